Background: an optimization exercise with open tools, aiming at small area and a short achievable clock period. Do not read the settings as production practice.
In this exercise RTL edits were held to simulation tests only and were not proved equivalent to the original.
The runs stand in the order in which they began. Some may have run side by side, so a run need not build on the results above it, and the first need not be the original design.
Some runs may be left out. An edit can pass the tests and still lose a function that they never use.
Power figures rest on the tool's default switching activity, not on a simulated workload.

==> design/flow/config.mk <==
export PLATFORM = sky130hd
export DESIGN_NAME = output_conversion
export DESIGN_NICKNAME = output_conversion
export VERILOG_FILES = /design/flow/design.v
export SDC_FILE = /design/flow/constraint.sdc
export NUM_CORES = 4
export LEC_CHECK = 0
export CAP_MARGIN = 20
export CORE_MARGIN = 2
export CORE_UTILIZATION = 40
export SLEW_MARGIN = 20
==> design/flow/run.sh <==
#!/bin/bash
# synth_recipe.tcl (not shown) runs the flow's synth.tcl, then flattens the netlist and writes it again
# the make line also repeats each setting of config.mk as NAME=value (left out here)
make -C /OpenROAD-flow-scripts/flow DESIGN_CONFIG=/design/flow/config.mk WORK_HOME=/design/flow/orfs CLKGATE_MAP_FILE= SYNTH_SCRIPT=/design/flow/synth_recipe.tcl finish
==> design/flow/design.v <==
module coeff_rom (
    input wire [3:0] phase,       
    input wire [2:0] tap_index,   
    output reg signed [15:0] coeff
);
    always @(*) begin
        case (phase)
            4'd0: case (tap_index)
                0: coeff = 16'sd218;   1: coeff = -379;   2: coeff = -2418;  3: coeff = 9643;
                4: coeff = 20288;      5: coeff = 6490;   6: coeff = -953;   7: coeff = -120;
            endcase
            4'd1: case (tap_index)
                0: coeff = 216;    1: coeff = -483;   2: coeff = -2134;  3: coeff = 10584;
                4: coeff = 19996;  5: coeff = 5695;   6: coeff = -1022;  7: coeff = -84;
            endcase
            4'd2: case (tap_index)
                0: coeff = 211;    1: coeff = -582;   2: coeff = -1810;  3: coeff = 11502;
                4: coeff = 19642;  5: coeff = 4927;   6: coeff = -1072;  7: coeff = -49;
            endcase
            4'd3: case (tap_index)
                0: coeff = 203;    1: coeff = -676;   2: coeff = -1447;  3: coeff = 12394;
                4: coeff = 19229;  5: coeff = 4185;   6: coeff = -1104;  7: coeff = -16;
            endcase
            4'd4: case (tap_index)
                0: coeff = 193;    1: coeff = -764;   2: coeff = -1045;  3: coeff = 13257;
                4: coeff = 18758;  5: coeff = 3472;   6: coeff = -1119;  7: coeff = 16;
            endcase
            4'd5: case (tap_index)
                0: coeff = 179;    1: coeff = -844;   2: coeff = -605;   3: coeff = 14088;
                4: coeff = 18233;  5: coeff = 2790;   6: coeff = -1119;  7: coeff = 46;
            endcase
            4'd6: case (tap_index)
                0: coeff = 163;    1: coeff = -917;   2: coeff = -128;   3: coeff = 14884;
                4: coeff = 17656;  5: coeff = 2139;   6: coeff = -1103;  7: coeff = 74;
            endcase
            4'd7: case (tap_index)
                0: coeff = 145;    1: coeff = -980;   2: coeff = 386;    3: coeff = 15641;
                4: coeff = 17030;  5: coeff = 1520;   6: coeff = -1074;  7: coeff = 100;
            endcase
            4'd8: case (tap_index)
                0: coeff = 124;    1: coeff = -1033;  2: coeff = 936;    3: coeff = 16357;
                4: coeff = 16357;  5: coeff = 936;    6: coeff = -1033;  7: coeff = 124;
            endcase
            4'd9: case (tap_index)
                0: coeff = 100;    1: coeff = -1074;  2: coeff = 1520;   3: coeff = 17030;
                4: coeff = 15641;  5: coeff = 386;    6: coeff = -980;   7: coeff = 145;
            endcase
            4'd10: case (tap_index)
                0: coeff = 74;     1: coeff = -1103;  2: coeff = 2139;   3: coeff = 17656;
                4: coeff = 14884;  5: coeff = -128;   6: coeff = -917;   7: coeff = 163;
            endcase
            4'd11: case (tap_index)
                0: coeff = 46;     1: coeff = -1119;  2: coeff = 2790;   3: coeff = 18233;
                4: coeff = 14088;  5: coeff = -605;   6: coeff = -844;   7: coeff = 179;
            endcase
            4'd12: case (tap_index)
                0: coeff = 16;     1: coeff = -1119;  2: coeff = 3472;   3: coeff = 18758;
                4: coeff = 13257;  5: coeff = -1045;  6: coeff = -764;   7: coeff = 193;
            endcase
            4'd13: case (tap_index)
                0: coeff = -16;    1: coeff = -1104;  2: coeff = 4185;   3: coeff = 19229;
                4: coeff = 12394;  5: coeff = -1447;  6: coeff = -676;   7: coeff = 203;
            endcase
            4'd14: case (tap_index)
                0: coeff = -49;    1: coeff = -1072;  2: coeff = 4927;   3: coeff = 19642;
                4: coeff = 11502;  5: coeff = -1810;  6: coeff = -582;   7: coeff = 211;
            endcase
            4'd15: case (tap_index)
                0: coeff = -84;    1: coeff = -1022;  2: coeff = 5695;   3: coeff = 19996;
                4: coeff = 10584;  5: coeff = -2134;  6: coeff = -483;   7: coeff = 216;
            endcase
            default: coeff = 16'sd0;
        endcase
    end
endmodule
module polyphase_upsampler (
    input wire clk,
    input wire reset_n,
    input wire signed [15:0] in_sample,
    input wire               valid_in,      
    output reg signed [15:0] out_sample,
	 output reg valid_out
);
    parameter UPSAMPLE_NUM = 274;
    parameter UPSAMPLE_DEN = 170;  
    reg [15:0] phase_accum;
    wire [3:0] phase_index = phase_accum[15:12];  
    reg signed [15:0] sample_buf [0:7];
    reg [2:0] wr_ptr;
    wire signed [15:0] coeff;
    reg [2:0] tap_index;
    coeff_rom coeffs (
        .phase(phase_index),
        .tap_index(tap_index),
        .coeff(coeff)
    );
    reg signed [31:0] acc;
    reg [2:0] mac_ptr;
    reg [2:0] rd_index;
    reg signed [15:0] sample_val;
    reg mac_active;
    always @(posedge clk) begin
			valid_out <= 0;
        if (!reset_n) begin
            wr_ptr <= 0;
            mac_ptr <= 0;
            phase_accum <= 0;
            mac_active <= 0;
            acc <= 0;
            out_sample <= 0;
            tap_index <= 0;
            rd_index <= 0;
            sample_val <= 0;
            sample_buf[0] <= 0; sample_buf[1] <= 0; sample_buf[2] <= 0; sample_buf[3] <= 0;
            sample_buf[4] <= 0; sample_buf[5] <= 0; sample_buf[6] <= 0; sample_buf[7] <= 0;
        end else begin
            if (valid_in) begin
                sample_buf[wr_ptr] <= in_sample;
                wr_ptr <= wr_ptr + 1;
                phase_accum <= phase_accum + UPSAMPLE_NUM;
            end
            if (!mac_active && (phase_accum >= UPSAMPLE_DEN)) begin
                mac_active <= 1;
                mac_ptr <= 0;
                acc <= 0;
            end
            if (mac_active) begin
                tap_index <= mac_ptr;
                rd_index <= wr_ptr - mac_ptr - 1;
                sample_val <= sample_buf[rd_index & 3'b111];
                acc <= acc + sample_val * coeff;
                mac_ptr <= mac_ptr + 1;
                if (mac_ptr == 7) begin
							valid_out <= 1;
							mac_active <= 0;
							out_sample <= acc[30:15];   
							phase_accum <= phase_accum - UPSAMPLE_DEN;
                end
            end
        end
    end
endmodule
module output_conversion (
    input  wire        clk,
    input  wire        reset_n,
    input  wire signed [15:0] sample_L,
    input  wire               valid_L,
    input  wire signed [15:0] sample_R,
    input  wire               valid_R,
    input  wire [7:0]  volume,
    input  wire        mute,
    output reg signed [15:0] out_L,
    output reg signed [15:0] out_R,
    output reg               valid_out
);
    wire signed [15:0] up_L, up_R;
    wire valid_up_L, valid_up_R;
    polyphase_upsampler up_left (
        .clk(clk),
        .reset_n(reset_n),
        .in_sample(sample_L),
        .valid_in(valid_L),
        .out_sample(up_L),
        .valid_out(valid_up_L)
    );
    polyphase_upsampler up_right (
        .clk(clk),
        .reset_n(reset_n),
        .in_sample(sample_R),
        .valid_in(valid_R),
        .out_sample(up_R),
        .valid_out(valid_up_R)
    );
    wire signed [23:0] scaled_L = (mute) ? 24'sd0 : (up_L * volume);
    wire signed [23:0] scaled_R = (mute) ? 24'sd0 : (up_R * volume);
    always @(posedge clk) begin
        if (!reset_n) begin
            out_L <= 0;
            out_R <= 0;
            valid_out <= 0;
        end else if (valid_up_L && valid_up_R) begin
            out_L <= scaled_L >>> 8;
            out_R <= scaled_R >>> 8;
            valid_out <= 1;
        end else begin
            valid_out <= 0;
        end
    end
endmodule
==> design/flow/constraint.sdc <==
create_clock -name core_clock -period 8.0 [get_ports {clk}]
set_input_delay 1.6000 -clock core_clock [delete_from_list [all_inputs] [get_ports {clk}]]
set_output_delay 1.6000 -clock core_clock [all_outputs]
set_load 0.01 [all_outputs]
==> results of run 1 <==
## path summary, 6_finish.rpt
| path | to | from |
|---|---|---|
| min | out_L[12] | out_L[12] |
| max reg2reg | up_left.acc[30] | up_left.phase_accum[15] |
| min reg2reg | out_L[12] | out_L[12] |
| max | up_left.acc[30] | up_left.phase_accum[15] |
## cell usage after synthesis, types with 18 or more instances
| cell type | count |
|---|---|
| a21o_1 | 21 |
| o21ai_0 | 140 |
| ha_1 | 306 |
| mux2i_1 | 76 |
| nand2_1 | 684 |
| and2_1 | 594 |
| a21boi_0 | 37 |
| clkbuf_1 | 242 |
| a22o_1 | 18 |
| o211a_1 | 36 |
| and3_1 | 29 |
| inv_1 | 901 |
| xnor2_1 | 90 |
| a22oi_1 | 83 |
| a31oi_1 | 24 |
| a32oi_1 | 18 |
| xor2_1 | 45 |
| nand2b_1 | 39 |
| o21a_1 | 24 |
| buf_1 | 36 |
| dfxtp_1 | 497 |
| nor3_1 | 68 |
| nand3_1 | 48 |
| a21oi_1 | 137 |
| a221oi_1 | 23 |
| edfxtp_1 | 256 |
| mux4_2 | 66 |
| fa_1 | 738 |
| nor2b_1 | 103 |
| nor2_1 | 325 |
## cell families after synthesis
family / after synthesis / synth area share, %
compound gates: 698 / 8.20
xor+xnor: 135 / 2.00
fa+ha+maj: 1044 / 31.5
buf+inv: 1203 / 7.71
flops: 753 / 29.9
mux: 159 / 4.13
simple gates: 1975 / 16.6
## metal layers
| layer | GRT usage, % | wire length [um] |
|---|---|---|
| met1 | 31.4 | 75800 |
| met2 | 35.9 | 76500 |
| met3 | 3.81 | 10000 |
| met5 | 0 | 13 |
| met4 | 7.05 | 5210 |
## layout make-up
type / count / area share [%]
Antenna cell: 3 / 0.0113
Clock buffer: 116 / 3.68
Clock inverter: 49 / 1.01
Inverter: 906 / 5.12
Multi-Input combinational cell: 4011 / 55.7
Sequential cell: 753 / 26.6
Tap cell: 1930 / 3.63
Timing Repair Buffer: 332 / 4.27
## per-stage QoR
step	instance area, um^2	setup slack, ps
CTS	66300	27.4
global placement	63200	77.7
detailed placement	63200	6.00
finish	66500	336
global route	66400	3.98
floorplan	59100	234
## worst max-delay path, stage by stage (launching register included)
cell and delay [ps]:
dfxtp_4 410, or2_2 390, nor2_1 580, a221oi_2 210
a31oi_2 340, buf_4 200, nand2_1 90, fa_1 610
inv_1 130, fa_1 500, inv_1 50, fa_1 490
inv_1 50, fa_1 490, fa_1 490, inv_1 50
fa_1 470, inv_1 40, ha_1 280, a21o_1 200
a21oi_1 180, o21ai_0 110, a221o_1 380, a311o_1 280
o211ai_1 140, o21ai_0 150, xnor2_1 160, o21ai_1 70
## power by group through the flow
stage	Clock (mW)	Combinational, mW	Sequential, mW
2_1_floorplan	0	5.53	4.39
3_3_place_gp	0	7.45	4.57
3_5_place_dp	0	7.58	4.57
4_1_cts	4.40	7.61	4.49
5_1_grt	4.53	8.76	4.51
6_report	4.30	7.59	4.49
## what timing repair did
item | 4_1_cts | 5_1_grt
buffers inserted | 0 | 4
endpoints found under the setup margin | 0 | 18
gates resized for setup | 0 | 27
==> results.py, run 1 <==
metrics = {
    "outcome": {
        "outcome": "complete, no violations",
    },
    "floorplan": {
        "start_util_pct": 40.1,
        "die_area_um2": 151000,
        "fp.dieW_um": 388,
        "fp.coreArea_um2": 147000,
        "die_y_um": 388,
        "std_cell_rows": 141,
        "ios": 78,
    },
    "sta": {
        "relSlewSlack_pct": 22.6,
        "slew_viol_final": 0,
        "holdWs_ps": 453,
        "rsz0062_at_grt": "no",
        "skew_ps": 57.3,
        "timing.final.crit_share_pct": 95.8,
        "tns_ps": 0,
        "max_freq_mhz": 130,
        "finalHoldViolations": 0,
        "fin_crit_ps": 7660,
        "setup_viol": 0,
        "worst_pin_slew_ps": 1160,
    },
    "final_layout": {
        "post-route-util_pct": 45.2,
        "multi_input_area_um2": 37000,
        "mostFrequentLayoutCell": "inv_1",
        "synthToLayoutAreaGrowth_pct": 12.5,
        "drive_gt1_share_pct": 8.71,
        "ff_latch_area_um2": 17700,
        "mostFrequentLayoutCells": "901 x inv_1, 738 x fa_1, 683 x nand2_1",
        "fin_nets": 7182,
        "fin_cells": 8100,
        "fillCellCount": 13900,
    },
    "power": {
        "p_seq_share_pct": 27.4,
        "p_int_mw": 10.1,
        "power_frac_comb_pct": 46.3,
        "pwr_density_cell_nw_per_um2": 246,
        "p_clk_share_pct": 26.3,
        "sw_frac_of_total_pct": 38.1,
        "vdd_drop_max_uv": 222,
        "p_sw_mw": 6.23,
        "power_mw": 16.4,
        "total_leakage_power_nw": 29.9,
    },
    "place": {
        "dp_hpwl_um": 127000,
        "dp_cells": 7926,
        "portBuffers": 77,
        "gp_congestion": 0.976,
    },
    "worst_hold_path": {
        "hold_class": "flip-flop to flip-flop",
        "whs_path_depth": 2,
    },
    "logic_synthesis": {
        "syn_inst": 5967,
        "synth_area_leaders": "fa_1 25%, dfxtp_1 17%, edfxtp_1 13%",
        "synth_warnings": 3,
        "synthArstFlopShare_pct": 0,
        "ys_types": 91,
        "synth_top_area_share_pct": 25.0,
        "synth_area_per_cell_um2": 9.90,
        "synth_area_leader_cell": "fa_1",
        "synth-seq-cells": 753,
        "synthFlopType": "dfxtp_1",
        "synth-edff-count": 256,
        "ys_seq_area_share_pct": 29.9,
        "netlist_area_um2": 59100,
    },
    "detailed_routing": {
        "antenna_left": 0,
        "routed_wl_um": 168000,
        "vias": 42100,
        "drt-initial-drc-count": 2898,
        "drt-wirelength-per-cell_um": 20.7,
        "dr.pass1.iters": 6,
        "drcViolationCount": 0,
        "via_per_inst": 5.20,
    },
    "run": {
        "cap_violations": 0,
    },
    "critical_path": {
        "setup.worst_path.end_class": "flip-flop",
        "path_class": "flip-flop to flip-flop",
        "path_max_fanout": 15,
        "worstSetupStartpointType": "flip-flop",
        "reg2reg_slack_ps": 340,
        "cp_data_required_time_ps": 8560,
        "cp.arrival_ps": 8220,
        "r2r_cells": 27,
    },
    "global_route": {
        "grt_pass1_vias": 44300,
        "antenna_found_initial": 3,
        "grt_usage_pct": 22.6,
        "overflow": 0,
        "grt_max_degree": 57,
        "grt_pass1_wl_um": 265000,
    },
    "clock_tree": {
        "cts_root_buf": "clkbuf_16",
        "cts_buffer_depth": 3,
        "tritoncts": "yes",
        "numCtsBuffers": 89,
        "clock_latency_ps": 730,
        "cts.clk_slew.worst_paths_ps": 60,
        "cts_sinks": 753,
        "cts_hold_buf": 0,
        "htree_levels": 3,
    },
}
==> run 2: changes to the inputs <==
==> design/flow/design.v (replaced) <==
module coeff_rom (
    input wire [3:0] phase,
    input wire [2:0] tap_index,
    output reg [23:0] booth
);
    always @(*) begin
        case ({phase, tap_index})
            7'd0: booth = 24'h001aae;  
            7'd1: booth = 24'h005c09;  
            7'd2: booth = 24'h155c46;  
            7'd3: booth = 24'h38ab6d;  
            7'd4: booth = 24'h245200;  
            7'd5: booth = 24'h0b12ae;  
            7'd6: booth = 24'h028215;  
            7'd7: booth = 24'h000c70;  
            7'd8: booth = 24'h001ab0;  
            7'd9: booth = 24'h0060a9;  
            7'd10: booth = 24'h150b6e;  
            7'd11: booth = 24'h3712b0;  
            7'd12: booth = 24'h2460a8;  
            7'd13: booth = 24'h056205;  
            7'd14: booth = 24'h02800e;  
            7'd15: booth = 24'h000b68;  
            7'd16: booth = 24'h001a4d;  
            7'd17: booth = 24'h02aa2e;  
            7'd18: booth = 24'h031146;  
            7'd19: booth = 24'h369146;  
            7'd20: booth = 24'h269a2e;  
            7'd21: booth = 24'h04d205;  
            7'd22: booth = 24'h028a40;  
            7'd23: booth = 24'h000a45;  
            7'd24: booth = 24'h001a6d;  
            7'd25: booth = 24'h0292a8;  
            7'd26: booth = 24'h02e2b1;  
            7'd27: booth = 24'h34056e;  
            7'd28: booth = 24'h26d0a9;  
            7'd29: booth = 24'h0402b1;  
            7'd30: booth = 24'h028b40;  
            7'd31: booth = 24'h000140;  
            7'd32: booth = 24'h001a01;  
            7'd33: booth = 24'h029008;  
            7'd34: booth = 24'h02816d;  
            7'd35: booth = 24'h348a71;  
            7'd36: booth = 24'h271216;  
            7'd37: booth = 24'h06ac40;  
            7'd38: booth = 24'h028b81;  
            7'd39: booth = 24'h000040;  
            7'd40: booth = 24'h001b4d;  
            7'd41: booth = 24'h029b48;  
            7'd42: booth = 24'h02ab8d;  
            7'd43: booth = 24'h355070;  
            7'd44: booth = 24'h215231;  
            7'd45: booth = 24'h06d196;  
            7'd46: booth = 24'h028b81;  
            7'd47: booth = 24'h000346;  
            7'd48: booth = 24'h001b8d;  
            7'd49: booth = 24'h02856d;  
            7'd50: booth = 24'h000c00;  
            7'd51: booth = 24'h22e388;  
            7'd52: booth = 24'h209030;  
            7'd53: booth = 24'h0702ad;  
            7'd54: booth = 24'h028b41;  
            7'd55: booth = 24'h00026e;  
            7'd56: booth = 24'h001c41;  
            7'd57: booth = 24'h028368;  
            7'd58: booth = 24'h002c0e;  
            7'd59: booth = 24'h2290b1;  
            7'd60: booth = 24'h20dc16;  
            7'd61: booth = 24'h00a140;  
            7'd62: booth = 24'h028a46;  
            7'd63: booth = 24'h000588;  
            7'd64: booth = 24'h000428;  
            7'd65: booth = 24'h028155;  
            7'd66: booth = 24'h008b70;  
            7'd67: booth = 24'h200189;  
            7'd68: booth = 24'h200189;  
            7'd69: booth = 24'h008b70;  
            7'd70: booth = 24'h028155;  
            7'd71: booth = 24'h000428;  
            7'd72: booth = 24'h000588;  
            7'd73: booth = 24'h028a46;  
            7'd74: booth = 24'h00a140;  
            7'd75: booth = 24'h20dc16;  
            7'd76: booth = 24'h2290b1;  
            7'd77: booth = 24'h002c0e;  
            7'd78: booth = 24'h028368;  
            7'd79: booth = 24'h001c41;  
            7'd80: booth = 24'h00026e;  
            7'd81: booth = 24'h028b41;  
            7'd82: booth = 24'h0702ad;  
            7'd83: booth = 24'h209030;  
            7'd84: booth = 24'h22e388;  
            7'd85: booth = 24'h000c00;  
            7'd86: booth = 24'h02856d;  
            7'd87: booth = 24'h001b8d;  
            7'd88: booth = 24'h000346;  
            7'd89: booth = 24'h028b81;  
            7'd90: booth = 24'h06d196;  
            7'd91: booth = 24'h215231;  
            7'd92: booth = 24'h355070;  
            7'd93: booth = 24'h02ab8d;  
            7'd94: booth = 24'h029b48;  
            7'd95: booth = 24'h001b4d;  
            7'd96: booth = 24'h000040;  
            7'd97: booth = 24'h028b81;  
            7'd98: booth = 24'h06ac40;  
            7'd99: booth = 24'h271216;  
            7'd100: booth = 24'h348a71;  
            7'd101: booth = 24'h02816d;  
            7'd102: booth = 24'h029008;  
            7'd103: booth = 24'h001a01;  
            7'd104: booth = 24'h000140;  
            7'd105: booth = 24'h028b40;  
            7'd106: booth = 24'h0402b1;  
            7'd107: booth = 24'h26d0a9;  
            7'd108: booth = 24'h34056e;  
            7'd109: booth = 24'h02e2b1;  
            7'd110: booth = 24'h0292a8;  
            7'd111: booth = 24'h001a6d;  
            7'd112: booth = 24'h000a45;  
            7'd113: booth = 24'h028a40;  
            7'd114: booth = 24'h04d205;  
            7'd115: booth = 24'h269a2e;  
            7'd116: booth = 24'h369146;  
            7'd117: booth = 24'h031146;  
            7'd118: booth = 24'h02aa2e;  
            7'd119: booth = 24'h001a4d;  
            7'd120: booth = 24'h000b68;  
            7'd121: booth = 24'h02800e;  
            7'd122: booth = 24'h056205;  
            7'd123: booth = 24'h2460a8;  
            7'd124: booth = 24'h3712b0;  
            7'd125: booth = 24'h150b6e;  
            7'd126: booth = 24'h0060a9;  
            7'd127: booth = 24'h001ab0;  
            default: booth = 24'h000000;
        endcase
    end
endmodule
module booth_mult (
    input wire [15:0] x,
    input wire [23:0] b,
    output wire [30:0] s,
    output wire [30:0] c
);
    wire m1, m2, m3, m4, m5, m6, m7, m8, m9, m10, m11, m12, m13, m14, m15, m16, m17, m18, m19, m20, m21, m22, m23, m24, m25, m26, m27, m28, m29, m30, m31, m32, m33, m34, m35, m36, m37, m38, m39, m40, m41, m42, m43, m44, m45, m46, m47, m48, m49, m50, m51, m52, m53, m54, m55, m56, m57, m58, m59, m60, m61, m62, m63, m64, m65, m66, m67, m68, m69, m70, m71, m72, m73, m74, m75, m76, m77, m78, m79, m80, m81, m82, m83, m84, m85, m86, m87, m88, m89, m90, m91, m92, m93, m94, m95, m96, m97, m98, m99, m100, m101, m102, m103, m104, m105, m106, m107, m108, m109, m110, m111, m112, m113, m114, m115, m116, m117, m118, m119, m120, m121, m122, m123, m124, m125, m126, m127, m128, m129, m130, m131, m132, m133, m134, m135, m136, m137, m138, m139, m140, m141, m142, m143, m144, m145, m146, m147, m148, m149, m150, m151, m152, m153, m154, m155, m156, m157, m158, m159, m160, m161, m162, m163, m164, m165, m166, m167, m168, m169, m170, m171, m172, m173, m174, m175, m176, m177, m178, m179, m180, m181, m182, m183, m184, m185, m186, m187, m188, m189, m190, m191, m192, m193, m194, m195, m196, m197, m198, m199, m200, m201, m202, m203, m204, m205, m206, m207, m208, m209, m210, m211, m212, m213, m214, m215, m216, m217, m218, m219, m220, m221, m222, m223, m224, m225, m226, m227, m228, m229, m230, m231, m232, m233, m234, m235, m236, m237, m238, m239, m240, m241, m242, m243, m244, m245, m246, m247, m248, m249, m250, m251, m252, m253, m254, m255, m256, m257, m258, m259, m260, m261, m262, m263, m264, m265, m266, m267, m268, m269, m270, m271, m272, m273, m274, m275, m276, m277, m278, m279, m280, m281, m282, m283, m284, m285, m286, m287, m288, m289, m290, m291, m292, m293, m294, m295, m296, m297, m298, m299, m300, m301, m302, m303, m304, m305, m306, m307, m308, m309, m310, m311, m312, m313, m314, m315, m316, m317, m318, m319, m320, m321, m322, m323, m324, m325, m326, m327, m328, m329, m330, m331, m332, m333, m334, m335, m336, m337, m338, m339, m340, m341, m342, m343, m344, m345, m346, m347, m348, m349, m350, m351, m352, m353, m354, m355, m356, m357;
    assign m1 = (b[0] & x[0]) ^ b[2];
    assign m2 = ((b[0] & x[1]) | (b[1] & x[0])) ^ b[2];
    assign m3 = ((b[0] & x[2]) | (b[1] & x[1])) ^ b[2];
    assign m4 = ((b[0] & x[3]) | (b[1] & x[2])) ^ b[2];
    assign m5 = ((b[0] & x[4]) | (b[1] & x[3])) ^ b[2];
    assign m6 = ((b[0] & x[5]) | (b[1] & x[4])) ^ b[2];
    assign m7 = ((b[0] & x[6]) | (b[1] & x[5])) ^ b[2];
    assign m8 = ((b[0] & x[7]) | (b[1] & x[6])) ^ b[2];
    assign m9 = ((b[0] & x[8]) | (b[1] & x[7])) ^ b[2];
    assign m10 = ((b[0] & x[9]) | (b[1] & x[8])) ^ b[2];
    assign m11 = ((b[0] & x[10]) | (b[1] & x[9])) ^ b[2];
    assign m12 = ((b[0] & x[11]) | (b[1] & x[10])) ^ b[2];
    assign m13 = ((b[0] & x[12]) | (b[1] & x[11])) ^ b[2];
    assign m14 = ((b[0] & x[13]) | (b[1] & x[12])) ^ b[2];
    assign m15 = ((b[0] & x[14]) | (b[1] & x[13])) ^ b[2];
    assign m16 = ((b[0] & x[15]) | (b[1] & x[14])) ^ b[2];
    assign m17 = ~(((b[0] & x[15]) | (b[1] & x[15])) ^ b[2]);
    assign m18 = (b[3] & x[0]) ^ b[5];
    assign m19 = ((b[3] & x[1]) | (b[4] & x[0])) ^ b[5];
    assign m20 = ((b[3] & x[2]) | (b[4] & x[1])) ^ b[5];
    assign m21 = ((b[3] & x[3]) | (b[4] & x[2])) ^ b[5];
    assign m22 = ((b[3] & x[4]) | (b[4] & x[3])) ^ b[5];
    assign m23 = ((b[3] & x[5]) | (b[4] & x[4])) ^ b[5];
    assign m24 = ((b[3] & x[6]) | (b[4] & x[5])) ^ b[5];
    assign m25 = ((b[3] & x[7]) | (b[4] & x[6])) ^ b[5];
    assign m26 = ((b[3] & x[8]) | (b[4] & x[7])) ^ b[5];
    assign m27 = ((b[3] & x[9]) | (b[4] & x[8])) ^ b[5];
    assign m28 = ((b[3] & x[10]) | (b[4] & x[9])) ^ b[5];
    assign m29 = ((b[3] & x[11]) | (b[4] & x[10])) ^ b[5];
    assign m30 = ((b[3] & x[12]) | (b[4] & x[11])) ^ b[5];
    assign m31 = ((b[3] & x[13]) | (b[4] & x[12])) ^ b[5];
    assign m32 = ((b[3] & x[14]) | (b[4] & x[13])) ^ b[5];
    assign m33 = ((b[3] & x[15]) | (b[4] & x[14])) ^ b[5];
    assign m34 = ~(((b[3] & x[15]) | (b[4] & x[15])) ^ b[5]);
    assign m35 = (b[6] & x[0]) ^ b[8];
    assign m36 = ((b[6] & x[1]) | (b[7] & x[0])) ^ b[8];
    assign m37 = ((b[6] & x[2]) | (b[7] & x[1])) ^ b[8];
    assign m38 = ((b[6] & x[3]) | (b[7] & x[2])) ^ b[8];
    assign m39 = ((b[6] & x[4]) | (b[7] & x[3])) ^ b[8];
    assign m40 = ((b[6] & x[5]) | (b[7] & x[4])) ^ b[8];
    assign m41 = ((b[6] & x[6]) | (b[7] & x[5])) ^ b[8];
    assign m42 = ((b[6] & x[7]) | (b[7] & x[6])) ^ b[8];
    assign m43 = ((b[6] & x[8]) | (b[7] & x[7])) ^ b[8];
    assign m44 = ((b[6] & x[9]) | (b[7] & x[8])) ^ b[8];
    assign m45 = ((b[6] & x[10]) | (b[7] & x[9])) ^ b[8];
    assign m46 = ((b[6] & x[11]) | (b[7] & x[10])) ^ b[8];
    assign m47 = ((b[6] & x[12]) | (b[7] & x[11])) ^ b[8];
    assign m48 = ((b[6] & x[13]) | (b[7] & x[12])) ^ b[8];
    assign m49 = ((b[6] & x[14]) | (b[7] & x[13])) ^ b[8];
    assign m50 = ((b[6] & x[15]) | (b[7] & x[14])) ^ b[8];
    assign m51 = ~(((b[6] & x[15]) | (b[7] & x[15])) ^ b[8]);
    assign m52 = (b[9] & x[0]) ^ b[11];
    assign m53 = ((b[9] & x[1]) | (b[10] & x[0])) ^ b[11];
    assign m54 = ((b[9] & x[2]) | (b[10] & x[1])) ^ b[11];
    assign m55 = ((b[9] & x[3]) | (b[10] & x[2])) ^ b[11];
    assign m56 = ((b[9] & x[4]) | (b[10] & x[3])) ^ b[11];
    assign m57 = ((b[9] & x[5]) | (b[10] & x[4])) ^ b[11];
    assign m58 = ((b[9] & x[6]) | (b[10] & x[5])) ^ b[11];
    assign m59 = ((b[9] & x[7]) | (b[10] & x[6])) ^ b[11];
    assign m60 = ((b[9] & x[8]) | (b[10] & x[7])) ^ b[11];
    assign m61 = ((b[9] & x[9]) | (b[10] & x[8])) ^ b[11];
    assign m62 = ((b[9] & x[10]) | (b[10] & x[9])) ^ b[11];
    assign m63 = ((b[9] & x[11]) | (b[10] & x[10])) ^ b[11];
    assign m64 = ((b[9] & x[12]) | (b[10] & x[11])) ^ b[11];
    assign m65 = ((b[9] & x[13]) | (b[10] & x[12])) ^ b[11];
    assign m66 = ((b[9] & x[14]) | (b[10] & x[13])) ^ b[11];
    assign m67 = ((b[9] & x[15]) | (b[10] & x[14])) ^ b[11];
    assign m68 = ~(((b[9] & x[15]) | (b[10] & x[15])) ^ b[11]);
    assign m69 = (b[12] & x[0]) ^ b[14];
    assign m70 = ((b[12] & x[1]) | (b[13] & x[0])) ^ b[14];
    assign m71 = ((b[12] & x[2]) | (b[13] & x[1])) ^ b[14];
    assign m72 = ((b[12] & x[3]) | (b[13] & x[2])) ^ b[14];
    assign m73 = ((b[12] & x[4]) | (b[13] & x[3])) ^ b[14];
    assign m74 = ((b[12] & x[5]) | (b[13] & x[4])) ^ b[14];
    assign m75 = ((b[12] & x[6]) | (b[13] & x[5])) ^ b[14];
    assign m76 = ((b[12] & x[7]) | (b[13] & x[6])) ^ b[14];
    assign m77 = ((b[12] & x[8]) | (b[13] & x[7])) ^ b[14];
    assign m78 = ((b[12] & x[9]) | (b[13] & x[8])) ^ b[14];
    assign m79 = ((b[12] & x[10]) | (b[13] & x[9])) ^ b[14];
    assign m80 = ((b[12] & x[11]) | (b[13] & x[10])) ^ b[14];
    assign m81 = ((b[12] & x[12]) | (b[13] & x[11])) ^ b[14];
    assign m82 = ((b[12] & x[13]) | (b[13] & x[12])) ^ b[14];
    assign m83 = ((b[12] & x[14]) | (b[13] & x[13])) ^ b[14];
    assign m84 = ((b[12] & x[15]) | (b[13] & x[14])) ^ b[14];
    assign m85 = ~(((b[12] & x[15]) | (b[13] & x[15])) ^ b[14]);
    assign m86 = (b[15] & x[0]) ^ b[17];
    assign m87 = ((b[15] & x[1]) | (b[16] & x[0])) ^ b[17];
    assign m88 = ((b[15] & x[2]) | (b[16] & x[1])) ^ b[17];
    assign m89 = ((b[15] & x[3]) | (b[16] & x[2])) ^ b[17];
    assign m90 = ((b[15] & x[4]) | (b[16] & x[3])) ^ b[17];
    assign m91 = ((b[15] & x[5]) | (b[16] & x[4])) ^ b[17];
    assign m92 = ((b[15] & x[6]) | (b[16] & x[5])) ^ b[17];
    assign m93 = ((b[15] & x[7]) | (b[16] & x[6])) ^ b[17];
    assign m94 = ((b[15] & x[8]) | (b[16] & x[7])) ^ b[17];
    assign m95 = ((b[15] & x[9]) | (b[16] & x[8])) ^ b[17];
    assign m96 = ((b[15] & x[10]) | (b[16] & x[9])) ^ b[17];
    assign m97 = ((b[15] & x[11]) | (b[16] & x[10])) ^ b[17];
    assign m98 = ((b[15] & x[12]) | (b[16] & x[11])) ^ b[17];
    assign m99 = ((b[15] & x[13]) | (b[16] & x[12])) ^ b[17];
    assign m100 = ((b[15] & x[14]) | (b[16] & x[13])) ^ b[17];
    assign m101 = ((b[15] & x[15]) | (b[16] & x[14])) ^ b[17];
    assign m102 = ~(((b[15] & x[15]) | (b[16] & x[15])) ^ b[17]);
    assign m103 = (b[18] & x[0]) ^ b[20];
    assign m104 = ((b[18] & x[1]) | (b[19] & x[0])) ^ b[20];
    assign m105 = ((b[18] & x[2]) | (b[19] & x[1])) ^ b[20];
    assign m106 = ((b[18] & x[3]) | (b[19] & x[2])) ^ b[20];
    assign m107 = ((b[18] & x[4]) | (b[19] & x[3])) ^ b[20];
    assign m108 = ((b[18] & x[5]) | (b[19] & x[4])) ^ b[20];
    assign m109 = ((b[18] & x[6]) | (b[19] & x[5])) ^ b[20];
    assign m110 = ((b[18] & x[7]) | (b[19] & x[6])) ^ b[20];
    assign m111 = ((b[18] & x[8]) | (b[19] & x[7])) ^ b[20];
    assign m112 = ((b[18] & x[9]) | (b[19] & x[8])) ^ b[20];
    assign m113 = ((b[18] & x[10]) | (b[19] & x[9])) ^ b[20];
    assign m114 = ((b[18] & x[11]) | (b[19] & x[10])) ^ b[20];
    assign m115 = ((b[18] & x[12]) | (b[19] & x[11])) ^ b[20];
    assign m116 = ((b[18] & x[13]) | (b[19] & x[12])) ^ b[20];
    assign m117 = ((b[18] & x[14]) | (b[19] & x[13])) ^ b[20];
    assign m118 = ((b[18] & x[15]) | (b[19] & x[14])) ^ b[20];
    assign m119 = ~(((b[18] & x[15]) | (b[19] & x[15])) ^ b[20]);
    assign m120 = (b[21] & x[0]) ^ b[23];
    assign m121 = ((b[21] & x[1]) | (b[22] & x[0])) ^ b[23];
    assign m122 = ((b[21] & x[2]) | (b[22] & x[1])) ^ b[23];
    assign m123 = ((b[21] & x[3]) | (b[22] & x[2])) ^ b[23];
    assign m124 = ((b[21] & x[4]) | (b[22] & x[3])) ^ b[23];
    assign m125 = ((b[21] & x[5]) | (b[22] & x[4])) ^ b[23];
    assign m126 = ((b[21] & x[6]) | (b[22] & x[5])) ^ b[23];
    assign m127 = ((b[21] & x[7]) | (b[22] & x[6])) ^ b[23];
    assign m128 = ((b[21] & x[8]) | (b[22] & x[7])) ^ b[23];
    assign m129 = ((b[21] & x[9]) | (b[22] & x[8])) ^ b[23];
    assign m130 = ((b[21] & x[10]) | (b[22] & x[9])) ^ b[23];
    assign m131 = ((b[21] & x[11]) | (b[22] & x[10])) ^ b[23];
    assign m132 = ((b[21] & x[12]) | (b[22] & x[11])) ^ b[23];
    assign m133 = ((b[21] & x[13]) | (b[22] & x[12])) ^ b[23];
    assign m134 = ((b[21] & x[14]) | (b[22] & x[13])) ^ b[23];
    assign m135 = ((b[21] & x[15]) | (b[22] & x[14])) ^ b[23];
    assign m136 = ~(((b[21] & x[15]) | (b[22] & x[15])) ^ b[23]);
    assign m137 = m11 ^ m26;
    assign m138 = m11 & m26;
    assign m139 = m12 ^ m27;
    assign m140 = m12 & m27;
    assign m141 = m13 ^ m28 ^ m43;
    assign m142 = (m13 & m28) | (m13 & m43) | (m28 & m43);
    assign m143 = m58 ^ m73;
    assign m144 = m58 & m73;
    assign m145 = m14 ^ m29 ^ m44;
    assign m146 = (m14 & m29) | (m14 & m44) | (m29 & m44);
    assign m147 = m59 ^ m74;
    assign m148 = m59 & m74;
    assign m149 = m15 ^ m30 ^ m45;
    assign m150 = (m15 & m30) | (m15 & m45) | (m30 & m45);
    assign m151 = m60 ^ m75 ^ m90;
    assign m152 = (m60 & m75) | (m60 & m90) | (m75 & m90);
    assign m153 = m105 ^ m120;
    assign m154 = m105 & m120;
    assign m155 = m16 ^ m31 ^ m46;
    assign m156 = (m16 & m31) | (m16 & m46) | (m31 & m46);
    assign m157 = m61 ^ m76 ^ m91;
    assign m158 = (m61 & m76) | (m61 & m91) | (m76 & m91);
    assign m159 = m106 ^ m121;
    assign m160 = m106 & m121;
    assign m161 = m17 ^ m32 ^ m47;
    assign m162 = (m17 & m32) | (m17 & m47) | (m32 & m47);
    assign m163 = m62 ^ m77 ^ m92;
    assign m164 = (m62 & m77) | (m62 & m92) | (m77 & m92);
    assign m165 = ~(m107 ^ m122);
    assign m166 = m107 | m122;
    assign m167 = m33 ^ m48 ^ m63;
    assign m168 = (m33 & m48) | (m33 & m63) | (m48 & m63);
    assign m169 = m78 ^ m93 ^ m108;
    assign m170 = (m78 & m93) | (m78 & m108) | (m93 & m108);
    assign m171 = ~m123;
    assign m172 = m34 ^ m49 ^ m64;
    assign m173 = (m34 & m49) | (m34 & m64) | (m49 & m64);
    assign m174 = m79 ^ m94 ^ m109;
    assign m175 = (m79 & m94) | (m79 & m109) | (m94 & m109);
    assign m176 = m50 ^ m65 ^ m80;
    assign m177 = (m50 & m65) | (m50 & m80) | (m65 & m80);
    assign m178 = m95 ^ m110;
    assign m179 = m95 & m110;
    assign m180 = m51 ^ m66 ^ m81;
    assign m181 = (m51 & m66) | (m51 & m81) | (m66 & m81);
    assign m182 = m67 ^ m82;
    assign m183 = m67 & m82;
    assign m184 = m7 ^ m22;
    assign m185 = m7 & m22;
    assign m186 = m8 ^ m23;
    assign m187 = m8 & m23;
    assign m188 = m9 ^ m24 ^ m39;
    assign m189 = (m9 & m24) | (m9 & m39) | (m24 & m39);
    assign m190 = m54 ^ m69;
    assign m191 = m54 & m69;
    assign m192 = m10 ^ m25 ^ m40;
    assign m193 = (m10 & m25) | (m10 & m40) | (m25 & m40);
    assign m194 = m55 ^ m70;
    assign m195 = m55 & m70;
    assign m196 = m137 ^ m41 ^ m56;
    assign m197 = (m137 & m41) | (m137 & m56) | (m41 & m56);
    assign m198 = m71 ^ m86 ^ b[17];
    assign m199 = (m71 & m86) | (m71 & b[17]) | (m86 & b[17]);
    assign m200 = m138 ^ m139 ^ m42;
    assign m201 = (m138 & m139) | (m138 & m42) | (m139 & m42);
    assign m202 = m57 ^ m72 ^ m87;
    assign m203 = (m57 & m72) | (m57 & m87) | (m72 & m87);
    assign m204 = m140 ^ m141 ^ m143;
    assign m205 = (m140 & m141) | (m140 & m143) | (m141 & m143);
    assign m206 = m88 ^ m103 ^ b[20];
    assign m207 = (m88 & m103) | (m88 & b[20]) | (m103 & b[20]);
    assign m208 = m142 ^ m144 ^ m145;
    assign m209 = (m142 & m144) | (m142 & m145) | (m144 & m145);
    assign m210 = m147 ^ m89 ^ m104;
    assign m211 = (m147 & m89) | (m147 & m104) | (m89 & m104);
    assign m212 = m146 ^ m148 ^ m149;
    assign m213 = (m146 & m148) | (m146 & m149) | (m148 & m149);
    assign m214 = m151 ^ m153 ^ b[23];
    assign m215 = (m151 & m153) | (m151 & b[23]) | (m153 & b[23]);
    assign m216 = m150 ^ m152 ^ m154;
    assign m217 = (m150 & m152) | (m150 & m154) | (m152 & m154);
    assign m218 = m155 ^ m157 ^ m159;
    assign m219 = (m155 & m157) | (m155 & m159) | (m157 & m159);
    assign m220 = m156 ^ m158 ^ m160;
    assign m221 = (m156 & m158) | (m156 & m160) | (m158 & m160);
    assign m222 = m161 ^ m163 ^ m165;
    assign m223 = (m161 & m163) | (m161 & m165) | (m163 & m165);
    assign m224 = m162 ^ m164 ^ m166;
    assign m225 = (m162 & m164) | (m162 & m166) | (m164 & m166);
    assign m226 = m167 ^ m169 ^ m171;
    assign m227 = (m167 & m169) | (m167 & m171) | (m169 & m171);
    assign m228 = m168 ^ m170 ^ m123;
    assign m229 = (m168 & m170) | (m168 & m123) | (m170 & m123);
    assign m230 = m172 ^ m174 ^ m124;
    assign m231 = (m172 & m174) | (m172 & m124) | (m174 & m124);
    assign m232 = m173 ^ m175 ^ m176;
    assign m233 = (m173 & m175) | (m173 & m176) | (m175 & m176);
    assign m234 = ~(m178 ^ m125);
    assign m235 = m178 | m125;
    assign m236 = m177 ^ m179 ^ m180;
    assign m237 = (m177 & m179) | (m177 & m180) | (m179 & m180);
    assign m238 = m96 ^ m111 ^ m126;
    assign m239 = (m96 & m111) | (m96 & m126) | (m111 & m126);
    assign m240 = m181 ^ m182 ^ m97;
    assign m241 = (m181 & m182) | (m181 & m97) | (m182 & m97);
    assign m242 = ~(m112 ^ m127);
    assign m243 = m112 | m127;
    assign m244 = m183 ^ m68 ^ m83;
    assign m245 = (m183 & m68) | (m183 & m83) | (m68 & m83);
    assign m246 = m98 ^ m113 ^ m128;
    assign m247 = (m98 & m113) | (m98 & m128) | (m113 & m128);
    assign m248 = m84 ^ m99 ^ m114;
    assign m249 = (m84 & m99) | (m84 & m114) | (m99 & m114);
    assign m250 = ~m129;
    assign m251 = m85 ^ m100 ^ m115;
    assign m252 = (m85 & m100) | (m85 & m115) | (m100 & m115);
    assign m253 = m101 ^ m116;
    assign m254 = m101 & m116;
    assign m255 = m5 ^ m20;
    assign m256 = m5 & m20;
    assign m257 = m6 ^ m21;
    assign m258 = m6 & m21;
    assign m259 = m184 ^ m37 ^ m52;
    assign m260 = (m184 & m37) | (m184 & m52) | (m37 & m52);
    assign m261 = m185 ^ m186 ^ m38;
    assign m262 = (m185 & m186) | (m185 & m38) | (m186 & m38);
    assign m263 = m187 ^ m188 ^ m190;
    assign m264 = (m187 & m188) | (m187 & m190) | (m188 & m190);
    assign m265 = m189 ^ m191 ^ m192;
    assign m266 = (m189 & m191) | (m189 & m192) | (m191 & m192);
    assign m267 = m193 ^ m195 ^ m196;
    assign m268 = (m193 & m195) | (m193 & m196) | (m195 & m196);
    assign m269 = m197 ^ m199 ^ m200;
    assign m270 = (m197 & m199) | (m197 & m200) | (m199 & m200);
    assign m271 = m201 ^ m203 ^ m204;
    assign m272 = (m201 & m203) | (m201 & m204) | (m203 & m204);
    assign m273 = m205 ^ m207 ^ m208;
    assign m274 = (m205 & m207) | (m205 & m208) | (m207 & m208);
    assign m275 = m209 ^ m211 ^ m212;
    assign m276 = (m209 & m211) | (m209 & m212) | (m211 & m212);
    assign m277 = m213 ^ m215 ^ m216;
    assign m278 = (m213 & m215) | (m213 & m216) | (m215 & m216);
    assign m279 = m217 ^ m219 ^ m220;
    assign m280 = (m217 & m219) | (m217 & m220) | (m219 & m220);
    assign m281 = m221 ^ m223 ^ m224;
    assign m282 = (m221 & m223) | (m221 & m224) | (m223 & m224);
    assign m283 = m225 ^ m227 ^ m228;
    assign m284 = (m225 & m227) | (m225 & m228) | (m227 & m228);
    assign m285 = m229 ^ m231 ^ m232;
    assign m286 = (m229 & m231) | (m229 & m232) | (m231 & m232);
    assign m287 = m233 ^ m235 ^ m236;
    assign m288 = (m233 & m235) | (m233 & m236) | (m235 & m236);
    assign m289 = m237 ^ m239 ^ m240;
    assign m290 = (m237 & m239) | (m237 & m240) | (m239 & m240);
    assign m291 = m241 ^ m243 ^ m244;
    assign m292 = (m241 & m243) | (m241 & m244) | (m243 & m244);
    assign m293 = m245 ^ m247 ^ m248;
    assign m294 = (m245 & m247) | (m245 & m248) | (m247 & m248);
    assign m295 = m249 ^ m129 ^ m251;
    assign m296 = (m249 & m129) | (m249 & m251) | (m129 & m251);
    assign m297 = m252 ^ m253 ^ m131;
    assign m298 = (m252 & m253) | (m252 & m131) | (m253 & m131);
    assign m299 = m254 ^ m102 ^ m117;
    assign m300 = (m254 & m102) | (m254 & m117) | (m102 & m117);
    assign m301 = m118 ^ m133;
    assign m302 = m118 & m133;
    assign m303 = m3 ^ m18;
    assign m304 = m3 & m18;
    assign m305 = m4 ^ m19;
    assign m306 = m4 & m19;
    assign m307 = m255 ^ m35 ^ b[8];
    assign m308 = (m255 & m35) | (m255 & b[8]) | (m35 & b[8]);
    assign m309 = m256 ^ m257 ^ m36;
    assign m310 = (m256 & m257) | (m256 & m36) | (m257 & m36);
    assign m311 = m258 ^ m259 ^ b[11];
    assign m312 = (m258 & m259) | (m258 & b[11]) | (m259 & b[11]);
    assign m313 = m260 ^ m261 ^ m53;
    assign m314 = (m260 & m261) | (m260 & m53) | (m261 & m53);
    assign m315 = m262 ^ m263 ^ b[14];
    assign m316 = (m262 & m263) | (m262 & b[14]) | (m263 & b[14]);
    assign m317 = m264 ^ m265 ^ m194;
    assign m318 = (m264 & m265) | (m264 & m194) | (m265 & m194);
    assign m319 = m266 ^ m267 ^ m198;
    assign m320 = (m266 & m267) | (m266 & m198) | (m267 & m198);
    assign m321 = m268 ^ m269 ^ m202;
    assign m322 = (m268 & m269) | (m268 & m202) | (m269 & m202);
    assign m323 = m270 ^ m271 ^ m206;
    assign m324 = (m270 & m271) | (m270 & m206) | (m271 & m206);
    assign m325 = m272 ^ m273 ^ m210;
    assign m326 = (m272 & m273) | (m272 & m210) | (m273 & m210);
    assign m327 = m274 ^ m275 ^ m214;
    assign m328 = (m274 & m275) | (m274 & m214) | (m275 & m214);
    assign m329 = m276 ^ m277 ^ m218;
    assign m330 = (m276 & m277) | (m276 & m218) | (m277 & m218);
    assign m331 = m278 ^ m279 ^ m222;
    assign m332 = (m278 & m279) | (m278 & m222) | (m279 & m222);
    assign m333 = m280 ^ m281 ^ m226;
    assign m334 = (m280 & m281) | (m280 & m226) | (m281 & m226);
    assign m335 = m282 ^ m283 ^ m230;
    assign m336 = (m282 & m283) | (m282 & m230) | (m283 & m230);
    assign m337 = m284 ^ m285 ^ m234;
    assign m338 = (m284 & m285) | (m284 & m234) | (m285 & m234);
    assign m339 = m286 ^ m287 ^ m238;
    assign m340 = (m286 & m287) | (m286 & m238) | (m287 & m238);
    assign m341 = m288 ^ m289 ^ m242;
    assign m342 = (m288 & m289) | (m288 & m242) | (m289 & m242);
    assign m343 = m290 ^ m291 ^ m246;
    assign m344 = (m290 & m291) | (m290 & m246) | (m291 & m246);
    assign m345 = m292 ^ m293 ^ m250;
    assign m346 = (m292 & m293) | (m292 & m250) | (m293 & m250);
    assign m347 = m294 ^ m295 ^ m130;
    assign m348 = (m294 & m295) | (m294 & m130) | (m295 & m130);
    assign m349 = ~(m296 ^ m297);
    assign m350 = m296 | m297;
    assign m351 = m298 ^ m299 ^ m132;
    assign m352 = (m298 & m299) | (m298 & m132) | (m299 & m132);
    assign m353 = ~(m300 ^ m301);
    assign m354 = m300 | m301;
    assign m355 = m302 ^ m119 ^ m134;
    assign m356 = (m302 & m119) | (m302 & m134) | (m119 & m134);
    assign m357 = ~m135;
    assign s = {m135, m356, m354, m352, m350, m348, m346, m344, m342, m340, m338, m336, m334, m332, m330, m328, m326, m324, m322, m320, m318, m316, m314, m312, m310, m308, m306, m304, m303, m2, m1};
    assign c = {m136, m357, m355, m353, m351, m349, m347, m345, m343, m341, m339, m337, m335, m333, m331, m329, m327, m325, m323, m321, m319, m317, m315, m313, m311, m309, m307, m305, b[5], 1'b0, b[2]};
endmodule
module polyphase_upsampler (
    input wire clk,
    input wire reset_n,
    input wire signed [15:0] in_sample,
    input wire               valid_in,
    output reg signed [15:0] out_sample,
    output reg valid_out
);
    parameter UPSAMPLE_NUM = 274;
    parameter UPSAMPLE_DEN = 170;
    reg [15:0] phase_accum;
    reg signed [15:0] sample_buf [0:7];
    reg [2:0] wr_ptr;
    reg [2:0] tap_index;
    reg [2:0] mac_ptr;
    reg [2:0] rd_index;
    reg signed [15:0] sample_val;
    reg mac_active;
    reg [23:0] coeff_b;
    reg [30:0] prod_s, prod_c;
    reg [30:0] acc;
    wire last = mac_active && (mac_ptr == 3'd7);
    reg [15:0] phase_next;
    reg [2:0] tap_next;
    always @(*) begin
        if (!reset_n) phase_next = 16'd0;
        else if (last) phase_next = phase_accum - UPSAMPLE_DEN;
        else if (valid_in) phase_next = phase_accum + UPSAMPLE_NUM;
        else phase_next = phase_accum;
        if (!reset_n) tap_next = 3'd0;
        else if (mac_active) tap_next = mac_ptr;
        else tap_next = tap_index;
    end
    wire [23:0] coeff_b_next;
    coeff_rom coeffs (
        .phase(phase_next[15:12]),
        .tap_index(tap_next),
        .booth(coeff_b_next)
    );
    wire [30:0] ps, pc;
    booth_mult mult (
        .x(sample_val),
        .b(coeff_b),
        .s(ps),
        .c(pc)
    );
    wire [30:0] acc_in = (mac_ptr == 3'd1) ? 31'd0 : acc;
    wire [30:0] csa_s = acc_in ^ prod_s ^ prod_c;
    wire [30:0] csa_c = (acc_in & prod_s) | (acc_in & prod_c) | (prod_s & prod_c);
    wire [30:0] sum = csa_s + {csa_c[29:0], 1'b0};
    always @(posedge clk) begin
        phase_accum <= phase_next;
        tap_index <= tap_next;
        coeff_b <= coeff_b_next;
        prod_s <= ps;
        prod_c <= pc;
        acc <= sum;
        valid_out <= 0;
        if (!reset_n) begin
            wr_ptr <= 0;
            mac_ptr <= 0;
            mac_active <= 0;
            out_sample <= 0;
            rd_index <= 0;
            sample_val <= 0;
            sample_buf[0] <= 0; sample_buf[1] <= 0; sample_buf[2] <= 0; sample_buf[3] <= 0;
            sample_buf[4] <= 0; sample_buf[5] <= 0; sample_buf[6] <= 0; sample_buf[7] <= 0;
        end else begin
            if (valid_in) begin
                sample_buf[wr_ptr] <= in_sample;
                wr_ptr <= wr_ptr + 1;
            end
            if (!mac_active && (phase_accum >= UPSAMPLE_DEN)) begin
                mac_active <= 1;
                mac_ptr <= 0;
            end
            if (mac_active) begin
                rd_index <= wr_ptr - mac_ptr - 1;
                sample_val <= sample_buf[rd_index];
                mac_ptr <= mac_ptr + 1;
                if (mac_ptr == 7) begin
                    valid_out <= 1;
                    mac_active <= 0;
                    out_sample <= sum[30:15];
                end
            end
        end
    end
endmodule
module output_conversion (
    input  wire        clk,
    input  wire        reset_n,
    input  wire signed [15:0] sample_L,
    input  wire               valid_L,
    input  wire signed [15:0] sample_R,
    input  wire               valid_R,
    input  wire [7:0]  volume,
    input  wire        mute,
    output reg signed [15:0] out_L,
    output reg signed [15:0] out_R,
    output reg               valid_out
);
    wire signed [15:0] up_L, up_R;
    wire valid_up_L, valid_up_R;
    polyphase_upsampler up_left (
        .clk(clk), .reset_n(reset_n),
        .in_sample(sample_L), .valid_in(valid_L),
        .out_sample(up_L), .valid_out(valid_up_L)
    );
    polyphase_upsampler up_right (
        .clk(clk), .reset_n(reset_n),
        .in_sample(sample_R), .valid_in(valid_R),
        .out_sample(up_R), .valid_out(valid_up_R)
    );
    wire [23:0] vs_L, vc_L, vs_R, vc_R;
    vol_mult mul_L (.a(up_L), .b(volume), .s(vs_L), .c(vc_L));
    vol_mult mul_R (.a(up_R), .b(volume), .s(vs_R), .c(vc_R));
    wire [23:0] scaled_L = vs_L + vc_L;
    wire [23:0] scaled_R = vs_R + vc_R;
    always @(posedge clk) begin
        if (!reset_n) begin
            out_L <= 0;
            out_R <= 0;
            valid_out <= 0;
        end else if (valid_up_L && valid_up_R) begin
            out_L <= mute ? 16'd0 : scaled_L[23:8];
            out_R <= mute ? 16'd0 : scaled_R[23:8];
            valid_out <= 1;
        end else begin
            valid_out <= 0;
        end
    end
endmodule
module vol_mult (
    input wire [15:0] a,
    input wire [7:0] b,
    output wire [23:0] s,
    output wire [23:0] c
);
    wire v1, v2, v3, v4, v5, v6, v7, v8, v9, v10, v11, v12, v13, v14, v15, v16, v17, v18, v19, v20, v21, v22, v23, v24, v25, v26, v27, v28, v29, v30, v31, v32, v33, v34, v35, v36, v37, v38, v39, v40, v41, v42, v43, v44, v45, v46, v47, v48, v49, v50, v51, v52, v53, v54, v55, v56, v57, v58, v59, v60, v61, v62, v63, v64, v65, v66, v67, v68, v69, v70, v71, v72, v73, v74, v75, v76, v77, v78, v79, v80, v81, v82, v83, v84, v85, v86, v87, v88, v89, v90, v91, v92, v93, v94, v95, v96, v97, v98, v99, v100, v101, v102, v103, v104, v105, v106, v107, v108, v109, v110, v111, v112, v113, v114, v115, v116, v117, v118, v119, v120, v121, v122, v123, v124, v125, v126, v127, v128, v129, v130, v131, v132, v133, v134, v135, v136, v137, v138, v139, v140, v141, v142, v143, v144, v145, v146, v147, v148, v149, v150, v151, v152, v153, v154, v155, v156, v157, v158, v159, v160, v161, v162, v163, v164, v165, v166, v167, v168, v169, v170, v171, v172, v173, v174, v175, v176, v177, v178, v179, v180, v181, v182, v183, v184, v185, v186, v187, v188, v189, v190, v191, v192, v193, v194, v195, v196, v197, v198, v199, v200, v201, v202, v203, v204, v205, v206, v207, v208, v209, v210, v211, v212, v213, v214, v215, v216, v217, v218, v219, v220, v221, v222, v223, v224, v225, v226, v227, v228, v229, v230, v231, v232, v233, v234, v235, v236, v237, v238, v239, v240, v241, v242, v243, v244, v245, v246, v247, v248, v249, v250, v251, v252, v253, v254, v255, v256, v257, v258, v259, v260, v261, v262, v263, v264, v265, v266, v267, v268, v269, v270, v271, v272, v273, v274, v275, v276, v277, v278, v279, v280, v281, v282, v283, v284, v285, v286, v287, v288, v289, v290, v291, v292, v293, v294, v295, v296, v297, v298, v299, v300, v301, v302, v303, v304, v305, v306, v307, v308;
    assign v1 = a[0] & b[0];
    assign v2 = a[1] & b[0];
    assign v3 = a[2] & b[0];
    assign v4 = a[3] & b[0];
    assign v5 = a[4] & b[0];
    assign v6 = a[5] & b[0];
    assign v7 = a[6] & b[0];
    assign v8 = a[7] & b[0];
    assign v9 = a[8] & b[0];
    assign v10 = a[9] & b[0];
    assign v11 = a[10] & b[0];
    assign v12 = a[11] & b[0];
    assign v13 = a[12] & b[0];
    assign v14 = a[13] & b[0];
    assign v15 = a[14] & b[0];
    assign v16 = a[15] & b[0];
    assign v17 = a[0] & b[1];
    assign v18 = a[1] & b[1];
    assign v19 = a[2] & b[1];
    assign v20 = a[3] & b[1];
    assign v21 = a[4] & b[1];
    assign v22 = a[5] & b[1];
    assign v23 = a[6] & b[1];
    assign v24 = a[7] & b[1];
    assign v25 = a[8] & b[1];
    assign v26 = a[9] & b[1];
    assign v27 = a[10] & b[1];
    assign v28 = a[11] & b[1];
    assign v29 = a[12] & b[1];
    assign v30 = a[13] & b[1];
    assign v31 = a[14] & b[1];
    assign v32 = a[15] & b[1];
    assign v33 = a[0] & b[2];
    assign v34 = a[1] & b[2];
    assign v35 = a[2] & b[2];
    assign v36 = a[3] & b[2];
    assign v37 = a[4] & b[2];
    assign v38 = a[5] & b[2];
    assign v39 = a[6] & b[2];
    assign v40 = a[7] & b[2];
    assign v41 = a[8] & b[2];
    assign v42 = a[9] & b[2];
    assign v43 = a[10] & b[2];
    assign v44 = a[11] & b[2];
    assign v45 = a[12] & b[2];
    assign v46 = a[13] & b[2];
    assign v47 = a[14] & b[2];
    assign v48 = a[15] & b[2];
    assign v49 = a[0] & b[3];
    assign v50 = a[1] & b[3];
    assign v51 = a[2] & b[3];
    assign v52 = a[3] & b[3];
    assign v53 = a[4] & b[3];
    assign v54 = a[5] & b[3];
    assign v55 = a[6] & b[3];
    assign v56 = a[7] & b[3];
    assign v57 = a[8] & b[3];
    assign v58 = a[9] & b[3];
    assign v59 = a[10] & b[3];
    assign v60 = a[11] & b[3];
    assign v61 = a[12] & b[3];
    assign v62 = a[13] & b[3];
    assign v63 = a[14] & b[3];
    assign v64 = a[15] & b[3];
    assign v65 = a[0] & b[4];
    assign v66 = a[1] & b[4];
    assign v67 = a[2] & b[4];
    assign v68 = a[3] & b[4];
    assign v69 = a[4] & b[4];
    assign v70 = a[5] & b[4];
    assign v71 = a[6] & b[4];
    assign v72 = a[7] & b[4];
    assign v73 = a[8] & b[4];
    assign v74 = a[9] & b[4];
    assign v75 = a[10] & b[4];
    assign v76 = a[11] & b[4];
    assign v77 = a[12] & b[4];
    assign v78 = a[13] & b[4];
    assign v79 = a[14] & b[4];
    assign v80 = a[15] & b[4];
    assign v81 = a[0] & b[5];
    assign v82 = a[1] & b[5];
    assign v83 = a[2] & b[5];
    assign v84 = a[3] & b[5];
    assign v85 = a[4] & b[5];
    assign v86 = a[5] & b[5];
    assign v87 = a[6] & b[5];
    assign v88 = a[7] & b[5];
    assign v89 = a[8] & b[5];
    assign v90 = a[9] & b[5];
    assign v91 = a[10] & b[5];
    assign v92 = a[11] & b[5];
    assign v93 = a[12] & b[5];
    assign v94 = a[13] & b[5];
    assign v95 = a[14] & b[5];
    assign v96 = a[15] & b[5];
    assign v97 = a[0] & b[6];
    assign v98 = a[1] & b[6];
    assign v99 = a[2] & b[6];
    assign v100 = a[3] & b[6];
    assign v101 = a[4] & b[6];
    assign v102 = a[5] & b[6];
    assign v103 = a[6] & b[6];
    assign v104 = a[7] & b[6];
    assign v105 = a[8] & b[6];
    assign v106 = a[9] & b[6];
    assign v107 = a[10] & b[6];
    assign v108 = a[11] & b[6];
    assign v109 = a[12] & b[6];
    assign v110 = a[13] & b[6];
    assign v111 = a[14] & b[6];
    assign v112 = a[15] & b[6];
    assign v113 = a[0] & b[7];
    assign v114 = a[1] & b[7];
    assign v115 = a[2] & b[7];
    assign v116 = a[3] & b[7];
    assign v117 = a[4] & b[7];
    assign v118 = a[5] & b[7];
    assign v119 = a[6] & b[7];
    assign v120 = a[7] & b[7];
    assign v121 = a[8] & b[7];
    assign v122 = a[9] & b[7];
    assign v123 = a[10] & b[7];
    assign v124 = a[11] & b[7];
    assign v125 = a[12] & b[7];
    assign v126 = a[13] & b[7];
    assign v127 = a[14] & b[7];
    assign v128 = a[15] & b[7];
    assign v129 = v7 ^ v22;
    assign v130 = v7 & v22;
    assign v131 = v8 ^ v23 ^ v38;
    assign v132 = (v8 & v23) | (v8 & v38) | (v23 & v38);
    assign v133 = v53 ^ v68;
    assign v134 = v53 & v68;
    assign v135 = v9 ^ v24 ^ v39;
    assign v136 = (v9 & v24) | (v9 & v39) | (v24 & v39);
    assign v137 = v54 ^ v69 ^ v84;
    assign v138 = (v54 & v69) | (v54 & v84) | (v69 & v84);
    assign v139 = v10 ^ v25 ^ v40;
    assign v140 = (v10 & v25) | (v10 & v40) | (v25 & v40);
    assign v141 = v55 ^ v70 ^ v85;
    assign v142 = (v55 & v70) | (v55 & v85) | (v70 & v85);
    assign v143 = v11 ^ v26 ^ v41;
    assign v144 = (v11 & v26) | (v11 & v41) | (v26 & v41);
    assign v145 = v56 ^ v71 ^ v86;
    assign v146 = (v56 & v71) | (v56 & v86) | (v71 & v86);
    assign v147 = v12 ^ v27 ^ v42;
    assign v148 = (v12 & v27) | (v12 & v42) | (v27 & v42);
    assign v149 = v57 ^ v72 ^ v87;
    assign v150 = (v57 & v72) | (v57 & v87) | (v72 & v87);
    assign v151 = v13 ^ v28 ^ v43;
    assign v152 = (v13 & v28) | (v13 & v43) | (v28 & v43);
    assign v153 = v58 ^ v73 ^ v88;
    assign v154 = (v58 & v73) | (v58 & v88) | (v73 & v88);
    assign v155 = v14 ^ v29 ^ v44;
    assign v156 = (v14 & v29) | (v14 & v44) | (v29 & v44);
    assign v157 = v59 ^ v74 ^ v89;
    assign v158 = (v59 & v74) | (v59 & v89) | (v74 & v89);
    assign v159 = v15 ^ v30 ^ v45;
    assign v160 = (v15 & v30) | (v15 & v45) | (v30 & v45);
    assign v161 = v60 ^ v75 ^ v90;
    assign v162 = (v60 & v75) | (v60 & v90) | (v75 & v90);
    assign v163 = v16 ^ v31 ^ v46;
    assign v164 = (v16 & v31) | (v16 & v46) | (v31 & v46);
    assign v165 = v61 ^ v76 ^ v91;
    assign v166 = (v61 & v76) | (v61 & v91) | (v76 & v91);
    assign v167 = v32 ^ v47 ^ v62;
    assign v168 = (v32 & v47) | (v32 & v62) | (v47 & v62);
    assign v169 = v77 ^ v92;
    assign v170 = v77 & v92;
    assign v171 = v48 ^ v63 ^ v78;
    assign v172 = (v48 & v63) | (v48 & v78) | (v63 & v78);
    assign v173 = v5 ^ v20;
    assign v174 = v5 & v20;
    assign v175 = v6 ^ v21 ^ v36;
    assign v176 = (v6 & v21) | (v6 & v36) | (v21 & v36);
    assign v177 = v51 ^ v66;
    assign v178 = v51 & v66;
    assign v179 = v129 ^ v37 ^ v52;
    assign v180 = (v129 & v37) | (v129 & v52) | (v37 & v52);
    assign v181 = v67 ^ v82 ^ v97;
    assign v182 = (v67 & v82) | (v67 & v97) | (v82 & v97);
    assign v183 = v130 ^ v131 ^ v133;
    assign v184 = (v130 & v131) | (v130 & v133) | (v131 & v133);
    assign v185 = v83 ^ v98 ^ v113;
    assign v186 = (v83 & v98) | (v83 & v113) | (v98 & v113);
    assign v187 = v132 ^ v134 ^ v135;
    assign v188 = (v132 & v134) | (v132 & v135) | (v134 & v135);
    assign v189 = v137 ^ v99 ^ v114;
    assign v190 = (v137 & v99) | (v137 & v114) | (v99 & v114);
    assign v191 = v136 ^ v138 ^ v139;
    assign v192 = (v136 & v138) | (v136 & v139) | (v138 & v139);
    assign v193 = v141 ^ v100 ^ v115;
    assign v194 = (v141 & v100) | (v141 & v115) | (v100 & v115);
    assign v195 = v140 ^ v142 ^ v143;
    assign v196 = (v140 & v142) | (v140 & v143) | (v142 & v143);
    assign v197 = v145 ^ v101 ^ v116;
    assign v198 = (v145 & v101) | (v145 & v116) | (v101 & v116);
    assign v199 = v144 ^ v146 ^ v147;
    assign v200 = (v144 & v146) | (v144 & v147) | (v146 & v147);
    assign v201 = v149 ^ v102 ^ v117;
    assign v202 = (v149 & v102) | (v149 & v117) | (v102 & v117);
    assign v203 = v148 ^ v150 ^ v151;
    assign v204 = (v148 & v150) | (v148 & v151) | (v150 & v151);
    assign v205 = v153 ^ v103 ^ v118;
    assign v206 = (v153 & v103) | (v153 & v118) | (v103 & v118);
    assign v207 = v152 ^ v154 ^ v155;
    assign v208 = (v152 & v154) | (v152 & v155) | (v154 & v155);
    assign v209 = v157 ^ v104 ^ v119;
    assign v210 = (v157 & v104) | (v157 & v119) | (v104 & v119);
    assign v211 = v156 ^ v158 ^ v159;
    assign v212 = (v156 & v158) | (v156 & v159) | (v158 & v159);
    assign v213 = v161 ^ v105 ^ v120;
    assign v214 = (v161 & v105) | (v161 & v120) | (v105 & v120);
    assign v215 = v160 ^ v162 ^ v163;
    assign v216 = (v160 & v162) | (v160 & v163) | (v162 & v163);
    assign v217 = v165 ^ v106 ^ v121;
    assign v218 = (v165 & v106) | (v165 & v121) | (v106 & v121);
    assign v219 = v164 ^ v166 ^ v167;
    assign v220 = (v164 & v166) | (v164 & v167) | (v166 & v167);
    assign v221 = v169 ^ v107 ^ v122;
    assign v222 = (v169 & v107) | (v169 & v122) | (v107 & v122);
    assign v223 = v168 ^ v170 ^ v171;
    assign v224 = (v168 & v170) | (v168 & v171) | (v170 & v171);
    assign v225 = v93 ^ v108 ^ v123;
    assign v226 = (v93 & v108) | (v93 & v123) | (v108 & v123);
    assign v227 = v172 ^ v64 ^ v79;
    assign v228 = (v172 & v64) | (v172 & v79) | (v64 & v79);
    assign v229 = v94 ^ v109 ^ v124;
    assign v230 = (v94 & v109) | (v94 & v124) | (v109 & v124);
    assign v231 = v80 ^ v95 ^ v110;
    assign v232 = (v80 & v95) | (v80 & v110) | (v95 & v110);
    assign v233 = v4 ^ v19;
    assign v234 = v4 & v19;
    assign v235 = v173 ^ v35 ^ v50;
    assign v236 = (v173 & v35) | (v173 & v50) | (v35 & v50);
    assign v237 = v174 ^ v175 ^ v177;
    assign v238 = (v174 & v175) | (v174 & v177) | (v175 & v177);
    assign v239 = v176 ^ v178 ^ v179;
    assign v240 = (v176 & v178) | (v176 & v179) | (v178 & v179);
    assign v241 = v180 ^ v182 ^ v183;
    assign v242 = (v180 & v182) | (v180 & v183) | (v182 & v183);
    assign v243 = v184 ^ v186 ^ v187;
    assign v244 = (v184 & v186) | (v184 & v187) | (v186 & v187);
    assign v245 = v188 ^ v190 ^ v191;
    assign v246 = (v188 & v190) | (v188 & v191) | (v190 & v191);
    assign v247 = v192 ^ v194 ^ v195;
    assign v248 = (v192 & v194) | (v192 & v195) | (v194 & v195);
    assign v249 = v196 ^ v198 ^ v199;
    assign v250 = (v196 & v198) | (v196 & v199) | (v198 & v199);
    assign v251 = v200 ^ v202 ^ v203;
    assign v252 = (v200 & v202) | (v200 & v203) | (v202 & v203);
    assign v253 = v204 ^ v206 ^ v207;
    assign v254 = (v204 & v206) | (v204 & v207) | (v206 & v207);
    assign v255 = v208 ^ v210 ^ v211;
    assign v256 = (v208 & v210) | (v208 & v211) | (v210 & v211);
    assign v257 = v212 ^ v214 ^ v215;
    assign v258 = (v212 & v214) | (v212 & v215) | (v214 & v215);
    assign v259 = v216 ^ v218 ^ v219;
    assign v260 = (v216 & v218) | (v216 & v219) | (v218 & v219);
    assign v261 = v220 ^ v222 ^ v223;
    assign v262 = (v220 & v222) | (v220 & v223) | (v222 & v223);
    assign v263 = v224 ^ v226 ^ v227;
    assign v264 = (v224 & v226) | (v224 & v227) | (v226 & v227);
    assign v265 = v228 ^ v230 ^ v231;
    assign v266 = (v228 & v230) | (v228 & v231) | (v230 & v231);
    assign v267 = v232 ^ v96 ^ v111;
    assign v268 = (v232 & v96) | (v232 & v111) | (v96 & v111);
    assign v269 = v3 ^ v18;
    assign v270 = v3 & v18;
    assign v271 = v233 ^ v34 ^ v49;
    assign v272 = (v233 & v34) | (v233 & v49) | (v34 & v49);
    assign v273 = v234 ^ v235 ^ v65;
    assign v274 = (v234 & v235) | (v234 & v65) | (v235 & v65);
    assign v275 = v236 ^ v237 ^ v81;
    assign v276 = (v236 & v237) | (v236 & v81) | (v237 & v81);
    assign v277 = v238 ^ v239 ^ v181;
    assign v278 = (v238 & v239) | (v238 & v181) | (v239 & v181);
    assign v279 = v240 ^ v241 ^ v185;
    assign v280 = (v240 & v241) | (v240 & v185) | (v241 & v185);
    assign v281 = v242 ^ v243 ^ v189;
    assign v282 = (v242 & v243) | (v242 & v189) | (v243 & v189);
    assign v283 = v244 ^ v245 ^ v193;
    assign v284 = (v244 & v245) | (v244 & v193) | (v245 & v193);
    assign v285 = v246 ^ v247 ^ v197;
    assign v286 = (v246 & v247) | (v246 & v197) | (v247 & v197);
    assign v287 = v248 ^ v249 ^ v201;
    assign v288 = (v248 & v249) | (v248 & v201) | (v249 & v201);
    assign v289 = v250 ^ v251 ^ v205;
    assign v290 = (v250 & v251) | (v250 & v205) | (v251 & v205);
    assign v291 = v252 ^ v253 ^ v209;
    assign v292 = (v252 & v253) | (v252 & v209) | (v253 & v209);
    assign v293 = v254 ^ v255 ^ v213;
    assign v294 = (v254 & v255) | (v254 & v213) | (v255 & v213);
    assign v295 = v256 ^ v257 ^ v217;
    assign v296 = (v256 & v257) | (v256 & v217) | (v257 & v217);
    assign v297 = v258 ^ v259 ^ v221;
    assign v298 = (v258 & v259) | (v258 & v221) | (v259 & v221);
    assign v299 = v260 ^ v261 ^ v225;
    assign v300 = (v260 & v261) | (v260 & v225) | (v261 & v225);
    assign v301 = v262 ^ v263 ^ v229;
    assign v302 = (v262 & v263) | (v262 & v229) | (v263 & v229);
    assign v303 = v264 ^ v265 ^ v125;
    assign v304 = (v264 & v265) | (v264 & v125) | (v265 & v125);
    assign v305 = v266 ^ v267 ^ v126;
    assign v306 = (v266 & v267) | (v266 & v126) | (v267 & v126);
    assign v307 = v268 ^ v112 ^ v127;
    assign v308 = (v268 & v112) | (v268 & v127) | (v112 & v127);
    assign s = {1'b0, v308, v306, v304, v302, v300, v298, v296, v294, v292, v290, v288, v286, v284, v282, v280, v278, v276, v274, v272, v270, v269, v2, v1};
    assign c = {1'b0, v128, v307, v305, v303, v301, v299, v297, v295, v293, v291, v289, v287, v285, v283, v281, v279, v277, v275, v273, v271, v33, v17, 1'b0};
endmodule
==> run 2 against run 1 <==
  * Total power is 6.9% lower
  * Clock skew is 19 ps lower
  * Non-clock buffer count is 146 lower
  * Critical path depth is 11 lower
  * Still clean on timing, DRC and antenna
  * Sequential power is 2% lower
  * Critical endpoint is now out_R[12]
  * Combinational power is 4.3% lower
  * Clock-buffer cell count is 16 lower
==> results.py, run 2 <==
metrics = {
    "run": {
        "cap_violations": 0,
    },
    "floorplan": {
        "die_y_um": 360,
        "fp.coreArea_um2": 126000,
        "fp.dieW_um": 360,
        "ios": 78,
        "die_area_um2": 130000,
        "std_cell_rows": 130,
        "start_util_pct": 40.3,
    },
    "sta": {
        "fin_crit_ps": 6450,
        "timing.final.crit_share_pct": 80.6,
        "skew_ps": 38.7,
        "slew_viol_final": 0,
        "setup_viol": 0,
        "rsz0062_at_grt": "no",
        "finalHoldViolations": 0,
        "tns_ps": 0,
        "max_freq_mhz": 155,
        "worst_pin_slew_ps": 1110,
        "holdWs_ps": 454,
        "relSlewSlack_pct": 25.7,
    },
    "power": {
        "p_int_mw": 9.35,
        "vdd_drop_max_uv": 222,
        "power_mw": 15.2,
        "p_seq_share_pct": 28.7,
        "total_leakage_power_nw": 22.3,
        "p_clk_share_pct": 23.6,
        "power_frac_comb_pct": 47.6,
        "pwr_density_cell_nw_per_um2": 275,
        "p_sw_mw": 5.90,
        "sw_frac_of_total_pct": 38.7,
    },
    "logic_synthesis": {
        "yosysMostFrequentCell": "and2_1",
        "synth-edff-count": 256,
        "synth_warnings": 3,
        "ys_types": 95,
        "synth_top_area_share_pct": 15.5,
        "ys_seq_area_share_pct": 30.3,
        "synthArstFlopShare_pct": 0,
        "synth-seq-cells": 639,
        "synth_area_per_cell_um2": 9.51,
        "synthFlopType": "dfxtp_1",
        "synth_commonest_cells": "550 x and2_1, 500 x inv_1, 392 x fa_1",
        "synth_area_leaders": "fa_1 15%, edfxtp_1 15%, dfxtp_1 15%",
        "syn_inst": 5328,
        "netlist_area_um2": 50700,
        "synth_area_leader_cell": "fa_1",
    },
    "final_layout": {
        "fin_cells": 6888,
        "fillCellCount": 12000,
        "mostFrequentLayoutCells": "550 x and2_1, 499 x inv_1, 392 x fa_1",
        "drive_gt1_share_pct": 6.70,
        "reg_top3": "up_left.sample_buf (128), up_right.sample_buf (128)",
        "fin_nets": 5827,
        "mostFrequentLayoutCell": "and2_1",
        "synthToLayoutAreaGrowth_pct": 9.28,
    },
    "detailed_routing": {
        "drcViolationCount": 0,
        "drt-initial-drc-count": 3946,
        "antenna_left": 0,
        "via_per_inst": 5.65,
        "drt-wirelength-per-cell_um": 20.0,
        "vias": 38900,
        "routed_wl_um": 138000,
        "dr.pass1.iters": 6,
    },
    "critical_path": {
        "setup.worst_path.end_class": "flip-flop",
        "cp_num_buf_inv": 3,
        "crit_top_cell": "fa_1",
        "critical_path.top_delay_family": "adder cells",
        "path_max_fanout": 22,
        "crit_chain": "clkdlybuf4s50_1 > and2_1 > fa_1 > inv_1 > fa_1 > inv_1 > fa_1 > fa_1 > ha_1 > a211o_1 > a211oi_1 > o311a_1 > o311ai_0 > a21oi_1 > xor2_1 > o21ai_0",
        "max_stage_delay_ps": 850,
        "path_class": "input port to flip-flop",
        "slowest_stage": "clkdlybuf4s50_1",
        "cp.arrival_ps": 6970,
        "worstSetupStartpointType": "input port",
        "cp_data_required_time_ps": 8530,
    },
    "clock_tree": {
        "cts_setup_buffers": 0,
        "cts_root_buf": "clkbuf_16",
        "numCtsBuffers": 75,
        "cts_buffer_depth": 3,
        "clock_latency_ps": 690,
        "cts.clk_slew.worst_paths_ps": 60,
        "htree_levels": 3,
        "cts_hold_buf": 0,
        "cts_resized": 0,
        "tritoncts": "yes",
        "cts_sinks": 639,
    },
    "global_route": {
        "overflow": 0,
        "grt_pass1_wl_um": 221000,
        "grt_pass1_vias": 38500,
        "grt_usage_pct": 21.1,
        "antenna_found_initial": 5,
        "grt_max_degree": 83,
    },
    "place": {
        "gp_congestion": 0.968,
        "dp_cells": 6751,
        "dp_hpwl_um": 94400,
        "portBuffers": 77,
    },
    "outcome": {
        "outcome": "complete, no violations",
    },
    "worst_hold_path": {
        "hold_class": "flip-flop to flip-flop",
    },
}
==> run 2: cell types whose count changed in the layout (fill, tap and decap cells not counted), moves of 113 or more <==
cell     previous run  this run
a22oi_1            83       234
buf_4             240       110
xnor2_1            90       256
fa_1              738       392
inv_1             901       499
dfxtp_1           489       376
nand2_1           683       345
==> run 2: final cells by class <==
| type | count | area, um^2 | share of cell area (%) |
|---|---|---|---|
| Sequential cell | 639 | 15400 | 27.7 |
| Clock buffer | 100 | 2080 | 3.76 |
| Tap cell | 1650 | 2060 | 3.73 |
| Multi-Input combinational cell | 3764 | 31800 | 57.5 |
| Timing Repair Buffer | 186 | 1590 | 2.86 |
| Inverter | 512 | 1920 | 3.47 |
| Clock inverter | 34 | 528 | 0.953 |
| Antenna cell | 3 | 7.51 | 0.0136 |
==> run 2: path summary, 6_finish.rpt <==
check / end / cells past startpoint / slack (ps) / from
max: out_R[12] / 16 / 1550 / volume[2]
min: out_R[12] / 2 / 450 / out_R[12]
max reg2reg: up_left.coeff_b[9] / 11 / 2900 / up_left.mac_active
min reg2reg: out_R[12] / 2 / 450 / out_R[12]
==> run 2: power by group through the flow <==
stage	combinational, mW	sequential [mW]	clock (mW)
floorplan	5.77	4.23	0
global placement	7.13	4.44	0
detailed placement	7.23	4.45	0
CTS	7.29	4.39	3.70
global route	8.26	4.44	3.82
finish	7.26	4.38	3.60
==> run 2: routing by layer <==
layer / share of wire [%] / wire length [um] / GRT usage [%]
met5: 0.012 / 17 / 0
met4: 2.6 / 3610 / 6.48
met3: 7.7 / 10600 / 3.69
met2: 44 / 61400 / 32.6
met1: 45 / 62400 / 30.1
==> run 2: worst min-delay path, stage by stage, from the launching register on <==
cell and delay (ps):
dfxtp_1 320, nand2_1 40, o21ai_0 50
==> run 2: logic make-up after synthesis <==
family	synth area share, %
DFF	30.3
adders and majority gates	20.7
xor gates and xnor gates	6.22
muxes	4.84
and+or+nand+nor	15.2
AOI/OAI and AO/OA	15.8
buffers and inverters	6.98
==> run 2: per-stage QoR <==
step	instance area (um^2)	setup WS (ps)	util [%]
3_5_place_dp	52800	879	42.0
2_1_floorplan	50700	2010	-
3_3_place_gp	52800	935	42.0
6_report	55400	1550	44.1
5_1_grt	55400	1280	44.1
4_1_cts	55400	1610	44.0
==> run 3: changes to the inputs <==
--- a/design/flow/config.mk
+++ b/design/flow/config.mk
@@ -5,7 +5,9 @@
 export SDC_FILE = /design/flow/constraint.sdc
 export NUM_CORES = 4
 export LEC_CHECK = 0
+export ABC_CLOCK_PERIOD_IN_PS = 4000
 export CAP_MARGIN = 20
 export CORE_MARGIN = 2
 export CORE_UTILIZATION = 40
+export SETUP_SLACK_MARGIN = 3.5
 export SLEW_MARGIN = 20
==> run 3 against run 2 <==
  * Still clean on timing, DRC and antenna
  * Wire length rose by 1.2%
  * Sequential cell count unchanged
  * Via count rose by 0.91%
==> results.py, run 3 <==
metrics = {
    "clock_tree": {
        "clock_latency_ps": 690,
        "tritoncts": "yes",
        "cts.clk_slew.worst_paths_ps": 50,
        "cts_root_buf": "clkbuf_16",
        "htree_levels": 3,
        "cts_sinks": 639,
        "cts_buffer_depth": 3,
        "numCtsBuffers": 75,
    },
    "logic_synthesis": {
        "synthArstFlopShare_pct": 0,
        "synth_top_area_share_pct": 15.5,
        "synth_commonest_cells": "550 x and2_1, 500 x inv_1, 392 x fa_1",
        "synth_area_leader_cell": "fa_1",
        "synth-seq-cells": 639,
        "ys_seq_area_share_pct": 30.3,
        "yosysMostFrequentCell": "and2_1",
        "synth-edff-count": 256,
        "synth_area_leaders": "fa_1 15%, edfxtp_1 15%, dfxtp_1 15%",
        "synth_warnings": 3,
        "synth_area_per_cell_um2": 9.51,
        "synthFlopType": "dfxtp_1",
        "syn_inst": 5328,
        "netlist_area_um2": 50700,
        "ys_types": 95,
    },
    "worst_hold_path": {
        "hold_class": "flip-flop to flip-flop",
        "hold_start": "out_L[11]",
    },
    "detailed_routing": {
        "dr.pass1.iters": 7,
        "top_layer": "met5",
        "drt-initial-drc-count": 3865,
        "wl_met2_um": 62800,
        "wl_met3_um": 10900,
        "antenna_left": 0,
        "vias": 39300,
        "wl_met1_um": 61700,
        "routed_wl_um": 140000,
        "drcViolationCount": 0,
        "via_per_inst": 5.66,
        "drt-wirelength-per-cell_um": 20.1,
    },
    "run": {
        "cap_violations": 0,
    },
    "critical_path": {
        "path_class": "input port to flip-flop",
        "cp.arrival_ps": 5630,
        "setup.worst_path.end_class": "flip-flop",
        "cp_data_required_time_ps": 8510,
        "crit_top_cell": "fa_1",
        "path_max_fanout": 7,
        "slowest_stage": "fa_1",
        "crit_chain": "buf_16 > and2_4 > fa_1 > inv_1 > fa_1 > inv_1 > fa_1 > fa_1 > ha_4 > a211o_1 > a211oi_4 > o311a_4 > o31a_1 > o31ai_2 > xnor2_1 > o21ai_1",
        "startpoint": "volume[2]",
        "worstSetupStartpointType": "input port",
        "max_stage_delay_ps": 540,
        "reg2reg_from": "up_left.out_sample[13]",
    },
    "power": {
        "vdd_drop_max_uv": 185,
        "pwr_density_cell_nw_per_um2": 270,
        "total_leakage_power_nw": 22.7,
    },
    "floorplan": {
        "die_y_um": 360,
        "ios": 78,
        "std_cell_rows": 130,
        "fp.dieW_um": 360,
        "die_area_um2": 130000,
        "start_util_pct": 40.3,
        "fp.coreArea_um2": 126000,
    },
    "sta": {
        "slew_viol_final": 0,
        "tns_ps": 0,
        "timing.final.crit_share_pct": 64.0,
        "max_freq_mhz": 195,
        "relSlewSlack_pct": 25.6,
        "skew_ps": 44.8,
        "finalHoldViolations": 0,
        "holdWs_ps": 438,
        "setup_viol": 0,
        "rsz0062_at_grt": "yes",
        "fin_crit_ps": 5120,
        "worst_pin_slew_ps": 1110,
    },
    "final_layout": {
        "fin_nets": 5873,
        "final_cell_area_um2": 57100,
        "reg_top3": "up_left.sample_buf (128), up_right.sample_buf (128)",
        "synthToLayoutAreaGrowth_pct": 12.6,
        "mostFrequentLayoutCell": "and2_1",
        "post-route-util_pct": 45.4,
        "drive_gt1_share_pct": 10.8,
        "mostFrequentLayoutCells": "518 x and2_1, 477 x inv_1, 388 x fa_1",
    },
    "global_route": {
        "antenna_found_initial": 10,
        "overflow": 0,
        "grt_max_degree": 125,
        "grt_pass1_vias": 39000,
        "grt_pass1_wl_um": 223000,
        "grt_usage_pct": 21.2,
    },
    "place": {
        "gp_congestion": 0.963,
        "dp_hpwl_um": 93500,
        "place_area_um2": 53000,
        "portBuffers": 77,
    },
    "outcome": {
        "outcome": "complete, no violations",
    },
}
## run 3: cell types whose count changed in the layout (fill, tap and decap cells not counted), moves of 13 or more
cell / delta
and2_4: +32
ha_4: +23
a21oi_1: -15
buf_6: +13
ha_1: -26
buf_4: +13
inv_1: -22
o21ai_0: -15
and2_1: -32
inv_2: +18
buf_12: +13
## run 3: worst max-delay path, delay by kind of cell
family / cells / cell delay [ps]
compound gates: 6 / 1250
buf+inv: 3 / 230
simple gates: 1 / 160
fa+ha+maj: 5 / 2240
xor+xnor: 1 / 150
## run 3: final timing paths
| path | endpoint | slack, ps | depth (start not counted) |
|---|---|---|---|
| worst max-delay path | out_R[14] | 2880 | 16 |
| worst min-delay path | out_L[11] | 440 | 2 |
| worst max register to register | out_L[14] | 3420 | 15 |
| worst min register to register | out_L[11] | 440 | 2 |
## run 3: cell type report
| cell class | instances | area (um^2) |
|---|---|---|
| Clock inverter | 38 | 503 |
| Antenna cell | 5 | 12.5 |
| Inverter | 512 | 1970 |
| Multi-Input combinational cell | 3764 | 32700 |
| Fill cell | 11700 | 68700 |
| Timing Repair Buffer | 232 | 2360 |
| Tap cell | 1650 | 2060 |
| Clock buffer | 100 | 2080 |
| Sequential cell | 639 | 15400 |
## run 3: per-layer routing
layer / vias up / track usage, %
li1: 18200 / -
met1: 19200 / 29.1
met4: 8 / 7.01
met5: - / 0
met2: 1613 / 33.7
met3: 310 / 4.02
## run 3: stage by stage
step                power [mW]  instances  worst slack (ps)
floorplan                 10.0       5328              2330
global placement          11.5       6739               958
detailed placement        11.6       6739               984
CTS                       15.4       6910              2910
global route              16.7       6938              2730
finish                    15.4       6940              2880
## run 3: what timing repair did
action | in CTS | in global routing
setup endpoints to repair | 87 | 90
hold buffers | 0 | 0
pin swaps | 82 | 63
gates resized for setup | 164 | 92
setup buffers | 26 | 25
gates cloned | 7 | 0
## run 3: where the power goes
part           internal (mW)  switching, mW  leakage, nW  total (mW)
Combinational           3.31           4.17         15.7        7.48
Sequential              4.02          0.372         5.81        4.39
Clock                   2.03           1.49         1.22        3.52
## run 3: cell families (layout without fill, tap and decap cells)
family	Yosys count	count (layout)	synth area share [%]
compound gates	1147	1147	15.8
buf+inv	925	882	6.98
simple gates	1495	1495	15.2
xor+xnor	356	356	6.22
mux	162	162	4.84
other cells	0	5	0
flops	639	639	30.3
fa+ha+maj	604	604	20.7
==> run 4: changes to the inputs <==
==> design/flow/design.v (replaced) <==
module coeff_rom (
    input wire [3:0] phase,
    input wire [2:0] tap_index,
    output reg [23:0] booth
);
    always @(*) begin
        case ({phase, tap_index})
            7'd0: booth = 24'h001aae;  
            7'd1: booth = 24'h005c09;  
            7'd2: booth = 24'h155c46;  
            7'd3: booth = 24'h38ab6d;  
            7'd4: booth = 24'h245200;  
            7'd5: booth = 24'h0b12ae;  
            7'd6: booth = 24'h028215;  
            7'd7: booth = 24'h000c70;  
            7'd8: booth = 24'h001ab0;  
            7'd9: booth = 24'h0060a9;  
            7'd10: booth = 24'h150b6e;  
            7'd11: booth = 24'h3712b0;  
            7'd12: booth = 24'h2460a8;  
            7'd13: booth = 24'h056205;  
            7'd14: booth = 24'h02800e;  
            7'd15: booth = 24'h000b68;  
            7'd16: booth = 24'h001a4d;  
            7'd17: booth = 24'h02aa2e;  
            7'd18: booth = 24'h031146;  
            7'd19: booth = 24'h369146;  
            7'd20: booth = 24'h269a2e;  
            7'd21: booth = 24'h04d205;  
            7'd22: booth = 24'h028a40;  
            7'd23: booth = 24'h000a45;  
            7'd24: booth = 24'h001a6d;  
            7'd25: booth = 24'h0292a8;  
            7'd26: booth = 24'h02e2b1;  
            7'd27: booth = 24'h34056e;  
            7'd28: booth = 24'h26d0a9;  
            7'd29: booth = 24'h0402b1;  
            7'd30: booth = 24'h028b40;  
            7'd31: booth = 24'h000140;  
            7'd32: booth = 24'h001a01;  
            7'd33: booth = 24'h029008;  
            7'd34: booth = 24'h02816d;  
            7'd35: booth = 24'h348a71;  
            7'd36: booth = 24'h271216;  
            7'd37: booth = 24'h06ac40;  
            7'd38: booth = 24'h028b81;  
            7'd39: booth = 24'h000040;  
            7'd40: booth = 24'h001b4d;  
            7'd41: booth = 24'h029b48;  
            7'd42: booth = 24'h02ab8d;  
            7'd43: booth = 24'h355070;  
            7'd44: booth = 24'h215231;  
            7'd45: booth = 24'h06d196;  
            7'd46: booth = 24'h028b81;  
            7'd47: booth = 24'h000346;  
            7'd48: booth = 24'h001b8d;  
            7'd49: booth = 24'h02856d;  
            7'd50: booth = 24'h000c00;  
            7'd51: booth = 24'h22e388;  
            7'd52: booth = 24'h209030;  
            7'd53: booth = 24'h0702ad;  
            7'd54: booth = 24'h028b41;  
            7'd55: booth = 24'h00026e;  
            7'd56: booth = 24'h001c41;  
            7'd57: booth = 24'h028368;  
            7'd58: booth = 24'h002c0e;  
            7'd59: booth = 24'h2290b1;  
            7'd60: booth = 24'h20dc16;  
            7'd61: booth = 24'h00a140;  
            7'd62: booth = 24'h028a46;  
            7'd63: booth = 24'h000588;  
            7'd64: booth = 24'h000428;  
            7'd65: booth = 24'h028155;  
            7'd66: booth = 24'h008b70;  
            7'd67: booth = 24'h200189;  
            7'd68: booth = 24'h200189;  
            7'd69: booth = 24'h008b70;  
            7'd70: booth = 24'h028155;  
            7'd71: booth = 24'h000428;  
            7'd72: booth = 24'h000588;  
            7'd73: booth = 24'h028a46;  
            7'd74: booth = 24'h00a140;  
            7'd75: booth = 24'h20dc16;  
            7'd76: booth = 24'h2290b1;  
            7'd77: booth = 24'h002c0e;  
            7'd78: booth = 24'h028368;  
            7'd79: booth = 24'h001c41;  
            7'd80: booth = 24'h00026e;  
            7'd81: booth = 24'h028b41;  
            7'd82: booth = 24'h0702ad;  
            7'd83: booth = 24'h209030;  
            7'd84: booth = 24'h22e388;  
            7'd85: booth = 24'h000c00;  
            7'd86: booth = 24'h02856d;  
            7'd87: booth = 24'h001b8d;  
            7'd88: booth = 24'h000346;  
            7'd89: booth = 24'h028b81;  
            7'd90: booth = 24'h06d196;  
            7'd91: booth = 24'h215231;  
            7'd92: booth = 24'h355070;  
            7'd93: booth = 24'h02ab8d;  
            7'd94: booth = 24'h029b48;  
            7'd95: booth = 24'h001b4d;  
            7'd96: booth = 24'h000040;  
            7'd97: booth = 24'h028b81;  
            7'd98: booth = 24'h06ac40;  
            7'd99: booth = 24'h271216;  
            7'd100: booth = 24'h348a71;  
            7'd101: booth = 24'h02816d;  
            7'd102: booth = 24'h029008;  
            7'd103: booth = 24'h001a01;  
            7'd104: booth = 24'h000140;  
            7'd105: booth = 24'h028b40;  
            7'd106: booth = 24'h0402b1;  
            7'd107: booth = 24'h26d0a9;  
            7'd108: booth = 24'h34056e;  
            7'd109: booth = 24'h02e2b1;  
            7'd110: booth = 24'h0292a8;  
            7'd111: booth = 24'h001a6d;  
            7'd112: booth = 24'h000a45;  
            7'd113: booth = 24'h028a40;  
            7'd114: booth = 24'h04d205;  
            7'd115: booth = 24'h269a2e;  
            7'd116: booth = 24'h369146;  
            7'd117: booth = 24'h031146;  
            7'd118: booth = 24'h02aa2e;  
            7'd119: booth = 24'h001a4d;  
            7'd120: booth = 24'h000b68;  
            7'd121: booth = 24'h02800e;  
            7'd122: booth = 24'h056205;  
            7'd123: booth = 24'h2460a8;  
            7'd124: booth = 24'h3712b0;  
            7'd125: booth = 24'h150b6e;  
            7'd126: booth = 24'h0060a9;  
            7'd127: booth = 24'h001ab0;  
            default: booth = 24'h000000;
        endcase
    end
endmodule
module mac_tree (
    input wire [15:0] x,
    input wire [23:0] b,
    input wire [30:0] as,
    input wire [30:0] ac,
    output wire [30:0] s,
    output wire [30:0] c
);
    wire m1, m2, m3, m4, m5, m6, m7, m8, m9, m10, m11, m12, m13, m14, m15, m16, m17, m18, m19, m20, m21, m22, m23, m24, m25, m26, m27, m28, m29, m30, m31, m32, m33, m34, m35, m36, m37, m38, m39, m40, m41, m42, m43, m44, m45, m46, m47, m48, m49, m50, m51, m52, m53, m54, m55, m56, m57, m58, m59, m60, m61, m62, m63, m64, m65, m66, m67, m68, m69, m70, m71, m72, m73, m74, m75, m76, m77, m78, m79, m80, m81, m82, m83, m84, m85, m86, m87, m88, m89, m90, m91, m92, m93, m94, m95, m96, m97, m98, m99, m100, m101, m102, m103, m104, m105, m106, m107, m108, m109, m110, m111, m112, m113, m114, m115, m116, m117, m118, m119, m120, m121, m122, m123, m124, m125, m126, m127, m128, m129, m130, m131, m132, m133, m134, m135, m136, m137, m138, m139, m140, m141, m142, m143, m144, m145, m146, m147, m148, m149, m150, m151, m152, m153, m154, m155, m156, m157, m158, m159, m160, m161, m162, m163, m164, m165, m166, m167, m168, m169, m170, m171, m172, m173, m174, m175, m176, m177, m178, m179, m180, m181, m182, m183, m184, m185, m186, m187, m188, m189, m190, m191, m192, m193, m194, m195, m196, m197, m198, m199, m200, m201, m202, m203, m204, m205, m206, m207, m208, m209, m210, m211, m212, m213, m214, m215, m216, m217, m218, m219, m220, m221, m222, m223, m224, m225, m226, m227, m228, m229, m230, m231, m232, m233, m234, m235, m236, m237, m238, m239, m240, m241, m242, m243, m244, m245, m246, m247, m248, m249, m250, m251, m252, m253, m254, m255, m256, m257, m258, m259, m260, m261, m262, m263, m264, m265, m266, m267, m268, m269, m270, m271, m272, m273, m274, m275, m276, m277, m278, m279, m280, m281, m282, m283, m284, m285, m286, m287, m288, m289, m290, m291, m292, m293, m294, m295, m296, m297, m298, m299, m300, m301, m302, m303, m304, m305, m306, m307, m308, m309, m310, m311, m312, m313, m314, m315, m316, m317, m318, m319, m320, m321, m322, m323, m324, m325, m326, m327, m328, m329, m330, m331, m332, m333, m334, m335, m336, m337, m338, m339, m340, m341, m342, m343, m344, m345, m346, m347, m348, m349, m350, m351, m352, m353, m354, m355, m356, m357, m358, m359, m360, m361, m362, m363, m364, m365, m366, m367, m368, m369, m370, m371, m372, m373, m374, m375, m376, m377, m378, m379, m380, m381, m382, m383, m384, m385, m386, m387, m388, m389, m390, m391, m392, m393, m394, m395, m396, m397, m398, m399, m400, m401, m402, m403, m404, m405, m406, m407, m408, m409, m410, m411, m412, m413, m414, m415, m416, m417, m418, m419, m420, m421, m422, m423, m424, m425, m426, m427, m428, m429, m430, m431, m432, m433, m434, m435, m436, m437, m438, m439, m440, m441, m442, m443, m444, m445, m446, m447, m448, m449, m450, m451, m452, m453, m454, m455, m456, m457, m458, m459, m460, m461, m462, m463, m464, m465, m466, m467, m468, m469, m470, m471, m472, m473, m474, m475, m476, m477, m478, m479, m480, m481, m482;
    assign m1 = (b[0] & x[0]) ^ b[2];
    assign m2 = ((b[0] & x[1]) | (b[1] & x[0])) ^ b[2];
    assign m3 = ((b[0] & x[2]) | (b[1] & x[1])) ^ b[2];
    assign m4 = ((b[0] & x[3]) | (b[1] & x[2])) ^ b[2];
    assign m5 = ((b[0] & x[4]) | (b[1] & x[3])) ^ b[2];
    assign m6 = ((b[0] & x[5]) | (b[1] & x[4])) ^ b[2];
    assign m7 = ((b[0] & x[6]) | (b[1] & x[5])) ^ b[2];
    assign m8 = ((b[0] & x[7]) | (b[1] & x[6])) ^ b[2];
    assign m9 = ((b[0] & x[8]) | (b[1] & x[7])) ^ b[2];
    assign m10 = ((b[0] & x[9]) | (b[1] & x[8])) ^ b[2];
    assign m11 = ((b[0] & x[10]) | (b[1] & x[9])) ^ b[2];
    assign m12 = ((b[0] & x[11]) | (b[1] & x[10])) ^ b[2];
    assign m13 = ((b[0] & x[12]) | (b[1] & x[11])) ^ b[2];
    assign m14 = ((b[0] & x[13]) | (b[1] & x[12])) ^ b[2];
    assign m15 = ((b[0] & x[14]) | (b[1] & x[13])) ^ b[2];
    assign m16 = ((b[0] & x[15]) | (b[1] & x[14])) ^ b[2];
    assign m17 = ~(((b[0] & x[15]) | (b[1] & x[15])) ^ b[2]);
    assign m18 = (b[3] & x[0]) ^ b[5];
    assign m19 = ((b[3] & x[1]) | (b[4] & x[0])) ^ b[5];
    assign m20 = ((b[3] & x[2]) | (b[4] & x[1])) ^ b[5];
    assign m21 = ((b[3] & x[3]) | (b[4] & x[2])) ^ b[5];
    assign m22 = ((b[3] & x[4]) | (b[4] & x[3])) ^ b[5];
    assign m23 = ((b[3] & x[5]) | (b[4] & x[4])) ^ b[5];
    assign m24 = ((b[3] & x[6]) | (b[4] & x[5])) ^ b[5];
    assign m25 = ((b[3] & x[7]) | (b[4] & x[6])) ^ b[5];
    assign m26 = ((b[3] & x[8]) | (b[4] & x[7])) ^ b[5];
    assign m27 = ((b[3] & x[9]) | (b[4] & x[8])) ^ b[5];
    assign m28 = ((b[3] & x[10]) | (b[4] & x[9])) ^ b[5];
    assign m29 = ((b[3] & x[11]) | (b[4] & x[10])) ^ b[5];
    assign m30 = ((b[3] & x[12]) | (b[4] & x[11])) ^ b[5];
    assign m31 = ((b[3] & x[13]) | (b[4] & x[12])) ^ b[5];
    assign m32 = ((b[3] & x[14]) | (b[4] & x[13])) ^ b[5];
    assign m33 = ((b[3] & x[15]) | (b[4] & x[14])) ^ b[5];
    assign m34 = ~(((b[3] & x[15]) | (b[4] & x[15])) ^ b[5]);
    assign m35 = (b[6] & x[0]) ^ b[8];
    assign m36 = ((b[6] & x[1]) | (b[7] & x[0])) ^ b[8];
    assign m37 = ((b[6] & x[2]) | (b[7] & x[1])) ^ b[8];
    assign m38 = ((b[6] & x[3]) | (b[7] & x[2])) ^ b[8];
    assign m39 = ((b[6] & x[4]) | (b[7] & x[3])) ^ b[8];
    assign m40 = ((b[6] & x[5]) | (b[7] & x[4])) ^ b[8];
    assign m41 = ((b[6] & x[6]) | (b[7] & x[5])) ^ b[8];
    assign m42 = ((b[6] & x[7]) | (b[7] & x[6])) ^ b[8];
    assign m43 = ((b[6] & x[8]) | (b[7] & x[7])) ^ b[8];
    assign m44 = ((b[6] & x[9]) | (b[7] & x[8])) ^ b[8];
    assign m45 = ((b[6] & x[10]) | (b[7] & x[9])) ^ b[8];
    assign m46 = ((b[6] & x[11]) | (b[7] & x[10])) ^ b[8];
    assign m47 = ((b[6] & x[12]) | (b[7] & x[11])) ^ b[8];
    assign m48 = ((b[6] & x[13]) | (b[7] & x[12])) ^ b[8];
    assign m49 = ((b[6] & x[14]) | (b[7] & x[13])) ^ b[8];
    assign m50 = ((b[6] & x[15]) | (b[7] & x[14])) ^ b[8];
    assign m51 = ~(((b[6] & x[15]) | (b[7] & x[15])) ^ b[8]);
    assign m52 = (b[9] & x[0]) ^ b[11];
    assign m53 = ((b[9] & x[1]) | (b[10] & x[0])) ^ b[11];
    assign m54 = ((b[9] & x[2]) | (b[10] & x[1])) ^ b[11];
    assign m55 = ((b[9] & x[3]) | (b[10] & x[2])) ^ b[11];
    assign m56 = ((b[9] & x[4]) | (b[10] & x[3])) ^ b[11];
    assign m57 = ((b[9] & x[5]) | (b[10] & x[4])) ^ b[11];
    assign m58 = ((b[9] & x[6]) | (b[10] & x[5])) ^ b[11];
    assign m59 = ((b[9] & x[7]) | (b[10] & x[6])) ^ b[11];
    assign m60 = ((b[9] & x[8]) | (b[10] & x[7])) ^ b[11];
    assign m61 = ((b[9] & x[9]) | (b[10] & x[8])) ^ b[11];
    assign m62 = ((b[9] & x[10]) | (b[10] & x[9])) ^ b[11];
    assign m63 = ((b[9] & x[11]) | (b[10] & x[10])) ^ b[11];
    assign m64 = ((b[9] & x[12]) | (b[10] & x[11])) ^ b[11];
    assign m65 = ((b[9] & x[13]) | (b[10] & x[12])) ^ b[11];
    assign m66 = ((b[9] & x[14]) | (b[10] & x[13])) ^ b[11];
    assign m67 = ((b[9] & x[15]) | (b[10] & x[14])) ^ b[11];
    assign m68 = ~(((b[9] & x[15]) | (b[10] & x[15])) ^ b[11]);
    assign m69 = (b[12] & x[0]) ^ b[14];
    assign m70 = ((b[12] & x[1]) | (b[13] & x[0])) ^ b[14];
    assign m71 = ((b[12] & x[2]) | (b[13] & x[1])) ^ b[14];
    assign m72 = ((b[12] & x[3]) | (b[13] & x[2])) ^ b[14];
    assign m73 = ((b[12] & x[4]) | (b[13] & x[3])) ^ b[14];
    assign m74 = ((b[12] & x[5]) | (b[13] & x[4])) ^ b[14];
    assign m75 = ((b[12] & x[6]) | (b[13] & x[5])) ^ b[14];
    assign m76 = ((b[12] & x[7]) | (b[13] & x[6])) ^ b[14];
    assign m77 = ((b[12] & x[8]) | (b[13] & x[7])) ^ b[14];
    assign m78 = ((b[12] & x[9]) | (b[13] & x[8])) ^ b[14];
    assign m79 = ((b[12] & x[10]) | (b[13] & x[9])) ^ b[14];
    assign m80 = ((b[12] & x[11]) | (b[13] & x[10])) ^ b[14];
    assign m81 = ((b[12] & x[12]) | (b[13] & x[11])) ^ b[14];
    assign m82 = ((b[12] & x[13]) | (b[13] & x[12])) ^ b[14];
    assign m83 = ((b[12] & x[14]) | (b[13] & x[13])) ^ b[14];
    assign m84 = ((b[12] & x[15]) | (b[13] & x[14])) ^ b[14];
    assign m85 = ~(((b[12] & x[15]) | (b[13] & x[15])) ^ b[14]);
    assign m86 = (b[15] & x[0]) ^ b[17];
    assign m87 = ((b[15] & x[1]) | (b[16] & x[0])) ^ b[17];
    assign m88 = ((b[15] & x[2]) | (b[16] & x[1])) ^ b[17];
    assign m89 = ((b[15] & x[3]) | (b[16] & x[2])) ^ b[17];
    assign m90 = ((b[15] & x[4]) | (b[16] & x[3])) ^ b[17];
    assign m91 = ((b[15] & x[5]) | (b[16] & x[4])) ^ b[17];
    assign m92 = ((b[15] & x[6]) | (b[16] & x[5])) ^ b[17];
    assign m93 = ((b[15] & x[7]) | (b[16] & x[6])) ^ b[17];
    assign m94 = ((b[15] & x[8]) | (b[16] & x[7])) ^ b[17];
    assign m95 = ((b[15] & x[9]) | (b[16] & x[8])) ^ b[17];
    assign m96 = ((b[15] & x[10]) | (b[16] & x[9])) ^ b[17];
    assign m97 = ((b[15] & x[11]) | (b[16] & x[10])) ^ b[17];
    assign m98 = ((b[15] & x[12]) | (b[16] & x[11])) ^ b[17];
    assign m99 = ((b[15] & x[13]) | (b[16] & x[12])) ^ b[17];
    assign m100 = ((b[15] & x[14]) | (b[16] & x[13])) ^ b[17];
    assign m101 = ((b[15] & x[15]) | (b[16] & x[14])) ^ b[17];
    assign m102 = ~(((b[15] & x[15]) | (b[16] & x[15])) ^ b[17]);
    assign m103 = (b[18] & x[0]) ^ b[20];
    assign m104 = ((b[18] & x[1]) | (b[19] & x[0])) ^ b[20];
    assign m105 = ((b[18] & x[2]) | (b[19] & x[1])) ^ b[20];
    assign m106 = ((b[18] & x[3]) | (b[19] & x[2])) ^ b[20];
    assign m107 = ((b[18] & x[4]) | (b[19] & x[3])) ^ b[20];
    assign m108 = ((b[18] & x[5]) | (b[19] & x[4])) ^ b[20];
    assign m109 = ((b[18] & x[6]) | (b[19] & x[5])) ^ b[20];
    assign m110 = ((b[18] & x[7]) | (b[19] & x[6])) ^ b[20];
    assign m111 = ((b[18] & x[8]) | (b[19] & x[7])) ^ b[20];
    assign m112 = ((b[18] & x[9]) | (b[19] & x[8])) ^ b[20];
    assign m113 = ((b[18] & x[10]) | (b[19] & x[9])) ^ b[20];
    assign m114 = ((b[18] & x[11]) | (b[19] & x[10])) ^ b[20];
    assign m115 = ((b[18] & x[12]) | (b[19] & x[11])) ^ b[20];
    assign m116 = ((b[18] & x[13]) | (b[19] & x[12])) ^ b[20];
    assign m117 = ((b[18] & x[14]) | (b[19] & x[13])) ^ b[20];
    assign m118 = ((b[18] & x[15]) | (b[19] & x[14])) ^ b[20];
    assign m119 = ~(((b[18] & x[15]) | (b[19] & x[15])) ^ b[20]);
    assign m120 = (b[21] & x[0]) ^ b[23];
    assign m121 = ((b[21] & x[1]) | (b[22] & x[0])) ^ b[23];
    assign m122 = ((b[21] & x[2]) | (b[22] & x[1])) ^ b[23];
    assign m123 = ((b[21] & x[3]) | (b[22] & x[2])) ^ b[23];
    assign m124 = ((b[21] & x[4]) | (b[22] & x[3])) ^ b[23];
    assign m125 = ((b[21] & x[5]) | (b[22] & x[4])) ^ b[23];
    assign m126 = ((b[21] & x[6]) | (b[22] & x[5])) ^ b[23];
    assign m127 = ((b[21] & x[7]) | (b[22] & x[6])) ^ b[23];
    assign m128 = ((b[21] & x[8]) | (b[22] & x[7])) ^ b[23];
    assign m129 = ((b[21] & x[9]) | (b[22] & x[8])) ^ b[23];
    assign m130 = ((b[21] & x[10]) | (b[22] & x[9])) ^ b[23];
    assign m131 = ((b[21] & x[11]) | (b[22] & x[10])) ^ b[23];
    assign m132 = ((b[21] & x[12]) | (b[22] & x[11])) ^ b[23];
    assign m133 = ((b[21] & x[13]) | (b[22] & x[12])) ^ b[23];
    assign m134 = ((b[21] & x[14]) | (b[22] & x[13])) ^ b[23];
    assign m135 = ((b[21] & x[15]) | (b[22] & x[14])) ^ b[23];
    assign m136 = ~(((b[21] & x[15]) | (b[22] & x[15])) ^ b[23]);
    assign m137 = m13 ^ m28;
    assign m138 = m13 & m28;
    assign m139 = m14 ^ m29;
    assign m140 = m14 & m29;
    assign m141 = m15 ^ m30 ^ m45;
    assign m142 = (m15 & m30) | (m15 & m45) | (m30 & m45);
    assign m143 = m60 ^ m75;
    assign m144 = m60 & m75;
    assign m145 = m16 ^ m31 ^ m46;
    assign m146 = (m16 & m31) | (m16 & m46) | (m31 & m46);
    assign m147 = m61 ^ m76;
    assign m148 = m61 & m76;
    assign m149 = m17 ^ m32 ^ m47;
    assign m150 = (m17 & m32) | (m17 & m47) | (m32 & m47);
    assign m151 = m62 ^ m77 ^ m92;
    assign m152 = (m62 & m77) | (m62 & m92) | (m77 & m92);
    assign m153 = m33 ^ m48 ^ m63;
    assign m154 = (m33 & m48) | (m33 & m63) | (m48 & m63);
    assign m155 = m78 ^ m93;
    assign m156 = m78 & m93;
    assign m157 = m34 ^ m49 ^ m64;
    assign m158 = (m34 & m49) | (m34 & m64) | (m49 & m64);
    assign m159 = m50 ^ m65;
    assign m160 = m50 & m65;
    assign m161 = m7 ^ m22;
    assign m162 = m7 & m22;
    assign m163 = m8 ^ m23;
    assign m164 = m8 & m23;
    assign m165 = m9 ^ m24 ^ m39;
    assign m166 = (m9 & m24) | (m9 & m39) | (m24 & m39);
    assign m167 = m54 ^ m69;
    assign m168 = m54 & m69;
    assign m169 = m10 ^ m25 ^ m40;
    assign m170 = (m10 & m25) | (m10 & m40) | (m25 & m40);
    assign m171 = m55 ^ m70;
    assign m172 = m55 & m70;
    assign m173 = m11 ^ m26 ^ m41;
    assign m174 = (m11 & m26) | (m11 & m41) | (m26 & m41);
    assign m175 = m56 ^ m71 ^ m86;
    assign m176 = (m56 & m71) | (m56 & m86) | (m71 & m86);
    assign m177 = b[17] ^ as[10];
    assign m178 = b[17] & as[10];
    assign m179 = m12 ^ m27 ^ m42;
    assign m180 = (m12 & m27) | (m12 & m42) | (m27 & m42);
    assign m181 = m57 ^ m72 ^ m87;
    assign m182 = (m57 & m72) | (m57 & m87) | (m72 & m87);
    assign m183 = as[11] ^ ac[11];
    assign m184 = as[11] & ac[11];
    assign m185 = m137 ^ m43 ^ m58;
    assign m186 = (m137 & m43) | (m137 & m58) | (m43 & m58);
    assign m187 = m73 ^ m88 ^ m103;
    assign m188 = (m73 & m88) | (m73 & m103) | (m88 & m103);
    assign m189 = b[20] ^ as[12] ^ ac[12];
    assign m190 = (b[20] & as[12]) | (b[20] & ac[12]) | (as[12] & ac[12]);
    assign m191 = m138 ^ m139 ^ m44;
    assign m192 = (m138 & m139) | (m138 & m44) | (m139 & m44);
    assign m193 = m59 ^ m74 ^ m89;
    assign m194 = (m59 & m74) | (m59 & m89) | (m74 & m89);
    assign m195 = m104 ^ as[13] ^ ac[13];
    assign m196 = (m104 & as[13]) | (m104 & ac[13]) | (as[13] & ac[13]);
    assign m197 = m140 ^ m141 ^ m143;
    assign m198 = (m140 & m141) | (m140 & m143) | (m141 & m143);
    assign m199 = m90 ^ m105 ^ m120;
    assign m200 = (m90 & m105) | (m90 & m120) | (m105 & m120);
    assign m201 = b[23] ^ as[14] ^ ac[14];
    assign m202 = (b[23] & as[14]) | (b[23] & ac[14]) | (as[14] & ac[14]);
    assign m203 = m142 ^ m144 ^ m145;
    assign m204 = (m142 & m144) | (m142 & m145) | (m144 & m145);
    assign m205 = m147 ^ m91 ^ m106;
    assign m206 = (m147 & m91) | (m147 & m106) | (m91 & m106);
    assign m207 = m121 ^ as[15] ^ ac[15];
    assign m208 = (m121 & as[15]) | (m121 & ac[15]) | (as[15] & ac[15]);
    assign m209 = m146 ^ m148 ^ m149;
    assign m210 = (m146 & m148) | (m146 & m149) | (m148 & m149);
    assign m211 = m151 ^ m107 ^ m122;
    assign m212 = (m151 & m107) | (m151 & m122) | (m107 & m122);
    assign m213 = ~(as[16] ^ ac[16]);
    assign m214 = as[16] | ac[16];
    assign m215 = m150 ^ m152 ^ m153;
    assign m216 = (m150 & m152) | (m150 & m153) | (m152 & m153);
    assign m217 = m155 ^ m108 ^ m123;
    assign m218 = (m155 & m108) | (m155 & m123) | (m108 & m123);
    assign m219 = ~(as[17] ^ ac[17]);
    assign m220 = as[17] | ac[17];
    assign m221 = m154 ^ m156 ^ m157;
    assign m222 = (m154 & m156) | (m154 & m157) | (m156 & m157);
    assign m223 = m79 ^ m94 ^ m109;
    assign m224 = (m79 & m94) | (m79 & m109) | (m94 & m109);
    assign m225 = m124 ^ as[18] ^ ac[18];
    assign m226 = (m124 & as[18]) | (m124 & ac[18]) | (as[18] & ac[18]);
    assign m227 = m158 ^ m159 ^ m80;
    assign m228 = (m158 & m159) | (m158 & m80) | (m159 & m80);
    assign m229 = m95 ^ m110 ^ m125;
    assign m230 = (m95 & m110) | (m95 & m125) | (m110 & m125);
    assign m231 = ~(as[19] ^ ac[19]);
    assign m232 = as[19] | ac[19];
    assign m233 = m160 ^ m51 ^ m66;
    assign m234 = (m160 & m51) | (m160 & m66) | (m51 & m66);
    assign m235 = m81 ^ m96 ^ m111;
    assign m236 = (m81 & m96) | (m81 & m111) | (m96 & m111);
    assign m237 = m126 ^ as[20] ^ ac[20];
    assign m238 = (m126 & as[20]) | (m126 & ac[20]) | (as[20] & ac[20]);
    assign m239 = m67 ^ m82 ^ m97;
    assign m240 = (m67 & m82) | (m67 & m97) | (m82 & m97);
    assign m241 = m112 ^ m127 ^ as[21];
    assign m242 = (m112 & m127) | (m112 & as[21]) | (m127 & as[21]);
    assign m243 = ~ac[21];
    assign m244 = m68 ^ m83 ^ m98;
    assign m245 = (m68 & m83) | (m68 & m98) | (m83 & m98);
    assign m246 = m113 ^ m128 ^ as[22];
    assign m247 = (m113 & m128) | (m113 & as[22]) | (m128 & as[22]);
    assign m248 = m84 ^ m99 ^ m114;
    assign m249 = (m84 & m99) | (m84 & m114) | (m99 & m114);
    assign m250 = m129 ^ as[23];
    assign m251 = m129 & as[23];
    assign m252 = m85 ^ m100 ^ m115;
    assign m253 = (m85 & m100) | (m85 & m115) | (m100 & m115);
    assign m254 = m101 ^ m116;
    assign m255 = m101 & m116;
    assign m256 = m3 ^ m18;
    assign m257 = m3 & m18;
    assign m258 = m4 ^ m19;
    assign m259 = m4 & m19;
    assign m260 = m5 ^ m20 ^ m35;
    assign m261 = (m5 & m20) | (m5 & m35) | (m20 & m35);
    assign m262 = b[8] ^ as[4];
    assign m263 = b[8] & as[4];
    assign m264 = m6 ^ m21 ^ m36;
    assign m265 = (m6 & m21) | (m6 & m36) | (m21 & m36);
    assign m266 = as[5] ^ ac[5];
    assign m267 = as[5] & ac[5];
    assign m268 = m161 ^ m37 ^ m52;
    assign m269 = (m161 & m37) | (m161 & m52) | (m37 & m52);
    assign m270 = b[11] ^ as[6] ^ ac[6];
    assign m271 = (b[11] & as[6]) | (b[11] & ac[6]) | (as[6] & ac[6]);
    assign m272 = m162 ^ m163 ^ m38;
    assign m273 = (m162 & m163) | (m162 & m38) | (m163 & m38);
    assign m274 = m53 ^ as[7] ^ ac[7];
    assign m275 = (m53 & as[7]) | (m53 & ac[7]) | (as[7] & ac[7]);
    assign m276 = m164 ^ m165 ^ m167;
    assign m277 = (m164 & m165) | (m164 & m167) | (m165 & m167);
    assign m278 = b[14] ^ as[8] ^ ac[8];
    assign m279 = (b[14] & as[8]) | (b[14] & ac[8]) | (as[8] & ac[8]);
    assign m280 = m166 ^ m168 ^ m169;
    assign m281 = (m166 & m168) | (m166 & m169) | (m168 & m169);
    assign m282 = m171 ^ as[9] ^ ac[9];
    assign m283 = (m171 & as[9]) | (m171 & ac[9]) | (as[9] & ac[9]);
    assign m284 = m170 ^ m172 ^ m173;
    assign m285 = (m170 & m172) | (m170 & m173) | (m172 & m173);
    assign m286 = m175 ^ m177 ^ ac[10];
    assign m287 = (m175 & m177) | (m175 & ac[10]) | (m177 & ac[10]);
    assign m288 = m174 ^ m176 ^ m178;
    assign m289 = (m174 & m176) | (m174 & m178) | (m176 & m178);
    assign m290 = m179 ^ m181 ^ m183;
    assign m291 = (m179 & m181) | (m179 & m183) | (m181 & m183);
    assign m292 = m180 ^ m182 ^ m184;
    assign m293 = (m180 & m182) | (m180 & m184) | (m182 & m184);
    assign m294 = m185 ^ m187 ^ m189;
    assign m295 = (m185 & m187) | (m185 & m189) | (m187 & m189);
    assign m296 = m186 ^ m188 ^ m190;
    assign m297 = (m186 & m188) | (m186 & m190) | (m188 & m190);
    assign m298 = m191 ^ m193 ^ m195;
    assign m299 = (m191 & m193) | (m191 & m195) | (m193 & m195);
    assign m300 = m192 ^ m194 ^ m196;
    assign m301 = (m192 & m194) | (m192 & m196) | (m194 & m196);
    assign m302 = m197 ^ m199 ^ m201;
    assign m303 = (m197 & m199) | (m197 & m201) | (m199 & m201);
    assign m304 = m198 ^ m200 ^ m202;
    assign m305 = (m198 & m200) | (m198 & m202) | (m200 & m202);
    assign m306 = m203 ^ m205 ^ m207;
    assign m307 = (m203 & m205) | (m203 & m207) | (m205 & m207);
    assign m308 = m204 ^ m206 ^ m208;
    assign m309 = (m204 & m206) | (m204 & m208) | (m206 & m208);
    assign m310 = m209 ^ m211 ^ m213;
    assign m311 = (m209 & m211) | (m209 & m213) | (m211 & m213);
    assign m312 = m210 ^ m212 ^ m214;
    assign m313 = (m210 & m212) | (m210 & m214) | (m212 & m214);
    assign m314 = m215 ^ m217 ^ m219;
    assign m315 = (m215 & m217) | (m215 & m219) | (m217 & m219);
    assign m316 = m216 ^ m218 ^ m220;
    assign m317 = (m216 & m218) | (m216 & m220) | (m218 & m220);
    assign m318 = m221 ^ m223 ^ m225;
    assign m319 = (m221 & m223) | (m221 & m225) | (m223 & m225);
    assign m320 = m222 ^ m224 ^ m226;
    assign m321 = (m222 & m224) | (m222 & m226) | (m224 & m226);
    assign m322 = m227 ^ m229 ^ m231;
    assign m323 = (m227 & m229) | (m227 & m231) | (m229 & m231);
    assign m324 = m228 ^ m230 ^ m232;
    assign m325 = (m228 & m230) | (m228 & m232) | (m230 & m232);
    assign m326 = m233 ^ m235 ^ m237;
    assign m327 = (m233 & m235) | (m233 & m237) | (m235 & m237);
    assign m328 = m234 ^ m236 ^ m238;
    assign m329 = (m234 & m236) | (m234 & m238) | (m236 & m238);
    assign m330 = m239 ^ m241 ^ m243;
    assign m331 = (m239 & m241) | (m239 & m243) | (m241 & m243);
    assign m332 = m240 ^ m242 ^ ac[21];
    assign m333 = (m240 & m242) | (m240 & ac[21]) | (m242 & ac[21]);
    assign m334 = m244 ^ m246 ^ ac[22];
    assign m335 = (m244 & m246) | (m244 & ac[22]) | (m246 & ac[22]);
    assign m336 = m245 ^ m247 ^ m248;
    assign m337 = (m245 & m247) | (m245 & m248) | (m247 & m248);
    assign m338 = ~(m250 ^ ac[23]);
    assign m339 = m250 | ac[23];
    assign m340 = m249 ^ m251 ^ m252;
    assign m341 = (m249 & m251) | (m249 & m252) | (m251 & m252);
    assign m342 = m130 ^ as[24] ^ ac[24];
    assign m343 = (m130 & as[24]) | (m130 & ac[24]) | (as[24] & ac[24]);
    assign m344 = m253 ^ m254 ^ m131;
    assign m345 = (m253 & m254) | (m253 & m131) | (m254 & m131);
    assign m346 = ~(as[25] ^ ac[25]);
    assign m347 = as[25] | ac[25];
    assign m348 = m255 ^ m102 ^ m117;
    assign m349 = (m255 & m102) | (m255 & m117) | (m102 & m117);
    assign m350 = m132 ^ as[26] ^ ac[26];
    assign m351 = (m132 & as[26]) | (m132 & ac[26]) | (as[26] & ac[26]);
    assign m352 = m118 ^ m133 ^ as[27];
    assign m353 = (m118 & m133) | (m118 & as[27]) | (m133 & as[27]);
    assign m354 = ~ac[27];
    assign m355 = m119 ^ m134 ^ as[28];
    assign m356 = (m119 & m134) | (m119 & as[28]) | (m134 & as[28]);
    assign m357 = m135 ^ as[29];
    assign m358 = m135 & as[29];
    assign m359 = m1 ^ b[2];
    assign m360 = m1 & b[2];
    assign m361 = m2 ^ as[1];
    assign m362 = m2 & as[1];
    assign m363 = m256 ^ b[5] ^ as[2];
    assign m364 = (m256 & b[5]) | (m256 & as[2]) | (b[5] & as[2]);
    assign m365 = m257 ^ m258 ^ as[3];
    assign m366 = (m257 & m258) | (m257 & as[3]) | (m258 & as[3]);
    assign m367 = m259 ^ m260 ^ m262;
    assign m368 = (m259 & m260) | (m259 & m262) | (m260 & m262);
    assign m369 = m261 ^ m263 ^ m264;
    assign m370 = (m261 & m263) | (m261 & m264) | (m263 & m264);
    assign m371 = m265 ^ m267 ^ m268;
    assign m372 = (m265 & m267) | (m265 & m268) | (m267 & m268);
    assign m373 = m269 ^ m271 ^ m272;
    assign m374 = (m269 & m271) | (m269 & m272) | (m271 & m272);
    assign m375 = m273 ^ m275 ^ m276;
    assign m376 = (m273 & m275) | (m273 & m276) | (m275 & m276);
    assign m377 = m277 ^ m279 ^ m280;
    assign m378 = (m277 & m279) | (m277 & m280) | (m279 & m280);
    assign m379 = m281 ^ m283 ^ m284;
    assign m380 = (m281 & m283) | (m281 & m284) | (m283 & m284);
    assign m381 = m285 ^ m287 ^ m288;
    assign m382 = (m285 & m287) | (m285 & m288) | (m287 & m288);
    assign m383 = m289 ^ m291 ^ m292;
    assign m384 = (m289 & m291) | (m289 & m292) | (m291 & m292);
    assign m385 = m293 ^ m295 ^ m296;
    assign m386 = (m293 & m295) | (m293 & m296) | (m295 & m296);
    assign m387 = m297 ^ m299 ^ m300;
    assign m388 = (m297 & m299) | (m297 & m300) | (m299 & m300);
    assign m389 = m301 ^ m303 ^ m304;
    assign m390 = (m301 & m303) | (m301 & m304) | (m303 & m304);
    assign m391 = m305 ^ m307 ^ m308;
    assign m392 = (m305 & m307) | (m305 & m308) | (m307 & m308);
    assign m393 = m309 ^ m311 ^ m312;
    assign m394 = (m309 & m311) | (m309 & m312) | (m311 & m312);
    assign m395 = m313 ^ m315 ^ m316;
    assign m396 = (m313 & m315) | (m313 & m316) | (m315 & m316);
    assign m397 = m317 ^ m319 ^ m320;
    assign m398 = (m317 & m319) | (m317 & m320) | (m319 & m320);
    assign m399 = m321 ^ m323 ^ m324;
    assign m400 = (m321 & m323) | (m321 & m324) | (m323 & m324);
    assign m401 = m325 ^ m327 ^ m328;
    assign m402 = (m325 & m327) | (m325 & m328) | (m327 & m328);
    assign m403 = m329 ^ m331 ^ m332;
    assign m404 = (m329 & m331) | (m329 & m332) | (m331 & m332);
    assign m405 = m333 ^ m335 ^ m336;
    assign m406 = (m333 & m335) | (m333 & m336) | (m335 & m336);
    assign m407 = m337 ^ m339 ^ m340;
    assign m408 = (m337 & m339) | (m337 & m340) | (m339 & m340);
    assign m409 = m341 ^ m343 ^ m344;
    assign m410 = (m341 & m343) | (m341 & m344) | (m343 & m344);
    assign m411 = m345 ^ m347 ^ m348;
    assign m412 = (m345 & m347) | (m345 & m348) | (m347 & m348);
    assign m413 = m349 ^ m351 ^ m352;
    assign m414 = (m349 & m351) | (m349 & m352) | (m351 & m352);
    assign m415 = m353 ^ ac[27] ^ m355;
    assign m416 = (m353 & ac[27]) | (m353 & m355) | (ac[27] & m355);
    assign m417 = m356 ^ m357 ^ ac[29];
    assign m418 = (m356 & m357) | (m356 & ac[29]) | (m357 & ac[29]);
    assign m419 = m358 ^ m136 ^ as[30];
    assign m420 = (m358 & m136) | (m358 & as[30]) | (m136 & as[30]);
    assign m421 = m359 ^ as[0];
    assign m422 = m359 & as[0];
    assign m423 = m360 ^ m361 ^ ac[1];
    assign m424 = (m360 & m361) | (m360 & ac[1]) | (m361 & ac[1]);
    assign m425 = m362 ^ m363 ^ ac[2];
    assign m426 = (m362 & m363) | (m362 & ac[2]) | (m363 & ac[2]);
    assign m427 = m364 ^ m365 ^ ac[3];
    assign m428 = (m364 & m365) | (m364 & ac[3]) | (m365 & ac[3]);
    assign m429 = m366 ^ m367 ^ ac[4];
    assign m430 = (m366 & m367) | (m366 & ac[4]) | (m367 & ac[4]);
    assign m431 = m368 ^ m369 ^ m266;
    assign m432 = (m368 & m369) | (m368 & m266) | (m369 & m266);
    assign m433 = m370 ^ m371 ^ m270;
    assign m434 = (m370 & m371) | (m370 & m270) | (m371 & m270);
    assign m435 = m372 ^ m373 ^ m274;
    assign m436 = (m372 & m373) | (m372 & m274) | (m373 & m274);
    assign m437 = m374 ^ m375 ^ m278;
    assign m438 = (m374 & m375) | (m374 & m278) | (m375 & m278);
    assign m439 = m376 ^ m377 ^ m282;
    assign m440 = (m376 & m377) | (m376 & m282) | (m377 & m282);
    assign m441 = m378 ^ m379 ^ m286;
    assign m442 = (m378 & m379) | (m378 & m286) | (m379 & m286);
    assign m443 = m380 ^ m381 ^ m290;
    assign m444 = (m380 & m381) | (m380 & m290) | (m381 & m290);
    assign m445 = m382 ^ m383 ^ m294;
    assign m446 = (m382 & m383) | (m382 & m294) | (m383 & m294);
    assign m447 = m384 ^ m385 ^ m298;
    assign m448 = (m384 & m385) | (m384 & m298) | (m385 & m298);
    assign m449 = m386 ^ m387 ^ m302;
    assign m450 = (m386 & m387) | (m386 & m302) | (m387 & m302);
    assign m451 = m388 ^ m389 ^ m306;
    assign m452 = (m388 & m389) | (m388 & m306) | (m389 & m306);
    assign m453 = m390 ^ m391 ^ m310;
    assign m454 = (m390 & m391) | (m390 & m310) | (m391 & m310);
    assign m455 = m392 ^ m393 ^ m314;
    assign m456 = (m392 & m393) | (m392 & m314) | (m393 & m314);
    assign m457 = m394 ^ m395 ^ m318;
    assign m458 = (m394 & m395) | (m394 & m318) | (m395 & m318);
    assign m459 = m396 ^ m397 ^ m322;
    assign m460 = (m396 & m397) | (m396 & m322) | (m397 & m322);
    assign m461 = m398 ^ m399 ^ m326;
    assign m462 = (m398 & m399) | (m398 & m326) | (m399 & m326);
    assign m463 = m400 ^ m401 ^ m330;
    assign m464 = (m400 & m401) | (m400 & m330) | (m401 & m330);
    assign m465 = m402 ^ m403 ^ m334;
    assign m466 = (m402 & m403) | (m402 & m334) | (m403 & m334);
    assign m467 = m404 ^ m405 ^ m338;
    assign m468 = (m404 & m405) | (m404 & m338) | (m405 & m338);
    assign m469 = m406 ^ m407 ^ m342;
    assign m470 = (m406 & m407) | (m406 & m342) | (m407 & m342);
    assign m471 = m408 ^ m409 ^ m346;
    assign m472 = (m408 & m409) | (m408 & m346) | (m409 & m346);
    assign m473 = m410 ^ m411 ^ m350;
    assign m474 = (m410 & m411) | (m410 & m350) | (m411 & m350);
    assign m475 = m412 ^ m413 ^ m354;
    assign m476 = (m412 & m413) | (m412 & m354) | (m413 & m354);
    assign m477 = m414 ^ m415 ^ ac[28];
    assign m478 = (m414 & m415) | (m414 & ac[28]) | (m415 & ac[28]);
    assign m479 = ~(m416 ^ m417);
    assign m480 = m416 | m417;
    assign m481 = m418 ^ m419 ^ ac[30];
    assign m482 = (m418 & m419) | (m418 & ac[30]) | (m419 & ac[30]);
    assign s = {m480, m478, m476, m474, m472, m470, m468, m466, m464, m462, m460, m458, m456, m454, m452, m450, m448, m446, m444, m442, m440, m438, m436, m434, m432, m430, m428, m426, m424, m422, m421};
    assign c = {m481, m479, m477, m475, m473, m471, m469, m467, m465, m463, m461, m459, m457, m455, m453, m451, m449, m447, m445, m443, m441, m439, m437, m435, m433, m431, m429, m427, m425, m423, ac[0]};
endmodule
module polyphase_upsampler (
    input wire clk,
    input wire reset_n,
    input wire signed [15:0] in_sample,
    input wire               valid_in,
    output reg signed [15:0] out_sample,
    output reg [17:0]        out_sample_x3,    
    output reg valid_out
);
    parameter UPSAMPLE_NUM = 274;
    parameter UPSAMPLE_DEN = 170;
    reg [15:0] phase_accum;
    reg [127:0] sample_buf;           
    reg [2:0] wr_ptr;
    reg [2:0] tap_index;
    reg [2:0] mac_ptr;
    reg [2:0] rd_index;
    reg signed [15:0] sample_val;
    reg mac_active;
    reg [23:0] coeff_b;
    reg [30:0] acc_s;
    reg [30:0] acc_c;
    reg acc_clr;
    wire last = mac_active && (mac_ptr == 3'd7);
    wire start = !mac_active && (phase_accum >= UPSAMPLE_DEN);
    reg [15:0] phase_next;
    reg [2:0] tap_next;
    reg [2:0] mac_ptr_next;
    always @(*) begin
        if (!reset_n) phase_next = 16'd0;
        else if (last) phase_next = phase_accum - UPSAMPLE_DEN;
        else if (valid_in) phase_next = phase_accum + UPSAMPLE_NUM;
        else phase_next = phase_accum;
        if (!reset_n) tap_next = 3'd0;
        else if (mac_active) tap_next = mac_ptr;
        else tap_next = tap_index;
        if (!reset_n || start) mac_ptr_next = 3'd0;
        else if (mac_active) mac_ptr_next = mac_ptr + 3'd1;
        else mac_ptr_next = mac_ptr;
    end
    wire [23:0] coeff_b_next;
    coeff_rom coeffs (
        .phase(phase_next[15:12]),
        .tap_index(tap_next),
        .booth(coeff_b_next)
    );
    wire [30:0] ts;
    wire [30:0] tc;
    mac_tree mac (
        .x(sample_val),
        .b(coeff_b),
        .as(acc_s & {31{~acc_clr}}),
        .ac(acc_c & {31{~acc_clr}}),
        .s(ts),
        .c(tc)
    );
    wire [30:0] sum = acc_s + acc_c;
    wire [15:0] up = sum[30:15];
    wire [15:0] din = in_sample & {16{reset_n}};
    integer i;
    always @(posedge clk) begin
        for (i = 0; i < 8; i = i + 1)
            if (!reset_n || (valid_in && wr_ptr == i))
                sample_buf[16*i +: 16] <= din;
    end
    always @(posedge clk) begin
        phase_accum <= phase_next;
        tap_index <= tap_next;
        mac_ptr <= mac_ptr_next;
        coeff_b <= coeff_b_next;
        acc_clr <= (mac_ptr_next == 3'd0);
        acc_s <= ts;
        acc_c <= tc;
        if (last) begin
            out_sample <= up;
            out_sample_x3 <= {2'b00, up} + {1'b0, up, 1'b0};
        end
        valid_out <= 0;
        if (!reset_n) begin
            wr_ptr <= 0;
            mac_active <= 0;
            rd_index <= 0;
            sample_val <= 0;
        end else begin
            if (valid_in)
                wr_ptr <= wr_ptr + 1;
            if (start)
                mac_active <= 1;
            if (mac_active) begin
                rd_index <= wr_ptr - mac_ptr - 1;
                sample_val <= sample_buf[16*rd_index +: 16];
                if (mac_ptr == 7) begin
                    valid_out <= 1;
                    mac_active <= 0;
                end
            end
        end
    end
endmodule
module output_conversion (
    input  wire        clk,
    input  wire        reset_n,
    input  wire signed [15:0] sample_L,
    input  wire               valid_L,
    input  wire signed [15:0] sample_R,
    input  wire               valid_R,
    input  wire [7:0]  volume,
    input  wire        mute,
    output reg signed [15:0] out_L,
    output reg signed [15:0] out_R,
    output reg               valid_out
);
    wire signed [15:0] up_L, up_R;
    wire [17:0] up3_L, up3_R;
    wire valid_up_L, valid_up_R;
    polyphase_upsampler up_left (
        .clk(clk), .reset_n(reset_n),
        .in_sample(sample_L), .valid_in(valid_L),
        .out_sample(up_L), .out_sample_x3(up3_L), .valid_out(valid_up_L)
    );
    polyphase_upsampler up_right (
        .clk(clk), .reset_n(reset_n),
        .in_sample(sample_R), .valid_in(valid_R),
        .out_sample(up_R), .out_sample_x3(up3_R), .valid_out(valid_up_R)
    );
    wire [23:0] vs_L, vc_L, vs_R, vc_R;
    vol_mult mul_L (.u1(up_L), .u3(up3_L), .v(volume), .s(vs_L), .c(vc_L));
    vol_mult mul_R (.u1(up_R), .u3(up3_R), .v(volume), .s(vs_R), .c(vc_R));
    wire [23:0] scaled_L = vs_L + vc_L;
    wire [23:0] scaled_R = vs_R + vc_R;
    always @(posedge clk) begin
        if (!reset_n) begin
            out_L <= 0;
            out_R <= 0;
            valid_out <= 0;
        end else if (valid_up_L && valid_up_R) begin
            out_L <= mute ? 16'd0 : scaled_L[23:8];
            out_R <= mute ? 16'd0 : scaled_R[23:8];
            valid_out <= 1;
        end else begin
            valid_out <= 0;
        end
    end
endmodule
module vol_mult (
    input wire [15:0] u1,
    input wire [17:0] u3,
    input wire [7:0] v,
    output wire [23:0] s,
    output wire [23:0] c
);
    wire v1, v2, v3, v4, v5, v6, v7, v8, v9, v10, v11, v12, v13, v14, v15, v16, v17, v18, v19, v20, v21, v22, v23, v24, v25, v26, v27, v28, v29, v30, v31, v32, v33, v34, v35, v36, v37, v38, v39, v40, v41, v42, v43, v44, v45, v46, v47, v48, v49, v50, v51, v52, v53, v54, v55, v56, v57, v58, v59, v60, v61, v62, v63, v64, v65, v66, v67, v68, v69, v70, v71, v72, v73, v74, v75, v76, v77, v78, v79, v80, v81, v82, v83, v84, v85, v86, v87, v88, v89, v90, v91, v92, v93, v94, v95, v96, v97, v98, v99, v100, v101, v102, v103, v104, v105, v106, v107, v108, v109, v110, v111, v112, v113, v114, v115, v116, v117, v118, v119, v120, v121, v122, v123, v124, v125, v126, v127, v128, v129, v130, v131, v132, v133, v134, v135, v136, v137, v138, v139, v140, v141, v142, v143, v144, v145, v146, v147, v148;
    assign v1 = ~v[1] & v[0];
    assign v2 = v[1] & ~v[0];
    assign v3 = v[1] & v[0];
    assign v4 = (v1 & u1[0]) | (v3 & u3[0]);
    assign v5 = (v1 & u1[1]) | (v2 & u1[0]) | (v3 & u3[1]);
    assign v6 = (v1 & u1[2]) | (v2 & u1[1]) | (v3 & u3[2]);
    assign v7 = (v1 & u1[3]) | (v2 & u1[2]) | (v3 & u3[3]);
    assign v8 = (v1 & u1[4]) | (v2 & u1[3]) | (v3 & u3[4]);
    assign v9 = (v1 & u1[5]) | (v2 & u1[4]) | (v3 & u3[5]);
    assign v10 = (v1 & u1[6]) | (v2 & u1[5]) | (v3 & u3[6]);
    assign v11 = (v1 & u1[7]) | (v2 & u1[6]) | (v3 & u3[7]);
    assign v12 = (v1 & u1[8]) | (v2 & u1[7]) | (v3 & u3[8]);
    assign v13 = (v1 & u1[9]) | (v2 & u1[8]) | (v3 & u3[9]);
    assign v14 = (v1 & u1[10]) | (v2 & u1[9]) | (v3 & u3[10]);
    assign v15 = (v1 & u1[11]) | (v2 & u1[10]) | (v3 & u3[11]);
    assign v16 = (v1 & u1[12]) | (v2 & u1[11]) | (v3 & u3[12]);
    assign v17 = (v1 & u1[13]) | (v2 & u1[12]) | (v3 & u3[13]);
    assign v18 = (v1 & u1[14]) | (v2 & u1[13]) | (v3 & u3[14]);
    assign v19 = (v1 & u1[15]) | (v2 & u1[14]) | (v3 & u3[15]);
    assign v20 = (v2 & u1[15]) | (v3 & u3[16]);
    assign v21 = (v3 & u3[17]);
    assign v22 = ~v[3] & v[2];
    assign v23 = v[3] & ~v[2];
    assign v24 = v[3] & v[2];
    assign v25 = (v22 & u1[0]) | (v24 & u3[0]);
    assign v26 = (v22 & u1[1]) | (v23 & u1[0]) | (v24 & u3[1]);
    assign v27 = (v22 & u1[2]) | (v23 & u1[1]) | (v24 & u3[2]);
    assign v28 = (v22 & u1[3]) | (v23 & u1[2]) | (v24 & u3[3]);
    assign v29 = (v22 & u1[4]) | (v23 & u1[3]) | (v24 & u3[4]);
    assign v30 = (v22 & u1[5]) | (v23 & u1[4]) | (v24 & u3[5]);
    assign v31 = (v22 & u1[6]) | (v23 & u1[5]) | (v24 & u3[6]);
    assign v32 = (v22 & u1[7]) | (v23 & u1[6]) | (v24 & u3[7]);
    assign v33 = (v22 & u1[8]) | (v23 & u1[7]) | (v24 & u3[8]);
    assign v34 = (v22 & u1[9]) | (v23 & u1[8]) | (v24 & u3[9]);
    assign v35 = (v22 & u1[10]) | (v23 & u1[9]) | (v24 & u3[10]);
    assign v36 = (v22 & u1[11]) | (v23 & u1[10]) | (v24 & u3[11]);
    assign v37 = (v22 & u1[12]) | (v23 & u1[11]) | (v24 & u3[12]);
    assign v38 = (v22 & u1[13]) | (v23 & u1[12]) | (v24 & u3[13]);
    assign v39 = (v22 & u1[14]) | (v23 & u1[13]) | (v24 & u3[14]);
    assign v40 = (v22 & u1[15]) | (v23 & u1[14]) | (v24 & u3[15]);
    assign v41 = (v23 & u1[15]) | (v24 & u3[16]);
    assign v42 = (v24 & u3[17]);
    assign v43 = ~v[5] & v[4];
    assign v44 = v[5] & ~v[4];
    assign v45 = v[5] & v[4];
    assign v46 = (v43 & u1[0]) | (v45 & u3[0]);
    assign v47 = (v43 & u1[1]) | (v44 & u1[0]) | (v45 & u3[1]);
    assign v48 = (v43 & u1[2]) | (v44 & u1[1]) | (v45 & u3[2]);
    assign v49 = (v43 & u1[3]) | (v44 & u1[2]) | (v45 & u3[3]);
    assign v50 = (v43 & u1[4]) | (v44 & u1[3]) | (v45 & u3[4]);
    assign v51 = (v43 & u1[5]) | (v44 & u1[4]) | (v45 & u3[5]);
    assign v52 = (v43 & u1[6]) | (v44 & u1[5]) | (v45 & u3[6]);
    assign v53 = (v43 & u1[7]) | (v44 & u1[6]) | (v45 & u3[7]);
    assign v54 = (v43 & u1[8]) | (v44 & u1[7]) | (v45 & u3[8]);
    assign v55 = (v43 & u1[9]) | (v44 & u1[8]) | (v45 & u3[9]);
    assign v56 = (v43 & u1[10]) | (v44 & u1[9]) | (v45 & u3[10]);
    assign v57 = (v43 & u1[11]) | (v44 & u1[10]) | (v45 & u3[11]);
    assign v58 = (v43 & u1[12]) | (v44 & u1[11]) | (v45 & u3[12]);
    assign v59 = (v43 & u1[13]) | (v44 & u1[12]) | (v45 & u3[13]);
    assign v60 = (v43 & u1[14]) | (v44 & u1[13]) | (v45 & u3[14]);
    assign v61 = (v43 & u1[15]) | (v44 & u1[14]) | (v45 & u3[15]);
    assign v62 = (v44 & u1[15]) | (v45 & u3[16]);
    assign v63 = (v45 & u3[17]);
    assign v64 = ~v[7] & v[6];
    assign v65 = v[7] & ~v[6];
    assign v66 = v[7] & v[6];
    assign v67 = (v64 & u1[0]) | (v66 & u3[0]);
    assign v68 = (v64 & u1[1]) | (v65 & u1[0]) | (v66 & u3[1]);
    assign v69 = (v64 & u1[2]) | (v65 & u1[1]) | (v66 & u3[2]);
    assign v70 = (v64 & u1[3]) | (v65 & u1[2]) | (v66 & u3[3]);
    assign v71 = (v64 & u1[4]) | (v65 & u1[3]) | (v66 & u3[4]);
    assign v72 = (v64 & u1[5]) | (v65 & u1[4]) | (v66 & u3[5]);
    assign v73 = (v64 & u1[6]) | (v65 & u1[5]) | (v66 & u3[6]);
    assign v74 = (v64 & u1[7]) | (v65 & u1[6]) | (v66 & u3[7]);
    assign v75 = (v64 & u1[8]) | (v65 & u1[7]) | (v66 & u3[8]);
    assign v76 = (v64 & u1[9]) | (v65 & u1[8]) | (v66 & u3[9]);
    assign v77 = (v64 & u1[10]) | (v65 & u1[9]) | (v66 & u3[10]);
    assign v78 = (v64 & u1[11]) | (v65 & u1[10]) | (v66 & u3[11]);
    assign v79 = (v64 & u1[12]) | (v65 & u1[11]) | (v66 & u3[12]);
    assign v80 = (v64 & u1[13]) | (v65 & u1[12]) | (v66 & u3[13]);
    assign v81 = (v64 & u1[14]) | (v65 & u1[13]) | (v66 & u3[14]);
    assign v82 = (v64 & u1[15]) | (v65 & u1[14]) | (v66 & u3[15]);
    assign v83 = (v65 & u1[15]) | (v66 & u3[16]);
    assign v84 = (v66 & u3[17]);
    assign v85 = v10 ^ v29;
    assign v86 = v10 & v29;
    assign v87 = v11 ^ v30 ^ v49;
    assign v88 = (v11 & v30) | (v11 & v49) | (v30 & v49);
    assign v89 = v12 ^ v31 ^ v50;
    assign v90 = (v12 & v31) | (v12 & v50) | (v31 & v50);
    assign v91 = v13 ^ v32 ^ v51;
    assign v92 = (v13 & v32) | (v13 & v51) | (v32 & v51);
    assign v93 = v14 ^ v33 ^ v52;
    assign v94 = (v14 & v33) | (v14 & v52) | (v33 & v52);
    assign v95 = v15 ^ v34 ^ v53;
    assign v96 = (v15 & v34) | (v15 & v53) | (v34 & v53);
    assign v97 = v16 ^ v35 ^ v54;
    assign v98 = (v16 & v35) | (v16 & v54) | (v35 & v54);
    assign v99 = v17 ^ v36 ^ v55;
    assign v100 = (v17 & v36) | (v17 & v55) | (v36 & v55);
    assign v101 = v18 ^ v37 ^ v56;
    assign v102 = (v18 & v37) | (v18 & v56) | (v37 & v56);
    assign v103 = v19 ^ v38 ^ v57;
    assign v104 = (v19 & v38) | (v19 & v57) | (v38 & v57);
    assign v105 = v20 ^ v39 ^ v58;
    assign v106 = (v20 & v39) | (v20 & v58) | (v39 & v58);
    assign v107 = v21 ^ v40 ^ v59;
    assign v108 = (v21 & v40) | (v21 & v59) | (v40 & v59);
    assign v109 = v41 ^ v60;
    assign v110 = v41 & v60;
    assign v111 = v42 ^ v61;
    assign v112 = v42 & v61;
    assign v113 = v8 ^ v27;
    assign v114 = v8 & v27;
    assign v115 = v9 ^ v28 ^ v47;
    assign v116 = (v9 & v28) | (v9 & v47) | (v28 & v47);
    assign v117 = v85 ^ v48 ^ v67;
    assign v118 = (v85 & v48) | (v85 & v67) | (v48 & v67);
    assign v119 = v86 ^ v87 ^ v68;
    assign v120 = (v86 & v87) | (v86 & v68) | (v87 & v68);
    assign v121 = v88 ^ v89 ^ v69;
    assign v122 = (v88 & v89) | (v88 & v69) | (v89 & v69);
    assign v123 = v90 ^ v91 ^ v70;
    assign v124 = (v90 & v91) | (v90 & v70) | (v91 & v70);
    assign v125 = v92 ^ v93 ^ v71;
    assign v126 = (v92 & v93) | (v92 & v71) | (v93 & v71);
    assign v127 = v94 ^ v95 ^ v72;
    assign v128 = (v94 & v95) | (v94 & v72) | (v95 & v72);
    assign v129 = v96 ^ v97 ^ v73;
    assign v130 = (v96 & v97) | (v96 & v73) | (v97 & v73);
    assign v131 = v98 ^ v99 ^ v74;
    assign v132 = (v98 & v99) | (v98 & v74) | (v99 & v74);
    assign v133 = v100 ^ v101 ^ v75;
    assign v134 = (v100 & v101) | (v100 & v75) | (v101 & v75);
    assign v135 = v102 ^ v103 ^ v76;
    assign v136 = (v102 & v103) | (v102 & v76) | (v103 & v76);
    assign v137 = v104 ^ v105 ^ v77;
    assign v138 = (v104 & v105) | (v104 & v77) | (v105 & v77);
    assign v139 = v106 ^ v107 ^ v78;
    assign v140 = (v106 & v107) | (v106 & v78) | (v107 & v78);
    assign v141 = v108 ^ v109 ^ v79;
    assign v142 = (v108 & v109) | (v108 & v79) | (v109 & v79);
    assign v143 = v110 ^ v111 ^ v80;
    assign v144 = (v110 & v111) | (v110 & v80) | (v111 & v80);
    assign v145 = v112 ^ v62 ^ v81;
    assign v146 = (v112 & v62) | (v112 & v81) | (v62 & v81);
    assign v147 = v63 ^ v82;
    assign v148 = v63 & v82;
    assign s = {v84, v148, v146, v144, v142, v140, v138, v136, v134, v132, v130, v128, v126, v124, v122, v120, v118, v116, v114, v113, v7, v6, v5, v4};
    assign c = {1'b0, v83, v147, v145, v143, v141, v139, v137, v135, v133, v131, v129, v127, v125, v123, v121, v119, v117, v115, v46, v26, v25, 1'b0, 1'b0};
endmodule
--- a/design/flow/config.mk
+++ b/design/flow/config.mk
@@ -5,9 +5,8 @@
 export SDC_FILE = /design/flow/constraint.sdc
 export NUM_CORES = 4
 export LEC_CHECK = 0
-export ABC_CLOCK_PERIOD_IN_PS = 4000
 export CAP_MARGIN = 20
 export CORE_MARGIN = 2
 export CORE_UTILIZATION = 40
-export SETUP_SLACK_MARGIN = 3.5
+export SETUP_SLACK_MARGIN = 4.5
 export SLEW_MARGIN = 20
==> run 4 against run 3 <==
  * Via count decreased by 0.37%
  * Worst hold slack improved by 9.1 ps
  * Combinational power grew about 70%
  * Worst setup slack improved by 73 ps
  * Sequential power rose by 6.4%
  * Sequential share of layout area down 0.64 points
  * Sequential cell count down 22
  * Synthesized cell count shrank 7.2%
  * Core utilization up 4.0 points
  * Clock power shrank 5%
  * Critical endpoint is now out_R[15]
  * Largest power group unchanged
==> results.py, run 4 <==
metrics = {
    "sta": {
        "finalHoldViolations": 0,
        "rsz0062_at_grt": "yes",
        "slew_viol_final": 0,
        "worst_pin_slew_ps": 969,
        "max_freq_mhz": 198,
        "timing.final.crit_share_pct": 63.1,
        "relSlewSlack_pct": 35.3,
        "tns_ps": 0,
        "setup_viol": 0,
        "fin_ws_ps": 2950,
        "fin_crit_ps": 5050,
        "holdWs_ps": 448,
        "skew_ps": 30.1,
    },
    "floorplan": {
        "ios": 78,
        "fp.dieW_um": 354,
        "die_area_um2": 125000,
        "die_y_um": 354,
        "fp.coreArea_um2": 122000,
        "std_cell_rows": 128,
        "start_util_pct": 40.3,
    },
    "detailed_routing": {
        "vias": 39100,
        "via_per_inst": 5.74,
        "drt-wirelength-per-cell_um": 21.1,
        "drt-initial-drc-count": 3856,
        "dr.pass1.iters": 6,
        "routed_wl_um": 144000,
        "drcViolationCount": 0,
        "antenna_left": 0,
    },
    "logic_synthesis": {
        "synth_top_area_share_pct": 19.7,
        "synthFlopType": "edfxtp_1",
        "syn_inst": 4947,
        "netlist_area_um2": 49000,
        "synth-edff-count": 322,
        "synthArstFlopShare_pct": 0,
        "synth-seq-cells": 617,
        "synth_commonest_cells": "474 x inv_1, 340 x fa_1, 322 x edfxtp_1",
        "yosysMostFrequentCell": "inv_1",
        "synth_area_leaders": "edfxtp_1 20%, fa_1 14%, dfxtp_1 12%",
        "ys_seq_area_share_pct": 31.8,
        "synth_warnings": 3,
        "synth_area_per_cell_um2": 9.91,
        "ys_types": 104,
        "synth_area_leader_cell": "edfxtp_1",
    },
    "clock_tree": {
        "htree_levels": 3,
        "numCtsBuffers": 72,
        "cts_root_buf": "clkbuf_16",
        "cts_buffer_depth": 3,
        "tritoncts": "yes",
        "cts.clk_slew.worst_paths_ps": 60,
        "cts_hold_buf": 0,
        "clock_latency_ps": 690,
        "cts_sinks": 617,
    },
    "critical_path": {
        "setup.worst_path.end_class": "flip-flop",
        "reg2reg_from": "up_left.acc_c[1]",
        "worstSetupStartpointType": "input port",
        "reg2reg_slack_ps": 3070,
        "rr_endpoint": "up_left.out_sample_x3[9]",
        "path_class": "input port to flip-flop",
        "path_max_fanout": 5,
        "cp_data_required_time_ps": 8550,
        "r2r_cells": 29,
        "cp.arrival_ps": 5600,
    },
    "final_layout": {
        "fin_nets": 5768,
        "synthToLayoutAreaGrowth_pct": 22.7,
        "fin_cells": 6813,
        "mostFrequentLayoutCell": "inv_1",
        "post-route-util_pct": 49.4,
        "mostFrequentLayoutCells": "458 x inv_1, 324 x fa_1, 322 x edfxtp_1",
        "final_cell_area_um2": 60100,
        "reg_top3": "up_left.sample_buf (128), up_right.sample_buf (128)",
        "drive_gt1_share_pct": 24.4,
        "fillCellCount": 11000,
        "num_antenna_cells": 0,
    },
    "outcome": {
        "outcome": "complete, no violations",
    },
    "power": {
        "p_sw_mw": 8.07,
        "vdd_drop_max_uv": 399,
        "p_clk_share_pct": 16.2,
        "total_leakage_power_nw": 23.5,
        "power_frac_comb_pct": 61.3,
        "sw_frac_of_total_pct": 38.9,
        "p_seq_share_pct": 22.5,
        "p_int_mw": 12.7,
        "pwr_density_cell_nw_per_um2": 345,
        "power_mw": 20.7,
    },
    "place": {
        "gp_congestion": 0.957,
        "dp_cells": 6338,
        "place_area_um2": 51500,
        "dp_slack_ps": 1310,
        "portBuffers": 77,
        "dp_hpwl_um": 92200,
    },
    "global_route": {
        "grt_pass1_vias": 38300,
        "grt_max_degree": 69,
        "antenna_found_initial": 2,
        "grt_usage_pct": 21.9,
        "grt_pass1_wl_um": 221000,
        "overflow": 0,
    },
    "worst_hold_path": {
        "whs_path_depth": 2,
        "hold_class": "flip-flop to flip-flop",
        "min_to": "out_R[14]",
        "hold_start": "out_R[14]",
    },
    "run": {
        "cap_violations": 0,
    },
}
==> run 4: cell count changes after synthesis, moves of 30 or more <==
cell,change
nand3_1,-39
mux2_2,+110
nor2b_1,+100
nand2b_1,+30
fa_1,-52
a21oi_1,+45
nand2_1,-73
clkbuf_1,-42
and2_1,-472
a22o_1,+92
dfxtp_1,-88
ha_1,+41
edfxtp_1,+66
==> run 4: worst max-delay path by stage <==
stage,start,endpoint,slack [ps],cells after the start
after global placement,volume[4],out_R[15],1340,18
after CTS,volume[0],out_R[15],3040,18
final,volume[2],out_R[15],2950,18
after detailed placement,volume[4],out_R[15],1310,18
after global routing,up_left.acc_c[1],up_left.out_sample_x3[17],2850,26
after floorplan,volume[0],out_R[15],2450,18
==> run 4: metal layers <==
| metal | vias to the layer above | track usage, % | wire, um |
|---|---|---|---|
| met5 | - | 0 | 0 |
| met1 | 19100 | 31.4 | 63500 |
| met2 | 1824 | 33.0 | 63200 |
| li1 | 17800 | - | - |
| met4 | 0 | 7.92 | 5030 |
| met3 | 413 | 4.07 | 11900 |
==> run 4: power groups by stage <==
stage	Clock (mW)	Combinational, mW	Sequential, mW
after floorplan	0	7.39	4.51
after global placement	0	8.79	4.74
after detailed placement	0	9.04	4.75
after CTS	3.45	10.8	4.68
after global routing	3.58	14.2	4.72
final	3.36	12.7	4.67
==> run 4: repair_timing <==
item,in CTS,in global routing
gates cloned,21,8
buffers inserted,157,157
resized for setup,433,373
pin swaps,98,196
setup endpoints to repair,165,143
==> run 4: cell families (layout without fill, tap and decap cells) <==
logic type	count (synthesis)	after routing	share of synthesized area (%)
AOI/OAI and AO/OA	1234	1234	17.5
xor gates and xnor gates	354	354	6.34
adders and majority gates	595	595	20.4
buffers and inverters	881	1118	6.98
DFF	617	617	31.8
muxes	246	246	7.05
and+or+nand+nor	1020	1024	9.96
==> run 4: layout make-up <==
cell class              instances  area [um^2]  share of cell area (%)
clock buffers                  89         1940                    3.23
clock inverters                43          510                   0.849
inverters                     486         1950                    3.24
multi-input cells            3453        32700                    54.4
flip-flops and latches        617        15800                    26.3
well taps                    1625         2030                    3.38
repair buffers                494         5150                    8.57
repair inverters                6         56.3                  0.0936
==> run 4: critical path, cell delays in order <==
cell and delay, ps:
buf_16 120, buf_12 140, mux2_4 290, a22o_1 220
fa_1 470, fa_1 540, ha_4 210, a21o_1 210
a21oi_4 160, nor3b_4 220, o31ai_4 110, o2111ai_2 260
o211ai_2 130, o41a_1 340, a21o_1 220, a21oi_2 130
xnor2_1 130, o21ai_1 80
==> run 5: changes to the inputs <==
--- a/design/flow/config.mk
+++ b/design/flow/config.mk
@@ -7,6 +7,6 @@
 export LEC_CHECK = 0
 export CAP_MARGIN = 20
 export CORE_MARGIN = 2
-export CORE_UTILIZATION = 40
+export CORE_UTILIZATION = 60
 export SETUP_SLACK_MARGIN = 4.5
 export SLEW_MARGIN = 20
==> run 5 against run 4 <==
  * Combinational power shrank 6%
  * Via count grew 2.3%
  * First-iteration DRC count grew 35%
  * Global-route usage increased by 12 points
  * Sequential share of layout area rose by 0.51 points
  * Non-clock buffer count is 37 lower
  * Critical endpoint unchanged
  * Highest routed layer is now met5
==> results.py, run 5 <==
metrics = {
    "final_layout": {
        "fin_nets": 5725,
        "fillCellCount": 5831,
        "drive_gt1_share_pct": 23.1,
        "synthToLayoutAreaGrowth_pct": 20.1,
        "reg_top3": "up_left.sample_buf (128), up_right.sample_buf (128)",
        "ff_latch_area_um2": 15800,
        "multi_input_area_um2": 32600,
        "mostFrequentLayoutCells": "455 x inv_1, 322 x edfxtp_1, 321 x fa_1",
        "mostFrequentLayoutCell": "inv_1",
    },
    "logic_synthesis": {
        "synth_area_leaders": "edfxtp_1 20%, fa_1 14%, dfxtp_1 12%",
        "synth_warnings": 3,
        "synthFlopType": "edfxtp_1",
        "synth-edff-count": 322,
        "synth-seq-cells": 617,
        "synth_top_area_share_pct": 19.7,
        "synth_area_per_cell_um2": 9.91,
        "synth_adder_area_share_pct": 20.4,
        "synth_compound_area_share_pct": 17.5,
        "synthArstFlopShare_pct": 0,
        "netlist_area_um2": 49000,
        "synth_commonest_cells": "474 x inv_1, 340 x fa_1, 322 x edfxtp_1",
        "ys_types": 104,
        "synth-simple-area-share_pct": 9.96,
        "muxShareOfSynthArea_pct": 7.05,
        "synth_top_family_by_area": "adder cells",
        "ys_seq_area_share_pct": 31.8,
        "yosysMostFrequentCell": "inv_1",
        "synth_xor_area_share_pct": 6.34,
        "syn_inst": 4947,
        "synth_area_leader_cell": "edfxtp_1",
    },
    "detailed_routing": {
        "antenna_left": 0,
        "dr.pass1.iters": 10,
        "vias": 40000,
        "routed_wl_um": 147000,
        "drt-initial-drc-count": 5221,
        "via_per_inst": 6.46,
        "drt-wirelength-per-cell_um": 23.7,
        "drcViolationCount": 0,
    },
    "clock_tree": {
        "clock_latency_ps": 650,
        "tritoncts": "yes",
        "cts_hold_buf": 0,
        "htree_levels": 3,
        "cts_buffer_depth": 3,
        "cts_root_buf": "clkbuf_16",
        "cts.clk_slew.worst_paths_ps": 50,
        "numCtsBuffers": 69,
        "cts_sinks": 617,
    },
    "critical_path": {
        "slowest_stage": "fa_1",
        "max_stage_delay_ps": 560,
        "crit_chain": "buf_16 > mux2_4 > a22o_1 > fa_1 > fa_1 > ha_4 > a21o_1 > a21oi_4 > nor3b_4 > o31ai_4 > o2111ai_4 > o211ai_2 > o41a_1 > a21o_1 > a21oi_2 > xnor2_1 > o21ai_1",
        "cp.arrival_ps": 5550,
        "path_max_fanout": 5,
        "cp_data_required_time_ps": 8480,
        "path_class": "input port to flip-flop",
        "setup.worst_path.end_class": "flip-flop",
        "worstSetupStartpointType": "input port",
    },
    "sta": {
        "relSlewSlack_pct": 32.7,
        "tns_ps": 0,
        "fin_crit_ps": 5060,
        "skew_ps": 47.7,
        "holdWs_ps": 444,
        "max_freq_mhz": 197,
        "slew_viol_final": 0,
        "finalHoldViolations": 0,
        "worst_pin_slew_ps": 1010,
        "setup_viol": 0,
        "rsz0062_at_grt": "yes",
        "timing.final.crit_share_pct": 63.3,
    },
    "floorplan": {
        "fp.dieW_um": 290,
        "die_y_um": 290,
        "die_area_um2": 84000,
        "start_util_pct": 60.8,
        "fp.coreArea_um2": 80700,
        "std_cell_rows": 104,
        "ios": 78,
    },
    "global_route": {
        "grt_usage_pct": 34.0,
        "grt_pass1_wl_um": 227000,
        "overflow": 0,
        "grt_max_degree": 70,
        "antenna_found_initial": 2,
        "grt_pass1_vias": 39400,
    },
    "power": {
        "total_leakage_power_nw": 23.3,
        "pwr_density_cell_nw_per_um2": 337,
        "vdd_drop_max_uv": 622,
    },
    "place": {
        "gp_congestion": 1.02,
        "portBuffers": 77,
        "dp_hpwl_um": 91700,
    },
    "run": {
        "cap_violations": 0,
    },
    "outcome": {
        "outcome": "complete, no violations",
    },
    "worst_hold_path": {
        "hold_class": "flip-flop to flip-flop",
    },
}
[run 5: cell counts after synthesis]
Identical to the previous run, type by type.
[run 5: layout make-up]
type                       count  share of cell area (%)
sequential                   617                    26.8
clock buffer                  85                    3.05
timing repair inverter         5                  0.0680
inverter                     486                    3.36
multi-input combinational   3451                    55.4
antenna                        1                 0.00425
timing repair buffer         457                    8.17
clock inverter                40                   0.886
tap                         1060                    2.25
[run 5: logic make-up after synthesis]
kind of cell             after synthesis
multiplexers                         246
buffers and inverters                881
AND/OR/NAND/NOR                     1020
AO/OA/AOI/OAI                       1234
adder cells (fa/ha/maj)              595
XOR/XNOR                             354
flip-flops                           617
[run 5: routing by layer]
| layer | global-route usage, % | wire (um) |
|---|---|---|
| met2 | 52.7 | 65300 |
| met1 | 46.7 | 60200 |
| met5 | 0 | 9 |
| met4 | 13.8 | 7060 |
| met3 | 7.04 | 14400 |
[run 5: critical path: cells and delay by family]
family                     cells  cell delay [ps]
AOI/OAI and AO/OA             10             1900
adders and majority gates      3             1260
muxes                          1              290
and+or+nand+nor                1              240
buffers and inverters          1              120
xor gates and xnor gates       1              120
[run 5: where the power goes]
part / internal [mW] / switching, mW
combinational: 5.69 / 6.27
clock: 1.86 / 1.39
sequential: 4.32 / 0.340
total: 11.9 / 8.01
[run 5: final timing paths]
| check | start | to | slack, ps | cells past startpoint |
|---|---|---|---|---|
| hold reg to reg | out_R[15] | out_R[15] | 440 | 2 |
| setup / recovery | volume[4] | out_R[15] | 2940 | 17 |
| setup reg to reg | up_left.acc_c[1] | up_left.out_sample_x3[15] | 3150 | 25 |
| hold / removal | out_R[15] | out_R[15] | 440 | 2 |
[run 5: timing repair]
item / 4_1_cts / 5_1_grt
pin swaps: 102 / 180
cloned: 23 / 4
buffers inserted: 124 / 158
gates resized for setup: 474 / 262
endpoints found under the setup margin: 167 / 146
[run 5: stage by stage]
step	util, %	setup WS (ps)	power [mW]	area (um^2)	cells
6_report	73.0	2940	19.9	58900	6202
5_1_grt	73.0	2800	21.4	58900	6201
4_1_cts	69.9	2990	18.2	56400	6039
3_5_place_dp	62.8	1230	13.9	50700	5767
3_3_place_gp	62.8	1330	13.6	50700	5767
2_1_floorplan	-	2450	11.9	50200	4947
==> run 6: changes to the inputs <==
--- a/design/flow/design.v
+++ b/design/flow/design.v
@@ -739,8 +739,8 @@
     input  wire               valid_R,
     input  wire [7:0]  volume,
     input  wire        mute,
-    output reg signed [15:0] out_L,
-    output reg signed [15:0] out_R,
+    output wire signed [15:0] out_L,
+    output wire signed [15:0] out_R,
     output reg               valid_out
 );
     wire signed [15:0] up_L, up_R;
@@ -759,16 +759,24 @@
     wire [23:0] vs_L, vc_L, vs_R, vc_R;
     vol_mult mul_L (.u1(up_L), .u3(up3_L), .v(volume), .s(vs_L), .c(vc_L));
     vol_mult mul_R (.u1(up_R), .u3(up3_R), .v(volume), .s(vs_R), .c(vc_R));
-    wire [23:0] scaled_L = vs_L + vc_L;
-    wire [23:0] scaled_R = vs_R + vc_R;
+    wire [8:0] low_L = vs_L[7:0] + vc_L[7:0];
+    wire [8:0] low_R = vs_R[7:0] + vc_R[7:0];
+    reg [15:0] hs_L, hc_L, hs_R, hc_R;
+    reg ci_L, ci_R;
+    assign out_L = hs_L + hc_L + {15'd0, ci_L};
+    assign out_R = hs_R + hc_R + {15'd0, ci_R};
     always @(posedge clk) begin
         if (!reset_n) begin
-            out_L <= 0;
-            out_R <= 0;
+            hs_L <= 0; hc_L <= 0; ci_L <= 0;
+            hs_R <= 0; hc_R <= 0; ci_R <= 0;
             valid_out <= 0;
         end else if (valid_up_L && valid_up_R) begin
-            out_L <= mute ? 16'd0 : scaled_L[23:8];
-            out_R <= mute ? 16'd0 : scaled_R[23:8];
+            hs_L <= mute ? 16'd0 : vs_L[23:8];
+            hc_L <= mute ? 16'd0 : vc_L[23:8];
+            ci_L <= mute ? 1'b0 : low_L[8];
+            hs_R <= mute ? 16'd0 : vs_R[23:8];
+            hc_R <= mute ? 16'd0 : vc_R[23:8];
+            ci_R <= mute ? 1'b0 : low_R[8];
             valid_out <= 1;
         end else begin
             valid_out <= 0;
--- a/design/flow/config.mk
+++ b/design/flow/config.mk
@@ -7,6 +7,6 @@
 export LEC_CHECK = 0
 export CAP_MARGIN = 20
 export CORE_MARGIN = 2
-export CORE_UTILIZATION = 60
-export SETUP_SLACK_MARGIN = 4.5
+export CORE_UTILIZATION = 40
+export SETUP_SLACK_MARGIN = 4.0
 export SLEW_MARGIN = 20
==> run 6 against run 5 <==
  * Worst setup slack improved by 54 ps
  * Cell area shrank 1.8%
  * Wire length down 5.2%
  * Synthesized cell count rose by 3.3%
  * Highest routed layer unchanged
  * Core utilization is 27 points lower
  * Combinational power up 11%
  * Critical endpoint is now out_R[14]
  * Non-clock buffer count fell by 145
  * Die area grew 53%
  * First-iteration DRC count down 39%
==> results.py, run 6 <==
metrics = {
    "outcome": {
        "outcome": "complete, no violations",
    },
    "run": {
        "cap_violations": 0,
    },
    "critical_path": {
        "reg2reg_from": "up_right.acc_c[7]",
        "cp_num_buf_inv": 3,
        "path_class": "flip-flop to primary output",
        "rr_endpoint": "up_right.out_sample_x3[13]",
        "cp_data_required_time_ps": 6400,
        "slowest_stage": "fa_2",
        "worstSetupStartpointType": "flip-flop",
        "setup.worst_path.end_class": "primary output",
        "path_max_fanout": 3,
        "cp.arrival_ps": 3410,
        "crit_top_cell": "a21oi_2",
        "max_stage_delay_ps": 340,
        "reg2reg_slack_ps": 3300,
        "r2r_cells": 25,
        "critical_path.top_delay_family": "compound AO/OA/AOI/OAI gates",
        "crit_chain": "inv_2 > fa_2 > inv_2 > fa_2 > a21o_1 > a21oi_2 > o21ai_1 > a21oi_2 > o21ai_2 > a21oi_2 > o21ai_2 > a21oi_2 > o21bai_1 > a21oi_2 > nor4bb_1 > or3_1 > buf_2",
    },
    "logic_synthesis": {
        "muxShareOfSynthArea_pct": 7.07,
        "synthFlopType": "dfxtp_1",
        "synth_top_area_share_pct": 19.3,
        "netlist_area_um2": 50200,
        "synth_compound_area_share_pct": 17.1,
        "syn_inst": 5109,
        "synthArstFlopShare_pct": 0,
        "synth_xor_area_share_pct": 6.09,
        "synth_area_per_cell_um2": 9.83,
        "synth_adder_area_share_pct": 19.9,
        "synth_commonest_cells": "424 x inv_1, 350 x nor2_1, 343 x fa_1",
        "synth-seq-cells": 649,
        "synth_top_family_by_area": "adder cells",
        "yosysMostFrequentCell": "inv_1",
        "synth_warnings": 3,
        "synth-simple-area-share_pct": 11.1,
        "synth_area_leader_cell": "edfxtp_1",
        "synth-edff-count": 322,
        "ys_seq_area_share_pct": 32.3,
        "synth_area_leaders": "edfxtp_1 19%, fa_1 14%, dfxtp_1 13%",
        "ys_types": 93,
    },
    "floorplan": {
        "fp.dieW_um": 358,
        "ios": 78,
        "fp.coreArea_um2": 125000,
        "std_cell_rows": 130,
        "start_util_pct": 40.1,
        "die_y_um": 358,
        "die_area_um2": 128000,
    },
    "clock_tree": {
        "htree_levels": 3,
        "cts.clk_slew.worst_paths_ps": 60,
        "tritoncts": "yes",
        "cts_buffer_depth": 3,
        "cts_root_buf": "clkbuf_16",
        "cts_hold_buf": 0,
        "numCtsBuffers": 78,
        "cts_sinks": 649,
        "clock_latency_ps": 700,
    },
    "sta": {
        "skew_ps": 38.6,
        "timing.final.crit_share_pct": 62.6,
        "relSlewSlack_pct": 26.3,
        "rsz0062_at_grt": "yes",
        "finalHoldViolations": 0,
        "setup_viol": 0,
        "max_freq_mhz": 200,
        "fin_crit_ps": 5010,
        "tns_ps": 0,
        "slew_viol_final": 0,
        "worst_pin_slew_ps": 1080,
    },
    "power": {
        "vdd_drop_max_uv": 371,
        "pwr_density_cell_nw_per_um2": 378,
        "total_leakage_power_nw": 22.3,
    },
    "place": {
        "portBuffers": 77,
        "dp_hpwl_um": 91900,
        "gp_congestion": 0.962,
        "place_area_um2": 52300,
    },
    "worst_hold_path": {
        "whs_path_depth": 1,
        "hold_class": "flip-flop to flip-flop",
    },
    "detailed_routing": {
        "drt-wirelength-per-cell_um": 20.5,
        "vias": 38700,
        "antenna_left": 0,
        "wl_met3_um": 8650,
        "via_per_inst": 5.69,
        "top_layer": "met5",
        "drt-initial-drc-count": 3193,
        "routed_wl_um": 139000,
        "dr.pass1.iters": 8,
        "drcViolationCount": 0,
        "wl_met2_um": 64100,
        "wl_met1_um": 62400,
    },
    "final_layout": {
        "drive_gt1_share_pct": 17.6,
        "fin_nets": 5715,
        "mostFrequentLayoutCells": "405 x inv_1, 338 x fa_1, 325 x nor2_1",
        "mostFrequentLayoutCell": "inv_1",
        "synthToLayoutAreaGrowth_pct": 15.2,
        "num_antenna_cells": 0,
        "reg_top3": "up_left.sample_buf (128), up_right.sample_buf (128)",
        "fillCellCount": 11700,
        "final_cell_area_um2": 57800,
    },
    "global_route": {
        "grt_pass1_vias": 38500,
        "grt_usage_pct": 21.3,
        "antenna_found_initial": 1,
        "overflow": 0,
        "grt_max_degree": 86,
        "grt_pass1_wl_um": 220000,
    },
}
[run 6: changes by cell type after synthesis, sizes merged, moves of 12 or more]
cell,previous run,this run
nor3b,6,22
o311ai,16,30
a21oi,233,270
dfxtp,295,327
o21ai,213,201
inv,483,430
nor3,65,123
a21boi,3,16
clkbuf,299,338
nor2,287,353
[run 6: cells by family (layout without fill, tap and decap cells)]
logic type                 after synthesis  count (layout)
muxes                                  253             253
AOI/OAI and AO/OA                     1249            1250
xor gates and xnor gates               345             345
buffers and inverters                  857             889
adders and majority gates              591             591
DFF                                    649             649
and+or+nand+nor                       1165            1166
[run 6: how the worst max path moves through the flow]
| stage | startpoint | end | depth (start not counted) |
|---|---|---|---|
| after detailed placement | reset_n | up_right.coeff_b[7] | 9 |
| after global placement | valid_R | up_right.coeff_b[7] | 13 |
| after global routing | hs_R[0] | out_R[14] | 17 |
| after floorplan | up_right.acc_c[1] | up_right.out_sample_x3[15] | 25 |
| final | hs_R[0] | out_R[14] | 17 |
| after CTS | hs_L[0] | out_L[14] | 17 |
[run 6: metal layers]
layer / vias to the layer above / GRT usage (%)
met5: - / 0
met4: 2 / 6.85
met3: 256 / 3.32
met2: 1359 / 33.9
met1: 19100 / 29.6
li1: 18000 / -
[run 6: cell type report]
cell class,instances,area (um^2),share of cell area [%]
Inverter,432,1670,2.88
Multi-Input combinational cell,3605,32200,55.7
Timing Repair Buffer,312,2950,5.09
Sequential cell,649,16300,28.2
Tap cell,1650,2060,3.57
Timing Repair inverter,1,8.76,0.0151
Clock buffer,94,2030,3.51
Clock inverter,50,629,1.09
[run 6: where the power goes]
| part | total (mW) | switching (mW) | internal (mW) |
|---|---|---|---|
| logic | 13.3 | 6.64 | 6.67 |
| registers | 4.87 | 0.384 | 4.49 |
| clock network | 3.67 | 1.56 | 2.11 |
[run 6: metrics by stage]
step	std cells	utilization [%]	setup WS, ps	power, mW	hold WS [ps]
2_1_floorplan	5109	-	3750	12.1	420
3_5_place_dp	6490	41.8	2210	14.1	446
3_3_place_gp	6490	41.8	2140	13.9	446
6_report	6793	46.2	2990	21.9	468
4_1_cts	6748	45.3	2860	20.0	467
5_1_grt	6793	46.2	2690	23.6	492
[run 6: worst register-to-register path, delay by kind of cell (launching register included)]
kind	cells	cell delay (ps)
DFF	1	320
adders and majority gates	2	680
xor gates and xnor gates	2	230
buffers and inverters	3	460
AOI/OAI and AO/OA	12	2090
and+or+nand+nor	6	650
[run 6: repair_timing]
item,CTS,global route
resized for setup,309,203
setup buffers,106,43
pin swaps,108,91
endpoints found under the setup margin,130,100
gates cloned,8,2
==> run 7: changes to the inputs <==
--- a/design/flow/design.v
+++ b/design/flow/design.v
@@ -637,7 +637,6 @@
     input wire signed [15:0] in_sample,
     input wire               valid_in,
     output reg signed [15:0] out_sample,
-    output reg [17:0]        out_sample_x3,    
     output reg valid_out
 );
     parameter UPSAMPLE_NUM = 274;
@@ -651,12 +650,14 @@
     reg signed [15:0] sample_val;
     reg mac_active;
     reg [23:0] coeff_b;
+    reg ph_inc, ph_dec;
     reg [30:0] acc_s;
     reg [30:0] acc_c;
     reg acc_clr;
     wire last = mac_active && (mac_ptr == 3'd7);
     wire start = !mac_active && (phase_accum >= UPSAMPLE_DEN);
     reg [15:0] phase_next;
+    reg [3:0] phase_hi_next;
     reg [2:0] tap_next;
     reg [2:0] mac_ptr_next;
     always @(*) begin
@@ -664,6 +665,10 @@
         else if (last) phase_next = phase_accum - UPSAMPLE_DEN;
         else if (valid_in) phase_next = phase_accum + UPSAMPLE_NUM;
         else phase_next = phase_accum;
+        if (!reset_n) phase_hi_next = 4'd0;
+        else if (last) phase_hi_next = phase_accum[15:12] - {3'd0, ph_dec};
+        else if (valid_in) phase_hi_next = phase_accum[15:12] + {3'd0, ph_inc};
+        else phase_hi_next = phase_accum[15:12];
         if (!reset_n) tap_next = 3'd0;
         else if (mac_active) tap_next = mac_ptr;
         else tap_next = tap_index;
@@ -673,7 +678,7 @@
     end
     wire [23:0] coeff_b_next;
     coeff_rom coeffs (
-        .phase(phase_next[15:12]),
+        .phase(phase_hi_next),
         .tap_index(tap_next),
         .booth(coeff_b_next)
     );
@@ -688,7 +693,6 @@
         .c(tc)
     );
     wire [30:0] sum = acc_s + acc_c;
-    wire [15:0] up = sum[30:15];
     wire [15:0] din = in_sample & {16{reset_n}};
     integer i;
     always @(posedge clk) begin
@@ -698,16 +702,15 @@
     end
     always @(posedge clk) begin
         phase_accum <= phase_next;
+        ph_inc <= (phase_next[11:0] >= 12'd3822);
+        ph_dec <= (phase_next[11:0] < 12'd170);
         tap_index <= tap_next;
         mac_ptr <= mac_ptr_next;
         coeff_b <= coeff_b_next;
         acc_clr <= (mac_ptr_next == 3'd0);
         acc_s <= ts;
         acc_c <= tc;
-        if (last) begin
-            out_sample <= up;
-            out_sample_x3 <= {2'b00, up} + {1'b0, up, 1'b0};
-        end
+        out_sample <= sum[30:15];
         valid_out <= 0;
         if (!reset_n) begin
             wr_ptr <= 0;
@@ -744,201 +747,285 @@
     output reg               valid_out
 );
     wire signed [15:0] up_L, up_R;
-    wire [17:0] up3_L, up3_R;
     wire valid_up_L, valid_up_R;
     polyphase_upsampler up_left (
         .clk(clk), .reset_n(reset_n),
         .in_sample(sample_L), .valid_in(valid_L),
-        .out_sample(up_L), .out_sample_x3(up3_L), .valid_out(valid_up_L)
+        .out_sample(up_L), .valid_out(valid_up_L)
     );
     polyphase_upsampler up_right (
         .clk(clk), .reset_n(reset_n),
         .in_sample(sample_R), .valid_in(valid_R),
-        .out_sample(up_R), .out_sample_x3(up3_R), .valid_out(valid_up_R)
+        .out_sample(up_R), .valid_out(valid_up_R)
     );
-    wire [23:0] vs_L, vc_L, vs_R, vc_R;
-    vol_mult mul_L (.u1(up_L), .u3(up3_L), .v(volume), .s(vs_L), .c(vc_L));
-    vol_mult mul_R (.u1(up_R), .u3(up3_R), .v(volume), .s(vs_R), .c(vc_R));
-    wire [8:0] low_L = vs_L[7:0] + vc_L[7:0];
-    wire [8:0] low_R = vs_R[7:0] + vc_R[7:0];
-    reg [15:0] hs_L, hc_L, hs_R, hc_R;
-    reg ci_L, ci_R;
-    assign out_L = hs_L + hc_L + {15'd0, ci_L};
-    assign out_R = hs_R + hc_R + {15'd0, ci_R};
+    wire load = valid_up_L && valid_up_R;
+    out_stage st_L (.clk(clk), .reset_n(reset_n), .load(load), .mute(mute),
+                    .up(up_L), .volume(volume), .out(out_L));
+    out_stage st_R (.clk(clk), .reset_n(reset_n), .load(load), .mute(mute),
+                    .up(up_R), .volume(volume), .out(out_R));
     always @(posedge clk) begin
-        if (!reset_n) begin
-            hs_L <= 0; hc_L <= 0; ci_L <= 0;
-            hs_R <= 0; hc_R <= 0; ci_R <= 0;
-            valid_out <= 0;
-        end else if (valid_up_L && valid_up_R) begin
-            hs_L <= mute ? 16'd0 : vs_L[23:8];
-            hc_L <= mute ? 16'd0 : vc_L[23:8];
-            ci_L <= mute ? 1'b0 : low_L[8];
-            hs_R <= mute ? 16'd0 : vs_R[23:8];
-            hc_R <= mute ? 16'd0 : vc_R[23:8];
-            ci_R <= mute ? 1'b0 : low_R[8];
-            valid_out <= 1;
-        end else begin
-            valid_out <= 0;
+        if (!reset_n) valid_out <= 0;
+        else valid_out <= load;
+    end
+endmodule
+module out_stage (
+    input  wire        clk,
+    input  wire        reset_n,
+    input  wire        load,
+    input  wire        mute,
+    input  wire [15:0] up,
+    input  wire [7:0]  volume,
+    output wire [15:0] out
+);
+    wire [23:0] vs, vc;
+    vol_mult mul (.u(up), .v(volume), .s(vs), .c(vc));
+    wire [8:0] low = {1'b0, vs[7:0]} + {1'b0, vc[7:0]};
+    wire [4:0] b0 = {1'b0, vs[11:8]}  + {1'b0, vc[11:8]};
+    wire [4:0] b1 = {1'b0, vs[15:12]} + {1'b0, vc[15:12]};
+    wire [4:0] b2 = {1'b0, vs[19:16]} + {1'b0, vc[19:16]};
+    wire [3:0] b3 = vs[23:20] + vc[23:20];
+    reg [15:0] bsum;
+    reg [2:0] bgen;
+    reg cin;
+    always @(posedge clk) begin
+        if (!reset_n || (load && mute)) begin
+            bsum <= 0;
+            bgen <= 0;
+            cin <= 0;
+        end else if (load) begin
+            bsum <= {b3, b2[3:0], b1[3:0], b0[3:0]};
+            bgen <= {b2[4], b1[4], b0[4]};
+            cin <= low[8];
         end
     end
+    wire p0 = &bsum[3:0];
+    wire p1 = &bsum[7:4];
+    wire p2 = &bsum[11:8];
+    wire c0 = cin;
+    wire c1 = bgen[0] | (p0 & cin);
+    wire c2 = bgen[1] | (p1 & bgen[0]) | (p1 & p0 & cin);
+    wire c3 = bgen[2] | (p2 & bgen[1]) | (p2 & p1 & bgen[0]) | (p2 & p1 & p0 & cin);
+    assign out = {bsum[15:12] + {3'd0, c3}, bsum[11:8] + {3'd0, c2},
+                  bsum[7:4] + {3'd0, c1}, bsum[3:0] + {3'd0, c0}};
 endmodule
 module vol_mult (
-    input wire [15:0] u1,
-    input wire [17:0] u3,
+    input wire [15:0] u,
     input wire [7:0] v,
     output wire [23:0] s,
     output wire [23:0] c
 );
-    wire v1, v2, v3, v4, v5, v6, v7, v8, v9, v10, v11, v12, v13, v14, v15, v16, v17, v18, v19, v20, v21, v22, v23, v24, v25, v26, v27, v28, v29, v30, v31, v32, v33, v34, v35, v36, v37, v38, v39, v40, v41, v42, v43, v44, v45, v46, v47, v48, v49, v50, v51, v52, v53, v54, v55, v56, v57, v58, v59, v60, v61, v62, v63, v64, v65, v66, v67, v68, v69, v70, v71, v72, v73, v74, v75, v76, v77, v78, v79, v80, v81, v82, v83, v84, v85, v86, v87, v88, v89, v90, v91, v92, v93, v94, v95, v96, v97, v98, v99, v100, v101, v102, v103, v104, v105, v106, v107, v108, v109, v110, v111, v112, v113, v114, v115, v116, v117, v118, v119, v120, v121, v122, v123, v124, v125, v126, v127, v128, v129, v130, v131, v132, v133, v134, v135, v136, v137, v138, v139, v140, v141, v142, v143, v144, v145, v146, v147, v148;
-    assign v1 = ~v[1] & v[0];
+    wire v1, v2, v3, v4, v5, v6, v7, v8, v9, v10, v11, v12, v13, v14, v15, v16, v17, v18, v19, v20, v21, v22, v23, v24, v25, v26, v27, v28, v29, v30, v31, v32, v33, v34, v35, v36, v37, v38, v39, v40, v41, v42, v43, v44, v45, v46, v47, v48, v49, v50, v51, v52, v53, v54, v55, v56, v57, v58, v59, v60, v61, v62, v63, v64, v65, v66, v67, v68, v69, v70, v71, v72, v73, v74, v75, v76, v77, v78, v79, v80, v81, v82, v83, v84, v85, v86, v87, v88, v89, v90, v91, v92, v93, v94, v95, v96, v97, v98, v99, v100, v101, v102, v103, v104, v105, v106, v107, v108, v109, v110, v111, v112, v113, v114, v115, v116, v117, v118, v119, v120, v121, v122, v123, v124, v125, v126, v127, v128, v129, v130, v131, v132, v133, v134, v135, v136, v137, v138, v139, v140, v141, v142, v143, v144, v145, v146, v147, v148, v149, v150, v151, v152, v153, v154, v155, v156, v157, v158, v159, v160, v161, v162, v163, v164, v165, v166, v167, v168, v169, v170, v171, v172, v173, v174, v175, v176, v177, v178, v179, v180, v181, v182, v183, v184, v185, v186, v187, v188, v189, v190, v191, v192, v193, v194, v195, v196, v197, v198, v199, v200, v201, v202, v203, v204, v205, v206, v207, v208, v209, v210, v211;
+    assign v1 = v[0];
     assign v2 = v[1] & ~v[0];
-    assign v3 = v[1] & v[0];
-    assign v4 = (v1 & u1[0]) | (v3 & u3[0]);
-    assign v5 = (v1 & u1[1]) | (v2 & u1[0]) | (v3 & u3[1]);
-    assign v6 = (v1 & u1[2]) | (v2 & u1[1]) | (v3 & u3[2]);
-    assign v7 = (v1 & u1[3]) | (v2 & u1[2]) | (v3 & u3[3]);
-    assign v8 = (v1 & u1[4]) | (v2 & u1[3]) | (v3 & u3[4]);
-    assign v9 = (v1 & u1[5]) | (v2 & u1[4]) | (v3 & u3[5]);
-    assign v10 = (v1 & u1[6]) | (v2 & u1[5]) | (v3 & u3[6]);
-    assign v11 = (v1 & u1[7]) | (v2 & u1[6]) | (v3 & u3[7]);
-    assign v12 = (v1 & u1[8]) | (v2 & u1[7]) | (v3 & u3[8]);
-    assign v13 = (v1 & u1[9]) | (v2 & u1[8]) | (v3 & u3[9]);
-    assign v14 = (v1 & u1[10]) | (v2 & u1[9]) | (v3 & u3[10]);
-    assign v15 = (v1 & u1[11]) | (v2 & u1[10]) | (v3 & u3[11]);
-    assign v16 = (v1 & u1[12]) | (v2 & u1[11]) | (v3 & u3[12]);
-    assign v17 = (v1 & u1[13]) | (v2 & u1[12]) | (v3 & u3[13]);
-    assign v18 = (v1 & u1[14]) | (v2 & u1[13]) | (v3 & u3[14]);
-    assign v19 = (v1 & u1[15]) | (v2 & u1[14]) | (v3 & u3[15]);
-    assign v20 = (v2 & u1[15]) | (v3 & u3[16]);
-    assign v21 = (v3 & u3[17]);
-    assign v22 = ~v[3] & v[2];
-    assign v23 = v[3] & ~v[2];
-    assign v24 = v[3] & v[2];
-    assign v25 = (v22 & u1[0]) | (v24 & u3[0]);
-    assign v26 = (v22 & u1[1]) | (v23 & u1[0]) | (v24 & u3[1]);
-    assign v27 = (v22 & u1[2]) | (v23 & u1[1]) | (v24 & u3[2]);
-    assign v28 = (v22 & u1[3]) | (v23 & u1[2]) | (v24 & u3[3]);
-    assign v29 = (v22 & u1[4]) | (v23 & u1[3]) | (v24 & u3[4]);
-    assign v30 = (v22 & u1[5]) | (v23 & u1[4]) | (v24 & u3[5]);
-    assign v31 = (v22 & u1[6]) | (v23 & u1[5]) | (v24 & u3[6]);
-    assign v32 = (v22 & u1[7]) | (v23 & u1[6]) | (v24 & u3[7]);
-    assign v33 = (v22 & u1[8]) | (v23 & u1[7]) | (v24 & u3[8]);
-    assign v34 = (v22 & u1[9]) | (v23 & u1[8]) | (v24 & u3[9]);
-    assign v35 = (v22 & u1[10]) | (v23 & u1[9]) | (v24 & u3[10]);
-    assign v36 = (v22 & u1[11]) | (v23 & u1[10]) | (v24 & u3[11]);
-    assign v37 = (v22 & u1[12]) | (v23 & u1[11]) | (v24 & u3[12]);
-    assign v38 = (v22 & u1[13]) | (v23 & u1[12]) | (v24 & u3[13]);
-    assign v39 = (v22 & u1[14]) | (v23 & u1[13]) | (v24 & u3[14]);
-    assign v40 = (v22 & u1[15]) | (v23 & u1[14]) | (v24 & u3[15]);
-    assign v41 = (v23 & u1[15]) | (v24 & u3[16]);
-    assign v42 = (v24 & u3[17]);
-    assign v43 = ~v[5] & v[4];
-    assign v44 = v[5] & ~v[4];
-    assign v45 = v[5] & v[4];
-    assign v46 = (v43 & u1[0]) | (v45 & u3[0]);
-    assign v47 = (v43 & u1[1]) | (v44 & u1[0]) | (v45 & u3[1]);
-    assign v48 = (v43 & u1[2]) | (v44 & u1[1]) | (v45 & u3[2]);
-    assign v49 = (v43 & u1[3]) | (v44 & u1[2]) | (v45 & u3[3]);
-    assign v50 = (v43 & u1[4]) | (v44 & u1[3]) | (v45 & u3[4]);
-    assign v51 = (v43 & u1[5]) | (v44 & u1[4]) | (v45 & u3[5]);
-    assign v52 = (v43 & u1[6]) | (v44 & u1[5]) | (v45 & u3[6]);
-    assign v53 = (v43 & u1[7]) | (v44 & u1[6]) | (v45 & u3[7]);
-    assign v54 = (v43 & u1[8]) | (v44 & u1[7]) | (v45 & u3[8]);
-    assign v55 = (v43 & u1[9]) | (v44 & u1[8]) | (v45 & u3[9]);
-    assign v56 = (v43 & u1[10]) | (v44 & u1[9]) | (v45 & u3[10]);
-    assign v57 = (v43 & u1[11]) | (v44 & u1[10]) | (v45 & u3[11]);
-    assign v58 = (v43 & u1[12]) | (v44 & u1[11]) | (v45 & u3[12]);
-    assign v59 = (v43 & u1[13]) | (v44 & u1[12]) | (v45 & u3[13]);
-    assign v60 = (v43 & u1[14]) | (v44 & u1[13]) | (v45 & u3[14]);
-    assign v61 = (v43 & u1[15]) | (v44 & u1[14]) | (v45 & u3[15]);
-    assign v62 = (v44 & u1[15]) | (v45 & u3[16]);
-    assign v63 = (v45 & u3[17]);
-    assign v64 = ~v[7] & v[6];
-    assign v65 = v[7] & ~v[6];
-    assign v66 = v[7] & v[6];
-    assign v67 = (v64 & u1[0]) | (v66 & u3[0]);
-    assign v68 = (v64 & u1[1]) | (v65 & u1[0]) | (v66 & u3[1]);
-    assign v69 = (v64 & u1[2]) | (v65 & u1[1]) | (v66 & u3[2]);
-    assign v70 = (v64 & u1[3]) | (v65 & u1[2]) | (v66 & u3[3]);
-    assign v71 = (v64 & u1[4]) | (v65 & u1[3]) | (v66 & u3[4]);
-    assign v72 = (v64 & u1[5]) | (v65 & u1[4]) | (v66 & u3[5]);
-    assign v73 = (v64 & u1[6]) | (v65 & u1[5]) | (v66 & u3[6]);
-    assign v74 = (v64 & u1[7]) | (v65 & u1[6]) | (v66 & u3[7]);
-    assign v75 = (v64 & u1[8]) | (v65 & u1[7]) | (v66 & u3[8]);
-    assign v76 = (v64 & u1[9]) | (v65 & u1[8]) | (v66 & u3[9]);
-    assign v77 = (v64 & u1[10]) | (v65 & u1[9]) | (v66 & u3[10]);
-    assign v78 = (v64 & u1[11]) | (v65 & u1[10]) | (v66 & u3[11]);
-    assign v79 = (v64 & u1[12]) | (v65 & u1[11]) | (v66 & u3[12]);
-    assign v80 = (v64 & u1[13]) | (v65 & u1[12]) | (v66 & u3[13]);
-    assign v81 = (v64 & u1[14]) | (v65 & u1[13]) | (v66 & u3[14]);
-    assign v82 = (v64 & u1[15]) | (v65 & u1[14]) | (v66 & u3[15]);
-    assign v83 = (v65 & u1[15]) | (v66 & u3[16]);
-    assign v84 = (v66 & u3[17]);
-    assign v85 = v10 ^ v29;
-    assign v86 = v10 & v29;
-    assign v87 = v11 ^ v30 ^ v49;
-    assign v88 = (v11 & v30) | (v11 & v49) | (v30 & v49);
-    assign v89 = v12 ^ v31 ^ v50;
-    assign v90 = (v12 & v31) | (v12 & v50) | (v31 & v50);
-    assign v91 = v13 ^ v32 ^ v51;
-    assign v92 = (v13 & v32) | (v13 & v51) | (v32 & v51);
-    assign v93 = v14 ^ v33 ^ v52;
-    assign v94 = (v14 & v33) | (v14 & v52) | (v33 & v52);
-    assign v95 = v15 ^ v34 ^ v53;
-    assign v96 = (v15 & v34) | (v15 & v53) | (v34 & v53);
-    assign v97 = v16 ^ v35 ^ v54;
-    assign v98 = (v16 & v35) | (v16 & v54) | (v35 & v54);
-    assign v99 = v17 ^ v36 ^ v55;
-    assign v100 = (v17 & v36) | (v17 & v55) | (v36 & v55);
-    assign v101 = v18 ^ v37 ^ v56;
-    assign v102 = (v18 & v37) | (v18 & v56) | (v37 & v56);
-    assign v103 = v19 ^ v38 ^ v57;
-    assign v104 = (v19 & v38) | (v19 & v57) | (v38 & v57);
-    assign v105 = v20 ^ v39 ^ v58;
-    assign v106 = (v20 & v39) | (v20 & v58) | (v39 & v58);
-    assign v107 = v21 ^ v40 ^ v59;
-    assign v108 = (v21 & v40) | (v21 & v59) | (v40 & v59);
-    assign v109 = v41 ^ v60;
-    assign v110 = v41 & v60;
-    assign v111 = v42 ^ v61;
-    assign v112 = v42 & v61;
-    assign v113 = v8 ^ v27;
-    assign v114 = v8 & v27;
-    assign v115 = v9 ^ v28 ^ v47;
-    assign v116 = (v9 & v28) | (v9 & v47) | (v28 & v47);
-    assign v117 = v85 ^ v48 ^ v67;
-    assign v118 = (v85 & v48) | (v85 & v67) | (v48 & v67);
-    assign v119 = v86 ^ v87 ^ v68;
-    assign v120 = (v86 & v87) | (v86 & v68) | (v87 & v68);
-    assign v121 = v88 ^ v89 ^ v69;
-    assign v122 = (v88 & v89) | (v88 & v69) | (v89 & v69);
-    assign v123 = v90 ^ v91 ^ v70;
-    assign v124 = (v90 & v91) | (v90 & v70) | (v91 & v70);
-    assign v125 = v92 ^ v93 ^ v71;
-    assign v126 = (v92 & v93) | (v92 & v71) | (v93 & v71);
-    assign v127 = v94 ^ v95 ^ v72;
-    assign v128 = (v94 & v95) | (v94 & v72) | (v95 & v72);
-    assign v129 = v96 ^ v97 ^ v73;
-    assign v130 = (v96 & v97) | (v96 & v73) | (v97 & v73);
-    assign v131 = v98 ^ v99 ^ v74;
-    assign v132 = (v98 & v99) | (v98 & v74) | (v99 & v74);
-    assign v133 = v100 ^ v101 ^ v75;
-    assign v134 = (v100 & v101) | (v100 & v75) | (v101 & v75);
-    assign v135 = v102 ^ v103 ^ v76;
-    assign v136 = (v102 & v103) | (v102 & v76) | (v103 & v76);
-    assign v137 = v104 ^ v105 ^ v77;
-    assign v138 = (v104 & v105) | (v104 & v77) | (v105 & v77);
-    assign v139 = v106 ^ v107 ^ v78;
-    assign v140 = (v106 & v107) | (v106 & v78) | (v107 & v78);
-    assign v141 = v108 ^ v109 ^ v79;
-    assign v142 = (v108 & v109) | (v108 & v79) | (v109 & v79);
-    assign v143 = v110 ^ v111 ^ v80;
-    assign v144 = (v110 & v111) | (v110 & v80) | (v111 & v80);
-    assign v145 = v112 ^ v62 ^ v81;
-    assign v146 = (v112 & v62) | (v112 & v81) | (v62 & v81);
-    assign v147 = v63 ^ v82;
-    assign v148 = v63 & v82;
-    assign s = {v84, v148, v146, v144, v142, v140, v138, v136, v134, v132, v130, v128, v126, v124, v122, v120, v118, v116, v114, v113, v7, v6, v5, v4};
-    assign c = {1'b0, v83, v147, v145, v143, v141, v139, v137, v135, v133, v131, v129, v127, v125, v123, v121, v119, v117, v115, v46, v26, v25, 1'b0, 1'b0};
+    assign v3 = (v1 & u[0]) ^ v[1];
+    assign v4 = ((v1 & u[1]) | (v2 & u[0])) ^ v[1];
+    assign v5 = ((v1 & u[2]) | (v2 & u[1])) ^ v[1];
+    assign v6 = ((v1 & u[3]) | (v2 & u[2])) ^ v[1];
+    assign v7 = ((v1 & u[4]) | (v2 & u[3])) ^ v[1];
+    assign v8 = ((v1 & u[5]) | (v2 & u[4])) ^ v[1];
+    assign v9 = ((v1 & u[6]) | (v2 & u[5])) ^ v[1];
+    assign v10 = ((v1 & u[7]) | (v2 & u[6])) ^ v[1];
+    assign v11 = ((v1 & u[8]) | (v2 & u[7])) ^ v[1];
+    assign v12 = ((v1 & u[9]) | (v2 & u[8])) ^ v[1];
+    assign v13 = ((v1 & u[10]) | (v2 & u[9])) ^ v[1];
+    assign v14 = ((v1 & u[11]) | (v2 & u[10])) ^ v[1];
+    assign v15 = ((v1 & u[12]) | (v2 & u[11])) ^ v[1];
+    assign v16 = ((v1 & u[13]) | (v2 & u[12])) ^ v[1];
+    assign v17 = ((v1 & u[14]) | (v2 & u[13])) ^ v[1];
+    assign v18 = ((v1 & u[15]) | (v2 & u[14])) ^ v[1];
+    assign v19 = ((v1 & 1'b0) | (v2 & u[15])) ^ v[1];
+    assign v20 = ~(((v1 & 1'b0) | (v2 & 1'b0)) ^ v[1]);
+    assign v21 = v[2] ^ v[1];
+    assign v22 = (v[3] & ~v[2] & ~v[1]) | (~v[3] & v[2] & v[1]);
+    assign v23 = (v21 & u[0]) ^ v[3];
+    assign v24 = ((v21 & u[1]) | (v22 & u[0])) ^ v[3];
+    assign v25 = ((v21 & u[2]) | (v22 & u[1])) ^ v[3];
+    assign v26 = ((v21 & u[3]) | (v22 & u[2])) ^ v[3];
+    assign v27 = ((v21 & u[4]) | (v22 & u[3])) ^ v[3];
+    assign v28 = ((v21 & u[5]) | (v22 & u[4])) ^ v[3];
+    assign v29 = ((v21 & u[6]) | (v22 & u[5])) ^ v[3];
+    assign v30 = ((v21 & u[7]) | (v22 & u[6])) ^ v[3];
+    assign v31 = ((v21 & u[8]) | (v22 & u[7])) ^ v[3];
+    assign v32 = ((v21 & u[9]) | (v22 & u[8])) ^ v[3];
+    assign v33 = ((v21 & u[10]) | (v22 & u[9])) ^ v[3];
+    assign v34 = ((v21 & u[11]) | (v22 & u[10])) ^ v[3];
+    assign v35 = ((v21 & u[12]) | (v22 & u[11])) ^ v[3];
+    assign v36 = ((v21 & u[13]) | (v22 & u[12])) ^ v[3];
+    assign v37 = ((v21 & u[14]) | (v22 & u[13])) ^ v[3];
+    assign v38 = ((v21 & u[15]) | (v22 & u[14])) ^ v[3];
+    assign v39 = ((v21 & 1'b0) | (v22 & u[15])) ^ v[3];
+    assign v40 = ~(((v21 & 1'b0) | (v22 & 1'b0)) ^ v[3]);
+    assign v41 = v[4] ^ v[3];
+    assign v42 = (v[5] & ~v[4] & ~v[3]) | (~v[5] & v[4] & v[3]);
+    assign v43 = (v41 & u[0]) ^ v[5];
+    assign v44 = ((v41 & u[1]) | (v42 & u[0])) ^ v[5];
+    assign v45 = ((v41 & u[2]) | (v42 & u[1])) ^ v[5];
+    assign v46 = ((v41 & u[3]) | (v42 & u[2])) ^ v[5];
+    assign v47 = ((v41 & u[4]) | (v42 & u[3])) ^ v[5];
+    assign v48 = ((v41 & u[5]) | (v42 & u[4])) ^ v[5];
+    assign v49 = ((v41 & u[6]) | (v42 & u[5])) ^ v[5];
+    assign v50 = ((v41 & u[7]) | (v42 & u[6])) ^ v[5];
+    assign v51 = ((v41 & u[8]) | (v42 & u[7])) ^ v[5];
+    assign v52 = ((v41 & u[9]) | (v42 & u[8])) ^ v[5];
+    assign v53 = ((v41 & u[10]) | (v42 & u[9])) ^ v[5];
+    assign v54 = ((v41 & u[11]) | (v42 & u[10])) ^ v[5];
+    assign v55 = ((v41 & u[12]) | (v42 & u[11])) ^ v[5];
+    assign v56 = ((v41 & u[13]) | (v42 & u[12])) ^ v[5];
+    assign v57 = ((v41 & u[14]) | (v42 & u[13])) ^ v[5];
+    assign v58 = ((v41 & u[15]) | (v42 & u[14])) ^ v[5];
+    assign v59 = ((v41 & 1'b0) | (v42 & u[15])) ^ v[5];
+    assign v60 = ~(((v41 & 1'b0) | (v42 & 1'b0)) ^ v[5]);
+    assign v61 = v[6] ^ v[5];
+    assign v62 = (v[7] & ~v[6] & ~v[5]) | (~v[7] & v[6] & v[5]);
+    assign v63 = (v61 & u[0]) ^ v[7];
+    assign v64 = ((v61 & u[1]) | (v62 & u[0])) ^ v[7];
+    assign v65 = ((v61 & u[2]) | (v62 & u[1])) ^ v[7];
+    assign v66 = ((v61 & u[3]) | (v62 & u[2])) ^ v[7];
+    assign v67 = ((v61 & u[4]) | (v62 & u[3])) ^ v[7];
+    assign v68 = ((v61 & u[5]) | (v62 & u[4])) ^ v[7];
+    assign v69 = ((v61 & u[6]) | (v62 & u[5])) ^ v[7];
+    assign v70 = ((v61 & u[7]) | (v62 & u[6])) ^ v[7];
+    assign v71 = ((v61 & u[8]) | (v62 & u[7])) ^ v[7];
+    assign v72 = ((v61 & u[9]) | (v62 & u[8])) ^ v[7];
+    assign v73 = ((v61 & u[10]) | (v62 & u[9])) ^ v[7];
+    assign v74 = ((v61 & u[11]) | (v62 & u[10])) ^ v[7];
+    assign v75 = ((v61 & u[12]) | (v62 & u[11])) ^ v[7];
+    assign v76 = ((v61 & u[13]) | (v62 & u[12])) ^ v[7];
+    assign v77 = ((v61 & u[14]) | (v62 & u[13])) ^ v[7];
+    assign v78 = ((v61 & u[15]) | (v62 & u[14])) ^ v[7];
+    assign v79 = ((v61 & 1'b0) | (v62 & u[15])) ^ v[7];
+    assign v80 = ~(((v61 & 1'b0) | (v62 & 1'b0)) ^ v[7]);
+    assign v81 = v[7] & u[0];
+    assign v82 = v[7] & u[1];
+    assign v83 = v[7] & u[2];
+    assign v84 = v[7] & u[3];
+    assign v85 = v[7] & u[4];
+    assign v86 = v[7] & u[5];
+    assign v87 = v[7] & u[6];
+    assign v88 = v[7] & u[7];
+    assign v89 = v[7] & u[8];
+    assign v90 = v[7] & u[9];
+    assign v91 = v[7] & u[10];
+    assign v92 = v[7] & u[11];
+    assign v93 = v[7] & u[12];
+    assign v94 = v[7] & u[13];
+    assign v95 = v[7] & u[14];
+    assign v96 = v[7] & u[15];
+    assign v97 = v9 ^ v27;
+    assign v98 = v9 & v27;
+    assign v99 = v10 ^ v28;
+    assign v100 = v10 & v28;
+    assign v101 = v11 ^ v29 ^ v47;
+    assign v102 = (v11 & v29) | (v11 & v47) | (v29 & v47);
+    assign v103 = v12 ^ v30 ^ v48;
+    assign v104 = (v12 & v30) | (v12 & v48) | (v30 & v48);
+    assign v105 = v13 ^ v31 ^ v49;
+    assign v106 = (v13 & v31) | (v13 & v49) | (v31 & v49);
+    assign v107 = v14 ^ v32 ^ v50;
+    assign v108 = (v14 & v32) | (v14 & v50) | (v32 & v50);
+    assign v109 = v15 ^ v33 ^ v51;
+    assign v110 = (v15 & v33) | (v15 & v51) | (v33 & v51);
+    assign v111 = v16 ^ v34 ^ v52;
+    assign v112 = (v16 & v34) | (v16 & v52) | (v34 & v52);
+    assign v113 = v17 ^ v35 ^ v53;
+    assign v114 = (v17 & v35) | (v17 & v53) | (v35 & v53);
+    assign v115 = v18 ^ v36 ^ v54;
+    assign v116 = (v18 & v36) | (v18 & v54) | (v36 & v54);
+    assign v117 = v19 ^ v37 ^ v55;
+    assign v118 = (v19 & v37) | (v19 & v55) | (v37 & v55);
+    assign v119 = v20 ^ v38 ^ v56;
+    assign v120 = (v20 & v38) | (v20 & v56) | (v38 & v56);
+    assign v121 = v74 ^ v90;
+    assign v122 = v74 & v90;
+    assign v123 = v39 ^ v57 ^ v75;
+    assign v124 = (v39 & v57) | (v39 & v75) | (v57 & v75);
+    assign v125 = ~v91;
+    assign v126 = v40 ^ v58 ^ v76;
+    assign v127 = (v40 & v58) | (v40 & v76) | (v58 & v76);
+    assign v128 = v59 ^ v77;
+    assign v129 = v59 & v77;
+    assign v130 = v7 ^ v25;
+    assign v131 = v7 & v25;
+    assign v132 = v8 ^ v26;
+    assign v133 = v8 & v26;
+    assign v134 = v97 ^ v45 ^ v63;
+    assign v135 = (v97 & v45) | (v97 & v63) | (v45 & v63);
+    assign v136 = v98 ^ v99 ^ v46;
+    assign v137 = (v98 & v99) | (v98 & v46) | (v99 & v46);
+    assign v138 = v100 ^ v101 ^ v65;
+    assign v139 = (v100 & v101) | (v100 & v65) | (v101 & v65);
+    assign v140 = v102 ^ v103 ^ v66;
+    assign v141 = (v102 & v103) | (v102 & v66) | (v103 & v66);
+    assign v142 = v104 ^ v105 ^ v67;
+    assign v143 = (v104 & v105) | (v104 & v67) | (v105 & v67);
+    assign v144 = v106 ^ v107 ^ v68;
+    assign v145 = (v106 & v107) | (v106 & v68) | (v107 & v68);
+    assign v146 = v108 ^ v109 ^ v69;
+    assign v147 = (v108 & v109) | (v108 & v69) | (v109 & v69);
+    assign v148 = v110 ^ v111 ^ v70;
+    assign v149 = (v110 & v111) | (v110 & v70) | (v111 & v70);
+    assign v150 = v112 ^ v113 ^ v71;
+    assign v151 = (v112 & v113) | (v112 & v71) | (v113 & v71);
+    assign v152 = v114 ^ v115 ^ v72;
+    assign v153 = (v114 & v115) | (v114 & v72) | (v115 & v72);
+    assign v154 = v116 ^ v117 ^ v73;
+    assign v155 = (v116 & v117) | (v116 & v73) | (v117 & v73);
+    assign v156 = v118 ^ v119 ^ v121;
+    assign v157 = (v118 & v119) | (v118 & v121) | (v119 & v121);
+    assign v158 = v120 ^ v122 ^ v123;
+    assign v159 = (v120 & v122) | (v120 & v123) | (v122 & v123);
+    assign v160 = v124 ^ v91 ^ v126;
+    assign v161 = (v124 & v91) | (v124 & v126) | (v91 & v126);
+    assign v162 = v127 ^ v128 ^ v93;
+    assign v163 = (v127 & v128) | (v127 & v93) | (v128 & v93);
+    assign v164 = v129 ^ v60 ^ v78;
+    assign v165 = (v129 & v60) | (v129 & v78) | (v60 & v78);
+    assign v166 = v79 ^ v95;
+    assign v167 = v79 & v95;
+    assign v168 = v5 ^ v23;
+    assign v169 = v5 & v23;
+    assign v170 = v6 ^ v24;
+    assign v171 = v6 & v24;
+    assign v172 = v130 ^ v43 ^ v[5];
+    assign v173 = (v130 & v43) | (v130 & v[5]) | (v43 & v[5]);
+    assign v174 = v131 ^ v132 ^ v44;
+    assign v175 = (v131 & v132) | (v131 & v44) | (v132 & v44);
+    assign v176 = v133 ^ v134 ^ v[7];
+    assign v177 = (v133 & v134) | (v133 & v[7]) | (v134 & v[7]);
+    assign v178 = v135 ^ v136 ^ v64;
+    assign v179 = (v135 & v136) | (v135 & v64) | (v136 & v64);
+    assign v180 = v137 ^ v138 ^ v81;
+    assign v181 = (v137 & v138) | (v137 & v81) | (v138 & v81);
+    assign v182 = v139 ^ v140 ^ v82;
+    assign v183 = (v139 & v140) | (v139 & v82) | (v140 & v82);
+    assign v184 = v141 ^ v142 ^ v83;
+    assign v185 = (v141 & v142) | (v141 & v83) | (v142 & v83);
+    assign v186 = v143 ^ v144 ^ v84;
+    assign v187 = (v143 & v144) | (v143 & v84) | (v144 & v84);
+    assign v188 = v145 ^ v146 ^ v85;
+    assign v189 = (v145 & v146) | (v145 & v85) | (v146 & v85);
+    assign v190 = v147 ^ v148 ^ v86;
+    assign v191 = (v147 & v148) | (v147 & v86) | (v148 & v86);
+    assign v192 = v149 ^ v150 ^ v87;
+    assign v193 = (v149 & v150) | (v149 & v87) | (v150 & v87);
+    assign v194 = v151 ^ v152 ^ v88;
+    assign v195 = (v151 & v152) | (v151 & v88) | (v152 & v88);
+    assign v196 = v153 ^ v154 ^ v89;
+    assign v197 = (v153 & v154) | (v153 & v89) | (v154 & v89);
+    assign v198 = ~(v155 ^ v156);
+    assign v199 = v155 | v156;
+    assign v200 = v157 ^ v158 ^ v125;
+    assign v201 = (v157 & v158) | (v157 & v125) | (v158 & v125);
+    assign v202 = v159 ^ v160 ^ v92;
+    assign v203 = (v159 & v160) | (v159 & v92) | (v160 & v92);
+    assign v204 = ~(v161 ^ v162);
+    assign v205 = v161 | v162;
+    assign v206 = v163 ^ v164 ^ v94;
+    assign v207 = (v163 & v164) | (v163 & v94) | (v164 & v94);
+    assign v208 = ~(v165 ^ v166);
+    assign v209 = v165 | v166;
+    assign v210 = v167 ^ v80 ^ v96;
+    assign v211 = (v167 & v80) | (v167 & v96) | (v80 & v96);
+    assign s = {v209, v207, v205, v203, v201, v199, v197, v195, v193, v191, v189, v187, v185, v183, v181, v179, v177, v175, v173, v171, v169, v168, v4, v3};
+    assign c = {v210, v208, v206, v204, v202, v200, v198, v196, v194, v192, v190, v188, v186, v184, v182, v180, v178, v176, v174, v172, v170, v[3], 1'b0, v[1]};
 endmodule
--- a/design/flow/config.mk
+++ b/design/flow/config.mk
@@ -8,5 +8,5 @@
 export CAP_MARGIN = 20
 export CORE_MARGIN = 2
 export CORE_UTILIZATION = 40
-export SETUP_SLACK_MARGIN = 4.0
+export SETUP_SLACK_MARGIN = 4.2
 export SLEW_MARGIN = 20
==> run 7 against run 6 <==
  * First-iteration DRC count rose by 47%
  * Fmax rose by 6.9%
  * Sequential share of layout area is 3.5 points lower
  * Via count up 11%
  * Sequential power decreased by 4.3%
  * Worst setup slack better by 330 ps
  * Worst hold slack lost 9.3 ps
  * Register-to-register slack better by 410 ps
  * Cell area rose by 2.1%
  * Clock skew is 24 ps higher
  * Critical path type is now input port to flip-flop
  * Still clean
  * Critical path depth increased by 1
==> results.py, run 7 <==
metrics = {
    "final_layout": {
        "num_antenna_cells": 0,
        "fillCellCount": 12000,
        "fin_cells": 7185,
        "synthToLayoutAreaGrowth_pct": 15.0,
        "mostFrequentLayoutCells": "464 x inv_1, 409 x nand2_1, 358 x nor2_1",
        "mostFrequentLayoutCell": "inv_1",
        "multi_input_area_um2": 34700,
        "reg_top3": "up_left.sample_buf (128), up_right.sample_buf (128)",
        "ff_latch_area_um2": 14600,
        "drive_gt1_share_pct": 15.4,
        "fin_nets": 6152,
        "final_cell_area_um2": 59100,
    },
    "logic_synthesis": {
        "ys_types": 99,
        "syn_inst": 5609,
        "synthArstFlopShare_pct": 0,
        "ys_seq_area_share_pct": 28.2,
        "synth_commonest_cells": "496 x inv_1, 423 x nand2_1, 378 x nor2_1",
        "synth_warnings": 4,
        "synth_area_leaders": "edfxtp_1 15%, fa_1 15%, dfxtp_1 13%",
        "synthFlopType": "dfxtp_1",
        "synth_area_leader_cell": "edfxtp_1",
        "synth_area_per_cell_um2": 9.16,
        "yosysMostFrequentCell": "inv_1",
        "netlist_area_um2": 51400,
        "synth-edff-count": 256,
        "synth_top_area_share_pct": 15.0,
        "synth-seq-cells": 595,
    },
    "clock_tree": {
        "cts_buffer_depth": 3,
        "numCtsBuffers": 73,
        "cts.clk_slew.worst_paths_ps": 60,
        "clock_latency_ps": 720,
        "htree_levels": 3,
        "tritoncts": "yes",
        "cts_sinks": 595,
        "cts_root_buf": "clkbuf_16",
    },
    "floorplan": {
        "start_util_pct": 40.3,
        "ios": 78,
        "die_y_um": 362,
        "std_cell_rows": 131,
        "fp.dieW_um": 362,
        "fp.coreArea_um2": 128000,
        "die_area_um2": 131000,
    },
    "place": {
        "place_area_um2": 53400,
        "dp_hpwl_um": 102000,
        "gp_congestion": 0.986,
        "dp_slack_ps": 1460,
        "dp_cells": 6916,
        "portBuffers": 77,
    },
    "critical_path": {
        "worstSetupStartpointType": "input port",
        "cp_data_required_time_ps": 8530,
        "setup.worst_path.end_class": "flip-flop",
        "path_class": "input port to flip-flop",
        "cp.arrival_ps": 5220,
        "path_max_fanout": 8,
    },
    "detailed_routing": {
        "dr.pass1.iters": 7,
        "vias": 43000,
        "drcViolationCount": 0,
        "via_per_inst": 5.98,
        "drt-initial-drc-count": 4701,
        "antenna_left": 0,
        "drt-wirelength-per-cell_um": 21.9,
        "routed_wl_um": 157000,
    },
    "sta": {
        "setup_viol": 0,
        "slew_viol_final": 0,
        "fin_ws_ps": 3310,
        "max_freq_mhz": 213,
        "fin_crit_ps": 4690,
        "skew_ps": 62.6,
        "finalHoldViolations": 0,
        "relSlewSlack_pct": 24.4,
        "rsz0062_at_grt": "yes",
        "tns_ps": 0,
        "timing.final.crit_share_pct": 58.6,
        "worst_pin_slew_ps": 1130,
    },
    "global_route": {
        "met3_usage_pct": 4.21,
        "busiest_layer": "met2",
        "antenna_found_initial": 3,
        "grt_pass1_wl_um": 246000,
        "grt_max_degree": 70,
        "overflow": 0,
        "met2_usage_pct": 36.7,
        "use_met1_pct": 31.8,
        "grt_usage_pct": 23.4,
        "grt_pass1_vias": 42300,
    },
    "power": {
        "vdd_drop_max_uv": 239,
        "pwr_density_cell_nw_per_um2": 305,
        "total_leakage_power_nw": 22.7,
    },
    "outcome": {
        "outcome": "complete, no violations",
    },
    "run": {
        "cap_violations": 0,
    },
    "worst_hold_path": {
        "hold_class": "flip-flop to flip-flop",
    },
}
[run 7: changes by cell type in the layout (fill, tap and decap cells not counted), moves of 66 or more]
| cell | change |
|---|---|
| o22ai_1 | +68 |
| a22o_1 | -86 |
| edfxtp_1 | -66 |
| mux2_2 | -112 |
| a21oi_1 | +67 |
| nand2_1 | +150 |
[run 7: cell families (layout without fill, tap and decap cells)]
logic type / Yosys count / in the layout / share of synthesized area, %
buffers and inverters: 1025 / 931 / 7.87
multiplexers: 146 / 146 / 4.54
AO/OA/AOI/OAI: 1486 / 1486 / 19.6
AND/OR/NAND/NOR: 1323 / 1331 / 12.0
flip-flops: 595 / 595 / 28.2
adder cells (fa/ha/maj): 658 / 658 / 21.4
XOR/XNOR: 376 / 376 / 6.41
[run 7: timing repair]
action | in CTS | in global routing
gates cloned | 18 | 5
setup buffers | 98 | 23
endpoints found under the hold margin | 0 | 0
endpoints found under the setup margin | 133 | 115
hold buffers | 0 | 0
pin swaps | 72 | 83
resized for setup | 381 | 198
[run 7: area by class of cell]
type	count	area share (%)
clock buffers	93	3.30
clock inverters	32	0.712
inverters	502	3.29
multi-input cells	3997	58.8
flip-flops and latches	595	24.7
well taps	1662	3.52
repair buffers	303	5.65
repair inverters	1	0.0127
[run 7: worst max-delay path: stages]
cell       delay, ps
buf_16           120
buf_16           130
buf_12           140
nor2_4           210
clkbuf_16        210
a211oi_2          50
nor2_1           130
a221oi_2          60
fa_1             590
inv_2             50
fa_1             550
fa_1             440
buf_4            160
fa_2             370
nor2b_2          140
nor3_1            70
a21oi_1          150
nor2_1            50
[run 7: stage by stage]
step,util (%),power (mW),hold slack [ps]
global placement,41.9,13.8,442
global route,46.3,19.9,480
floorplan,-,11.9,428
finish,46.3,18.0,459
CTS,45.5,17.7,459
detailed placement,41.9,14.0,443
[run 7: power by group]
| group | internal (mW) | switching, mW | total [mW] |
|---|---|---|---|
| Clock | 1.86 | 1.42 | 3.28 |
| Combinational | 4.76 | 5.35 | 10.1 |
| Sequential | 3.79 | 0.866 | 4.66 |
| Total | 10.4 | 7.63 | 18.0 |
[run 7: final timing paths]
check                                            start                endpoint  slack (ps)  cells past startpoint
worst max-delay path                         volume[1]            st_R.bsum[6]        3310                     18
worst min-delay path            up_left.phase_accum[0]  up_left.phase_accum[0]         460                      1
worst max register to register   up_left.out_sample[6]            st_L.bsum[3]        3710                     15
worst min register to register  up_left.phase_accum[0]  up_left.phase_accum[0]         460                      1
[run 7: routing by layer]
layer	part of all wire, %	routed length, um	vias to the layer above
met5	0.015	24	-
met4	4.5	7020	4
met3	8.5	13400	528
met2	45	70100	2128
met1	42	66700	20900
li1	-	-	19400
==> run 8: changes to the inputs <==
--- a/design/flow/design.v
+++ b/design/flow/design.v
@@ -777,8 +777,9 @@
     input  wire [7:0]  volume,
     output wire [15:0] out
 );
+    wire [17:0] up3 = {2'b00, up} + {1'b0, up, 1'b0};
     wire [23:0] vs, vc;
-    vol_mult mul (.u(up), .v(volume), .s(vs), .c(vc));
+    vol_mult mul (.u1(up), .u3(up3), .v(volume), .s(vs), .c(vc));
     wire [8:0] low = {1'b0, vs[7:0]} + {1'b0, vc[7:0]};
     wire [4:0] b0 = {1'b0, vs[11:8]}  + {1'b0, vc[11:8]};
     wire [4:0] b1 = {1'b0, vs[15:12]} + {1'b0, vc[15:12]};
@@ -809,223 +810,161 @@
                   bsum[7:4] + {3'd0, c1}, bsum[3:0] + {3'd0, c0}};
 endmodule
 module vol_mult (
-    input wire [15:0] u,
+    input wire [15:0] u1,
+    input wire [17:0] u3,
     input wire [7:0] v,
     output wire [23:0] s,
     output wire [23:0] c
 );
-    wire v1, v2, v3, v4, v5, v6, v7, v8, v9, v10, v11, v12, v13, v14, v15, v16, v17, v18, v19, v20, v21, v22, v23, v24, v25, v26, v27, v28, v29, v30, v31, v32, v33, v34, v35, v36, v37, v38, v39, v40, v41, v42, v43, v44, v45, v46, v47, v48, v49, v50, v51, v52, v53, v54, v55, v56, v57, v58, v59, v60, v61, v62, v63, v64, v65, v66, v67, v68, v69, v70, v71, v72, v73, v74, v75, v76, v77, v78, v79, v80, v81, v82, v83, v84, v85, v86, v87, v88, v89, v90, v91, v92, v93, v94, v95, v96, v97, v98, v99, v100, v101, v102, v103, v104, v105, v106, v107, v108, v109, v110, v111, v112, v113, v114, v115, v116, v117, v118, v119, v120, v121, v122, v123, v124, v125, v126, v127, v128, v129, v130, v131, v132, v133, v134, v135, v136, v137, v138, v139, v140, v141, v142, v143, v144, v145, v146, v147, v148, v149, v150, v151, v152, v153, v154, v155, v156, v157, v158, v159, v160, v161, v162, v163, v164, v165, v166, v167, v168, v169, v170, v171, v172, v173, v174, v175, v176, v177, v178, v179, v180, v181, v182, v183, v184, v185, v186, v187, v188, v189, v190, v191, v192, v193, v194, v195, v196, v197, v198, v199, v200, v201, v202, v203, v204, v205, v206, v207, v208, v209, v210, v211;
-    assign v1 = v[0];
+    wire v1, v2, v3, v4, v5, v6, v7, v8, v9, v10, v11, v12, v13, v14, v15, v16, v17, v18, v19, v20, v21, v22, v23, v24, v25, v26, v27, v28, v29, v30, v31, v32, v33, v34, v35, v36, v37, v38, v39, v40, v41, v42, v43, v44, v45, v46, v47, v48, v49, v50, v51, v52, v53, v54, v55, v56, v57, v58, v59, v60, v61, v62, v63, v64, v65, v66, v67, v68, v69, v70, v71, v72, v73, v74, v75, v76, v77, v78, v79, v80, v81, v82, v83, v84, v85, v86, v87, v88, v89, v90, v91, v92, v93, v94, v95, v96, v97, v98, v99, v100, v101, v102, v103, v104, v105, v106, v107, v108, v109, v110, v111, v112, v113, v114, v115, v116, v117, v118, v119, v120, v121, v122, v123, v124, v125, v126, v127, v128, v129, v130, v131, v132, v133, v134, v135, v136, v137, v138, v139, v140, v141, v142, v143, v144, v145, v146, v147, v148;
+    assign v1 = ~v[1] & v[0];
     assign v2 = v[1] & ~v[0];
-    assign v3 = (v1 & u[0]) ^ v[1];
-    assign v4 = ((v1 & u[1]) | (v2 & u[0])) ^ v[1];
-    assign v5 = ((v1 & u[2]) | (v2 & u[1])) ^ v[1];
-    assign v6 = ((v1 & u[3]) | (v2 & u[2])) ^ v[1];
-    assign v7 = ((v1 & u[4]) | (v2 & u[3])) ^ v[1];
-    assign v8 = ((v1 & u[5]) | (v2 & u[4])) ^ v[1];
-    assign v9 = ((v1 & u[6]) | (v2 & u[5])) ^ v[1];
-    assign v10 = ((v1 & u[7]) | (v2 & u[6])) ^ v[1];
-    assign v11 = ((v1 & u[8]) | (v2 & u[7])) ^ v[1];
-    assign v12 = ((v1 & u[9]) | (v2 & u[8])) ^ v[1];
-    assign v13 = ((v1 & u[10]) | (v2 & u[9])) ^ v[1];
-    assign v14 = ((v1 & u[11]) | (v2 & u[10])) ^ v[1];
-    assign v15 = ((v1 & u[12]) | (v2 & u[11])) ^ v[1];
-    assign v16 = ((v1 & u[13]) | (v2 & u[12])) ^ v[1];
-    assign v17 = ((v1 & u[14]) | (v2 & u[13])) ^ v[1];
-    assign v18 = ((v1 & u[15]) | (v2 & u[14])) ^ v[1];
-    assign v19 = ((v1 & 1'b0) | (v2 & u[15])) ^ v[1];
-    assign v20 = ~(((v1 & 1'b0) | (v2 & 1'b0)) ^ v[1]);
-    assign v21 = v[2] ^ v[1];
-    assign v22 = (v[3] & ~v[2] & ~v[1]) | (~v[3] & v[2] & v[1]);
-    assign v23 = (v21 & u[0]) ^ v[3];
-    assign v24 = ((v21 & u[1]) | (v22 & u[0])) ^ v[3];
-    assign v25 = ((v21 & u[2]) | (v22 & u[1])) ^ v[3];
-    assign v26 = ((v21 & u[3]) | (v22 & u[2])) ^ v[3];
-    assign v27 = ((v21 & u[4]) | (v22 & u[3])) ^ v[3];
-    assign v28 = ((v21 & u[5]) | (v22 & u[4])) ^ v[3];
-    assign v29 = ((v21 & u[6]) | (v22 & u[5])) ^ v[3];
-    assign v30 = ((v21 & u[7]) | (v22 & u[6])) ^ v[3];
-    assign v31 = ((v21 & u[8]) | (v22 & u[7])) ^ v[3];
-    assign v32 = ((v21 & u[9]) | (v22 & u[8])) ^ v[3];
-    assign v33 = ((v21 & u[10]) | (v22 & u[9])) ^ v[3];
-    assign v34 = ((v21 & u[11]) | (v22 & u[10])) ^ v[3];
-    assign v35 = ((v21 & u[12]) | (v22 & u[11])) ^ v[3];
-    assign v36 = ((v21 & u[13]) | (v22 & u[12])) ^ v[3];
-    assign v37 = ((v21 & u[14]) | (v22 & u[13])) ^ v[3];
-    assign v38 = ((v21 & u[15]) | (v22 & u[14])) ^ v[3];
-    assign v39 = ((v21 & 1'b0) | (v22 & u[15])) ^ v[3];
-    assign v40 = ~(((v21 & 1'b0) | (v22 & 1'b0)) ^ v[3]);
-    assign v41 = v[4] ^ v[3];
-    assign v42 = (v[5] & ~v[4] & ~v[3]) | (~v[5] & v[4] & v[3]);
-    assign v43 = (v41 & u[0]) ^ v[5];
-    assign v44 = ((v41 & u[1]) | (v42 & u[0])) ^ v[5];
-    assign v45 = ((v41 & u[2]) | (v42 & u[1])) ^ v[5];
-    assign v46 = ((v41 & u[3]) | (v42 & u[2])) ^ v[5];
-    assign v47 = ((v41 & u[4]) | (v42 & u[3])) ^ v[5];
-    assign v48 = ((v41 & u[5]) | (v42 & u[4])) ^ v[5];
-    assign v49 = ((v41 & u[6]) | (v42 & u[5])) ^ v[5];
-    assign v50 = ((v41 & u[7]) | (v42 & u[6])) ^ v[5];
-    assign v51 = ((v41 & u[8]) | (v42 & u[7])) ^ v[5];
-    assign v52 = ((v41 & u[9]) | (v42 & u[8])) ^ v[5];
-    assign v53 = ((v41 & u[10]) | (v42 & u[9])) ^ v[5];
-    assign v54 = ((v41 & u[11]) | (v42 & u[10])) ^ v[5];
-    assign v55 = ((v41 & u[12]) | (v42 & u[11])) ^ v[5];
-    assign v56 = ((v41 & u[13]) | (v42 & u[12])) ^ v[5];
-    assign v57 = ((v41 & u[14]) | (v42 & u[13])) ^ v[5];
-    assign v58 = ((v41 & u[15]) | (v42 & u[14])) ^ v[5];
-    assign v59 = ((v41 & 1'b0) | (v42 & u[15])) ^ v[5];
-    assign v60 = ~(((v41 & 1'b0) | (v42 & 1'b0)) ^ v[5]);
-    assign v61 = v[6] ^ v[5];
-    assign v62 = (v[7] & ~v[6] & ~v[5]) | (~v[7] & v[6] & v[5]);
-    assign v63 = (v61 & u[0]) ^ v[7];
-    assign v64 = ((v61 & u[1]) | (v62 & u[0])) ^ v[7];
-    assign v65 = ((v61 & u[2]) | (v62 & u[1])) ^ v[7];
-    assign v66 = ((v61 & u[3]) | (v62 & u[2])) ^ v[7];
-    assign v67 = ((v61 & u[4]) | (v62 & u[3])) ^ v[7];
-    assign v68 = ((v61 & u[5]) | (v62 & u[4])) ^ v[7];
-    assign v69 = ((v61 & u[6]) | (v62 & u[5])) ^ v[7];
-    assign v70 = ((v61 & u[7]) | (v62 & u[6])) ^ v[7];
-    assign v71 = ((v61 & u[8]) | (v62 & u[7])) ^ v[7];
-    assign v72 = ((v61 & u[9]) | (v62 & u[8])) ^ v[7];
-    assign v73 = ((v61 & u[10]) | (v62 & u[9])) ^ v[7];
-    assign v74 = ((v61 & u[11]) | (v62 & u[10])) ^ v[7];
-    assign v75 = ((v61 & u[12]) | (v62 & u[11])) ^ v[7];
-    assign v76 = ((v61 & u[13]) | (v62 & u[12])) ^ v[7];
-    assign v77 = ((v61 & u[14]) | (v62 & u[13])) ^ v[7];
-    assign v78 = ((v61 & u[15]) | (v62 & u[14])) ^ v[7];
-    assign v79 = ((v61 & 1'b0) | (v62 & u[15])) ^ v[7];
-    assign v80 = ~(((v61 & 1'b0) | (v62 & 1'b0)) ^ v[7]);
-    assign v81 = v[7] & u[0];
-    assign v82 = v[7] & u[1];
-    assign v83 = v[7] & u[2];
-    assign v84 = v[7] & u[3];
-    assign v85 = v[7] & u[4];
-    assign v86 = v[7] & u[5];
-    assign v87 = v[7] & u[6];
-    assign v88 = v[7] & u[7];
-    assign v89 = v[7] & u[8];
-    assign v90 = v[7] & u[9];
-    assign v91 = v[7] & u[10];
-    assign v92 = v[7] & u[11];
-    assign v93 = v[7] & u[12];
-    assign v94 = v[7] & u[13];
-    assign v95 = v[7] & u[14];
-    assign v96 = v[7] & u[15];
-    assign v97 = v9 ^ v27;
-    assign v98 = v9 & v27;
-    assign v99 = v10 ^ v28;
-    assign v100 = v10 & v28;
-    assign v101 = v11 ^ v29 ^ v47;
-    assign v102 = (v11 & v29) | (v11 & v47) | (v29 & v47);
-    assign v103 = v12 ^ v30 ^ v48;
-    assign v104 = (v12 & v30) | (v12 & v48) | (v30 & v48);
-    assign v105 = v13 ^ v31 ^ v49;
-    assign v106 = (v13 & v31) | (v13 & v49) | (v31 & v49);
-    assign v107 = v14 ^ v32 ^ v50;
-    assign v108 = (v14 & v32) | (v14 & v50) | (v32 & v50);
-    assign v109 = v15 ^ v33 ^ v51;
-    assign v110 = (v15 & v33) | (v15 & v51) | (v33 & v51);
-    assign v111 = v16 ^ v34 ^ v52;
-    assign v112 = (v16 & v34) | (v16 & v52) | (v34 & v52);
-    assign v113 = v17 ^ v35 ^ v53;
-    assign v114 = (v17 & v35) | (v17 & v53) | (v35 & v53);
-    assign v115 = v18 ^ v36 ^ v54;
-    assign v116 = (v18 & v36) | (v18 & v54) | (v36 & v54);
-    assign v117 = v19 ^ v37 ^ v55;
-    assign v118 = (v19 & v37) | (v19 & v55) | (v37 & v55);
-    assign v119 = v20 ^ v38 ^ v56;
-    assign v120 = (v20 & v38) | (v20 & v56) | (v38 & v56);
-    assign v121 = v74 ^ v90;
-    assign v122 = v74 & v90;
-    assign v123 = v39 ^ v57 ^ v75;
-    assign v124 = (v39 & v57) | (v39 & v75) | (v57 & v75);
-    assign v125 = ~v91;
-    assign v126 = v40 ^ v58 ^ v76;
-    assign v127 = (v40 & v58) | (v40 & v76) | (v58 & v76);
-    assign v128 = v59 ^ v77;
-    assign v129 = v59 & v77;
-    assign v130 = v7 ^ v25;
-    assign v131 = v7 & v25;
-    assign v132 = v8 ^ v26;
-    assign v133 = v8 & v26;
-    assign v134 = v97 ^ v45 ^ v63;
-    assign v135 = (v97 & v45) | (v97 & v63) | (v45 & v63);
-    assign v136 = v98 ^ v99 ^ v46;
-    assign v137 = (v98 & v99) | (v98 & v46) | (v99 & v46);
-    assign v138 = v100 ^ v101 ^ v65;
-    assign v139 = (v100 & v101) | (v100 & v65) | (v101 & v65);
-    assign v140 = v102 ^ v103 ^ v66;
-    assign v141 = (v102 & v103) | (v102 & v66) | (v103 & v66);
-    assign v142 = v104 ^ v105 ^ v67;
-    assign v143 = (v104 & v105) | (v104 & v67) | (v105 & v67);
-    assign v144 = v106 ^ v107 ^ v68;
-    assign v145 = (v106 & v107) | (v106 & v68) | (v107 & v68);
-    assign v146 = v108 ^ v109 ^ v69;
-    assign v147 = (v108 & v109) | (v108 & v69) | (v109 & v69);
-    assign v148 = v110 ^ v111 ^ v70;
-    assign v149 = (v110 & v111) | (v110 & v70) | (v111 & v70);
-    assign v150 = v112 ^ v113 ^ v71;
-    assign v151 = (v112 & v113) | (v112 & v71) | (v113 & v71);
-    assign v152 = v114 ^ v115 ^ v72;
-    assign v153 = (v114 & v115) | (v114 & v72) | (v115 & v72);
-    assign v154 = v116 ^ v117 ^ v73;
-    assign v155 = (v116 & v117) | (v116 & v73) | (v117 & v73);
-    assign v156 = v118 ^ v119 ^ v121;
-    assign v157 = (v118 & v119) | (v118 & v121) | (v119 & v121);
-    assign v158 = v120 ^ v122 ^ v123;
-    assign v159 = (v120 & v122) | (v120 & v123) | (v122 & v123);
-    assign v160 = v124 ^ v91 ^ v126;
-    assign v161 = (v124 & v91) | (v124 & v126) | (v91 & v126);
-    assign v162 = v127 ^ v128 ^ v93;
-    assign v163 = (v127 & v128) | (v127 & v93) | (v128 & v93);
-    assign v164 = v129 ^ v60 ^ v78;
-    assign v165 = (v129 & v60) | (v129 & v78) | (v60 & v78);
-    assign v166 = v79 ^ v95;
-    assign v167 = v79 & v95;
-    assign v168 = v5 ^ v23;
-    assign v169 = v5 & v23;
-    assign v170 = v6 ^ v24;
-    assign v171 = v6 & v24;
-    assign v172 = v130 ^ v43 ^ v[5];
-    assign v173 = (v130 & v43) | (v130 & v[5]) | (v43 & v[5]);
-    assign v174 = v131 ^ v132 ^ v44;
-    assign v175 = (v131 & v132) | (v131 & v44) | (v132 & v44);
-    assign v176 = v133 ^ v134 ^ v[7];
-    assign v177 = (v133 & v134) | (v133 & v[7]) | (v134 & v[7]);
-    assign v178 = v135 ^ v136 ^ v64;
-    assign v179 = (v135 & v136) | (v135 & v64) | (v136 & v64);
-    assign v180 = v137 ^ v138 ^ v81;
-    assign v181 = (v137 & v138) | (v137 & v81) | (v138 & v81);
-    assign v182 = v139 ^ v140 ^ v82;
-    assign v183 = (v139 & v140) | (v139 & v82) | (v140 & v82);
-    assign v184 = v141 ^ v142 ^ v83;
-    assign v185 = (v141 & v142) | (v141 & v83) | (v142 & v83);
-    assign v186 = v143 ^ v144 ^ v84;
-    assign v187 = (v143 & v144) | (v143 & v84) | (v144 & v84);
-    assign v188 = v145 ^ v146 ^ v85;
-    assign v189 = (v145 & v146) | (v145 & v85) | (v146 & v85);
-    assign v190 = v147 ^ v148 ^ v86;
-    assign v191 = (v147 & v148) | (v147 & v86) | (v148 & v86);
-    assign v192 = v149 ^ v150 ^ v87;
-    assign v193 = (v149 & v150) | (v149 & v87) | (v150 & v87);
-    assign v194 = v151 ^ v152 ^ v88;
-    assign v195 = (v151 & v152) | (v151 & v88) | (v152 & v88);
-    assign v196 = v153 ^ v154 ^ v89;
-    assign v197 = (v153 & v154) | (v153 & v89) | (v154 & v89);
-    assign v198 = ~(v155 ^ v156);
-    assign v199 = v155 | v156;
-    assign v200 = v157 ^ v158 ^ v125;
-    assign v201 = (v157 & v158) | (v157 & v125) | (v158 & v125);
-    assign v202 = v159 ^ v160 ^ v92;
-    assign v203 = (v159 & v160) | (v159 & v92) | (v160 & v92);
-    assign v204 = ~(v161 ^ v162);
-    assign v205 = v161 | v162;
-    assign v206 = v163 ^ v164 ^ v94;
-    assign v207 = (v163 & v164) | (v163 & v94) | (v164 & v94);
-    assign v208 = ~(v165 ^ v166);
-    assign v209 = v165 | v166;
-    assign v210 = v167 ^ v80 ^ v96;
-    assign v211 = (v167 & v80) | (v167 & v96) | (v80 & v96);
-    assign s = {v209, v207, v205, v203, v201, v199, v197, v195, v193, v191, v189, v187, v185, v183, v181, v179, v177, v175, v173, v171, v169, v168, v4, v3};
-    assign c = {v210, v208, v206, v204, v202, v200, v198, v196, v194, v192, v190, v188, v186, v184, v182, v180, v178, v176, v174, v172, v170, v[3], 1'b0, v[1]};
+    assign v3 = v[1] & v[0];
+    assign v4 = (v1 & u1[0]) | (v3 & u3[0]);
+    assign v5 = (v1 & u1[1]) | (v2 & u1[0]) | (v3 & u3[1]);
+    assign v6 = (v1 & u1[2]) | (v2 & u1[1]) | (v3 & u3[2]);
+    assign v7 = (v1 & u1[3]) | (v2 & u1[2]) | (v3 & u3[3]);
+    assign v8 = (v1 & u1[4]) | (v2 & u1[3]) | (v3 & u3[4]);
+    assign v9 = (v1 & u1[5]) | (v2 & u1[4]) | (v3 & u3[5]);
+    assign v10 = (v1 & u1[6]) | (v2 & u1[5]) | (v3 & u3[6]);
+    assign v11 = (v1 & u1[7]) | (v2 & u1[6]) | (v3 & u3[7]);
+    assign v12 = (v1 & u1[8]) | (v2 & u1[7]) | (v3 & u3[8]);
+    assign v13 = (v1 & u1[9]) | (v2 & u1[8]) | (v3 & u3[9]);
+    assign v14 = (v1 & u1[10]) | (v2 & u1[9]) | (v3 & u3[10]);
+    assign v15 = (v1 & u1[11]) | (v2 & u1[10]) | (v3 & u3[11]);
+    assign v16 = (v1 & u1[12]) | (v2 & u1[11]) | (v3 & u3[12]);
+    assign v17 = (v1 & u1[13]) | (v2 & u1[12]) | (v3 & u3[13]);
+    assign v18 = (v1 & u1[14]) | (v2 & u1[13]) | (v3 & u3[14]);
+    assign v19 = (v1 & u1[15]) | (v2 & u1[14]) | (v3 & u3[15]);
+    assign v20 = (v2 & u1[15]) | (v3 & u3[16]);
+    assign v21 = (v3 & u3[17]);
+    assign v22 = ~v[3] & v[2];
+    assign v23 = v[3] & ~v[2];
+    assign v24 = v[3] & v[2];
+    assign v25 = (v22 & u1[0]) | (v24 & u3[0]);
+    assign v26 = (v22 & u1[1]) | (v23 & u1[0]) | (v24 & u3[1]);
+    assign v27 = (v22 & u1[2]) | (v23 & u1[1]) | (v24 & u3[2]);
+    assign v28 = (v22 & u1[3]) | (v23 & u1[2]) | (v24 & u3[3]);
+    assign v29 = (v22 & u1[4]) | (v23 & u1[3]) | (v24 & u3[4]);
+    assign v30 = (v22 & u1[5]) | (v23 & u1[4]) | (v24 & u3[5]);
+    assign v31 = (v22 & u1[6]) | (v23 & u1[5]) | (v24 & u3[6]);
+    assign v32 = (v22 & u1[7]) | (v23 & u1[6]) | (v24 & u3[7]);
+    assign v33 = (v22 & u1[8]) | (v23 & u1[7]) | (v24 & u3[8]);
+    assign v34 = (v22 & u1[9]) | (v23 & u1[8]) | (v24 & u3[9]);
+    assign v35 = (v22 & u1[10]) | (v23 & u1[9]) | (v24 & u3[10]);
+    assign v36 = (v22 & u1[11]) | (v23 & u1[10]) | (v24 & u3[11]);
+    assign v37 = (v22 & u1[12]) | (v23 & u1[11]) | (v24 & u3[12]);
+    assign v38 = (v22 & u1[13]) | (v23 & u1[12]) | (v24 & u3[13]);
+    assign v39 = (v22 & u1[14]) | (v23 & u1[13]) | (v24 & u3[14]);
+    assign v40 = (v22 & u1[15]) | (v23 & u1[14]) | (v24 & u3[15]);
+    assign v41 = (v23 & u1[15]) | (v24 & u3[16]);
+    assign v42 = (v24 & u3[17]);
+    assign v43 = ~v[5] & v[4];
+    assign v44 = v[5] & ~v[4];
+    assign v45 = v[5] & v[4];
+    assign v46 = (v43 & u1[0]) | (v45 & u3[0]);
+    assign v47 = (v43 & u1[1]) | (v44 & u1[0]) | (v45 & u3[1]);
+    assign v48 = (v43 & u1[2]) | (v44 & u1[1]) | (v45 & u3[2]);
+    assign v49 = (v43 & u1[3]) | (v44 & u1[2]) | (v45 & u3[3]);
+    assign v50 = (v43 & u1[4]) | (v44 & u1[3]) | (v45 & u3[4]);
+    assign v51 = (v43 & u1[5]) | (v44 & u1[4]) | (v45 & u3[5]);
+    assign v52 = (v43 & u1[6]) | (v44 & u1[5]) | (v45 & u3[6]);
+    assign v53 = (v43 & u1[7]) | (v44 & u1[6]) | (v45 & u3[7]);
+    assign v54 = (v43 & u1[8]) | (v44 & u1[7]) | (v45 & u3[8]);
+    assign v55 = (v43 & u1[9]) | (v44 & u1[8]) | (v45 & u3[9]);
+    assign v56 = (v43 & u1[10]) | (v44 & u1[9]) | (v45 & u3[10]);
+    assign v57 = (v43 & u1[11]) | (v44 & u1[10]) | (v45 & u3[11]);
+    assign v58 = (v43 & u1[12]) | (v44 & u1[11]) | (v45 & u3[12]);
+    assign v59 = (v43 & u1[13]) | (v44 & u1[12]) | (v45 & u3[13]);
+    assign v60 = (v43 & u1[14]) | (v44 & u1[13]) | (v45 & u3[14]);
+    assign v61 = (v43 & u1[15]) | (v44 & u1[14]) | (v45 & u3[15]);
+    assign v62 = (v44 & u1[15]) | (v45 & u3[16]);
+    assign v63 = (v45 & u3[17]);
+    assign v64 = ~v[7] & v[6];
+    assign v65 = v[7] & ~v[6];
+    assign v66 = v[7] & v[6];
+    assign v67 = (v64 & u1[0]) | (v66 & u3[0]);
+    assign v68 = (v64 & u1[1]) | (v65 & u1[0]) | (v66 & u3[1]);
+    assign v69 = (v64 & u1[2]) | (v65 & u1[1]) | (v66 & u3[2]);
+    assign v70 = (v64 & u1[3]) | (v65 & u1[2]) | (v66 & u3[3]);
+    assign v71 = (v64 & u1[4]) | (v65 & u1[3]) | (v66 & u3[4]);
+    assign v72 = (v64 & u1[5]) | (v65 & u1[4]) | (v66 & u3[5]);
+    assign v73 = (v64 & u1[6]) | (v65 & u1[5]) | (v66 & u3[6]);
+    assign v74 = (v64 & u1[7]) | (v65 & u1[6]) | (v66 & u3[7]);
+    assign v75 = (v64 & u1[8]) | (v65 & u1[7]) | (v66 & u3[8]);
+    assign v76 = (v64 & u1[9]) | (v65 & u1[8]) | (v66 & u3[9]);
+    assign v77 = (v64 & u1[10]) | (v65 & u1[9]) | (v66 & u3[10]);
+    assign v78 = (v64 & u1[11]) | (v65 & u1[10]) | (v66 & u3[11]);
+    assign v79 = (v64 & u1[12]) | (v65 & u1[11]) | (v66 & u3[12]);
+    assign v80 = (v64 & u1[13]) | (v65 & u1[12]) | (v66 & u3[13]);
+    assign v81 = (v64 & u1[14]) | (v65 & u1[13]) | (v66 & u3[14]);
+    assign v82 = (v64 & u1[15]) | (v65 & u1[14]) | (v66 & u3[15]);
+    assign v83 = (v65 & u1[15]) | (v66 & u3[16]);
+    assign v84 = (v66 & u3[17]);
+    assign v85 = v10 ^ v29;
+    assign v86 = v10 & v29;
+    assign v87 = v11 ^ v30 ^ v49;
+    assign v88 = (v11 & v30) | (v11 & v49) | (v30 & v49);
+    assign v89 = v12 ^ v31 ^ v50;
+    assign v90 = (v12 & v31) | (v12 & v50) | (v31 & v50);
+    assign v91 = v13 ^ v32 ^ v51;
+    assign v92 = (v13 & v32) | (v13 & v51) | (v32 & v51);
+    assign v93 = v14 ^ v33 ^ v52;
+    assign v94 = (v14 & v33) | (v14 & v52) | (v33 & v52);
+    assign v95 = v15 ^ v34 ^ v53;
+    assign v96 = (v15 & v34) | (v15 & v53) | (v34 & v53);
+    assign v97 = v16 ^ v35 ^ v54;
+    assign v98 = (v16 & v35) | (v16 & v54) | (v35 & v54);
+    assign v99 = v17 ^ v36 ^ v55;
+    assign v100 = (v17 & v36) | (v17 & v55) | (v36 & v55);
+    assign v101 = v18 ^ v37 ^ v56;
+    assign v102 = (v18 & v37) | (v18 & v56) | (v37 & v56);
+    assign v103 = v19 ^ v38 ^ v57;
+    assign v104 = (v19 & v38) | (v19 & v57) | (v38 & v57);
+    assign v105 = v20 ^ v39 ^ v58;
+    assign v106 = (v20 & v39) | (v20 & v58) | (v39 & v58);
+    assign v107 = v21 ^ v40 ^ v59;
+    assign v108 = (v21 & v40) | (v21 & v59) | (v40 & v59);
+    assign v109 = v41 ^ v60;
+    assign v110 = v41 & v60;
+    assign v111 = v42 ^ v61;
+    assign v112 = v42 & v61;
+    assign v113 = v8 ^ v27;
+    assign v114 = v8 & v27;
+    assign v115 = v9 ^ v28 ^ v47;
+    assign v116 = (v9 & v28) | (v9 & v47) | (v28 & v47);
+    assign v117 = v85 ^ v48 ^ v67;
+    assign v118 = (v85 & v48) | (v85 & v67) | (v48 & v67);
+    assign v119 = v86 ^ v87 ^ v68;
+    assign v120 = (v86 & v87) | (v86 & v68) | (v87 & v68);
+    assign v121 = v88 ^ v89 ^ v69;
+    assign v122 = (v88 & v89) | (v88 & v69) | (v89 & v69);
+    assign v123 = v90 ^ v91 ^ v70;
+    assign v124 = (v90 & v91) | (v90 & v70) | (v91 & v70);
+    assign v125 = v92 ^ v93 ^ v71;
+    assign v126 = (v92 & v93) | (v92 & v71) | (v93 & v71);
+    assign v127 = v94 ^ v95 ^ v72;
+    assign v128 = (v94 & v95) | (v94 & v72) | (v95 & v72);
+    assign v129 = v96 ^ v97 ^ v73;
+    assign v130 = (v96 & v97) | (v96 & v73) | (v97 & v73);
+    assign v131 = v98 ^ v99 ^ v74;
+    assign v132 = (v98 & v99) | (v98 & v74) | (v99 & v74);
+    assign v133 = v100 ^ v101 ^ v75;
+    assign v134 = (v100 & v101) | (v100 & v75) | (v101 & v75);
+    assign v135 = v102 ^ v103 ^ v76;
+    assign v136 = (v102 & v103) | (v102 & v76) | (v103 & v76);
+    assign v137 = v104 ^ v105 ^ v77;
+    assign v138 = (v104 & v105) | (v104 & v77) | (v105 & v77);
+    assign v139 = v106 ^ v107 ^ v78;
+    assign v140 = (v106 & v107) | (v106 & v78) | (v107 & v78);
+    assign v141 = v108 ^ v109 ^ v79;
+    assign v142 = (v108 & v109) | (v108 & v79) | (v109 & v79);
+    assign v143 = v110 ^ v111 ^ v80;
+    assign v144 = (v110 & v111) | (v110 & v80) | (v111 & v80);
+    assign v145 = v112 ^ v62 ^ v81;
+    assign v146 = (v112 & v62) | (v112 & v81) | (v62 & v81);
+    assign v147 = v63 ^ v82;
+    assign v148 = v63 & v82;
+    assign s = {v84, v148, v146, v144, v142, v140, v138, v136, v134, v132, v130, v128, v126, v124, v122, v120, v118, v116, v114, v113, v7, v6, v5, v4};
+    assign c = {1'b0, v83, v147, v145, v143, v141, v139, v137, v135, v133, v131, v129, v127, v125, v123, v121, v119, v117, v115, v46, v26, v25, 1'b0, 1'b0};
 endmodule
--- a/design/flow/config.mk
+++ b/design/flow/config.mk
@@ -8,5 +8,5 @@
 export CAP_MARGIN = 20
 export CORE_MARGIN = 2
 export CORE_UTILIZATION = 40
-export SETUP_SLACK_MARGIN = 4.2
+export SETUP_SLACK_MARGIN = 4.3
 export SLEW_MARGIN = 20
==> run 8 against run 7 <==
  * Sequential share of layout area grew 1.7 points
  * Non-clock buffer count shrank 37
  * Sequential power shrank 4%
  * Synthesized cell count shrank 7.9%
  * Largest power group unchanged
  * Register-to-register slack lost 390 ps
  * Clock-buffer cell count shrank 5
  * Cell area shrank 5.7%
  * Sequential cell count is the same
  * Combinational power grew 24%
  * Global-route usage shrank 1.5 points
==> results.py, run 8 <==
metrics = {
    "outcome": {
        "outcome": "complete, no violations",
    },
    "clock_tree": {
        "htree_levels": 3,
        "cts_buffer_depth": 3,
        "cts_sinks": 595,
        "cts.clk_slew.worst_paths_ps": 50,
        "tritoncts": "yes",
        "clock_latency_ps": 690,
        "cts_root_buf": "clkbuf_16",
        "numCtsBuffers": 74,
    },
    "logic_synthesis": {
        "synth-edff-count": 256,
        "ys_seq_area_share_pct": 30.0,
        "synthArstFlopShare_pct": 0,
        "synth_commonest_cells": "476 x inv_1, 434 x nand2_1, 371 x clkbuf_1",
        "synthFlopType": "dfxtp_1",
        "synth-seq-cells": 595,
        "netlist_area_um2": 48300,
        "synth_area_per_cell_um2": 9.34,
        "ys_types": 80,
        "yosysMostFrequentCell": "inv_1",
        "synth_warnings": 4,
        "synth_top_area_share_pct": 15.9,
        "syn_inst": 5168,
        "synth_area_leaders": "edfxtp_1 16%, fa_1 14%, dfxtp_1 14%",
        "synth_area_leader_cell": "edfxtp_1",
    },
    "detailed_routing": {
        "dr.pass1.iters": 10,
        "antenna_left": 0,
        "vias": 38800,
        "drt-wirelength-per-cell_um": 20.3,
        "drt-initial-drc-count": 4303,
        "via_per_inst": 5.75,
        "routed_wl_um": 137000,
        "drcViolationCount": 0,
    },
    "floorplan": {
        "start_util_pct": 40.3,
        "fp.coreArea_um2": 120000,
        "ios": 78,
        "fp.dieW_um": 351,
        "die_area_um2": 124000,
        "die_y_um": 351,
        "std_cell_rows": 127,
    },
    "place": {
        "dp_cells": 6493,
        "dp_hpwl_um": 90500,
        "portBuffers": 77,
        "place_area_um2": 50300,
        "gp_congestion": 0.931,
        "dp_slack_ps": 1980,
    },
    "final_layout": {
        "fin_nets": 5754,
        "post-route-util_pct": 46.5,
        "final_cell_area_um2": 55700,
        "num_antenna_cells": 0,
        "fin_cells": 6758,
        "mostFrequentLayoutCells": "437 x inv_1, 406 x nand2_1, 323 x fa_1",
        "mostFrequentLayoutCell": "inv_1",
        "fillCellCount": 11300,
        "drive_gt1_share_pct": 16.6,
        "multi_input_area_um2": 32100,
        "synthToLayoutAreaGrowth_pct": 15.3,
        "ff_latch_area_um2": 14700,
        "reg_top3": "up_left.sample_buf (128), up_right.sample_buf (128)",
    },
    "sta": {
        "max_freq_mhz": 214,
        "tns_ps": 0,
        "skew_ps": 39.3,
        "fin_ws_ps": 3320,
        "relSlewSlack_pct": 25.1,
        "slew_viol_final": 0,
        "fin_crit_ps": 4680,
        "finalHoldViolations": 0,
        "setup_viol": 0,
        "rsz0062_at_grt": "yes",
        "holdWs_ps": 459,
        "worst_pin_slew_ps": 1120,
        "timing.final.crit_share_pct": 58.4,
    },
    "global_route": {
        "grt_usage_pct": 21.9,
        "grt_pass1_wl_um": 218000,
        "overflow": 0,
        "grt_pass1_vias": 38400,
        "antenna_found_initial": 0,
        "grt_max_degree": 77,
    },
    "power": {
        "pwr_density_cell_nw_per_um2": 369,
        "power_mw": 20.5,
        "total_leakage_power_nw": 22.0,
        "vdd_drop_max_uv": 348,
    },
    "critical_path": {
        "worstSetupStartpointType": "flip-flop",
        "cp.arrival_ps": 5200,
        "path_class": "flip-flop to flip-flop",
        "setup.worst_path.end_class": "flip-flop",
        "path_max_fanout": 4,
        "cp_data_required_time_ps": 8520,
    },
    "worst_hold_path": {
        "hold_class": "flip-flop to flip-flop",
    },
    "run": {
        "cap_violations": 0,
    },
}
==> run 8: cell count changes after synthesis, sizes merged, moves of 39 or more <==
cell    delta
o22ai     -67
a211oi    -47
a21oi    -100
nor2      -62
o21ai     +39
buf       -89
==> run 8: final cells by class <==
cell class	instances	area share [%]
Timing Repair inverter	1	0.0135
Timing Repair Buffer	266	4.36
Multi-Input combinational cell	3669	57.7
Tap cell	1612	3.62
Clock inverter	49	1.22
Sequential cell	595	26.4
Inverter	478	3.27
Clock buffer	88	3.51
==> run 8: kinds of logic (layout without fill, tap and decap cells) <==
kind of cell / count (synthesis) / count (layout) / synth area share [%]
buf+inv: 908 / 882 / 7.10
flops: 595 / 595 / 30.0
mux: 204 / 204 / 6.04
compound gates: 1216 / 1216 / 16.7
simple gates: 1266 / 1270 / 12.1
fa+ha+maj: 625 / 625 / 21.6
xor+xnor: 354 / 354 / 6.42
==> run 8: per-layer routing <==
| layer | global-route usage, % | routed length [um] | up-vias |
|---|---|---|---|
| li1 | - | - | 17800 |
| met1 | 30.5 | 60700 | 18900 |
| met2 | 34.2 | 61500 | 1768 |
| met3 | 3.83 | 10800 | 335 |
| met4 | 7.68 | 4470 | 0 |
| met5 | 0 | 0 | - |
==> run 8: report_power, final <==
part / leakage (nW) / internal (mW) / switching [mW]
Clock: 1.26 / 2.11 / 1.47
Sequential: 5.45 / 3.81 / 0.663
Combinational: 15.3 / 6.04 / 6.44
Total: 22.0 / 12.0 / 8.57
==> run 8: worst paths after layout <==
path                             end                     from  slack (ps)  cells past startpoint
min reg2reg  up_right.phase_accum[0]  up_right.phase_accum[0]         460                      1
min          up_right.phase_accum[0]  up_right.phase_accum[0]         460                      1
max                    st_L.bsum[14]    up_left.out_sample[1]        3320                     26
max reg2reg            st_L.bsum[14]    up_left.out_sample[1]        3320                     26
==> run 8: critical path, cell delays in order (launching register included) <==
cell,delay (ps)
dfxtp_4,370
ha_4,130
inv_2,30
fa_2,340
nor2b_2,130
o21ai_2,80
a21boi_2,160
o21ai_2,80
a21oi_2,190
a41oi_2,160
a211oi_2,370
a21o_2,290
buf_4,140
buf_6,100
xor2_4,170
o221ai_2,150
ha_4,300
inv_2,30
fa_2,360
inv_2,80
ha_4,130
inv_2,30
fa_2,320
xor2_1,130
nor2_1,50
a21oi_1,140
nor2_1,50
==> run 8: timing repair <==
| item | 4_1_cts | 5_1_grt |
|---|---|---|
| hold endpoints to repair | 0 | 0 |
| endpoints found under the setup margin | 147 | 112 |
| hold buffers | 0 | 0 |
| buffers inserted | 86 | 36 |
| gates resized for setup | 405 | 166 |
| gates cloned | 5 | 1 |
| pin swaps | 132 | 97 |
==> run 9: changes to the inputs <==
--- a/design/flow/design.v
+++ b/design/flow/design.v
@@ -636,7 +636,7 @@
     input wire reset_n,
     input wire signed [15:0] in_sample,
     input wire               valid_in,
-    output reg signed [15:0] out_sample,
+    output reg [15:0]        out_sample,
     output reg valid_out
 );
     parameter UPSAMPLE_NUM = 274;
@@ -658,40 +658,647 @@
     wire start = !mac_active && (phase_accum >= UPSAMPLE_DEN);
     reg [15:0] phase_next;
     reg [3:0] phase_hi_next;
-    reg [2:0] tap_next;
+    reg [2:0] tap_next, tap_rom;
     reg [2:0] mac_ptr_next;
     always @(*) begin
         if (!reset_n) phase_next = 16'd0;
         else if (last) phase_next = phase_accum - UPSAMPLE_DEN;
         else if (valid_in) phase_next = phase_accum + UPSAMPLE_NUM;
         else phase_next = phase_accum;
-        if (!reset_n) phase_hi_next = 4'd0;
-        else if (last) phase_hi_next = phase_accum[15:12] - {3'd0, ph_dec};
+        if (last) phase_hi_next = phase_accum[15:12] - {3'd0, ph_dec};
         else if (valid_in) phase_hi_next = phase_accum[15:12] + {3'd0, ph_inc};
         else phase_hi_next = phase_accum[15:12];
-        if (!reset_n) tap_next = 3'd0;
-        else if (mac_active) tap_next = mac_ptr;
-        else tap_next = tap_index;
+        if (mac_active) tap_rom = mac_ptr;
+        else tap_rom = tap_index;
+        tap_next = reset_n ? tap_rom : 3'd0;
         if (!reset_n || start) mac_ptr_next = 3'd0;
         else if (mac_active) mac_ptr_next = mac_ptr + 3'd1;
         else mac_ptr_next = mac_ptr;
     end
-    wire [23:0] coeff_b_next;
-    coeff_rom coeffs (
-        .phase(phase_hi_next),
-        .tap_index(tap_next),
-        .booth(coeff_b_next)
-    );
+    reg [23:0] coeff_b_rom;
+    wire [23:0] coeff_b_next = reset_n ? coeff_b_rom : 24'h001aae;
+    always @(*) begin
+        case ({phase_hi_next, tap_rom})
+            7'd0: coeff_b_rom = 24'h001aae;  
+            7'd1: coeff_b_rom = 24'h005c09;  
+            7'd2: coeff_b_rom = 24'h155c46;  
+            7'd3: coeff_b_rom = 24'h38ab6d;  
+            7'd4: coeff_b_rom = 24'h245200;  
+            7'd5: coeff_b_rom = 24'h0b12ae;  
+            7'd6: coeff_b_rom = 24'h028215;  
+            7'd7: coeff_b_rom = 24'h000c70;  
+            7'd8: coeff_b_rom = 24'h001ab0;  
+            7'd9: coeff_b_rom = 24'h0060a9;  
+            7'd10: coeff_b_rom = 24'h150b6e;  
+            7'd11: coeff_b_rom = 24'h3712b0;  
+            7'd12: coeff_b_rom = 24'h2460a8;  
+            7'd13: coeff_b_rom = 24'h056205;  
+            7'd14: coeff_b_rom = 24'h02800e;  
+            7'd15: coeff_b_rom = 24'h000b68;  
+            7'd16: coeff_b_rom = 24'h001a4d;  
+            7'd17: coeff_b_rom = 24'h02aa2e;  
+            7'd18: coeff_b_rom = 24'h031146;  
+            7'd19: coeff_b_rom = 24'h369146;  
+            7'd20: coeff_b_rom = 24'h269a2e;  
+            7'd21: coeff_b_rom = 24'h04d205;  
+            7'd22: coeff_b_rom = 24'h028a40;  
+            7'd23: coeff_b_rom = 24'h000a45;  
+            7'd24: coeff_b_rom = 24'h001a6d;  
+            7'd25: coeff_b_rom = 24'h0292a8;  
+            7'd26: coeff_b_rom = 24'h02e2b1;  
+            7'd27: coeff_b_rom = 24'h34056e;  
+            7'd28: coeff_b_rom = 24'h26d0a9;  
+            7'd29: coeff_b_rom = 24'h0402b1;  
+            7'd30: coeff_b_rom = 24'h028b40;  
+            7'd31: coeff_b_rom = 24'h000140;  
+            7'd32: coeff_b_rom = 24'h001a01;  
+            7'd33: coeff_b_rom = 24'h029008;  
+            7'd34: coeff_b_rom = 24'h02816d;  
+            7'd35: coeff_b_rom = 24'h348a71;  
+            7'd36: coeff_b_rom = 24'h271216;  
+            7'd37: coeff_b_rom = 24'h06ac40;  
+            7'd38: coeff_b_rom = 24'h028b81;  
+            7'd39: coeff_b_rom = 24'h000040;  
+            7'd40: coeff_b_rom = 24'h001b4d;  
+            7'd41: coeff_b_rom = 24'h029b48;  
+            7'd42: coeff_b_rom = 24'h02ab8d;  
+            7'd43: coeff_b_rom = 24'h355070;  
+            7'd44: coeff_b_rom = 24'h215231;  
+            7'd45: coeff_b_rom = 24'h06d196;  
+            7'd46: coeff_b_rom = 24'h028b81;  
+            7'd47: coeff_b_rom = 24'h000346;  
+            7'd48: coeff_b_rom = 24'h001b8d;  
+            7'd49: coeff_b_rom = 24'h02856d;  
+            7'd50: coeff_b_rom = 24'h000c00;  
+            7'd51: coeff_b_rom = 24'h22e388;  
+            7'd52: coeff_b_rom = 24'h209030;  
+            7'd53: coeff_b_rom = 24'h0702ad;  
+            7'd54: coeff_b_rom = 24'h028b41;  
+            7'd55: coeff_b_rom = 24'h00026e;  
+            7'd56: coeff_b_rom = 24'h001c41;  
+            7'd57: coeff_b_rom = 24'h028368;  
+            7'd58: coeff_b_rom = 24'h002c0e;  
+            7'd59: coeff_b_rom = 24'h2290b1;  
+            7'd60: coeff_b_rom = 24'h20dc16;  
+            7'd61: coeff_b_rom = 24'h00a140;  
+            7'd62: coeff_b_rom = 24'h028a46;  
+            7'd63: coeff_b_rom = 24'h000588;  
+            7'd64: coeff_b_rom = 24'h000428;  
+            7'd65: coeff_b_rom = 24'h028155;  
+            7'd66: coeff_b_rom = 24'h008b70;  
+            7'd67: coeff_b_rom = 24'h200189;  
+            7'd68: coeff_b_rom = 24'h200189;  
+            7'd69: coeff_b_rom = 24'h008b70;  
+            7'd70: coeff_b_rom = 24'h028155;  
+            7'd71: coeff_b_rom = 24'h000428;  
+            7'd72: coeff_b_rom = 24'h000588;  
+            7'd73: coeff_b_rom = 24'h028a46;  
+            7'd74: coeff_b_rom = 24'h00a140;  
+            7'd75: coeff_b_rom = 24'h20dc16;  
+            7'd76: coeff_b_rom = 24'h2290b1;  
+            7'd77: coeff_b_rom = 24'h002c0e;  
+            7'd78: coeff_b_rom = 24'h028368;  
+            7'd79: coeff_b_rom = 24'h001c41;  
+            7'd80: coeff_b_rom = 24'h00026e;  
+            7'd81: coeff_b_rom = 24'h028b41;  
+            7'd82: coeff_b_rom = 24'h0702ad;  
+            7'd83: coeff_b_rom = 24'h209030;  
+            7'd84: coeff_b_rom = 24'h22e388;  
+            7'd85: coeff_b_rom = 24'h000c00;  
+            7'd86: coeff_b_rom = 24'h02856d;  
+            7'd87: coeff_b_rom = 24'h001b8d;  
+            7'd88: coeff_b_rom = 24'h000346;  
+            7'd89: coeff_b_rom = 24'h028b81;  
+            7'd90: coeff_b_rom = 24'h06d196;  
+            7'd91: coeff_b_rom = 24'h215231;  
+            7'd92: coeff_b_rom = 24'h355070;  
+            7'd93: coeff_b_rom = 24'h02ab8d;  
+            7'd94: coeff_b_rom = 24'h029b48;  
+            7'd95: coeff_b_rom = 24'h001b4d;  
+            7'd96: coeff_b_rom = 24'h000040;  
+            7'd97: coeff_b_rom = 24'h028b81;  
+            7'd98: coeff_b_rom = 24'h06ac40;  
+            7'd99: coeff_b_rom = 24'h271216;  
+            7'd100: coeff_b_rom = 24'h348a71;  
+            7'd101: coeff_b_rom = 24'h02816d;  
+            7'd102: coeff_b_rom = 24'h029008;  
+            7'd103: coeff_b_rom = 24'h001a01;  
+            7'd104: coeff_b_rom = 24'h000140;  
+            7'd105: coeff_b_rom = 24'h028b40;  
+            7'd106: coeff_b_rom = 24'h0402b1;  
+            7'd107: coeff_b_rom = 24'h26d0a9;  
+            7'd108: coeff_b_rom = 24'h34056e;  
+            7'd109: coeff_b_rom = 24'h02e2b1;  
+            7'd110: coeff_b_rom = 24'h0292a8;  
+            7'd111: coeff_b_rom = 24'h001a6d;  
+            7'd112: coeff_b_rom = 24'h000a45;  
+            7'd113: coeff_b_rom = 24'h028a40;  
+            7'd114: coeff_b_rom = 24'h04d205;  
+            7'd115: coeff_b_rom = 24'h269a2e;  
+            7'd116: coeff_b_rom = 24'h369146;  
+            7'd117: coeff_b_rom = 24'h031146;  
+            7'd118: coeff_b_rom = 24'h02aa2e;  
+            7'd119: coeff_b_rom = 24'h001a4d;  
+            7'd120: coeff_b_rom = 24'h000b68;  
+            7'd121: coeff_b_rom = 24'h02800e;  
+            7'd122: coeff_b_rom = 24'h056205;  
+            7'd123: coeff_b_rom = 24'h2460a8;  
+            7'd124: coeff_b_rom = 24'h3712b0;  
+            7'd125: coeff_b_rom = 24'h150b6e;  
+            7'd126: coeff_b_rom = 24'h0060a9;  
+            7'd127: coeff_b_rom = 24'h001ab0;  
+            default: coeff_b_rom = 24'h000000;
+        endcase
+    end
     wire [30:0] ts;
     wire [30:0] tc;
-    mac_tree mac (
-        .x(sample_val),
-        .b(coeff_b),
-        .as(acc_s & {31{~acc_clr}}),
-        .ac(acc_c & {31{~acc_clr}}),
-        .s(ts),
-        .c(tc)
-    );
+    wire [30:0] acc_in_s = acc_s & {31{~acc_clr}};
+    wire [30:0] acc_in_c = acc_c & {31{~acc_clr}};
+    wire m1, m2, m3, m4, m5, m6, m7, m8, m9, m10, m11, m12, m13, m14, m15, m16, m17, m18, m19, m20, m21, m22, m23, m24, m25, m26, m27, m28, m29, m30, m31, m32, m33, m34, m35, m36, m37, m38, m39, m40, m41, m42, m43, m44, m45, m46, m47, m48, m49, m50, m51, m52, m53, m54, m55, m56, m57, m58, m59, m60, m61, m62, m63, m64, m65, m66, m67, m68, m69, m70, m71, m72, m73, m74, m75, m76, m77, m78, m79, m80, m81, m82, m83, m84, m85, m86, m87, m88, m89, m90, m91, m92, m93, m94, m95, m96, m97, m98, m99, m100, m101, m102, m103, m104, m105, m106, m107, m108, m109, m110, m111, m112, m113, m114, m115, m116, m117, m118, m119, m120, m121, m122, m123, m124, m125, m126, m127, m128, m129, m130, m131, m132, m133, m134, m135, m136, m137, m138, m139, m140, m141, m142, m143, m144, m145, m146, m147, m148, m149, m150, m151, m152, m153, m154, m155, m156, m157, m158, m159, m160, m161, m162, m163, m164, m165, m166, m167, m168, m169, m170, m171, m172, m173, m174, m175, m176, m177, m178, m179, m180, m181, m182, m183, m184, m185, m186, m187, m188, m189, m190, m191, m192, m193, m194, m195, m196, m197, m198, m199, m200, m201, m202, m203, m204, m205, m206, m207, m208, m209, m210, m211, m212, m213, m214, m215, m216, m217, m218, m219, m220, m221, m222, m223, m224, m225, m226, m227, m228, m229, m230, m231, m232, m233, m234, m235, m236, m237, m238, m239, m240, m241, m242, m243, m244, m245, m246, m247, m248, m249, m250, m251, m252, m253, m254, m255, m256, m257, m258, m259, m260, m261, m262, m263, m264, m265, m266, m267, m268, m269, m270, m271, m272, m273, m274, m275, m276, m277, m278, m279, m280, m281, m282, m283, m284, m285, m286, m287, m288, m289, m290, m291, m292, m293, m294, m295, m296, m297, m298, m299, m300, m301, m302, m303, m304, m305, m306, m307, m308, m309, m310, m311, m312, m313, m314, m315, m316, m317, m318, m319, m320, m321, m322, m323, m324, m325, m326, m327, m328, m329, m330, m331, m332, m333, m334, m335, m336, m337, m338, m339, m340, m341, m342, m343, m344, m345, m346, m347, m348, m349, m350, m351, m352, m353, m354, m355, m356, m357, m358, m359, m360, m361, m362, m363, m364, m365, m366, m367, m368, m369, m370, m371, m372, m373, m374, m375, m376, m377, m378, m379, m380, m381, m382, m383, m384, m385, m386, m387, m388, m389, m390, m391, m392, m393, m394, m395, m396, m397, m398, m399, m400, m401, m402, m403, m404, m405, m406, m407, m408, m409, m410, m411, m412, m413, m414, m415, m416, m417, m418, m419, m420, m421, m422, m423, m424, m425, m426, m427, m428, m429, m430, m431, m432, m433, m434, m435, m436, m437, m438, m439, m440, m441, m442, m443, m444, m445, m446, m447, m448, m449, m450, m451, m452, m453, m454, m455, m456, m457, m458, m459, m460, m461, m462, m463, m464, m465, m466, m467, m468, m469, m470, m471, m472, m473, m474, m475, m476, m477, m478, m479, m480, m481, m482;
+    assign m1 = (coeff_b[0] & sample_val[0]) ^ coeff_b[2];
+    assign m2 = ((coeff_b[0] & sample_val[1]) | (coeff_b[1] & sample_val[0])) ^ coeff_b[2];
+    assign m3 = ((coeff_b[0] & sample_val[2]) | (coeff_b[1] & sample_val[1])) ^ coeff_b[2];
+    assign m4 = ((coeff_b[0] & sample_val[3]) | (coeff_b[1] & sample_val[2])) ^ coeff_b[2];
+    assign m5 = ((coeff_b[0] & sample_val[4]) | (coeff_b[1] & sample_val[3])) ^ coeff_b[2];
+    assign m6 = ((coeff_b[0] & sample_val[5]) | (coeff_b[1] & sample_val[4])) ^ coeff_b[2];
+    assign m7 = ((coeff_b[0] & sample_val[6]) | (coeff_b[1] & sample_val[5])) ^ coeff_b[2];
+    assign m8 = ((coeff_b[0] & sample_val[7]) | (coeff_b[1] & sample_val[6])) ^ coeff_b[2];
+    assign m9 = ((coeff_b[0] & sample_val[8]) | (coeff_b[1] & sample_val[7])) ^ coeff_b[2];
+    assign m10 = ((coeff_b[0] & sample_val[9]) | (coeff_b[1] & sample_val[8])) ^ coeff_b[2];
+    assign m11 = ((coeff_b[0] & sample_val[10]) | (coeff_b[1] & sample_val[9])) ^ coeff_b[2];
+    assign m12 = ((coeff_b[0] & sample_val[11]) | (coeff_b[1] & sample_val[10])) ^ coeff_b[2];
+    assign m13 = ((coeff_b[0] & sample_val[12]) | (coeff_b[1] & sample_val[11])) ^ coeff_b[2];
+    assign m14 = ((coeff_b[0] & sample_val[13]) | (coeff_b[1] & sample_val[12])) ^ coeff_b[2];
+    assign m15 = ((coeff_b[0] & sample_val[14]) | (coeff_b[1] & sample_val[13])) ^ coeff_b[2];
+    assign m16 = ((coeff_b[0] & sample_val[15]) | (coeff_b[1] & sample_val[14])) ^ coeff_b[2];
+    assign m17 = ~(((coeff_b[0] & sample_val[15]) | (coeff_b[1] & sample_val[15])) ^ coeff_b[2]);
+    assign m18 = (coeff_b[3] & sample_val[0]) ^ coeff_b[5];
+    assign m19 = ((coeff_b[3] & sample_val[1]) | (coeff_b[4] & sample_val[0])) ^ coeff_b[5];
+    assign m20 = ((coeff_b[3] & sample_val[2]) | (coeff_b[4] & sample_val[1])) ^ coeff_b[5];
+    assign m21 = ((coeff_b[3] & sample_val[3]) | (coeff_b[4] & sample_val[2])) ^ coeff_b[5];
+    assign m22 = ((coeff_b[3] & sample_val[4]) | (coeff_b[4] & sample_val[3])) ^ coeff_b[5];
+    assign m23 = ((coeff_b[3] & sample_val[5]) | (coeff_b[4] & sample_val[4])) ^ coeff_b[5];
+    assign m24 = ((coeff_b[3] & sample_val[6]) | (coeff_b[4] & sample_val[5])) ^ coeff_b[5];
+    assign m25 = ((coeff_b[3] & sample_val[7]) | (coeff_b[4] & sample_val[6])) ^ coeff_b[5];
+    assign m26 = ((coeff_b[3] & sample_val[8]) | (coeff_b[4] & sample_val[7])) ^ coeff_b[5];
+    assign m27 = ((coeff_b[3] & sample_val[9]) | (coeff_b[4] & sample_val[8])) ^ coeff_b[5];
+    assign m28 = ((coeff_b[3] & sample_val[10]) | (coeff_b[4] & sample_val[9])) ^ coeff_b[5];
+    assign m29 = ((coeff_b[3] & sample_val[11]) | (coeff_b[4] & sample_val[10])) ^ coeff_b[5];
+    assign m30 = ((coeff_b[3] & sample_val[12]) | (coeff_b[4] & sample_val[11])) ^ coeff_b[5];
+    assign m31 = ((coeff_b[3] & sample_val[13]) | (coeff_b[4] & sample_val[12])) ^ coeff_b[5];
+    assign m32 = ((coeff_b[3] & sample_val[14]) | (coeff_b[4] & sample_val[13])) ^ coeff_b[5];
+    assign m33 = ((coeff_b[3] & sample_val[15]) | (coeff_b[4] & sample_val[14])) ^ coeff_b[5];
+    assign m34 = ~(((coeff_b[3] & sample_val[15]) | (coeff_b[4] & sample_val[15])) ^ coeff_b[5]);
+    assign m35 = (coeff_b[6] & sample_val[0]) ^ coeff_b[8];
+    assign m36 = ((coeff_b[6] & sample_val[1]) | (coeff_b[7] & sample_val[0])) ^ coeff_b[8];
+    assign m37 = ((coeff_b[6] & sample_val[2]) | (coeff_b[7] & sample_val[1])) ^ coeff_b[8];
+    assign m38 = ((coeff_b[6] & sample_val[3]) | (coeff_b[7] & sample_val[2])) ^ coeff_b[8];
+    assign m39 = ((coeff_b[6] & sample_val[4]) | (coeff_b[7] & sample_val[3])) ^ coeff_b[8];
+    assign m40 = ((coeff_b[6] & sample_val[5]) | (coeff_b[7] & sample_val[4])) ^ coeff_b[8];
+    assign m41 = ((coeff_b[6] & sample_val[6]) | (coeff_b[7] & sample_val[5])) ^ coeff_b[8];
+    assign m42 = ((coeff_b[6] & sample_val[7]) | (coeff_b[7] & sample_val[6])) ^ coeff_b[8];
+    assign m43 = ((coeff_b[6] & sample_val[8]) | (coeff_b[7] & sample_val[7])) ^ coeff_b[8];
+    assign m44 = ((coeff_b[6] & sample_val[9]) | (coeff_b[7] & sample_val[8])) ^ coeff_b[8];
+    assign m45 = ((coeff_b[6] & sample_val[10]) | (coeff_b[7] & sample_val[9])) ^ coeff_b[8];
+    assign m46 = ((coeff_b[6] & sample_val[11]) | (coeff_b[7] & sample_val[10])) ^ coeff_b[8];
+    assign m47 = ((coeff_b[6] & sample_val[12]) | (coeff_b[7] & sample_val[11])) ^ coeff_b[8];
+    assign m48 = ((coeff_b[6] & sample_val[13]) | (coeff_b[7] & sample_val[12])) ^ coeff_b[8];
+    assign m49 = ((coeff_b[6] & sample_val[14]) | (coeff_b[7] & sample_val[13])) ^ coeff_b[8];
+    assign m50 = ((coeff_b[6] & sample_val[15]) | (coeff_b[7] & sample_val[14])) ^ coeff_b[8];
+    assign m51 = ~(((coeff_b[6] & sample_val[15]) | (coeff_b[7] & sample_val[15])) ^ coeff_b[8]);
+    assign m52 = (coeff_b[9] & sample_val[0]) ^ coeff_b[11];
+    assign m53 = ((coeff_b[9] & sample_val[1]) | (coeff_b[10] & sample_val[0])) ^ coeff_b[11];
+    assign m54 = ((coeff_b[9] & sample_val[2]) | (coeff_b[10] & sample_val[1])) ^ coeff_b[11];
+    assign m55 = ((coeff_b[9] & sample_val[3]) | (coeff_b[10] & sample_val[2])) ^ coeff_b[11];
+    assign m56 = ((coeff_b[9] & sample_val[4]) | (coeff_b[10] & sample_val[3])) ^ coeff_b[11];
+    assign m57 = ((coeff_b[9] & sample_val[5]) | (coeff_b[10] & sample_val[4])) ^ coeff_b[11];
+    assign m58 = ((coeff_b[9] & sample_val[6]) | (coeff_b[10] & sample_val[5])) ^ coeff_b[11];
+    assign m59 = ((coeff_b[9] & sample_val[7]) | (coeff_b[10] & sample_val[6])) ^ coeff_b[11];
+    assign m60 = ((coeff_b[9] & sample_val[8]) | (coeff_b[10] & sample_val[7])) ^ coeff_b[11];
+    assign m61 = ((coeff_b[9] & sample_val[9]) | (coeff_b[10] & sample_val[8])) ^ coeff_b[11];
+    assign m62 = ((coeff_b[9] & sample_val[10]) | (coeff_b[10] & sample_val[9])) ^ coeff_b[11];
+    assign m63 = ((coeff_b[9] & sample_val[11]) | (coeff_b[10] & sample_val[10])) ^ coeff_b[11];
+    assign m64 = ((coeff_b[9] & sample_val[12]) | (coeff_b[10] & sample_val[11])) ^ coeff_b[11];
+    assign m65 = ((coeff_b[9] & sample_val[13]) | (coeff_b[10] & sample_val[12])) ^ coeff_b[11];
+    assign m66 = ((coeff_b[9] & sample_val[14]) | (coeff_b[10] & sample_val[13])) ^ coeff_b[11];
+    assign m67 = ((coeff_b[9] & sample_val[15]) | (coeff_b[10] & sample_val[14])) ^ coeff_b[11];
+    assign m68 = ~(((coeff_b[9] & sample_val[15]) | (coeff_b[10] & sample_val[15])) ^ coeff_b[11]);
+    assign m69 = (coeff_b[12] & sample_val[0]) ^ coeff_b[14];
+    assign m70 = ((coeff_b[12] & sample_val[1]) | (coeff_b[13] & sample_val[0])) ^ coeff_b[14];
+    assign m71 = ((coeff_b[12] & sample_val[2]) | (coeff_b[13] & sample_val[1])) ^ coeff_b[14];
+    assign m72 = ((coeff_b[12] & sample_val[3]) | (coeff_b[13] & sample_val[2])) ^ coeff_b[14];
+    assign m73 = ((coeff_b[12] & sample_val[4]) | (coeff_b[13] & sample_val[3])) ^ coeff_b[14];
+    assign m74 = ((coeff_b[12] & sample_val[5]) | (coeff_b[13] & sample_val[4])) ^ coeff_b[14];
+    assign m75 = ((coeff_b[12] & sample_val[6]) | (coeff_b[13] & sample_val[5])) ^ coeff_b[14];
+    assign m76 = ((coeff_b[12] & sample_val[7]) | (coeff_b[13] & sample_val[6])) ^ coeff_b[14];
+    assign m77 = ((coeff_b[12] & sample_val[8]) | (coeff_b[13] & sample_val[7])) ^ coeff_b[14];
+    assign m78 = ((coeff_b[12] & sample_val[9]) | (coeff_b[13] & sample_val[8])) ^ coeff_b[14];
+    assign m79 = ((coeff_b[12] & sample_val[10]) | (coeff_b[13] & sample_val[9])) ^ coeff_b[14];
+    assign m80 = ((coeff_b[12] & sample_val[11]) | (coeff_b[13] & sample_val[10])) ^ coeff_b[14];
+    assign m81 = ((coeff_b[12] & sample_val[12]) | (coeff_b[13] & sample_val[11])) ^ coeff_b[14];
+    assign m82 = ((coeff_b[12] & sample_val[13]) | (coeff_b[13] & sample_val[12])) ^ coeff_b[14];
+    assign m83 = ((coeff_b[12] & sample_val[14]) | (coeff_b[13] & sample_val[13])) ^ coeff_b[14];
+    assign m84 = ((coeff_b[12] & sample_val[15]) | (coeff_b[13] & sample_val[14])) ^ coeff_b[14];
+    assign m85 = ~(((coeff_b[12] & sample_val[15]) | (coeff_b[13] & sample_val[15])) ^ coeff_b[14]);
+    assign m86 = (coeff_b[15] & sample_val[0]) ^ coeff_b[17];
+    assign m87 = ((coeff_b[15] & sample_val[1]) | (coeff_b[16] & sample_val[0])) ^ coeff_b[17];
+    assign m88 = ((coeff_b[15] & sample_val[2]) | (coeff_b[16] & sample_val[1])) ^ coeff_b[17];
+    assign m89 = ((coeff_b[15] & sample_val[3]) | (coeff_b[16] & sample_val[2])) ^ coeff_b[17];
+    assign m90 = ((coeff_b[15] & sample_val[4]) | (coeff_b[16] & sample_val[3])) ^ coeff_b[17];
+    assign m91 = ((coeff_b[15] & sample_val[5]) | (coeff_b[16] & sample_val[4])) ^ coeff_b[17];
+    assign m92 = ((coeff_b[15] & sample_val[6]) | (coeff_b[16] & sample_val[5])) ^ coeff_b[17];
+    assign m93 = ((coeff_b[15] & sample_val[7]) | (coeff_b[16] & sample_val[6])) ^ coeff_b[17];
+    assign m94 = ((coeff_b[15] & sample_val[8]) | (coeff_b[16] & sample_val[7])) ^ coeff_b[17];
+    assign m95 = ((coeff_b[15] & sample_val[9]) | (coeff_b[16] & sample_val[8])) ^ coeff_b[17];
+    assign m96 = ((coeff_b[15] & sample_val[10]) | (coeff_b[16] & sample_val[9])) ^ coeff_b[17];
+    assign m97 = ((coeff_b[15] & sample_val[11]) | (coeff_b[16] & sample_val[10])) ^ coeff_b[17];
+    assign m98 = ((coeff_b[15] & sample_val[12]) | (coeff_b[16] & sample_val[11])) ^ coeff_b[17];
+    assign m99 = ((coeff_b[15] & sample_val[13]) | (coeff_b[16] & sample_val[12])) ^ coeff_b[17];
+    assign m100 = ((coeff_b[15] & sample_val[14]) | (coeff_b[16] & sample_val[13])) ^ coeff_b[17];
+    assign m101 = ((coeff_b[15] & sample_val[15]) | (coeff_b[16] & sample_val[14])) ^ coeff_b[17];
+    assign m102 = ~(((coeff_b[15] & sample_val[15]) | (coeff_b[16] & sample_val[15])) ^ coeff_b[17]);
+    assign m103 = (coeff_b[18] & sample_val[0]) ^ coeff_b[20];
+    assign m104 = ((coeff_b[18] & sample_val[1]) | (coeff_b[19] & sample_val[0])) ^ coeff_b[20];
+    assign m105 = ((coeff_b[18] & sample_val[2]) | (coeff_b[19] & sample_val[1])) ^ coeff_b[20];
+    assign m106 = ((coeff_b[18] & sample_val[3]) | (coeff_b[19] & sample_val[2])) ^ coeff_b[20];
+    assign m107 = ((coeff_b[18] & sample_val[4]) | (coeff_b[19] & sample_val[3])) ^ coeff_b[20];
+    assign m108 = ((coeff_b[18] & sample_val[5]) | (coeff_b[19] & sample_val[4])) ^ coeff_b[20];
+    assign m109 = ((coeff_b[18] & sample_val[6]) | (coeff_b[19] & sample_val[5])) ^ coeff_b[20];
+    assign m110 = ((coeff_b[18] & sample_val[7]) | (coeff_b[19] & sample_val[6])) ^ coeff_b[20];
+    assign m111 = ((coeff_b[18] & sample_val[8]) | (coeff_b[19] & sample_val[7])) ^ coeff_b[20];
+    assign m112 = ((coeff_b[18] & sample_val[9]) | (coeff_b[19] & sample_val[8])) ^ coeff_b[20];
+    assign m113 = ((coeff_b[18] & sample_val[10]) | (coeff_b[19] & sample_val[9])) ^ coeff_b[20];
+    assign m114 = ((coeff_b[18] & sample_val[11]) | (coeff_b[19] & sample_val[10])) ^ coeff_b[20];
+    assign m115 = ((coeff_b[18] & sample_val[12]) | (coeff_b[19] & sample_val[11])) ^ coeff_b[20];
+    assign m116 = ((coeff_b[18] & sample_val[13]) | (coeff_b[19] & sample_val[12])) ^ coeff_b[20];
+    assign m117 = ((coeff_b[18] & sample_val[14]) | (coeff_b[19] & sample_val[13])) ^ coeff_b[20];
+    assign m118 = ((coeff_b[18] & sample_val[15]) | (coeff_b[19] & sample_val[14])) ^ coeff_b[20];
+    assign m119 = ~(((coeff_b[18] & sample_val[15]) | (coeff_b[19] & sample_val[15])) ^ coeff_b[20]);
+    assign m120 = (coeff_b[21] & sample_val[0]) ^ coeff_b[23];
+    assign m121 = ((coeff_b[21] & sample_val[1]) | (coeff_b[22] & sample_val[0])) ^ coeff_b[23];
+    assign m122 = ((coeff_b[21] & sample_val[2]) | (coeff_b[22] & sample_val[1])) ^ coeff_b[23];
+    assign m123 = ((coeff_b[21] & sample_val[3]) | (coeff_b[22] & sample_val[2])) ^ coeff_b[23];
+    assign m124 = ((coeff_b[21] & sample_val[4]) | (coeff_b[22] & sample_val[3])) ^ coeff_b[23];
+    assign m125 = ((coeff_b[21] & sample_val[5]) | (coeff_b[22] & sample_val[4])) ^ coeff_b[23];
+    assign m126 = ((coeff_b[21] & sample_val[6]) | (coeff_b[22] & sample_val[5])) ^ coeff_b[23];
+    assign m127 = ((coeff_b[21] & sample_val[7]) | (coeff_b[22] & sample_val[6])) ^ coeff_b[23];
+    assign m128 = ((coeff_b[21] & sample_val[8]) | (coeff_b[22] & sample_val[7])) ^ coeff_b[23];
+    assign m129 = ((coeff_b[21] & sample_val[9]) | (coeff_b[22] & sample_val[8])) ^ coeff_b[23];
+    assign m130 = ((coeff_b[21] & sample_val[10]) | (coeff_b[22] & sample_val[9])) ^ coeff_b[23];
+    assign m131 = ((coeff_b[21] & sample_val[11]) | (coeff_b[22] & sample_val[10])) ^ coeff_b[23];
+    assign m132 = ((coeff_b[21] & sample_val[12]) | (coeff_b[22] & sample_val[11])) ^ coeff_b[23];
+    assign m133 = ((coeff_b[21] & sample_val[13]) | (coeff_b[22] & sample_val[12])) ^ coeff_b[23];
+    assign m134 = ((coeff_b[21] & sample_val[14]) | (coeff_b[22] & sample_val[13])) ^ coeff_b[23];
+    assign m135 = ((coeff_b[21] & sample_val[15]) | (coeff_b[22] & sample_val[14])) ^ coeff_b[23];
+    assign m136 = ~(((coeff_b[21] & sample_val[15]) | (coeff_b[22] & sample_val[15])) ^ coeff_b[23]);
+    assign m137 = m13 ^ m28;
+    assign m138 = m13 & m28;
+    assign m139 = m14 ^ m29;
+    assign m140 = m14 & m29;
+    assign m141 = m15 ^ m30 ^ m45;
+    assign m142 = (m15 & m30) | (m15 & m45) | (m30 & m45);
+    assign m143 = m60 ^ m75;
+    assign m144 = m60 & m75;
+    assign m145 = m16 ^ m31 ^ m46;
+    assign m146 = (m16 & m31) | (m16 & m46) | (m31 & m46);
+    assign m147 = m61 ^ m76;
+    assign m148 = m61 & m76;
+    assign m149 = m17 ^ m32 ^ m47;
+    assign m150 = (m17 & m32) | (m17 & m47) | (m32 & m47);
+    assign m151 = m62 ^ m77 ^ m92;
+    assign m152 = (m62 & m77) | (m62 & m92) | (m77 & m92);
+    assign m153 = m33 ^ m48 ^ m63;
+    assign m154 = (m33 & m48) | (m33 & m63) | (m48 & m63);
+    assign m155 = m78 ^ m93;
+    assign m156 = m78 & m93;
+    assign m157 = m34 ^ m49 ^ m64;
+    assign m158 = (m34 & m49) | (m34 & m64) | (m49 & m64);
+    assign m159 = m50 ^ m65;
+    assign m160 = m50 & m65;
+    assign m161 = m7 ^ m22;
+    assign m162 = m7 & m22;
+    assign m163 = m8 ^ m23;
+    assign m164 = m8 & m23;
+    assign m165 = m9 ^ m24 ^ m39;
+    assign m166 = (m9 & m24) | (m9 & m39) | (m24 & m39);
+    assign m167 = m54 ^ m69;
+    assign m168 = m54 & m69;
+    assign m169 = m10 ^ m25 ^ m40;
+    assign m170 = (m10 & m25) | (m10 & m40) | (m25 & m40);
+    assign m171 = m55 ^ m70;
+    assign m172 = m55 & m70;
+    assign m173 = m11 ^ m26 ^ m41;
+    assign m174 = (m11 & m26) | (m11 & m41) | (m26 & m41);
+    assign m175 = m56 ^ m71 ^ m86;
+    assign m176 = (m56 & m71) | (m56 & m86) | (m71 & m86);
+    assign m177 = coeff_b[17] ^ acc_in_s[10];
+    assign m178 = coeff_b[17] & acc_in_s[10];
+    assign m179 = m12 ^ m27 ^ m42;
+    assign m180 = (m12 & m27) | (m12 & m42) | (m27 & m42);
+    assign m181 = m57 ^ m72 ^ m87;
+    assign m182 = (m57 & m72) | (m57 & m87) | (m72 & m87);
+    assign m183 = acc_in_s[11] ^ acc_in_c[11];
+    assign m184 = acc_in_s[11] & acc_in_c[11];
+    assign m185 = m137 ^ m43 ^ m58;
+    assign m186 = (m137 & m43) | (m137 & m58) | (m43 & m58);
+    assign m187 = m73 ^ m88 ^ m103;
+    assign m188 = (m73 & m88) | (m73 & m103) | (m88 & m103);
+    assign m189 = coeff_b[20] ^ acc_in_s[12] ^ acc_in_c[12];
+    assign m190 = (coeff_b[20] & acc_in_s[12]) | (coeff_b[20] & acc_in_c[12]) | (acc_in_s[12] & acc_in_c[12]);
+    assign m191 = m138 ^ m139 ^ m44;
+    assign m192 = (m138 & m139) | (m138 & m44) | (m139 & m44);
+    assign m193 = m59 ^ m74 ^ m89;
+    assign m194 = (m59 & m74) | (m59 & m89) | (m74 & m89);
+    assign m195 = m104 ^ acc_in_s[13] ^ acc_in_c[13];
+    assign m196 = (m104 & acc_in_s[13]) | (m104 & acc_in_c[13]) | (acc_in_s[13] & acc_in_c[13]);
+    assign m197 = m140 ^ m141 ^ m143;
+    assign m198 = (m140 & m141) | (m140 & m143) | (m141 & m143);
+    assign m199 = m90 ^ m105 ^ m120;
+    assign m200 = (m90 & m105) | (m90 & m120) | (m105 & m120);
+    assign m201 = coeff_b[23] ^ acc_in_s[14] ^ acc_in_c[14];
+    assign m202 = (coeff_b[23] & acc_in_s[14]) | (coeff_b[23] & acc_in_c[14]) | (acc_in_s[14] & acc_in_c[14]);
+    assign m203 = m142 ^ m144 ^ m145;
+    assign m204 = (m142 & m144) | (m142 & m145) | (m144 & m145);
+    assign m205 = m147 ^ m91 ^ m106;
+    assign m206 = (m147 & m91) | (m147 & m106) | (m91 & m106);
+    assign m207 = m121 ^ acc_in_s[15] ^ acc_in_c[15];
+    assign m208 = (m121 & acc_in_s[15]) | (m121 & acc_in_c[15]) | (acc_in_s[15] & acc_in_c[15]);
+    assign m209 = m146 ^ m148 ^ m149;
+    assign m210 = (m146 & m148) | (m146 & m149) | (m148 & m149);
+    assign m211 = m151 ^ m107 ^ m122;
+    assign m212 = (m151 & m107) | (m151 & m122) | (m107 & m122);
+    assign m213 = ~(acc_in_s[16] ^ acc_in_c[16]);
+    assign m214 = acc_in_s[16] | acc_in_c[16];
+    assign m215 = m150 ^ m152 ^ m153;
+    assign m216 = (m150 & m152) | (m150 & m153) | (m152 & m153);
+    assign m217 = m155 ^ m108 ^ m123;
+    assign m218 = (m155 & m108) | (m155 & m123) | (m108 & m123);
+    assign m219 = ~(acc_in_s[17] ^ acc_in_c[17]);
+    assign m220 = acc_in_s[17] | acc_in_c[17];
+    assign m221 = m154 ^ m156 ^ m157;
+    assign m222 = (m154 & m156) | (m154 & m157) | (m156 & m157);
+    assign m223 = m79 ^ m94 ^ m109;
+    assign m224 = (m79 & m94) | (m79 & m109) | (m94 & m109);
+    assign m225 = m124 ^ acc_in_s[18] ^ acc_in_c[18];
+    assign m226 = (m124 & acc_in_s[18]) | (m124 & acc_in_c[18]) | (acc_in_s[18] & acc_in_c[18]);
+    assign m227 = m158 ^ m159 ^ m80;
+    assign m228 = (m158 & m159) | (m158 & m80) | (m159 & m80);
+    assign m229 = m95 ^ m110 ^ m125;
+    assign m230 = (m95 & m110) | (m95 & m125) | (m110 & m125);
+    assign m231 = ~(acc_in_s[19] ^ acc_in_c[19]);
+    assign m232 = acc_in_s[19] | acc_in_c[19];
+    assign m233 = m160 ^ m51 ^ m66;
+    assign m234 = (m160 & m51) | (m160 & m66) | (m51 & m66);
+    assign m235 = m81 ^ m96 ^ m111;
+    assign m236 = (m81 & m96) | (m81 & m111) | (m96 & m111);
+    assign m237 = m126 ^ acc_in_s[20] ^ acc_in_c[20];
+    assign m238 = (m126 & acc_in_s[20]) | (m126 & acc_in_c[20]) | (acc_in_s[20] & acc_in_c[20]);
+    assign m239 = m67 ^ m82 ^ m97;
+    assign m240 = (m67 & m82) | (m67 & m97) | (m82 & m97);
+    assign m241 = m112 ^ m127 ^ acc_in_s[21];
+    assign m242 = (m112 & m127) | (m112 & acc_in_s[21]) | (m127 & acc_in_s[21]);
+    assign m243 = ~acc_in_c[21];
+    assign m244 = m68 ^ m83 ^ m98;
+    assign m245 = (m68 & m83) | (m68 & m98) | (m83 & m98);
+    assign m246 = m113 ^ m128 ^ acc_in_s[22];
+    assign m247 = (m113 & m128) | (m113 & acc_in_s[22]) | (m128 & acc_in_s[22]);
+    assign m248 = m84 ^ m99 ^ m114;
+    assign m249 = (m84 & m99) | (m84 & m114) | (m99 & m114);
+    assign m250 = m129 ^ acc_in_s[23];
+    assign m251 = m129 & acc_in_s[23];
+    assign m252 = m85 ^ m100 ^ m115;
+    assign m253 = (m85 & m100) | (m85 & m115) | (m100 & m115);
+    assign m254 = m101 ^ m116;
+    assign m255 = m101 & m116;
+    assign m256 = m3 ^ m18;
+    assign m257 = m3 & m18;
+    assign m258 = m4 ^ m19;
+    assign m259 = m4 & m19;
+    assign m260 = m5 ^ m20 ^ m35;
+    assign m261 = (m5 & m20) | (m5 & m35) | (m20 & m35);
+    assign m262 = coeff_b[8] ^ acc_in_s[4];
+    assign m263 = coeff_b[8] & acc_in_s[4];
+    assign m264 = m6 ^ m21 ^ m36;
+    assign m265 = (m6 & m21) | (m6 & m36) | (m21 & m36);
+    assign m266 = acc_in_s[5] ^ acc_in_c[5];
+    assign m267 = acc_in_s[5] & acc_in_c[5];
+    assign m268 = m161 ^ m37 ^ m52;
+    assign m269 = (m161 & m37) | (m161 & m52) | (m37 & m52);
+    assign m270 = coeff_b[11] ^ acc_in_s[6] ^ acc_in_c[6];
+    assign m271 = (coeff_b[11] & acc_in_s[6]) | (coeff_b[11] & acc_in_c[6]) | (acc_in_s[6] & acc_in_c[6]);
+    assign m272 = m162 ^ m163 ^ m38;
+    assign m273 = (m162 & m163) | (m162 & m38) | (m163 & m38);
+    assign m274 = m53 ^ acc_in_s[7] ^ acc_in_c[7];
+    assign m275 = (m53 & acc_in_s[7]) | (m53 & acc_in_c[7]) | (acc_in_s[7] & acc_in_c[7]);
+    assign m276 = m164 ^ m165 ^ m167;
+    assign m277 = (m164 & m165) | (m164 & m167) | (m165 & m167);
+    assign m278 = coeff_b[14] ^ acc_in_s[8] ^ acc_in_c[8];
+    assign m279 = (coeff_b[14] & acc_in_s[8]) | (coeff_b[14] & acc_in_c[8]) | (acc_in_s[8] & acc_in_c[8]);
+    assign m280 = m166 ^ m168 ^ m169;
+    assign m281 = (m166 & m168) | (m166 & m169) | (m168 & m169);
+    assign m282 = m171 ^ acc_in_s[9] ^ acc_in_c[9];
+    assign m283 = (m171 & acc_in_s[9]) | (m171 & acc_in_c[9]) | (acc_in_s[9] & acc_in_c[9]);
+    assign m284 = m170 ^ m172 ^ m173;
+    assign m285 = (m170 & m172) | (m170 & m173) | (m172 & m173);
+    assign m286 = m175 ^ m177 ^ acc_in_c[10];
+    assign m287 = (m175 & m177) | (m175 & acc_in_c[10]) | (m177 & acc_in_c[10]);
+    assign m288 = m174 ^ m176 ^ m178;
+    assign m289 = (m174 & m176) | (m174 & m178) | (m176 & m178);
+    assign m290 = m179 ^ m181 ^ m183;
+    assign m291 = (m179 & m181) | (m179 & m183) | (m181 & m183);
+    assign m292 = m180 ^ m182 ^ m184;
+    assign m293 = (m180 & m182) | (m180 & m184) | (m182 & m184);
+    assign m294 = m185 ^ m187 ^ m189;
+    assign m295 = (m185 & m187) | (m185 & m189) | (m187 & m189);
+    assign m296 = m186 ^ m188 ^ m190;
+    assign m297 = (m186 & m188) | (m186 & m190) | (m188 & m190);
+    assign m298 = m191 ^ m193 ^ m195;
+    assign m299 = (m191 & m193) | (m191 & m195) | (m193 & m195);
+    assign m300 = m192 ^ m194 ^ m196;
+    assign m301 = (m192 & m194) | (m192 & m196) | (m194 & m196);
+    assign m302 = m197 ^ m199 ^ m201;
+    assign m303 = (m197 & m199) | (m197 & m201) | (m199 & m201);
+    assign m304 = m198 ^ m200 ^ m202;
+    assign m305 = (m198 & m200) | (m198 & m202) | (m200 & m202);
+    assign m306 = m203 ^ m205 ^ m207;
+    assign m307 = (m203 & m205) | (m203 & m207) | (m205 & m207);
+    assign m308 = m204 ^ m206 ^ m208;
+    assign m309 = (m204 & m206) | (m204 & m208) | (m206 & m208);
+    assign m310 = m209 ^ m211 ^ m213;
+    assign m311 = (m209 & m211) | (m209 & m213) | (m211 & m213);
+    assign m312 = m210 ^ m212 ^ m214;
+    assign m313 = (m210 & m212) | (m210 & m214) | (m212 & m214);
+    assign m314 = m215 ^ m217 ^ m219;
+    assign m315 = (m215 & m217) | (m215 & m219) | (m217 & m219);
+    assign m316 = m216 ^ m218 ^ m220;
+    assign m317 = (m216 & m218) | (m216 & m220) | (m218 & m220);
+    assign m318 = m221 ^ m223 ^ m225;
+    assign m319 = (m221 & m223) | (m221 & m225) | (m223 & m225);
+    assign m320 = m222 ^ m224 ^ m226;
+    assign m321 = (m222 & m224) | (m222 & m226) | (m224 & m226);
+    assign m322 = m227 ^ m229 ^ m231;
+    assign m323 = (m227 & m229) | (m227 & m231) | (m229 & m231);
+    assign m324 = m228 ^ m230 ^ m232;
+    assign m325 = (m228 & m230) | (m228 & m232) | (m230 & m232);
+    assign m326 = m233 ^ m235 ^ m237;
+    assign m327 = (m233 & m235) | (m233 & m237) | (m235 & m237);
+    assign m328 = m234 ^ m236 ^ m238;
+    assign m329 = (m234 & m236) | (m234 & m238) | (m236 & m238);
+    assign m330 = m239 ^ m241 ^ m243;
+    assign m331 = (m239 & m241) | (m239 & m243) | (m241 & m243);
+    assign m332 = m240 ^ m242 ^ acc_in_c[21];
+    assign m333 = (m240 & m242) | (m240 & acc_in_c[21]) | (m242 & acc_in_c[21]);
+    assign m334 = m244 ^ m246 ^ acc_in_c[22];
+    assign m335 = (m244 & m246) | (m244 & acc_in_c[22]) | (m246 & acc_in_c[22]);
+    assign m336 = m245 ^ m247 ^ m248;
+    assign m337 = (m245 & m247) | (m245 & m248) | (m247 & m248);
+    assign m338 = ~(m250 ^ acc_in_c[23]);
+    assign m339 = m250 | acc_in_c[23];
+    assign m340 = m249 ^ m251 ^ m252;
+    assign m341 = (m249 & m251) | (m249 & m252) | (m251 & m252);
+    assign m342 = m130 ^ acc_in_s[24] ^ acc_in_c[24];
+    assign m343 = (m130 & acc_in_s[24]) | (m130 & acc_in_c[24]) | (acc_in_s[24] & acc_in_c[24]);
+    assign m344 = m253 ^ m254 ^ m131;
+    assign m345 = (m253 & m254) | (m253 & m131) | (m254 & m131);
+    assign m346 = ~(acc_in_s[25] ^ acc_in_c[25]);
+    assign m347 = acc_in_s[25] | acc_in_c[25];
+    assign m348 = m255 ^ m102 ^ m117;
+    assign m349 = (m255 & m102) | (m255 & m117) | (m102 & m117);
+    assign m350 = m132 ^ acc_in_s[26] ^ acc_in_c[26];
+    assign m351 = (m132 & acc_in_s[26]) | (m132 & acc_in_c[26]) | (acc_in_s[26] & acc_in_c[26]);
+    assign m352 = m118 ^ m133 ^ acc_in_s[27];
+    assign m353 = (m118 & m133) | (m118 & acc_in_s[27]) | (m133 & acc_in_s[27]);
+    assign m354 = ~acc_in_c[27];
+    assign m355 = m119 ^ m134 ^ acc_in_s[28];
+    assign m356 = (m119 & m134) | (m119 & acc_in_s[28]) | (m134 & acc_in_s[28]);
+    assign m357 = m135 ^ acc_in_s[29];
+    assign m358 = m135 & acc_in_s[29];
+    assign m359 = m1 ^ coeff_b[2];
+    assign m360 = m1 & coeff_b[2];
+    assign m361 = m2 ^ acc_in_s[1];
+    assign m362 = m2 & acc_in_s[1];
+    assign m363 = m256 ^ coeff_b[5] ^ acc_in_s[2];
+    assign m364 = (m256 & coeff_b[5]) | (m256 & acc_in_s[2]) | (coeff_b[5] & acc_in_s[2]);
+    assign m365 = m257 ^ m258 ^ acc_in_s[3];
+    assign m366 = (m257 & m258) | (m257 & acc_in_s[3]) | (m258 & acc_in_s[3]);
+    assign m367 = m259 ^ m260 ^ m262;
+    assign m368 = (m259 & m260) | (m259 & m262) | (m260 & m262);
+    assign m369 = m261 ^ m263 ^ m264;
+    assign m370 = (m261 & m263) | (m261 & m264) | (m263 & m264);
+    assign m371 = m265 ^ m267 ^ m268;
+    assign m372 = (m265 & m267) | (m265 & m268) | (m267 & m268);
+    assign m373 = m269 ^ m271 ^ m272;
+    assign m374 = (m269 & m271) | (m269 & m272) | (m271 & m272);
+    assign m375 = m273 ^ m275 ^ m276;
+    assign m376 = (m273 & m275) | (m273 & m276) | (m275 & m276);
+    assign m377 = m277 ^ m279 ^ m280;
+    assign m378 = (m277 & m279) | (m277 & m280) | (m279 & m280);
+    assign m379 = m281 ^ m283 ^ m284;
+    assign m380 = (m281 & m283) | (m281 & m284) | (m283 & m284);
+    assign m381 = m285 ^ m287 ^ m288;
+    assign m382 = (m285 & m287) | (m285 & m288) | (m287 & m288);
+    assign m383 = m289 ^ m291 ^ m292;
+    assign m384 = (m289 & m291) | (m289 & m292) | (m291 & m292);
+    assign m385 = m293 ^ m295 ^ m296;
+    assign m386 = (m293 & m295) | (m293 & m296) | (m295 & m296);
+    assign m387 = m297 ^ m299 ^ m300;
+    assign m388 = (m297 & m299) | (m297 & m300) | (m299 & m300);
+    assign m389 = m301 ^ m303 ^ m304;
+    assign m390 = (m301 & m303) | (m301 & m304) | (m303 & m304);
+    assign m391 = m305 ^ m307 ^ m308;
+    assign m392 = (m305 & m307) | (m305 & m308) | (m307 & m308);
+    assign m393 = m309 ^ m311 ^ m312;
+    assign m394 = (m309 & m311) | (m309 & m312) | (m311 & m312);
+    assign m395 = m313 ^ m315 ^ m316;
+    assign m396 = (m313 & m315) | (m313 & m316) | (m315 & m316);
+    assign m397 = m317 ^ m319 ^ m320;
+    assign m398 = (m317 & m319) | (m317 & m320) | (m319 & m320);
+    assign m399 = m321 ^ m323 ^ m324;
+    assign m400 = (m321 & m323) | (m321 & m324) | (m323 & m324);
+    assign m401 = m325 ^ m327 ^ m328;
+    assign m402 = (m325 & m327) | (m325 & m328) | (m327 & m328);
+    assign m403 = m329 ^ m331 ^ m332;
+    assign m404 = (m329 & m331) | (m329 & m332) | (m331 & m332);
+    assign m405 = m333 ^ m335 ^ m336;
+    assign m406 = (m333 & m335) | (m333 & m336) | (m335 & m336);
+    assign m407 = m337 ^ m339 ^ m340;
+    assign m408 = (m337 & m339) | (m337 & m340) | (m339 & m340);
+    assign m409 = m341 ^ m343 ^ m344;
+    assign m410 = (m341 & m343) | (m341 & m344) | (m343 & m344);
+    assign m411 = m345 ^ m347 ^ m348;
+    assign m412 = (m345 & m347) | (m345 & m348) | (m347 & m348);
+    assign m413 = m349 ^ m351 ^ m352;
+    assign m414 = (m349 & m351) | (m349 & m352) | (m351 & m352);
+    assign m415 = m353 ^ acc_in_c[27] ^ m355;
+    assign m416 = (m353 & acc_in_c[27]) | (m353 & m355) | (acc_in_c[27] & m355);
+    assign m417 = m356 ^ m357 ^ acc_in_c[29];
+    assign m418 = (m356 & m357) | (m356 & acc_in_c[29]) | (m357 & acc_in_c[29]);
+    assign m419 = m358 ^ m136 ^ acc_in_s[30];
+    assign m420 = (m358 & m136) | (m358 & acc_in_s[30]) | (m136 & acc_in_s[30]);
+    assign m421 = m359 ^ acc_in_s[0];
+    assign m422 = m359 & acc_in_s[0];
+    assign m423 = m360 ^ m361 ^ acc_in_c[1];
+    assign m424 = (m360 & m361) | (m360 & acc_in_c[1]) | (m361 & acc_in_c[1]);
+    assign m425 = m362 ^ m363 ^ acc_in_c[2];
+    assign m426 = (m362 & m363) | (m362 & acc_in_c[2]) | (m363 & acc_in_c[2]);
+    assign m427 = m364 ^ m365 ^ acc_in_c[3];
+    assign m428 = (m364 & m365) | (m364 & acc_in_c[3]) | (m365 & acc_in_c[3]);
+    assign m429 = m366 ^ m367 ^ acc_in_c[4];
+    assign m430 = (m366 & m367) | (m366 & acc_in_c[4]) | (m367 & acc_in_c[4]);
+    assign m431 = m368 ^ m369 ^ m266;
+    assign m432 = (m368 & m369) | (m368 & m266) | (m369 & m266);
+    assign m433 = m370 ^ m371 ^ m270;
+    assign m434 = (m370 & m371) | (m370 & m270) | (m371 & m270);
+    assign m435 = m372 ^ m373 ^ m274;
+    assign m436 = (m372 & m373) | (m372 & m274) | (m373 & m274);
+    assign m437 = m374 ^ m375 ^ m278;
+    assign m438 = (m374 & m375) | (m374 & m278) | (m375 & m278);
+    assign m439 = m376 ^ m377 ^ m282;
+    assign m440 = (m376 & m377) | (m376 & m282) | (m377 & m282);
+    assign m441 = m378 ^ m379 ^ m286;
+    assign m442 = (m378 & m379) | (m378 & m286) | (m379 & m286);
+    assign m443 = m380 ^ m381 ^ m290;
+    assign m444 = (m380 & m381) | (m380 & m290) | (m381 & m290);
+    assign m445 = m382 ^ m383 ^ m294;
+    assign m446 = (m382 & m383) | (m382 & m294) | (m383 & m294);
+    assign m447 = m384 ^ m385 ^ m298;
+    assign m448 = (m384 & m385) | (m384 & m298) | (m385 & m298);
+    assign m449 = m386 ^ m387 ^ m302;
+    assign m450 = (m386 & m387) | (m386 & m302) | (m387 & m302);
+    assign m451 = m388 ^ m389 ^ m306;
+    assign m452 = (m388 & m389) | (m388 & m306) | (m389 & m306);
+    assign m453 = m390 ^ m391 ^ m310;
+    assign m454 = (m390 & m391) | (m390 & m310) | (m391 & m310);
+    assign m455 = m392 ^ m393 ^ m314;
+    assign m456 = (m392 & m393) | (m392 & m314) | (m393 & m314);
+    assign m457 = m394 ^ m395 ^ m318;
+    assign m458 = (m394 & m395) | (m394 & m318) | (m395 & m318);
+    assign m459 = m396 ^ m397 ^ m322;
+    assign m460 = (m396 & m397) | (m396 & m322) | (m397 & m322);
+    assign m461 = m398 ^ m399 ^ m326;
+    assign m462 = (m398 & m399) | (m398 & m326) | (m399 & m326);
+    assign m463 = m400 ^ m401 ^ m330;
+    assign m464 = (m400 & m401) | (m400 & m330) | (m401 & m330);
+    assign m465 = m402 ^ m403 ^ m334;
+    assign m466 = (m402 & m403) | (m402 & m334) | (m403 & m334);
+    assign m467 = m404 ^ m405 ^ m338;
+    assign m468 = (m404 & m405) | (m404 & m338) | (m405 & m338);
+    assign m469 = m406 ^ m407 ^ m342;
+    assign m470 = (m406 & m407) | (m406 & m342) | (m407 & m342);
+    assign m471 = m408 ^ m409 ^ m346;
+    assign m472 = (m408 & m409) | (m408 & m346) | (m409 & m346);
+    assign m473 = m410 ^ m411 ^ m350;
+    assign m474 = (m410 & m411) | (m410 & m350) | (m411 & m350);
+    assign m475 = m412 ^ m413 ^ m354;
+    assign m476 = (m412 & m413) | (m412 & m354) | (m413 & m354);
+    assign m477 = m414 ^ m415 ^ acc_in_c[28];
+    assign m478 = (m414 & m415) | (m414 & acc_in_c[28]) | (m415 & acc_in_c[28]);
+    assign m479 = ~(m416 ^ m417);
+    assign m480 = m416 | m417;
+    assign m481 = m418 ^ m419 ^ acc_in_c[30];
+    assign m482 = (m418 & m419) | (m418 & acc_in_c[30]) | (m419 & acc_in_c[30]);
+    assign ts = {m480, m478, m476, m474, m472, m470, m468, m466, m464, m462, m460, m458, m456, m454, m452, m450, m448, m446, m444, m442, m440, m438, m436, m434, m432, m430, m428, m426, m424, m422, m421};
+    assign tc = {m481, m479, m477, m475, m473, m471, m469, m467, m465, m463, m461, m459, m457, m455, m453, m451, m449, m447, m445, m443, m441, m439, m437, m435, m433, m431, m429, m427, m425, m423, acc_in_c[0]};
     wire [30:0] sum = acc_s + acc_c;
     wire [15:0] din = in_sample & {16{reset_n}};
     integer i;
@@ -746,68 +1353,98 @@
     output wire signed [15:0] out_R,
     output reg               valid_out
 );
-    wire signed [15:0] up_L, up_R;
     wire valid_up_L, valid_up_R;
+    wire [15:0] up_L, up_R;
+    wire [15:0] nsum_L, nsum_R;
+    wire [6:0] ngen_L, ngen_R, nprop_L, nprop_R;
+    wire ncin_L, ncin_R;
     polyphase_upsampler up_left (
         .clk(clk), .reset_n(reset_n),
         .in_sample(sample_L), .valid_in(valid_L),
         .out_sample(up_L), .valid_out(valid_up_L)
     );
+    vol_front vol_left (.up(up_L), .volume(volume),
+        .bsum(nsum_L), .bgen(ngen_L), .bprop(nprop_L), .cin(ncin_L));
     polyphase_upsampler up_right (
         .clk(clk), .reset_n(reset_n),
         .in_sample(sample_R), .valid_in(valid_R),
         .out_sample(up_R), .valid_out(valid_up_R)
     );
+    vol_front vol_right (.up(up_R), .volume(volume),
+        .bsum(nsum_R), .bgen(ngen_R), .bprop(nprop_R), .cin(ncin_R));
     wire load = valid_up_L && valid_up_R;
-    out_stage st_L (.clk(clk), .reset_n(reset_n), .load(load), .mute(mute),
-                    .up(up_L), .volume(volume), .out(out_L));
-    out_stage st_R (.clk(clk), .reset_n(reset_n), .load(load), .mute(mute),
-                    .up(up_R), .volume(volume), .out(out_R));
+    reg [15:0] bsum_L, bsum_R;
+    reg [6:0] bgen_L, bgen_R, bprop_L, bprop_R;
+    reg cin_L, cin_R;
+    always @(posedge clk) begin
+        if (!reset_n || (load && mute)) begin
+            bsum_L <= 0; bgen_L <= 0; bprop_L <= 0; cin_L <= 0;
+            bsum_R <= 0; bgen_R <= 0; bprop_R <= 0; cin_R <= 0;
+        end else if (load) begin
+            bsum_L <= nsum_L; bgen_L <= ngen_L; bprop_L <= nprop_L; cin_L <= ncin_L;
+            bsum_R <= nsum_R; bgen_R <= ngen_R; bprop_R <= nprop_R; cin_R <= ncin_R;
+        end
+    end
     always @(posedge clk) begin
         if (!reset_n) valid_out <= 0;
         else valid_out <= load;
     end
+    block_add add_L (.bsum(bsum_L), .bgen(bgen_L), .bprop(bprop_L), .cin(cin_L), .out(out_L));
+    block_add add_R (.bsum(bsum_R), .bgen(bgen_R), .bprop(bprop_R), .cin(cin_R), .out(out_R));
 endmodule
-module out_stage (
-    input  wire        clk,
-    input  wire        reset_n,
-    input  wire        load,
-    input  wire        mute,
+module vol_front (
     input  wire [15:0] up,
     input  wire [7:0]  volume,
-    output wire [15:0] out
+    output wire [15:0] bsum,
+    output wire [6:0]  bgen,
+    output wire [6:0]  bprop,
+    output wire        cin
 );
     wire [17:0] up3 = {2'b00, up} + {1'b0, up, 1'b0};
     wire [23:0] vs, vc;
     vol_mult mul (.u1(up), .u3(up3), .v(volume), .s(vs), .c(vc));
     wire [8:0] low = {1'b0, vs[7:0]} + {1'b0, vc[7:0]};
-    wire [4:0] b0 = {1'b0, vs[11:8]}  + {1'b0, vc[11:8]};
-    wire [4:0] b1 = {1'b0, vs[15:12]} + {1'b0, vc[15:12]};
-    wire [4:0] b2 = {1'b0, vs[19:16]} + {1'b0, vc[19:16]};
-    wire [3:0] b3 = vs[23:20] + vc[23:20];
-    reg [15:0] bsum;
-    reg [2:0] bgen;
-    reg cin;
-    always @(posedge clk) begin
-        if (!reset_n || (load && mute)) begin
-            bsum <= 0;
-            bgen <= 0;
-            cin <= 0;
-        end else if (load) begin
-            bsum <= {b3, b2[3:0], b1[3:0], b0[3:0]};
-            bgen <= {b2[4], b1[4], b0[4]};
-            cin <= low[8];
+    assign cin = low[8];
+    wire [15:0] hs = vs[23:8];
+    wire [15:0] hc = vc[23:8];
+    genvar k;
+    generate
+        for (k = 0; k < 8; k = k + 1) begin : blk
+            wire [2:0] t = {1'b0, hs[2*k+1:2*k]} + {1'b0, hc[2*k+1:2*k]};
+            assign bsum[2*k+1:2*k] = t[1:0];
+            if (k < 7) begin : gp
+                assign bgen[k] = t[2];
+                assign bprop[k] = (hs[2*k] ^ hc[2*k]) & (hs[2*k+1] ^ hc[2*k+1]);
+            end
         end
-    end
-    wire p0 = &bsum[3:0];
-    wire p1 = &bsum[7:4];
-    wire p2 = &bsum[11:8];
-    wire c0 = cin;
-    wire c1 = bgen[0] | (p0 & cin);
-    wire c2 = bgen[1] | (p1 & bgen[0]) | (p1 & p0 & cin);
-    wire c3 = bgen[2] | (p2 & bgen[1]) | (p2 & p1 & bgen[0]) | (p2 & p1 & p0 & cin);
-    assign out = {bsum[15:12] + {3'd0, c3}, bsum[11:8] + {3'd0, c2},
-                  bsum[7:4] + {3'd0, c1}, bsum[3:0] + {3'd0, c0}};
+    endgenerate
+endmodule
+module block_add (
+    input  wire [15:0] bsum,
+    input  wire [6:0]  bgen,
+    input  wire [6:0]  bprop,
+    input  wire        cin,
+    output wire [15:0] out
+);
+    wire [2:0] pg = {bgen[5] | (bprop[5] & bgen[4]), bgen[3] | (bprop[3] & bgen[2]),
+                     bgen[1] | (bprop[1] & bgen[0])};
+    wire [2:0] pp = {bprop[5] & bprop[4], bprop[3] & bprop[2], bprop[1] & bprop[0]};
+    wire [7:0] c;
+    assign c[0] = cin;
+    assign c[2] = pg[0] | (pp[0] & cin);
+    assign c[4] = pg[1] | (pp[1] & pg[0]) | (pp[1] & pp[0] & cin);
+    assign c[6] = pg[2] | (pp[2] & pg[1]) | (pp[2] & pp[1] & pg[0]) | (pp[2] & pp[1] & pp[0] & cin);
+    assign c[1] = bgen[0] | (bprop[0] & c[0]);
+    assign c[3] = bgen[2] | (bprop[2] & c[2]);
+    assign c[5] = bgen[4] | (bprop[4] & c[4]);
+    assign c[7] = bgen[6] | (bprop[6] & c[6]);
+    genvar k;
+    generate
+        for (k = 0; k < 8; k = k + 1) begin : inc
+            assign out[2*k] = bsum[2*k] ^ c[k];
+            assign out[2*k+1] = bsum[2*k+1] ^ (bsum[2*k] & c[k]);
+        end
+    endgenerate
 endmodule
 module vol_mult (
     input wire [15:0] u1,
--- a/design/flow/config.mk
+++ b/design/flow/config.mk
@@ -10,3 +10,5 @@
 export CORE_UTILIZATION = 40
 export SETUP_SLACK_MARGIN = 4.3
 export SLEW_MARGIN = 20
+export SYNTH_HIERARCHICAL = 1
+export SYNTH_MINIMUM_KEEP_SIZE = 300
==> run 9 against run 8 <==
  * Still clean
  * Combinational power is 12% higher
  * Final cell count rose by 4.8%
  * Critical path depth down 10
  * Cell area increased by 7.4%
  * Clock power is 2% higher
  * First-iteration DRC count grew 0.88%
  * Global-route usage decreased by 0.45 points
  * Die area increased by 8.5%
  * Critical endpoint is now bsum_L[7]
  * Largest power group unchanged
  * Highest routed layer unchanged
==> results.py, run 9 <==
metrics = {
    "clock_tree": {
        "tritoncts": "yes",
        "cts_hold_buf": 0,
        "cts_root_buf": "clkbuf_16",
        "clock_latency_ps": 700,
        "cts_sinks": 615,
        "htree_levels": 3,
        "cts.clk_slew.worst_paths_ps": 60,
        "cts_buffer_depth": 3,
        "numCtsBuffers": 74,
    },
    "logic_synthesis": {
        "synth_area_leaders": "edfxtp_1 15%, dfxtp_1 14%, fa_1 14%",
        "synth-edff-count": 256,
        "synth_top_area_share_pct": 14.7,
        "ys_seq_area_share_pct": 28.4,
        "syn_inst": 5433,
        "yosysMostFrequentCell": "inv_1",
        "synth_commonest_cells": "424 x inv_1, 416 x nand2_1, 359 x dfxtp_1",
        "netlist_area_um2": 52400,
        "synthFlopType": "dfxtp_1",
        "synth-seq-cells": 615,
        "ys_types": 97,
        "synthArstFlopShare_pct": 0,
        "synth_warnings": 30,
        "synth_area_leader_cell": "edfxtp_1",
        "synth_area_per_cell_um2": 9.65,
    },
    "floorplan": {
        "die_y_um": 366,
        "fp.coreArea_um2": 130000,
        "ios": 78,
        "die_area_um2": 134000,
        "start_util_pct": 40.4,
        "std_cell_rows": 132,
        "fp.dieW_um": 366,
    },
    "critical_path": {
        "cp_data_required_time_ps": 8600,
        "setup.worst_path.end_class": "flip-flop",
        "crit_top_cell": "fa_2",
        "path_max_fanout": 4,
        "max_stage_delay_ps": 580,
        "cp.arrival_ps": 4870,
        "path_class": "flip-flop to flip-flop",
        "worstSetupStartpointType": "flip-flop",
        "crit_chain": "ha_4 > fa_2 > a21o_4 > a221oi_4 > buf_6 > o21ai_4 > o311ai_4 > mux2_4 > a22oi_2 > fa_2 > inv_2 > fa_2 > ha_4 > fa_2 > nand2_2 > a21oi_2",
        "slowest_stage": "fa_2",
    },
    "final_layout": {
        "num_antenna_cells": 0,
        "ff_latch_area_um2": 15200,
        "mostFrequentLayoutCells": "403 x inv_1, 395 x nand2_1, 315 x fa_1",
        "fin_cells": 7081,
        "synthToLayoutAreaGrowth_pct": 14.1,
        "multi_input_area_um2": 35600,
        "drive_gt1_share_pct": 19.2,
        "reg_top3": "up_left.sample_buf (128), up_right.sample_buf (128)",
        "mostFrequentLayoutCell": "inv_1",
        "fin_nets": 5964,
        "fillCellCount": 12200,
    },
    "place": {
        "dp_hpwl_um": 99900,
        "dp_slack_ps": 2780,
        "dp_cells": 6785,
        "portBuffers": 77,
        "gp_congestion": 0.972,
    },
    "sta": {
        "relSlewSlack_pct": 33.6,
        "rsz0062_at_grt": "yes",
        "setup_viol": 0,
        "tns_ps": 0,
        "worst_pin_slew_ps": 992,
        "skew_ps": 65.0,
        "finalHoldViolations": 0,
        "timing.final.crit_share_pct": 53.4,
        "max_freq_mhz": 234,
        "slew_viol_final": 0,
        "fin_ws_ps": 3730,
        "holdWs_ps": 453,
        "fin_crit_ps": 4270,
    },
    "global_route": {
        "grt_pass1_vias": 40700,
        "antenna_found_initial": 1,
        "grt_pass1_wl_um": 234000,
        "grt_usage_pct": 21.5,
        "grt_max_degree": 65,
        "overflow": 0,
    },
    "detailed_routing": {
        "dr.pass1.iters": 8,
        "vias": 41200,
        "via_per_inst": 5.82,
        "antenna_left": 0,
        "drt-initial-drc-count": 4341,
        "drcViolationCount": 0,
        "routed_wl_um": 149000,
        "drt-wirelength-per-cell_um": 21.0,
    },
    "power": {
        "vdd_drop_max_uv": 287,
        "total_leakage_power_nw": 23.0,
        "power_mw": 22.3,
        "pwr_density_cell_nw_per_um2": 373,
    },
    "worst_hold_path": {
        "hold_class": "flip-flop to flip-flop",
    },
    "run": {
        "cap_violations": 0,
    },
    "outcome": {
        "outcome": "complete, no violations",
    },
}
[run 9: final timing paths]
kind	slack, ps	to	cells past startpoint	from
worst max-delay path	3730	bsum_L[7]	16	up_left.out_sample[1]
worst min-delay path	450	bprop_L[4]	2	bprop_L[4]
worst max register to register	3730	bsum_L[7]	16	up_left.out_sample[1]
worst min register to register	450	bprop_L[4]	2	bprop_L[4]
[run 9: per-module statistics from Yosys, one instance, submodules excluded]
| module | flip-flops and latches | cell area [um^2] | copies in the design | cells |
|---|---|---|---|---|
| vol_front | 0 | 1350 | 2 | 155 |
| polyphase_upsampler | 276 | 20900 | 2 | 2126 |
| vol_mult | 0 | 2630 | 2 | 267 |
| output_conversion | 63 | 2700 | 1 | 337 |
[run 9: layout make-up]
cell class	count	area share (%)
clock buffer	98	3.35
sequential	615	25.3
clock inverter	40	1.05
inverter	425	2.69
tap	1742	3.64
multi-input combinational	3865	59.4
timing repair buffer	296	4.50
[run 9: cell families (layout without fill, tap and decap cells)]
| group | Yosys count | in the layout | synth area share [%] |
|---|---|---|---|
| AO/OA/AOI/OAI | 1438 | 1443 | 19.2 |
| AND/OR/NAND/NOR | 1144 | 1144 | 10.4 |
| buffers and inverters | 964 | 859 | 8.38 |
| adder cells (fa/ha/maj) | 642 | 642 | 20.4 |
| flip-flops | 615 | 615 | 28.4 |
| XOR/XNOR | 354 | 356 | 6.00 |
| multiplexers | 274 | 274 | 7.22 |
| other | 2 | 6 | 0.0143 |
[run 9: what timing repair did]
action                     CTS  global route
setup endpoints to repair  165           131
buffers inserted            97            51
pin swaps                  123            74
cloned                       7             3
gates resized for setup    461           151
[run 9: power breakdown]
| part | internal [mW] | total, mW | switching (mW) |
|---|---|---|---|
| clock | 2.18 | 3.64 | 1.46 |
| sequential | 3.94 | 4.65 | 0.711 |
| combinational | 7.00 | 14.0 | 7.02 |
[run 9: per-stage QoR]
| step | utilization (%) | area (um^2) |
|---|---|---|
| floorplan | - | 53400 |
| global placement | 41.6 | 54000 |
| detailed placement | 41.6 | 54000 |
| CTS | 45.3 | 58900 |
| global route | 46.1 | 59800 |
| finish | 46.1 | 59800 |
[run 9: worst max-delay path: cells and delay by family (launching register included)]
kind	cells	cell delay (ps)
multiplexers	1	230
buffers and inverters	2	200
adder cells (fa/ha/maj)	6	2160
AO/OA/AOI/OAI	6	1150
flip-flops	1	390
AND/OR/NAND/NOR	1	50
[run 9: metal layers]
layer  share of wire [%]  vias to the layer above  track usage, %  wire, um
li1                    -                    18900               -         -
met1                  44                    20200            30.0     65800
met2                  45                     1738            33.5     67000
met3                 7.3                      370            3.01     10800
met4                 3.4                        0            8.21      5080
met5                   0                        -               0         0
==> run 10: changes to the inputs <==
--- a/design/flow/design.v
+++ b/design/flow/design.v
@@ -637,6 +637,7 @@
     input wire signed [15:0] in_sample,
     input wire               valid_in,
     output reg [15:0]        out_sample,
+    output reg [17:0]        out_sample_x3,    
     output reg valid_out
 );
     parameter UPSAMPLE_NUM = 274;
@@ -1318,6 +1319,7 @@
         acc_s <= ts;
         acc_c <= tc;
         out_sample <= sum[30:15];
+        out_sample_x3 <= {2'b00, sum[30:15]} + {1'b0, sum[30:15], 1'b0};
         valid_out <= 0;
         if (!reset_n) begin
             wr_ptr <= 0;
@@ -1355,22 +1357,23 @@
 );
     wire valid_up_L, valid_up_R;
     wire [15:0] up_L, up_R;
+    wire [17:0] up3_L, up3_R;
     wire [15:0] nsum_L, nsum_R;
     wire [6:0] ngen_L, ngen_R, nprop_L, nprop_R;
     wire ncin_L, ncin_R;
     polyphase_upsampler up_left (
         .clk(clk), .reset_n(reset_n),
         .in_sample(sample_L), .valid_in(valid_L),
-        .out_sample(up_L), .valid_out(valid_up_L)
+        .out_sample(up_L), .out_sample_x3(up3_L), .valid_out(valid_up_L)
     );
-    vol_front vol_left (.up(up_L), .volume(volume),
+    vol_front vol_left (.up(up_L), .up3(up3_L), .volume(volume),
         .bsum(nsum_L), .bgen(ngen_L), .bprop(nprop_L), .cin(ncin_L));
     polyphase_upsampler up_right (
         .clk(clk), .reset_n(reset_n),
         .in_sample(sample_R), .valid_in(valid_R),
-        .out_sample(up_R), .valid_out(valid_up_R)
+        .out_sample(up_R), .out_sample_x3(up3_R), .valid_out(valid_up_R)
     );
-    vol_front vol_right (.up(up_R), .volume(volume),
+    vol_front vol_right (.up(up_R), .up3(up3_R), .volume(volume),
         .bsum(nsum_R), .bgen(ngen_R), .bprop(nprop_R), .cin(ncin_R));
     wire load = valid_up_L && valid_up_R;
     reg [15:0] bsum_L, bsum_R;
@@ -1394,13 +1397,13 @@
 endmodule
 module vol_front (
     input  wire [15:0] up,
+    input  wire [17:0] up3,
     input  wire [7:0]  volume,
     output wire [15:0] bsum,
     output wire [6:0]  bgen,
     output wire [6:0]  bprop,
     output wire        cin
 );
-    wire [17:0] up3 = {2'b00, up} + {1'b0, up, 1'b0};
     wire [23:0] vs, vc;
     vol_mult mul (.u1(up), .u3(up3), .v(volume), .s(vs), .c(vc));
     wire [8:0] low = {1'b0, vs[7:0]} + {1'b0, vc[7:0]};
==> run 10 against run 9 <==
  * Still clean
  * Final cell count is 0.24% lower
  * Sequential share of layout area is 0.89 points higher
  * Area after synthesis is 0.29% lower
  * Clock skew is 33 ps lower
  * Wire length is 0.60% higher
  * Critical path type is now flip-flop to primary output
  * Critical endpoint is now out_R[15]
==> results.py, run 10 <==
metrics = {
    "outcome": {
        "outcome": "complete, no violations",
    },
    "final_layout": {
        "reg_top3": "up_left.sample_buf (128), up_right.sample_buf (128)",
        "drive_gt1_share_pct": 19.4,
        "num_antenna_cells": 0,
        "synthToLayoutAreaGrowth_pct": 15.2,
        "final_cell_area_um2": 60200,
        "mostFrequentLayoutCell": "inv_1",
        "mostFrequentLayoutCells": "387 x inv_1, 370 x nand2_1, 338 x fa_1",
        "fin_nets": 5939,
    },
    "place": {
        "dp_hpwl_um": 99300,
        "place_area_um2": 54200,
        "portBuffers": 77,
        "gp_congestion": 0.943,
    },
    "critical_path": {
        "critical_path.top_delay_family": "compound AO/OA/AOI/OAI gates",
        "setup.worst_path.end_class": "primary output",
        "slowest_stage": "dfxtp_4",
        "max_stage_delay_ps": 360,
        "worstSetupStartpointType": "flip-flop",
        "path_class": "flip-flop to primary output",
        "crit_chain": "a211oi_2 > o21bai_2 > o31a_1 > a31o_1 > ha_4 > xor2_1 > buf_2",
        "cp_num_buf_inv": 1,
        "cp_data_required_time_ps": 6400,
        "cp.arrival_ps": 2360,
        "path_max_fanout": 4,
    },
    "logic_synthesis": {
        "synth_commonest_cells": "398 x inv_1, 397 x nand2_1, 395 x dfxtp_1",
        "syn_inst": 5395,
        "ys_types": 96,
        "synth_top_area_share_pct": 15.1,
        "synthFlopType": "dfxtp_1",
        "yosysMostFrequentCell": "inv_1",
        "synth_area_leaders": "dfxtp_1 15%, edfxtp_1 15%, fa_1 14%",
        "synth_area_leader_cell": "dfxtp_1",
        "synth-edff-count": 256,
        "synth_area_per_cell_um2": 9.69,
        "synth-seq-cells": 651,
        "synthArstFlopShare_pct": 0,
        "synth_warnings": 30,
        "ys_seq_area_share_pct": 29.8,
        "netlist_area_um2": 52300,
    },
    "power": {
        "power_mw": 23.4,
        "total_leakage_power_nw": 23.0,
        "pwr_density_cell_nw_per_um2": 388,
        "vdd_drop_max_uv": 361,
    },
    "floorplan": {
        "std_cell_rows": 132,
        "ios": 78,
        "start_util_pct": 40.3,
        "fp.dieW_um": 366,
        "die_area_um2": 134000,
        "fp.coreArea_um2": 130000,
        "die_y_um": 366,
    },
    "clock_tree": {
        "cts.clk_slew.worst_paths_ps": 60,
        "cts_root_buf": "clkbuf_16",
        "cts_sinks": 651,
        "clock_latency_ps": 690,
        "numCtsBuffers": 77,
        "htree_levels": 3,
        "tritoncts": "yes",
        "cts_buffer_depth": 3,
    },
    "global_route": {
        "grt_usage_pct": 21.7,
        "antenna_found_initial": 3,
        "grt_pass1_vias": 39900,
        "overflow": 0,
        "grt_max_degree": 65,
        "grt_pass1_wl_um": 231000,
    },
    "detailed_routing": {
        "dr.pass1.iters": 6,
        "drt-initial-drc-count": 3873,
        "drcViolationCount": 0,
        "antenna_left": 0,
        "drt-wirelength-per-cell_um": 21.2,
        "routed_wl_um": 150000,
        "vias": 40400,
        "via_per_inst": 5.72,
    },
    "sta": {
        "relSlewSlack_pct": 26.4,
        "fin_crit_ps": 3960,
        "skew_ps": 31.7,
        "worst_pin_slew_ps": 1100,
        "tns_ps": 0,
        "finalHoldViolations": 0,
        "slew_viol_final": 0,
        "setup_viol": 0,
        "max_freq_mhz": 253,
        "rsz0062_at_grt": "yes",
        "timing.final.crit_share_pct": 49.5,
    },
    "run": {
        "cap_violations": 0,
    },
    "worst_hold_path": {
        "hold_class": "flip-flop to flip-flop",
    },
}
-- run 10: changes by cell type after synthesis, sizes merged, moves of 21 or more --
cell	before	now
o21ai	199	248
a211oi	79	104
clkbuf	268	330
o21a	35	14
xor2	100	134
nor2	238	266
nor3	53	84
dfxtp	359	395
o211ai	90	44
xnor2	254	230
buf	271	187
-- run 10: worst reg2reg max path, delay by kind of cell (launching register included) --
kind                       cells  cell delay (ps)
and+or+nand+nor                4             1100
xor gates and xnor gates       1              180
AOI/OAI and AO/OA              7             1460
DFF                            1              350
adders and majority gates      2              690
-- run 10: final timing paths --
check,to,slack [ps],from,depth (start not counted)
worst min register to register,bgen_R[2],450,bgen_R[2],2
worst max register to register,up_left.out_sample_x3[16],4060,up_left.acc_s[16],14
worst max-delay path,out_R[15],4040,cin_R,7
worst min-delay path,bgen_R[2],450,bgen_R[2],2
-- run 10: kinds of logic after synthesis --
kind of cell,after synthesis,synth area share [%]
adders and majority gates,630,20.2
and+or+nand+nor,1207,11.1
muxes,264,7.06
AOI/OAI and AO/OA,1354,17.9
other,2,0.0144
buffers and inverters,923,7.81
xor gates and xnor gates,364,6.17
DFF,651,29.8
-- run 10: layout make-up --
type,count,area (um^2)
tap,1742,2180
clock inverter,41,523
fill,12000,69400
multi-input combinational,3832,35200
sequential,651,15800
clock buffer,96,2030
timing repair buffer,294,2980
timing repair inverter,2,10.0
inverter,406,1540
-- run 10: where the power goes --
part	total, mW	internal (mW)	switching, mW
Combinational	14.7	7.06	7.68
Clock	3.59	2.06	1.53
Sequential	5.03	4.28	0.747
-- run 10: modules after synthesis, one instance, submodules excluded --
| module | flops+latches | cells | cell area (um^2) | copies in the design |
|---|---|---|---|---|
| output_conversion | 63 | 405 | 3650 | 1 |
| polyphase_upsampler | 294 | 2228 | 21700 | 2 |
| vol_mult | 0 | 267 | 2640 | 2 |
-- run 10: metal layers --
metal	up-vias	GRT usage [%]	routed length [um]
li1	18700	-	-
met1	19700	30.7	68200
met2	1629	33.0	65100
met3	364	3.57	10500
met4	4	8.30	5680
met5	-	0	25
-- run 10: repair_timing --
action / in CTS / in global routing
resized for setup: 434 / 171
hold buffers: 0 / 0
buffers inserted: 70 / 70
gates cloned: 6 / 16
endpoints found under the setup margin: 186 / 114
pin swaps: 77 / 88
-- run 10: per-stage QoR --
step	utilization [%]	setup slack [ps]	hold slack (ps)	std cells
after floorplan	-	3810	428	5399
after detailed placement	41.8	2730	446	6765
final	46.5	4040	453	7064
after CTS	45.2	3970	452	6978
after global routing	46.5	3840	471	7064
after global placement	41.8	2770	443	6765
==> run 11: changes to the inputs <==
--- a/design/flow/design.v
+++ b/design/flow/design.v
@@ -11,7 +11,7 @@
             7'd3: booth = 24'h38ab6d;  
             7'd4: booth = 24'h245200;  
             7'd5: booth = 24'h0b12ae;  
-            7'd6: booth = 24'h028215;  
+            7'd6: booth = 24'h000000;  
             7'd7: booth = 24'h000c70;  
             7'd8: booth = 24'h001ab0;  
             7'd9: booth = 24'h0060a9;  
@@ -19,7 +19,7 @@
             7'd11: booth = 24'h3712b0;  
             7'd12: booth = 24'h2460a8;  
             7'd13: booth = 24'h056205;  
-            7'd14: booth = 24'h02800e;  
+            7'd14: booth = 24'h000000;  
             7'd15: booth = 24'h000b68;  
             7'd16: booth = 24'h001a4d;  
             7'd17: booth = 24'h02aa2e;  
@@ -27,7 +27,7 @@
             7'd19: booth = 24'h369146;  
             7'd20: booth = 24'h269a2e;  
             7'd21: booth = 24'h04d205;  
-            7'd22: booth = 24'h028a40;  
+            7'd22: booth = 24'h000000;  
             7'd23: booth = 24'h000a45;  
             7'd24: booth = 24'h001a6d;  
             7'd25: booth = 24'h0292a8;  
@@ -35,7 +35,7 @@
             7'd27: booth = 24'h34056e;  
             7'd28: booth = 24'h26d0a9;  
             7'd29: booth = 24'h0402b1;  
-            7'd30: booth = 24'h028b40;  
+            7'd30: booth = 24'h000000;  
             7'd31: booth = 24'h000140;  
             7'd32: booth = 24'h001a01;  
             7'd33: booth = 24'h029008;  
@@ -43,7 +43,7 @@
             7'd35: booth = 24'h348a71;  
             7'd36: booth = 24'h271216;  
             7'd37: booth = 24'h06ac40;  
-            7'd38: booth = 24'h028b81;  
+            7'd38: booth = 24'h000000;  
             7'd39: booth = 24'h000040;  
             7'd40: booth = 24'h001b4d;  
             7'd41: booth = 24'h029b48;  
@@ -51,7 +51,7 @@
             7'd43: booth = 24'h355070;  
             7'd44: booth = 24'h215231;  
             7'd45: booth = 24'h06d196;  
-            7'd46: booth = 24'h028b81;  
+            7'd46: booth = 24'h000000;  
             7'd47: booth = 24'h000346;  
             7'd48: booth = 24'h001b8d;  
             7'd49: booth = 24'h02856d;  
@@ -59,7 +59,7 @@
             7'd51: booth = 24'h22e388;  
             7'd52: booth = 24'h209030;  
             7'd53: booth = 24'h0702ad;  
-            7'd54: booth = 24'h028b41;  
+            7'd54: booth = 24'h000000;  
             7'd55: booth = 24'h00026e;  
             7'd56: booth = 24'h001c41;  
             7'd57: booth = 24'h028368;  
@@ -67,7 +67,7 @@
             7'd59: booth = 24'h2290b1;  
             7'd60: booth = 24'h20dc16;  
             7'd61: booth = 24'h00a140;  
-            7'd62: booth = 24'h028a46;  
+            7'd62: booth = 24'h000000;  
             7'd63: booth = 24'h000588;  
             7'd64: booth = 24'h000428;  
             7'd65: booth = 24'h028155;  
@@ -75,7 +75,7 @@
             7'd67: booth = 24'h200189;  
             7'd68: booth = 24'h200189;  
             7'd69: booth = 24'h008b70;  
-            7'd70: booth = 24'h028155;  
+            7'd70: booth = 24'h000000;  
             7'd71: booth = 24'h000428;  
             7'd72: booth = 24'h000588;  
             7'd73: booth = 24'h028a46;  
@@ -83,7 +83,7 @@
             7'd75: booth = 24'h20dc16;  
             7'd76: booth = 24'h2290b1;  
             7'd77: booth = 24'h002c0e;  
-            7'd78: booth = 24'h028368;  
+            7'd78: booth = 24'h000000;  
             7'd79: booth = 24'h001c41;  
             7'd80: booth = 24'h00026e;  
             7'd81: booth = 24'h028b41;  
@@ -91,7 +91,7 @@
             7'd83: booth = 24'h209030;  
             7'd84: booth = 24'h22e388;  
             7'd85: booth = 24'h000c00;  
-            7'd86: booth = 24'h02856d;  
+            7'd86: booth = 24'h000000;  
             7'd87: booth = 24'h001b8d;  
             7'd88: booth = 24'h000346;  
             7'd89: booth = 24'h028b81;  
@@ -99,7 +99,7 @@
             7'd91: booth = 24'h215231;  
             7'd92: booth = 24'h355070;  
             7'd93: booth = 24'h02ab8d;  
-            7'd94: booth = 24'h029b48;  
+            7'd94: booth = 24'h000000;  
             7'd95: booth = 24'h001b4d;  
             7'd96: booth = 24'h000040;  
             7'd97: booth = 24'h028b81;  
@@ -107,7 +107,7 @@
             7'd99: booth = 24'h271216;  
             7'd100: booth = 24'h348a71;  
             7'd101: booth = 24'h02816d;  
-            7'd102: booth = 24'h029008;  
+            7'd102: booth = 24'h000000;  
             7'd103: booth = 24'h001a01;  
             7'd104: booth = 24'h000140;  
             7'd105: booth = 24'h028b40;  
@@ -115,7 +115,7 @@
             7'd107: booth = 24'h26d0a9;  
             7'd108: booth = 24'h34056e;  
             7'd109: booth = 24'h02e2b1;  
-            7'd110: booth = 24'h0292a8;  
+            7'd110: booth = 24'h000000;  
             7'd111: booth = 24'h001a6d;  
             7'd112: booth = 24'h000a45;  
             7'd113: booth = 24'h028a40;  
@@ -123,7 +123,7 @@
             7'd115: booth = 24'h269a2e;  
             7'd116: booth = 24'h369146;  
             7'd117: booth = 24'h031146;  
-            7'd118: booth = 24'h02aa2e;  
+            7'd118: booth = 24'h000000;  
             7'd119: booth = 24'h001a4d;  
             7'd120: booth = 24'h000b68;  
             7'd121: booth = 24'h02800e;  
@@ -131,7 +131,7 @@
             7'd123: booth = 24'h2460a8;  
             7'd124: booth = 24'h3712b0;  
             7'd125: booth = 24'h150b6e;  
-            7'd126: booth = 24'h0060a9;  
+            7'd126: booth = 24'h000000;  
             7'd127: booth = 24'h001ab0;  
             default: booth = 24'h000000;
         endcase
@@ -686,7 +686,7 @@
             7'd3: coeff_b_rom = 24'h38ab6d;  
             7'd4: coeff_b_rom = 24'h245200;  
             7'd5: coeff_b_rom = 24'h0b12ae;  
-            7'd6: coeff_b_rom = 24'h028215;  
+            7'd6: coeff_b_rom = 24'h000000;  
             7'd7: coeff_b_rom = 24'h000c70;  
             7'd8: coeff_b_rom = 24'h001ab0;  
             7'd9: coeff_b_rom = 24'h0060a9;  
@@ -694,7 +694,7 @@
             7'd11: coeff_b_rom = 24'h3712b0;  
             7'd12: coeff_b_rom = 24'h2460a8;  
             7'd13: coeff_b_rom = 24'h056205;  
-            7'd14: coeff_b_rom = 24'h02800e;  
+            7'd14: coeff_b_rom = 24'h000000;  
             7'd15: coeff_b_rom = 24'h000b68;  
             7'd16: coeff_b_rom = 24'h001a4d;  
             7'd17: coeff_b_rom = 24'h02aa2e;  
@@ -702,7 +702,7 @@
             7'd19: coeff_b_rom = 24'h369146;  
             7'd20: coeff_b_rom = 24'h269a2e;  
             7'd21: coeff_b_rom = 24'h04d205;  
-            7'd22: coeff_b_rom = 24'h028a40;  
+            7'd22: coeff_b_rom = 24'h000000;  
             7'd23: coeff_b_rom = 24'h000a45;  
             7'd24: coeff_b_rom = 24'h001a6d;  
             7'd25: coeff_b_rom = 24'h0292a8;  
@@ -710,7 +710,7 @@
             7'd27: coeff_b_rom = 24'h34056e;  
             7'd28: coeff_b_rom = 24'h26d0a9;  
             7'd29: coeff_b_rom = 24'h0402b1;  
-            7'd30: coeff_b_rom = 24'h028b40;  
+            7'd30: coeff_b_rom = 24'h000000;  
             7'd31: coeff_b_rom = 24'h000140;  
             7'd32: coeff_b_rom = 24'h001a01;  
             7'd33: coeff_b_rom = 24'h029008;  
@@ -718,7 +718,7 @@
             7'd35: coeff_b_rom = 24'h348a71;  
             7'd36: coeff_b_rom = 24'h271216;  
             7'd37: coeff_b_rom = 24'h06ac40;  
-            7'd38: coeff_b_rom = 24'h028b81;  
+            7'd38: coeff_b_rom = 24'h000000;  
             7'd39: coeff_b_rom = 24'h000040;  
             7'd40: coeff_b_rom = 24'h001b4d;  
             7'd41: coeff_b_rom = 24'h029b48;  
@@ -726,7 +726,7 @@
             7'd43: coeff_b_rom = 24'h355070;  
             7'd44: coeff_b_rom = 24'h215231;  
             7'd45: coeff_b_rom = 24'h06d196;  
-            7'd46: coeff_b_rom = 24'h028b81;  
+            7'd46: coeff_b_rom = 24'h000000;  
             7'd47: coeff_b_rom = 24'h000346;  
             7'd48: coeff_b_rom = 24'h001b8d;  
             7'd49: coeff_b_rom = 24'h02856d;  
@@ -734,7 +734,7 @@
             7'd51: coeff_b_rom = 24'h22e388;  
             7'd52: coeff_b_rom = 24'h209030;  
             7'd53: coeff_b_rom = 24'h0702ad;  
-            7'd54: coeff_b_rom = 24'h028b41;  
+            7'd54: coeff_b_rom = 24'h000000;  
             7'd55: coeff_b_rom = 24'h00026e;  
             7'd56: coeff_b_rom = 24'h001c41;  
             7'd57: coeff_b_rom = 24'h028368;  
@@ -742,7 +742,7 @@
             7'd59: coeff_b_rom = 24'h2290b1;  
             7'd60: coeff_b_rom = 24'h20dc16;  
             7'd61: coeff_b_rom = 24'h00a140;  
-            7'd62: coeff_b_rom = 24'h028a46;  
+            7'd62: coeff_b_rom = 24'h000000;  
             7'd63: coeff_b_rom = 24'h000588;  
             7'd64: coeff_b_rom = 24'h000428;  
             7'd65: coeff_b_rom = 24'h028155;  
@@ -750,7 +750,7 @@
             7'd67: coeff_b_rom = 24'h200189;  
             7'd68: coeff_b_rom = 24'h200189;  
             7'd69: coeff_b_rom = 24'h008b70;  
-            7'd70: coeff_b_rom = 24'h028155;  
+            7'd70: coeff_b_rom = 24'h000000;  
             7'd71: coeff_b_rom = 24'h000428;  
             7'd72: coeff_b_rom = 24'h000588;  
             7'd73: coeff_b_rom = 24'h028a46;  
@@ -758,7 +758,7 @@
             7'd75: coeff_b_rom = 24'h20dc16;  
             7'd76: coeff_b_rom = 24'h2290b1;  
             7'd77: coeff_b_rom = 24'h002c0e;  
-            7'd78: coeff_b_rom = 24'h028368;  
+            7'd78: coeff_b_rom = 24'h000000;  
             7'd79: coeff_b_rom = 24'h001c41;  
             7'd80: coeff_b_rom = 24'h00026e;  
             7'd81: coeff_b_rom = 24'h028b41;  
@@ -766,7 +766,7 @@
             7'd83: coeff_b_rom = 24'h209030;  
             7'd84: coeff_b_rom = 24'h22e388;  
             7'd85: coeff_b_rom = 24'h000c00;  
-            7'd86: coeff_b_rom = 24'h02856d;  
+            7'd86: coeff_b_rom = 24'h000000;  
             7'd87: coeff_b_rom = 24'h001b8d;  
             7'd88: coeff_b_rom = 24'h000346;  
             7'd89: coeff_b_rom = 24'h028b81;  
@@ -774,7 +774,7 @@
             7'd91: coeff_b_rom = 24'h215231;  
             7'd92: coeff_b_rom = 24'h355070;  
             7'd93: coeff_b_rom = 24'h02ab8d;  
-            7'd94: coeff_b_rom = 24'h029b48;  
+            7'd94: coeff_b_rom = 24'h000000;  
             7'd95: coeff_b_rom = 24'h001b4d;  
             7'd96: coeff_b_rom = 24'h000040;  
             7'd97: coeff_b_rom = 24'h028b81;  
@@ -782,7 +782,7 @@
             7'd99: coeff_b_rom = 24'h271216;  
             7'd100: coeff_b_rom = 24'h348a71;  
             7'd101: coeff_b_rom = 24'h02816d;  
-            7'd102: coeff_b_rom = 24'h029008;  
+            7'd102: coeff_b_rom = 24'h000000;  
             7'd103: coeff_b_rom = 24'h001a01;  
             7'd104: coeff_b_rom = 24'h000140;  
             7'd105: coeff_b_rom = 24'h028b40;  
@@ -790,7 +790,7 @@
             7'd107: coeff_b_rom = 24'h26d0a9;  
             7'd108: coeff_b_rom = 24'h34056e;  
             7'd109: coeff_b_rom = 24'h02e2b1;  
-            7'd110: coeff_b_rom = 24'h0292a8;  
+            7'd110: coeff_b_rom = 24'h000000;  
             7'd111: coeff_b_rom = 24'h001a6d;  
             7'd112: coeff_b_rom = 24'h000a45;  
             7'd113: coeff_b_rom = 24'h028a40;  
@@ -798,7 +798,7 @@
             7'd115: coeff_b_rom = 24'h269a2e;  
             7'd116: coeff_b_rom = 24'h369146;  
             7'd117: coeff_b_rom = 24'h031146;  
-            7'd118: coeff_b_rom = 24'h02aa2e;  
+            7'd118: coeff_b_rom = 24'h000000;  
             7'd119: coeff_b_rom = 24'h001a4d;  
             7'd120: coeff_b_rom = 24'h000b68;  
             7'd121: coeff_b_rom = 24'h02800e;  
@@ -806,7 +806,7 @@
             7'd123: coeff_b_rom = 24'h2460a8;  
             7'd124: coeff_b_rom = 24'h3712b0;  
             7'd125: coeff_b_rom = 24'h150b6e;  
-            7'd126: coeff_b_rom = 24'h0060a9;  
+            7'd126: coeff_b_rom = 24'h000000;  
             7'd127: coeff_b_rom = 24'h001ab0;  
             default: coeff_b_rom = 24'h000000;
         endcase
--- a/design/flow/config.mk
+++ b/design/flow/config.mk
@@ -8,7 +8,7 @@
 export CAP_MARGIN = 20
 export CORE_MARGIN = 2
 export CORE_UTILIZATION = 40
-export SETUP_SLACK_MARGIN = 4.3
+export SETUP_SLACK_MARGIN = 4.1
 export SLEW_MARGIN = 20
 export SYNTH_HIERARCHICAL = 1
 export SYNTH_MINIMUM_KEEP_SIZE = 300
==> run 11 against run 10 <==
  * Still clean
  * Final cell count down 2.3%
  * Clock power increased by 5.6%
  * Sequential power grew 0.8%
  * Synthesized cell count shrank 2.2%
  * Critical path type unchanged
  * Largest power group unchanged
==> results.py, run 11 <==
metrics = {
    "outcome": {
        "outcome": "complete, no violations",
    },
    "floorplan": {
        "std_cell_rows": 131,
        "start_util_pct": 40.4,
        "ios": 78,
        "fp.dieW_um": 364,
        "die_y_um": 364,
        "fp.coreArea_um2": 128000,
        "die_area_um2": 132000,
    },
    "critical_path": {
        "cp_num_buf_inv": 1,
        "critical_path.top_delay_family": "compound AO/OA/AOI/OAI gates",
        "cp.arrival_ps": 2310,
        "cp_num_cells": 7,
        "path_max_fanout": 3,
        "slowest_stage": "dfxtp_2",
        "path_class": "flip-flop to primary output",
        "setup.worst_path.end_class": "primary output",
        "cp_data_required_time_ps": 6400,
        "worstSetupStartpointType": "flip-flop",
        "crit_chain": "a211oi_4 > o21bai_2 > o31a_1 > a21o_1 > ha_4 > xor2_1 > buf_2",
        "max_stage_delay_ps": 340,
        "r2r_cells": 16,
    },
    "sta": {
        "skew_ps": 63.7,
        "timing.final.crit_share_pct": 48.9,
        "rsz0062_at_grt": "yes",
        "relSlewSlack_pct": 24.6,
        "worst_pin_slew_ps": 1130,
        "setup_viol": 0,
        "fin_crit_ps": 3910,
        "finalHoldViolations": 0,
        "tns_ps": 0,
        "max_freq_mhz": 256,
        "slew_viol_final": 0,
    },
    "logic_synthesis": {
        "synth-seq-cells": 651,
        "synth_warnings": 30,
        "synth_top_area_share_pct": 15.3,
        "ys_seq_area_share_pct": 30.1,
        "synth_commonest_cells": "453 x nand2_1, 406 x inv_1, 395 x dfxtp_1",
        "syn_inst": 5279,
        "synth_area_per_cell_um2": 9.80,
        "netlist_area_um2": 51700,
        "synthFlopType": "dfxtp_1",
        "ys_types": 99,
        "synth_area_leaders": "dfxtp_1 15%, edfxtp_1 15%, fa_1 14%",
        "synth-edff-count": 256,
        "synthArstFlopShare_pct": 0,
        "yosysMostFrequentCell": "nand2_1",
        "synth_area_leader_cell": "dfxtp_1",
    },
    "power": {
        "pwr_density_cell_nw_per_um2": 395,
        "vdd_drop_max_uv": 360,
        "power_mw": 23.0,
        "total_leakage_power_nw": 23.1,
    },
    "clock_tree": {
        "clock_latency_ps": 700,
        "htree_levels": 3,
        "cts_sinks": 651,
        "cts_root_buf": "clkbuf_16",
        "cts_buffer_depth": 3,
        "tritoncts": "yes",
        "cts.clk_slew.worst_paths_ps": 50,
        "cts_hold_buf": 0,
        "numCtsBuffers": 79,
    },
    "final_layout": {
        "final_cell_area_um2": 58300,
        "mostFrequentLayoutCell": "nand2_1",
        "mostFrequentLayoutCells": "443 x nand2_1, 403 x inv_1, 347 x fa_1",
        "post-route-util_pct": 45.6,
        "fin_nets": 5774,
        "reg_top3": "up_left.sample_buf (128), up_right.sample_buf (128)",
        "synthToLayoutAreaGrowth_pct": 12.7,
        "fin_cells": 6900,
        "drive_gt1_share_pct": 17.0,
        "num_antenna_cells": 0,
    },
    "global_route": {
        "overflow": 0,
        "grt_pass1_wl_um": 224000,
        "use_met1_pct": 29.8,
        "met3_usage_pct": 2.81,
        "busiest_layer": "met2",
        "grt_pass1_vias": 39100,
        "grt_usage_pct": 21.0,
        "met2_usage_pct": 32.6,
        "antenna_found_initial": 1,
        "grt_max_degree": 83,
    },
    "detailed_routing": {
        "antenna_left": 0,
        "drt-wirelength-per-cell_um": 20.5,
        "vias": 39200,
        "dr.pass1.iters": 6,
        "drcViolationCount": 0,
        "drt-initial-drc-count": 3433,
        "routed_wl_um": 142000,
        "via_per_inst": 5.68,
    },
    "place": {
        "dp_cells": 6646,
        "dp_hpwl_um": 96100,
        "place_area_um2": 53300,
        "portBuffers": 77,
        "gp_congestion": 0.956,
    },
    "worst_hold_path": {
        "hold_class": "flip-flop to flip-flop",
        "whs_path_depth": 2,
    },
    "run": {
        "cap_violations": 0,
    },
}
run 11: changes by cell type after synthesis, moves of 18 or more:
cell	delta
nand2_1	+56
a211oi_1	-56
o211a_1	+34
a21oi_1	-18
o21ai_0	-58
nor3_1	-28
nor2_1	-74
run 11: worst paths after layout:
kind                startpoint                    endpoint  slack, ps
max                 bprop_R[0]                   out_R[13]       4090
min                  bgen_R[2]                   bgen_R[2]        450
max reg2reg  up_right.acc_s[9]  up_right.out_sample_x3[16]       4120
min reg2reg          bgen_R[2]                   bgen_R[2]        450
run 11: layer usage:
layer | vias to the layer above | share of wire (%)
met3 | 329 | 6.3
met5 | - | 0
met4 | 0 | 3.4
met2 | 1436 | 45
li1 | 18100 | -
met1 | 19300 | 46
run 11: timing repair:
item	CTS	global route
pin swaps	66	73
cloned	2	2
buffers inserted	60	45
gates resized for setup	216	194
endpoints found under the setup margin	147	103
run 11: power by group:
group	switching, mW	leakage, nW	internal (mW)
combinational	7.32	15.8	6.85
sequential	0.778	5.90	4.29
clock	1.51	1.34	2.28
total	9.60	23.1	13.4
run 11: kinds of logic (layout without fill, tap and decap cells):
logic type | count (synthesis) | in the layout | share of synthesized area [%]
XOR/XNOR | 374 | 374 | 6.46
flip-flops | 651 | 651 | 30.1
multiplexers | 258 | 258 | 7.06
buffers and inverters | 923 | 808 | 7.84
other | 2 | 6 | 0.0145
AO/OA/AOI/OAI | 1278 | 1278 | 17.4
adder cells (fa/ha/maj) | 622 | 622 | 20.2
AND/OR/NAND/NOR | 1171 | 1174 | 10.9
run 11: cell type report:
class	count	area, um^2
Tap cell	1729	2160
Fill cell	12000	69700
Clock inverter	40	594
Multi-Input combinational cell	3712	33900
Sequential cell	651	15700
Inverter	414	1560
Clock buffer	105	2160
Timing Repair Buffer	249	2190
run 11: worst register-to-register path, delay by kind of cell (launching register included):
kind	cells	cell delay [ps]
fa+ha+maj	2	530
simple gates	3	790
compound gates	9	1980
buf+inv	1	70
flops	1	340
xor+xnor	1	100
run 11: per-stage QoR:
stage	worst slack (ps)	hold slack (ps)
2_1_floorplan	3810	428
3_3_place_gp	2700	439
3_5_place_dp	2670	443
4_1_cts	3930	449
5_1_grt	3940	468
6_report	4090	449
run 11: modules after synthesis, one instance, submodules excluded:
module               times used  flops+latches  area (um^2)  cells
output_conversion             1             63         3650    405
polyphase_upsampler           2            294        21400   2170
vol_mult                      2              0         2640    267
==> run 12: changes to the inputs <==
--- a/design/flow/config.mk
+++ b/design/flow/config.mk
@@ -8,6 +8,7 @@
 export CAP_MARGIN = 20
 export CORE_MARGIN = 2
 export CORE_UTILIZATION = 40
+export CTS_BUF_LIST = sky130_fd_sc_hd__clkbuf_8
 export SETUP_SLACK_MARGIN = 4.1
 export SLEW_MARGIN = 20
 export SYNTH_HIERARCHICAL = 1
==> run 12 against run 11 <==
  * Still clean on timing, DRC and antenna
  * Clock skew increased by 16 ps
  * Critical path depth unchanged
  * Wire length increased by 0.24%
  * Combinational power about the same
  * Register-to-register slack got worse by 40 ps
  * Global-route usage about the same
  * Critical path type unchanged
==> results.py, run 12 <==
metrics = {
    "sta": {
        "setup_viol": 0,
        "max_freq_mhz": 247,
        "relSlewSlack_pct": 24.5,
        "timing.final.crit_share_pct": 50.6,
        "fin_ws_ps": 3950,
        "skew_ps": 79.6,
        "tns_ps": 0,
        "fin_crit_ps": 4050,
        "rsz0062_at_grt": "yes",
        "worst_pin_slew_ps": 1130,
        "slew_viol_final": 0,
        "finalHoldViolations": 0,
    },
    "detailed_routing": {
        "vias": 39300,
        "drcViolationCount": 0,
        "via_per_inst": 5.63,
        "antenna_left": 0,
        "dr.pass1.iters": 6,
        "drt-wirelength-per-cell_um": 20.4,
        "routed_wl_um": 142000,
        "drt-initial-drc-count": 3400,
    },
    "global_route": {
        "grt_max_degree": 83,
        "overflow": 0,
        "antenna_found_initial": 1,
        "grt_pass1_vias": 39300,
        "grt_pass1_wl_um": 224000,
        "grt_usage_pct": 21.0,
    },
    "floorplan": {
        "fp.dieW_um": 364,
        "ios": 78,
        "die_area_um2": 132000,
        "std_cell_rows": 131,
        "start_util_pct": 40.4,
        "die_y_um": 364,
        "fp.coreArea_um2": 128000,
    },
    "clock_tree": {
        "numCtsBuffers": 116,
        "cts_root_buf": "clkbuf_8",
        "cts.clk_slew.worst_paths_ps": 70,
        "clock_latency_ps": 860,
        "cts_buffer_depth": 3,
        "htree_levels": 3,
        "cts_hold_buf": 0,
        "tritoncts": "yes",
        "cts_sinks": 651,
    },
    "logic_synthesis": {
        "ys_seq_area_share_pct": 30.1,
        "synth_area_leader_cell": "dfxtp_1",
        "synth_warnings": 30,
        "synth_top_area_share_pct": 15.3,
        "netlist_area_um2": 51700,
        "synthFlopType": "dfxtp_1",
        "ys_types": 99,
        "synthArstFlopShare_pct": 0,
        "synth-edff-count": 256,
        "yosysMostFrequentCell": "nand2_1",
        "synth_area_leaders": "dfxtp_1 15%, edfxtp_1 15%, fa_1 14%",
        "synth_commonest_cells": "453 x nand2_1, 406 x inv_1, 395 x dfxtp_1",
        "synth-seq-cells": 651,
        "synth_area_per_cell_um2": 9.80,
        "syn_inst": 5279,
    },
    "power": {
        "pwr_density_cell_nw_per_um2": 388,
        "power_frac_comb_pct": 63.0,
        "p_clk_share_pct": 14.5,
        "p_sw_mw": 9.60,
        "p_int_mw": 12.9,
        "power_mw": 22.5,
        "p_seq_share_pct": 22.5,
        "total_leakage_power_nw": 23.0,
        "vdd_drop_max_uv": 353,
        "sw_frac_of_total_pct": 42.7,
    },
    "critical_path": {
        "max_stage_delay_ps": 370,
        "worstSetupStartpointType": "flip-flop",
        "slowest_stage": "dfxtp_4",
        "setup.worst_path.end_class": "primary output",
        "path_class": "flip-flop to primary output",
        "critical_path.top_delay_family": "compound AO/OA/AOI/OAI gates",
        "startpoint": "cin_L",
        "reg2reg_from": "up_right.acc_s[4]",
        "path_max_fanout": 4,
        "cp.arrival_ps": 2450,
        "cp_num_buf_inv": 1,
        "cp_data_required_time_ps": 6400,
        "crit_chain": "a211oi_2 > o21bai_2 > o31a_1 > a31o_1 > ha_1 > xor2_1 > buf_2",
    },
    "final_layout": {
        "final_cell_area_um2": 57900,
        "mostFrequentLayoutCell": "nand2_1",
        "fin_nets": 5809,
        "mostFrequentLayoutCells": "442 x nand2_1, 427 x inv_1, 347 x fa_1",
        "drive_gt1_share_pct": 17.8,
        "synthToLayoutAreaGrowth_pct": 11.9,
        "reg_top3": "up_left.sample_buf (128), up_right.sample_buf (128)",
        "post-route-util_pct": 45.2,
        "fillCellCount": 12100,
    },
    "place": {
        "place_area_um2": 53300,
        "portBuffers": 77,
        "gp_congestion": 0.956,
        "dp_slack_ps": 2670,
        "dp_hpwl_um": 96100,
    },
    "worst_hold_path": {
        "hold_class": "flip-flop to flip-flop",
        "hold_start": "bgen_R[2]",
    },
    "run": {
        "cap_violations": 0,
    },
    "outcome": {
        "outcome": "complete, no violations",
    },
}
run 12: per-layer routing:
| metal | vias up | global-route usage [%] | routed length, um | share of wire [%] |
|---|---|---|---|---|
| li1 | 18200 | - | - | - |
| met5 | - | 0 | 0 | 0 |
| met1 | 19300 | 29.6 | 65400 | 46 |
| met3 | 338 | 2.98 | 8520 | 6.0 |
| met4 | 0 | 8.30 | 4980 | 3.5 |
| met2 | 1400 | 32.6 | 63200 | 44 |
run 12: Yosys stat by module, one instance, submodules excluded:
module	times used	cells
polyphase_upsampler	2	2170
output_conversion	1	405
vol_mult	2	267
run 12: repair_timing:
action,in CTS,in global routing
cloned,1,2
endpoints found under the setup margin,125,96
pin swaps,67,91
buffers inserted,54,50
resized for setup,232,177
run 12: through the flow:
stage                     hold slack, ps  instances
after floorplan                      428       5283
after global placement               439       6646
after detailed placement             443       6646
after CTS                            450       6914
after global routing                 469       6968
final                                449       6969
run 12: power by group through the flow:
stage | Sequential (mW) | Combinational, mW | Clock (mW)
2_1_floorplan | 4.66 | 10.2 | 0
3_3_place_gp | 5.01 | 11.6 | 0
3_5_place_dp | 5.03 | 11.8 | 0
4_1_cts | 5.01 | 12.9 | 3.36
5_1_grt | 5.14 | 15.8 | 3.49
6_report | 5.06 | 14.1 | 3.25
run 12: path summary, 6_finish.rpt:
check                                                  end  slack, ps  cells after the start
worst max-delay path                             out_L[15]       3950                      7
worst min-delay path                             bgen_R[2]        450                      2
worst max register to register  up_right.out_sample_x3[16]       4080                     17
worst min register to register                   bgen_R[2]        450                      2
run 12: cells by family (layout without fill, tap and decap cells):
| group | count (synthesis) | count (layout) | share of synthesized area (%) |
|---|---|---|---|
| other cells | 2 | 9 | 0.0145 |
| mux | 258 | 258 | 7.06 |
| xor+xnor | 374 | 374 | 6.46 |
| simple gates | 1171 | 1174 | 10.9 |
| flops | 651 | 651 | 30.1 |
| compound gates | 1278 | 1278 | 17.4 |
| fa+ha+maj | 622 | 622 | 20.2 |
| buf+inv | 923 | 874 | 7.84 |
run 12: layout make-up:
| class | instances | area [um^2] | area share (%) |
|---|---|---|---|
| flip-flops and latches | 651 | 15700 | 27.1 |
| clock buffers | 131 | 1800 | 3.11 |
| repair buffers | 247 | 2110 | 3.64 |
| diodes | 3 | 7.51 | 0.0130 |
| clock inverters | 82 | 634 | 1.10 |
| multi-input cells | 3712 | 33900 | 58.6 |
| inverters | 414 | 1560 | 2.69 |
| well taps | 1729 | 2160 | 3.74 |
run 12: worst register-to-register path: cells and delay by family (launching register included):
family	cells	cell delay, ps
buffers and inverters	2	260
XOR/XNOR	2	450
flip-flops	1	360
adder cells (fa/ha/maj)	2	550
AND/OR/NAND/NOR	3	440
AO/OA/AOI/OAI	8	1860
==> run 13: changes to the inputs <==
--- a/design/flow/config.mk
+++ b/design/flow/config.mk
@@ -8,8 +8,7 @@
 export CAP_MARGIN = 20
 export CORE_MARGIN = 2
 export CORE_UTILIZATION = 40
-export CTS_BUF_LIST = sky130_fd_sc_hd__clkbuf_8
-export SETUP_SLACK_MARGIN = 4.1
+export SETUP_SLACK_MARGIN = 4.3
 export SLEW_MARGIN = 20
 export SYNTH_HIERARCHICAL = 1
 export SYNTH_MINIMUM_KEEP_SIZE = 300
==> run 13 against run 12 <==
  * Area after synthesis did not move
  * Via count is 1.0% higher
  * Sequential cell count did not move
  * Worst setup slack improved by 130 ps
  * Clock-buffer cell count down 31
  * Still clean
  * Total power increased by 5.0%
  * Register-to-register slack better by 160 ps
  * Critical path depth did not move
  * Non-clock buffer count increased by 68
  * Worst hold slack better by 0.64 ps
  * Largest power group unchanged
==> results.py, run 13 <==
metrics = {
    "critical_path": {
        "path_class": "flip-flop to primary output",
        "path_max_fanout": 3,
        "worstSetupStartpointType": "flip-flop",
        "cp_data_required_time_ps": 6400,
        "setup.worst_path.end_class": "primary output",
        "cp.arrival_ps": 2320,
    },
    "power": {
        "pwr_density_cell_nw_per_um2": 395,
        "total_leakage_power_nw": 23.5,
        "vdd_drop_max_uv": 326,
    },
    "logic_synthesis": {
        "synthArstFlopShare_pct": 0,
        "synth_area_leaders": "dfxtp_1 15%, edfxtp_1 15%, fa_1 14%",
        "syn_inst": 5279,
        "yosysMostFrequentCell": "nand2_1",
        "synth-edff-count": 256,
        "synthFlopType": "dfxtp_1",
        "synth_warnings": 30,
        "synth_area_leader_cell": "dfxtp_1",
        "netlist_area_um2": 51700,
        "synth_area_per_cell_um2": 9.80,
        "synth_commonest_cells": "453 x nand2_1, 406 x inv_1, 395 x dfxtp_1",
        "ys_seq_area_share_pct": 30.1,
        "synth_top_area_share_pct": 15.3,
        "ys_types": 99,
        "synth-seq-cells": 651,
    },
    "sta": {
        "relSlewSlack_pct": 25.0,
        "worst_pin_slew_ps": 1120,
        "fin_crit_ps": 3920,
        "rsz0062_at_grt": "yes",
        "max_freq_mhz": 255,
        "finalHoldViolations": 0,
        "fin_ws_ps": 4080,
        "setup_viol": 0,
        "tns_ps": 0,
        "skew_ps": 37.9,
        "slew_viol_final": 0,
        "timing.final.crit_share_pct": 49.0,
    },
    "final_layout": {
        "fin_cells": 6969,
        "mostFrequentLayoutCells": "439 x nand2_1, 399 x inv_1, 338 x fa_1",
        "mostFrequentLayoutCell": "nand2_1",
        "drive_gt1_share_pct": 20.1,
        "reg_top3": "up_left.sample_buf (128), up_right.sample_buf (128)",
        "fin_nets": 5843,
        "post-route-util_pct": 46.6,
        "synthToLayoutAreaGrowth_pct": 15.2,
    },
    "detailed_routing": {
        "dr.pass1.iters": 7,
        "drcViolationCount": 0,
        "antenna_left": 0,
        "vias": 39700,
        "drt-initial-drc-count": 3708,
        "via_per_inst": 5.69,
        "drt-wirelength-per-cell_um": 20.7,
        "routed_wl_um": 144000,
    },
    "clock_tree": {
        "numCtsBuffers": 78,
        "htree_levels": 3,
        "cts_root_buf": "clkbuf_16",
        "clock_latency_ps": 690,
        "cts_buffer_depth": 3,
        "cts_sinks": 651,
        "cts.clk_slew.worst_paths_ps": 60,
        "tritoncts": "yes",
    },
    "floorplan": {
        "ios": 78,
        "std_cell_rows": 131,
        "fp.dieW_um": 364,
        "die_area_um2": 132000,
        "fp.coreArea_um2": 128000,
        "start_util_pct": 40.4,
        "die_y_um": 364,
    },
    "run": {
        "cap_violations": 0,
    },
    "global_route": {
        "overflow": 0,
        "grt_usage_pct": 21.2,
        "grt_pass1_wl_um": 226000,
        "grt_pass1_vias": 39900,
        "antenna_found_initial": 3,
        "grt_max_degree": 75,
    },
    "place": {
        "dp_cells": 6644,
        "dp_hpwl_um": 95100,
        "gp_congestion": 0.970,
        "dp_slack_ps": 2730,
        "portBuffers": 77,
    },
    "worst_hold_path": {
        "hold_class": "flip-flop to flip-flop",
    },
    "outcome": {
        "outcome": "complete, no violations",
    },
}
[run 13: final timing paths]
| path | start | end | slack, ps | depth (start not counted) |
|---|---|---|---|---|
| max | bgen_R[0] | out_R[15] | 4080 | 7 |
| min | bgen_R[2] | bgen_R[2] | 450 | 2 |
| max reg2reg | up_right.acc_s[4] | up_right.out_sample_x3[16] | 4240 | 16 |
| min reg2reg | bgen_R[2] | bgen_R[2] | 450 | 2 |
[run 13: area by class of cell]
type                    count  area, um^2
fillers                 11900       68400
multi-input cells        3715       34400
flip-flops and latches    651       15800
repair buffers            315        2990
clock buffers             100        2220
well taps                1729        2160
inverters                 414        1560
clock inverters            43         447
repair inverters            1        5.00
diodes                      1        2.50
[run 13: per-stage QoR]
step                area [um^2]  hold slack, ps  total power [mW]
detailed placement        53600             447              17.2
floorplan                 52800             428              15.2
global route              59600             469              25.6
finish                    59600             450              23.6
CTS                       58200             455              22.8
global placement          53600             439              17.0
[run 13: cell families after synthesis]
group | Yosys count | share of synthesized area, %
AO/OA/AOI/OAI | 1278 | 17.4
XOR/XNOR | 374 | 6.46
adder cells (fa/ha/maj) | 622 | 20.2
buffers and inverters | 923 | 7.84
flip-flops | 651 | 30.1
multiplexers | 258 | 7.06
other | 2 | 0.0145
AND/OR/NAND/NOR | 1171 | 10.9
[run 13: where the power goes]
part	total [mW]	switching [mW]	internal, mW	leakage, nW
clock	3.64	1.50	2.14	1.32
combinational	14.9	7.53	7.33	16.3
sequential	5.07	0.777	4.29	5.91
[run 13: per-layer routing]
layer | global-route usage [%] | up-vias | share of wire [%]
met4 | 7.84 | 0 | 3.7
li1 | - | 18200 | -
met3 | 3.68 | 339 | 7.4
met2 | 33.4 | 1695 | 45
met5 | 0 | - | 0
met1 | 29.2 | 19400 | 43
[run 13: timing repair]
| action | in CTS | in global routing |
|---|---|---|
| gates resized for setup | 372 | 199 |
| setup endpoints to repair | 175 | 116 |
| cloned | 8 | 8 |
| hold buffers | 0 | 0 |
| pin swaps | 123 | 120 |
| buffers inserted | 94 | 71 |
[run 13: modules after synthesis, one instance, submodules excluded]
module | area [um^2] | copies in the design
output_conversion | 3650 | 1
polyphase_upsampler | 21400 | 2
vol_mult | 2640 | 2
[run 13: worst max-delay path, cell delays in order, from the launching register on]
cell      delay (ps)
dfxtp_1          350
a211oi_4         240
o21bai_2          90
o31a_1           290
a31o_1           200
ha_2             170
xor2_1           170
buf_4            160
==> run 14: changes to the inputs <==
--- a/design/flow/config.mk
+++ b/design/flow/config.mk
@@ -7,8 +7,8 @@
 export LEC_CHECK = 0
 export CAP_MARGIN = 20
 export CORE_MARGIN = 2
-export CORE_UTILIZATION = 40
-export SETUP_SLACK_MARGIN = 4.3
+export CORE_UTILIZATION = 55
+export SETUP_SLACK_MARGIN = 4.1
 export SLEW_MARGIN = 20
 export SYNTH_HIERARCHICAL = 1
 export SYNTH_MINIMUM_KEEP_SIZE = 300
==> run 14 against run 13 <==
  * Sequential cell count is the same
  * Register-to-register slack got worse by 190 ps
  * Largest power group unchanged
  * Critical endpoint unchanged
  * Wire length decreased by 3.0%
  * Still clean
  * First-iteration DRC count rose by 4.8%
  * Core utilization is 15 points higher
  * Total power down 6.0%
==> results.py, run 14 <==
metrics = {
    "floorplan": {
        "ios": 78,
        "start_util_pct": 55.4,
        "die_y_um": 311,
        "std_cell_rows": 112,
        "die_area_um2": 96600,
        "fp.coreArea_um2": 93300,
        "fp.dieW_um": 311,
    },
    "sta": {
        "fin_crit_ps": 4020,
        "setup_viol": 0,
        "relSlewSlack_pct": 27.6,
        "timing.final.crit_share_pct": 50.2,
        "tns_ps": 0,
        "finalHoldViolations": 0,
        "worst_pin_slew_ps": 1090,
        "max_freq_mhz": 249,
        "slew_viol_final": 0,
        "skew_ps": 35.9,
        "rsz0062_at_grt": "yes",
    },
    "detailed_routing": {
        "routed_wl_um": 140000,
        "drcViolationCount": 0,
        "dr.pass1.iters": 8,
        "antenna_left": 0,
        "via_per_inst": 6.14,
        "drt-wirelength-per-cell_um": 21.8,
        "vias": 39400,
        "drt-initial-drc-count": 3885,
    },
    "clock_tree": {
        "cts.clk_slew.worst_paths_ps": 60,
        "numCtsBuffers": 79,
        "cts_hold_buf": 0,
        "htree_levels": 3,
        "clock_latency_ps": 670,
        "cts_buffer_depth": 3,
        "cts_root_buf": "clkbuf_16",
        "cts_sinks": 651,
        "tritoncts": "yes",
    },
    "power": {
        "total_leakage_power_nw": 22.9,
        "vdd_drop_max_uv": 284,
        "pwr_density_cell_nw_per_um2": 387,
    },
    "global_route": {
        "grt_max_degree": 105,
        "grt_pass1_wl_um": 220000,
        "grt_pass1_vias": 39000,
        "overflow": 0,
        "antenna_found_initial": 3,
        "grt_usage_pct": 28.1,
    },
    "final_layout": {
        "multi_input_area_um2": 33800,
        "ff_latch_area_um2": 15700,
        "drive_gt1_share_pct": 16.2,
        "mostFrequentLayoutCells": "446 x nand2_1, 404 x inv_1, 347 x fa_1",
        "synthToLayoutAreaGrowth_pct": 10.7,
        "fillCellCount": 7916,
        "fin_cells": 6410,
        "fin_nets": 5758,
        "mostFrequentLayoutCell": "nand2_1",
        "reg_top3": "up_left.sample_buf (128), up_right.sample_buf (128)",
    },
    "outcome": {
        "outcome": "complete, no violations",
    },
    "logic_synthesis": {
        "synth-simple-area-share_pct": 10.9,
        "netlist_area_um2": 51700,
        "synth_warnings": 30,
        "synth_adder_area_share_pct": 20.2,
        "synth-edff-count": 256,
        "synth_commonest_cells": "453 x nand2_1, 406 x inv_1, 395 x dfxtp_1",
        "yosysMostFrequentCell": "nand2_1",
        "syn_inst": 5279,
        "ys_types": 99,
        "muxShareOfSynthArea_pct": 7.06,
        "synthArstFlopShare_pct": 0,
        "synth_area_leader_cell": "dfxtp_1",
        "synth_top_area_share_pct": 15.3,
        "synthFlopType": "dfxtp_1",
        "ys_seq_area_share_pct": 30.1,
        "synth-seq-cells": 651,
        "synth_area_per_cell_um2": 9.80,
        "synth_xor_area_share_pct": 6.46,
        "synth_area_leaders": "dfxtp_1 15%, edfxtp_1 15%, fa_1 14%",
        "synth_top_family_by_area": "adder cells",
        "synth_compound_area_share_pct": 17.4,
    },
    "place": {
        "gp_congestion": 0.978,
        "dp_cells": 6177,
        "portBuffers": 77,
        "dp_hpwl_um": 94400,
    },
    "critical_path": {
        "cp_data_required_time_ps": 6400,
        "path_class": "flip-flop to primary output",
        "worstSetupStartpointType": "flip-flop",
        "cp.arrival_ps": 2420,
        "setup.worst_path.end_class": "primary output",
        "path_max_fanout": 3,
    },
    "worst_hold_path": {
        "hold_class": "flip-flop to flip-flop",
    },
    "run": {
        "cap_violations": 0,
    },
}
## run 14: repair_timing
item / 4_1_cts / 5_1_grt
endpoints found under the setup margin: 144 / 106
cloned: 4 / 6
pin swaps: 64 / 58
setup buffers: 46 / 31
gates resized for setup: 218 / 155
## run 14: per-stage QoR
stage               util [%]  hold slack (ps)  setup slack (ps)  instance area, um^2  power (mW)
finish                  61.4              449              3980                57300        22.2
global placement        56.5              443              2750                52700        16.6
global route            61.4              471              3850                57300        24.1
CTS                     60.4              450              3870                56400        21.4
floorplan                  -              428              3810                52400        14.8
detailed placement      56.5              444              2800                52700        16.8
## run 14: final timing paths
check | from | endpoint | slack (ps) | cells after the start
max | bprop_R[0] | out_R[15] | 3980 | 8
min | bgen_R[2] | bgen_R[2] | 450 | 2
max reg2reg | up_right.acc_s[9] | up_right.out_sample_x3[16] | 4050 | 16
min reg2reg | bgen_R[2] | bgen_R[2] | 450 | 2
## run 14: critical path, cell delays in order, from the launching register on
cell and delay, ps:
dfxtp_2 340, a211oi_4 250, o21bai_2 100, o31a_1 280
buf_4 150, a31o_4 220, ha_4 150, xor2_1 150
buf_2 140
## run 14: where the power goes
part / internal [mW] / total [mW] / switching [mW]
sequential: 4.29 / 5.07 / 0.786
clock: 2.08 / 3.57 / 1.49
combinational: 6.47 / 13.5 / 7.04
## run 14: layer usage
| layer | vias up | global-route usage [%] | share of wire (%) |
|---|---|---|---|
| met4 | 0 | 9.19 | 3.3 |
| met2 | 1682 | 42.5 | 44 |
| met5 | - | 0 | 0 |
| li1 | 18100 | - | - |
| met1 | 19200 | 41.0 | 45 |
| met3 | 359 | 4.87 | 7.8 |
## run 14: per-module statistics from Yosys (local to each module, per instance)
module | flops+latches | times used
polyphase_upsampler | 294 | 2
vol_mult | 0 | 2
output_conversion | 63 | 1
## run 14: layout make-up
type	instances	share of cell area, %
Sequential cell	651	27.4
Timing Repair Buffer	228	3.59
Inverter	414	2.71
Tap cell	1254	2.74
Multi-Input combinational cell	3717	59.0
Clock buffer	102	3.76
Clock inverter	43	0.760
Antenna cell	1	0.00437
## run 14: cell families (layout without fill, tap and decap cells)
group           count (synthesis)  in the layout
other cells                     2              7
flops                         651            651
buf+inv                       923            787
xor+xnor                      374            375
simple gates                 1171           1178
mux                           258            258
fa+ha+maj                     622            622
compound gates               1278           1278
==> run 15: changes to the inputs <==
--- a/design/flow/config.mk
+++ b/design/flow/config.mk
@@ -7,8 +7,8 @@
 export LEC_CHECK = 0
 export CAP_MARGIN = 20
 export CORE_MARGIN = 2
-export CORE_UTILIZATION = 55
+export CORE_UTILIZATION = 40
 export SETUP_SLACK_MARGIN = 4.1
 export SLEW_MARGIN = 20
 export SYNTH_HIERARCHICAL = 1
-export SYNTH_MINIMUM_KEEP_SIZE = 300
+export SYNTH_MINIMUM_KEEP_SIZE = 1000
==> run 15 against run 14 <==
  * Sequential share of layout area down 0.068 points
  * Register-to-register slack is essentially flat
  * Still clean on timing, DRC and antenna
  * Non-clock buffer count decreased by 3
  * Global-route usage is 7.2 points lower
  * Via count fell by 0.68%
  * Area after synthesis fell by 2.1%
  * Critical path type is now flip-flop to flip-flop
  * Critical path depth rose by 8
  * Clock power hardly changed
  * Clock skew fell by 0.76 ps
  * Fmax rose by 1.9%
==> results.py, run 15 <==
metrics = {
    "sta": {
        "slew_viol_final": 0,
        "relSlewSlack_pct": 27.2,
        "rsz0062_at_grt": "yes",
        "skew_ps": 35.1,
        "fin_crit_ps": 3940,
        "tns_ps": 0,
        "timing.final.crit_share_pct": 49.2,
        "worst_pin_slew_ps": 1090,
        "finalHoldViolations": 0,
        "max_freq_mhz": 254,
        "setup_viol": 0,
    },
    "place": {
        "dp_cells": 6605,
        "portBuffers": 77,
        "place_area_um2": 52500,
        "dp_hpwl_um": 91900,
        "gp_congestion": 0.945,
    },
    "logic_synthesis": {
        "netlist_area_um2": 50600,
        "syn_inst": 5232,
        "synth_commonest_cells": "456 x nand2_1, 438 x inv_1, 395 x dfxtp_1",
        "ys_seq_area_share_pct": 30.8,
        "synthFlopType": "dfxtp_1",
        "synth_area_per_cell_um2": 9.68,
        "synthArstFlopShare_pct": 0,
        "synth_area_leaders": "dfxtp_1 16%, edfxtp_1 15%, fa_1 14%",
        "synth_area_leader_cell": "dfxtp_1",
        "yosysMostFrequentCell": "nand2_1",
        "ys_types": 87,
        "synth-edff-count": 256,
        "synth-seq-cells": 651,
        "synth_top_area_share_pct": 15.6,
        "synth_warnings": 30,
    },
    "global_route": {
        "grt_pass1_wl_um": 221000,
        "grt_max_degree": 108,
        "grt_pass1_vias": 39100,
        "grt_usage_pct": 20.9,
        "antenna_found_initial": 3,
        "met2_usage_pct": 33.1,
        "overflow": 0,
        "busiest_layer": "met2",
        "met3_usage_pct": 3.52,
        "use_met1_pct": 28.9,
    },
    "critical_path": {
        "crit_chain": "ha_4 > a21o_1 > o21bai_4 > a311oi_2 > nand3_2 > a311oi_2 > nor2b_1 > o21a_1 > o2111a_1 > a2111oi_4 > xor2_2 > ha_4 > inv_6 > nor3_4 > a2111oi_4 > o311ai_2",
        "slowest_stage": "a2111oi_4",
        "path_max_fanout": 6,
        "worstSetupStartpointType": "flip-flop",
        "cp.arrival_ps": 4460,
        "path_class": "flip-flop to flip-flop",
        "cp_data_required_time_ps": 8520,
        "max_stage_delay_ps": 350,
        "setup.worst_path.end_class": "flip-flop",
    },
    "floorplan": {
        "fp.coreArea_um2": 126000,
        "ios": 78,
        "start_util_pct": 40.3,
        "die_y_um": 360,
        "fp.dieW_um": 360,
        "die_area_um2": 129000,
        "std_cell_rows": 130,
    },
    "final_layout": {
        "ff_latch_area_um2": 15700,
        "mostFrequentLayoutCell": "nand2_1",
        "multi_input_area_um2": 33100,
        "final_cell_area_um2": 57300,
        "fin_cells": 6838,
        "synthToLayoutAreaGrowth_pct": 13.2,
        "reg_top3": "up_left.sample_buf (128), up_right.sample_buf (128)",
        "mostFrequentLayoutCells": "446 x nand2_1, 434 x inv_1, 350 x fa_1",
        "drive_gt1_share_pct": 15.4,
        "fin_nets": 5792,
        "fillCellCount": 11800,
    },
    "clock_tree": {
        "clock_latency_ps": 690,
        "tritoncts": "yes",
        "cts.clk_slew.worst_paths_ps": 50,
        "cts_sinks": 651,
        "htree_levels": 3,
        "cts_root_buf": "clkbuf_16",
        "cts_buffer_depth": 3,
        "cts_hold_buf": 0,
        "numCtsBuffers": 77,
    },
    "run": {
        "cap_violations": 0,
    },
    "outcome": {
        "outcome": "complete, no violations",
    },
    "power": {
        "vdd_drop_max_uv": 348,
        "pwr_density_cell_nw_per_um2": 386,
        "total_leakage_power_nw": 22.9,
    },
    "detailed_routing": {
        "antenna_left": 0,
        "vias": 39100,
        "via_per_inst": 5.72,
        "dr.pass1.iters": 6,
        "drt-initial-drc-count": 3200,
        "routed_wl_um": 138000,
        "drcViolationCount": 0,
        "drt-wirelength-per-cell_um": 20.2,
    },
    "worst_hold_path": {
        "hold_class": "flip-flop to flip-flop",
    },
}
run 15: cell count changes after synthesis, sizes merged, moves of 9 or more:
cell,delta
xnor2,-16
buf,-108
o311a,-10
a32oi,-12
and3,+12
clkbuf,+17
nand3,+14
a31oi,+16
inv,+28
o21ai,+53
o211ai,-18
a21oi,+9
nor2,-20
nor3,+23
run 15: worst paths after layout:
path,startpoint,to,slack [ps],depth (start not counted)
max reg2reg,up_left.acc_s[19],up_left.out_sample_x3[15],4060,16
min reg2reg,bprop_R[4],bprop_R[4],450,2
max,up_left.acc_s[19],up_left.out_sample_x3[15],4060,16
min,bprop_R[4],bprop_R[4],450,2
run 15: cells by family (layout without fill, tap and decap cells):
family	Yosys count	after routing	synth area share, %
simple gates	1192	1199	11.4
other cells	0	2	0
flops	651	651	30.8
buf+inv	860	807	6.58
xor+xnor	364	364	6.35
mux	258	258	7.04
compound gates	1285	1285	17.2
fa+ha+maj	622	622	20.6
run 15: final cells by class:
| cell class | instances | area share [%] |
|---|---|---|
| Sequential cell | 651 | 27.4 |
| Timing Repair Buffer | 225 | 3.92 |
| Tap cell | 1650 | 3.60 |
| Inverter | 442 | 2.90 |
| Clock buffer | 112 | 3.87 |
| Clock inverter | 28 | 0.655 |
| Antenna cell | 2 | 0.00873 |
| Multi-Input combinational cell | 3728 | 57.7 |
run 15: per-layer routing:
| layer | vias up | routed length (um) |
|---|---|---|
| met4 | 2 | 4210 |
| met3 | 305 | 10100 |
| met5 | - | 13 |
| met2 | 1546 | 62700 |
| met1 | 19000 | 61400 |
| li1 | 18200 | - |
run 15: Yosys stat by module, one instance, submodules excluded:
module	cell area (um^2)	cells	flip-flops and latches
polyphase_upsampler	21400	2190	294
output_conversion	7830	852	63
run 15: repair_timing:
item / 4_1_cts / 5_1_grt
setup endpoints to repair: 156 / 105
setup buffers: 42 / 33
cloned: 12 / 4
gates resized for setup: 227 / 207
pin swaps: 37 / 66
run 15: through the flow:
stage               utilization (%)  setup slack (ps)  hold WS [ps]  total power [mW]
global placement               41.8              2390           440              16.4
floorplan                         -              3710           428              14.2
global route                   45.7              3880           470              24.2
finish                         45.7              4060           451              22.1
CTS                            44.9              3910           454              21.0
detailed placement             41.8              2340           448              16.7
run 15: power breakdown:
part	switching, mW	total [mW]	internal, mW
clock	1.46	3.60	2.13
sequential	0.733	5.03	4.30
combinational	7.21	13.5	6.29
total	9.40	22.1	12.7
run 15: worst max-delay path: cells and delay by family (launching register included):
family / cells / cell delay (ps)
compound gates: 9 / 2250
fa+ha+maj: 2 / 510
flops: 1 / 340
simple gates: 3 / 330
xor+xnor: 1 / 290
buf+inv: 1 / 90
==> run 16: changes to the inputs <==
--- a/design/flow/config.mk
+++ b/design/flow/config.mk
@@ -8,6 +8,8 @@
 export CAP_MARGIN = 20
 export CORE_MARGIN = 2
 export CORE_UTILIZATION = 40
+export CTS_CLUSTER_DIAMETER = 100
+export CTS_CLUSTER_SIZE = 30
 export SETUP_SLACK_MARGIN = 4.1
 export SLEW_MARGIN = 20
 export SYNTH_HIERARCHICAL = 1
==> run 16 against run 15 <==
  * Still clean
  * Register-to-register slack worse by 90 ps
  * Clock power down 36%
  * Clock-buffer cell count down 67
  * Via count down 1.0%
  * Synthesized cell count unchanged
  * Final cell count down 0.86%
  * Sequential power about the same
  * Combinational power about the same
  * First-iteration DRC count up 8.2%
  * Largest power group unchanged
==> results.py, run 16 <==
metrics = {
    "outcome": {
        "outcome": "complete, no violations",
    },
    "logic_synthesis": {
        "synth-seq-cells": 651,
        "synthFlopType": "dfxtp_1",
        "ys_types": 87,
        "synth_warnings": 30,
        "synthArstFlopShare_pct": 0,
        "synth-edff-count": 256,
        "synth_top_area_share_pct": 15.6,
        "synth_area_leaders": "dfxtp_1 16%, edfxtp_1 15%, fa_1 14%",
        "ys_seq_area_share_pct": 30.8,
        "synth_commonest_cells": "456 x nand2_1, 438 x inv_1, 395 x dfxtp_1",
        "syn_inst": 5232,
        "yosysMostFrequentCell": "nand2_1",
        "synth_area_leader_cell": "dfxtp_1",
        "synth_area_per_cell_um2": 9.68,
        "netlist_area_um2": 50600,
    },
    "worst_hold_path": {
        "hold_class": "flip-flop to flip-flop",
    },
    "clock_tree": {
        "htree_levels": 2,
        "cts_root_buf": "clkbuf_16",
        "numCtsBuffers": 36,
        "clock_latency_ps": 660,
        "cts_buffer_depth": 3,
        "cts.clk_slew.worst_paths_ps": 110,
        "cts_sinks": 651,
        "tritoncts": "yes",
        "cts_hold_buf": 0,
    },
    "power": {
        "vdd_drop_max_uv": 388,
        "pwr_density_cell_nw_per_um2": 366,
        "total_leakage_power_nw": 22.3,
    },
    "sta": {
        "tns_ps": 0,
        "relSlewSlack_pct": 27.5,
        "fin_crit_ps": 4030,
        "max_freq_mhz": 248,
        "worst_pin_slew_ps": 1090,
        "skew_ps": 34.5,
        "timing.final.crit_share_pct": 50.4,
        "setup_viol": 0,
        "fin_ws_ps": 3970,
        "finalHoldViolations": 0,
        "rsz0062_at_grt": "yes",
        "slew_viol_final": 0,
    },
    "run": {
        "cap_violations": 0,
    },
    "place": {
        "place_area_um2": 52500,
        "dp_slack_ps": 2340,
        "dp_hpwl_um": 91900,
        "gp_congestion": 0.945,
        "dp_cells": 6605,
        "portBuffers": 77,
    },
    "floorplan": {
        "ios": 78,
        "fp.coreArea_um2": 126000,
        "die_y_um": 360,
        "die_area_um2": 129000,
        "fp.dieW_um": 360,
        "std_cell_rows": 130,
        "start_util_pct": 40.3,
    },
    "detailed_routing": {
        "vias": 38700,
        "drt-initial-drc-count": 3463,
        "antenna_left": 0,
        "routed_wl_um": 137000,
        "drt-wirelength-per-cell_um": 20.2,
        "drcViolationCount": 0,
        "via_per_inst": 5.71,
        "dr.pass1.iters": 6,
    },
    "global_route": {
        "grt_usage_pct": 20.7,
        "grt_pass1_wl_um": 221000,
        "antenna_found_initial": 2,
        "grt_pass1_vias": 38900,
        "overflow": 0,
        "grt_max_degree": 108,
    },
    "critical_path": {
        "slowest_stage": "a2111oi_4",
        "worstSetupStartpointType": "flip-flop",
        "cp.arrival_ps": 4540,
        "setup.worst_path.end_class": "flip-flop",
        "path_max_fanout": 6,
        "max_stage_delay_ps": 360,
        "crit_chain": "ha_4 > a21o_1 > o21bai_4 > a311oi_2 > nand3_2 > a311oi_2 > nor2b_1 > o21a_1 > o2111a_1 > a2111oi_4 > xor2_2 > ha_4 > inv_6 > nor3_4 > a2111oi_4 > o311ai_2",
        "cp_data_required_time_ps": 8510,
        "path_class": "flip-flop to flip-flop",
    },
    "final_layout": {
        "fin_cells": 6779,
        "final_cell_area_um2": 56300,
        "fin_nets": 5767,
        "drive_gt1_share_pct": 14.8,
        "post-route-util_pct": 44.8,
        "mostFrequentLayoutCell": "nand2_1",
        "mostFrequentLayoutCells": "446 x nand2_1, 433 x inv_1, 350 x fa_1",
        "synthToLayoutAreaGrowth_pct": 11.1,
        "reg_top3": "up_left.sample_buf (128), up_right.sample_buf (128)",
    },
}
-- run 16: changes by cell type in the layout (fill, tap and decap cells not counted), sizes merged --
| cell | previous run | this run |
|---|---|---|
| clkinvlp | 2 | 1 |
| clkinv | 18 | 7 |
| bufinv | 6 | 1 |
| clkdlybuf4s15 | 0 | 1 |
| inv | 444 | 454 |
| bufbuf | 5 | 6 |
| clkbuf | 122 | 54 |
| dlygate4sd2 | 4 | 5 |
| diode | 2 | 1 |
| buf | 159 | 173 |
-- run 16: cells by family after synthesis --
logic type               count (synthesis)  synth area share (%)
AO/OA/AOI/OAI                         1285                  17.2
XOR/XNOR                               364                  6.35
adder cells (fa/ha/maj)                622                  20.6
buffers and inverters                  860                  6.58
flip-flops                             651                  30.8
multiplexers                           258                  7.04
AND/OR/NAND/NOR                       1192                  11.4
-- run 16: worst paths after layout --
path | depth (start not counted) | from | slack [ps] | to
max | 16 | up_left.acc_s[19] | 3970 | up_left.out_sample_x3[15]
min | 2 | bprop_R[4] | 460 | bprop_R[4]
max reg2reg | 16 | up_left.acc_s[19] | 3970 | up_left.out_sample_x3[15]
min reg2reg | 2 | bprop_R[4] | 460 | bprop_R[4]
-- run 16: cell type report --
class / instances / area [um^2]
Sequential cell: 651 / 15700
Clock inverter: 21 / 354
Fill cell: 11900 / 69300
Timing Repair Buffer: 241 / 2420
Tap cell: 1650 / 2060
Antenna cell: 1 / 2.50
Clock buffer: 45 / 966
Inverter: 442 / 1670
Multi-Input combinational cell: 3728 / 33100
-- run 16: per-module statistics from Yosys, one instance, submodules excluded --
module / flops+latches / copies in the design / cells
output_conversion: 63 / 1 / 852
polyphase_upsampler: 294 / 2 / 2190
-- run 16: worst max-delay path: cells and delay by family, from the launching register on --
family / cells / cell delay (ps)
DFF: 1 / 350
adders and majority gates: 2 / 510
AOI/OAI and AO/OA: 9 / 2370
and+or+nand+nor: 3 / 310
buffers and inverters: 1 / 80
xor gates and xnor gates: 1 / 280
-- run 16: metal layers --
layer  up-vias  part of all wire, %  global-route usage, %
met2      1515                   45                   33.4
met3       261                  6.8                   3.00
met5         -                    0                      0
met1     18800                   45                   28.9
met4         0                  2.9                   6.10
li1      18100                    -                      -
-- run 16: where the power goes --
group | total (mW) | internal, mW | switching [mW]
Combinational | 13.3 | 6.16 | 7.11
Sequential | 5.02 | 4.29 | 0.734
Clock | 2.29 | 0.989 | 1.30
Total | 20.6 | 11.4 | 9.15
-- run 16: repair_timing --
action,4_1_cts,5_1_grt
setup buffers,53,38
gates resized for setup,253,192
cloned,14,2
pin swaps,44,69
endpoints found under the setup margin,156,104
-- run 16: metrics by stage --
step,power [mW],hold WS (ps)
after floorplan,14.2,428
after global placement,16.4,440
after detailed placement,16.7,448
after CTS,19.8,460
after global routing,22.7,476
final,20.6,458
==> run 17: changes to the inputs <==
--- a/design/flow/config.mk
+++ b/design/flow/config.mk
@@ -5,11 +5,10 @@
 export SDC_FILE = /design/flow/constraint.sdc
 export NUM_CORES = 4
 export LEC_CHECK = 0
+export ABC_AREA = 1
 export CAP_MARGIN = 20
 export CORE_MARGIN = 2
 export CORE_UTILIZATION = 40
-export CTS_CLUSTER_DIAMETER = 100
-export CTS_CLUSTER_SIZE = 30
 export SETUP_SLACK_MARGIN = 4.1
 export SLEW_MARGIN = 20
 export SYNTH_HIERARCHICAL = 1
==> run 17 against run 16 <==
  * Worst hold slack worse by 19 ps
  * Fmax up 3.8%
  * Sequential share of layout area down 0.62 points
  * Sequential cell count down 2
  * Global-route usage up 3.0 points
  * Die area about the same
  * Clock skew up 11 ps
  * Cell area up 1.9%
  * Synthesized cell count up 20%
==> results.py, run 17 <==
metrics = {
    "critical_path": {
        "cp.arrival_ps": 4480,
        "r2r_cells": 8,
        "reg2reg_slack_ps": 4150,
        "cp_data_required_time_ps": 8600,
        "path_max_fanout": 13,
        "worstSetupStartpointType": "input port",
        "reg2reg_from": "up_right.coeff_b[14]",
        "path_class": "input port to flip-flop",
        "rr_endpoint": "up_right.acc_c[17]",
        "setup.worst_path.end_class": "flip-flop",
    },
    "floorplan": {
        "fp.coreArea_um2": 126000,
        "die_area_um2": 130000,
        "ios": 78,
        "start_util_pct": 40.3,
        "die_y_um": 360,
        "std_cell_rows": 130,
        "fp.dieW_um": 360,
    },
    "sta": {
        "rsz0062_at_grt": "yes",
        "relSlewSlack_pct": 25.5,
        "slew_viol_final": 0,
        "tns_ps": 0,
        "skew_ps": 45.5,
        "max_freq_mhz": 257,
        "worst_pin_slew_ps": 1110,
        "finalHoldViolations": 0,
        "fin_crit_ps": 3880,
        "timing.final.crit_share_pct": 48.6,
        "setup_viol": 0,
    },
    "logic_synthesis": {
        "netlist_area_um2": 50700,
        "synth-seq-cells": 649,
        "synth_area_leader_cell": "dfxtp_1",
        "synth-edff-count": 256,
        "synth_top_area_share_pct": 15.5,
        "ys_seq_area_share_pct": 30.7,
        "yosysMostFrequentCell": "nand2_1",
        "synth_warnings": 30,
        "synthArstFlopShare_pct": 0,
        "synthFlopType": "dfxtp_1",
        "synth_area_leaders": "dfxtp_1 16%, edfxtp_1 15%, fa_1 14%",
        "ys_types": 63,
        "synth_area_per_cell_um2": 8.05,
        "synth_commonest_cells": "1122 x nand2_1, 1112 x inv_1, 393 x dfxtp_1",
        "syn_inst": 6297,
    },
    "place": {
        "dp_hpwl_um": 114000,
        "portBuffers": 77,
        "gp_congestion": 0.997,
    },
    "final_layout": {
        "drive_gt1_share_pct": 10.3,
        "reg_top3": "up_left.sample_buf (128), up_right.sample_buf (128)",
        "post-route-util_pct": 45.6,
        "fin_nets": 7041,
        "mostFrequentLayoutCell": "nand2_1",
        "mostFrequentLayoutCells": "1111 x nand2_1, 1059 x inv_1, 374 x nor2_1",
        "synthToLayoutAreaGrowth_pct": 13.1,
        "num_antenna_cells": 0,
    },
    "clock_tree": {
        "numCtsBuffers": 79,
        "cts_hold_buf": 0,
        "cts_sinks": 649,
        "htree_levels": 3,
        "clock_latency_ps": 700,
        "tritoncts": "yes",
        "cts.clk_slew.worst_paths_ps": 60,
        "cts_buffer_depth": 3,
        "cts_root_buf": "clkbuf_16",
    },
    "detailed_routing": {
        "drt-wirelength-per-cell_um": 19.4,
        "routed_wl_um": 157000,
        "dr.pass1.iters": 7,
        "drcViolationCount": 0,
        "via_per_inst": 5.43,
        "vias": 43900,
        "drt-initial-drc-count": 4194,
        "antenna_left": 0,
    },
    "outcome": {
        "outcome": "complete, no violations",
    },
    "worst_hold_path": {
        "hold_start": "up_right.acc_c[0]",
        "min_to": "up_right.acc_c[0]",
        "hold_class": "flip-flop to flip-flop",
        "whs_path_depth": 2,
    },
    "global_route": {
        "grt_max_degree": 81,
        "overflow": 0,
        "grt_pass1_vias": 43100,
        "antenna_found_initial": 1,
        "grt_usage_pct": 23.8,
        "grt_pass1_wl_um": 246000,
    },
    "run": {
        "cap_violations": 0,
    },
    "power": {
        "pwr_density_cell_nw_per_um2": 399,
        "vdd_drop_max_uv": 317,
        "total_leakage_power_nw": 26.1,
    },
}
run 17: cell count changes in the layout (fill, tap and decap cells not counted), moves of 66 or more:
| cell | previous run | this run |
|---|---|---|
| a21oi_1 | 264 | 365 |
| a22oi_1 | 257 | 0 |
| and2_1 | 95 | 2 |
| inv_1 | 433 | 1059 |
| mux2_2 | 117 | 0 |
| mux4_2 | 66 | 0 |
| nand2_1 | 446 | 1111 |
| nor2_1 | 152 | 374 |
| nor2b_1 | 106 | 0 |
| o21ai_0 | 215 | 351 |
| o22ai_1 | 22 | 280 |
| xnor2_1 | 201 | 18 |
| xor2_1 | 140 | 278 |
run 17: kinds of logic after synthesis:
group | after synthesis | share of synthesized area, %
AO/OA/AOI/OAI | 1340 | 15.8
XOR/XNOR | 300 | 5.18
adder cells (fa/ha/maj) | 622 | 20.6
buffers and inverters | 1437 | 11.0
flip-flops | 649 | 30.7
multiplexers | 64 | 1.26
AND/OR/NAND/NOR | 1885 | 15.5
run 17: power breakdown:
part,switching (mW),internal (mW),leakage (nW)
registers,0.640,4.34,5.90
logic,8.95,5.17,18.9
clock network,1.58,2.22,1.32
run 17: worst max path at each step:
stage / from / end / slack [ps]
floorplan: volume[1] / bsum_R[5] / 3850
global placement: volume[2] / bsum_R[5] / 2580
detailed placement: volume[2] / bsum_R[5] / 2540
CTS: volume[3] / bsum_R[5] / 4020
global route: cin_L / out_L[7] / 4020
finish: volume[5] / bsum_L[1] / 4120
run 17: modules after synthesis, one instance, submodules excluded:
module               times used  flip-flops and latches
output_conversion             1                      63
polyphase_upsampler           2                     293
run 17: critical path, stage by stage:
cell and delay, ps:
clkbuf_4 200, nand2_4 130, buf_12 150, clkinvlp_4 120
buf_12 140, a21oi_1 210, fa_1 450, inv_1 90
fa_1 420, ha_1 210, fa_1 500, nand2_1 70
a21oi_2 170
run 17: per-stage QoR:
stage | hold WS, ps | setup WS [ps] | total power, mW | area, um^2 | instances
floorplan | 417 | 3850 | 15.3 | 50900 | 6297
global placement | 424 | 2580 | 18.7 | 52800 | 7790
detailed placement | 432 | 2540 | 18.9 | 52800 | 7790
CTS | 442 | 4020 | 22.9 | 56200 | 7984
global route | 463 | 4020 | 25.5 | 57300 | 8088
finish | 439 | 4120 | 22.9 | 57300 | 8088
run 17: area by class of cell:
cell class,instances,area (um^2)
flip-flops and latches,649,15600
clock inverters,54,688
repair buffers,270,2300
clock buffers,91,2070
fillers,12300,68400
multi-input cells,4217,30000
well taps,1650,2060
repair inverters,2,10.0
inverters,1155,4560
run 17: routing by layer:
| metal | up-vias | track usage, % | part of all wire, % |
|---|---|---|---|
| met3 | 436 | 4.59 | 7.7 |
| met5 | - | 0 | 0 |
| met2 | 1872 | 38.1 | 45 |
| met4 | 0 | 8.35 | 3.8 |
| li1 | 20800 | - | - |
| met1 | 20800 | 32.0 | 44 |
run 17: what timing repair did:
action                     CTS  global route
gates cloned                 5             5
setup buffers               44            99
gates resized for setup    137           136
hold endpoints to repair     0             0
setup endpoints to repair  153           100
pin swaps                   10            21
==> run 18: changes to the inputs <==
--- a/design/flow/config.mk
+++ b/design/flow/config.mk
@@ -12,4 +12,4 @@
 export SETUP_SLACK_MARGIN = 4.1
 export SLEW_MARGIN = 20
 export SYNTH_HIERARCHICAL = 1
-export SYNTH_MINIMUM_KEEP_SIZE = 1000
+export SYNTH_MINIMUM_KEEP_SIZE = 300
==> run 18 against run 17 <==
  * Non-clock buffer count fell by 29
  * Synthesized cell count rose by 7.2%
  * Final cell count rose by 5.0%
  * Total power fell by 2.3%
  * Worst setup slack improved by 76 ps
  * Largest cell class unchanged
  * First-iteration DRC count fell by 1.5%
  * Combinational power fell by 4%
  * Highest routed layer unchanged
  * Critical endpoint is now out_R[15]
  * Register-to-register slack improved by 60 ps
  * Worst hold slack improved by 4.7 ps
  * Clock skew fell by 3.6 ps
  * Area after synthesis rose by 4.1%
==> results.py, run 18 <==
metrics = {
    "outcome": {
        "outcome": "complete, no violations",
    },
    "sta": {
        "slew_viol_final": 0,
        "max_freq_mhz": 263,
        "skew_ps": 41.9,
        "fin_crit_ps": 3810,
        "relSlewSlack_pct": 33.1,
        "rsz0062_at_grt": "yes",
        "fin_ws_ps": 4190,
        "worst_pin_slew_ps": 1000,
        "timing.final.crit_share_pct": 47.6,
        "tns_ps": 0,
        "setup_viol": 0,
        "finalHoldViolations": 0,
    },
    "logic_synthesis": {
        "synthArstFlopShare_pct": 0,
        "ys_seq_area_share_pct": 29.5,
        "synth_top_area_share_pct": 14.9,
        "syn_inst": 6753,
        "ys_types": 65,
        "synth_area_per_cell_um2": 7.82,
        "synthFlopType": "dfxtp_1",
        "netlist_area_um2": 52800,
        "synth_warnings": 30,
        "synth_area_leaders": "dfxtp_1 15%, edfxtp_1 15%, fa_1 13%",
        "synth-seq-cells": 649,
        "synth_commonest_cells": "1209 x nand2_1, 1072 x inv_1, 512 x nor2_1",
        "synth-edff-count": 256,
        "yosysMostFrequentCell": "nand2_1",
        "synth_area_leader_cell": "dfxtp_1",
    },
    "clock_tree": {
        "numCtsBuffers": 80,
        "cts_sinks": 649,
        "cts_hold_buf": 0,
        "cts_root_buf": "clkbuf_16",
        "cts.clk_slew.worst_paths_ps": 60,
        "cts_buffer_depth": 3,
        "tritoncts": "yes",
        "clock_latency_ps": 710,
        "htree_levels": 3,
    },
    "critical_path": {
        "critical_path.top_delay_family": "simple AND/OR/NAND/NOR gates",
        "setup.worst_path.end_class": "primary output",
        "cp_num_buf_inv": 2,
        "crit_top_cell": "nand2_2",
        "path_class": "flip-flop to primary output",
        "path_max_fanout": 3,
        "max_stage_delay_ps": 370,
        "slowest_stage": "dfxtp_4",
        "crit_chain": "nand2_4 > inv_2 > a21oi_4 > nand3_4 > nand2_2 > nand2_2 > ha_4 > xor2_4 > buf_6",
        "worstSetupStartpointType": "flip-flop",
        "cp_data_required_time_ps": 6400,
        "cp.arrival_ps": 2210,
    },
    "floorplan": {
        "die_y_um": 367,
        "std_cell_rows": 133,
        "start_util_pct": 40.2,
        "ios": 78,
        "die_area_um2": 135000,
        "fp.coreArea_um2": 131000,
        "fp.dieW_um": 367,
    },
    "detailed_routing": {
        "drt-wirelength-per-cell_um": 18.9,
        "drcViolationCount": 0,
        "wl_met3_um": 11100,
        "drt-initial-drc-count": 4133,
        "antenna_left": 0,
        "vias": 45000,
        "wl_met2_um": 73100,
        "top_layer": "met4",
        "dr.pass1.iters": 6,
        "via_per_inst": 5.30,
        "wl_met1_um": 71400,
        "routed_wl_um": 161000,
    },
    "run": {
        "cap_violations": 0,
    },
    "final_layout": {
        "drive_gt1_share_pct": 8.77,
        "mostFrequentLayoutCell": "nand2_1",
        "fin_nets": 7342,
        "multi_input_area_um2": 31100,
        "reg_top3": "up_left.sample_buf (128), up_right.sample_buf (128)",
        "fillCellCount": 13100,
        "ff_latch_area_um2": 15600,
        "mostFrequentLayoutCells": "1194 x nand2_1, 1030 x inv_1, 503 x nand3_1",
        "synthToLayoutAreaGrowth_pct": 10.2,
    },
    "global_route": {
        "grt_pass1_vias": 44600,
        "antenna_found_initial": 0,
        "overflow": 0,
        "grt_pass1_wl_um": 253000,
        "grt_usage_pct": 23.4,
        "grt_max_degree": 98,
    },
    "place": {
        "portBuffers": 77,
        "gp_congestion": 0.976,
        "dp_hpwl_um": 118000,
        "dp_slack_ps": 2580,
    },
    "power": {
        "vdd_drop_max_uv": 353,
        "total_leakage_power_nw": 26.8,
        "pwr_density_cell_nw_per_um2": 385,
    },
    "worst_hold_path": {
        "hold_class": "flip-flop to flip-flop",
    },
}
==> run 18: layer usage <==
layer	up-vias	track usage, %
li1	21600	-
met1	21300	31.9
met2	1764	38.1
met3	369	3.47
met4	0	7.57
met5	-	0
==> run 18: power by group <==
part	internal [mW]	switching (mW)	leakage (nW)
Clock	2.19	1.53	1.31
Sequential	4.34	0.688	5.90
Combinational	5.06	8.57	19.6
==> run 18: metrics by stage <==
| step | total power [mW] | area, um^2 | utilization (%) | hold slack, ps | cells |
|---|---|---|---|---|---|
| after floorplan | 15.6 | 53100 | - | 417 | 6757 |
| after global placement | 18.3 | 54000 | 41.2 | 429 | 8235 |
| after detailed placement | 18.5 | 54000 | 41.2 | 435 | 8235 |
| after CTS | 22.4 | 57100 | 43.5 | 445 | 8403 |
| after global routing | 25.0 | 58200 | 44.3 | 463 | 8495 |
| final | 22.4 | 58200 | 44.3 | 443 | 8496 |
==> run 18: kinds of logic (layout without fill, tap and decap cells) <==
logic type | Yosys count | count (layout) | synth area share (%)
AO/OA/AOI/OAI | 1137 | 1137 | 12.5
multiplexers | 64 | 64 | 1.21
buffers and inverters | 1537 | 1520 | 12.3
XOR/XNOR | 302 | 302 | 5.04
flip-flops | 649 | 649 | 29.5
adder cells (fa/ha/maj) | 622 | 622 | 19.8
AND/OR/NAND/NOR | 2440 | 2440 | 19.7
other | 2 | 7 | 0.0142
==> run 18: Yosys stat by module (local to each module, per instance) <==
module | times used | cells inside | area (um^2) | flip-flops and latches
polyphase_upsampler | 2 | 2663 | 21700 | 293
output_conversion | 1 | 477 | 3820 | 63
vol_mult | 2 | 475 | 2810 | 0
==> run 18: area by class of cell <==
| cell class | instances | share of cell area [%] |
|---|---|---|
| Timing Repair inverter | 1 | 0.00860 |
| Tap cell | 1755 | 3.77 |
| Sequential cell | 649 | 26.8 |
| Clock inverter | 45 | 0.942 |
| Inverter | 1131 | 7.65 |
| Timing Repair Buffer | 241 | 3.66 |
| Multi-Input combinational cell | 4571 | 53.4 |
| Antenna cell | 1 | 0.00430 |
| Clock buffer | 102 | 3.71 |
==> run 18: final timing paths <==
check	startpoint	end	slack (ps)	cells past startpoint
hold reg to reg	up_right.acc_c[0]	up_right.acc_c[0]	440	2
hold / removal	up_right.acc_c[0]	up_right.acc_c[0]	440	2
setup / recovery	bprop_R[4]	out_R[15]	4190	9
setup reg to reg	up_right.coeff_b[9]	up_right.acc_c[19]	4210	10
==> run 18: what timing repair did <==
item | CTS | global route
setup endpoints to repair | 141 | 76
gates cloned | 1 | 3
resized for setup | 113 | 105
buffers inserted | 20 | 88
pin swaps | 7 | 10
==> run 18: worst register-to-register path, stage by stage (launching register included) <==
cell        delay (ps)
dfxtp_1            490
clkinvlp_4         280
o22ai_1            210
xor2_1             200
fa_1               460
fa_1               510
inv_1               60
fa_1               440
fa_1               510
inv_1               50
fa_1               430

[static timing again, ports no longer ideal]
The results above use ideal ports. As a check the final layouts listed here were re-extracted and re-timed, cells and wires unchanged. Step 1, drivers: a clkbuf_16 drives clk and a buf_2 each remaining input, both assumed. Step 2 times the ports against the registers' clock, not the clock port: input delays grow and output delays shrink by t, the midpoint of the rising clock arrivals with the driver on. Three values: ideal ports, drivers, drivers and shift; two values: the first two.
| run | t, ns | setup WS [ns] | worst setup path at the end | slew at the worst register clock pin (ns) |
|---|---|---|---|---|
| run 1 | 0.775 | 0.336 / 0.336 / 0.336 | register to register | 0.08 / 0.08 |
| run 2 | 0.740 | 1.554 / 1.598 / 0.858 | input to register | 0.07 / 0.07 |
| run 3 | 0.755 | 2.881 / 2.742 / 1.987 | input to register | 0.06 / 0.06 |
| run 4 | 0.748 | 2.954 / 2.966 / 2.217 | input to register | 0.06 / 0.06 |
| run 5 | 0.697 | 2.935 / 2.862 / 2.165 | input to register | 0.07 / 0.07 |
| run 6 | 0.758 | 2.989 / 2.910 / 3.304 | register to register | 0.07 / 0.07 |
| run 7 | 0.756 | 3.315 / 3.281 / 2.525 | input to register | 0.07 / 0.07 |
| run 8 | 0.741 | 3.325 / 3.325 / 2.722 | input to register | 0.07 / 0.07 |
| run 9 | 0.746 | 3.728 / 3.728 / 3.231 | input to register | 0.07 / 0.07 |
| run 10 | 0.752 | 4.041 / 3.968 / 3.383 | input to register | 0.07 / 0.07 |
| run 11 | 0.744 | 4.090 / 4.014 / 3.464 | input to register | 0.07 / 0.07 |
| run 12 | 0.894 | 3.954 / 3.884 / 3.308 | input to register | 0.07 / 0.07 |
| run 13 | 0.748 | 4.079 / 3.996 / 3.489 | input to register | 0.07 / 0.07 |
| run 14 | 0.733 | 3.984 / 3.907 / 3.459 | input to register | 0.08 / 0.08 |
| run 15 | 0.742 | 4.061 / 4.020 / 3.339 | input to register | 0.07 / 0.07 |
| run 16 | 0.705 | 3.967 / 3.967 / 3.385 | input to register | 0.11 / 0.11 |
| run 17 | 0.748 | 4.115 / 4.070 / 3.403 | input to register | 0.07 / 0.07 |
| run 18 | 0.764 | 4.191 / 4.113 / 3.508 | input to register | 0.07 / 0.07 |
After both steps every run listed still meets setup and hold. For run 3, which loses most, drivers alone change the setup slack by -0.139 ns; drivers and shift together by -0.894 ns.
